What follows belongs to an exercise in optimizing a design on an open flow for small area, a short achievable clock period and few clock cycles per item; a production flow would make more cautious choices. At most, simulation tests tie the RTL to the original design; equivalence was not proved. Order is by start time. A run may have started before the one above it ended, and the first run may already hold edits. Some runs may be left out. An edit can pass the tests and still lose a function that they never use. For runs 3, 4, 7, 8, 10, 11 and 15, only the layout was checked, not whether the RTL still works. Power and IR drop assume default switching activity.

### design.v
module flex_counter
#(
	parameter NUM_CNT_BITS = 4
)
(
	input wire clk,
	input wire n_rst,
	input wire clear,
	input wire count_enable,
	input wire [(NUM_CNT_BITS-1):0] rollover_val,
	output logic [(NUM_CNT_BITS-1):0] count_out,
	output logic rollover_flag
);
	logic [(NUM_CNT_BITS-1):0] next_count;  
	logic next_rollover_flag;
	always_ff @ (posedge clk, negedge n_rst) begin
	if (n_rst == 1'b0) begin  
		rollover_flag <= 0;
		count_out <= 0;
	end
	else begin
		count_out <= next_count;
		rollover_flag <= next_rollover_flag;
	end
	end
	always_comb begin
	  next_count = count_out;
	  next_rollover_flag = 0;
	  if (clear == 1'b1) begin 
		next_count = 0;
	  end
	  else if ((rollover_val == count_out) && (count_enable == 1)) begin
		next_count = 1;
	  end
	  else if (count_enable == 1) begin 
		next_count = count_out + 1; 
	  end
	  if (rollover_val == next_count) begin 
		next_rollover_flag = 1'b1; 
	  end
	end
endmodule
module counter(
    input clk,
          n_rst,
          cnt_up,
          clear,
    output one_k_samples
);
flex_counter 
					#(
                        .NUM_CNT_BITS(10)
					)
					A1 (
                    .clk(clk), 
					.n_rst(n_rst), 
					.clear(clear), 
					.count_enable(cnt_up), 	
					.rollover_val(10'd1000),
					.count_out(),
					.rollover_flag(one_k_samples)
                    );
endmodule
module magnitude(
    input logic  [16:0] in,
    output logic [15:0] out
);
always_comb begin
    if (in[16] == 1'b1) begin  
        out = ~(in[15:0]) + 1;
    end
    else begin
        out = in[15:0];
    end
end
endmodule
module datapath (
    input  logic        clk,
    input  logic        n_reset,
    input  logic [2:0]  op,
    input  logic [3:0]  src1,
    input  logic [3:0]  src2,
    input  logic [3:0]  dest,
    input  logic [15:0] ext_data1,
    input  logic [15:0] ext_data2,
    output logic [16:0] outreg_data,
    output logic        overflow
);
    logic        w_en;
    logic [1:0]  w_data_sel;
    logic [1:0]  alu_op;
    logic [16:0] src1_data, src2_data, alu_result, dest_data;
    always_comb begin
        w_en = 1'b0;
        w_data_sel = 2'b10;
        alu_op = 2'b00;
        case (op)
            3'b001: begin w_en = 1'b1; w_data_sel = 2'b10; alu_op = 2'b00; end
            3'b010: begin w_en = 1'b1; w_data_sel = 2'b00; end
            3'b011: begin w_en = 1'b1; w_data_sel = 2'b01; end
            3'b100: begin w_en = 1'b1; w_data_sel = 2'b10; alu_op = 2'b01; end
            3'b101: begin w_en = 1'b1; w_data_sel = 2'b10; alu_op = 2'b10; end
            3'b110: begin w_en = 1'b1; w_data_sel = 2'b10; alu_op = 2'b11; end
            default: ;
        endcase
    end
    alu CORE (.src1_data(src1_data), .src2_data(src2_data), .alu_op(alu_op),
              .result(alu_result), .overflow(overflow));
    always_comb begin
        case (w_data_sel)
            2'b00:   dest_data = {1'b0, ext_data1};
            2'b01:   dest_data = {1'b0, ext_data2};
            default: dest_data = alu_result;
        endcase
    end
    register_file RF (.clk(clk), .n_reset(n_reset), .w_en(w_en),
                      .r1_sel(src1), .r2_sel(src2), .w_sel(dest),
                      .w_data(dest_data), .r1_data(src1_data),
                      .r2_data(src2_data), .outreg_data(outreg_data));
endmodule
module alu (
    input  logic [16:0] src1_data,
    input  logic [16:0] src2_data,
    input  logic [1:0]  alu_op,
    output logic [16:0] result,
    output logic        overflow
);
    logic [17:0] large_sum, large_dif;
    logic [31:0] full_mult;
    assign large_sum = {src1_data[16], src1_data} + {src2_data[16], src2_data};
    assign large_dif = {src1_data[16], src1_data} - {src2_data[16], src2_data};
    assign full_mult = src1_data[15:0] * src2_data[15:0];
    always_comb begin
        case (alu_op)
            2'b00: begin result = src1_data; overflow = 1'b0; end
            2'b01: begin result = large_sum[16:0]; overflow = large_sum[17] ^ large_sum[16]; end
            2'b10: begin result = large_dif[16:0]; overflow = large_dif[17] ^ large_dif[16]; end
            default: begin result = {1'b0, full_mult[30:15]}; overflow = full_mult[31]; end
        endcase
    end
endmodule
module register_file (
    input  logic        clk,
    input  logic        n_reset,
    input  logic        w_en,
    input  logic [3:0]  r1_sel,
    input  logic [3:0]  r2_sel,
    input  logic [3:0]  w_sel,
    input  logic [16:0] w_data,
    output logic [16:0] r1_data,
    output logic [16:0] r2_data,
    output logic [16:0] outreg_data
);
    logic [16:0] regs_matrix [15:0];
    always_ff @ (posedge clk, negedge n_reset) begin
        if (!n_reset) begin
            for (int i = 0; i < 16; i++) regs_matrix[i] <= 17'd0;
        end
        else if (w_en) begin
            regs_matrix[w_sel] <= w_data;
        end
    end
    assign r1_data = regs_matrix[r1_sel];
    assign r2_data = regs_matrix[r2_sel];
    assign outreg_data = regs_matrix[0];
endmodule
module controller (
    input clk,
          n_rst,
    input logic dr,
                lc,
                overflow,
    output logic cnt_up,
                 clear,
                 modwait,
    output reg [2:0] op,
    output reg [3:0] src1,
                     src2,
                     dest,
    output logic err,
                 processed
);
typedef enum bit[4:0] {idle, 
                    eidle, 
                    eidle2,
                    load1, 
                    load2, 
                    load3, 
                    load4, 
                    coeff1, 
                    coeff2, 
                    coeff3, 
                    coeff4, 
                    store, 
                    check, 
                    zero, 
                    sort1, 
                    sort2, 
                    sort3, 
                    sort4, 
                    mul1, 
                    mul2, 
                    mul3, 
                    mul4, 
                    sub1, 
                    sub2, 
                    add1, 
                    add2, 
                    done
}firState;
firState curstate, nexstate;
logic next_modwait, next_processed;
always_ff @ (posedge clk, negedge n_rst) begin
    if (!n_rst)begin
    curstate <= idle;
    modwait <= 0;
    processed <= 0;
    end
    else begin
    curstate <= nexstate;
    modwait <= next_modwait;
    processed <= next_processed;
    end
end
always_comb begin
    nexstate = idle;
    err = 0;
    clear = 0;
    cnt_up = 0;
    next_modwait = 0;
    next_processed = 0;
    op = 3'b000;
    src1 = 4'd0;
    src2 = 4'd0;
    dest = 4'd0;
    case (curstate) 
        idle:
            begin
                next_modwait = 0; 
                clear = 0;
                cnt_up = 0;
                op = 3'b000;
                err = 0;
                if (lc) begin
                    nexstate = load1;
                end
                else if (dr) begin
                    nexstate = store;
                    next_modwait = 1;
                end
                else begin
                    nexstate = idle;
                end
            end
        eidle:
                begin
                    err = 1;
                    next_modwait = 0;
                    nexstate = eidle2;
                end
        eidle2:
                begin
                    err = 1;
                    if (lc) begin
                        nexstate = load1;
                    end
                    else if (dr) begin
                        nexstate = store;
                    end
                    else begin
                        nexstate = eidle2; 
                    end
                end
        load1:  
                begin
                    next_modwait = 1;
                    clear = 1;
                    err = 0;
                    op = 3'b011;
                    dest = 4'd5;  
                    nexstate = coeff1;
                end
        coeff1:  
                begin
                    next_modwait = 0;
                    clear = 0;
                    op = 3'b000;
                    if (lc) begin
                        nexstate = load2;
                    end
                    else begin
                        nexstate = coeff1;
                    end
                end
        load2:
                begin
                    next_modwait = 1;
                    op = 3'b011;
                    dest = 4'd6;  
                    nexstate = coeff2;
                end
        coeff2:  
                begin
                    next_modwait = 0;
                    op = 3'b000;
                    if (lc) begin
                        nexstate = load3;
                    end
                    else begin
                        nexstate = coeff2;
                    end
                end
        load3:
                begin
                    next_modwait = 1;
                    op = 3'b011;
                    dest = 4'd7;  
                    nexstate = coeff3;
                end
        coeff3:  
                begin
                    next_modwait = 0;
                    op = 3'b000;
                    if (lc) begin
                        nexstate = load4;
                    end
                    else begin
                    nexstate = coeff3;
                    end
                end
        load4:
                begin
                  next_modwait = 1;
                  op = 3'b011;
                  dest = 4'd8;  
                  nexstate = coeff4;
                end
        coeff4:  
                begin
                    next_modwait = 0;
                    op = 3'b000;
                    nexstate = idle;
                end
        store:  
                begin
                    if (dr) begin
                    cnt_up = 1;
                    next_modwait = 1;
                    op = 3'b010;
                    dest = 4'd9;  
                    nexstate = zero;
                    end
                    else begin
                        nexstate = eidle;
                    end
                end
        zero:
                begin
                    cnt_up = 0;
                    next_modwait = 1;
                    src1 = 4'd0;
                    src2 = 4'd0;
                    dest = 4'd0;  
                    op = 3'b101;  
                    nexstate = sort1;
                end
        sort1:
                begin
                    next_modwait = 1;
                    src1 = 4'd2;
                    dest = 4'd1;  
                    op = 3'b001;  
                    nexstate = sort2;
                end
        sort2:
                begin
                    next_modwait = 1;
                    src1 = 4'd3;
                    dest = 4'd2;  
                    op = 3'b001;  
                    nexstate = sort3;
                end
        sort3:
                begin
                    next_modwait = 1;
                    src1 = 4'd4;
                    dest = 4'd3;  
                    op = 3'b001;  
                    nexstate = sort4;
                end
        sort4:
                begin
                    next_modwait = 1;
                    src1 = 4'd9;
                    dest = 4'd4;  
                    op = 3'b001;  
                    nexstate = mul1;
                end
        mul1:
                begin
                    next_modwait = 1;
                    src1 = 4'd4; 
                    src2 = 4'd5; 
                    dest = 4'd9;  
                    op = 3'b110;  
                    nexstate = sub1;
                end
        sub1:
                begin
                    next_modwait = 1;
                    src1 = 4'd0;
                    src2 = 4'd9;
                    dest = 4'd0;  
                    op = 3'b101;  
                    if (overflow) begin
                        nexstate = eidle;
                        next_processed = 1;
                    end
                    else begin
                        nexstate = mul2;
                    end
                end
        mul2: 
                begin
                    next_modwait = 1;
                    src1 = 4'd3; 
                    src2 = 4'd6; 
                    dest = 4'd9;  
                    op = 3'b110;  
                    nexstate = add1;
                end
        add1:
                begin
                    next_modwait = 1;
                    src1 = 4'd0;
                    src2 = 4'd9;
                    dest = 4'd0;  
                    op = 3'b100;  
                    if (overflow) begin
                        nexstate = eidle;
                        next_processed = 1;
                    end
                    else begin
                        nexstate = mul3;
                    end
                end
        mul3:
                begin
                    next_modwait = 1;
                    src1 = 4'd2; 
                    src2 = 4'd7; 
                    dest = 4'd9;  
                    op = 3'b110;  
                    nexstate = sub2;
                end
        sub2:
                begin
                    next_modwait = 1;
                    src1 = 4'd0;
                    src2 = 4'd9;
                    dest = 4'd0;  
                    op = 3'b101;  
                    if (overflow) begin
                        nexstate = eidle;
                        next_processed = 1;
                    end
                    else begin
                        nexstate = mul4;
                    end
                end
        mul4:
                begin
                    next_modwait = 1;
                    src1 = 4'd1; 
                    src2 = 4'd8; 
                    dest = 4'd9;  
                    op = 3'b110;  
                    nexstate = add2;
                end
        add2:
                begin
                    next_modwait = 1;
                    src1 = 4'd0;
                    src2 = 4'd9;
                    dest = 4'd0;  
                    op = 3'b100;  
                    if (overflow) begin
                        nexstate = eidle;
                        next_processed = 1;
                    end
                    else begin
                        nexstate = done;
                        next_processed = 1;
                    end
                end
        done:
                begin
                    op = 3'b000;
                    next_modwait = 0;
                    nexstate = idle;
                end
    endcase
end
endmodule
module fir_filter(
    input clk,
          n_reset,
    input logic [15:0] sample_data,
                        fir_coefficient,
    input logic load_coeff,
                data_ready,
    output logic one_k_samples,
                 processed,
                 modwait,
    output logic [15:0] fir_out,
    output logic err
);
    logic  cnt_up,
          clear,
          overflow;
    logic [2:0] op;
    logic [3:0] src1, src2, dest;
    logic [16:0] outreg_data;  
    logic done;
    assign processed = done;
    controller    B1(
                    .clk(clk),
                    .n_rst(n_reset),
                    .dr(data_ready),
                    .lc(load_coeff),
                    .overflow(overflow),
                    .cnt_up(cnt_up),
                    .clear(clear),
                    .modwait(modwait),
                    .op(op),
                    .src1(src1),
                    .src2(src2),
                    .dest(dest),
                    .err(err),
                    .processed(done)
                    );
    counter   C1(
                    .clk(clk),
                    .n_rst(n_reset),
                    .cnt_up(cnt_up),
                    .clear(clear),
                    .one_k_samples(one_k_samples)
                    );
    datapath    D1(
                    .clk(clk),
                    .n_reset(n_reset),
                    .op(op),
                    .src1(src1),
                    .src2(src2),
                    .dest(dest),
                    .ext_data1(sample_data),
                    .ext_data2(fir_coefficient),
                    .outreg_data(outreg_data),
                    .overflow(overflow)
                    );
    magnitude   E1(
                    .in(outreg_data),
                    .out(fir_out)
                    );
endmodule
module coefficient_loader(
    input clk,
          n_reset,
    input logic new_coefficient_set,
    input logic modwait,
    output logic load_coeff,
    output logic [1:0] coefficient_num,
    output logic clear_new_coefficient
);
typedef enum bit [2:0] {IDLE, 
                        F0,
                        F1,
                        F2,
			            F3} loadState;	
loadState state, nexstate;
always_ff @ (posedge clk, negedge n_reset) begin
    if(!n_reset) begin
        state <= IDLE;
    end
    else begin
        state <= nexstate;
    end
end
always_comb begin
     nexstate = state;  
     coefficient_num = 2'b00;  
     load_coeff = 0;  
     clear_new_coefficient = 0;  
    case (state)
        IDLE:
            begin
                clear_new_coefficient = 0;
                if(new_coefficient_set && !modwait) begin
                    nexstate = F0;
                end
                else begin
                    nexstate = IDLE;
                end
            end
        F0:
            begin
                coefficient_num = 2'b00;  
                if(!modwait) begin
                    load_coeff = 1;  
                end
                else if (load_coeff && !modwait) begin
                    load_coeff = 0;  
                end
                else begin
                    nexstate = F1;  
                end
            end
        F1:
            begin
                coefficient_num = 2'b01;  
                if(!modwait) begin
                    load_coeff = 1;  
                end
                else if (load_coeff) begin
                    load_coeff = 0;  
                end
                else begin
                     nexstate = F2;  
                end
            end
        F2:
            begin
                 coefficient_num = 2'b10;  
                if(!modwait) begin
                    load_coeff = 1;  
                end
                else if (load_coeff) begin
                    load_coeff = 0;  
                end
                else begin
                    nexstate = F3;  
                end
            end
        F3:
            begin
                  coefficient_num = 2'b11;  
                if(!modwait) begin
                    load_coeff = 1;  
                end
                else if (load_coeff) begin
                    load_coeff = 0;  
                end
                else begin
                    nexstate = IDLE;  
                    clear_new_coefficient = 1;  
                end
            end
    endcase 
end
endmodule
module ahb_lite_slave(
    input   clk,
            n_rst,
    output logic [15:0] sample_data,
    output logic data_ready,
                new_coefficient_set,
    input logic clear_new_coefficient,
                processed,
    input logic [1:0] coefficient_num,
    output logic [15:0] fir_coefficient,
    input logic modwait,
    input logic [15:0] fir_out,
    input logic err,
                hsel,
    input logic [3:0] haddr,
    input logic hsize,
    input logic [1:0] htrans,
    input logic hwrite,
    input logic [15:0] hwdata,
    output logic [15:0] hrdata,
    output logic hresp
);
logic [15:0] [7:0] register, nexregister; 
logic [15:0] nexhrdata, nexfir_coefficient;
logic next_data_ready;
logic write1, nexwrite1;
logic [3:0]storeadd, nexstoreadd;
always_ff @ (posedge clk, negedge n_rst) begin
if(!n_rst) begin
    hrdata <= 0;
    data_ready <= 0;
    write1 <= 0;
    storeadd <= 0;
    register[0] <= 0;
    register[1] <= 0;
    register[2] <= 0;
    register[3] <= 0;
    register[4] <= 0;
    register[5] <= 0;
    register[6] <= 0;
    register[7] <= 0;
    register[8] <= 0;
    register[9] <= 0;
    register[10] <= 0;
    register[11] <= 0;
    register[12] <= 0;
    register[13] <= 0;
    register[14] <= 0;
    register[15] <= 0;
end
else begin
    hrdata <= nexhrdata;
    data_ready <= next_data_ready;
    write1 <= nexwrite1;
    storeadd <= nexstoreadd;
    register[0] <= nexregister[0];
    register[1] <= nexregister[1];
    register[2] <= nexregister[2];
    register[3] <= nexregister[3];
    register[4] <= nexregister[4];
    register[5] <= nexregister[5];
    register[6] <= nexregister[6];
    register[7] <= nexregister[7];
    register[8] <= nexregister[8];
    register[9] <= nexregister[9];
    register[10] <= nexregister[10];
    register[11] <= nexregister[11];
    register[12] <= nexregister[12];
    register[13] <= nexregister[13];
    register[14] <= nexregister[14];
    register[15] <= nexregister[15];
end
end
always_comb begin
    hresp = 0;  
    nexhrdata = 0;  
    if(processed) begin
        next_data_ready = 0;
    end
    else begin
        next_data_ready = data_ready;  
    end
    nexwrite1 = write1;  
    nexstoreadd = storeadd;  
    nexregister[0][0] = {modwait | new_coefficient_set | data_ready | write1 | (hsel & hwrite & (htrans == 2'd2))};  
    nexregister[0][7:1] = {7'd0};  
    nexregister[1][0] = {err};  
    nexregister[1][7:1] = {7'd0};  
    nexregister[2] = fir_out[7:0];
    nexregister[3] = fir_out[15:8];
    nexregister[4] = register[4];
    nexregister[5] = register[5];
    nexregister[6] = register[6];
    nexregister[7] = register[7];
    nexregister[8] = register[8];
    nexregister[9] = register[9];
    nexregister[10] = register[10];
    nexregister[11] = register[11];
    nexregister[12] = register[12];
    nexregister[13] = register[13];
    if (clear_new_coefficient) begin
        nexregister[14] = 8'h0000;
    end
    else begin
        nexregister[14] = register[14];
    end
    nexregister[15] = register[15];
            if (write1) begin
                nexwrite1 = 0;  
                if({storeadd[3:1], 1'b0} == 4'd4) 
                begin
                    next_data_ready = 1'b1;
                end
                nexregister[{storeadd[3:1], 1'b0}] = hwdata[7:0];  
                nexregister[{storeadd[3:1], 1'b1}] = hwdata[15:8];  
            end
    if (hsel)  
    begin
        if(haddr < 0  ||  14 < haddr)
        begin
            hresp = 1;
        end
        else
        begin
            if(hwrite && (htrans == 2'd2)) 
            begin
                if(!hsize)  
                begin
                    if(!((haddr == 0)
                    | (haddr == 1)
                    | (haddr == 2)
                    | (haddr == 3))) 
                    begin
                        if(haddr[3:1] == 4'd6) 
                        begin
                            next_data_ready = 1'b1;
                        end
                        nexregister[haddr] = hwdata;  
                    end
                    else  
                    begin
                            hresp = 1;  
                    end  
                end
                else  
                begin
                    if(!((haddr == 0)
                    | (haddr == 1)
                    | (haddr == 2)
                    | (haddr == 3))) 
                    begin
                        nexwrite1 = 1;  
                        nexstoreadd = haddr;  
                    end
                    else  
                    begin
                            hresp = 1;  
                    end  
                end
            end
            else 
            begin
                if(!hsize)  
                begin
                        nexhrdata = register[haddr];  
                end
                else  
                begin
                       nexhrdata[7:0] = nexregister[{haddr[3:1], 1'b0}];  
                       nexhrdata[15:8] = nexregister[{haddr[3:1], 1'b1}];  
                end
            end
        end
    end
end
assign fir_coefficient = {register[7 + (coefficient_num * 2)], register[6 + (coefficient_num * 2)]};
assign new_coefficient_set = {register[14][0]};
assign  sample_data = {register[5], register[4]};
endmodule
module ahb_lite_fir_filter(
    input clk,
          n_rst,
    input logic hsel,
    input logic [3:0] haddr,
    input logic hsize,
    input logic [1:0] htrans,
    input logic hwrite,
    input logic [15:0] hwdata,
    output logic [15:0] hrdata,
    output logic hresp
);
logic [15:0] fir_out, sample_data, fir_coefficient;
logic [1:0] coefficient_num;
logic processed, err, modwait, data_ready, new_coefficient_set, load_coeff, clear_new_coefficient;
ahb_lite_slave AHB (.clk(clk), 
                    .n_rst(n_rst),
                    .fir_out(fir_out),
                    .modwait(modwait),
                    .err(err),
                    .sample_data(sample_data),
                    .data_ready(data_ready),
                    .fir_coefficient(fir_coefficient),
                    .new_coefficient_set(new_coefficient_set),
                    .coefficient_num(coefficient_num),
                    .clear_new_coefficient(clear_new_coefficient),
                    .hsel(hsel),
                    .htrans(htrans),
                    .haddr(haddr),
                    .hsize(hsize),
                    .hwrite(hwrite),
                    .hwdata(hwdata),
                    .hrdata(hrdata),
                    .hresp(hresp),
                    .processed(processed));
coefficient_loader CFL  (.clk(clk),
                        .n_reset(n_rst),
                        .new_coefficient_set(new_coefficient_set),
                        .modwait(modwait),
                        .load_coeff(load_coeff),
                        .coefficient_num(coefficient_num),
                        .clear_new_coefficient(clear_new_coefficient));
fir_filter FF      (.clk(clk),
                  .n_reset(n_rst),
                  .sample_data(sample_data),
                  .fir_coefficient(fir_coefficient),
                  .load_coeff(load_coeff),
                  .data_ready(data_ready),
                  .one_k_samples(),
                  .modwait(modwait),
                  .fir_out(fir_out),
                  .err(err),
                  .processed(processed)
);
endmodule
### config.mk
export PLATFORM = sky130hd
export DESIGN_NAME = ahb_lite_fir_filter
export DESIGN_NICKNAME = ahb_lite_fir_filter
export VERILOG_FILES = /design/flow/design.v
export SDC_FILE = /design/flow/constraint.sdc
export NUM_CORES = 4
export LEC_CHECK = 0
export CAP_MARGIN = 20
export CORE_MARGIN = 2
export CORE_UTILIZATION = 40
export SLEW_MARGIN = 20
### constraint.sdc
create_clock -name core_clock -period 12.0 [get_ports {clk}]
set_input_delay 2.4000 -clock core_clock [delete_from_list [all_inputs] [get_ports {clk}]]
set_output_delay 2.4000 -clock core_clock [all_outputs]
set_load 0.01 [all_outputs]
### run.sh
#!/bin/bash
# synth_recipe.tcl (not shown) runs the flow's synth.tcl, then flattens the netlist and writes it again
# the make line also repeats each setting of config.mk as NAME=value (left out here)
make -C /OpenROAD-flow-scripts/flow DESIGN_CONFIG=/design/flow/config.mk WORK_HOME=/design/flow/orfs CLKGATE_MAP_FILE= SYNTH_SCRIPT=/design/flow/synth_recipe.tcl finish
==> results of run 1 <==
==> through the flow <==
stage	instances	setup slack, ns
2_1_floorplan	3178	3.99
4_1_cts	4093	2.20
5_1_grt	4093	1.58
3_5_place_dp	4025	2.29
6_report	4094	2.02
3_3_place_gp	4025	2.34
==> flip-flops by register name (all words and copies together), names as in the netlist, 3 cells and up <==
| register | count |
|---|---|
| FF.D1.RF.regs_matrix | 170 |
| AHB.register | 128 |
| AHB.hrdata | 16 |
| FF.B1.curstate | 5 |
| AHB.storeadd | 3 |
| CFL.state | 3 |
==> cells in the mapped netlist (14+ instances only) <==
cell	count	area, um2
nand2_1	470	1760
nor2_1	343	1290
dfrtp_1	329	8230
inv_1	277	1040
fa_1	195	3900
o21ai_0	158	791
clkbuf_1	157	589
a21oi_1	153	766
ha_1	136	1700
mux2_2	115	1290
mux2i_1	68	681
mux4_2	51	1150
nor2b_1	48	300
a21o_1	38	285
a31oi_1	36	225
a22oi_1	34	255
nand3_1	34	170
nor3_1	31	155
a211oi_1	30	225
a222oi_1	30	300
and2_1	29	181
o221ai_1	24	210
o22ai_1	23	144
nand2b_1	22	138
buf_2	21	105
buf_1	20	75.1
a211o_1	18	158
nand3b_1	16	120
o21a_1	16	120
xor2_1	15	131
o31ai_1	14	105
==> worst reg2reg max path: cells and delay by family (launching register included) <==
kind            cells  cell delay [ns]
buf+inv             6             1.48
fa+ha+maj           7             3.34
compound gates      5             1.59
xor+xnor            1             0.21
mux                 2             1.10
flops               1             0.72
simple gates        6             1.45
==> final cells by class <==
class	instances	area, um2	area share [%]
inverters	290	1090	3.51
clock inverters	14	114	0.367
repair buffers	110	937	3.02
flip-flops and latches	329	8230	26.5
well taps	940	1180	3.79
diodes	1	2.50	0.00806
multi-input cells	2356	18400	59.3
clock buffers	54	1070	3.46
==> per-layer routing <==
layer,routed length [um],GRT usage [%]
met5,0,0
met4,3000,8.52
met3,9550,4.94
met2,42500,40.1
met1,43900,40.1
==> cell families (layout without fill, tap and decap cells) <==
kind of cell / Yosys count / count (layout) / synth area share [%]
AOI/OAI and AO/OA: 682 / 682 / 16.1
xor gates and xnor gates: 27 / 27 / 0.831
adders and majority gates: 331 / 331 / 19.7
buffers and inverters: 493 / 468 / 6.65
DFF: 329 / 329 / 28.9
muxes: 236 / 236 / 11.1
other: 0 / 1 / 0
and+or+nand+nor: 1080 / 1080 / 16.8
==> worst paths after layout <==
check                                            start                           to  slack [ns]  depth (start not counted)
min in group asynchronous                        n_rst  FF.D1.RF.regs_matrix[6][14]        1.88                          1
max in group asynchronous                        n_rst            FF.B1.curstate[1]        8.62                          2
hold / removal             FF.D1.RF.regs_matrix[1][11]  FF.D1.RF.regs_matrix[1][11]        0.48                          2
hold reg to reg            FF.D1.RF.regs_matrix[1][11]  FF.D1.RF.regs_matrix[1][11]        0.48                          2
setup reg to reg                     FF.B1.curstate[1]   FF.D1.RF.regs_matrix[2][2]        2.02                         27
setup / recovery                     FF.B1.curstate[1]   FF.D1.RF.regs_matrix[2][2]        2.02                         27
==> metrics.cfg, run 1 <==
[status]
status=complete, no violations

[cts]
postCtsResizedCells=0
htreeDepth=2
clockBufferDepth=3
cts-buffers-inserted=38
cts_tree=yes
clock_latency_ns=0.57
hold_buffers=0
clk_pin_slew_ns=0.06
cts_setup_buffers=0
cts_root_buffer=clkbuf_16
clock_sink_count=329

[yosys]
synth_edf_count=0
synthesis.nets=3536
synth-seq-area-share_pct=28.9
ys.flop_type=dfrtp_1
ys_types=99
synth_warnings=9
yosys_register_bits=329
synth.avg_cell_area_um2=8.95
synthesis.area_um2=28500
syn-instance-count=3178
async_flop_share_pct=100

[placed_design]
io_buffers=43
post-dp-hpwl_mm=72.3
routabilityCongestion=0.973
placed_cell_area_um2=29800

[layout]
final_core_util_pct=44.2
n_fill_cell=6823
mostFrequentLayoutCells=470 x nand2_1, 340 x nor2_1, 329 x dfrtp_1
finalInstanceArea_um2=31000
layout_commonest_cell=nand2_1
syn_to_final_growth_pct=9.06
nNetsFinal=3483
drive_gt1_share_pct=11.1

[detailed_routing]
via_per_inst=5.99
wl_per_cell_um=24.2
wirelength_mm=99.0
vias=24500
drt_pass1_iterations=8
dr.first_iter.drc_count=3155
ant_nets=0
drc=0

[timing]
fmax_mhz=100
hold_viol=0
tightest_slew_ns=1.18
rsz0062_at_grt=no
period_needed_ns=9.98
fin_crit_sh_pct=83.2
maxSlewViolCount=0
clock_skew_ns=0.0234
setup_tns_ns=0
hold_ws_ns=0.478
maxSlewHeadroom_pct=19.4
setup_viol=0

[global_route]
antenna_found_initial=1
grt_max_degree=163
grtUsageTotal_pct=27.1
grt_overflow=0
grt_pass1_wl_mm=153
grt_pass1_vias=24000

[floorplan]
die_h_um=271
row_count=97
core_area_um2=70300
dieArea_um2=73300
dieWidth_um=271
start_util_pct=40.5
pin_count=44

[critical_path]
path_common_cell=fa_1
critPathSlowestCell=dfrtp_1
critPathMaxFanout=30
required_ns=12.45
critPathBufInv=6
critPathArrivalTime_ns=10.43
critical_path_class=reg -> reg
crit_family=adder cells
max_stage_delay_ns=0.72
cp-end-kind=flop
cp-start-kind=flop

[flow_run]
drv_cap=0

[hold_path]
min_path_type=reg -> reg

Testbench counts, summed over its fixed seeds: cycles 10,248, samples 512.
Power of run 1 is left out: the tool's default activity adds up to more than one toggle a clock period on the data nets, which glitch-free logic cannot reach.
==> run 2: changes to the inputs <==
==> design.v (replaced) <==
module ahb_lite_fir_filter(
    input clk,
          n_rst,
    input logic hsel,
    input logic [3:0] haddr,
    input logic hsize,
    input logic [1:0] htrans,
    input logic hwrite,
    input logic [15:0] hwdata,
    output logic [15:0] hrdata,
    output logic hresp
);
    logic nonseq_wr, a15, ro, wr_req, rd_req;
    assign nonseq_wr = hwrite & (htrans == 2'b10);
    assign a15       = (haddr == 4'd15);
    assign ro        = (haddr[3:2] == 2'b00);
    assign hresp     = hsel & (a15 | (nonseq_wr & ro));
    assign wr_req    = hsel & nonseq_wr & ~ro & ~a15;
    assign rd_req    = hsel & ~nonseq_wr & ~a15;
    logic        wr_pend;
    logic [2:0]  wr_pair;
    logic [15:0] smp, c0, c1, c2, c3;       
    logic [7:0]  r14, r15;                  
    logic [15:0] f0, f1, f2, f3;            
    logic [15:0] h1, h2;                    
    logic        samp_pend;                 
    logic [1:0]  pst;                       
    logic        shf;                       
    logic [16:0] acc_a;                     
    logic [17:0] acc_b;                     
    logic [16:0] res;                       
    logic        err;
    logic wr_smp, wr_c0, wr_c1, wr_c2, wr_c3, wr_r14;
    assign wr_smp = wr_pend & (wr_pair == 3'd2);
    assign wr_c0  = wr_pend & (wr_pair == 3'd3);
    assign wr_c1  = wr_pend & (wr_pair == 3'd4);
    assign wr_c2  = wr_pend & (wr_pair == 3'd5);
    assign wr_c3  = wr_pend & (wr_pair == 3'd6);
    assign wr_r14 = wr_pend & (wr_pair == 3'd7);
    logic ready, do_cmp, do_load;
    assign ready   = (pst == 2'd0);
    assign do_cmp  = samp_pend & ready;
    assign do_load = r14[0] & ready & ~samp_pend;
    logic [15:0] ma, mb;
    always_comb begin
        case (pst)
            2'd0:    begin ma = smp;               mb = f0; end
            2'd1:    begin ma = h2;                mb = f3; end
            2'd2:    begin ma = h1;                mb = f2; end
            default: begin ma = shf ? h1 : smp;    mb = f1; end
        endcase
    end
    logic [30:0] prod;
    logic [15:0] t;
    assign prod = ma * mb;
    assign t    = prod[30:15];
    logic [17:0] u1_b, u1, u2;
    logic        u1_sub;
    assign u1_b   = (pst == 2'd1) ? 18'd0 : acc_b;
    assign u1_sub = (pst == 2'd0) | (pst == 2'd2);
    assign u1     = u1_sub ? (u1_b - {2'b00, t}) : (u1_b + {2'b00, t});
    assign u2     = {2'b00, t} - ((pst == 2'd2) ? 18'd0 : {acc_a[16], acc_a});
    logic err_new;
    assign err_new = (~u2[17] & u2[16] & (|u2[15:0])) | (~u1[17] & u1[16]);
    logic busy, err_bit;
    assign busy    = wr_pend | ((samp_pend | r14[0]) & ~ready) | (samp_pend & r14[0]);
    assign err_bit = do_cmp ? err_new : (do_load ? 1'b0 : err);
    logic [15:0] mag, pdata, rdata;
    assign mag = res[16] ? (~res[15:0] + 16'd1) : res[15:0];
    always_comb begin
        case (haddr[3:1])
            3'd0:    pdata = {7'd0, err_bit, 7'd0, busy};
            3'd1:    pdata = mag;
            3'd2:    pdata = smp;
            3'd3:    pdata = c0;
            3'd4:    pdata = c1;
            3'd5:    pdata = c2;
            3'd6:    pdata = c3;
            default: pdata = {r15, r14};
        endcase
        if (hsize)
            rdata = pdata;
        else
            rdata = {8'd0, haddr[0] ? pdata[15:8] : pdata[7:0]};
    end
    always_ff @(posedge clk, negedge n_rst) begin
        if (!n_rst) begin
            hrdata    <= 16'd0;
            wr_pend   <= 1'b0;
            wr_pair   <= 3'd0;
            smp       <= 16'd0;
            c0        <= 16'd0;
            c1        <= 16'd0;
            c2        <= 16'd0;
            c3        <= 16'd0;
            r14       <= 8'd0;
            r15       <= 8'd0;
            f0        <= 16'd0;
            f1        <= 16'd0;
            f2        <= 16'd0;
            f3        <= 16'd0;
            h1        <= 16'd0;
            h2        <= 16'd0;
            samp_pend <= 1'b0;
            pst       <= 2'd0;
            shf       <= 1'b0;
            acc_a     <= 17'd0;
            acc_b     <= 18'd0;
            res       <= 17'd0;
            err       <= 1'b0;
        end else begin
            hrdata  <= rd_req ? rdata : 16'd0;
            wr_pend <= wr_req;
            wr_pair <= haddr[3:1];
            if (wr_smp) begin
                smp <= hwdata;
                h1  <= smp;
                h2  <= h1;
            end
            if (wr_c0) c0 <= hwdata;
            if (wr_c1) c1 <= hwdata;
            if (wr_c2) c2 <= hwdata;
            if (wr_c3) c3 <= hwdata;
            if (wr_r14) begin
                r14 <= hwdata[7:0];
                r15 <= hwdata[15:8];
            end else if (do_load) begin
                r14 <= 8'd0;
            end
            if (do_load) begin
                f0 <= c0;
                f1 <= c1;
                f2 <= c2;
                f3 <= c3;
            end
            if (wr_smp)
                samp_pend <= 1'b1;
            else if (do_cmp)
                samp_pend <= 1'b0;
            if (do_cmp) begin
                res <= u1[16:0];
                err <= err_new;
            end else if (do_load) begin
                err <= 1'b0;
            end
            case (pst)
                2'd0:    pst <= (do_cmp | do_load) ? 2'd1 : 2'd0;
                2'd1:    pst <= 2'd2;
                2'd2:    pst <= 2'd3;
                default: pst <= 2'd0;
            endcase
            shf <= (pst == 2'd2) & wr_smp;
            if (pst != 2'd0) acc_b <= u1;
            if (pst[1]) acc_a <= u2[16:0];
        end
    end
endmodule
==> run 2 against run 1 <==
Effect of this change:
- largest cell class unchanged
- critical path type unchanged
- critical path depth up 12
- design area down 20%
- global-route usage down 4.3 points
- clock skew up 0.0023 ns
- sequential share of layout area up 0.57 points
- hold slack worse by 0.0024 ns
==> metrics.cfg, run 2 <==
[yosys]
ys_types=81  ; -18%
synth.avg_cell_area_um2=9.72  ; +8.5%
synthAdderAreaFrac_pct=24.9  ; +5.2 points
yosys_register_bits=269  ; -18%
synth_top_area_share_pct=29.9  ; +0.98 points
synth_top_family_by_area=adder cells
syn-instance-count=2316  ; -27%
synthSimpleGateAreaFrac_pct=13.3  ; -3.5 points
synthesis.area_um2=22500  ; -21%
synthMuxAreaShare_pct=12.2  ; +1.1 points
yosysMostFrequentCell=nand2_1
synthesis.nets=2672  ; -24%
synth_compound_area_share_pct=10.7  ; -5.4 points
synth.area.top_cells=dfrtp_1 30%, fa_1 17%, mux2_2 10%
synth_warnings=1  ; -8
ys.flop_type=dfrtp_1
async_flop_share_pct=100  ; unchanged
synth-seq-area-share_pct=29.9  ; +0.98 points
synth_common_cells=322 x nand2_1, 269 x dfrtp_1, 253 x inv_1, 207 x mux2_2, 197 x nor2_1
synth_edf_count=0  ; unchanged
synth-xor-area-share_pct=3.07  ; +2.2 points
yosys.area.top_type=dfrtp_1

[critical_path]
reg2regPathDepth=39  ; +44%
critical_path_class=reg -> reg
rr_startpoint=pst[1]
cp-start-kind=flop
critPathArrivalTime_ns=11.71  ; +1.28 ns
required_ns=12.42  ; -0.03 ns
worstReg2RegEnd=acc_b[17]
critPathMaxFanout=30  ; unchanged
critPathBufInv=8  ; +2
crit_family=adder cells
cp-end-kind=flop
path_common_cell=fa_1
reg2reg_slack_ns=0.70  ; -1.32 ns
max_stage_delay_ns=0.78  ; +0.06 ns
critPathSlowestCell=ha_2

[floorplan]
row_count=86  ; -11%
pin_count=44  ; unchanged
start_util_pct=40.7  ; +0.19 points
dieWidth_um=241  ; -11%
dieArea_um2=58200  ; -21%
die_h_um=241  ; -11%
core_area_um2=55300  ; -21%

[timing]
rsz0062_at_grt=no
setup_tns_ns=0  ; unchanged
hold_ws_ns=0.476  ; -0.00235 ns
clock_skew_ns=0.0257  ; +0.00231 ns
tightest_slew_ns=1.12  ; -0.0545 ns
setup_viol=0  ; unchanged
fmax_mhz=88.5  ; -12%
maxSlewViolCount=0  ; unchanged
maxSlewHeadroom_pct=24.8  ; +5.5 points
fin_crit_sh_pct=94.2  ; +11 points
hold_viol=0  ; unchanged
period_needed_ns=11.30  ; +1.32 ns

[layout]
drive_gt1_share_pct=14.2  ; +3.1 points
finalInstanceArea_um2=24800  ; -20%
nNetsFinal=2698  ; -23%
mostFrequentLayoutCells=322 x nand2_1, 269 x dfrtp_1, 253 x inv_1
regMostFlops=acc_b
final_core_util_pct=44.9  ; +0.74 points
layout_commonest_cell=nand2_1
largest_reg_flops=18  ; -89%
largestRegisters=acc_b: 18 flops, acc_a: 17 flops, res: 17 flops
syn_to_final_growth_pct=10.4
diodes=0  ; -1

[global_route]
grt_pass1_vias=17600  ; -27%
antenna_found_initial=0  ; -1
grt_overflow=0  ; unchanged
grt_pass1_wl_mm=102  ; -33%
grtUsageTotal_pct=22.9  ; -4.3 points
grt_max_degree=181  ; +11%

[flow_run]
drv_cap=0  ; unchanged

[cts]
clock_sink_count=269  ; -18%
cts-buffers-inserted=28  ; -26%
cts_tree=yes
clockBufferDepth=3  ; unchanged
clk_pin_slew_ns=0.07  ; about the same
htreeDepth=1  ; -1
cts_root_buffer=clkbuf_16
clock_latency_ns=0.57  ; about the same

[hold_path]
holdPathEnd=r15[1]
hold_depth=2  ; unchanged
hold_start=r15[1]
min_path_type=reg -> reg

[detailed_routing]
vias=17200  ; -30%
via_per_inst=5.52  ; -7.7%
ant_nets=0  ; unchanged
drt_pass1_iterations=8  ; unchanged
wirelength_mm=65.1  ; -34%
drc=0  ; unchanged
wl_per_cell_um=20.9  ; -13%
dr.first_iter.drc_count=1221  ; -61%

[placed_design]
post-dp-hpwl_mm=48.4  ; -33%
placed_cell_area_um2=23900  ; -20%
routabilityCongestion=0.945  ; -2.8%
io_buffers=43  ; unchanged

[status]
status=complete, no violations

==> run 2: final cells by class <==
class / instances / area, um2
well taps: 748 / 936
inverters: 257 / 965
fillers: 5368 / 30500
repair buffers: 92 / 806
multi-input cells: 1694 / 14400
flip-flops and latches: 269 / 6730
clock inverters: 8 / 143
clock buffers: 43 / 807
==> run 2: tightest hold or removal path: cells and delay by family (launching register included) <==
family	cells	cell delay (ns)
and+or+nand+nor	2	0.11
DFF	1	0.34
==> run 2: metrics by stage <==
step                cells  setup slack (ns)
CTS                  3111             0.798
global placement     3060              1.02
detailed placement   3060             0.921
global route         3111             0.115
floorplan            2316              1.97
finish               3111             0.701
==> run 2: worst max-delay path by stage <==
stage               startpoint        end  slack, ns  cells past startpoint
finish                  pst[1]  acc_b[17]       0.70                     39
global route            pst[1]  acc_b[17]       0.11                     39
CTS                     pst[1]  acc_b[17]       0.80                     39
detailed placement      pst[1]  acc_b[17]       0.92                     39
global placement        pst[1]  acc_b[17]       1.02                     38
floorplan               pst[1]  hrdata[0]       1.97                     43
==> run 2: cell families (layout without fill, tap and decap cells) <==
kind of cell	count (synthesis)	in the layout
compound gates	357	357
xor+xnor	78	78
fa+ha+maj	331	331
buf+inv	353	400
flops	269	269
mux	244	244
simple gates	684	684
==> run 2: routing by layer <==
metal  wire length [um]  vias up  track usage [%]
li1                   -     7767                -
met1              29300     8782             32.0
met2              29800      526             36.7
met3               3760      113             2.91
met4               2190        0             7.91
met5                  0        -                0
==> run 2: repair_timing <==
item,CTS,global route
endpoints found under the setup margin,0,1
hold buffers,0,0
buffers inserted,0,0
gates resized for setup,0,1
endpoints found under the hold margin,0,0
Testbench counts for the RTL of run 2, summed over its fixed seeds: cycles 2,064, samples 512.
Power of run 2 is left out for the same reason.
==> run 3: changes to the inputs <==
--- a/design.v
+++ b/design.v
@@ -26,4 +26,7 @@
     logic        samp_pend;                 
-    logic [1:0]  pst;                       
+    logic [1:0]  seq;                       
+    logic        s2_v;                      
+    logic [1:0]  s2_k;                      
     logic        shf;                       
+    logic [15:0] pl;                        
     logic [16:0] acc_a;                     
@@ -39,30 +42,45 @@
     assign wr_r14 = wr_pend & (wr_pair == 3'd7);
-    logic ready, do_cmp, do_load;
-    assign ready   = (pst == 2'd0);
-    assign do_cmp  = samp_pend & ready;
-    assign do_load = r14[0] & ready & ~samp_pend;
-    logic [15:0] ma, mb;
+    logic s1_free, s1_hw, s1_sm, do_load;
+    assign s1_free = (seq == 2'd0);
+    assign s1_hw   = s1_free & wr_smp;                  
+    assign s1_sm   = s1_free & ~wr_smp & samp_pend;     
+    assign do_load = s1_free & ~wr_smp & ~samp_pend & r14[0];
+    logic [7:0]  a1;
+    logic [15:0] b1;
     always_comb begin
-        case (pst)
-            2'd0:    begin ma = smp;               mb = f0; end
-            2'd1:    begin ma = h2;                mb = f3; end
-            2'd2:    begin ma = h1;                mb = f2; end
-            default: begin ma = shf ? h1 : smp;    mb = f1; end
+        case (seq)
+            2'd0:    begin a1 = s1_hw ? hwdata[7:0] : smp[7:0]; b1 = f0; end
+            2'd1:    begin a1 = h2[7:0];                        b1 = f3; end
+            2'd2:    begin a1 = h1[7:0];                        b1 = f2; end
+            default: begin a1 = smp[7:0];                       b1 = f1; end
         endcase
     end
-    logic [30:0] prod;
+    logic [23:0] p1;
+    assign p1 = a1 * b1;
+    logic [7:0]  a2;
+    logic [15:0] b2;
+    always_comb begin
+        case (s2_k)
+            2'd0:    begin a2 = smp[15:8];                  b2 = f0; end
+            2'd1:    begin a2 = h2[15:8];                   b2 = f3; end
+            2'd2:    begin a2 = h1[15:8];                   b2 = f2; end
+            default: begin a2 = shf ? h1[15:8] : smp[15:8]; b2 = f1; end
+        endcase
+    end
+    logic [23:0] p2;
     logic [15:0] t;
-    assign prod = ma * mb;
-    assign t    = prod[30:15];
+    assign p2 = a2 * b2 + {8'd0, pl};     
+    assign t  = p2[22:7];                 
     logic [17:0] u1_b, u1, u2;
     logic        u1_sub;
-    assign u1_b   = (pst == 2'd1) ? 18'd0 : acc_b;
-    assign u1_sub = (pst == 2'd0) | (pst == 2'd2);
+    assign u1_b   = (s2_k == 2'd1) ? 18'd0 : acc_b;
+    assign u1_sub = ~s2_k[0];
     assign u1     = u1_sub ? (u1_b - {2'b00, t}) : (u1_b + {2'b00, t});
-    assign u2     = {2'b00, t} - ((pst == 2'd2) ? 18'd0 : {acc_a[16], acc_a});
-    logic err_new;
+    assign u2     = {2'b00, t} - ((s2_k == 2'd2) ? 18'd0 : {acc_a[16], acc_a});
+    logic err_new, s2_t0;
     assign err_new = (~u2[17] & u2[16] & (|u2[15:0])) | (~u1[17] & u1[16]);
+    assign s2_t0   = s2_v & (s2_k == 2'd0);
     logic busy, err_bit;
-    assign busy    = wr_pend | ((samp_pend | r14[0]) & ~ready) | (samp_pend & r14[0]);
-    assign err_bit = do_cmp ? err_new : (do_load ? 1'b0 : err);
+    assign busy    = wr_pend | samp_pend | r14[0];
+    assign err_bit = s2_t0 ? err_new : err;
     logic [15:0] mag, pdata, rdata;
@@ -104,4 +122,7 @@
             samp_pend <= 1'b0;
-            pst       <= 2'd0;
+            seq       <= 2'd0;
+            s2_v      <= 1'b0;
+            s2_k      <= 2'd0;
             shf       <= 1'b0;
+            pl        <= 16'd0;
             acc_a     <= 17'd0;
@@ -135,7 +156,12 @@
             end
-            if (wr_smp)
+            if (wr_smp & ~s1_hw)
                 samp_pend <= 1'b1;
-            else if (do_cmp)
+            else if (s1_sm)
                 samp_pend <= 1'b0;
-            if (do_cmp) begin
+            seq  <= (s1_hw | s1_sm | do_load) ? 2'd1 : (seq + {1'b0, ~s1_free});
+            s2_v <= s1_hw | s1_sm | ~s1_free;
+            s2_k <= seq;
+            shf  <= (seq == 2'd3) & wr_smp;
+            pl   <= p1[23:8];
+            if (s2_t0) begin
                 res <= u1[16:0];
@@ -145,11 +171,4 @@
             end
-            case (pst)
-                2'd0:    pst <= (do_cmp | do_load) ? 2'd1 : 2'd0;
-                2'd1:    pst <= 2'd2;
-                2'd2:    pst <= 2'd3;
-                default: pst <= 2'd0;
-            endcase
-            shf <= (pst == 2'd2) & wr_smp;
-            if (pst != 2'd0) acc_b <= u1;
-            if (pst[1]) acc_a <= u2[16:0];
+            if (s2_v & (s2_k != 2'd0)) acc_b <= u1;
+            if (s2_v & s2_k[1]) acc_a <= u2[16:0];
         end
==> run 3 against run 2 <==
Effect of this change:
- via count is 5.7% higher
- worst setup slack better by 0.54 ns
- synthesized area is 4.7% higher
- critical endpoint is now hrdata[0]
==> metrics.cfg, run 3 <==
[status]
status=complete, no violations

[detailed_routing]
wirelength_mm=65.6  ; +0.90%
ant_nets=0  ; unchanged
wl_per_cell_um=20.1  ; -4.0%
via_per_inst=5.55  ; +0.49%
dr.first_iter.drc_count=1394  ; +14%
drt_pass1_iterations=5  ; -3
vias=18200  ; +5.7%
drc=0  ; unchanged

[global_route]
grt_max_degree=189  ; +4.4%
grt_pass1_vias=18900  ; +7.3%
antenna_found_initial=0  ; unchanged
grt_pass1_wl_mm=106  ; +3.2%
grtUsageTotal_pct=22.1  ; -0.76 points
grt_overflow=0  ; unchanged

[cts]
cts_setup_buffers=0  ; unchanged
cts_root_buffer=clkbuf_16
cts_tree=yes
clockBufferDepth=3  ; unchanged
clk_pin_slew_ns=0.06  ; about the same
clock_sink_count=288  ; +7.1%
cts-buffers-inserted=34  ; +21%
clock_latency_ns=0.55  ; -0.02 ns
postCtsResizedCells=0  ; unchanged
hold_buffers=0  ; unchanged
htreeDepth=2  ; +1

[floorplan]
core_area_um2=58000  ; +4.9%
die_h_um=247  ; +2.3%
dieWidth_um=247  ; +2.3%
pin_count=44  ; unchanged
start_util_pct=40.6  ; -0.064 points
row_count=88  ; +2.3%
dieArea_um2=60900  ; +4.7%

[timing]
hold_viol=0  ; unchanged
setup_tns_ns=0  ; unchanged
hold_ws_ns=0.472  ; -0.00367 ns
period_needed_ns=10.76  ; -0.544 ns
maxSlewHeadroom_pct=27.5  ; +2.7 points
fin_crit_sh_pct=89.6  ; -4.5 points
rsz0062_at_grt=no
fmax_mhz=93.0  ; +5.1%
setup_viol=0  ; unchanged
clock_skew_ns=0.0187  ; -0.00702 ns
maxSlewViolCount=0  ; unchanged
tightest_slew_ns=1.08  ; -0.0401 ns

[critical_path]
critPathArrivalTime_ns=11.22  ; -0.49 ns
path_common_cell=fa_1
cp-end-kind=flop
max_stage_delay_ns=0.94  ; +0.16 ns
critPathMaxFanout=34  ; +13%
critPathBufInv=3  ; -5
critical_path_class=reg -> reg
required_ns=12.47  ; +0.05 ns
cp-start-kind=flop
critPathSlowestCell=dfrtp_2
crit_family=compound AO/OA/AOI/OAI gates

[yosys]
yosys_register_bits=288  ; +7.1%
synth_edf_count=0  ; unchanged
yosysMostFrequentCell=nand2_1
synth-seq-area-share_pct=30.6  ; +0.66 points
ys.flop_type=dfrtp_1
ys_types=85  ; +4.9%
synth.area.top_cells=dfrtp_1 31%, fa_1 16%, mux2_2 7.9%
synth.avg_cell_area_um2=9.49  ; -2.3%
synth-xor-area-share_pct=3.32  ; +0.25 points
synth_compound_area_share_pct=11.4  ; +0.76 points
synth_top_area_share_pct=30.6  ; +0.66 points
synthMuxAreaShare_pct=10.5  ; -1.6 points
yosys.area.top_type=dfrtp_1
synth_common_cells=430 x nand2_1, 288 x dfrtp_1, 248 x inv_1, 183 x fa_1, 166 x mux2_2
synthesis.nets=2812  ; +5.2%
synthSimpleGateAreaFrac_pct=16.5  ; +3.2 points
synth_warnings=1  ; unchanged
syn-instance-count=2484  ; +7.3%
synthesis.area_um2=23600  ; +4.7%
synth_top_family_by_area=adder cells
synthAdderAreaFrac_pct=21.9  ; -3.0 points
async_flop_share_pct=100  ; unchanged

[layout]
largest_reg_flops=18  ; unchanged
syn_to_final_growth_pct=10.3  ; about the same
mostFrequentLayoutCells=430 x nand2_1, 287 x dfrtp_1, 248 x inv_1
diodes=0  ; unchanged
nNetsFinal=2813  ; +4.3%
regMostFlops=acc_b
layout_commonest_cell=nand2_1
largestRegisters=acc_b: 18 flops, acc_a: 17 flops, res: 17 flops
drive_gt1_share_pct=11.8  ; -2.4 points

[flow_run]
drv_cap=0  ; unchanged

[hold_path]
min_path_type=reg -> reg

[placed_design]
post-dp-hpwl_mm=48.7  ; +0.49%
routabilityCongestion=0.881  ; -6.8%
io_buffers=43  ; unchanged

run 3: cell types whose count changed in the layout (fill, tap and decap cells not counted), moves of 14 or more:
cell / change
nor2_1: -74
nor2b_1: +30
mux2_2: -41
nand2_1: +108
ha_1: -14
dfrtp_1: +18
o21ai_0: +19
and2_1: +54
a211oi_1: +21
a21oi_1: -24
a31oi_1: +16
buf_4: -20
run 3: logic make-up (layout without fill, tap and decap cells):
group,after synthesis,in the layout
simple gates,843,843
mux,210,210
flops,288,288
buf+inv,359,381
fa+ha+maj,302,302
xor+xnor,86,86
compound gates,396,396
run 3: path summary, 6_finish.rpt:
kind                           start  depth (start not counted)        end  slack (ns)
setup / recovery             s2_k[0]                         31  hrdata[0]        1.24
hold / removal             acc_b[12]                          2  acc_b[12]        0.47
setup reg to reg             s2_k[0]                         31  hrdata[0]        1.24
hold reg to reg            acc_b[12]                          2  acc_b[12]        0.47
max in group asynchronous      n_rst                          3      pl[8]        8.69
min in group asynchronous      n_rst                          1     r15[3]        1.86
run 3: stage by stage:
step	area (um2)	util, %	worst slack, ns	instances
floorplan	23600	-	2.40	2484
global placement	24800	42.8	1.73	3212
detailed placement	24800	42.8	1.41	3212
CTS	25900	44.7	1.40	3269
global route	26000	44.8	0.519	3271
finish	26000	44.8	1.24	3271
run 3: per-layer routing:
| layer | wire, um | track usage, % | part of all wire (%) | vias to the layer above |
|---|---|---|---|---|
| li1 | - | - | - | 8397 |
| met1 | 29600 | 30.4 | 45 | 9181 |
| met5 | 0 | 0 | 0 | - |
| met4 | 1620 | 6.40 | 2.5 | 0 |
| met2 | 31200 | 36.6 | 48 | 497 |
| met3 | 3180 | 2.87 | 4.8 | 85 |
run 3: worst register-to-register path: cells and delay by family, from the launching register on:
| family | cells | cell delay, ns |
|---|---|---|
| buffers and inverters | 3 | 0.15 |
| xor gates and xnor gates | 1 | 0.19 |
| DFF | 1 | 0.94 |
| and+or+nand+nor | 7 | 1.99 |
| adders and majority gates | 6 | 2.72 |
| AOI/OAI and AO/OA | 14 | 4.65 |
run 3: final cells by class:
cell class / count / area [um2]
clock buffer: 43 / 925
clock inverter: 14 / 204
fill: 5573 / 32000
inverter: 250 / 938
multi-input combinational: 1837 / 15100
sequential: 288 / 7210
tap: 765 / 957
timing repair buffer: 74 / 711
Power of run 3 is left out for the same reason.
==> run 4: changes to the inputs <==
--- a/config.mk
+++ b/config.mk
@@ -7,2 +7,3 @@
 export LEC_CHECK = 0
+export ABC_CLOCK_PERIOD_IN_PS = 6000
 export CAP_MARGIN = 20
@@ -10,2 +11,3 @@
 export CORE_UTILIZATION = 40
+export SETUP_SLACK_MARGIN = 5
 export SLEW_MARGIN = 20
==> run 4 against run 3 <==
Effect of this change:
- flip-flop and latch count unchanged
- design area up 12%
- cell count up 4.9%
- routed wire length up 5.4%
- critical path type unchanged
- die area unchanged
- register-to-register slack better by 2.1 ns
- fmax up 24%
==> metrics.cfg, run 4 <==
[status]
status=complete, no violations

[timing]
fin_crit_sh_pct=72.3  ; -17 points
clock_skew_ns=0.0452  ; +0.0265 ns
setup_viol=0  ; unchanged
setup_tns_ns=0  ; unchanged
maxSlewViolCount=0  ; unchanged
rsz0062_at_grt=yes
hold_viol=0  ; unchanged
maxSlewHeadroom_pct=27.7  ; +0.15 points
period_needed_ns=8.68  ; -2.08 ns
tightest_slew_ns=1.08  ; -0.00223 ns
hold_ws_ns=0.470  ; -0.00212 ns
fmax_mhz=115  ; +24%

[layout]
largestRegisters=acc_b: 18 flops, acc_a: 17 flops, res: 17 flops
regMostFlops=acc_b
largest_reg_flops=18  ; unchanged
instances_no_fill=3432  ; +4.9%
final_core_util_pct=50.2  ; +5.4 points
mostFrequentLayoutCells=425 x nand2_1, 286 x dfrtp_1, 244 x inv_1
layout_commonest_cell=nand2_1
syn_to_final_growth_pct=23.5
drive_gt1_share_pct=25.2  ; +13 points
nNetsFinal=2970  ; +5.6%

[yosys]
yosys_register_bits=288  ; unchanged
synth-seq-area-share_pct=30.6  ; unchanged
synth_warnings=1  ; unchanged
synth_common_cells=430 x nand2_1, 288 x dfrtp_1, 248 x inv_1, 183 x fa_1, 166 x mux2_2
synth.avg_cell_area_um2=9.49  ; unchanged
synthesis.area_um2=23600  ; unchanged
synth_edf_count=0  ; unchanged
synthesis.nets=2812  ; unchanged
synth_top_area_share_pct=30.6  ; unchanged
synth.area.top_cells=dfrtp_1 31%, fa_1 16%, mux2_2 7.9%
yosys.area.top_type=dfrtp_1
syn-instance-count=2484  ; unchanged
ys_types=85  ; unchanged
ys.flop_type=dfrtp_1
async_flop_share_pct=100  ; unchanged
yosysMostFrequentCell=nand2_1

[critical_path]
crit_end=hrdata[0]
required_ns=12.51  ; +0.04 ns
max_stage_delay_ns=0.67  ; -0.27 ns
startpoint=s2_k[0]
reg2regPathDepth=33  ; +6.5%
cp-start-kind=flop
path_common_cell=fa_1
cp-end-kind=flop
rr_startpoint=s2_k[0]
critPathSlowestCell=mux4_2
critical_path_class=reg -> reg
critPathMaxFanout=7  ; -79%
critPathArrivalTime_ns=9.18  ; -2.04 ns
worstReg2RegEnd=hrdata[0]
reg2reg_slack_ns=3.32  ; +2.08 ns

[detailed_routing]
wl_per_cell_um=20.2  ; +0.46%
drc=0  ; unchanged
wirelength_mm=69.2  ; +5.4%
drt_pass1_iterations=6  ; +1
via_per_inst=5.52  ; -0.50%
vias=19000  ; +4.4%
ant_nets=0  ; unchanged
dr.first_iter.drc_count=1339  ; -3.9%

[global_route]
grt_pass1_wl_mm=108  ; +2.4%
grtUsageTotal_pct=22.6  ; +0.44 points
grt_pass1_vias=19400  ; +2.6%
antenna_found_initial=0  ; unchanged
grt_overflow=0  ; unchanged
grt_max_degree=123  ; -35%

[cts]
cts_tree=yes
clockBufferDepth=3  ; unchanged
clk_pin_slew_ns=0.07  ; about the same
cts_root_buffer=clkbuf_16
clock_sink_count=288  ; unchanged
clock_latency_ns=0.63  ; +0.08 ns
cts-buffers-inserted=30  ; -12%
htreeDepth=1  ; -1

[floorplan]
pin_count=44  ; unchanged
dieWidth_um=247  ; unchanged
dieArea_um2=60900  ; unchanged
start_util_pct=40.6  ; unchanged
die_h_um=247  ; unchanged
row_count=88  ; unchanged
core_area_um2=58000  ; unchanged

[hold_path]
min_path_type=reg -> reg

[placed_design]
post-dp-hpwl_mm=48.3  ; -0.77%
dp.cells=3209  ; -0.093%
routabilityCongestion=0.886  ; +0.57%
io_buffers=43  ; unchanged

[flow_run]
drv_cap=0  ; unchanged

run 4: metal layers:
metal / vias up / wire length [um] / share of wire (%) / global-route usage (%)
met1: 9627 / 30900 / 45 / 31.2
met4: 0 / 2780 / 4.0 / 8.24
met5: - / 0 / 0 / 0
met3: 128 / 3020 / 4.4 / 2.19
met2: 509 / 32500 / 47 / 36.8
li1: 8694 / - / - / -
run 4: logic make-up after synthesis:
group | after synthesis | synth area share, %
AND/OR/NAND/NOR | 843 | 16.5
AO/OA/AOI/OAI | 396 | 11.4
buffers and inverters | 359 | 5.78
adder cells (fa/ha/maj) | 302 | 21.9
flip-flops | 288 | 30.6
multiplexers | 210 | 10.5
XOR/XNOR | 86 | 3.32
run 4: worst min-delay path by stage:
stage               cells past startpoint      end  slack, ns    from
global placement                        0  s2_k[1]       0.44  seq[1]
CTS                                     2   r15[3]       0.47  r15[3]
detailed placement                      0  s2_k[1]       0.46  seq[1]
floorplan                               0  s2_k[1]       0.42  seq[1]
finish                                  2   r15[3]       0.47  r15[3]
global route                            0  s2_k[1]       0.50  seq[1]
run 4: area by class of cell:
cell class / count / area (um2)
fill: 5201 / 28900
multi-input combinational: 1837 / 16700
inverter: 250 / 947
tap: 765 / 957
clock inverter: 12 / 201
clock buffer: 44 / 883
sequential: 288 / 7210
antenna: 1 / 2.50
timing repair buffer: 235 / 2210
run 4: metrics by stage:
step / instance area (um2) / setup slack (ns)
2_1_floorplan: 24000 / 3.92
3_3_place_gp: 25100 / 2.12
3_5_place_dp: 25100 / 2.25
4_1_cts: 27600 / 3.48
5_1_grt: 29100 / 3.06
6_report: 29100 / 3.32
run 4: what timing repair did:
action                                  4_1_cts  5_1_grt
buffers inserted                             83       77
pin swaps                                    51       75
cloned                                        3        2
endpoints found under the setup margin       65       52
hold buffers                                  0        0
resized for setup                           137      195
run 4: critical path, delay by kind of cell (launching register included):
family	cells	cell delay (ns)
flip-flops	1	0.47
adder cells (fa/ha/maj)	6	2.64
buffers and inverters	7	0.92
AND/OR/NAND/NOR	8	1.69
multiplexers	1	0.67
XOR/XNOR	1	0.18
AO/OA/AOI/OAI	10	2.00
Power of run 4 is left out for the same reason.
==> run 5: changes to the inputs <==
--- a/design.v
+++ b/design.v
@@ -27,8 +27,8 @@
     logic [1:0]  seq;                       
-    logic        s2_v;                      
-    logic [1:0]  s2_k;                      
-    logic        shf;                       
+    logic        k_t0, k_t2, k_t1, k_t3;    
     logic [15:0] pl;                        
-    logic [16:0] acc_a;                     
-    logic [17:0] acc_b;                     
+    logic [7:0]  a2;                        
+    logic [15:0] b2;                        
+    logic [17:0] ap;                        
+    logic [17:0] nb;                        
     logic [16:0] res;                       
@@ -47,10 +47,9 @@
     assign do_load = s1_free & ~wr_smp & ~samp_pend & r14[0];
-    logic [7:0]  a1;
-    logic [15:0] b1;
+    logic [15:0] a1, b1;
     always_comb begin
         case (seq)
-            2'd0:    begin a1 = s1_hw ? hwdata[7:0] : smp[7:0]; b1 = f0; end
-            2'd1:    begin a1 = h2[7:0];                        b1 = f3; end
-            2'd2:    begin a1 = h1[7:0];                        b1 = f2; end
-            default: begin a1 = smp[7:0];                       b1 = f1; end
+            2'd0:    begin a1 = s1_hw ? hwdata : smp; b1 = f0; end
+            2'd1:    begin a1 = h1;                   b1 = f2; end
+            2'd2:    begin a1 = smp;                  b1 = f1; end
+            default: begin a1 = h2;                   b1 = f3; end
         endcase
@@ -58,29 +57,19 @@
     logic [23:0] p1;
-    assign p1 = a1 * b1;
-    logic [7:0]  a2;
-    logic [15:0] b2;
-    always_comb begin
-        case (s2_k)
-            2'd0:    begin a2 = smp[15:8];                  b2 = f0; end
-            2'd1:    begin a2 = h2[15:8];                   b2 = f3; end
-            2'd2:    begin a2 = h1[15:8];                   b2 = f2; end
-            default: begin a2 = shf ? h1[15:8] : smp[15:8]; b2 = f1; end
-        endcase
-    end
+    assign p1 = a1[7:0] * b1;
     logic [23:0] p2;
-    logic [15:0] t;
+    logic [17:0] t;
     assign p2 = a2 * b2 + {8'd0, pl};     
-    assign t  = p2[22:7];                 
-    logic [17:0] u1_b, u1, u2;
+    assign t  = {2'b00, p2[22:7]};        
+    logic [17:0] u1_x, u2_y, u1, u2;
     logic        u1_sub;
-    assign u1_b   = (s2_k == 2'd1) ? 18'd0 : acc_b;
-    assign u1_sub = ~s2_k[0];
-    assign u1     = u1_sub ? (u1_b - {2'b00, t}) : (u1_b + {2'b00, t});
-    assign u2     = {2'b00, t} - ((s2_k == 2'd2) ? 18'd0 : {acc_a[16], acc_a});
-    logic err_new, s2_t0;
-    assign err_new = (~u2[17] & u2[16] & (|u2[15:0])) | (~u1[17] & u1[16]);
-    assign s2_t0   = s2_v & (s2_k == 2'd0);
+    assign u1_x   = k_t2 ? 18'h3FFFF : nb;
+    assign u1_sub = k_t1 | k_t3;
+    assign u1     = u1_x + (t ^ {18{u1_sub}}) + {17'd0, u1_sub};
+    assign u2_y   = k_t2 ? 18'd1 : ap;
+    assign u2     = t - u2_y;
+    logic err_new;
+    assign err_new = (u2[17:16] == 2'b01) | (u1[17:16] == 2'b10);
     logic busy, err_bit;
     assign busy    = wr_pend | samp_pend | r14[0];
-    assign err_bit = s2_t0 ? err_new : err;
+    assign err_bit = k_t0 ? err_new : err;
     logic [15:0] mag, pdata, rdata;
@@ -102,2 +91,7 @@
             rdata = {8'd0, haddr[0] ? pdata[15:8] : pdata[7:0]};
+    end
+    always_ff @(posedge clk) begin
+        pl <= p1[23:8];
+        a2 <= a1[15:8];
+        b2 <= b1;
     end
@@ -123,8 +117,8 @@
             seq       <= 2'd0;
-            s2_v      <= 1'b0;
-            s2_k      <= 2'd0;
-            shf       <= 1'b0;
-            pl        <= 16'd0;
-            acc_a     <= 17'd0;
-            acc_b     <= 18'd0;
+            k_t0      <= 1'b0;
+            k_t2      <= 1'b0;
+            k_t1      <= 1'b0;
+            k_t3      <= 1'b0;
+            ap        <= 18'd1;
+            nb        <= 18'h3FFFF;
             res       <= 17'd0;
@@ -161,8 +155,8 @@
             seq  <= (s1_hw | s1_sm | do_load) ? 2'd1 : (seq + {1'b0, ~s1_free});
-            s2_v <= s1_hw | s1_sm | ~s1_free;
-            s2_k <= seq;
-            shf  <= (seq == 2'd3) & wr_smp;
-            pl   <= p1[23:8];
-            if (s2_t0) begin
-                res <= u1[16:0];
+            k_t0 <= s1_hw | s1_sm;
+            k_t2 <= (seq == 2'd1);
+            k_t1 <= (seq == 2'd2);
+            k_t3 <= (seq == 2'd3);
+            if (k_t0) begin
+                res <= ~u1[16:0];
                 err <= err_new;
@@ -171,4 +165,4 @@
             end
-            if (s2_v & (s2_k != 2'd0)) acc_b <= u1;
-            if (s2_v & s2_k[1]) acc_a <= u2[16:0];
+            if (k_t2 | k_t1 | k_t3) nb <= u1;
+            if (k_t2 | k_t1) ap <= u2;
         end
--- a/config.mk
+++ b/config.mk
@@ -7,3 +7,2 @@
 export LEC_CHECK = 0
-export ABC_CLOCK_PERIOD_IN_PS = 6000
 export CAP_MARGIN = 20
@@ -11,3 +10,2 @@
 export CORE_UTILIZATION = 40
-export SETUP_SLACK_MARGIN = 5
 export SLEW_MARGIN = 20
==> run 5 against run 4 <==
Effect of this change:
- cell count is 10% lower
- hold slack is essentially flat
- routed wire length down 15%
- die area down 3.3%
- count of clock-buffer cells in the layout rose by 10
- fmax up 5.8%
- global-route usage shrank 2.4 points
- via count decreased by 14%
- first-iteration DRC count shrank 24%
==> metrics.cfg, run 5 <==
[yosys]
synth_warnings=1  ; unchanged
syn-instance-count=2286  ; -8.0%
ys.flop_type=dfrtp_1
yosys.area.top_type=dfrtp_1
async_flop_share_pct=87.2  ; -13 points
synthesis.nets=2612  ; -7.1%
yosys_register_bits=313  ; +8.7%
synthesis.area_um2=22800  ; -3.3%
synth_edf_count=0  ; unchanged
synth.avg_cell_area_um2=9.97  ; +5.0%
synth.area.top_cells=dfrtp_1 28%, fa_1 16%, mux2_2 9.1%
yosysMostFrequentCell=inv_1
synth_top_area_share_pct=27.9  ; -2.7 points
synth_common_cells=262 x inv_1, 254 x dfrtp_1, 251 x nand2_1, 184 x mux2_2, 183 x fa_1
synth-seq-area-share_pct=33.6  ; +3.0 points
ys_types=72  ; -15%

[detailed_routing]
ant_nets=0  ; unchanged
via_per_inst=5.30  ; -4.0%
drt_pass1_iterations=5  ; -1
wl_per_cell_um=19.1  ; -5.5%
vias=16400  ; -14%
drc=0  ; unchanged
dr.first_iter.drc_count=1019  ; -24%
wirelength_mm=58.8  ; -15%

[layout]
nNetsFinal=2631  ; -11%
n_fill_cell=5403  ; +3.9%
largestRegisters=ap: 18 flops, nb: 18 flops, res: 17 flops
diodes=0  ; -1
multi_input_area_um2=13800  ; -17%
layout_commonest_cell=inv_1
syn_to_final_growth_pct=11.3
drive_gt1_share_pct=14.4  ; -11 points
mostFrequentLayoutCells=262 x inv_1, 254 x dfrtp_1, 251 x nand2_1
final_core_util_pct=45.0  ; -5.2 points
regArea_um2=7660  ; +6.1%

[cts]
cts_root_buffer=clkbuf_16
cts_setup_buffers=0  ; -100%
clockBufferDepth=3  ; unchanged
postCtsResizedCells=0  ; -100%
cts_tree=yes
htreeDepth=2  ; +1
clock_latency_ns=0.56  ; -0.07 ns
clk_pin_slew_ns=0.06  ; about the same
clock_sink_count=313  ; +8.7%
hold_buffers=0  ; unchanged
cts-buffers-inserted=38  ; +27%

[critical_path]
critPathArrivalTime_ns=8.67  ; -0.51 ns
required_ns=12.48  ; -0.03 ns
rr_startpoint=a2[0]
critPathSlowestCell=dfxtp_1
cp-end-kind=flop
critical_path_class=reg -> reg
max_stage_delay_ns=0.69  ; +0.02 ns
cp-start-kind=flop
critPathMaxFanout=16  ; +9
startpoint=a2[0]

[timing]
maxSlewViolCount=0  ; unchanged
rsz0062_at_grt=no
period_needed_ns=8.20  ; -0.478 ns
hold_viol=0  ; unchanged
tightest_slew_ns=1.12  ; +0.0419 ns
setup_slack_ns=3.80  ; +0.478 ns
maxSlewHeadroom_pct=25.0  ; -2.6 points
fin_crit_sh_pct=68.3  ; -4.0 points
setup_tns_ns=0  ; unchanged
setup_viol=0  ; unchanged
clock_skew_ns=0.0223  ; -0.0228 ns
fmax_mhz=122  ; +5.8%

[placed_design]
post-dp-hpwl_mm=43.4  ; -10%
place_ws_ns=3.51  ; +1.25 ns
routabilityCongestion=0.848  ; -4.4%
io_buffers=43  ; unchanged

[hold_path]
min_path_type=reg -> reg
hold_start=r15[4]

[global_route]
grt_pass1_vias=17000  ; -12%
grtUsageTotal_pct=20.1  ; -2.4 points
grt_overflow=0  ; unchanged
grt_max_degree=129  ; +4.9%
antenna_found_initial=1  ; +1
grt_pass1_wl_mm=94.7  ; -12%

[floorplan]
start_util_pct=40.4  ; -0.22 points
core_area_um2=56400  ; -2.8%
row_count=87  ; -1.1%
dieArea_um2=58900  ; -3.3%
dieWidth_um=243  ; -1.7%
die_h_um=243  ; -1.7%
pin_count=44  ; unchanged

[status]
status=complete, no violations

[flow_run]
drv_cap=0  ; unchanged

[run 5: changes by cell type after synthesis, sizes merged, moves of 20 or more]
cell / previous run / this run
mux2: 166 / 186
nand2: 430 / 251
xnor2: 41 / 64
dfrtp: 288 / 254
dfxtp: 0 / 40
a21oi: 62 / 95
nor2b: 57 / 28
[run 5: path summary, 6_finish.rpt]
check / cells after the start / end / slack [ns]
max: 30 / hrdata[8] / 3.80
max in group asynchronous: 3 / ap[14] / 7.82
min in group asynchronous: 1 / f2[5] / 1.93
min: 2 / r15[4] / 0.47
max reg2reg: 30 / hrdata[8] / 3.80
min reg2reg: 2 / r15[4] / 0.47
[run 5: worst max-delay path: cells and delay by family, from the launching register on]
family                   cells  cell delay (ns)
flip-flops                   1             0.69
XOR/XNOR                     2             0.36
AO/OA/AOI/OAI               12             3.17
buffers and inverters        4             0.19
adder cells (fa/ha/maj)      6             2.62
AND/OR/NAND/NOR              5             0.96
multiplexers                 1             0.11
[run 5: final cells by class]
cell class,count,share of cell area (%)
well taps,756,3.73
repair buffers,73,2.63
clock inverters,14,0.627
clock buffers,54,4.47
multi-input cells,1616,54.5
inverters,263,3.89
flip-flops and latches,313,30.2
[run 5: kinds of logic after synthesis]
logic type / Yosys count / share of synthesized area [%]
multiplexers: 214 / 10.5
AND/OR/NAND/NOR: 643 / 13.4
AO/OA/AOI/OAI: 372 / 10.8
adder cells (fa/ha/maj): 299 / 22.5
flip-flops: 313 / 33.6
buffers and inverters: 357 / 5.89
XOR/XNOR: 88 / 3.38
[run 5: metal layers]
metal | part of all wire [%] | vias to the layer above | wire (um) | GRT usage [%]
met1 | 45 | 8334 | 26500 | 26.9
met2 | 48 | 323 | 28500 | 34.2
met3 | 3.7 | 93 | 2150 | 2.42
li1 | - | 7633 | - | -
met4 | 2.8 | 0 | 1670 | 6.21
met5 | 0 | - | 0 | 0
[run 5: through the flow]
stage               std cells  hold WS, ns  area, um2
floorplan                2286        0.440      22800
detailed placement       3020        0.459      24000
global placement         3020        0.454      24000
CTS                      3088        0.473      25300
finish                   3089        0.470      25400
global route             3089        0.496      25400
Testbench counts for the RTL of run 5, summed over its fixed seeds: cycles 2,064, samples 512.
Power of run 5 is left out for the same reason.
==> run 6: changes to the inputs <==
--- a/config.mk
+++ b/config.mk
@@ -7,2 +7,3 @@
 export LEC_CHECK = 0
+export ABC_CLOCK_PERIOD_IN_PS = 6000
 export CAP_MARGIN = 20
@@ -10,2 +11,3 @@
 export CORE_UTILIZATION = 40
+export SETUP_SLACK_MARGIN = 5
 export SLEW_MARGIN = 20
==> run 6 against run 5 <==
Effect of this change:
- via count increased by 2.2%
- flip-flop and latch count unchanged
- design area increased by 3.8%
- non-clock buffer count increased by 39
- critical path depth increased by 2
- critical path type unchanged
- register-to-register slack improved by 1.2 ns
- largest cell class unchanged
- hold slack improved by 0.0070 ns
- global-route usage increased by 0.26 points
==> metrics.cfg, run 6 <==
[yosys]
synth_top_area_share_pct=27.9  ; unchanged
synth_warnings=1  ; unchanged
synthesis.nets=2612  ; unchanged
synth_edf_count=0  ; unchanged
async_flop_share_pct=87.2  ; unchanged
synth_top_family_by_area=adder cells
synthSimpleGateAreaFrac_pct=13.4  ; unchanged
yosysMostFrequentCell=inv_1
synth_compound_area_share_pct=10.8  ; unchanged
synth-xor-area-share_pct=3.38  ; unchanged
yosys_register_bits=313  ; unchanged
synth.area.top_cells=dfrtp_1 28%, fa_1 16%, mux2_2 9.1%
synth_common_cells=262 x inv_1, 254 x dfrtp_1, 251 x nand2_1, 184 x mux2_2, 183 x fa_1
ys_types=72  ; unchanged
yosys.area.top_type=dfrtp_1
synthMuxAreaShare_pct=10.5  ; unchanged
synth.avg_cell_area_um2=9.97  ; unchanged
ys.flop_type=dfrtp_1
synth-seq-area-share_pct=33.6  ; unchanged
synthesis.area_um2=22800  ; unchanged
syn-instance-count=2286  ; unchanged
synthAdderAreaFrac_pct=22.5  ; unchanged

[timing]
setup_tns_ns=0  ; unchanged
hold_viol=0  ; unchanged
period_needed_ns=6.99  ; -1.21 ns
clock_skew_ns=0.0295  ; +0.00716 ns
fin_crit_sh_pct=58.2  ; -10 points
setup_viol=0  ; unchanged
maxSlewHeadroom_pct=30.5  ; +5.5 points
tightest_slew_ns=1.04  ; -0.0831 ns
fmax_mhz=143  ; +17%
maxSlewViolCount=0  ; unchanged
rsz0062_at_grt=yes

[critical_path]
path_common_cell=inv_1
cp-end-kind=flop
worstReg2RegEnd=hrdata[0]
critPathArrivalTime_ns=7.47  ; -1.20 ns
rr_startpoint=a2[0]
crit_family=compound AO/OA/AOI/OAI gates
crit_cells=32  ; +6.7%
reg2reg_slack_ns=5.01  ; +1.21 ns
reg2regPathDepth=32  ; +6.7%
critPathBufInv=6  ; +2
max_stage_delay_ns=0.50  ; -0.19 ns
required_ns=12.48  ; about the same
cp-start-kind=flop
critPathMaxFanout=7  ; -9
critical_path_class=reg -> reg
critPathSlowestCell=fa_1

[global_route]
grt_overflow=0  ; unchanged
grt_pass1_vias=17200  ; +1.4%
grt_max_degree=172  ; +33%
grtUsageTotal_pct=20.4  ; +0.26 points
grt_pass1_wl_mm=95.4  ; +0.74%
antenna_found_initial=0  ; -1

[floorplan]
pin_count=44  ; unchanged
start_util_pct=40.4  ; unchanged
dieArea_um2=58900  ; unchanged
row_count=87  ; unchanged
core_area_um2=56400  ; unchanged
dieWidth_um=243  ; unchanged
die_h_um=243  ; unchanged

[placed_design]
io_buffers=43  ; unchanged
placed_cell_area_um2=24100  ; +0.13%
routabilityCongestion=0.855  ; +0.86%
post-dp-hpwl_mm=42.8  ; -1.3%

[hold_path]
holdPathEnd=nb[16]
hold_depth=2  ; unchanged
hold_start=nb[16]
min_path_type=reg -> reg

[cts]
cts_tree=yes
clock_sink_count=313  ; unchanged
htreeDepth=2  ; unchanged
cts-buffers-inserted=36  ; -5.3%
clock_latency_ns=0.57  ; about the same
clockBufferDepth=3  ; unchanged
clk_pin_slew_ns=0.06  ; about the same
hold_buffers=0  ; unchanged
cts_root_buffer=clkbuf_16

[detailed_routing]
ant_nets=0  ; unchanged
wl_per_cell_um=19.4  ; +1.6%
wirelength_mm=60.6  ; +2.9%
vias=16700  ; +2.2%
drt_pass1_iterations=5  ; unchanged
via_per_inst=5.35  ; +0.91%
dr.first_iter.drc_count=1246  ; +22%
drc=0  ; unchanged

[layout]
mostFrequentLayoutCells=257 x inv_1, 254 x dfrtp_1, 249 x nand2_1
final_core_util_pct=46.7  ; +1.7 points
largestRegisters=ap: 18 flops, nb: 18 flops, res: 17 flops
nNetsFinal=2671  ; +1.5%
diodes=0  ; unchanged
layout_commonest_cell=inv_1
finalInstanceArea_um2=26300  ; +3.8%
drive_gt1_share_pct=20.4  ; +5.9 points
syn_to_final_growth_pct=15.5

[flow_run]
drv_cap=0  ; unchanged

[status]
status=complete, no violations

==> run 6: timing repair <==
| action | CTS | global route |
|---|---|---|
| setup buffers | 29 | 14 |
| endpoints found under the setup margin | 35 | 20 |
| gates cloned | 1 | 2 |
| gates resized for setup | 89 | 70 |
| pin swaps | 13 | 12 |
==> run 6: final cells by class <==
class / count / area [um2]
clock buffers: 49 / 1050
clock inverters: 17 / 293
fillers: 5335 / 30100
inverters: 263 / 987
multi-input cells: 1619 / 14400
flip-flops and latches: 313 / 7690
well taps: 756 / 946
repair buffers: 112 / 948
==> run 6: how the worst max path moves through the flow <==
stage          startpoint   endpoint  slack [ns]
2_1_floorplan   hwdata[2]     pl[14]        4.96
3_3_place_gp    hwdata[5]     pl[14]        3.72
3_5_place_dp    hwdata[5]     pl[14]        3.64
4_1_cts             a2[0]  hrdata[8]        5.00
5_1_grt             b2[4]  hrdata[8]        4.69
6_report            a2[0]  hrdata[0]        5.01
==> run 6: cell families after synthesis <==
logic type,count (synthesis)
adder cells (fa/ha/maj),299
AND/OR/NAND/NOR,643
AO/OA/AOI/OAI,372
multiplexers,214
XOR/XNOR,88
flip-flops,313
buffers and inverters,357
==> run 6: worst register-to-register path, delay by kind of cell (launching register included) <==
kind                     cells  cell delay [ns]
adder cells (fa/ha/maj)      6             2.35
buffers and inverters        6             0.53
AND/OR/NAND/NOR              5             0.69
flip-flops                   1             0.41
multiplexers                 1             0.08
AO/OA/AOI/OAI               12             2.58
XOR/XNOR                     2             0.28
==> run 6: metrics by stage <==
stage	hold WS (ns)	setup WS, ns	cells
CTS	0.480	5.00	3112
floorplan	0.440	4.96	2286
global placement	0.460	3.72	3016
detailed placement	0.465	3.64	3016
global route	0.504	4.69	3129
finish	0.477	5.01	3129
==> run 6: routing by layer <==
metal	vias up	wire length, um	global-route usage, %	share of wire [%]
met5	-	0	0	0
met4	0	1720	6.28	2.8
met3	86	2740	2.62	4.5
met2	408	29600	34.5	49
met1	8518	26600	27.2	44
li1	7734	-	-	-
Power of run 6 is left out for the same reason.
==> run 7: changes to the inputs <==
--- a/design.v
+++ b/design.v
@@ -12,2 +12,3 @@
 );
+    localparam int K = 4;                   
     logic nonseq_wr, a15, ro, wr_req, rd_req;
@@ -19,18 +20,20 @@
     assign rd_req    = hsel & ~nonseq_wr & ~a15;
-    logic        wr_pend;
-    logic [2:0]  wr_pair;
-    logic [15:0] smp, c0, c1, c2, c3;       
-    logic [7:0]  r14, r15;                  
-    logic [15:0] f0, f1, f2, f3;            
-    logic [15:0] h1, h2;                    
-    logic        samp_pend;                 
-    logic [1:0]  seq;                       
-    logic        k_t0, k_t2, k_t1, k_t3;    
-    logic [15:0] pl;                        
-    logic [7:0]  a2;                        
-    logic [15:0] b2;                        
-    logic [17:0] ap;                        
-    logic [17:0] nb;                        
-    logic [16:0] res;                       
-    logic        err;
+    logic          wr_pend;
+    logic [2:0]    wr_pair;
+    logic [15:0]   smp, c0, c1, c2, c3;     
+    logic [7:0]    r14, r15;                
+    logic [15:0]   f0, f1, f2, f3;          
+    logic [15:0]   h1, h2;                  
+    logic          samp_pend;               
+    logic [1:0]    seq;                     
+    logic          k_t0, k_t2, k_t1, k_t3;  
+    logic          s3_t0, s3_t2, s3_t1, s3_t3;  
+    logic [15:0]   pl;                      
+    logic [15-K:0] a2;                      
+    logic [15:0]   b2;                      
+    logic [15:0]   tq;                      
+    logic [16:0]   acc_a;                   
+    logic [17:0]   acc_b;                   
+    logic [16:0]   res;                     
+    logic          err;
     logic wr_smp, wr_c0, wr_c1, wr_c2, wr_c3, wr_r14;
@@ -56,17 +59,19 @@
     end
-    logic [23:0] p1;
-    assign p1 = a1[7:0] * b1;
-    logic [23:0] p2;
-    logic [17:0] t;
-    assign p2 = a2 * b2 + {8'd0, pl};     
-    assign t  = {2'b00, p2[22:7]};        
-    logic [17:0] u1_x, u2_y, u1, u2;
-    logic        u1_sub;
-    assign u1_x   = k_t2 ? 18'h3FFFF : nb;
-    assign u1_sub = k_t1 | k_t3;
-    assign u1     = u1_x + (t ^ {18{u1_sub}}) + {17'd0, u1_sub};
-    assign u2_y   = k_t2 ? 18'd1 : ap;
-    assign u2     = t - u2_y;
-    logic err_new;
-    assign err_new = (u2[17:16] == 2'b01) | (u1[17:16] == 2'b10);
+    logic [15+K:0] p1;
+    assign p1 = a1[K-1:0] * b1;
+    logic [31-K:0] p2;
+    logic [15:0]   t;
+    assign p2 = a2 * b2 + {{(16-K){1'b0}}, pl};    
+    assign t  = p2[30-K:15-K];                      
+    logic [17:0] ad, rn, ad_x, ad_y;
+    assign ad_x = s3_t2 ? 18'd0 : {acc_a[16], acc_a};
+    assign ad_y = s3_t2 ? (18'd0 - {2'b00, tq}) : {2'b00, tq};
+    assign ad   = ad_x + ad_y;
+    assign rn   = acc_b - {2'b00, tq};
+    logic [17:0] b_cmp;
+    logic        err3, err4, err_new;
+    assign b_cmp   = s3_t3 ? ad : acc_b;
+    assign err3    = acc_a[16] & (acc_a[15:0] < t);
+    assign err4    = (b_cmp[17:16] == 2'b01) & (b_cmp[15:0] >= t);
+    assign err_new = err3 | err4;
     logic busy, err_bit;
@@ -74,4 +79,6 @@
     assign err_bit = k_t0 ? err_new : err;
+    logic [16:0] res_now;
     logic [15:0] mag, pdata, rdata;
-    assign mag = res[16] ? (~res[15:0] + 16'd1) : res[15:0];
+    assign res_now = s3_t0 ? rn[16:0] : res;
+    assign mag = res_now[16] ? (~res_now[15:0] + 16'd1) : res_now[15:0];
     always_comb begin
@@ -93,5 +100,6 @@
     always_ff @(posedge clk) begin
-        pl <= p1[23:8];
-        a2 <= a1[15:8];
+        pl <= p1[15+K:K];
+        a2 <= a1[15:K];
         b2 <= b1;
+        tq <= t;
     end
@@ -121,4 +129,8 @@
             k_t3      <= 1'b0;
-            ap        <= 18'd1;
-            nb        <= 18'h3FFFF;
+            s3_t0     <= 1'b0;
+            s3_t2     <= 1'b0;
+            s3_t1     <= 1'b0;
+            s3_t3     <= 1'b0;
+            acc_a     <= 17'd0;
+            acc_b     <= 18'd0;
             res       <= 17'd0;
@@ -154,15 +166,18 @@
                 samp_pend <= 1'b0;
-            seq  <= (s1_hw | s1_sm | do_load) ? 2'd1 : (seq + {1'b0, ~s1_free});
-            k_t0 <= s1_hw | s1_sm;
-            k_t2 <= (seq == 2'd1);
-            k_t1 <= (seq == 2'd2);
-            k_t3 <= (seq == 2'd3);
-            if (k_t0) begin
-                res <= ~u1[16:0];
+            seq   <= (s1_hw | s1_sm | do_load) ? 2'd1 : (seq + {1'b0, ~s1_free});
+            k_t0  <= s1_hw | s1_sm;
+            k_t2  <= (seq == 2'd1);
+            k_t1  <= (seq == 2'd2);
+            k_t3  <= (seq == 2'd3);
+            s3_t0 <= k_t0;
+            s3_t2 <= k_t2;
+            s3_t1 <= k_t1;
+            s3_t3 <= k_t3;
+            if (k_t0)
                 err <= err_new;
-            end else if (do_load) begin
+            else if (do_load)
                 err <= 1'b0;
-            end
-            if (k_t2 | k_t1 | k_t3) nb <= u1;
-            if (k_t2 | k_t1) ap <= u2;
+            if (s3_t0) res <= rn[16:0];
+            if (s3_t2 | s3_t1) acc_a <= ad[16:0];
+            if (s3_t3) acc_b <= ad;
         end
--- a/config.mk
+++ b/config.mk
@@ -7,3 +7,3 @@
 export LEC_CHECK = 0
-export ABC_CLOCK_PERIOD_IN_PS = 6000
+export ABC_CLOCK_PERIOD_IN_PS = 4000
 export CAP_MARGIN = 20
==> run 7 against run 6 <==
Effect of this change:
- critical path depth rose by 3
- flip-flop and latch count rose by 23
- core utilization down 0.16 points
- synthesized cell count rose by 5.1%
- hold slack got worse by 0.13 ns
- fmax shrank 7.7%
- via count increased by 4.8%
- die area increased by 5.5%
- still clean on timing, DRC and antenna
- clock skew fell by 0.011 ns
- first-iteration DRC count up 2.5%
==> metrics.cfg, run 7 <==
[yosys]
ys_types=85  ; +18%
synth-seq-area-share_pct=33.7  ; +0.11 points
synthesis.nets=2765  ; +5.9%
synth.area.top_cells=dfrtp_1 29%, fa_1 15%, mux2_2 9.2%
yosys_register_bits=336  ; +7.3%
async_flop_share_pct=82.1  ; -5.1 points
synth_warnings=1  ; unchanged
ys.flop_type=dfrtp_1
synth.avg_cell_area_um2=10.0  ; +0.45%
synth_common_cells=320 x inv_1, 276 x dfrtp_1, 263 x nand2_1, 197 x mux2_2, 182 x fa_1
yosysMostFrequentCell=inv_1
synth_edf_count=0  ; unchanged
syn-instance-count=2402  ; +5.1%
synth_top_area_share_pct=28.7  ; +0.82 points
yosys.area.top_type=dfrtp_1
synthesis.area_um2=24000  ; +5.5%

[detailed_routing]
drc=0  ; unchanged
wl_per_cell_um=19.7  ; +1.5%
dr.first_iter.drc_count=1277  ; +2.5%
wirelength_mm=64.2  ; +6.0%
drt_pass1_iterations=5  ; unchanged
ant_nets=0  ; unchanged
vias=17500  ; +4.8%
via_per_inst=5.37  ; +0.31%

[layout]
regArea_um2=8200  ; +6.7%
mostFrequentLayoutCells=312 x inv_1, 276 x dfrtp_1, 261 x nand2_1
multi_input_area_um2=14800  ; +3.0%
n_fill_cell=5537  ; +3.8%
layout_commonest_cell=inv_1
drive_gt1_share_pct=18.6  ; -1.8 points
regMostFlops=acc_b
diodes=0  ; unchanged
largestRegisters=acc_b: 18 flops, acc_a: 17 flops, res: 17 flops
syn_to_final_growth_pct=14.6
nNetsFinal=2829  ; +5.9%
largest_reg_flops=18

[critical_path]
critPathSlowestCell=or4_4
reg2regPathDepth=35  ; +9.4%
max_stage_delay_ns=0.57  ; +0.07 ns
critPathArrivalTime_ns=8.01  ; +0.54 ns
cp-start-kind=flop
cp-end-kind=flop
critPathMaxFanout=6  ; -1
required_ns=12.44  ; -0.04 ns
reg2reg_slack_ns=4.43  ; -0.58 ns
worstReg2RegEnd=hrdata[0]
rr_startpoint=a2[0]
critical_path_class=reg -> reg
path_common_cell=fa_1

[hold_path]
holdPathEnd=s3_t3
hold_start=k_t3
min_path_type=reg -> reg
hold_depth=0  ; -2

[floorplan]
die_h_um=249  ; +2.7%
dieWidth_um=249  ; +2.7%
start_util_pct=40.6  ; +0.19 points
pin_count=44  ; unchanged
core_area_um2=59200  ; +5.1%
row_count=89  ; +2.3%
dieArea_um2=62100  ; +5.5%

[timing]
period_needed_ns=7.57  ; +0.580 ns
fin_crit_sh_pct=63.1  ; +4.8 points
maxSlewHeadroom_pct=23.4  ; -7.2 points
setup_tns_ns=0  ; unchanged
rsz0062_at_grt=yes
setup_viol=0  ; unchanged
fmax_mhz=132  ; -7.7%
clock_skew_ns=0.0190  ; -0.0105 ns
tightest_slew_ns=1.15  ; +0.108 ns
maxSlewViolCount=0  ; unchanged
hold_viol=0  ; unchanged

[placed_design]
post-dp-hpwl_mm=46.5  ; +8.6%
io_buffers=43  ; unchanged
routabilityCongestion=0.869  ; +1.6%

[global_route]
grt_max_degree=81  ; -53%
antenna_found_initial=1  ; +1
grt_pass1_vias=18300  ; +6.1%
grtUsageTotal_pct=20.6  ; +0.20 points
grt_overflow=0  ; unchanged
grt_pass1_wl_mm=102  ; +6.6%

[cts]
cts_root_buffer=clkbuf_16
clockBufferDepth=3  ; unchanged
cts-buffers-inserted=40  ; +11%
cts_tree=yes
htreeDepth=2  ; unchanged
clock_sink_count=336  ; +7.3%
clock_latency_ns=0.58  ; about the same
clk_pin_slew_ns=0.06  ; about the same

[status]
status=complete, no violations

[flow_run]
drv_cap=0  ; unchanged

==> run 7: changes by cell type after synthesis, sizes merged, moves of 13 or more <==
cell	previous run	this run
inv	262	321
ha	116	154
nor2	133	103
nand2b	41	15
dfrtp	254	276
dfxtp	40	60
or2	24	4
dfstp	19	0
and2	90	107
o21ai	92	79
==> run 7: worst max-delay path: cells and delay by family, from the launching register on <==
| kind | cells | cell delay, ns |
|---|---|---|
| and+or+nand+nor | 8 | 1.49 |
| adders and majority gates | 7 | 3.03 |
| DFF | 1 | 0.36 |
| buffers and inverters | 7 | 0.62 |
| AOI/OAI and AO/OA | 12 | 1.62 |
| xor gates and xnor gates | 1 | 0.28 |
==> run 7: cell type report <==
cell class	count	share of cell area (%)
multi-input combinational	1646	53.8
tap	773	3.51
sequential	336	29.8
inverter	322	4.39
clock inverter	14	0.699
timing repair buffer	120	3.78
clock buffer	57	4.05
==> run 7: cell families (layout without fill, tap and decap cells) <==
group                      count (synthesis)  after routing  synth area share (%)
AOI/OAI and AO/OA                        393            393                  11.0
xor gates and xnor gates                  81             81                  2.98
adders and majority gates                336            336                  23.2
buffers and inverters                    420            513                  6.58
DFF                                      336            336                  33.7
muxes                                    216            216                  10.1
and+or+nand+nor                          620            620                  12.4
==> run 7: per-stage QoR <==
stage | utilization [%] | std cells | setup WS [ns] | area [um2] | hold WS [ns]
global placement | 42.7 | 3141 | 3.56 | 25300 | 0.336
floorplan | - | 2402 | 5.00 | 24100 | 0.331
global route | 46.5 | 3268 | 4.13 | 27600 | 0.350
finish | 46.5 | 3268 | 4.43 | 27600 | 0.345
CTS | 45.9 | 3242 | 4.31 | 27200 | 0.345
detailed placement | 42.7 | 3141 | 3.42 | 25300 | 0.335
==> run 7: timing repair <==
action | in CTS | in global routing
buffers inserted | 30 | 26
endpoints found under the setup margin | 3 | 3
gates cloned | 0 | 0
hold buffers | 0 | 0
pin swaps | 46 | 39
resized for setup | 109 | 36
==> run 7: worst max path at each step <==
stage | start | end | slack (ns)
after detailed placement | a2[5] | hrdata[0] | 3.42
final | a2[0] | hrdata[0] | 4.43
after global placement | a2[5] | hrdata[0] | 3.56
after floorplan | a2[10] | hrdata[0] | 5.00
after CTS | a2[2] | hrdata[0] | 4.31
after global routing | b2[6] | hrdata[0] | 4.13
==> run 7: per-layer routing <==
| metal | routed length, um | track usage, % |
|---|---|---|
| met2 | 30900 | 34.6 |
| met5 | 0 | 0 |
| met3 | 3320 | 3.27 |
| met1 | 28500 | 27.7 |
| met4 | 1530 | 5.20 |
Power of run 7 is not shown: the default activity estimate is doubtful for this run.
==> run 8: changes to the inputs <==
--- a/config.mk
+++ b/config.mk
@@ -7,3 +7,3 @@
 export LEC_CHECK = 0
-export ABC_CLOCK_PERIOD_IN_PS = 4000
+export ABC_CLOCK_PERIOD_IN_PS = 6000
 export CAP_MARGIN = 20
==> run 8 against run 7 <==
Effect of this change:
- first-iteration DRC count is the same
- synthesized cell count did not move
- worst setup slack unchanged
- still clean on timing, DRC and antenna
- count of clock-buffer cells in the layout is the same
- fmax stayed put
- cell count unchanged
- hold slack stayed put
- design area unchanged
- highest routed layer unchanged
==> metrics.cfg, run 8 <==
[status]
status=complete, no violations

[yosys]
yosys.area.top_type=dfrtp_1
yosys_register_bits=336  ; unchanged
synth_common_cells=320 x inv_1, 276 x dfrtp_1, 263 x nand2_1, 197 x mux2_2, 182 x fa_1
ys.flop_type=dfrtp_1
synth.avg_cell_area_um2=10.0  ; unchanged
synth_top_area_share_pct=28.7  ; unchanged
syn-instance-count=2402  ; unchanged
synth_warnings=1  ; unchanged
yosysMostFrequentCell=inv_1
synthesis.nets=2765  ; unchanged
synth.area.top_cells=dfrtp_1 29%, fa_1 15%, mux2_2 9.2%
ys_types=85  ; unchanged
synth_edf_count=0  ; unchanged
synthesis.area_um2=24000  ; unchanged
synth-seq-area-share_pct=33.7  ; unchanged
async_flop_share_pct=82.1  ; unchanged

[layout]
layout_commonest_cell=inv_1
largestRegisters=acc_b: 18 flops, acc_a: 17 flops, res: 17 flops
mostFrequentLayoutCells=312 x inv_1, 276 x dfrtp_1, 261 x nand2_1
final_core_util_pct=46.5  ; unchanged
finalInstanceArea_um2=27600  ; unchanged
multi_input_area_um2=14800  ; unchanged
regArea_um2=8200  ; unchanged
nNetsFinal=2829  ; unchanged
n_fill_cell=5537  ; unchanged
largest_reg_flops=18  ; unchanged
syn_to_final_growth_pct=14.6  ; unchanged
diodes=0  ; unchanged
regMostFlops=acc_b
drive_gt1_share_pct=18.6  ; unchanged

[placed_design]
routabilityCongestion=0.869  ; unchanged
post-dp-hpwl_mm=46.5  ; unchanged
io_buffers=43  ; unchanged
placed_cell_area_um2=25300  ; unchanged

[global_route]
grt_overflow=0  ; unchanged
grt_max_degree=81  ; unchanged
antenna_found_initial=1  ; unchanged
grt_pass1_vias=18300  ; unchanged
grt_pass1_wl_mm=102  ; unchanged
grtUsageTotal_pct=20.6  ; unchanged

[critical_path]
cp-end-kind=flop
reg2regPathDepth=35  ; unchanged
max_stage_delay_ns=0.57  ; about the same
rr_startpoint=a2[0]
cp-start-kind=flop
critPathArrivalTime_ns=8.01  ; about the same
critical_path_class=reg -> reg
path_common_cell=fa_1
critPathBufInv=7  ; unchanged
critPathSlowestCell=or4_4
crit_family=adder cells
reg2reg_slack_ns=4.43  ; about the same
required_ns=12.44  ; about the same
critPathMaxFanout=6  ; unchanged
worstReg2RegEnd=hrdata[0]

[detailed_routing]
via_per_inst=5.37  ; unchanged
wl_met3_mm=3.32  ; unchanged
wl_per_cell_um=19.7  ; unchanged
wl_met2_mm=30.9  ; unchanged
drt_pass1_iterations=5  ; unchanged
met1Wirelength_mm=28.5  ; unchanged
top_layer_used=met4
drc=0  ; unchanged
dr.first_iter.drc_count=1277  ; unchanged
wirelength_mm=64.2  ; unchanged
vias=17500  ; unchanged
ant_nets=0  ; unchanged

[floorplan]
row_count=89  ; unchanged
dieArea_um2=62100  ; unchanged
pin_count=44  ; unchanged
core_area_um2=59200  ; unchanged
dieWidth_um=249  ; unchanged
start_util_pct=40.6  ; unchanged
die_h_um=249  ; unchanged

[cts]
clock_latency_ns=0.58  ; about the same
clk_pin_slew_ns=0.06  ; about the same
cts_tree=yes
htreeDepth=2  ; unchanged
clock_sink_count=336  ; unchanged
cts_root_buffer=clkbuf_16
cts-buffers-inserted=40  ; unchanged
clockBufferDepth=3  ; unchanged

[hold_path]
min_path_type=reg -> reg
hold_start=k_t3
holdPathEnd=s3_t3
hold_depth=0  ; unchanged

[timing]
fin_crit_sh_pct=63.1  ; unchanged
tightest_slew_ns=1.15  ; unchanged
hold_viol=0  ; unchanged
maxSlewViolCount=0  ; unchanged
rsz0062_at_grt=yes
setup_viol=0  ; unchanged
clock_skew_ns=0.0190  ; unchanged
maxSlewHeadroom_pct=23.4  ; unchanged
setup_tns_ns=0  ; unchanged
fmax_mhz=132  ; unchanged
period_needed_ns=7.57  ; unchanged

[flow_run]
drv_cap=0  ; unchanged

==> run 8: repair_timing <==
item,CTS,global route
setup buffers,30,26
setup endpoints to repair,3,3
hold buffers,0,0
gates cloned,0,0
pin swaps,46,39
resized for setup,109,36
==> run 8: layer usage <==
layer | GRT usage, % | vias to the layer above
met4 | 5.20 | 0
met5 | 0 | -
li1 | - | 8157
met2 | 34.6 | 439
met1 | 27.7 | 8856
met3 | 3.27 | 93
==> run 8: worst max-delay path by stage <==
stage	endpoint	start	slack, ns	cells past startpoint
detailed placement	hrdata[0]	a2[5]	3.42	32
finish	hrdata[0]	a2[0]	4.43	35
global placement	hrdata[0]	a2[5]	3.56	32
floorplan	hrdata[0]	a2[10]	5.00	33
CTS	hrdata[0]	a2[2]	4.31	35
global route	hrdata[0]	b2[6]	4.13	34
==> run 8: stage by stage <==
stage	setup slack [ns]	std cells	hold slack [ns]
final	4.43	3268	0.345
after global routing	4.13	3268	0.350
after CTS	4.31	3242	0.345
after detailed placement	3.42	3141	0.335
after global placement	3.56	3141	0.336
after floorplan	5.00	2402	0.331
==> run 8: layout make-up <==
cell class                      instances  area share, %
Tap cell                              773           3.51
Clock buffer                           57           4.05
Inverter                              322           4.39
Sequential cell                       336           29.8
Multi-Input combinational cell       1646           53.8
Timing Repair Buffer                  120           3.78
Clock inverter                         14          0.699
==> run 8: cells by family after synthesis <==
group | synth area share (%)
adders and majority gates | 23.2
DFF | 33.7
AOI/OAI and AO/OA | 11.0
muxes | 10.1
buffers and inverters | 6.58
and+or+nand+nor | 12.4
xor gates and xnor gates | 2.98
Power of run 8 is not shown: the default activity estimate is doubtful for this run.
--- run 9: outline of the changes from run 8 ---
design.v: 185 -> 683 lines; modules unchanged: 0
  ahb_lite_fir_filter: edited, 185 -> 683 lines, shown in part
==> module ahb_lite_fir_filter, changes in run 9, first 44 of 641 lines <==
@@ -12,3 +12,2 @@
 );
-    localparam int K = 4;                   
     logic nonseq_wr, a15, ro, wr_req, rd_req;
@@ -20,2 +19,4 @@
     assign rd_req    = hsel & ~nonseq_wr & ~a15;
+    localparam int K = 9;                   
+    localparam int L = 15 - K;              
     logic          wr_pend;
@@ -29,9 +30,8 @@
     logic          k_t0, k_t2, k_t1, k_t3;  
-    logic          s3_t0, s3_t2, s3_t1, s3_t3;  
-    logic [15:0]   pl;                      
+    logic [15:0]   s1s, s1c;                
+    logic          s1k;                     
     logic [15-K:0] a2;                      
     logic [15:0]   b2;                      
-    logic [15:0]   tq;                      
-    logic [16:0]   acc_a;                   
-    logic [17:0]   acc_b;                   
+    logic [17:0]   ap;                      
+    logic [17:0]   nb;                      
     logic [16:0]   res;                     
@@ -50,28 +50,534 @@
     assign do_load = s1_free & ~wr_smp & ~samp_pend & r14[0];
-    logic [15:0] a1, b1;
+    logic [15:0] a1r, a1, b1;
     always_comb begin
         case (seq)
-            2'd0:    begin a1 = s1_hw ? hwdata : smp; b1 = f0; end
-            2'd1:    begin a1 = h1;                   b1 = f2; end
-            2'd2:    begin a1 = smp;                  b1 = f1; end
-            default: begin a1 = h2;                   b1 = f3; end
+            2'd0:    begin a1r = smp; b1 = f0; end
+            2'd1:    begin a1r = h1;  b1 = f2; end
+            2'd2:    begin a1r = smp; b1 = f1; end
+            default: begin a1r = h2;  b1 = f3; end
         endcase
     end
-    logic [15+K:0] p1;
-    assign p1 = a1[K-1:0] * b1;
-    logic [31-K:0] p2;
-    logic [15:0]   t;
-    assign p2 = a2 * b2 + {{(16-K){1'b0}}, pl};    
==> run 9 against run 8 <==
Effect of this change:
- die area down 3.3%
- core utilization decreased by 1.7 points
- clock skew rose by 0.013 ns
- hold slack improved by 0.11 ns
- sequential share of layout area grew 1.1 points
- synthesized cell count decreased by 4.4%
- largest cell class unchanged
==> metrics.cfg, run 9 <==
[status]
status=complete, no violations

[critical_path]
critPathSlowestCell=clkdlybuf4s50_1
path_common_cell=clkdlybuf4s50_1
critPathMaxFanout=37  ; +31
cp-start-kind=input pin
critPathBufInv=3  ; -4
crit_family=buffers and inverters
required_ns=9.60  ; -2.84 ns
max_stage_delay_ns=0.53  ; -0.04 ns
cp-end-kind=output port
critPathArrivalTime_ns=4.34  ; -3.67 ns
critical_path_class=in -> out
crit_chain=clkdlybuf4s50_1, buf_4, nand4_1, o31ai_1, and2_1, clkdlybuf4s50_1

[floorplan]
die_h_um=245  ; -1.7%
row_count=88  ; -1.1%
pin_count=44  ; unchanged
dieWidth_um=245  ; -1.7%
core_area_um2=57600  ; -2.8%
dieArea_um2=60000  ; -3.3%
start_util_pct=40.4  ; -0.23 points

[layout]
final_core_util_pct=44.8  ; -1.7 points
n_fill_cell=5447  ; -1.6%
largestRegisters=ap: 18 flops, nb: 18 flops, res: 17 flops
layout_commonest_cell=inv_1
drive_gt1_share_pct=14.7  ; -3.9 points
mostFrequentLayoutCells=311 x inv_1, 292 x nand2_1, 254 x dfrtp_1
syn_to_final_growth_pct=11.0
nNetsFinal=2668  ; -5.7%
diodes=0  ; unchanged

[yosys]
async_flop_share_pct=83.5  ; +1.3 points
synthesis.area_um2=23200  ; -3.3%
synth-seq-area-share_pct=34.1  ; +0.43 points
synthMuxAreaShare_pct=10.7  ; +0.64 points
synth_common_cells=311 x inv_1, 292 x nand2_1, 254 x dfrtp_1, 228 x fa_1, 186 x mux2_2
synth.area.top_cells=dfrtp_1 27%, fa_1 20%, mux2_2 9.0%
syn-instance-count=2296  ; -4.4%
synthSimpleGateAreaFrac_pct=12.6  ; +0.15 points
synth_top_family_by_area=adder cells
synth_warnings=1  ; unchanged
synth-xor-area-share_pct=2.86  ; -0.12 points
synthAdderAreaFrac_pct=24.4  ; +1.3 points
synth_top_area_share_pct=27.3  ; -1.4 points
ys_types=72  ; -15%
yosys_register_bits=327  ; -2.7%
ys.flop_type=dfrtp_1
yosysMostFrequentCell=inv_1
yosys.area.top_type=dfrtp_1
synthesis.nets=2640  ; -4.5%
synth_compound_area_share_pct=8.76  ; -2.3 points
synth_edf_count=0  ; unchanged
synth.avg_cell_area_um2=10.1  ; +1.1%

[timing]
hold_viol=0  ; unchanged
hold_ws_ns=0.452  ; +0.108 ns
setup_tns_ns=0  ; unchanged
setup_slack_ns=5.26  ; +0.830 ns
maxSlewHeadroom_pct=25.5  ; +2.1 points
fin_crit_sh_pct=56.2  ; -6.9 points
setup_viol=0  ; unchanged
tightest_slew_ns=1.09  ; -0.0629 ns
period_needed_ns=6.74  ; -0.830 ns
rsz0062_at_grt=no
maxSlewViolCount=0  ; unchanged
fmax_mhz=148  ; +12%
clock_skew_ns=0.0323  ; +0.0133 ns

[placed_design]
place_ws_ns=4.71  ; +1.29 ns
post-dp-hpwl_mm=46.3  ; -0.39%
routabilityCongestion=0.900  ; +3.6%
io_buffers=43  ; unchanged

[cts]
clk_pin_slew_ns=0.06  ; about the same
clock_sink_count=327  ; -2.7%
htreeDepth=2  ; unchanged
clock_latency_ns=0.58  ; about the same
cts_root_buffer=clkbuf_16
hold_buffers=0  ; unchanged
clockBufferDepth=3  ; unchanged
cts_tree=yes
cts-buffers-inserted=37  ; -7.5%

[global_route]
antenna_found_initial=0  ; -1
grtUsageTotal_pct=21.2  ; +0.58 points
grt_pass1_vias=17300  ; -5.1%
grt_max_degree=107  ; +32%
grt_pass1_wl_mm=98.8  ; -2.9%
grt_overflow=0  ; unchanged

[detailed_routing]
ant_nets=0  ; unchanged
vias=16500  ; -5.8%
drc=0  ; unchanged
drt_pass1_iterations=5  ; unchanged
wl_per_cell_um=20.1  ; +2.4%
via_per_inst=5.31  ; -1.1%
dr.first_iter.drc_count=1101  ; -14%
wirelength_mm=62.7  ; -2.4%

[flow_run]
drv_cap=0  ; unchanged

[hold_path]
min_path_type=reg -> reg

[run 9: cell types whose count changed after synthesis, moves of 15 or more]
cell     delta
nor2_1     +64
nand2_1    +29
dfstp_2    +19
or2_2      +16
a22oi_1    +15
fa_1       +46
ha_1       -65
a21oi_1    -52
dfrtp_1    -22
and2_1     -63
[run 9: tightest hold or removal path, cell delays in order, from the launching register on]
cell and delay, ns:
dfstp_2 0.37, nand2_1 0.04, nand2_1 0.04
[run 9: metrics by stage]
stage	instances	instance area (um2)
after floorplan	2296	23200
after global placement	3048	24600
after detailed placement	3048	24600
after CTS	3112	25800
after global routing	3114	25800
final	3114	25800
[run 9: routing by layer]
layer  vias up  global-route usage (%)  part of all wire [%]
met4         0                    6.33                   2.9
met2       455                    35.2                    48
met1      8408                    28.7                    44
met5         -                       0                     0
met3       107                    2.86                   5.0
li1       7565                       -                     -
[run 9: layout make-up]
type | instances | area, um2 | area share (%)
inverter | 312 | 1170 | 4.54
clock inverter | 12 | 154 | 0.596
tap | 765 | 957 | 3.71
timing repair buffer | 78 | 688 | 2.67
clock buffer | 52 | 1020 | 3.96
sequential | 327 | 7960 | 30.8
multi-input combinational | 1568 | 13900 | 53.7
[run 9: kinds of logic (layout without fill, tap and decap cells)]
| family | count (synthesis) | count (layout) |
|---|---|---|
| AO/OA/AOI/OAI | 303 | 303 |
| XOR/XNOR | 76 | 76 |
| multiplexers | 218 | 218 |
| buffers and inverters | 401 | 454 |
| AND/OR/NAND/NOR | 654 | 654 |
| adder cells (fa/ha/maj) | 317 | 317 |
| flip-flops | 327 | 327 |
[run 9: path summary, 6_finish.rpt]
kind	endpoint	slack (ns)	cells past startpoint	startpoint
hold reg to reg	nb[9]	0.45	2	nb[9]
max in group asynchronous	h2[4]	8.03	3	n_rst
setup / recovery	hresp	5.26	6	haddr[3]
hold / removal	nb[9]	0.45	2	nb[9]
min in group asynchronous	ap[9]	1.88	1	n_rst
setup reg to reg	hrdata[0]	5.42	27	a2[1]
[run 9: timing repair]
item,in CTS,in global routing
setup buffers,0,2
pin swaps,0,3
setup endpoints to repair,3,3
gates resized for setup,7,14
Testbench counts for the RTL of run 9, summed over its fixed seeds: cycles 2,064, samples 512.
Power of run 9 is not shown: default switching activity piles up to over one toggle a cycle in this logic, so the estimate is an artifact.
==> run 10: changes to the inputs <==
--- a/design.v
+++ b/design.v
@@ -557,15 +557,9 @@
     assign m2_r1 = {1'b0, m2_w222, m2_w220, m2_w218, m2_w217, m2_w215, m2_w213, m2_w211, m2_w209, m2_w207, m2_w205, m2_w203, m2_w201, m2_w199, m2_w197, m2_w195, m2_w193, m2_w191, m2_w189, m2_w187, m2_w185, m2_w183, m2_w181};
-    logic [L:0]  m2_lo;
-    logic [15:0] s16, c16;
-    logic        c_lo;
-    assign m2_lo = {1'b0, m2_r0[L-1:0]} + {1'b0, m2_r1[L-1:0]} + {{L{1'b0}}, s1k};
-    assign c_lo  = m2_lo[L];
-    assign s16   = m2_r0[L+15:L];
-    assign c16   = m2_r1[L+15:L];
-    logic [16:0] wsum;
-    logic        w;                         
-    assign wsum  = {1'b0, s16} + {1'b0, c16} + {16'd0, c_lo};
-    assign w     = wsum[16];
-    logic [17:0] nb_x, ap_y, s18, c18, v1, v2, u1, u2;
-    logic        sub;
+    logic [31-K:0] r;
+    logic          w;
+    assign r = m2_r0 + m2_r1 + {{(31-K){1'b0}}, s1k};
+    assign w = r[31-K];
+    logic [17:0]   nb_x, ap_y, v1, v2, u1, u2;
+    logic [17+L:0] z1, z2;
+    logic          sub;
     assign sub  = k_t1 | k_t3;
@@ -573,11 +567,10 @@
     assign ap_y = k_t2 ? 18'd1 : ap;
-    assign s18  = {2'b00, s16} ^ {18{sub}};
-    assign c18  = {2'b00, c16} ^ {18{sub}};
-    assign v1   = nb_x + s18 + c18 + {17'd0, sub} + {17'd0, c_lo ^ sub};    
-    assign v2   = {2'b00, s16} + {2'b00, c16} + {17'd0, c_lo} + ~ap_y + 18'd1;   
-    assign u1   = {v1[17:16] + (sub ? {1'b0, w} : -{1'b0, w}), v1[15:0]};
+    assign z1   = {nb_x ^ {18{sub}}, {L{1'b0}}} + m2_r0 + m2_r1 + {{(17+L){1'b0}}, s1k};
+    assign z2   = {~ap_y, {L{1'b1}}} + m2_r0 + m2_r1 + {{(17+L){1'b0}}, s1k} + {{(17+L){1'b0}}, 1'b1};
+    assign v1   = z1[17+L:L];
+    assign v2   = z2[17+L:L];
+    assign u1   = sub ? {~v1[17:16] + {1'b0, w}, ~v1[15:0]} : {v1[17:16] - {1'b0, w}, v1[15:0]};
     assign u2   = {v2[17:16] - {1'b0, w}, v2[15:0]};
     logic err_new;
-    assign err_new = (w ? (v2[17:16] == 2'b10) : (v2[17:16] == 2'b01)) |
-                     (w ? (v1[17:16] == 2'b11) : (v1[17:16] == 2'b10));
+    assign err_new = (v1[17] & ~(v1[16] ^ w)) | ((v2[17] ^ v2[16]) & ~(v2[17] ^ w));
     logic busy, err_bit;
@@ -586,6 +579,9 @@
     logic [15:0] mag, pdata, rdata;
+    logic        st_hw, st_b1;
     assign mag = res[16] ? (~res[15:0] + 16'd1) : res[15:0];
+    assign st_hw = rd_req & (haddr[3:1] == 3'd0) & hsize;
+    assign st_b1 = rd_req & (haddr == 4'd1) & ~hsize;
     always_comb begin
         case (haddr[3:1])
-            3'd0:    pdata = {7'd0, err_bit, 7'd0, busy};
+            3'd0:    pdata = {15'd0, busy};
             3'd1:    pdata = mag;
@@ -598,3 +594,5 @@
         endcase
-        if (hsize)
+        if (!rd_req)
+            rdata = 16'd0;
+        else if (hsize)
             rdata = pdata;
@@ -602,2 +600,4 @@
             rdata = {8'd0, haddr[0] ? pdata[15:8] : pdata[7:0]};
+        rdata[8] = rdata[8] | (st_hw & err_bit);
+        rdata[0] = rdata[0] | (st_b1 & err_bit);
     end
@@ -639,3 +639,3 @@
         end else begin
-            hrdata  <= rd_req ? rdata : 16'd0;
+            hrdata  <= rdata;
             wr_pend <= wr_req;
==> flow/run.sh (new file) <==
#!/bin/bash
# The standard layout, with timing repair aimed at a setup slack margin
# (a shorter achieved period than the 12 ns constraint) and port buffers of a
# regular buffer cell. The clock and constraints are the standard flow's own.
set -euo pipefail
MARGIN=${MARGIN:-7.0}
bash standard.sh "SETUP_SLACK_MARGIN=$MARGIN" \
    "BUFFER_PORTS_ARGS=-buffer_cell sky130_fd_sc_hd__buf_2" finish > standard_flow.log 2>&1
==> standard.sh (new file) <==
#!/bin/bash
# synth_recipe.tcl (not shown) runs the flow's synth.tcl, then flattens the netlist and writes it again
# the make line also repeats each setting of config.mk as NAME=value (left out here)
make -C /OpenROAD-flow-scripts/flow DESIGN_CONFIG=/design/flow/config.mk WORK_HOME=/design/flow/orfs CLKGATE_MAP_FILE= SYNTH_SCRIPT=/design/flow/synth_recipe.tcl "${@:-finish}"
--- a/config.mk
+++ b/config.mk
@@ -7,3 +7,3 @@
 export LEC_CHECK = 0
-export ABC_CLOCK_PERIOD_IN_PS = 6000
+export ABC_CLOCK_PERIOD_IN_PS = 5500
 export CAP_MARGIN = 20
@@ -11,3 +11,2 @@
 export CORE_UTILIZATION = 40
-export SETUP_SLACK_MARGIN = 5
 export SLEW_MARGIN = 20
removed: run.sh
==> run 10 against run 9 <==
Effect of this change:
- still clean
- synthesized cell count is 6.1% higher
- via count is 12% higher
- core utilization is 4.3 points higher
- critical endpoint is now hrdata[0]
==> metrics.cfg, run 10 <==
[yosys]
ys_types=80  ; +11%
ys.flop_type=dfrtp_1
synth_top_area_share_pct=26.2  ; -1.2 points
async_flop_share_pct=83.5  ; unchanged
syn-instance-count=2437  ; +6.1%
synth.area.top_cells=dfrtp_1 26%, fa_1 19%, mux2_2 9.0%
yosys.area.top_type=dfrtp_1
synthesis.area_um2=24300  ; +4.5%
synth_common_cells=350 x inv_1, 301 x nand2_1, 254 x dfrtp_1, 231 x fa_1, 194 x mux2_2
synthesis.nets=2815  ; +6.6%
synth_edf_count=0  ; unchanged
synth.avg_cell_area_um2=9.96  ; -1.6%
synth-seq-area-share_pct=32.7  ; -1.5 points
yosys_register_bits=327  ; unchanged
synth_warnings=1  ; unchanged
yosysMostFrequentCell=inv_1

[timing]
setup_slack_ns=5.84  ; +0.581 ns
period_needed_ns=6.16  ; -0.581 ns
hold_ws_ns=0.480  ; +0.0275 ns
setup_viol=0  ; unchanged
hold_viol=0  ; unchanged
fmax_mhz=162  ; +9.4%
setup_tns_ns=0  ; unchanged
rsz0062_at_grt=yes
clock_skew_ns=0.0241  ; -0.00821 ns
tightest_slew_ns=1.08  ; -0.00581 ns
fin_crit_sh_pct=51.3  ; -4.8 points
maxSlewViolCount=0  ; unchanged
maxSlewHeadroom_pct=25.9  ; +0.40 points

[global_route]
grtUsageTotal_pct=22.7  ; +1.5 points
grt_pass1_vias=19500  ; +12%
grt_overflow=0  ; unchanged
grt_pass1_wl_mm=111  ; +12%
antenna_found_initial=2  ; +2
grt_max_degree=84  ; -21%

[critical_path]
worstReg2RegEnd=hrdata[0]
reg2regPathDepth=23  ; -15%
max_stage_delay_ns=0.56  ; +0.03 ns
crit_chain=and2_4, fa_1, fa_2, fa_2, inv_2, fa_2, fa_1, inv_2, ha_4, o21ai_2, a32oi_2, a21oi_2, o31a_1, o211ai_1, a211oi_2, nor3_2, xnor2_1, ha_2, nand2b_1, or4_1, nand4_1, a211oi_2, o21ai_1
crit_family=adder cells
critPathArrivalTime_ns=6.65  ; +2.31 ns
rr_startpoint=b2[3]
critPathSlowestCell=fa_1
crit_end=hrdata[0]
reg2reg_slack_ns=5.84  ; +0.42 ns
startpoint=b2[3]
cp-end-kind=flop
critPathBufInv=2  ; -1
crit_cells=23  ; +17
cp-start-kind=flop
critPathMaxFanout=7  ; -81%
path_common_cell=fa_2
required_ns=12.49  ; +2.89 ns
critical_path_class=reg -> reg

[cts]
hold_buffers=0  ; unchanged
cts_root_buffer=clkbuf_16
clockBufferDepth=3  ; unchanged
clock_latency_ns=0.57  ; about the same
cts-buffers-inserted=39  ; +5.4%
cts_tree=yes
clk_pin_slew_ns=0.06  ; about the same
htreeDepth=2  ; unchanged
clock_sink_count=327  ; unchanged

[placed_design]
routabilityCongestion=0.882  ; -2.0%
placed_cell_area_um2=25700  ; +4.7%
place_ws_ns=5.38  ; +0.675 ns
io_buffers=43  ; unchanged
post-dp-hpwl_mm=49.0  ; +5.8%

[layout]
n_fill_cell=5506  ; +1.1%
finalInstanceArea_um2=29600  ; +15%
syn_to_final_growth_pct=21.7
multi_input_area_um2=16100  ; +16%
nNetsFinal=2973  ; +11%
diodes=0  ; unchanged
mostFrequentLayoutCells=332 x inv_1, 281 x nand2_1, 254 x dfrtp_1
largestRegisters=ap: 18 flops, nb: 18 flops, res: 17 flops
drive_gt1_share_pct=28.4  ; +14 points
regArea_um2=8000  ; +0.46%
layout_commonest_cell=inv_1

[floorplan]
row_count=90  ; +2.3%
dieArea_um2=62700  ; +4.4%
dieWidth_um=250  ; +2.2%
die_h_um=250  ; +2.2%
pin_count=44  ; unchanged
start_util_pct=40.4  ; about the same
core_area_um2=60100  ; +4.4%

[detailed_routing]
ant_nets=0  ; unchanged
drt_pass1_iterations=6  ; +1
dr.first_iter.drc_count=1545  ; +40%
drc=0  ; unchanged
wl_per_cell_um=21.0  ; +4.4%
wirelength_mm=71.6  ; +14%
vias=18600  ; +12%
via_per_inst=5.45  ; +2.6%

[flow_run]
drv_cap=0  ; unchanged

[hold_path]
min_path_type=reg -> reg

[status]
status=complete, no violations

==> run 10: area by class of cell <==
type / instances / area share [%]
Multi-Input combinational cell: 1667 / 54.5
Sequential cell: 327 / 27.1
Tap cell: 782 / 3.31
Inverter: 351 / 4.46
Timing Repair Buffer: 209 / 6.28
Clock inverter: 20 / 0.775
Clock buffer: 51 / 3.66
==> run 10: worst min-delay path by stage <==
stage / from / endpoint / cells after the start
after floorplan: r15[1] / r15[1] / 2
after global placement: r15[7] / r15[7] / 2
after detailed placement: r15[5] / r15[5] / 2
after CTS: r15[5] / r15[5] / 2
after global routing: r15[5] / r15[5] / 2
final: r15[5] / r15[5] / 2
==> run 10: tightest hold or removal path: stages, from the launching register on <==
cell     delay, ns
dfrtp_1       0.34
nand2_1       0.05
nand2_1       0.05
==> run 10: stage by stage <==
stage	utilization, %	std cells
after global routing	49.1	3407
after CTS	47.6	3368
final	49.1	3407
after floorplan	-	2437
after detailed placement	42.8	3200
after global placement	42.8	3200
==> run 10: metal layers <==
layer	vias to the layer above	GRT usage [%]	share of wire (%)
li1	8340	-	-
met1	9486	30.3	43
met2	602	38.2	49
met3	124	3.06	5.5
met4	4	7.36	3.0
met5	-	0	0.034
==> run 10: timing repair <==
| action | in CTS | in global routing |
|---|---|---|
| pin swaps | 94 | 104 |
| hold endpoints to repair | 0 | 0 |
| resized for setup | 203 | 150 |
| endpoints found under the setup margin | 56 | 66 |
| cloned | 2 | 1 |
| setup buffers | 95 | 38 |
==> run 10: logic make-up (layout without fill, tap and decap cells) <==
| kind of cell | count (synthesis) | in the layout | share of synthesized area, % |
|---|---|---|---|
| adder cells (fa/ha/maj) | 352 | 352 | 25.3 |
| XOR/XNOR | 79 | 79 | 2.91 |
| AND/OR/NAND/NOR | 655 | 656 | 12.1 |
| flip-flops | 327 | 327 | 32.7 |
| buffers and inverters | 444 | 631 | 6.88 |
| multiplexers | 229 | 229 | 10.5 |
| AO/OA/AOI/OAI | 351 | 351 | 9.65 |
Power of run 10 is left out for the same reason.
==> run 11: changes to the inputs <==
--- a/flow/run.sh
+++ b/flow/run.sh
@@ -5,3 +5,3 @@
 set -euo pipefail
-MARGIN=${MARGIN:-7.0}
+MARGIN=${MARGIN:-6.5}
 bash standard.sh "SETUP_SLACK_MARGIN=$MARGIN" \
==> run 11 against run 10 <==
Effect of this change:
- synthesized cell count stayed put
- largest cell class unchanged
- still clean on timing, DRC and antenna
- worst setup slack worse by 0.057 ns
- critical path type unchanged
- global-route usage is 0.14 points lower
==> metrics.cfg, run 11 <==
[timing]
fmax_mhz=161  ; -0.91%
clock_skew_ns=0.0154  ; -0.00869 ns
hold_viol=0  ; unchanged
setup_tns_ns=0  ; unchanged
period_needed_ns=6.22  ; +0.0567 ns
maxSlewHeadroom_pct=24.9  ; -1.0 points
tightest_slew_ns=1.10  ; +0.0149 ns
maxSlewViolCount=0  ; unchanged
setup_viol=0  ; unchanged
fin_crit_sh_pct=51.8  ; +0.47 points
rsz0062_at_grt=yes

[critical_path]
required_ns=12.48  ; about the same
startpoint=a2[3]
critPathMaxFanout=6  ; -1
reg2regPathDepth=28  ; +22%
rr_startpoint=a2[3]
critPathSlowestCell=fa_1
worstReg2RegEnd=hrdata[8]
cp-end-kind=flop
path_common_cell=inv_2
critPathArrivalTime_ns=6.70  ; +0.05 ns
reg2reg_slack_ns=5.78  ; -0.06 ns
cp-start-kind=flop
crit_end=hrdata[8]
max_stage_delay_ns=0.54  ; -0.02 ns
critical_path_class=reg -> reg

[hold_path]
min_path_type=reg -> reg

[yosys]
syn-instance-count=2437  ; unchanged
yosys.area.top_type=dfrtp_1
synth_top_family_by_area=adder cells
async_flop_share_pct=83.5  ; unchanged
synthMuxAreaShare_pct=10.5  ; unchanged
yosys_register_bits=327  ; unchanged
synthAdderAreaFrac_pct=25.3  ; unchanged
synth_common_cells=350 x inv_1, 301 x nand2_1, 254 x dfrtp_1, 231 x fa_1, 194 x mux2_2
synth_warnings=1  ; unchanged
synth_compound_area_share_pct=9.65  ; unchanged
ys_types=80  ; unchanged
ys.flop_type=dfrtp_1
synth.avg_cell_area_um2=9.96  ; unchanged
synthesis.area_um2=24300  ; unchanged
synth_edf_count=0  ; unchanged
synth-seq-area-share_pct=32.7  ; unchanged
synth.area.top_cells=dfrtp_1 26%, fa_1 19%, mux2_2 9.0%
synthSimpleGateAreaFrac_pct=12.1  ; unchanged
synth_top_area_share_pct=26.2  ; unchanged
synth-xor-area-share_pct=2.91  ; unchanged
yosysMostFrequentCell=inv_1
synthesis.nets=2815  ; unchanged

[detailed_routing]
drc=0  ; unchanged
ant_nets=0  ; unchanged
via_per_inst=5.46  ; +0.26%
dr.first_iter.drc_count=1371  ; -11%
drt_pass1_iterations=6  ; unchanged
wl_per_cell_um=21.0  ; -0.20%
wirelength_mm=70.4  ; -1.6%
vias=18300  ; -1.2%

[placed_design]
io_buffers=43  ; unchanged
routabilityCongestion=0.891  ; +1.0%
post-dp-hpwl_mm=49.1  ; +0.18%
placed_cell_area_um2=25500  ; -0.87%

[layout]
nNetsFinal=2928  ; -1.5%
largestRegisters=ap: 18 flops, nb: 18 flops, res: 17 flops
mostFrequentLayoutCells=332 x inv_1, 287 x nand2_1, 254 x dfrtp_1
layout_commonest_cell=inv_1
drive_gt1_share_pct=24.2  ; -4.2 points
syn_to_final_growth_pct=17.4
final_core_util_pct=47.4  ; -1.7 points
finalInstanceArea_um2=28500  ; -3.5%
n_fill_cell=5498  ; -0.15%

[cts]
cts-buffers-inserted=39  ; unchanged
clock_sink_count=327  ; unchanged
clock_latency_ns=0.57  ; about the same
cts_tree=yes
clockBufferDepth=3  ; unchanged
htreeDepth=2  ; unchanged
cts_root_buffer=clkbuf_16
hold_buffers=0  ; unchanged
clk_pin_slew_ns=0.06  ; about the same

[floorplan]
die_h_um=250  ; unchanged
start_util_pct=40.4  ; unchanged
dieArea_um2=62700  ; unchanged
pin_count=44  ; unchanged
row_count=90  ; unchanged
core_area_um2=60100  ; unchanged
dieWidth_um=250  ; unchanged

[global_route]
grtUsageTotal_pct=22.6  ; -0.14 points
grt_util_met1_pct=29.2  ; -1.1 points
met3_usage_pct=3.69  ; +0.63 points
grt_overflow=0  ; unchanged
busiest_layer=met2
antenna_found_initial=3  ; +1
grt_max_degree=78  ; -7.1%
use_met2_pct=37.9  ; -0.36 points
grt_pass1_wl_mm=110  ; -0.52%
grt_pass1_vias=19500  ; -0.056%

[status]
status=complete, no violations

[flow_run]
drv_cap=0  ; unchanged

## run 11: stage by stage
step                      cells  setup WS [ns]  hold slack [ns]
after floorplan            2437           6.12            0.440
after global placement     3201           5.38            0.453
after detailed placement   3201           5.20            0.457
after CTS                  3345           5.89            0.471
after global routing       3358           5.58            0.493
final                      3359           5.78            0.469
## run 11: worst min-delay path by stage
stage,cells after the start,start,slack (ns),to
floorplan,2,r15[1],0.44,r15[1]
global placement,2,r15[5],0.45,r15[5]
detailed placement,2,r15[5],0.46,r15[5]
CTS,2,r15[5],0.47,r15[5]
global route,2,r15[6],0.49,r15[6]
finish,2,r15[3],0.47,r15[3]
## run 11: area by class of cell
type	count	area (um2)	area share, %
Antenna cell	1	2.50	0.00878
Clock buffer	58	1160	4.06
Clock inverter	9	136	0.478
Inverter	351	1320	4.62
Multi-Input combinational cell	1666	15600	54.6
Sequential cell	327	7990	28.0
Tap cell	782	978	3.43
Timing Repair Buffer	165	1350	4.73
## run 11: routing by layer
metal | vias to the layer above | wire, um
li1 | 8242 | -
met1 | 9324 | 29700
met2 | 620 | 33700
met3 | 154 | 4310
met4 | 2 | 2720
met5 | - | 11
## run 11: cells by family after synthesis
group           after synthesis
simple gates                655
buf+inv                     444
fa+ha+maj                   352
compound gates              351
flops                       327
mux                         229
xor+xnor                     79
## run 11: what timing repair did
action,in CTS,in global routing
gates cloned,4,0
endpoints found under the setup margin,42,38
pin swaps,72,24
gates resized for setup,165,46
setup buffers,73,13
## run 11: critical path, delay by kind of cell, from the launching register on
| kind | cells | cell delay [ns] |
|---|---|---|
| simple gates | 6 | 0.95 |
| buf+inv | 7 | 0.50 |
| fa+ha+maj | 7 | 2.84 |
| xor+xnor | 1 | 0.13 |
| flops | 1 | 0.41 |
| compound gates | 7 | 1.30 |
Power of run 11 is left out for the same reason.
==> run 12: changes to the inputs <==
==> design.v: back to that of run 9 <==
==> run 12 against run 11 <==
Effect of this change:
- still clean
- synthesized cell count decreased by 5.8%
- cell count shrank 4.7%
- non-clock buffer count fell by 5
- worst setup slack improved by 0.14 ns
- sequential share of layout area grew 1.3 points
- synthesized area decreased by 4.3%
==> metrics.cfg, run 12 <==
[status]
status=complete, no violations

[timing]
tightest_slew_ns=1.17  ; +0.0713 ns
clock_skew_ns=0.0398  ; +0.0244 ns
setup_tns_ns=0  ; unchanged
period_needed_ns=6.07  ; -0.141 ns
maxSlewViolCount=0  ; unchanged
hold_viol=0  ; unchanged
fin_crit_sh_pct=50.6  ; -1.2 points
setup_viol=0  ; unchanged
maxSlewHeadroom_pct=21.7  ; -3.2 points
fmax_mhz=165  ; +2.3%
hold_ws_ns=0.452  ; -0.0165 ns
rsz0062_at_grt=yes

[cts]
clk_pin_slew_ns=0.06  ; about the same
cts_tree=yes
clock_latency_ns=0.59  ; +0.02 ns
cts-buffers-inserted=37  ; -5.1%
clockBufferDepth=3  ; unchanged
hold_buffers=0  ; unchanged
cts_root_buffer=clkbuf_16
clock_sink_count=327  ; unchanged
htreeDepth=2  ; unchanged

[critical_path]
critical_path_class=reg -> reg
cp-start-kind=flop
crit_end=hrdata[0]
rr_startpoint=a2[2]
critPathSlowestCell=fa_1
reg2regPathDepth=27  ; -3.6%
cp-end-kind=flop
critPathArrivalTime_ns=6.59  ; -0.11 ns
worstReg2RegEnd=hrdata[0]
reg2reg_slack_ns=5.93  ; +0.14 ns
critPathMaxFanout=6  ; unchanged
startpoint=a2[2]
required_ns=12.52  ; +0.04 ns
max_stage_delay_ns=0.52  ; -0.02 ns

[yosys]
ys_types=72  ; -10%
synth.area.top_cells=dfrtp_1 27%, fa_1 20%, mux2_2 9.0%
synth_warnings=1  ; unchanged
synthesis.nets=2640  ; -6.2%
synth.avg_cell_area_um2=10.1  ; +1.6%
synth_common_cells=311 x inv_1, 292 x nand2_1, 254 x dfrtp_1, 228 x fa_1, 186 x mux2_2
syn-instance-count=2296  ; -5.8%
yosys_register_bits=327  ; unchanged
async_flop_share_pct=83.5  ; unchanged
synthesis.area_um2=23200  ; -4.3%
synth_top_area_share_pct=27.3  ; +1.2 points
yosysMostFrequentCell=inv_1
yosys.area.top_type=dfrtp_1
synth-seq-area-share_pct=34.1  ; +1.5 points
ys.flop_type=dfrtp_1
synth_edf_count=0  ; unchanged

[global_route]
grt_max_degree=113  ; +45%
grt_pass1_vias=18200  ; -6.7%
grtUsageTotal_pct=22.5  ; -0.076 points
grt_pass1_wl_mm=104  ; -5.9%
grt_overflow=0  ; unchanged
antenna_found_initial=5  ; +2

[detailed_routing]
drc=0  ; unchanged
wirelength_mm=66.5  ; -5.6%
wl_per_cell_um=20.8  ; -0.89%
drt_pass1_iterations=6  ; unchanged
dr.first_iter.drc_count=1218  ; -11%
ant_nets=0  ; unchanged
vias=17200  ; -6.3%
via_per_inst=5.37  ; -1.6%

[floorplan]
dieWidth_um=245  ; -2.1%
pin_count=44  ; unchanged
start_util_pct=40.4  ; about the same
dieArea_um2=60000  ; -4.2%
core_area_um2=57600  ; -4.2%
row_count=88  ; -2.2%
die_h_um=245  ; -2.1%

[hold_path]
hold_depth=2  ; unchanged
min_path_type=reg -> reg
hold_start=nb[9]

[layout]
finalInstanceArea_um2=27200  ; -4.6%
drive_gt1_share_pct=23.7  ; -0.44 points
largestRegisters=ap: 18 flops, nb: 18 flops, res: 17 flops
syn_to_final_growth_pct=17.0
mostFrequentLayoutCells=304 x inv_1, 291 x nand2_1, 254 x dfrtp_1
nNetsFinal=2750  ; -6.1%
layout_commonest_cell=inv_1

[placed_design]
post-dp-hpwl_mm=46.0  ; -6.3%
routabilityCongestion=0.893  ; +0.31%
io_buffers=43  ; unchanged
placed_cell_area_um2=24500  ; -4.0%

[flow_run]
drv_cap=0  ; unchanged

run 12: cell type report:
cell class | instances | area [um2]
Clock buffer | 51 | 1060
Multi-Input combinational cell | 1568 | 14400
Sequential cell | 327 | 7990
Fill cell | 5297 | 30400
Tap cell | 765 | 957
Inverter | 312 | 1170
Antenna cell | 2 | 5.00
Timing Repair Buffer | 160 | 1350
Clock inverter | 16 | 259
run 12: metrics by stage:
step	utilization, %	setup slack (ns)	instances
6_report	47.2	5.93	3201
5_1_grt	47.2	5.58	3199
4_1_cts	46.5	5.87	3184
3_5_place_dp	42.5	5.23	3047
3_3_place_gp	42.5	5.39	3047
2_1_floorplan	-	6.25	2296
run 12: what timing repair did:
| action | CTS | global route |
|---|---|---|
| gates cloned | 5 | 0 |
| setup endpoints to repair | 24 | 35 |
| gates resized for setup | 76 | 67 |
| pin swaps | 22 | 32 |
| setup buffers | 65 | 15 |
run 12: routing by layer:
metal	wire, um	up-vias	track usage, %	part of all wire, %
li1	-	7738	-	-
met1	28100	8799	29.4	42
met2	31700	505	37.3	48
met3	3950	147	3.75	5.9
met4	2720	6	8.82	4.1
met5	43	-	0	0.065
run 12: worst min-delay path by stage:
stage / to / slack [ns]
2_1_floorplan: nb[3] / 0.43
6_report: nb[9] / 0.45
5_1_grt: nb[13] / 0.47
3_5_place_dp: nb[3] / 0.44
3_3_place_gp: nb[9] / 0.44
4_1_cts: nb[3] / 0.45
run 12: cells by family (layout without fill, tap and decap cells):
| kind of cell | count (synthesis) | after routing | synth area share (%) |
|---|---|---|---|
| AND/OR/NAND/NOR | 654 | 654 | 12.6 |
| flip-flops | 327 | 327 | 34.1 |
| other | 0 | 2 | 0 |
| XOR/XNOR | 76 | 76 | 2.86 |
| buffers and inverters | 401 | 539 | 6.50 |
| AO/OA/AOI/OAI | 303 | 303 | 8.76 |
| adder cells (fa/ha/maj) | 317 | 317 | 24.4 |
| multiplexers | 218 | 218 | 10.7 |
run 12: worst max-delay path: cells and delay by family, from the launching register on:
family / cells / cell delay [ns]
DFF: 1 / 0.37
muxes: 1 / 0.27
AOI/OAI and AO/OA: 10 / 1.60
and+or+nand+nor: 3 / 0.71
adders and majority gates: 7 / 2.54
xor gates and xnor gates: 2 / 0.33
buffers and inverters: 4 / 0.20
Testbench counts for the RTL of run 12, summed over its fixed seeds: cycles 2,064, samples 512.
Power of run 12 is left out for the same reason.
## Run 13: large edit since run 12, in outline
design.v: 683 -> 609 lines; modules unchanged: 0
  ahb_lite_fir_filter: edited, 683 -> 609 lines, shown in part
==> module ahb_lite_fir_filter, changes in run 13, first 33 of 414 lines <==
@@ -32,3 +32,4 @@
     logic          s1k;                     
-    logic [15-K:0] a2;                      
+    localparam int M = (18 - K) / 2;        
+    logic [M-1:0]  bo_neg, bo_one, bo_two;  
     logic [15:0]   b2;                      
@@ -60,2 +61,12 @@
     assign a1 = s1_hw ? hwdata : a1r;
+    logic [17-K:0] xb;
+    logic [M-1:0]  b1_neg, b1_one, b1_two;
+    assign xb = {1'b0, a1[15:K], 1'b0};
+    always_comb begin
+        for (int i = 0; i < M; i++) begin
+            b1_neg[i] = xb[2*i+2];
+            b1_one[i] = xb[2*i+1] ^ xb[2*i];
+            b1_two[i] = (xb[2*i+2] & ~xb[2*i+1] & ~xb[2*i]) | (~xb[2*i+2] & xb[2*i+1] & xb[2*i]);
+        end
+    end
     logic [15+K:0] m1_r0, m1_r1;
@@ -321,238 +332,151 @@
     logic m2_w137, m2_w138, m2_w139, m2_w140, m2_w141, m2_w142, m2_w143, m2_w144;
-    logic m2_w145, m2_w146, m2_w147, m2_w148, m2_w149, m2_w150, m2_w151, m2_w152;
-    logic m2_w153, m2_w154, m2_w155, m2_w156, m2_w157, m2_w158, m2_w159, m2_w160;
-    logic m2_w161, m2_w162, m2_w163, m2_w164, m2_w165, m2_w166, m2_w167, m2_w168;
-    logic m2_w169, m2_w170, m2_w171, m2_w172, m2_w173, m2_w174, m2_w175, m2_w176;
-    logic m2_w177, m2_w178, m2_w179, m2_w180, m2_w181, m2_w182, m2_w183, m2_w184;
-    logic m2_w185, m2_w186, m2_w187, m2_w188, m2_w189, m2_w190, m2_w191, m2_w192;
-    logic m2_w193, m2_w194, m2_w195, m2_w196, m2_w197, m2_w198, m2_w199, m2_w200;
-    logic m2_w201, m2_w202, m2_w203, m2_w204, m2_w205, m2_w206, m2_w207, m2_w208;
-    logic m2_w209, m2_w210, m2_w211, m2_w212, m2_w213, m2_w214, m2_w215, m2_w216;
-    logic m2_w217, m2_w218, m2_w219, m2_w220, m2_w221, m2_w222, m2_w223, m2_w224;
-    assign m2_w1 = (a2[0] & b2[4]) ^ (a2[1] & b2[3]);
-    assign m2_w2 = (a2[0] & b2[4]) & (a2[1] & b2[3]);
==> flow/run.sh (replaced) <==
#!/bin/bash
# The standard layout (its synthesis script, registers unchanged), with:
#  - adders mapped by ABC like the rest of the logic (no fixed full/half-adder cells),
#  - timing repair aimed at a setup slack margin (a shorter achieved period than
#    the 12 ns constraint), and
#  - port buffers of a regular buffer cell.
# The clock and constraints are the standard flow's own.
set -euo pipefail
MARGIN=${MARGIN:-6.5}
bash standard.sh "ADDER_MAP_FILE=" "SETUP_SLACK_MARGIN=$MARGIN" \
    "BUFFER_PORTS_ARGS=-buffer_cell sky130_fd_sc_hd__buf_2" finish > standard_flow.log 2>&1
==> run 13 against run 12 <==
Effect of this change:
- synthesized cell count grew 22%
- fmax grew 6.4%
- count of clock-buffer cells in the layout is the same
- design area grew 3.7%
- routed wire length grew 11%
- critical endpoint is now hresp
==> metrics.cfg, run 13 <==
[critical_path]
critPathMaxFanout=2  ; -4
max_stage_delay_ns=0.39  ; -0.13 ns
cp-start-kind=input pin
critical_path_class=in -> out
required_ns=9.60  ; -2.92 ns
crit_family=simple AND/OR/NAND/NOR gates
crit_chain=buf_6, nand3b_1, or3_4, a21boi_2, buf_2
critPathBufInv=2  ; -2
cp-end-kind=output port
critPathArrivalTime_ns=3.31  ; -3.28 ns
critPathSlowestCell=or3_4

[placed_design]
placed_cell_area_um2=26200  ; +6.9%
routabilityCongestion=0.943  ; +5.5%
post-dp-hpwl_mm=52.7  ; +15%
io_buffers=43  ; unchanged

[cts]
clk_pin_slew_ns=0.06  ; about the same
hold_buffers=0  ; unchanged
clock_sink_count=331  ; +1.2%
clockBufferDepth=3  ; unchanged
cts_tree=yes
cts-buffers-inserted=38  ; +2.7%
cts_root_buffer=clkbuf_16
clock_latency_ns=0.57  ; -0.02 ns
htreeDepth=2  ; unchanged

[layout]
nNetsFinal=2820  ; +2.5%
layout_commonest_cell=nand2_1
multi_input_area_um2=16900  ; +17%
finalInstanceArea_um2=28200  ; +3.7%
mostFrequentLayoutCells=519 x nand2_1, 289 x xnor2_1, 252 x dfrtp_1
largestRegisters=ap: 18 flops, nb: 18 flops, res: 17 flops
drive_gt1_share_pct=18.0  ; -5.8 points
regArea_um2=8060  ; +0.89%
syn_to_final_growth_pct=11.3
n_fill_cell=6102  ; +15%

[yosys]
async_flop_share_pct=82.5  ; -1.0 points
synthSimpleGateAreaFrac_pct=16.1  ; +3.5 points
ys_types=98  ; +36%
synth_common_cells=520 x nand2_1, 305 x xnor2_1, 254 x dfrtp_1, 173 x nor2_1, 145 x mux2_2
synthesis.area_um2=25300  ; +9.0%
synth_warnings=1  ; unchanged
synth-seq-area-share_pct=31.6  ; -2.5 points
yosys.area.top_type=dfrtp_1
synthAdderAreaFrac_pct=6.19  ; -18 points
synth_edf_count=0  ; unchanged
yosysMostFrequentCell=nand2_1
yosys_register_bits=331  ; +1.2%
synth_top_family_by_area=XOR/XNOR gates
synth-xor-area-share_pct=19.1  ; +16 points
ys.flop_type=dfrtp_1
synth_top_area_share_pct=25.1  ; -2.3 points
synthesis.nets=2835  ; +7.4%
synth.area.top_cells=dfrtp_1 25%, xnor2_1 11%, nand2_1 7.7%
synth.avg_cell_area_um2=9.02  ; -11%
synth_compound_area_share_pct=13.6  ; +4.8 points
synthMuxAreaShare_pct=9.96  ; -0.75 points
syn-instance-count=2808  ; +22%

[detailed_routing]
drc=0  ; unchanged
via_per_inst=5.63  ; +4.8%
ant_nets=0  ; unchanged
dr.first_iter.drc_count=1481  ; +22%
vias=20700  ; +20%
wl_per_cell_um=20.1  ; -3.2%
drt_pass1_iterations=6  ; unchanged
wirelength_mm=73.8  ; +11%

[timing]
rsz0062_at_grt=yes
hold_viol=0  ; unchanged
setup_tns_ns=0  ; unchanged
setup_viol=0  ; unchanged
maxSlewHeadroom_pct=32.9  ; +11 points
fin_crit_sh_pct=47.6  ; -3.0 points
tightest_slew_ns=1.00  ; -0.163 ns
period_needed_ns=5.71  ; -0.366 ns
maxSlewViolCount=0  ; unchanged
fmax_mhz=175  ; +6.4%
clock_skew_ns=0.0266  ; -0.0131 ns
hold_ws_ns=0.457  ; +0.00477 ns

[floorplan]
die_h_um=256  ; +4.4%
start_util_pct=40.3  ; about the same
row_count=92  ; +4.5%
dieArea_um2=65400  ; +8.9%
core_area_um2=62900  ; +9.1%
dieWidth_um=256  ; +4.4%
pin_count=44  ; unchanged

[global_route]
grt_overflow=0  ; unchanged
antenna_found_initial=4  ; -1
grtUsageTotal_pct=21.9  ; -0.63 points
grt_max_degree=81  ; -28%
grt_pass1_vias=20400  ; +12%
grt_pass1_wl_mm=115  ; +11%

[hold_path]
min_path_type=reg -> reg

[flow_run]
drv_cap=0  ; unchanged

[status]
status=complete, no violations

==> run 13: cells by family (layout without fill, tap and decap cells) <==
logic type,Yosys count,in the layout
AO/OA/AOI/OAI,499,499
XOR/XNOR,487,487
adder cells (fa/ha/maj),154,154
buffers and inverters,197,208
flip-flops,331,331
multiplexers,210,210
other,0,1
AND/OR/NAND/NOR,930,932
==> run 13: area by class of cell <==
type / count / area share (%)
diodes: 1 / 0.00887
clock buffers: 51 / 3.79
clock inverters: 17 / 0.595
inverters: 45 / 0.621
multi-input cells: 2282 / 59.9
flip-flops and latches: 331 / 28.6
well taps: 846 / 3.75
repair buffers: 95 / 2.70
==> run 13: timing repair <==
action                                  CTS  global route
endpoints found under the setup margin   27            17
cloned                                    3             2
gates resized for setup                  52            62
pin swaps                                 1            13
buffers inserted                          8            13
hold endpoints to repair                  0             0
==> run 13: layer usage <==
layer / part of all wire (%) / up-vias / track usage, %
met1: 45 / 10200 / 29.3
met2: 48 / 571 / 37.2
li1: - / 9743 / -
met3: 4.8 / 107 / 2.49
met4: 2.3 / 4 / 6.21
met5: 0.038 / - / 0
==> run 13: worst register-to-register path: cells and delay by family, from the launching register on <==
| kind | cells | cell delay, ns |
|---|---|---|
| adders and majority gates | 1 | 0.40 |
| AOI/OAI and AO/OA | 6 | 1.29 |
| xor gates and xnor gates | 5 | 1.70 |
| buffers and inverters | 2 | 0.27 |
| and+or+nand+nor | 4 | 1.18 |
| DFF | 1 | 0.43 |
==> run 13: path summary, 6_finish.rpt <==
path | start | to | slack [ns] | cells past startpoint
setup / recovery | htrans[0] | hresp | 6.29 | 5
setup reg to reg | bo_one[3] | hrdata[0] | 6.65 | 18
min in group asynchronous | n_rst | ap[1] | 1.75 | 1
hold reg to reg | ap[12] | ap[12] | 0.46 | 2
hold / removal | ap[12] | ap[12] | 0.46 | 2
max in group asynchronous | n_rst | f2[3] | 8.83 | 2
==> run 13: metrics by stage <==
stage | cells | util [%] | setup slack (ns)
6_report | 3668 | 44.9 | 6.29
5_1_grt | 3668 | 44.9 | 6.27
4_1_cts | 3652 | 44.2 | 6.29
3_5_place_dp | 3573 | 41.6 | 5.77
3_3_place_gp | 3573 | 41.6 | 5.78
2_1_floorplan | 2808 | - | 6.28
Testbench counts for the RTL of run 13, summed over its fixed seeds: cycles 2,064, samples 512.
Power of run 13 is left out for the same reason.
==> run 14: changes to the inputs <==
==> flow/run.sh (replaced) <==
#!/bin/bash
# The standard layout, with timing repair aimed at a setup slack margin
# (a shorter achieved period than the 12 ns constraint) and port buffers of a
# regular buffer cell. The clock and constraints are the standard flow's own.
set -euo pipefail
MARGIN=${MARGIN:-6.5}
bash standard.sh "SETUP_SLACK_MARGIN=$MARGIN" \
    "BUFFER_PORTS_ARGS=-buffer_cell sky130_fd_sc_hd__buf_2" finish > standard_flow.log 2>&1
==> run 14 against run 13 <==
Effect of this change:
- flip-flop and latch count stayed put
- synthesized cell count down 22%
- synthesized area down 9.9%
- fmax shrank 3.0%
- count of clock-buffer cells in the layout up 1
- hold slack got worse by 0.0032 ns
- critical path type is now reg -> reg
==> metrics.cfg, run 14 <==
[detailed_routing]
dr.first_iter.drc_count=1017  ; -31%
drc=0  ; unchanged
via_per_inst=5.44  ; -3.3%
wirelength_mm=62.2  ; -16%
wl_per_cell_um=20.6  ; +2.6%
vias=16400  ; -21%
drt_pass1_iterations=5  ; -1
ant_nets=0  ; unchanged

[critical_path]
required_ns=12.46  ; +2.86 ns
reg2regPathDepth=23  ; +5
cp-end-kind=flop
worstReg2RegEnd=nb[17]
critPathArrivalTime_ns=6.35  ; +3.04 ns
critical_path_class=reg -> reg
cp-start-kind=flop
startpoint=bo_two[0]
critPathMaxFanout=9  ; +7
rr_startpoint=bo_two[0]
reg2reg_slack_ns=6.11  ; -0.54 ns
crit_end=nb[17]

[yosys]
ys_types=87  ; -11%
synth_common_cells=254 x dfrtp_1, 242 x inv_1, 208 x nand2_1, 196 x mux2_2, 190 x fa_1
synth_edf_count=0  ; unchanged
yosysMostFrequentCell=dfrtp_1
synth.area.top_cells=dfrtp_1 28%, fa_1 17%, mux2_2 9.7%
synthesis.nets=2490  ; -12%
synth.avg_cell_area_um2=10.4  ; +16%
yosys.area.top_type=dfrtp_1
async_flop_share_pct=82.5  ; unchanged
synth_warnings=1  ; unchanged
syn-instance-count=2186  ; -22%
synth_top_area_share_pct=27.8  ; +2.8 points
synthesis.area_um2=22800  ; -9.9%
synth-seq-area-share_pct=35.1  ; +3.5 points
ys.flop_type=dfrtp_1
yosys_register_bits=331  ; unchanged

[timing]
clock_skew_ns=0.0288  ; +0.00219 ns
maxSlewHeadroom_pct=21.2  ; -12 points
period_needed_ns=5.89  ; +0.178 ns
rsz0062_at_grt=yes
setup_tns_ns=0  ; unchanged
tightest_slew_ns=1.15  ; +0.145 ns
setup_viol=0  ; unchanged
fin_crit_sh_pct=49.1  ; +1.5 points
maxSlewViolCount=0  ; unchanged
fmax_mhz=170  ; -3.0%
hold_viol=0  ; unchanged

[global_route]
grtUsageTotal_pct=21.2  ; -0.67 points
grt_max_degree=85  ; +4.9%
grt_pass1_wl_mm=97.8  ; -15%
grt_overflow=0  ; unchanged
grt_pass1_vias=16900  ; -17%
antenna_found_initial=1  ; -3

[layout]
largestRegisters=ap: 18 flops, nb: 18 flops, res: 17 flops
nNetsFinal=2530  ; -10%
mostFrequentLayoutCells=253 x dfrtp_1, 237 x inv_1, 207 x nand2_1
n_fill_cell=5242  ; -14%
multi_input_area_um2=13800  ; -18%
layout_commonest_cell=dfrtp_1
regArea_um2=8050  ; about the same
syn_to_final_growth_pct=14.2
drive_gt1_share_pct=23.3  ; +5.3 points

[hold_path]
holdPathEnd=nb[6]
hold_start=nb[6]
hold_depth=2  ; unchanged
min_path_type=reg -> reg

[cts]
hold_buffers=0  ; unchanged
clock_latency_ns=0.57  ; about the same
clock_sink_count=331  ; unchanged
cts-buffers-inserted=37  ; -2.6%
cts_root_buffer=clkbuf_16
cts_tree=yes
clk_pin_slew_ns=0.06  ; about the same
htreeDepth=2  ; unchanged
clockBufferDepth=3  ; unchanged

[floorplan]
row_count=87  ; -5.4%
pin_count=44  ; unchanged
dieArea_um2=59000  ; -9.8%
dieWidth_um=243  ; -5.0%
die_h_um=243  ; -5.0%
start_util_pct=40.5  ; +0.16 points
core_area_um2=56400  ; -10%

[placed_design]
post-dp-hpwl_mm=43.6  ; -17%
io_buffers=43  ; unchanged
routabilityCongestion=0.868  ; -8.0%

[flow_run]
drv_cap=0  ; unchanged

[status]
status=complete, no violations

## run 14: cell types whose count changed after synthesis, moves of 39 or more
cell / previous run / this run
xnor2_1: 305 / 76
xor2_1: 137 / 51
maj3_1: 135 / 1
a21oi_1: 101 / 55
fa_1: 0 / 190
o21ai_0: 119 / 74
ha_1: 0 / 87
nand2_1: 520 / 208
inv_1: 44 / 242
a22oi_1: 43 / 82
mux2_2: 145 / 196
## run 14: timing repair
action | in CTS | in global routing
pin swaps | 46 | 41
gates cloned | 4 | 0
buffers inserted | 25 | 14
setup endpoints to repair | 24 | 22
resized for setup | 72 | 48
## run 14: final cells by class
cell class / instances / share of cell area [%]
multi-input combinational: 1495 / 53.1
sequential: 331 / 30.9
clock buffer: 52 / 4.20
timing repair buffer: 119 / 3.96
tap: 756 / 3.63
inverter: 242 / 3.48
clock inverter: 15 / 0.749
antenna: 1 / 0.00960
## run 14: worst max-delay path, stage by stage, from the launching register on
cell and delay [ns]:
dfxtp_4 0.37, buf_8 0.14, buf_4 0.15, a22oi_1 0.22, xnor2_1 0.17, fa_1 0.47
fa_1 0.54, inv_1 0.05, fa_1 0.58, inv_1 0.14, xnor2_2 0.17, fa_1 0.56
ha_4 0.23, o21a_1 0.20, o21ai_1 0.18, a31oi_2 0.07, o31a_2 0.38, a21oi_4 0.17
or4_4 0.16, nand3_4 0.06, ha_4 0.16, xor2_2 0.18, o21a_1 0.20, a311oi_2 0.23
## run 14: stage by stage
| step | setup slack, ns | cells | util, % | cell area, um2 | hold WS, ns |
|---|---|---|---|---|---|
| detailed placement | 5.54 | 2900 | 42.3 | 23900 | 0.445 |
| global route | 5.89 | 3010 | 46.2 | 26100 | 0.469 |
| global placement | 5.67 | 2900 | 42.3 | 23900 | 0.439 |
| finish | 6.11 | 3011 | 46.2 | 26100 | 0.454 |
| floorplan | 6.28 | 2186 | - | 23000 | 0.431 |
| CTS | 6.07 | 2996 | 45.7 | 25800 | 0.453 |
## run 14: layer usage
metal	routed length (um)	global-route usage [%]	share of wire [%]
met3	3170	2.70	5.1
met2	30100	35.5	48
met5	11	0	0.018
met1	27500	29.0	44
met4	1420	5.68	2.3
## run 14: cells by family (layout without fill, tap and decap cells)
family                   count (synthesis)  in the layout  share of synthesized area (%)
flip-flops                             331            331                           35.1
AO/OA/AOI/OAI                          352            352                           10.8
other                                    0              1                              0
buffers and inverters                  360            428                           6.13
XOR/XNOR                               127            127                           4.87
AND/OR/NAND/NOR                        499            499                           9.92
multiplexers                           239            239                           11.7
adder cells (fa/ha/maj)                278            278                           21.5
Power of run 14 is left out for the same reason.
==> run 15: changes to the inputs <==
--- a/design.v
+++ b/design.v
@@ -481,14 +481,15 @@
     assign m2_r1 = {m2_w144, m2_w143, m2_w140, m2_w139, m2_w137, m2_w135, m2_w133, m2_w131, m2_w129, m2_w127, m2_w125, m2_w123, m2_w121, m2_w119, m2_w117, m2_w115, m2_w113, m2_w111, m2_w109, m2_w107, m2_w105, m2_w103, m2_w101};
-    logic [L:0]  m2_lo;
-    logic [15:0] s16, c16;
-    logic        c_lo;
-    assign m2_lo = {1'b0, m2_r0[L-1:0]} + {1'b0, m2_r1[L-1:0]} + {{L{1'b0}}, s1k};
-    assign c_lo  = m2_lo[L];
+    logic [L+1:0] m2_lo;
+    logic [15:0]  s16, c16;
+    logic         c_lo;
+    assign m2_lo = {1'b0, m2_r0[L-1:0], 1'b1} + {1'b0, m2_r1[L-1:0], s1k};
+    assign c_lo  = m2_lo[L+1];
     assign s16   = m2_r0[L+15:L];
     assign c16   = m2_r1[L+15:L];
-    logic [16:0] wsum;
+    logic [17:0] wsum;
     logic        w;                         
-    assign wsum  = {1'b0, s16} + {1'b0, c16} + {16'd0, c_lo};
-    assign w     = wsum[16];
-    logic [17:0] nb_x, ap_y, s18, c18, v1, v2, u1, u2;
+    assign wsum  = {1'b0, s16, 1'b1} + {1'b0, c16, c_lo};
+    assign w     = wsum[17];
+    logic [17:0] nb_x, ap_y, ra, rb, x1, y1, x2, y2, v1, v2, u1, u2;
+    logic [18:0] v2c;
     logic        sub;
@@ -497,11 +498,21 @@
     assign ap_y = k_t2 ? 18'd1 : ap;
-    assign s18  = {2'b00, s16} ^ {18{sub}};
-    assign c18  = {2'b00, c16} ^ {18{sub}};
-    assign v1   = nb_x + s18 + c18 + {17'd0, sub} + {17'd0, c_lo ^ sub};    
-    assign v2   = {2'b00, s16} + {2'b00, c16} + {17'd0, c_lo} + ~ap_y + 18'd1;   
-    assign u1   = {v1[17:16] + (sub ? {1'b0, w} : -{1'b0, w}), v1[15:0]};
+    assign ra   = {2'b00, s16};
+    assign rb   = {2'b00, c16};
+    logic [17:0] a1x, a2x;
+    assign a1x  = nb_x ^ {18{sub}};
+    assign a2x  = ~ap_y;
+    logic [17:0] q1, q2;
+    assign x1   = a1x ^ ra ^ rb;
+    assign q1   = (a1x & ra) | (rb & (a1x ^ ra));
+    assign y1   = {q1[16:0], c_lo};
+    assign x2   = a2x ^ ra ^ rb;
+    assign q2   = (a2x & ra) | (rb & (a2x ^ ra));
+    assign y2   = {q2[16:0], 1'b1};
+    assign v1   = x1 + y1;
+    assign v2c  = {x2, 1'b1} + {y2, c_lo};
+    assign v2   = v2c[18:1];
+    assign u1   = sub ? {~v1[17:16] + {1'b0, w}, ~v1[15:0]} : {v1[17:16] - {1'b0, w}, v1[15:0]};
     assign u2   = {v2[17:16] - {1'b0, w}, v2[15:0]};
     logic err_new;
-    assign err_new = (w ? (v2[17:16] == 2'b10) : (v2[17:16] == 2'b01)) |
-                     (w ? (v1[17:16] == 2'b11) : (v1[17:16] == 2'b10));
+    assign err_new = (v1[17] & ~(v1[16] ^ w)) | ((v2[17] ^ v2[16]) & ~(v2[17] ^ w));
     logic busy, err_bit;
==> run 15 against run 14 <==
Effect of this change:
- highest routed layer unchanged
- register-to-register slack better by 0.07 ns
- via count grew 4.0%
- cell count rose by 3.9%
- synthesized area increased by 0.92%
- flip-flop and latch count unchanged
- count of clock-buffer cells in the layout did not move
- still clean on timing, DRC and antenna
- global-route usage rose by 0.68 points
- hold slack improved by 0.021 ns
==> metrics.cfg, run 15 <==
[critical_path]
critPathArrivalTime_ns=6.30  ; -0.05 ns
required_ns=12.48  ; +0.02 ns
reg2reg_slack_ns=6.18  ; +0.07 ns
critical_path_class=reg -> reg
cp-start-kind=flop
startpoint=bo_two[0]
reg2regPathDepth=26  ; +13%
cp-end-kind=flop
rr_startpoint=bo_two[0]
worstReg2RegEnd=hrdata[0]
critPathMaxFanout=5  ; -4

[cts]
clock_latency_ns=0.57  ; about the same
cts_root_buffer=clkbuf_16
clock_sink_count=331  ; unchanged
clk_pin_slew_ns=0.06  ; about the same
htreeDepth=2  ; unchanged
cts-buffers-inserted=37  ; unchanged
cts_tree=yes
hold_buffers=0  ; unchanged
clockBufferDepth=3  ; unchanged

[global_route]
grt_pass1_wl_mm=102  ; +3.9%
grt_overflow=0  ; unchanged
grt_pass1_vias=17700  ; +4.6%
antenna_found_initial=3  ; +2
grt_max_degree=79  ; -7.1%
grtUsageTotal_pct=21.9  ; +0.68 points

[timing]
rsz0062_at_grt=yes
setup_tns_ns=0  ; unchanged
setup_viol=0  ; unchanged
fin_crit_sh_pct=48.5  ; -0.56 points
maxSlewViolCount=0  ; unchanged
tightest_slew_ns=1.13  ; -0.0193 ns
maxSlewHeadroom_pct=24.4  ; +3.2 points
clock_skew_ns=0.0322  ; +0.00336 ns
period_needed_ns=5.82  ; -0.0671 ns
hold_viol=0  ; unchanged
fmax_mhz=172  ; +1.2%

[yosys]
synth_common_cells=254 x dfrtp_1, 253 x inv_1, 196 x mux2_2, 190 x nand2_1, 187 x nor2_1
synth-seq-area-share_pct=34.8  ; -0.32 points
yosys_register_bits=331  ; unchanged
synth_top_area_share_pct=27.6  ; -0.25 points
synthesis.area_um2=23000  ; +0.92%
ys.flop_type=dfrtp_1
ys_types=72  ; -17%
synthesis.nets=2580  ; +3.6%
synth_edf_count=0  ; unchanged
async_flop_share_pct=82.5  ; unchanged
syn-instance-count=2275  ; +4.1%
synth.avg_cell_area_um2=10.1  ; -3.0%
yosys.area.top_type=dfrtp_1
synth.area.top_cells=dfrtp_1 28%, fa_1 15%, mux2_2 9.6%
yosysMostFrequentCell=dfrtp_1
synth_warnings=1  ; unchanged

[detailed_routing]
vias=17000  ; +4.0%
wl_per_cell_um=20.6  ; -0.11%
via_per_inst=5.45  ; about the same
dr.first_iter.drc_count=1276  ; +25%
drc=0  ; unchanged
ant_nets=0  ; unchanged
drt_pass1_iterations=6  ; +1
wirelength_mm=64.5  ; +3.8%

[layout]
final_core_util_pct=46.8  ; +0.59 points
drive_gt1_share_pct=22.8  ; -0.54 points
mostFrequentLayoutCells=254 x dfrtp_1, 243 x inv_1, 195 x mux2_2
largestRegisters=ap: 18 flops, nb: 18 flops, res: 17 flops
layout_commonest_cell=dfrtp_1
diodes=0  ; -1
syn_to_final_growth_pct=15.3
nNetsFinal=2652  ; +4.8%

[placed_design]
io_buffers=43  ; unchanged
routabilityCongestion=0.898  ; +3.5%
post-dp-hpwl_mm=45.3  ; +3.8%

[hold_path]
hold_depth=2  ; unchanged
min_path_type=reg -> reg
hold_start=r15[5]
holdPathEnd=r15[5]

[floorplan]
pin_count=44  ; unchanged
core_area_um2=56700  ; +0.58%
start_util_pct=40.6  ; +0.14 points
dieArea_um2=59500  ; +0.90%
row_count=87  ; unchanged
dieWidth_um=244  ; +0.45%
die_h_um=244  ; +0.45%

[status]
status=complete, no violations

[flow_run]
drv_cap=0  ; unchanged

-- run 15: cell types whose count changed in the layout (fill, tap and decap cells not counted), moves of 20 or more --
cell | before | now
buf_4 | 59 | 91
o21ai_0 | 69 | 93
a21oi_1 | 52 | 72
nor2_1 | 148 | 184
xnor2_1 | 70 | 100
nand2_1 | 207 | 187
-- run 15: how the worst max path moves through the flow --
stage,endpoint,slack (ns),depth (start not counted)
floorplan,hrdata[0],6.26,26
global placement,hrdata[0],5.20,28
detailed placement,hrdata[0],5.07,28
CTS,hrdata[0],6.26,24
global route,hrdata[0],5.94,24
finish,hrdata[0],6.18,26
-- run 15: through the flow --
step | area (um2) | hold slack, ns | cells | worst slack [ns]
2_1_floorplan | 23200 | 0.440 | 2275 | 6.26
3_3_place_gp | 24100 | 0.455 | 2993 | 5.20
3_5_place_dp | 24100 | 0.460 | 2993 | 5.07
4_1_cts | 26200 | 0.475 | 3108 | 6.26
5_1_grt | 26600 | 0.502 | 3129 | 5.94
6_report | 26600 | 0.475 | 3129 | 6.18
-- run 15: cell families after synthesis --
kind of cell / synth area share, %
mux: 11.0
xor+xnor: 5.21
compound gates: 12.1
simple gates: 9.84
buf+inv: 6.11
fa+ha+maj: 20.9
flops: 34.8
-- run 15: area by class of cell --
cell class | instances | area [um2]
timing repair buffer | 150 | 1220
clock buffer | 52 | 1070
fill | 5264 | 30200
sequential | 331 | 8080
inverter | 255 | 962
multi-input combinational | 1572 | 14100
tap | 756 | 946
clock inverter | 13 | 223
-- run 15: per-layer routing --
metal	wire (um)	share of wire, %	track usage, %	vias up
met5	34	0.053	0	-
met4	2100	3.3	7.84	6
met3	3740	5.8	3.33	154
met2	30500	47	35.7	498
met1	28200	44	29.6	8631
li1	-	-	-	7755
-- run 15: repair_timing --
action,4_1_cts,5_1_grt
buffers inserted,47,21
endpoints found under the setup margin,42,21
resized for setup,84,58
cloned,3,0
pin swaps,18,45
-- run 15: critical path, stage by stage, from the launching register on --
cell,delay (ns)
dfxtp_4,0.37
buf_6,0.13
a22oi_2,0.15
xor2_1,0.22
fa_2,0.25
inv_2,0.04
fa_1,0.51
inv_1,0.06
fa_2,0.54
inv_2,0.06
fa_1,0.53
ha_4,0.15
inv_2,0.04
fa_2,0.41
nor2b_4,0.13
o21ai_2,0.08
a21oi_2,0.18
o221ai_2,0.17
a211oi_2,0.30
nor3_2,0.08
o21bai_1,0.16
a21oi_2,0.10
xor2_2,0.20
ha_4,0.30
nand2_4,0.05
a311o_1,0.31
a211oi_2,0.20
Power of run 15 is left out for the same reason.
==> run 16: changes to the inputs <==
==> design.v: back to that of run 13 <==
--- a/flow/run.sh
+++ b/flow/run.sh
@@ -5,3 +5,3 @@
 set -euo pipefail
-MARGIN=${MARGIN:-6.5}
+MARGIN=${MARGIN:-6.0}
 bash standard.sh "SETUP_SLACK_MARGIN=$MARGIN" \
==> run 16 against run 15 <==
Effect of this change:
- worst setup slack got worse by 0.11 ns
- routed wire length down 4.2%
- critical path depth up 1
- design area down 2.5%
- hold slack worse by 0.025 ns
- die area decreased by 0.90%
- core utilization decreased by 0.91 points
- global-route usage shrank 0.77 points
- non-clock buffer count down 41
- highest routed layer unchanged
==> metrics.cfg, run 16 <==
[status]
status=complete, no violations

[yosys]
synthAdderAreaFrac_pct=21.5  ; +0.56 points
yosys_register_bits=331  ; unchanged
synth.area.top_cells=dfrtp_1 28%, fa_1 17%, mux2_2 9.7%
ys_types=87  ; +21%
synth_warnings=1  ; unchanged
synth_common_cells=254 x dfrtp_1, 242 x inv_1, 208 x nand2_1, 196 x mux2_2, 190 x fa_1
synthesis.nets=2490  ; -3.5%
yosysMostFrequentCell=dfrtp_1
synthesis.area_um2=22800  ; -0.91%
synth_compound_area_share_pct=10.8  ; -1.3 points
yosys.area.top_type=dfrtp_1
synth.avg_cell_area_um2=10.4  ; +3.1%
synth_top_area_share_pct=27.8  ; +0.25 points
async_flop_share_pct=82.5  ; unchanged
synth-xor-area-share_pct=4.87  ; -0.34 points
syn-instance-count=2186  ; -3.9%
synthMuxAreaShare_pct=11.7  ; +0.70 points
synth_edf_count=0  ; unchanged
synth-seq-area-share_pct=35.1  ; +0.32 points
synthSimpleGateAreaFrac_pct=9.92  ; +0.074 points
ys.flop_type=dfrtp_1
synth_top_family_by_area=adder cells

[layout]
syn_to_final_growth_pct=13.4
finalInstanceArea_um2=25900  ; -2.5%
diodes=0  ; unchanged
largestRegisters=ap: 18 flops, nb: 18 flops, res: 17 flops
nNetsFinal=2522  ; -4.9%
layout_commonest_cell=dfrtp_1
mostFrequentLayoutCells=253 x dfrtp_1, 236 x inv_1, 208 x nand2_1
drive_gt1_share_pct=22.5  ; -0.23 points

[floorplan]
pin_count=44  ; unchanged
core_area_um2=56400  ; -0.58%
row_count=87  ; unchanged
die_h_um=243  ; -0.45%
dieWidth_um=243  ; -0.45%
dieArea_um2=59000  ; -0.90%
start_util_pct=40.5  ; -0.14 points

[global_route]
grt_pass1_vias=17100  ; -2.9%
grtUsageTotal_pct=21.1  ; -0.77 points
antenna_found_initial=6  ; +3
grt_overflow=0  ; unchanged
grt_pass1_wl_mm=97.5  ; -4.1%
grt_max_degree=82  ; +3.8%

[cts]
clockBufferDepth=3  ; unchanged
hold_buffers=0  ; unchanged
clock_latency_ns=0.56  ; about the same
cts-buffers-inserted=39  ; +5.4%
clock_sink_count=331  ; unchanged
cts_root_buffer=clkbuf_16
htreeDepth=2  ; unchanged
cts_tree=yes
clk_pin_slew_ns=0.06  ; about the same

[detailed_routing]
top_layer_used=met5
drt_pass1_iterations=5  ; -1
wl_met2_mm=29.5  ; -3.3%
vias=16200  ; -5.1%
wl_met3_mm=3.59  ; -4.0%
wirelength_mm=61.8  ; -4.2%
met1Wirelength_mm=26.7  ; -5.3%
via_per_inst=5.39  ; -1.1%
ant_nets=0  ; unchanged
wl_per_cell_um=20.6  ; -0.14%
dr.first_iter.drc_count=1173  ; -8.1%
drc=0  ; unchanged

[critical_path]
startpoint=bo_one[0]
rr_startpoint=bo_one[0]
cp-end-kind=flop
required_ns=12.45  ; -0.03 ns
reg2reg_slack_ns=6.07  ; -0.11 ns
critical_path_class=reg -> reg
critPathMaxFanout=5  ; unchanged
reg2regPathDepth=27  ; +3.8%
cp-start-kind=flop
critPathArrivalTime_ns=6.38  ; +0.08 ns
worstReg2RegEnd=nb[17]
crit_end=nb[17]

[placed_design]
post-dp-hpwl_mm=43.9  ; -3.1%
io_buffers=43  ; unchanged
placed_cell_area_um2=23800  ; -1.5%
routabilityCongestion=0.872  ; -3.0%

[timing]
period_needed_ns=5.93  ; +0.111 ns
clock_skew_ns=0.0199  ; -0.0123 ns
hold_viol=0  ; unchanged
fmax_mhz=169  ; -1.9%
setup_viol=0  ; unchanged
fin_crit_sh_pct=49.4  ; +0.93 points
setup_tns_ns=0  ; unchanged
rsz0062_at_grt=yes
tightest_slew_ns=1.08  ; -0.0473 ns
maxSlewHeadroom_pct=25.7  ; +1.4 points
maxSlewViolCount=0  ; unchanged

[flow_run]
drv_cap=0  ; unchanged

[hold_path]
min_path_type=reg -> reg
hold_depth=2  ; unchanged

## run 16: cell types whose count changed after synthesis, moves of 17 or more
cell,previous run,this run
a21o_1,27,10
a21oi_1,79,55
buf_2,3,24
nand2_1,190,208
nor2_1,187,152
o21ai_0,101,74
xnor2_1,103,76
xor2_1,34,51
## run 16: how the worst min path moves through the flow
stage	slack, ns	start	end
2_1_floorplan	0.43	nb[9]	nb[9]
6_report	0.45	nb[9]	nb[9]
3_3_place_gp	0.44	nb[9]	nb[9]
4_1_cts	0.45	nb[9]	nb[9]
3_5_place_dp	0.44	nb[9]	nb[9]
5_1_grt	0.47	nb[13]	nb[13]
## run 16: cells by family after synthesis
group | count (synthesis)
AND/OR/NAND/NOR | 499
buffers and inverters | 360
AO/OA/AOI/OAI | 352
flip-flops | 331
adder cells (fa/ha/maj) | 278
multiplexers | 239
XOR/XNOR | 127
## run 16: metal layers
layer  vias up  GRT usage (%)
li1       7362              -
met1      8236           27.5
met2       428           34.7
met3       131           4.27
met4        14           7.74
met5         -          0.490
## run 16: area by class of cell
class / instances / area, um2
inverters: 242 / 908
flip-flops and latches: 331 / 8050
multi-input cells: 1495 / 13800
repair buffers: 109 / 835
fillers: 5257 / 30500
clock buffers: 54 / 1140
well taps: 756 / 946
clock inverters: 15 / 228
## run 16: metrics by stage
stage / hold WS (ns) / utilization [%] / instances / setup slack (ns)
3_5_place_dp: 0.444 / 42.1 / 2899 / 5.17
3_3_place_gp: 0.439 / 42.1 / 2899 / 5.38
5_1_grt: 0.473 / 45.9 / 3002 / 5.82
4_1_cts: 0.452 / 45.3 / 2993 / 5.92
2_1_floorplan: 0.431 / - / 2186 / 6.00
6_report: 0.450 / 45.9 / 3002 / 6.07
## run 16: timing repair
item,CTS,global route
buffers inserted,25,6
pin swaps,29,40
setup endpoints to repair,12,9
gates cloned,0,1
gates resized for setup,60,43
## run 16: worst max-delay path, stage by stage (launching register included)
cell      delay, ns
dfxtp_4        0.37
buf_6          0.13
buf_8          0.13
a22oi_2        0.14
xnor2_1        0.15
ha_2           0.20
inv_2          0.04
fa_1           0.54
inv_2          0.04
fa_1           0.55
ha_4           0.22
a31oi_4        0.27
buf_6          0.15
xnor2_2        0.07
fa_2           0.39
fa_2           0.35
nor2b_1        0.12
o21a_1         0.15
o21ai_2        0.08
a31oi_2        0.21
o31a_2         0.21
a21oi_4        0.07
or4_4          0.51
nand3_4        0.09
ha_4           0.16
xor2_4         0.17
a21oi_1        0.07
a311oi_2       0.26
Testbench counts for the RTL of run 16, summed over its fixed seeds: cycles 2,064, samples 512.
Power of run 16 is left out for the same reason.
==> run 17: changes to the inputs <==
--- a/flow/run.sh
+++ b/flow/run.sh
@@ -5,3 +5,3 @@
 set -euo pipefail
-MARGIN=${MARGIN:-6.0}
+MARGIN=${MARGIN:-7.0}
 bash standard.sh "SETUP_SLACK_MARGIN=$MARGIN" \
==> run 17 against run 16 <==
Effect of this change:
- core utilization is 1.6 points higher
- hold slack better by 0.0086 ns
- global-route usage increased by 0.72 points
- critical endpoint is now hrdata[8]
- die area is the same
- synthesized cell count is the same
- via count increased by 2.2%
- cell count is 1.6% higher
- count of clock-buffer cells in the layout up 3
- routed wire length grew 4.0%
==> metrics.cfg, run 17 <==
[detailed_routing]
via_per_inst=5.42  ; +0.56%
dr.first_iter.drc_count=1240  ; +5.7%
drt_pass1_iterations=6  ; +1
vias=16500  ; +2.2%
wl_per_cell_um=21.1  ; +2.3%
wirelength_mm=64.3  ; +4.0%
drc=0  ; unchanged
ant_nets=0  ; unchanged

[critical_path]
critical_path_class=reg -> reg
reg2reg_slack_ns=6.21  ; +0.14 ns
critPathMaxFanout=7  ; +2
rr_startpoint=b2[1]
required_ns=12.50  ; +0.05 ns
critPathArrivalTime_ns=6.29  ; -0.09 ns
reg2regPathDepth=26  ; -3.7%
cp-start-kind=flop
cp-end-kind=flop
worstReg2RegEnd=hrdata[8]

[yosys]
synth.avg_cell_area_um2=10.4  ; unchanged
yosys.area.top_type=dfrtp_1
synth_top_area_share_pct=27.8  ; unchanged
yosysMostFrequentCell=dfrtp_1
synth.area.top_cells=dfrtp_1 28%, fa_1 17%, mux2_2 9.7%
async_flop_share_pct=82.5  ; unchanged
yosys_register_bits=331  ; unchanged
synth_common_cells=254 x dfrtp_1, 242 x inv_1, 208 x nand2_1, 196 x mux2_2, 190 x fa_1
synth_warnings=1  ; unchanged
ys.flop_type=dfrtp_1
synthesis.nets=2490  ; unchanged
syn-instance-count=2186  ; unchanged
ys_types=87  ; unchanged
synthesis.area_um2=22800  ; unchanged
synth-seq-area-share_pct=35.1  ; unchanged
synth_edf_count=0  ; unchanged

[timing]
hold_viol=0  ; unchanged
maxSlewViolCount=0  ; unchanged
setup_viol=0  ; unchanged
clock_skew_ns=0.0309  ; +0.0110 ns
setup_tns_ns=0  ; unchanged
hold_ws_ns=0.459  ; +0.00857 ns
maxSlewHeadroom_pct=23.5  ; -2.2 points
tightest_slew_ns=1.14  ; +0.0618 ns
fin_crit_sh_pct=48.2  ; -1.2 points
rsz0062_at_grt=yes
period_needed_ns=5.79  ; -0.142 ns
fmax_mhz=173  ; +2.4%

[hold_path]
hold_depth=2  ; unchanged
min_path_type=reg -> reg
hold_start=nb[6]
holdPathEnd=nb[6]

[placed_design]
routabilityCongestion=0.883  ; +1.3%
post-dp-hpwl_mm=43.7  ; -0.34%
io_buffers=43  ; unchanged

[layout]
diodes=0  ; unchanged
final_core_util_pct=47.5  ; +1.6 points
mostFrequentLayoutCells=253 x dfrtp_1, 231 x inv_1, 206 x nand2_1
layout_commonest_cell=dfrtp_1
largestRegisters=ap: 18 flops, nb: 18 flops, res: 17 flops
nNetsFinal=2570  ; +1.9%
syn_to_final_growth_pct=17.3
n_fill_cell=5157  ; -1.9%
drive_gt1_share_pct=27.6  ; +5.1 points

[cts]
cts_root_buffer=clkbuf_16
clockBufferDepth=3  ; unchanged
htreeDepth=2  ; unchanged
clock_latency_ns=0.59  ; +0.03 ns
clock_sink_count=331  ; unchanged
cts-buffers-inserted=38  ; -2.6%
clk_pin_slew_ns=0.06  ; about the same
cts_tree=yes

[global_route]
grt_overflow=0  ; unchanged
grt_pass1_vias=17200  ; +0.55%
grt_pass1_wl_mm=99.7  ; +2.3%
grtUsageTotal_pct=21.8  ; +0.72 points
grt_max_degree=163  ; +99%
antenna_found_initial=3  ; -3

[floorplan]
core_area_um2=56400  ; unchanged
dieArea_um2=59000  ; unchanged
dieWidth_um=243  ; unchanged
row_count=87  ; unchanged
start_util_pct=40.5  ; unchanged
die_h_um=243  ; unchanged
pin_count=44  ; unchanged

[flow_run]
drv_cap=0  ; unchanged

[status]
status=complete, no violations

[run 17: changes by cell type in the layout (fill, tap and decap cells not counted), sizes merged]
cell    previous run  this run
buf              106       154
bufbuf             0         4
bufinv             4         0
clkinv             7         6
inv              245       246
[run 17: final cells by class]
cell class                      instances  area (um2)  share of cell area (%)
Multi-Input combinational cell       1495       14200                    53.0
Clock buffer                           57        1140                    4.27
Sequential cell                       331        8070                    30.1
Inverter                              242         908                    3.39
Timing Repair Buffer                  158        1410                    5.26
Clock inverter                         11         110                   0.411
Tap cell                              756         946                    3.53
[run 17: what timing repair did]
action	4_1_cts	5_1_grt
pin swaps	81	50
hold endpoints to repair	0	0
cloned	4	0
resized for setup	159	59
setup buffers	57	23
hold buffers	0	0
setup endpoints to repair	61	38
[run 17: worst max path at each step]
stage	endpoint	startpoint	depth (start not counted)	slack, ns
floorplan	nb[17]	bo_two[0]	26	6.28
global placement	nb[17]	bo_one[0]	24	5.67
detailed placement	nb[17]	bo_one[0]	24	5.55
CTS	nb[17]	bo_two[0]	24	6.11
global route	hrdata[8]	bo_neg[2]	26	5.95
finish	hrdata[8]	b2[1]	26	6.21
[run 17: cells by family (layout without fill, tap and decap cells)]
logic type	Yosys count	in the layout	share of synthesized area (%)
AOI/OAI and AO/OA	352	352	10.8
and+or+nand+nor	499	499	9.92
adders and majority gates	278	278	21.5
xor gates and xnor gates	127	127	4.87
muxes	239	239	11.7
buffers and inverters	360	468	6.13
DFF	331	331	35.1
[run 17: stage by stage]
| step | std cells | worst slack, ns | cell area, um2 |
|---|---|---|---|
| floorplan | 2186 | 6.28 | 23100 |
| global placement | 2898 | 5.67 | 23900 |
| detailed placement | 2898 | 5.55 | 23900 |
| CTS | 3027 | 6.11 | 26400 |
| global route | 3050 | 5.95 | 26800 |
| finish | 3050 | 6.21 | 26800 |
[run 17: per-layer routing]
layer	vias to the layer above	share of wire (%)	global-route usage, %
li1	7470	-	-
met1	8376	42	28.8
met2	534	48	35.8
met3	136	6.5	3.95
met4	6	3.5	8.25
met5	-	0.068	0
[run 17: worst max-delay path, stage by stage, from the launching register on]
cell,delay (ns)
dfxtp_4,0.34
buf_4,0.16
a22oi_2,0.16
xnor2_1,0.09
ha_1,0.28
inv_1,0.06
fa_1,0.51
inv_1,0.06
fa_1,0.51
ha_4,0.29
a31oi_4,0.12
buf_6,0.15
ha_4,0.26
fa_2,0.23
inv_2,0.05
fa_2,0.33
a21o_1,0.18
a21oi_2,0.16
o21ai_2,0.10
a311oi_2,0.28
o21ai_1,0.15
a41o_1,0.22
a21oi_2,0.14
xnor2_1,0.10
ha_1,0.35
o221a_4,0.31
a21oi_2,0.13
Power of run 17 is left out for the same reason.
==> run 18: changes to the inputs <==
--- a/design.v
+++ b/design.v
@@ -36,4 +36,7 @@
     logic [17:0]   ap;                      
+    logic          apw;
     logic [17:0]   nb;                      
+    logic [1:0]    nbc;
     logic [16:0]   res;                     
+    logic          resw;
     logic          err;
@@ -481,27 +484,38 @@
     assign m2_r1 = {m2_w144, m2_w143, m2_w140, m2_w139, m2_w137, m2_w135, m2_w133, m2_w131, m2_w129, m2_w127, m2_w125, m2_w123, m2_w121, m2_w119, m2_w117, m2_w115, m2_w113, m2_w111, m2_w109, m2_w107, m2_w105, m2_w103, m2_w101};
-    logic [L:0]  m2_lo;
-    logic [15:0] s16, c16;
-    logic        c_lo;
-    assign m2_lo = {1'b0, m2_r0[L-1:0]} + {1'b0, m2_r1[L-1:0]} + {{L{1'b0}}, s1k};
-    assign c_lo  = m2_lo[L];
+    logic [L+1:0] m2_lo;
+    logic [15:0]  s16, c16;
+    logic         c_lo;
+    assign m2_lo = {1'b0, m2_r0[L-1:0], 1'b1} + {1'b0, m2_r1[L-1:0], s1k};
+    assign c_lo  = m2_lo[L+1];
     assign s16   = m2_r0[L+15:L];
     assign c16   = m2_r1[L+15:L];
-    logic [16:0] wsum;
+    logic [17:0] wsum;
     logic        w;                         
-    assign wsum  = {1'b0, s16} + {1'b0, c16} + {16'd0, c_lo};
-    assign w     = wsum[16];
-    logic [17:0] nb_x, ap_y, s18, c18, v1, v2, u1, u2;
+    assign wsum  = {1'b0, s16, 1'b1} + {1'b0, c16, c_lo};
+    assign w     = wsum[17];
+    logic [17:0] nb_x, ap_y, ra, rb, x1, y1, x2, y2, v1, v2;
+    logic [18:0] v2c;
     logic        sub;
     assign sub  = k_t1 | k_t3;
-    assign nb_x = k_t2 ? 18'h3FFFF : nb;
-    assign ap_y = k_t2 ? 18'd1 : ap;
-    assign s18  = {2'b00, s16} ^ {18{sub}};
-    assign c18  = {2'b00, c16} ^ {18{sub}};
-    assign v1   = nb_x + s18 + c18 + {17'd0, sub} + {17'd0, c_lo ^ sub};    
-    assign v2   = {2'b00, s16} + {2'b00, c16} + {17'd0, c_lo} + ~ap_y + 18'd1;   
-    assign u1   = {v1[17:16] + (sub ? {1'b0, w} : -{1'b0, w}), v1[15:0]};
-    assign u2   = {v2[17:16] - {1'b0, w}, v2[15:0]};
-    logic err_new;
-    assign err_new = (w ? (v2[17:16] == 2'b10) : (v2[17:16] == 2'b01)) |
-                     (w ? (v1[17:16] == 2'b11) : (v1[17:16] == 2'b10));
+    assign nb_x = k_t2 ? 18'h3FFFF : {nb[17:16] + nbc, nb[15:0]};
+    assign ap_y = k_t2 ? 18'd1 : {ap[17:16] - {1'b0, apw}, ap[15:0]};
+    assign ra   = {2'b00, s16};
+    assign rb   = {2'b00, c16};
+    logic [17:0] a1x, a2x;
+    assign a1x  = nb_x ^ {18{sub}};
+    assign a2x  = ~ap_y;
+    logic [17:0] q1, q2;
+    assign x1   = a1x ^ ra ^ rb;
+    assign q1   = (a1x & ra) | (rb & (a1x ^ ra));
+    assign y1   = {q1[16:0], c_lo};
+    assign x2   = a2x ^ ra ^ rb;
+    assign q2   = (a2x & ra) | (rb & (a2x ^ ra));
+    assign y2   = {q2[16:0], 1'b1};
+    assign v1   = x1 + y1;
+    assign v2c  = {x2, 1'b1} + {y2, c_lo};
+    assign v2   = v2c[18:1];
+    logic err_new, err3, err4;
+    assign err4    = w ? (v1[17] & v1[16]) : (v1[17] & ~v1[16]);
+    assign err3    = w ? (v2[17] & ~v2[16]) : (~v2[17] & v2[16]);
+    assign err_new = err3 | err4;
     logic busy, err_bit;
@@ -509,7 +523,12 @@
     assign err_bit = k_t0 ? err_new : err;
+    logic [16:0] res_c;
     logic [15:0] mag, pdata, rdata;
-    assign mag = res[16] ? (~res[15:0] + 16'd1) : res[15:0];
+    logic        st_hw, st_b1;
+    assign res_c = {res[16] ^ resw, res[15:0]};
+    assign mag   = res_c[16] ? (~res_c[15:0] + 16'd1) : res_c[15:0];
+    assign st_hw = rd_req & (haddr[3:1] == 3'd0) & hsize;
+    assign st_b1 = rd_req & (haddr == 4'd1) & ~hsize;
     always_comb begin
         case (haddr[3:1])
-            3'd0:    pdata = {7'd0, err_bit, 7'd0, busy};
+            3'd0:    pdata = {15'd0, busy};
             3'd1:    pdata = mag;
@@ -522,3 +541,5 @@
         endcase
-        if (hsize)
+        if (!rd_req)
+            rdata = 16'd0;
+        else if (hsize)
             rdata = pdata;
@@ -526,2 +547,4 @@
             rdata = {8'd0, haddr[0] ? pdata[15:8] : pdata[7:0]};
+        rdata[8] = rdata[8] | (st_hw & err_bit);
+        rdata[0] = rdata[0] | (st_b1 & err_bit);
     end
@@ -561,7 +584,10 @@
             ap        <= 18'd1;
+            apw       <= 1'b0;
             nb        <= 18'h3FFFF;
+            nbc       <= 2'd0;
             res       <= 17'd0;
+            resw      <= 1'b0;
             err       <= 1'b0;
         end else begin
-            hrdata  <= rd_req ? rdata : 16'd0;
+            hrdata  <= rdata;
             wr_pend <= wr_req;
@@ -599,4 +625,5 @@
             if (k_t0) begin
-                res <= ~u1[16:0];
-                err <= err_new;
+                res  <= ~v1[16:0];
+                resw <= w;
+                err  <= err_new;
             end else if (do_load) begin
@@ -604,4 +631,10 @@
             end
-            if (k_t2 | k_t1 | k_t3) nb <= u1;
-            if (k_t2 | k_t1) ap <= u2;
+            if (k_t2 | k_t1 | k_t3) begin
+                nb  <= sub ? ~v1 : v1;
+                nbc <= sub ? {1'b0, w} : {w, w};
+            end
+            if (k_t2 | k_t1) begin
+                ap  <= v2;
+                apw <= w;
+            end
         end
--- a/flow/run.sh
+++ b/flow/run.sh
@@ -5,3 +5,3 @@
 set -euo pipefail
-MARGIN=${MARGIN:-7.0}
+MARGIN=${MARGIN:-6.5}
 bash standard.sh "SETUP_SLACK_MARGIN=$MARGIN" \
==> run 18 against run 17 <==
Effect of this change:
- largest cell class unchanged
- core utilization decreased by 0.93 points
- still clean on timing, DRC and antenna
- first-iteration DRC count shrank 11%
- non-clock buffer count fell by 29
- count of clock-buffer cells in the layout decreased by 1
- via count up 1.8%
==> metrics.cfg, run 18 <==
[floorplan]
core_area_um2=56700  ; +0.58%
dieArea_um2=59600  ; +0.97%
pin_count=44  ; unchanged
start_util_pct=40.6  ; +0.16 points
row_count=87  ; unchanged
die_h_um=244  ; +0.48%
dieWidth_um=244  ; +0.48%

[global_route]
grt_util_met1_pct=29.1  ; +0.27 points
grtUsageTotal_pct=21.5  ; -0.29 points
grt_pass1_wl_mm=100  ; +0.44%
met3_usage_pct=3.25  ; -0.70 points
busiest_layer=met2
antenna_found_initial=3  ; unchanged
grt_pass1_vias=17400  ; +1.1%
grt_overflow=0  ; unchanged
grt_max_degree=84  ; -48%
use_met2_pct=35.1  ; -0.68 points

[cts]
clock_sink_count=335  ; +1.2%
cts_tree=yes
hold_buffers=0  ; unchanged
cts-buffers-inserted=38  ; unchanged
cts_root_buffer=clkbuf_16
htreeDepth=2  ; unchanged
clock_latency_ns=0.58  ; about the same
clk_pin_slew_ns=0.06  ; about the same
clockBufferDepth=3  ; unchanged

[layout]
mostFrequentLayoutCells=258 x dfrtp_1, 242 x inv_1, 206 x nand2_1
largestRegisters=ap: 18 flops, nb: 18 flops, res: 17 flops
syn_to_final_growth_pct=14.6
layout_commonest_cell=dfrtp_1
nNetsFinal=2606  ; +1.4%
n_fill_cell=5179  ; +0.43%
drive_gt1_share_pct=23.2  ; -4.4 points
instances_no_fill=3087  ; +1.2%

[placed_design]
dp.cells=2962  ; +2.2%
io_buffers=43  ; unchanged
routabilityCongestion=0.898  ; +1.7%
post-dp-hpwl_mm=45.1  ; +3.0%

[yosys]
synth.area.top_cells=dfrtp_1 28%, fa_1 15%, mux2_2 9.7%
syn-instance-count=2246  ; +2.7%
yosys_register_bits=335  ; +1.2%
synth_common_cells=258 x dfrtp_1, 254 x inv_1, 207 x nand2_1, 199 x mux2_2, 177 x fa_1
synth.avg_cell_area_um2=10.3  ; -1.7%
yosys.area.top_type=dfrtp_1
ys.flop_type=dfrtp_1
async_flop_share_pct=82.7  ; +0.21 points
synth_edf_count=0  ; unchanged
synthesis.area_um2=23000  ; +0.98%
synthesis.nets=2550  ; +2.4%
synth_warnings=1  ; unchanged
synth-seq-area-share_pct=35.2  ; +0.093 points
synth_top_area_share_pct=28.0  ; +0.16 points
ys_types=81  ; -6.9%
yosysMostFrequentCell=dfrtp_1

[status]
status=complete, no violations

[critical_path]
max_stage_delay_ns=0.15  ; -0.36 ns
cp-end-kind=output port
reg2regPathDepth=18  ; -31%
startpoint=haddr[1]
critPathArrivalTime_ns=3.04  ; -3.25 ns
critical_path_class=in -> out
rr_startpoint=bo_two[1]
crit_family=buffers and inverters
crit_cells=5  ; -81%
critPathSlowestCell=buf_2
critPathBufInv=3  ; -2
required_ns=9.60  ; -2.90 ns
cp-start-kind=input pin
crit_chain=buf_6, buf_12, nand4_1, a21boi_1, buf_2
critPathMaxFanout=3  ; -4

[timing]
maxSlewHeadroom_pct=20.3  ; -3.2 points
hold_ws_ns=0.468  ; +0.00960 ns
setup_viol=0  ; unchanged
maxSlewViolCount=0  ; unchanged
tightest_slew_ns=1.16  ; +0.0176 ns
period_needed_ns=5.44  ; -0.347 ns
fin_crit_sh_pct=45.4  ; -2.9 points
hold_viol=0  ; unchanged
setup_tns_ns=0  ; unchanged
clock_skew_ns=0.0276  ; -0.00327 ns
fmax_mhz=184  ; +6.4%
rsz0062_at_grt=yes

[hold_path]
hold_start=r15[5]
min_path_type=reg -> reg
hold_depth=2  ; unchanged

[detailed_routing]
drc=0  ; unchanged
via_per_inst=5.45  ; +0.54%
ant_nets=0  ; unchanged
drt_pass1_iterations=5  ; -1
wl_per_cell_um=20.9  ; -0.91%
dr.first_iter.drc_count=1107  ; -11%
wirelength_mm=64.5  ; +0.29%
vias=16800  ; +1.8%

[flow_run]
drv_cap=0  ; unchanged

==> run 18: cell count changes after synthesis, sizes merged, moves of 13 or more <==
cell   before  now
xor2       51   31
a21oi      58   83
ha         87  100
nor2      152  171
xnor2      76   98
fa        190  177
==> run 18: routing by layer <==
metal	vias to the layer above	routed length, um
met4	2	2290
met2	539	30400
met5	-	14
met3	139	3710
met1	8478	28100
li1	7655	-
==> run 18: timing repair <==
action	in CTS	in global routing
resized for setup	64	86
setup buffers	14	38
setup endpoints to repair	42	13
cloned	3	1
pin swaps	14	35
==> run 18: layout make-up <==
| class | instances | area (um2) | area share [%] |
|---|---|---|---|
| Multi-Input combinational cell | 1543 | 14000 | 52.9 |
| Timing Repair Buffer | 129 | 1060 | 4.02 |
| Inverter | 255 | 962 | 3.64 |
| Clock buffer | 56 | 1120 | 4.24 |
| Antenna cell | 2 | 5.00 | 0.0190 |
| Sequential cell | 335 | 8180 | 31.0 |
| Tap cell | 756 | 946 | 3.58 |
| Clock inverter | 11 | 163 | 0.616 |
==> run 18: stage by stage <==
step,utilization [%],cell area (um2),setup WS (ns)
final,46.6,26400,6.56
after floorplan,-,23100,6.51
after global placement,42.4,24000,5.28
after detailed placement,42.4,24000,5.19
after global routing,46.5,26400,6.38
after CTS,45.4,25700,6.49
==> run 18: path summary, 6_finish.rpt <==
path,to,slack [ns]
setup / recovery,hresp,6.56
hold / removal,r15[5],0.47
setup reg to reg,hrdata[8],6.60
hold reg to reg,r15[5],0.47
max in group asynchronous,smp[1],8.17
min in group asynchronous,ap[7],1.74
==> run 18: cells by family (layout without fill, tap and decap cells) <==
family | Yosys count | in the layout | synth area share [%]
mux | 237 | 237 | 11.6
xor+xnor | 129 | 129 | 4.90
compound gates | 394 | 394 | 11.8
fa+ha+maj | 278 | 278 | 20.8
buf+inv | 368 | 451 | 6.16
simple gates | 505 | 505 | 9.53
other cells | 0 | 2 | 0
flops | 335 | 335 | 35.2
==> run 18: worst register-to-register path, cell delays in order (launching register included) <==
cell,delay [ns]
dfxtp_4,0.40
clkbuf_4,0.21
a22oi_1,0.25
xnor2_1,0.11
fa_1,0.40
fa_1,0.53
fa_1,0.53
inv_1,0.19
fa_1,0.43
inv_1,0.07
ha_1,0.30
a21oi_1,0.17
o21ai_0,0.16
a2111o_1,0.45
o221ai_2,0.22
xnor2_2,0.15
a221o_1,0.37
a31oi_4,0.25
o22ai_1,0.10
Testbench counts for the RTL of run 18, summed over its fixed seeds: cycles 2,064, samples 512.
Power of run 18 is left out for the same reason.
==> run 19: changes to the inputs <==
--- a/flow/run.sh
+++ b/flow/run.sh
@@ -5,3 +5,3 @@
 set -euo pipefail
-MARGIN=${MARGIN:-6.5}
+MARGIN=${MARGIN:-7.2}
 bash standard.sh "SETUP_SLACK_MARGIN=$MARGIN" \
==> run 19 against run 18 <==
Effect of this change:
- fmax rose by 0.34%
- clock skew rose by 0.0079 ns
- first-iteration DRC count rose by 2.3%
- still clean on timing, DRC and antenna
- critical path type unchanged
- synthesized area did not move
- cell count rose by 1.8%
- die area did not move
==> metrics.cfg, run 19 <==
[status]
status=complete, no violations

[timing]
maxSlewViolCount=0  ; unchanged
setup_tns_ns=0  ; unchanged
setup_slack_ns=6.58  ; +0.0183 ns
period_needed_ns=5.42  ; -0.0183 ns
tightest_slew_ns=1.12  ; -0.0443 ns
fmax_mhz=184  ; +0.34%
maxSlewHeadroom_pct=25.3  ; +5.0 points
hold_viol=0  ; unchanged
fin_crit_sh_pct=45.2  ; -0.15 points
clock_skew_ns=0.0355  ; +0.00793 ns
setup_viol=0  ; unchanged
rsz0062_at_grt=yes

[layout]
final_core_util_pct=48.8  ; +2.3 points
nNetsFinal=2662  ; +2.1%
layout_commonest_cell=dfrtp_1
largestRegisters=ap: 18 flops, nb: 18 flops, res: 17 flops
drive_gt1_share_pct=30.0  ; +6.8 points
finalInstanceArea_um2=27700  ; +4.9%
mostFrequentLayoutCells=258 x dfrtp_1, 232 x inv_1, 203 x nand2_1
syn_to_final_growth_pct=20.2
n_fill_cell=5093  ; -1.7%

[global_route]
grt_pass1_vias=18000  ; +3.3%
grt_pass1_wl_mm=105  ; +5.1%
grt_overflow=0  ; unchanged
grtUsageTotal_pct=22.8  ; +1.3 points
antenna_found_initial=4  ; +1
grt_max_degree=84  ; unchanged

[flow_run]
drv_cap=0  ; unchanged

[detailed_routing]
drt_pass1_iterations=8  ; +3
dr.first_iter.drc_count=1133  ; +2.3%
via_per_inst=5.49  ; +0.81%
top_layer_used=met5
wl_met2_mm=32.6  ; +7.5%
drc=0  ; unchanged
wl_met3_mm=4.04  ; +9.1%
wl_per_cell_um=21.6  ; +3.2%
ant_nets=0  ; unchanged
wirelength_mm=67.8  ; +5.1%
met1Wirelength_mm=28.4  ; +1.2%
vias=17300  ; +2.6%

[cts]
cts_tree=yes
clock_sink_count=335  ; unchanged
cts-buffers-inserted=38  ; unchanged
hold_buffers=0  ; unchanged
htreeDepth=2  ; unchanged
clock_latency_ns=0.59  ; about the same
cts_root_buffer=clkbuf_16
clk_pin_slew_ns=0.07  ; about the same
clockBufferDepth=3  ; unchanged

[yosys]
synth.avg_cell_area_um2=10.3  ; unchanged
async_flop_share_pct=82.7  ; unchanged
synthesis.nets=2550  ; unchanged
yosysMostFrequentCell=dfrtp_1
yosys.area.top_type=dfrtp_1
ys.flop_type=dfrtp_1
synth_common_cells=258 x dfrtp_1, 254 x inv_1, 207 x nand2_1, 199 x mux2_2, 177 x fa_1
syn-instance-count=2246  ; unchanged
synth-seq-area-share_pct=35.2  ; unchanged
synth_warnings=1  ; unchanged
synthesis.area_um2=23000  ; unchanged
synth_top_area_share_pct=28.0  ; unchanged
synth.area.top_cells=dfrtp_1 28%, fa_1 15%, mux2_2 9.7%
synth_edf_count=0  ; unchanged
yosys_register_bits=335  ; unchanged
ys_types=81  ; unchanged

[critical_path]
critical_path_class=in -> out
cp-end-kind=output port
critPathArrivalTime_ns=3.02  ; -0.02 ns
max_stage_delay_ns=0.16  ; about the same
critPathSlowestCell=a21boi_2
critPathMaxFanout=3  ; unchanged
crit_chain=buf_8, buf_12, nand4_1, a21boi_2, buf_2
required_ns=9.60  ; about the same
cp-start-kind=input pin

[placed_design]
post-dp-hpwl_mm=46.2  ; +2.5%
place_ws_ns=5.34  ; +0.156 ns
routabilityCongestion=0.873  ; -2.7%
io_buffers=43  ; unchanged
placed_cell_area_um2=24200  ; +0.67%

[floorplan]
core_area_um2=56700  ; unchanged
pin_count=44  ; unchanged
dieWidth_um=244  ; unchanged
row_count=87  ; unchanged
die_h_um=244  ; unchanged
start_util_pct=40.6  ; unchanged
dieArea_um2=59600  ; unchanged

[hold_path]
min_path_type=reg -> reg

[run 19: cell counts after synthesis]
Identical to the previous run, type by type.
[run 19: cell families (layout without fill, tap and decap cells)]
logic type,Yosys count,after routing,share of synthesized area (%)
and+or+nand+nor,505,505,9.53
adders and majority gates,278,278,20.8
buffers and inverters,368,508,6.16
muxes,237,237,11.6
other,0,1,0
AOI/OAI and AO/OA,394,394,11.8
xor gates and xnor gates,129,129,4.90
DFF,335,335,35.2
[run 19: final timing paths]
check | startpoint | end | slack [ns] | cells past startpoint
setup / recovery | haddr[1] | hresp | 6.58 | 5
hold / removal | ap[7] | ap[7] | 0.47 | 2
setup reg to reg | b2[6] | hrdata[0] | 6.69 | 20
hold reg to reg | ap[7] | ap[7] | 0.47 | 2
max in group asynchronous | n_rst | c3[6] | 8.27 | 3
min in group asynchronous | n_rst | ap[7] | 1.71 | 1
[run 19: layout make-up]
type,instances,area [um2],area share [%]
Antenna cell,1,2.50,0.00903
Clock buffer,57,1120,4.05
Clock inverter,11,165,0.596
Inverter,255,960,3.46
Multi-Input combinational cell,1543,14700,53.2
Sequential cell,335,8180,29.5
Tap cell,756,946,3.41
Timing Repair Buffer,185,1600,5.77
[run 19: metrics by stage]
stage	hold WS, ns	cells
3_5_place_dp	0.457	2959
5_1_grt	0.486	3142
4_1_cts	0.472	3107
3_3_place_gp	0.454	2959
6_report	0.470	3143
2_1_floorplan	0.440	2246
[run 19: worst max-delay path, delay by kind of cell]
family	cells	cell delay, ns
AO/OA/AOI/OAI	1	0.16
AND/OR/NAND/NOR	1	0.12
buffers and inverters	3	0.35
[run 19: timing repair]
item,in CTS,in global routing
gates resized for setup,186,114
setup endpoints to repair,79,53
pin swaps,57,105
endpoints found under the hold margin,0,0
setup buffers,75,35
gates cloned,5,0
[run 19: layer usage]
layer | up-vias | global-route usage [%]
met5 | - | 0
met4 | 6 | 8.68
met3 | 155 | 3.98
met2 | 541 | 38.1
met1 | 8804 | 29.7
li1 | 7750 | -
Power of run 19 is left out for the same reason.
==> run 20: changes to the inputs <==
--- a/flow/run.sh
+++ b/flow/run.sh
@@ -5,3 +5,3 @@
 set -euo pipefail
-MARGIN=${MARGIN:-7.2}
+MARGIN=${MARGIN:-6.8}
 bash standard.sh "SETUP_SLACK_MARGIN=$MARGIN" \
==> run 20 against run 19 <==
Effect of this change:
- still clean
- core utilization fell by 1.8 points
- cell count fell by 0.95%
- non-clock buffer count fell by 31
- global-route usage fell by 0.83 points
- critical path depth rose by 15
- hold slack improved by 0.0021 ns
- first-iteration DRC count fell by 4.6%
- count of clock-buffer cells in the layout fell by 6
- design area fell by 3.6%
- via count fell by 1.6%
- flip-flop and latch count did not move
- highest routed layer is now met4
==> metrics.cfg, run 20 <==
[status]
status=complete, no violations

[cts]
htreeDepth=2  ; unchanged
clk_pin_slew_ns=0.06  ; about the same
cts_root_buffer=clkbuf_16
clock_sink_count=335  ; unchanged
clock_latency_ns=0.57  ; -0.02 ns
clockBufferDepth=3  ; unchanged
hold_buffers=0  ; unchanged
cts-buffers-inserted=38  ; unchanged
cts_tree=yes

[detailed_routing]
drt_pass1_iterations=5  ; -3
ant_nets=0  ; unchanged
wl_per_cell_um=21.0  ; -2.8%
wirelength_mm=65.3  ; -3.7%
via_per_inst=5.45  ; -0.66%
drc=0  ; unchanged
dr.first_iter.drc_count=1081  ; -4.6%
vias=17000  ; -1.6%

[yosys]
synthesis.nets=2550  ; unchanged
syn-instance-count=2246  ; unchanged
synth.avg_cell_area_um2=10.3  ; unchanged
synth-seq-area-share_pct=35.2  ; unchanged
async_flop_share_pct=82.7  ; unchanged
synthesis.area_um2=23000  ; unchanged
synth_top_area_share_pct=28.0  ; unchanged
yosysMostFrequentCell=dfrtp_1
ys_types=81  ; unchanged
yosys_register_bits=335  ; unchanged
synth_warnings=1  ; unchanged
yosys.area.top_type=dfrtp_1
ys.flop_type=dfrtp_1
synth_common_cells=258 x dfrtp_1, 254 x inv_1, 207 x nand2_1, 199 x mux2_2, 177 x fa_1
synth.area.top_cells=dfrtp_1 28%, fa_1 15%, mux2_2 9.7%
synth_edf_count=0  ; unchanged

[flow_run]
drv_cap=0  ; unchanged

[critical_path]
crit_chain=a22oi_2, xnor2_2, fa_1, fa_1, inv_1, fa_1, inv_2, fa_1, ha_4, inv_2, fa_2, nor2b_4, o31ai_4, a221oi_4, buf_4, a211oi_4, a2111oi_4, o221ai_2, a31oi_4, o22ai_2
critPathMaxFanout=4  ; +1
startpoint=b2[6]
crit_end=hrdata[8]
worstReg2RegEnd=hrdata[8]
reg2reg_slack_ns=6.53  ; -0.16 ns
cp-start-kind=flop
max_stage_delay_ns=0.58  ; +0.42 ns
reg2regPathDepth=20  ; unchanged
rr_startpoint=b2[6]
required_ns=12.43  ; +2.83 ns
cp-end-kind=flop
path_common_cell=fa_1
critical_path_class=reg -> reg
critPathArrivalTime_ns=5.91  ; +2.89 ns
critPathSlowestCell=fa_1

[global_route]
grt_overflow=0  ; unchanged
grt_max_degree=86  ; +2.4%
grtUsageTotal_pct=22.0  ; -0.83 points
grt_pass1_vias=17500  ; -2.6%
grt_pass1_wl_mm=102  ; -2.7%
antenna_found_initial=0  ; -4

[timing]
period_needed_ns=5.47  ; +0.0498 ns
maxSlewHeadroom_pct=23.5  ; -1.8 points
maxSlewViolCount=0  ; unchanged
setup_tns_ns=0  ; unchanged
setup_slack_ns=6.53  ; -0.0498 ns
clock_skew_ns=0.0240  ; -0.0115 ns
fmax_mhz=183  ; -0.91%
rsz0062_at_grt=yes
setup_viol=0  ; unchanged
fin_crit_sh_pct=45.6  ; +0.41 points
tightest_slew_ns=1.12  ; -0.00256 ns
hold_viol=0  ; unchanged

[floorplan]
die_h_um=244  ; unchanged
pin_count=44  ; unchanged
start_util_pct=40.6  ; unchanged
row_count=87  ; unchanged
dieArea_um2=59600  ; unchanged
core_area_um2=56700  ; unchanged
dieWidth_um=244  ; unchanged

[layout]
largestRegisters=ap: 18 flops, nb: 18 flops, res: 17 flops
n_fill_cell=5163  ; +1.4%
nNetsFinal=2631  ; -1.2%
drive_gt1_share_pct=24.7  ; -5.3 points
syn_to_final_growth_pct=15.8
instances_no_fill=3113  ; -0.95%
multi_input_area_um2=14100  ; -4.4%
diodes=0  ; -1
mostFrequentLayoutCells=258 x dfrtp_1, 244 x inv_1, 206 x nand2_1
regArea_um2=8180  ; about the same
layout_commonest_cell=dfrtp_1

[hold_path]
min_path_type=reg -> reg
hold_start=ap[1]

[placed_design]
io_buffers=43  ; unchanged
post-dp-hpwl_mm=45.0  ; -2.5%
place_ws_ns=5.29  ; -0.0577 ns
routabilityCongestion=0.879  ; +0.61%
dp.cells=2960  ; +0.034%

==> run 20: cell count changes in the layout (fill, tap and decap cells not counted), sizes merged <==
cell      before  now
bufinv         2    3
clkinvlp       2    3
clkinv         6   11
inv          256  257
diode          1    0
buf          180  149
bufbuf         5    4
clkbuf        57   52
==> run 20: through the flow <==
stage	utilization [%]	instance area [um2]	hold WS, ns
floorplan	-	23200	0.440
global placement	42.5	24100	0.452
detailed placement	42.5	24100	0.457
CTS	46.2	26200	0.472
global route	47.1	26700	0.490
finish	47.1	26700	0.472
==> run 20: worst min path at each step <==
stage / cells past startpoint / slack (ns) / to
6_report: 2 / 0.47 / ap[1]
5_1_grt: 2 / 0.49 / r15[4]
4_1_cts: 2 / 0.47 / r15[0]
3_5_place_dp: 2 / 0.46 / r15[0]
3_3_place_gp: 2 / 0.45 / r15[0]
2_1_floorplan: 2 / 0.44 / r15[0]
==> run 20: repair_timing <==
action,CTS,global route
setup buffers,43,36
pin swaps,41,29
cloned,4,0
setup endpoints to repair,66,29
resized for setup,109,53
==> run 20: layout make-up <==
cell class              count  area share, %
multi-input cells        1543           52.7
flip-flops and latches    335           30.6
repair buffers            154           4.76
clock buffers              51           3.89
inverters                 255           3.60
well taps                 756           3.54
clock inverters            19          0.848
==> run 20: routing by layer <==
metal / global-route usage (%) / part of all wire, %
met3: 2.92 / 5.2
met5: 0 / 0
met4: 6.24 / 2.7
met1: 30.1 / 44
met2: 36.6 / 48
==> run 20: cell families after synthesis <==
| group | after synthesis | share of synthesized area (%) |
|---|---|---|
| AO/OA/AOI/OAI | 394 | 11.8 |
| XOR/XNOR | 129 | 4.90 |
| AND/OR/NAND/NOR | 505 | 9.53 |
| buffers and inverters | 368 | 6.16 |
| adder cells (fa/ha/maj) | 278 | 20.8 |
| flip-flops | 335 | 35.2 |
| multiplexers | 237 | 11.6 |
==> run 20: critical path: cells and delay by family (launching register included) <==
family	cells	cell delay, ns
AND/OR/NAND/NOR	1	0.15
AO/OA/AOI/OAI	8	1.72
adder cells (fa/ha/maj)	6	2.61
flip-flops	1	0.36
buffers and inverters	4	0.35
XOR/XNOR	1	0.16
Power of run 20 is left out for the same reason.
==> run 21: changes to the inputs <==
--- a/flow/run.sh
+++ b/flow/run.sh
@@ -5,3 +5,3 @@
 set -euo pipefail
-MARGIN=${MARGIN:-6.8}
+MARGIN=${MARGIN:-6.5}
 bash standard.sh "SETUP_SLACK_MARGIN=$MARGIN" \
--- a/config.mk
+++ b/config.mk
@@ -10,3 +10,3 @@
 export CORE_MARGIN = 2
-export CORE_UTILIZATION = 40
+export CORE_UTILIZATION = 55
 export SLEW_MARGIN = 20
==> run 21 against run 20 <==
Effect of this change:
- critical endpoint is now hresp
- global-route usage up 7.6 points
- still clean
- register-to-register slack improved by 0.07 ns
- critical path type is now in -> out
- hold slack lost 0.0030 ns
- sequential share of layout area is 0.83 points higher
- synthesized area did not move
- non-clock buffer count shrank 39
==> metrics.cfg, run 21 <==
[critical_path]
required_ns=9.60  ; -2.83 ns
critical_path_class=in -> out
startpoint=haddr[1]
rr_startpoint=bo_one[0]
reg2regPathDepth=25  ; +25%
critPathMaxFanout=3  ; -1
cp-end-kind=output port
crit_end=hresp
cp-start-kind=input pin
worstReg2RegEnd=hrdata[0]
reg2reg_slack_ns=6.60  ; +0.07 ns
critPathArrivalTime_ns=3.07  ; -2.84 ns

[timing]
maxSlewHeadroom_pct=23.4  ; -0.14 points
setup_tns_ns=0  ; unchanged
fmax_mhz=183  ; +0.15%
setup_viol=0  ; unchanged
clock_skew_ns=0.0188  ; -0.00527 ns
period_needed_ns=5.47  ; -0.00818 ns
rsz0062_at_grt=yes
fin_crit_sh_pct=45.5  ; -0.068 points
maxSlewViolCount=0  ; unchanged
hold_viol=0  ; unchanged
tightest_slew_ns=1.12  ; +0.00200 ns
hold_ws_ns=0.469  ; -0.00299 ns

[yosys]
synthesis.nets=2550  ; unchanged
synth_top_family_by_area=adder cells
synth.area.top_cells=dfrtp_1 28%, fa_1 15%, mux2_2 9.7%
synth.avg_cell_area_um2=10.3  ; unchanged
synth_compound_area_share_pct=11.8  ; unchanged
synthAdderAreaFrac_pct=20.8  ; unchanged
yosysMostFrequentCell=dfrtp_1
async_flop_share_pct=82.7  ; unchanged
synthesis.area_um2=23000  ; unchanged
synth-seq-area-share_pct=35.2  ; unchanged
synthMuxAreaShare_pct=11.6  ; unchanged
synthSimpleGateAreaFrac_pct=9.53  ; unchanged
synth_warnings=1  ; unchanged
syn-instance-count=2246  ; unchanged
yosys_register_bits=335  ; unchanged
synth_edf_count=0  ; unchanged
ys_types=81  ; unchanged
synth_common_cells=258 x dfrtp_1, 254 x inv_1, 207 x nand2_1, 199 x mux2_2, 177 x fa_1
ys.flop_type=dfrtp_1
synth_top_area_share_pct=28.0  ; unchanged
yosys.area.top_type=dfrtp_1
synth-xor-area-share_pct=4.90  ; unchanged

[cts]
cts-buffers-inserted=38  ; unchanged
htreeDepth=2  ; unchanged
clock_latency_ns=0.56  ; about the same
cts_root_buffer=clkbuf_16
hold_buffers=0  ; unchanged
clk_pin_slew_ns=0.05  ; about the same
clockBufferDepth=3  ; unchanged
cts_tree=yes
clock_sink_count=335  ; unchanged

[flow_run]
drv_cap=0  ; unchanged

[layout]
n_fill_cell=3400  ; -34%
largestRegisters=ap: 18 flops, nb: 18 flops, res: 17 flops
layout_commonest_cell=dfrtp_1
drive_gt1_share_pct=22.9  ; -1.8 points
syn_to_final_growth_pct=12.6
nNetsFinal=2592  ; -1.5%
mostFrequentLayoutCells=258 x dfrtp_1, 243 x inv_1, 204 x nand2_1

[detailed_routing]
vias=16700  ; -1.9%
wirelength_mm=62.7  ; -3.9%
dr.first_iter.drc_count=1354  ; +25%
drc=0  ; unchanged
wl_per_cell_um=22.0  ; +5.1%
ant_nets=0  ; unchanged
drt_pass1_iterations=6  ; +1
via_per_inst=5.85  ; +7.3%

[global_route]
antenna_found_initial=1  ; +1
grt_pass1_vias=17300  ; -1.1%
grtUsageTotal_pct=29.6  ; +7.6 points
grt_pass1_wl_mm=99.2  ; -3.1%
met3_usage_pct=4.55  ; +1.6 points
grt_max_degree=186  ; +120%
busiest_layer=met2
use_met2_pct=49.1  ; +12 points
grt_util_met1_pct=39.4  ; +9.3 points
grt_overflow=0  ; unchanged

[floorplan]
dieArea_um2=43600  ; -27%
die_h_um=209  ; -14%
row_count=74  ; -15%
core_area_um2=41100  ; -28%
dieWidth_um=209  ; -14%
pin_count=44  ; unchanged
start_util_pct=56.1  ; +15 points

[status]
status=complete, no violations

[placed_design]
post-dp-hpwl_mm=44.5  ; -1.2%
io_buffers=43  ; unchanged
routabilityCongestion=0.903  ; +2.7%

[hold_path]
min_path_type=reg -> reg

## run 21: repair_timing
item                                   CTS  global route
resized for setup                       73            79
setup endpoints to repair               50            15
pin swaps                               15            46
gates cloned                             3             0
setup buffers                           28            15
endpoints found under the hold margin    0             0
## run 21: layer usage
metal	up-vias	share of wire, %
met1	8361	43
li1	7623	-
met5	-	0
met2	526	47
met4	0	3.9
met3	150	6.0
## run 21: worst min path at each step
stage | startpoint | endpoint | slack, ns | cells past startpoint
floorplan | r15[0] | r15[0] | 0.44 | 2
global placement | r15[1] | r15[1] | 0.45 | 2
detailed placement | r15[4] | r15[4] | 0.46 | 2
CTS | r15[4] | r15[4] | 0.47 | 2
global route | r15[5] | r15[5] | 0.50 | 2
finish | ap[7] | ap[7] | 0.47 | 2
## run 21: metrics by stage
| stage | cells | setup WS, ns | instance area (um2) | util (%) |
|---|---|---|---|---|
| floorplan | 2246 | 6.51 | 23100 | - |
| global placement | 2734 | 5.36 | 23700 | 57.7 |
| finish | 2847 | 6.53 | 26000 | 63.1 |
| CTS | 2831 | 6.50 | 25600 | 62.2 |
| detailed placement | 2734 | 5.21 | 23700 | 57.7 |
| global route | 2846 | 6.46 | 26000 | 63.1 |
## run 21: cell type report
cell class	instances	area, um2	area share [%]
antenna	1	2.50	0.00964
clock buffer	53	1080	4.15
clock inverter	13	183	0.704
inverter	255	962	3.71
multi-input combinational	1543	14000	53.8
sequential	335	8170	31.5
tap	532	666	2.56
timing repair buffer	115	933	3.60
## run 21: critical path, cell delays in order
cell      delay (ns)
buf_4           0.14
buf_12          0.11
nand4_1         0.12
a21boi_1        0.15
buf_2           0.15
## run 21: logic make-up after synthesis
| family | count (synthesis) |
|---|---|
| XOR/XNOR | 129 |
| flip-flops | 335 |
| AO/OA/AOI/OAI | 394 |
| adder cells (fa/ha/maj) | 278 |
| buffers and inverters | 368 |
| AND/OR/NAND/NOR | 505 |
| multiplexers | 237 |
Power of run 21 is left out for the same reason.
==> run 22: changes to the inputs <==
--- a/config.mk
+++ b/config.mk
@@ -10,3 +10,3 @@
 export CORE_MARGIN = 2
-export CORE_UTILIZATION = 55
+export CORE_UTILIZATION = 70
 export SLEW_MARGIN = 20
==> run 22 against run 21 <==
Effect of this change:
- still clean
- hold slack gained 0.0096 ns
- synthesized cell count is the same
- cell count shrank 3.6%
- critical path depth grew 1
- sequential share of layout area grew 0.37 points
- design area shrank 1.1%
- non-clock buffer count shrank 13
- count of clock-buffer cells in the layout shrank 4
==> metrics.cfg, run 22 <==
[critical_path]
reg2reg_slack_ns=6.59  ; about the same
max_stage_delay_ns=0.14  ; about the same
critical_path_class=in -> out
critPathArrivalTime_ns=3.08  ; about the same
cp-end-kind=output port
critPathSlowestCell=buf_2
cp-start-kind=input pin
required_ns=9.60  ; about the same
critPathMaxFanout=4  ; +1
crit_chain=buf_6, buf_12, nor2_4, nand2_1, a21boi_1, buf_2

[timing]
hold_viol=0  ; unchanged
tightest_slew_ns=1.15  ; +0.0283 ns
setup_viol=0  ; unchanged
maxSlewViolCount=0  ; unchanged
setup_slack_ns=6.52  ; -0.0188 ns
rsz0062_at_grt=yes
maxSlewHeadroom_pct=23.1  ; -0.27 points
fin_crit_sh_pct=45.7  ; +0.16 points
clock_skew_ns=0.0239  ; +0.00515 ns
fmax_mhz=182  ; -0.34%
period_needed_ns=5.48  ; +0.0188 ns
setup_tns_ns=0  ; unchanged

[cts]
clock_sink_count=335  ; unchanged
cts-buffers-inserted=37  ; -2.6%
clock_latency_ns=0.55  ; about the same
cts_tree=yes
clockBufferDepth=3  ; unchanged
cts_root_buffer=clkbuf_16
clk_pin_slew_ns=0.06  ; about the same
htreeDepth=2  ; unchanged

[detailed_routing]
dr.first_iter.drc_count=1631  ; +20%
drt_pass1_iterations=5  ; -1
drc=0  ; unchanged
vias=17200  ; +3.0%
ant_nets=0  ; unchanged
wl_per_cell_um=22.6  ; +2.7%
via_per_inst=6.26  ; +6.9%
wirelength_mm=62.1  ; -1.0%

[hold_path]
min_path_type=reg -> reg

[yosys]
syn-instance-count=2246  ; unchanged
ys.flop_type=dfrtp_1
synth_edf_count=0  ; unchanged
synthesis.area_um2=23000  ; unchanged
synth_common_cells=258 x dfrtp_1, 254 x inv_1, 207 x nand2_1, 199 x mux2_2, 177 x fa_1
synth_top_area_share_pct=28.0  ; unchanged
synthesis.nets=2550  ; unchanged
yosys.area.top_type=dfrtp_1
yosys_register_bits=335  ; unchanged
synth-seq-area-share_pct=35.2  ; unchanged
synth.area.top_cells=dfrtp_1 28%, fa_1 15%, mux2_2 9.7%
synth.avg_cell_area_um2=10.3  ; unchanged
yosysMostFrequentCell=dfrtp_1
synth_warnings=1  ; unchanged
async_flop_share_pct=82.7  ; unchanged
ys_types=81  ; unchanged

[placed_design]
io_buffers=43  ; unchanged
post-dp-hpwl_mm=43.1  ; -3.1%
routabilityCongestion=0.966  ; +7.0%
place_ws_ns=5.39  ; +0.181 ns
placed_cell_area_um2=23600  ; -0.59%
dp.cells=2642  ; -3.4%

[floorplan]
core_area_um2=32500  ; -21%
die_h_um=185  ; -11%
pin_count=44  ; unchanged
dieArea_um2=34400  ; -21%
row_count=66  ; -11%
dieWidth_um=185  ; -11%
start_util_pct=71.0  ; +15 points

[global_route]
antenna_found_initial=3  ; +2
grt_pass1_wl_mm=95.9  ; -3.4%
grt_overflow=0  ; unchanged
grt_pass1_vias=17400  ; +0.31%
grtUsageTotal_pct=36.7  ; +7.1 points
grt_max_degree=140  ; -25%

[layout]
mostFrequentLayoutCells=258 x dfrtp_1, 252 x inv_1, 206 x nand2_1
nNetsFinal=2578  ; -0.54%
instances_no_fill=2744  ; -3.6%
largestRegisters=ap: 18 flops, nb: 18 flops, res: 17 flops
finalInstanceArea_um2=25700  ; -1.1%
syn_to_final_growth_pct=11.4
layout_commonest_cell=dfrtp_1
n_fill_cell=2098  ; -38%
drive_gt1_share_pct=21.1  ; -1.8 points

[status]
status=complete, no violations

[flow_run]
drv_cap=0  ; unchanged

[run 22: cell counts after synthesis]
No cell type changed its count.
[run 22: final timing paths]
kind                              to       from  depth (start not counted)
setup / recovery               hresp   haddr[2]                          6
hold / removal                ap[11]     ap[11]                          2
setup reg to reg           hrdata[8]  bo_one[0]                         21
hold reg to reg               ap[11]     ap[11]                          2
max in group asynchronous      ap[1]      n_rst                          3
min in group asynchronous     seq[1]      n_rst                          1
[run 22: metal layers]
layer / GRT usage, % / routed length, um / vias up
met5: 0 / 27 / -
met4: 16.2 / 2950 / 4
met3: 7.34 / 4940 / 181
met2: 60.0 / 29600 / 761
met1: 47.7 / 24600 / 8619
li1: - / - / 7599
[run 22: what timing repair did]
item | in CTS | in global routing
buffers inserted | 17 | 12
gates resized for setup | 57 | 47
hold endpoints to repair | 0 | 0
hold buffers | 0 | 0
cloned | 3 | 1
pin swaps | 10 | 18
setup endpoints to repair | 34 | 11
[run 22: worst max-delay path, delay by kind of cell]
kind            cells  cell delay (ns)
simple gates        2             0.18
buf+inv             3             0.38
compound gates      1             0.12
[run 22: logic make-up after synthesis]
kind of cell,share of synthesized area [%]
AND/OR/NAND/NOR,9.53
buffers and inverters,6.16
flip-flops,35.2
AO/OA/AOI/OAI,11.8
adder cells (fa/ha/maj),20.8
multiplexers,11.6
XOR/XNOR,4.90
[run 22: final cells by class]
type / instances / area, um2 / area share, %
clock buffer: 49 / 1040 / 4.06
tap: 442 / 553 / 2.15
inverter: 255 / 957 / 3.73
clock inverter: 17 / 269 / 1.05
sequential: 335 / 8170 / 31.8
antenna: 1 / 2.50 / 0.00975
timing repair buffer: 102 / 881 / 3.43
multi-input combinational: 1543 / 13800 / 53.7
[run 22: through the flow]
step,util (%),hold slack [ns]
after detailed placement,72.7,0.464
after CTS,77.9,0.479
after global placement,72.7,0.454
after global routing,79.1,0.498
after floorplan,-,0.440
final,79.1,0.479
Power of run 22 is left out for the same reason.
==> run 23: changes to the inputs <==
==> flow/run.sh (replaced) <==
#!/bin/bash
# The standard layout (its synthesis script, registers unchanged), with:
#  - no ABC pass inside yosys's generic synth before the adders are extracted
#    (SYNTH_ARGS=-noabc), so the hand-built adder trees reach extract_fa as
#    written, without inverters around every full adder; ABC still maps the
#    logic afterwards as usual,
#  - timing repair aimed at a setup slack margin (a shorter achieved period
#    than the 12 ns constraint), and
#  - port buffers of a regular buffer cell.
# The clock and constraints are the standard flow's own.
set -euo pipefail
MARGIN=${MARGIN:-6.8}
bash standard.sh "SYNTH_ARGS=-noabc" "SETUP_SLACK_MARGIN=$MARGIN" \
    "BUFFER_PORTS_ARGS=-buffer_cell sky130_fd_sc_hd__buf_2" finish > standard_flow.log 2>&1
==> run 23 against run 22 <==
Effect of this change:
- still clean
- synthesized cell count decreased by 9.2%
- fmax grew 0.91%
- sequential share of layout area is 0.26 points higher
- critical endpoint is now err
- non-clock buffer count up 50
==> metrics.cfg, run 23 <==
[status]
status=complete, no violations

[global_route]
grt_util_met1_pct=49.6  ; +1.8 points
grt_pass1_wl_mm=94.0  ; -2.0%
use_met2_pct=59.8  ; -0.21 points
grt_pass1_vias=17000  ; -2.1%
grt_overflow=0  ; unchanged
grt_max_degree=160  ; +14%
grtUsageTotal_pct=37.1  ; +0.41 points
met3_usage_pct=5.67  ; -1.7 points
antenna_found_initial=1  ; -2
busiest_layer=met2

[hold_path]
min_path_type=reg -> reg

[yosys]
synth.avg_cell_area_um2=10.9  ; +6.3%
yosys.area.top_type=dfrtp_1
synth-seq-area-share_pct=36.5  ; +1.3 points
syn-instance-count=2040  ; -9.2%
synth_common_cells=258 x dfrtp_1, 227 x nor2_1, 207 x mux2_2, 189 x fa_1, 125 x nand2_1
ys.flop_type=dfrtp_1
synth_top_area_share_pct=29.0  ; +1.0 points
synth.area.top_cells=dfrtp_1 29%, fa_1 17%, mux2_2 10%
yosysMostFrequentCell=dfrtp_1
synth_edf_count=0  ; unchanged
synthesis.area_um2=22200  ; -3.5%
ys_types=76  ; -6.2%
async_flop_share_pct=82.7  ; unchanged
synthesis.nets=2345  ; -8.0%
synth_warnings=1  ; unchanged
yosys_register_bits=335  ; unchanged

[timing]
tightest_slew_ns=1.18  ; +0.0321 ns
setup_tns_ns=0  ; unchanged
setup_viol=0  ; unchanged
maxSlewViolCount=0  ; unchanged
fmax_mhz=184  ; +0.91%
maxSlewHeadroom_pct=21.0  ; -2.2 points
clock_skew_ns=0.0326  ; +0.00870 ns
rsz0062_at_grt=yes
hold_viol=0  ; unchanged
period_needed_ns=5.44  ; -0.0492 ns
fin_crit_sh_pct=45.3  ; -0.41 points

[critical_path]
reg2reg_slack_ns=6.56  ; -0.03 ns
critical_path_class=reg -> reg
required_ns=12.45  ; +2.85 ns
critPathArrivalTime_ns=5.89  ; +2.81 ns
critPathSlowestCell=fa_2
crit_chain=buf_8, a22oi_2, xnor2_1, fa_1, fa_1, fa_2, buf_6, fa_2, fa_2, a211o_1, o211ai_1, a21oi_2, a221o_1, o22ai_2, xor2_2, xnor2_2, buf_4, o21ai_1, nand2_1, o21ai_1
cp-end-kind=flop
crit_family=adder cells
max_stage_delay_ns=0.57  ; +0.43 ns
critPathBufInv=3  ; unchanged
path_common_cell=fa_2
critPathMaxFanout=7  ; +3
cp-start-kind=flop

[floorplan]
start_util_pct=70.9  ; -0.14 points
core_area_um2=31400  ; -3.3%
die_h_um=182  ; -1.7%
dieArea_um2=33200  ; -3.4%
dieWidth_um=182  ; -1.7%
pin_count=44  ; unchanged
row_count=65  ; -1.5%

[cts]
clock_latency_ns=0.55  ; about the same
clock_sink_count=335  ; unchanged
cts_root_buffer=clkbuf_16
clk_pin_slew_ns=0.06  ; about the same
cts-buffers-inserted=36  ; -2.7%
hold_buffers=0  ; unchanged
cts_tree=yes
clockBufferDepth=3  ; unchanged
htreeDepth=2  ; unchanged

[detailed_routing]
vias=16600  ; -3.2%
via_per_inst=6.54  ; +4.6%
dr.first_iter.drc_count=1578  ; -3.2%
drc=0  ; unchanged
wl_per_cell_um=24.0  ; +5.9%
drt_pass1_iterations=8  ; +3
ant_nets=0  ; unchanged
wirelength_mm=60.9  ; -2.0%

[layout]
multi_input_area_um2=13900  ; +0.65%
mostFrequentLayoutCells=258 x dfrtp_1, 221 x nor2_1, 207 x mux2_2
drive_gt1_share_pct=27.9  ; +6.8 points
largestRegisters=ap: 18 flops, nb: 18 flops, res: 17 flops
diodes=0  ; -1
regArea_um2=8170  ; about the same
layout_commonest_cell=dfrtp_1
syn_to_final_growth_pct=14.4
n_fill_cell=1865  ; -11%
nNetsFinal=2417  ; -6.2%
finalInstanceArea_um2=25400  ; -0.86%

[placed_design]
post-dp-hpwl_mm=39.9  ; -7.3%
routabilityCongestion=0.951  ; -1.6%
placed_cell_area_um2=22800  ; -3.3%
io_buffers=43  ; unchanged

[flow_run]
drv_cap=0  ; unchanged

## run 23: cell count changes in the layout (fill, tap and decap cells not counted), moves of 20 or more
cell	before	now
inv_1	252	99
nand2_1	206	124
nor2_1	165	221
buf_4	48	86
a21oi_1	81	52
ha_1	98	74
a22oi_1	68	48
## run 23: tightest hold or removal path, cell delays in order (launching register included)
cell     delay [ns]
dfrtp_1        0.34
nand2_1        0.05
o31ai_1        0.05
## run 23: layout make-up
class,instances,share of cell area (%)
repair buffers,152,5.24
inverters,105,1.55
well taps,402,1.98
flip-flops and latches,335,32.1
clock inverters,10,0.462
clock buffers,54,4.12
multi-input cells,1482,54.5
## run 23: routing by layer
| layer | share of wire [%] | wire length (um) | vias to the layer above |
|---|---|---|---|
| li1 | - | - | 7189 |
| met1 | 39 | 23600 | 8357 |
| met2 | 48 | 29000 | 872 |
| met3 | 8.2 | 4970 | 200 |
| met4 | 5.3 | 3260 | 2 |
| met5 | 0.021 | 13 | - |
## run 23: stage by stage
step | util, % | setup slack [ns] | std cells | hold slack (ns)
after global routing | 81.1 | 6.39 | 2540 | 0.485
final | 81.1 | 6.56 | 2540 | 0.468
after floorplan | - | 6.58 | 2040 | 0.440
after detailed placement | 72.7 | 5.82 | 2398 | 0.457
after global placement | 72.7 | 5.93 | 2398 | 0.454
after CTS | 79.3 | 6.59 | 2504 | 0.472
## run 23: logic make-up after synthesis
family,share of synthesized area (%)
buffers and inverters,3.87
and+or+nand+nor,9.35
DFF,36.5
AOI/OAI and AO/OA,11.8
xor gates and xnor gates,4.82
muxes,11.7
adders and majority gates,22.0
## run 23: timing repair
action                     4_1_cts  5_1_grt
gates cloned                     3        0
setup buffers                   39       35
setup endpoints to repair       33       19
pin swaps                       29       41
hold endpoints to repair         0        0
resized for setup              124       55
## run 23: final timing paths
check                               start      to  cells after the start
worst max register to register  bo_one[0]     err                     20
worst min register to register     ap[10]  ap[10]                      2
max in group asynchronous           n_rst   h1[6]                      2
min in group asynchronous           n_rst   ap[3]                      1
worst max-delay path            bo_one[0]     err                     20
worst min-delay path               ap[10]  ap[10]                      2
Power of run 23 is left out for the same reason.
==> run 24: changes to the inputs <==
--- a/flow/run.sh
+++ b/flow/run.sh
@@ -11,3 +11,3 @@
 set -euo pipefail
-MARGIN=${MARGIN:-6.8}
+MARGIN=${MARGIN:-6.5}
 bash standard.sh "SYNTH_ARGS=-noabc" "SETUP_SLACK_MARGIN=$MARGIN" \
==> run 24 against run 23 <==
Effect of this change:
- still clean on timing, DRC and antenna
- design area is 2.1% lower
- cell count fell by 0.51%
- sequential share of layout area increased by 0.72 points
- critical path depth decreased by 2
- global-route usage shrank 0.98 points
- flip-flop and latch count unchanged
- clock skew shrank 0.015 ns
==> metrics.cfg, run 24 <==
[critical_path]
required_ns=12.42  ; -0.03 ns
cp-start-kind=flop
reg2regPathDepth=18  ; -10%
critPathArrivalTime_ns=5.96  ; +0.07 ns
critPathSlowestCell=fa_2
rr_startpoint=bo_two[0]
critPathMaxFanout=15  ; +8
worstReg2RegEnd=hrdata[8]
path_common_cell=fa_1
critical_path_class=reg -> reg
crit_chain=a22oi_1, xnor2_1, fa_1, fa_1, fa_2, fa_1, ha_1, fa_2, a211o_1, o211ai_1, a21oi_2, a221o_1, o22ai_2, xor2_2, xnor2_2, o211ai_2, a31oi_1, nor2_1
max_stage_delay_ns=0.62  ; +0.05 ns
reg2reg_slack_ns=6.46  ; -0.10 ns
cp-end-kind=flop

[cts]
clk_pin_slew_ns=0.06  ; about the same
cts_tree=yes
clock_latency_ns=0.55  ; about the same
cts_root_buffer=clkbuf_16
cts-buffers-inserted=37  ; +2.8%
clock_sink_count=335  ; unchanged
hold_buffers=0  ; unchanged
htreeDepth=2  ; unchanged
clockBufferDepth=3  ; unchanged

[status]
status=complete, no violations

[timing]
fmax_mhz=181  ; -1.8%
fin_crit_sh_pct=46.1  ; +0.83 points
tightest_slew_ns=1.10  ; -0.0754 ns
period_needed_ns=5.54  ; +0.100 ns
maxSlewHeadroom_pct=26.0  ; +5.1 points
hold_ws_ns=0.474  ; +0.00626 ns
setup_viol=0  ; unchanged
setup_tns_ns=0  ; unchanged
clock_skew_ns=0.0173  ; -0.0153 ns
hold_viol=0  ; unchanged
maxSlewViolCount=0  ; unchanged
rsz0062_at_grt=yes

[yosys]
synth-seq-area-share_pct=36.5  ; unchanged
synth.avg_cell_area_um2=10.9  ; unchanged
synth_common_cells=258 x dfrtp_1, 227 x nor2_1, 207 x mux2_2, 189 x fa_1, 125 x nand2_1
synth_compound_area_share_pct=11.8  ; unchanged
synthAdderAreaFrac_pct=22.0  ; unchanged
synth_warnings=1  ; unchanged
ys.flop_type=dfrtp_1
syn-instance-count=2040  ; unchanged
synth-xor-area-share_pct=4.82  ; unchanged
async_flop_share_pct=82.7  ; unchanged
yosysMostFrequentCell=dfrtp_1
ys_types=76  ; unchanged
synthesis.nets=2345  ; unchanged
yosys.area.top_type=dfrtp_1
synth_top_family_by_area=adder cells
yosys_register_bits=335  ; unchanged
synthSimpleGateAreaFrac_pct=9.35  ; unchanged
synth_top_area_share_pct=29.0  ; unchanged
synthMuxAreaShare_pct=11.7  ; unchanged
synth.area.top_cells=dfrtp_1 29%, fa_1 17%, mux2_2 10%
synth_edf_count=0  ; unchanged
synthesis.area_um2=22200  ; unchanged

[layout]
finalInstanceArea_um2=24900  ; -2.1%
mostFrequentLayoutCells=258 x dfrtp_1, 224 x nor2_1, 207 x mux2_2
regArea_um2=8180  ; +0.12%
instances_no_fill=2527  ; -0.51%
drive_gt1_share_pct=25.5  ; -2.5 points
diodes=0  ; unchanged
multi_input_area_um2=13600  ; -2.3%
n_fill_cell=1997  ; +7.1%
layout_commonest_cell=dfrtp_1
syn_to_final_growth_pct=12.0
nNetsFinal=2401  ; -0.66%
largestRegisters=ap: 18 flops, nb: 18 flops, res: 17 flops

[placed_design]
routabilityCongestion=0.929  ; -2.4%
post-dp-hpwl_mm=40.1  ; +0.30%
placed_cell_area_um2=22800  ; -0.26%
dp.cells=2398  ; unchanged
io_buffers=43  ; unchanged

[global_route]
grt_overflow=0  ; unchanged
antenna_found_initial=1  ; unchanged
grt_max_degree=175  ; +9.4%
grtUsageTotal_pct=36.1  ; -0.98 points
grt_pass1_wl_mm=91.9  ; -2.3%
grt_pass1_vias=16400  ; -3.9%

[floorplan]
dieArea_um2=33200  ; unchanged
start_util_pct=70.9  ; unchanged
row_count=65  ; unchanged
dieWidth_um=182  ; unchanged
pin_count=44  ; unchanged
core_area_um2=31400  ; unchanged
die_h_um=182  ; unchanged

[detailed_routing]
ant_nets=0  ; unchanged
drc=0  ; unchanged
dr.first_iter.drc_count=1674  ; +6.1%
vias=16400  ; -1.2%
wl_per_cell_um=23.5  ; -1.8%
via_per_inst=6.50  ; -0.68%
drt_pass1_iterations=6  ; -2
wirelength_mm=59.5  ; -2.3%

[hold_path]
hold_start=ap[13]
min_path_type=reg -> reg
holdPathEnd=ap[13]
hold_depth=2  ; unchanged

[flow_run]
drv_cap=0  ; unchanged

-- run 24: cell counts after synthesis --
No cell type changed its count.
-- run 24: cell type report --
class / instances / share of cell area, %
multi-input combinational: 1482 / 54.4
clock inverter: 16 / 0.643
tap: 402 / 2.02
sequential: 335 / 32.8
timing repair buffer: 135 / 4.19
clock buffer: 52 / 4.31
inverter: 105 / 1.58
-- run 24: critical path, delay by kind of cell (launching register included) --
family                   cells  cell delay, ns
AO/OA/AOI/OAI                8            1.72
adder cells (fa/ha/maj)      6            2.63
XOR/XNOR                     3            0.58
flip-flops                   1            0.41
AND/OR/NAND/NOR              1            0.06
-- run 24: worst max-delay path by stage --
stage          cells past startpoint  slack, ns  startpoint        end
3_5_place_dp                      20       5.66   bo_neg[2]  hrdata[8]
5_1_grt                           20       6.29   bo_two[0]     ap[14]
6_report                          18       6.46   bo_two[0]  hrdata[8]
3_3_place_gp                      18       5.85   bo_neg[1]  hrdata[8]
4_1_cts                           19       6.50   bo_one[1]  hrdata[8]
2_1_floorplan                      4       6.46    haddr[2]      hresp
-- run 24: cell families after synthesis --
group / count (synthesis)
and+or+nand+nor: 473
adders and majority gates: 278
DFF: 335
buffers and inverters: 223
xor gates and xnor gates: 120
AOI/OAI and AO/OA: 379
muxes: 232
-- run 24: repair_timing --
item / CTS / global route
pin swaps: 12 / 23
buffers inserted: 18 / 41
setup endpoints to repair: 22 / 14
hold endpoints to repair: 0 / 0
resized for setup: 68 / 49
gates cloned: 1 / 0
-- run 24: metrics by stage --
| step | util (%) | worst slack (ns) |
|---|---|---|
| after CTS | 77.7 | 6.50 |
| final | 79.4 | 6.46 |
| after detailed placement | 72.5 | 5.66 |
| after floorplan | - | 6.46 |
| after global routing | 79.4 | 6.29 |
| after global placement | 72.5 | 5.85 |
-- run 24: layer usage --
layer / up-vias / track usage, % / wire, um
li1: 7139 / - / -
met1: 8269 / 49.0 / 23200
met2: 828 / 59.2 / 28800
met3: 185 / 4.31 / 4400
met4: 2 / 16.3 / 3100
met5: - / 0 / 7
Power of run 24 is left out for the same reason.
==> run 25: changes to the inputs <==
--- a/config.mk
+++ b/config.mk
@@ -10,3 +10,3 @@
 export CORE_MARGIN = 2
-export CORE_UTILIZATION = 70
+export CORE_UTILIZATION = 40
 export SLEW_MARGIN = 20
==> run 25 against run 24 <==
Effect of this change:
- first-iteration DRC count down 33%
- count of clock-buffer cells in the layout grew 2
- cell count grew 13%
- synthesized area is the same
- sequential share of layout area decreased by 0.47 points
- synthesized cell count stayed put
- largest cell class unchanged
- highest routed layer unchanged
==> metrics.cfg, run 25 <==
[floorplan]
row_count=86  ; +32%
core_area_um2=55100  ; +75%
start_util_pct=40.4  ; -30 points
pin_count=44  ; unchanged
dieWidth_um=240  ; +32%
dieArea_um2=57500  ; +73%
die_h_um=240  ; +32%

[cts]
htreeDepth=2  ; unchanged
clock_latency_ns=0.58  ; +0.03 ns
cts_root_buffer=clkbuf_16
cts-buffers-inserted=38  ; +2.7%
clk_pin_slew_ns=0.06  ; about the same
hold_buffers=0  ; unchanged
cts_tree=yes
clockBufferDepth=3  ; unchanged
clock_sink_count=335  ; unchanged

[critical_path]
critPathMaxFanout=8  ; -7
required_ns=12.44  ; +0.02 ns
critical_path_class=reg -> reg
cp-end-kind=flop
critPathArrivalTime_ns=5.99  ; +0.03 ns
cp-start-kind=flop

[yosys]
synth-seq-area-share_pct=36.5  ; unchanged
synthesis.nets=2345  ; unchanged
synth.avg_cell_area_um2=10.9  ; unchanged
ys.flop_type=dfrtp_1
synth_edf_count=0  ; unchanged
async_flop_share_pct=82.7  ; unchanged
syn-instance-count=2040  ; unchanged
ys_types=76  ; unchanged
synth.area.top_cells=dfrtp_1 29%, fa_1 17%, mux2_2 10%
synth_top_area_share_pct=29.0  ; unchanged
yosysMostFrequentCell=dfrtp_1
synth_common_cells=258 x dfrtp_1, 227 x nor2_1, 207 x mux2_2, 189 x fa_1, 125 x nand2_1
yosys_register_bits=335  ; unchanged
synth_warnings=1  ; unchanged
yosys.area.top_type=dfrtp_1
synthesis.area_um2=22200  ; unchanged

[layout]
instances_no_fill=2850  ; +13%
mostFrequentLayoutCells=258 x dfrtp_1, 225 x nor2_1, 207 x mux2_2
syn_to_final_growth_pct=13.5
drive_gt1_share_pct=23.8  ; -1.7 points
nNetsFinal=2378  ; -0.96%
layout_commonest_cell=dfrtp_1
largestRegisters=ap: 18 flops, nb: 18 flops, res: 17 flops

[placed_design]
io_buffers=43  ; unchanged
place_ws_ns=5.61  ; -0.0428 ns
post-dp-hpwl_mm=41.9  ; +4.6%
dp.cells=2751  ; +15%
routabilityCongestion=0.866  ; -6.7%

[global_route]
grt_pass1_wl_mm=94.5  ; +2.8%
grt_overflow=0  ; unchanged
grt_pass1_vias=16200  ; -1.1%
grt_max_degree=154  ; -12%
antenna_found_initial=4  ; +3
grtUsageTotal_pct=21.5  ; -15 points

[timing]
fmax_mhz=180  ; -0.30%
maxSlewHeadroom_pct=21.7  ; -4.3 points
fin_crit_sh_pct=46.3  ; +0.14 points
setup_tns_ns=0  ; unchanged
rsz0062_at_grt=yes
hold_ws_ns=0.474  ; -0.000447 ns
period_needed_ns=5.55  ; +0.0167 ns
hold_viol=0  ; unchanged
clock_skew_ns=0.0311  ; +0.0138 ns
tightest_slew_ns=1.17  ; +0.0694 ns
setup_slack_ns=6.45  ; -0.0167 ns
maxSlewViolCount=0  ; unchanged
setup_viol=0  ; unchanged

[flow_run]
drv_cap=0  ; unchanged

[status]
status=complete, no violations

[detailed_routing]
ant_nets=0  ; unchanged
wl_per_cell_um=21.4  ; -9.3%
drc=0  ; unchanged
wirelength_mm=60.9  ; +2.3%
drt_pass1_iterations=6  ; unchanged
via_per_inst=5.52  ; -15%
vias=15700  ; -4.2%
dr.first_iter.drc_count=1125  ; -33%

[hold_path]
min_path_type=reg -> reg

[run 25: cell counts after synthesis]
Identical to the previous run, type by type.
[run 25: final cells by class]
cell class,count,area (um2)
fill,5159,29800
multi-input combinational,1482,13500
sequential,335,8170
clock buffer,54,1080
timing repair buffer,111,948
tap,748,936
inverter,105,394
clock inverter,14,178
antenna,1,2.50
[run 25: logic make-up after synthesis]
logic type	count (synthesis)	synth area share [%]
muxes	232	11.7
and+or+nand+nor	473	9.35
xor gates and xnor gates	120	4.82
adders and majority gates	278	22.0
buffers and inverters	223	3.87
DFF	335	36.5
AOI/OAI and AO/OA	379	11.8
[run 25: critical path: stages (launching register included)]
cell and delay, ns:
dfxtp_4 0.35, buf_6 0.14, a22oi_2 0.20, xnor2_2 0.11, fa_2 0.59, fa_1 0.45, fa_2 0.66, fa_1 0.44
ha_2 0.20, fa_2 0.37, a211o_1 0.30, o211ai_1 0.15, a21oi_2 0.11, a221o_1 0.36, o22ai_2 0.22, xor2_2 0.25
xnor2_2 0.16, o211ai_2 0.12, a31oi_1 0.20, nor2_1 0.06
[run 25: metrics by stage]
step / area [um2] / util, %
floorplan: 22300 / -
global placement: 23300 / 42.2
detailed placement: 23300 / 42.2
CTS: 24900 / 45.2
global route: 25200 / 45.8
finish: 25200 / 45.8
[run 25: worst paths after layout]
check / depth (start not counted) / slack [ns] / start / endpoint
max: 19 / 6.45 / bo_two[0] / hrdata[8]
min: 2 / 0.47 / ap[9] / ap[9]
min in group asynchronous: 1 / 1.69 / n_rst / ap[14]
min reg2reg: 2 / 0.47 / ap[9] / ap[9]
max reg2reg: 19 / 6.45 / bo_two[0] / hrdata[8]
max in group asynchronous: 2 / 9.13 / n_rst / h1[8]
[run 25: timing repair]
| item | in CTS | in global routing |
|---|---|---|
| pin swaps | 8 | 28 |
| gates cloned | 3 | 0 |
| setup endpoints to repair | 22 | 11 |
| buffers inserted | 16 | 10 |
| resized for setup | 52 | 53 |
[run 25: metal layers]
layer	GRT usage, %	up-vias	part of all wire [%]
met5	0	-	0.056
met4	8.47	6	3.8
met3	4.37	122	6.5
met2	33.5	492	46
met1	29.3	8019	44
li1	-	7093	-
Power of run 25 is not shown: the default activity estimate is doubtful for this run.
==> run 26: changes to the inputs <==
--- a/config.mk
+++ b/config.mk
@@ -7,3 +7,3 @@
 export LEC_CHECK = 0
-export ABC_CLOCK_PERIOD_IN_PS = 5500
+export ABC_CLOCK_PERIOD_IN_PS = 4500
 export CAP_MARGIN = 20
==> run 26 against run 25 <==
Effect of this change:
- fmax did not move
- sequential share of layout area did not move
- global-route usage did not move
- synthesized area did not move
- die area did not move
- flip-flop and latch count did not move
- worst setup slack did not move
- critical path depth did not move
- count of clock-buffer cells in the layout did not move
- core utilization did not move
- first-iteration DRC count did not move
==> metrics.cfg, run 26 <==
[global_route]
grt_max_degree=154  ; unchanged
grtUsageTotal_pct=21.5  ; unchanged
grt_pass1_vias=16200  ; unchanged
grt_overflow=0  ; unchanged
grt_pass1_wl_mm=94.5  ; unchanged
antenna_found_initial=4  ; unchanged

[detailed_routing]
dr.first_iter.drc_count=1125  ; unchanged
wl_per_cell_um=21.4  ; unchanged
via_per_inst=5.52  ; unchanged
ant_nets=0  ; unchanged
wirelength_mm=60.9  ; unchanged
drt_pass1_iterations=6  ; unchanged
vias=15700  ; unchanged
drc=0  ; unchanged

[yosys]
ys_types=76  ; unchanged
synth.avg_cell_area_um2=10.9  ; unchanged
synthesis.nets=2345  ; unchanged
yosysMostFrequentCell=dfrtp_1
synth_edf_count=0  ; unchanged
synth-seq-area-share_pct=36.5  ; unchanged
ys.flop_type=dfrtp_1
synthesis.area_um2=22200  ; unchanged
synth_top_area_share_pct=29.0  ; unchanged
async_flop_share_pct=82.7  ; unchanged
synth.area.top_cells=dfrtp_1 29%, fa_1 17%, mux2_2 10%
yosys.area.top_type=dfrtp_1
yosys_register_bits=335  ; unchanged
synth_common_cells=258 x dfrtp_1, 227 x nor2_1, 207 x mux2_2, 189 x fa_1, 125 x nand2_1
synth_warnings=1  ; unchanged
syn-instance-count=2040  ; unchanged

[floorplan]
row_count=86  ; unchanged
start_util_pct=40.4  ; unchanged
dieArea_um2=57500  ; unchanged
pin_count=44  ; unchanged
core_area_um2=55100  ; unchanged
dieWidth_um=240  ; unchanged
die_h_um=240  ; unchanged

[layout]
n_fill_cell=5159  ; unchanged
syn_to_final_growth_pct=13.5  ; unchanged
layout_commonest_cell=dfrtp_1
mostFrequentLayoutCells=258 x dfrtp_1, 225 x nor2_1, 207 x mux2_2
multi_input_area_um2=13500  ; unchanged
nNetsFinal=2378  ; unchanged
regArea_um2=8170  ; unchanged
drive_gt1_share_pct=23.8  ; unchanged
largestRegisters=ap: 18 flops, nb: 18 flops, res: 17 flops

[timing]
rsz0062_at_grt=yes
clock_skew_ns=0.0311  ; unchanged
hold_viol=0  ; unchanged
setup_tns_ns=0  ; unchanged
tightest_slew_ns=1.17  ; unchanged
maxSlewHeadroom_pct=21.7  ; unchanged
maxSlewViolCount=0  ; unchanged
fmax_mhz=180  ; unchanged
setup_viol=0  ; unchanged
fin_crit_sh_pct=46.3  ; unchanged
period_needed_ns=5.55  ; unchanged

[critical_path]
cp-start-kind=flop
reg2regPathDepth=19  ; unchanged
critical_path_class=reg -> reg
cp-end-kind=flop
required_ns=12.44  ; about the same
critPathArrivalTime_ns=5.99  ; about the same
rr_startpoint=bo_two[0]
critPathMaxFanout=8  ; unchanged
startpoint=bo_two[0]

[hold_path]
min_path_type=reg -> reg
hold_start=ap[9]
hold_depth=2  ; unchanged

[cts]
htreeDepth=2  ; unchanged
clock_sink_count=335  ; unchanged
hold_buffers=0  ; unchanged
clockBufferDepth=3  ; unchanged
cts_root_buffer=clkbuf_16
clock_latency_ns=0.58  ; about the same
cts_tree=yes
clk_pin_slew_ns=0.06  ; about the same
cts-buffers-inserted=38  ; unchanged

[placed_design]
io_buffers=43  ; unchanged
post-dp-hpwl_mm=41.9  ; unchanged
routabilityCongestion=0.866  ; unchanged

[flow_run]
drv_cap=0  ; unchanged

[status]
status=complete, no violations

[run 26: cell counts in the layout (fill, tap and decap cells not counted)]
Identical to the previous run, type by type.
[run 26: area by class of cell]
type / instances / share of cell area, %
Multi-Input combinational cell: 1482 / 53.6
Antenna cell: 1 / 0.00991
Sequential cell: 335 / 32.3
Inverter: 105 / 1.56
Tap cell: 748 / 3.71
Timing Repair Buffer: 111 / 3.76
Clock inverter: 14 / 0.704
Clock buffer: 54 / 4.28
[run 26: path summary, 6_finish.rpt]
path / end / slack, ns
worst min-delay path: ap[9] / 0.47
worst max register to register: hrdata[8] / 6.45
max in group asynchronous: h1[8] / 9.13
worst min register to register: ap[9] / 0.47
min in group asynchronous: ap[14] / 1.69
worst max-delay path: hrdata[8] / 6.45
[run 26: routing by layer]
| metal | vias up | routed length [um] | track usage [%] |
|---|---|---|---|
| met1 | 8019 | 26700 | 29.3 |
| met4 | 6 | 2340 | 8.47 |
| met5 | - | 34 | 0 |
| met3 | 122 | 3960 | 4.37 |
| met2 | 492 | 27900 | 33.5 |
| li1 | 7093 | - | - |
[run 26: critical path: stages, from the launching register on]
cell	delay [ns]
dfxtp_4	0.35
buf_6	0.14
a22oi_2	0.20
xnor2_2	0.11
fa_2	0.59
fa_1	0.45
fa_2	0.66
fa_1	0.44
ha_2	0.20
fa_2	0.37
a211o_1	0.30
o211ai_1	0.15
a21oi_2	0.11
a221o_1	0.36
o22ai_2	0.22
xor2_2	0.25
xnor2_2	0.16
o211ai_2	0.12
a31oi_1	0.20
nor2_1	0.06
[run 26: cells by family after synthesis]
family	count (synthesis)	share of synthesized area, %
simple gates	473	9.35
compound gates	379	11.8
flops	335	36.5
fa+ha+maj	278	22.0
mux	232	11.7
buf+inv	223	3.87
xor+xnor	120	4.82
[run 26: through the flow]
stage	hold WS [ns]	area, um2	util, %	worst slack (ns)	cells
final	0.474	25200	45.8	6.45	2850
after global routing	0.501	25200	45.8	6.22	2849
after CTS	0.481	24900	45.2	6.49	2838
after detailed placement	0.466	23300	42.2	5.61	2751
after global placement	0.457	23300	42.2	5.79	2751
after floorplan	0.440	22300	-	6.46	2040
[run 26: what timing repair did]
action,CTS,global route
gates cloned,3,0
endpoints found under the setup margin,22,11
gates resized for setup,52,53
setup buffers,16,10
pin swaps,8,28
Power of run 26 is not shown: the default activity estimate is doubtful for this run.
==> run 27: changes to the inputs <==
--- a/config.mk
+++ b/config.mk
@@ -7,6 +7,6 @@
 export LEC_CHECK = 0
-export ABC_CLOCK_PERIOD_IN_PS = 4500
-export CAP_MARGIN = 20
+export ABC_CLOCK_PERIOD_IN_PS = 5500
+export CAP_MARGIN = 0
 export CORE_MARGIN = 2
 export CORE_UTILIZATION = 40
-export SLEW_MARGIN = 20
+export SLEW_MARGIN = 0
==> run 27 against run 26 <==
Effect of this change:
- core utilization down 0.050 points
- synthesized area unchanged
- sequential share of layout area about the same
- clock skew up 0.0018 ns
==> metrics.cfg, run 27 <==
[status]
status=complete, no violations

[floorplan]
start_util_pct=40.4  ; unchanged
core_area_um2=55100  ; unchanged
dieWidth_um=240  ; unchanged
row_count=86  ; unchanged
die_h_um=240  ; unchanged
dieArea_um2=57500  ; unchanged
pin_count=44  ; unchanged

[yosys]
synthesis.area_um2=22200  ; unchanged
synth_common_cells=258 x dfrtp_1, 227 x nor2_1, 207 x mux2_2, 189 x fa_1, 125 x nand2_1
ys.flop_type=dfrtp_1
synthesis.nets=2345  ; unchanged
async_flop_share_pct=82.7  ; unchanged
yosysMostFrequentCell=dfrtp_1
synth_edf_count=0  ; unchanged
synth_warnings=1  ; unchanged
synth-seq-area-share_pct=36.5  ; unchanged
yosys.area.top_type=dfrtp_1
syn-instance-count=2040  ; unchanged
yosys_register_bits=335  ; unchanged
ys_types=76  ; unchanged
synth_top_area_share_pct=29.0  ; unchanged
synth.area.top_cells=dfrtp_1 29%, fa_1 17%, mux2_2 10%
synth.avg_cell_area_um2=10.9  ; unchanged

[detailed_routing]
drt_pass1_iterations=7  ; +1
ant_nets=0  ; unchanged
vias=15700  ; -0.50%
via_per_inst=5.49  ; -0.47%
drc=0  ; unchanged
wirelength_mm=61.0  ; +0.12%
dr.first_iter.drc_count=1129  ; +0.36%
wl_per_cell_um=21.4  ; +0.16%

[cts]
clockBufferDepth=3  ; unchanged
clock_sink_count=335  ; unchanged
htreeDepth=2  ; unchanged
clk_pin_slew_ns=0.06  ; about the same
cts-buffers-inserted=38  ; unchanged
clock_latency_ns=0.58  ; about the same
cts_root_buffer=clkbuf_16
cts_tree=yes

[flow_run]
drv_cap=0  ; unchanged

[timing]
rsz0062_at_grt=yes
fmax_mhz=180  ; -0.27%
setup_viol=0  ; unchanged
tightest_slew_ns=1.17  ; -0.00165 ns
fin_crit_sh_pct=46.4  ; +0.13 points
clock_skew_ns=0.0328  ; +0.00178 ns
hold_viol=0  ; unchanged
maxSlewViolCount=0  ; unchanged
maxSlewHeadroom_pct=21.8  ; +0.11 points
setup_tns_ns=0  ; unchanged
period_needed_ns=5.57  ; +0.0152 ns

[critical_path]
cp-end-kind=flop
worstReg2RegEnd=hrdata[8]
crit_chain=buf_6, a22oi_2, xnor2_2, fa_2, fa_1, fa_2, fa_1, ha_2, fa_2, a211o_1, o211ai_1, a21oi_2, a221o_1, o22ai_2, xor2_2, xnor2_2, o211ai_2, a31oi_1, nor2_1
critPathMaxFanout=8  ; unchanged
critPathArrivalTime_ns=6.00  ; about the same
critical_path_class=reg -> reg
reg2regPathDepth=19  ; unchanged
rr_startpoint=bo_two[0]
path_common_cell=fa_2
cp-start-kind=flop
critPathSlowestCell=fa_2
max_stage_delay_ns=0.66  ; about the same
reg2reg_slack_ns=6.43  ; -0.02 ns
required_ns=12.44  ; about the same

[global_route]
grtUsageTotal_pct=21.5  ; unchanged
grt_pass1_wl_mm=94.5  ; unchanged
grt_overflow=0  ; unchanged
grt_max_degree=154  ; unchanged
grt_pass1_vias=16200  ; unchanged
antenna_found_initial=4  ; unchanged

[hold_path]
hold_start=ap[9]
hold_depth=2  ; unchanged
holdPathEnd=ap[9]
min_path_type=reg -> reg

[layout]
drive_gt1_share_pct=23.8  ; -0.036 points
mostFrequentLayoutCells=258 x dfrtp_1, 225 x nor2_1, 207 x mux2_2
regArea_um2=8170  ; unchanged
instances_no_fill=2849  ; -0.035%
largestRegisters=ap: 18 flops, nb: 18 flops, res: 17 flops
syn_to_final_growth_pct=13.4
multi_input_area_um2=13500  ; unchanged
nNetsFinal=2377  ; -0.042%
layout_commonest_cell=dfrtp_1
n_fill_cell=5163  ; +0.078%

[placed_design]
routabilityCongestion=0.866  ; unchanged
post-dp-hpwl_mm=41.9  ; unchanged
io_buffers=43  ; unchanged
dp.cells=2751  ; unchanged

-- run 27: changes by cell type in the layout (fill, tap and decap cells not counted), sizes merged --
cell	previous run	this run
buf	108	107
-- run 27: area by class of cell --
class / count / area share [%]
repair buffers: 110 / 3.65
diodes: 1 / 0.00992
flip-flops and latches: 335 / 32.4
inverters: 105 / 1.56
well taps: 748 / 3.71
multi-input cells: 1482 / 53.7
clock inverters: 14 / 0.705
clock buffers: 54 / 4.29
-- run 27: timing repair --
item	in CTS	in global routing
resized for setup	52	53
endpoints found under the setup margin	22	11
hold buffers	0	0
setup buffers	16	10
cloned	3	0
pin swaps	8	28
-- run 27: cells by family (layout without fill, tap and decap cells) --
logic type	after synthesis	in the layout	synth area share [%]
and+or+nand+nor	473	473	9.35
AOI/OAI and AO/OA	379	379	11.8
DFF	335	335	36.5
adders and majority gates	278	278	22.0
muxes	232	232	11.7
buffers and inverters	223	283	3.87
xor gates and xnor gates	120	120	4.82
other	0	1	0
-- run 27: stage by stage --
step / worst slack [ns] / utilization, % / instance area, um2 / hold slack (ns)
finish: 6.43 / 45.8 / 25200 / 0.474
floorplan: 6.46 / - / 22300 / 0.440
detailed placement: 5.61 / 42.2 / 23300 / 0.466
CTS: 6.49 / 45.2 / 24900 / 0.481
global route: 6.22 / 45.8 / 25200 / 0.501
global placement: 5.79 / 42.2 / 23300 / 0.457
-- run 27: worst max-delay path by stage --
stage	startpoint	to	slack, ns	cells after the start
after global placement	bo_neg[2]	hrdata[8]	5.79	20
after global routing	bo_two[0]	hrdata[8]	6.22	20
after CTS	bo_two[0]	hrdata[8]	6.49	18
after floorplan	haddr[2]	hresp	6.46	4
final	bo_two[0]	hrdata[8]	6.43	19
after detailed placement	bo_neg[2]	hrdata[8]	5.61	20
-- run 27: routing by layer --
metal	global-route usage [%]	up-vias	wire, um
met5	0	-	34
met4	8.47	6	2300
met3	4.37	119	3740
met2	33.5	463	28000
met1	29.3	7983	26900
li1	-	7082	-
-- run 27: worst max-delay path, delay by kind of cell, from the launching register on --
kind,cells,cell delay (ns)
flip-flops,1,0.35
AO/OA/AOI/OAI,8,1.69
adder cells (fa/ha/maj),6,2.70
AND/OR/NAND/NOR,1,0.06
XOR/XNOR,3,0.52
buffers and inverters,1,0.14
Power of run 27 is not shown: the default activity estimate is doubtful for this run.
==> run 28: changes to the inputs <==
--- a/config.mk
+++ b/config.mk
@@ -8,5 +8,6 @@
 export ABC_CLOCK_PERIOD_IN_PS = 5500
-export CAP_MARGIN = 0
+export CAP_MARGIN = 20
 export CORE_MARGIN = 2
 export CORE_UTILIZATION = 40
-export SLEW_MARGIN = 0
+export CTS_BUF_LIST = sky130_fd_sc_hd__clkbuf_4 sky130_fd_sc_hd__clkbuf_8
+export SLEW_MARGIN = 20
==> run 28 against run 27 <==
Effect of this change:
- synthesized area is the same
- fmax up 1.9%
- via count grew 1.0%
- synthesized cell count unchanged
- register-to-register slack better by 0.15 ns
- non-clock buffer count is 6 higher
- design area rose by 1.0%
- global-route usage is essentially flat
- largest cell class unchanged
==> metrics.cfg, run 28 <==
[status]
status=complete, no violations

[placed_design]
io_buffers=43  ; unchanged
dp.cells=2751  ; unchanged
routabilityCongestion=0.866  ; unchanged
post-dp-hpwl_mm=41.9  ; unchanged

[global_route]
busiest_layer=met2
grt_pass1_vias=16300  ; +0.79%
grt_util_met1_pct=29.5  ; +0.18 points
grtUsageTotal_pct=21.5  ; +0.046 points
grt_max_degree=154  ; unchanged
grt_pass1_wl_mm=94.7  ; +0.22%
antenna_found_initial=4  ; unchanged
grt_overflow=0  ; unchanged
met3_usage_pct=4.29  ; -0.081 points
use_met2_pct=33.6  ; +0.079 points

[yosys]
synth_warnings=1  ; unchanged
synth-seq-area-share_pct=36.5  ; unchanged
synth_common_cells=258 x dfrtp_1, 227 x nor2_1, 207 x mux2_2, 189 x fa_1, 125 x nand2_1
synthesis.area_um2=22200  ; unchanged
ys_types=76  ; unchanged
synth_top_area_share_pct=29.0  ; unchanged
yosys_register_bits=335  ; unchanged
async_flop_share_pct=82.7  ; unchanged
synthesis.nets=2345  ; unchanged
yosys.area.top_type=dfrtp_1
syn-instance-count=2040  ; unchanged
synth.avg_cell_area_um2=10.9  ; unchanged
synth.area.top_cells=dfrtp_1 29%, fa_1 17%, mux2_2 10%
ys.flop_type=dfrtp_1
synth_edf_count=0  ; unchanged
yosysMostFrequentCell=dfrtp_1

[floorplan]
start_util_pct=40.4  ; unchanged
pin_count=44  ; unchanged
core_area_um2=55100  ; unchanged
row_count=86  ; unchanged
die_h_um=240  ; unchanged
dieArea_um2=57500  ; unchanged
dieWidth_um=240  ; unchanged

[timing]
tightest_slew_ns=1.16  ; -0.0138 ns
maxSlewViolCount=0  ; unchanged
fin_crit_sh_pct=45.5  ; -0.86 points
clock_skew_ns=0.0442  ; +0.0114 ns
fmax_mhz=183  ; +1.9%
setup_viol=0  ; unchanged
rsz0062_at_grt=yes
period_needed_ns=5.46  ; -0.103 ns
setup_tns_ns=0  ; unchanged
hold_viol=0  ; unchanged
maxSlewHeadroom_pct=22.8  ; +0.95 points

[critical_path]
critPathBufInv=3  ; +2
critPathSlowestCell=buf_12
max_stage_delay_ns=0.13  ; -0.53 ns
critPathArrivalTime_ns=3.06  ; -2.94 ns
critical_path_class=in -> out
critPathMaxFanout=3  ; -5
crit_chain=buf_8, buf_12, nor2_4, nand2_2, a21boi_2, buf_2
cp-start-kind=input pin
required_ns=9.60  ; -2.84 ns
crit_family=buffers and inverters
cp-end-kind=output port

[cts]
clock_sink_count=335  ; unchanged
cts-buffers-inserted=58  ; +53%
htreeDepth=2  ; unchanged
cts_tree=yes
hold_buffers=0  ; unchanged
cts_root_buffer=clkbuf_8
clockBufferDepth=3  ; unchanged
clock_latency_ns=0.67  ; +0.09 ns
clk_pin_slew_ns=0.06  ; about the same

[detailed_routing]
vias=15800  ; +1.0%
dr.first_iter.drc_count=1002  ; -11%
ant_nets=0  ; unchanged
wl_per_cell_um=21.2  ; -0.98%
drt_pass1_iterations=6  ; -1
drc=0  ; unchanged
via_per_inst=5.46  ; -0.58%
wirelength_mm=61.3  ; +0.62%

[layout]
syn_to_final_growth_pct=14.5
instances_no_fill=2895  ; +1.6%
drive_gt1_share_pct=26.3  ; +2.5 points
nNetsFinal=2403  ; +1.1%
n_fill_cell=5153  ; -0.19%
layout_commonest_cell=dfrtp_1
mostFrequentLayoutCells=258 x dfrtp_1, 225 x nor2_1, 207 x mux2_2
largestRegisters=ap: 18 flops, nb: 18 flops, res: 17 flops

[hold_path]
min_path_type=reg -> reg

[flow_run]
drv_cap=0  ; unchanged

run 28: cell families after synthesis:
family	synth area share, %
DFF	36.5
xor gates and xnor gates	4.82
AOI/OAI and AO/OA	11.8
muxes	11.7
adders and majority gates	22.0
buffers and inverters	3.87
and+or+nand+nor	9.35
run 28: metal layers:
metal	vias to the layer above	wire length [um]
met5	-	34
met4	6	2000
met3	113	3820
met2	482	28300
met1	8063	27100
li1	7149	-
run 28: layout make-up:
type | instances | area (um2) | area share [%]
clock buffer | 87 | 1100 | 4.31
timing repair buffer | 116 | 992 | 3.90
clock inverter | 20 | 263 | 1.03
antenna | 2 | 5.00 | 0.0196
tap | 748 | 936 | 3.67
inverter | 105 | 394 | 1.55
multi-input combinational | 1482 | 13600 | 53.4
sequential | 335 | 8180 | 32.1
run 28: stage by stage:
step                utilization [%]  setup slack, ns  hold slack (ns)  area (um2)
global placement               42.2             5.79            0.457       23300
floorplan                         -             6.46            0.440       22300
global route                   46.2             6.32            0.503       25500
finish                         46.2             6.54            0.474       25500
CTS                            45.3             6.49            0.481       25000
detailed placement             42.2             5.61            0.466       23300
run 28: worst paths after layout:
kind	startpoint	slack, ns	end	depth (start not counted)
worst max-delay path	haddr[2]	6.54	hresp	6
worst min-delay path	ap[9]	0.47	ap[9]	2
worst max register to register	bo_two[0]	6.58	hrdata[8]	20
worst min register to register	ap[9]	0.47	ap[9]	2
max in group asynchronous	n_rst	8.80	smp[11]	2
min in group asynchronous	n_rst	1.78	ap[14]	1
run 28: worst min-delay path, cell delays in order (launching register included):
cell     delay (ns)
dfrtp_1        0.34
nand2_1        0.05
o31ai_1        0.05
run 28: timing repair:
item,4_1_cts,5_1_grt
gates cloned,3,0
gates resized for setup,48,75
endpoints found under the setup margin,22,11
endpoints found under the hold margin,0,0
setup buffers,15,15
pin swaps,7,33
Power of run 28 is not shown: the default activity estimate is doubtful for this run.
==> run 29: changes to the inputs <==
--- a/config.mk
+++ b/config.mk
@@ -11,3 +11,4 @@
 export CORE_UTILIZATION = 40
-export CTS_BUF_LIST = sky130_fd_sc_hd__clkbuf_4 sky130_fd_sc_hd__clkbuf_8
+export CTS_BUF_LIST = sky130_fd_sc_hd__clkbuf_2 sky130_fd_sc_hd__clkbuf_4 sky130_fd_sc_hd__clkbuf_8
+export CTS_CLUSTER_SIZE = 30
 export SLEW_MARGIN = 20
==> run 29 against run 28 <==
Effect of this change:
- still clean on timing, DRC and antenna
- core utilization stayed put
- die area stayed put
- worst setup slack stayed put
- via count stayed put
- largest cell class unchanged
==> metrics.cfg, run 29 <==
[status]
status=complete, no violations

[placed_design]
post-dp-hpwl_mm=41.9  ; unchanged
dp.cells=2751  ; unchanged
io_buffers=43  ; unchanged
routabilityCongestion=0.866  ; unchanged

[critical_path]
critPathArrivalTime_ns=3.06  ; about the same
cp-end-kind=output port
required_ns=9.60  ; about the same
critical_path_class=in -> out
cp-start-kind=input pin
critPathMaxFanout=3  ; unchanged

[timing]
clock_skew_ns=0.0442  ; unchanged
rsz0062_at_grt=yes
fmax_mhz=183  ; unchanged
hold_viol=0  ; unchanged
maxSlewHeadroom_pct=22.8  ; unchanged
setup_tns_ns=0  ; unchanged
period_needed_ns=5.46  ; unchanged
tightest_slew_ns=1.16  ; unchanged
maxSlewViolCount=0  ; unchanged
fin_crit_sh_pct=45.5  ; unchanged
setup_viol=0  ; unchanged

[cts]
cts_root_buffer=clkbuf_8
htreeDepth=2  ; unchanged
cts-buffers-inserted=58  ; unchanged
cts_tree=yes
clk_pin_slew_ns=0.06  ; about the same
clock_latency_ns=0.67  ; about the same
clockBufferDepth=3  ; unchanged
clock_sink_count=335  ; unchanged

[yosys]
yosys_register_bits=335  ; unchanged
synth.area.top_cells=dfrtp_1 29%, fa_1 17%, mux2_2 10%
synth_common_cells=258 x dfrtp_1, 227 x nor2_1, 207 x mux2_2, 189 x fa_1, 125 x nand2_1
synth.avg_cell_area_um2=10.9  ; unchanged
synthesis.area_um2=22200  ; unchanged
syn-instance-count=2040  ; unchanged
synthesis.nets=2345  ; unchanged
async_flop_share_pct=82.7  ; unchanged
yosysMostFrequentCell=dfrtp_1
ys.flop_type=dfrtp_1
synth_top_area_share_pct=29.0  ; unchanged
ys_types=76  ; unchanged
synth_warnings=1  ; unchanged
synth-seq-area-share_pct=36.5  ; unchanged
synth_edf_count=0  ; unchanged
yosys.area.top_type=dfrtp_1

[floorplan]
row_count=86  ; unchanged
dieWidth_um=240  ; unchanged
core_area_um2=55100  ; unchanged
die_h_um=240  ; unchanged
start_util_pct=40.4  ; unchanged
pin_count=44  ; unchanged
dieArea_um2=57500  ; unchanged

[detailed_routing]
via_per_inst=5.46  ; unchanged
drc=0  ; unchanged
vias=15800  ; unchanged
dr.first_iter.drc_count=1002  ; unchanged
drt_pass1_iterations=6  ; unchanged
ant_nets=0  ; unchanged
wl_per_cell_um=21.2  ; unchanged
wirelength_mm=61.3  ; unchanged

[layout]
nNetsFinal=2403  ; unchanged
largestRegisters=ap: 18 flops, nb: 18 flops, res: 17 flops
mostFrequentLayoutCells=258 x dfrtp_1, 225 x nor2_1, 207 x mux2_2
instances_no_fill=2895  ; unchanged
layout_commonest_cell=dfrtp_1
syn_to_final_growth_pct=14.5  ; unchanged
drive_gt1_share_pct=26.3  ; unchanged

[global_route]
busiest_layer=met2
met3_usage_pct=4.29  ; unchanged
grt_util_met1_pct=29.5  ; unchanged
antenna_found_initial=4  ; unchanged
grt_pass1_wl_mm=94.7  ; unchanged
grt_pass1_vias=16300  ; unchanged
grt_overflow=0  ; unchanged
grt_max_degree=154  ; unchanged
grtUsageTotal_pct=21.5  ; unchanged
use_met2_pct=33.6  ; unchanged

[flow_run]
drv_cap=0  ; unchanged

[hold_path]
min_path_type=reg -> reg

[run 29: worst max-delay path, stage by stage]
cell      delay, ns
buf_8          0.10
buf_12         0.13
nor2_4         0.11
nand2_2        0.06
a21boi_2       0.13
buf_2          0.13
[run 29: per-stage QoR]
| stage | util (%) | instance area (um2) | hold WS, ns | setup WS [ns] |
|---|---|---|---|---|
| 2_1_floorplan | - | 22300 | 0.440 | 6.46 |
| 3_3_place_gp | 42.2 | 23300 | 0.457 | 5.79 |
| 3_5_place_dp | 42.2 | 23300 | 0.466 | 5.61 |
| 4_1_cts | 45.3 | 25000 | 0.481 | 6.49 |
| 5_1_grt | 46.2 | 25500 | 0.503 | 6.32 |
| 6_report | 46.2 | 25500 | 0.474 | 6.54 |
[run 29: cells by family (layout without fill, tap and decap cells)]
group                    count (synthesis)  count (layout)  share of synthesized area, %
buffers and inverters                  223             328                          3.87
other                                    0               2                             0
XOR/XNOR                               120             120                          4.82
adder cells (fa/ha/maj)                278             278                          22.0
flip-flops                             335             335                          36.5
AND/OR/NAND/NOR                        473             473                          9.35
AO/OA/AOI/OAI                          379             379                          11.8
multiplexers                           232             232                          11.7
[run 29: worst paths after layout]
kind,start,end,slack [ns],cells after the start
setup / recovery,haddr[2],hresp,6.54,6
hold / removal,ap[9],ap[9],0.47,2
setup reg to reg,bo_two[0],hrdata[8],6.58,20
hold reg to reg,ap[9],ap[9],0.47,2
max in group asynchronous,n_rst,smp[11],8.80,2
min in group asynchronous,n_rst,ap[14],1.78,1
[run 29: routing by layer]
metal / vias up / share of wire [%]
li1: 7149 / -
met1: 8063 / 44
met2: 482 / 46
met3: 113 / 6.2
met4: 6 / 3.3
met5: - / 0.055
[run 29: layout make-up]
type                    instances  area [um2]
inverters                     105         394
flip-flops and latches        335        8180
well taps                     748         936
fillers                      5153       29600
clock inverters                20         263
multi-input cells            1482       13600
diodes                          2        5.00
clock buffers                  87        1100
repair buffers                116         992
[run 29: repair_timing]
action                     CTS  global route
setup endpoints to repair   22            11
gates cloned                 3             0
pin swaps                    7            33
hold buffers                 0             0
setup buffers               15            15
resized for setup           48            75
Power of run 29 is not shown: the default activity estimate is doubtful for this run.
==> run 30: changes to the inputs <==
--- a/flow/run.sh
+++ b/flow/run.sh
@@ -8,3 +8,5 @@
 #    than the 12 ns constraint), and
-#  - port buffers of a regular buffer cell.
+#  - port buffers of a regular buffer cell, and
+#  - clock tree synthesis without dummy loads (capacitive cells that only balance
+#    the tree).
 # The clock and constraints are the standard flow's own.
@@ -13,2 +15,3 @@
 bash standard.sh "SYNTH_ARGS=-noabc" "SETUP_SLACK_MARGIN=$MARGIN" \
-    "BUFFER_PORTS_ARGS=-buffer_cell sky130_fd_sc_hd__buf_2" finish > standard_flow.log 2>&1
+    "BUFFER_PORTS_ARGS=-buffer_cell sky130_fd_sc_hd__buf_2" \
+    "CTS_ARGS=-sink_clustering_enable -repair_clock_nets -dont_use_dummy_load" finish > standard_flow.log 2>&1
--- a/config.mk
+++ b/config.mk
@@ -11,4 +11,2 @@
 export CORE_UTILIZATION = 40
-export CTS_BUF_LIST = sky130_fd_sc_hd__clkbuf_2 sky130_fd_sc_hd__clkbuf_4 sky130_fd_sc_hd__clkbuf_8
-export CTS_CLUSTER_SIZE = 30
 export SLEW_MARGIN = 20
==> run 30 against run 29 <==
Effect of this change:
- highest routed layer unchanged
- count of clock-buffer cells in the layout down 49
- synthesized area unchanged
- flip-flop and latch count unchanged
- global-route usage about the same
- synthesized cell count unchanged
- first-iteration DRC count up 8.3%
- design area down 1.4%
- die area unchanged
==> metrics.cfg, run 30 <==
[layout]
nNetsFinal=2388  ; -0.62%
instances_no_fill=2830  ; -2.2%
syn_to_final_growth_pct=12.9
drive_gt1_share_pct=24.3  ; -2.0 points
finalInstanceArea_um2=25100  ; -1.4%
layout_commonest_cell=dfrtp_1
n_fill_cell=5159  ; +0.12%
multi_input_area_um2=13600  ; +0.29%
regArea_um2=8170  ; about the same
mostFrequentLayoutCells=258 x dfrtp_1, 225 x nor2_1, 207 x mux2_2
largestRegisters=ap: 18 flops, nb: 18 flops, res: 17 flops

[critical_path]
crit_cells=6  ; unchanged
reg2reg_slack_ns=6.59  ; about the same
reg2regPathDepth=22  ; +10%
critPathMaxFanout=3  ; unchanged
critical_path_class=in -> out
max_stage_delay_ns=0.13  ; about the same
crit_chain=buf_8, buf_12, nor2_4, nand2_2, a21boi_2, buf_2
required_ns=9.60  ; about the same
critPathSlowestCell=buf_12
critPathBufInv=3  ; unchanged
critPathArrivalTime_ns=3.06  ; about the same
worstReg2RegEnd=hrdata[8]
cp-end-kind=output port
rr_startpoint=bo_one[0]
cp-start-kind=input pin
crit_family=buffers and inverters

[yosys]
yosys.area.top_type=dfrtp_1
synth.area.top_cells=dfrtp_1 29%, fa_1 17%, mux2_2 10%
synth.avg_cell_area_um2=10.9  ; unchanged
synth-seq-area-share_pct=36.5  ; unchanged
ys_types=76  ; unchanged
synth_warnings=1  ; unchanged
synth_common_cells=258 x dfrtp_1, 227 x nor2_1, 207 x mux2_2, 189 x fa_1, 125 x nand2_1
ys.flop_type=dfrtp_1
synthesis.nets=2345  ; unchanged
synth_top_area_share_pct=29.0  ; unchanged
synthesis.area_um2=22200  ; unchanged
syn-instance-count=2040  ; unchanged
async_flop_share_pct=82.7  ; unchanged
yosys_register_bits=335  ; unchanged
yosysMostFrequentCell=dfrtp_1
synth_edf_count=0  ; unchanged

[timing]
setup_tns_ns=0  ; unchanged
maxSlewViolCount=0  ; unchanged
setup_viol=0  ; unchanged
clock_skew_ns=0.0776  ; +0.0334 ns
fmax_mhz=183  ; about the same
tightest_slew_ns=1.15  ; -0.00941 ns
maxSlewHeadroom_pct=23.0  ; +0.27 points
rsz0062_at_grt=yes
period_needed_ns=5.46  ; -0.00174 ns
fin_crit_sh_pct=45.5  ; about the same
hold_viol=0  ; unchanged

[cts]
htreeDepth=2  ; unchanged
cts_root_buffer=clkbuf_16
clockBufferDepth=3  ; unchanged
cts_tree=yes
clk_pin_slew_ns=0.05  ; about the same
hold_buffers=0  ; unchanged
clock_sink_count=335  ; unchanged
clock_latency_ns=0.57  ; -0.10 ns
cts-buffers-inserted=38  ; -34%

[placed_design]
io_buffers=43  ; unchanged
dp.cells=2751  ; unchanged
post-dp-hpwl_mm=41.9  ; unchanged
routabilityCongestion=0.866  ; unchanged
placed_cell_area_um2=23300  ; unchanged

[flow_run]
drv_cap=0  ; unchanged

[floorplan]
start_util_pct=40.4  ; unchanged
die_h_um=240  ; unchanged
row_count=86  ; unchanged
core_area_um2=55100  ; unchanged
dieArea_um2=57500  ; unchanged
pin_count=44  ; unchanged
dieWidth_um=240  ; unchanged

[global_route]
grt_overflow=0  ; unchanged
antenna_found_initial=4  ; unchanged
grt_pass1_vias=16200  ; -0.94%
grt_max_degree=154  ; unchanged
grtUsageTotal_pct=21.5  ; about the same
grt_pass1_wl_mm=94.6  ; -0.10%

[hold_path]
hold_start=ap[9]
min_path_type=reg -> reg
holdPathEnd=ap[9]
hold_depth=2  ; unchanged

[detailed_routing]
wirelength_mm=61.3  ; about the same
drc=0  ; unchanged
dr.first_iter.drc_count=1085  ; +8.3%
via_per_inst=5.53  ; +1.2%
vias=15600  ; -1.1%
wl_per_cell_um=21.7  ; +2.3%
ant_nets=0  ; unchanged
drt_pass1_iterations=5  ; -1

[status]
status=complete, no violations

-- run 30: cells by family after synthesis --
group / synth area share, %
buffers and inverters: 3.87
DFF: 36.5
adders and majority gates: 22.0
and+or+nand+nor: 9.35
AOI/OAI and AO/OA: 11.8
xor gates and xnor gates: 4.82
muxes: 11.7
-- run 30: layout make-up --
type / instances / share of cell area [%]
multi-input cells: 1482 / 54.4
well taps: 748 / 3.73
clock buffers: 38 / 3.79
diodes: 1 / 0.00997
inverters: 105 / 1.57
repair buffers: 121 / 4.00
flip-flops and latches: 335 / 32.6
-- run 30: layer usage --
metal / part of all wire [%] / up-vias / track usage (%)
met5: 0.062 / - / 0
met4: 4.1 / 6 / 8.60
met3: 6.3 / 124 / 4.52
met2: 45 / 440 / 33.4
met1: 44 / 7990 / 29.4
li1: - / 7078 / -
-- run 30: tightest hold or removal path: stages, from the launching register on --
cell and delay [ns]:
dfrtp_1 0.33, nand2_1 0.05, o31ai_1 0.05
-- run 30: worst max-delay path by stage --
stage | start | to | slack, ns
floorplan | haddr[2] | hresp | 6.46
global placement | bo_neg[2] | hrdata[8] | 5.79
detailed placement | bo_neg[2] | hrdata[8] | 5.61
CTS | b2[12] | hrdata[8] | 6.50
global route | bo_one[0] | hrdata[8] | 6.40
finish | haddr[2] | hresp | 6.54
-- run 30: what timing repair did --
action | 4_1_cts | 5_1_grt
gates cloned | 3 | 0
setup buffers | 18 | 17
pin swaps | 7 | 46
resized for setup | 50 | 82
endpoints found under the setup margin | 22 | 11
-- run 30: stage by stage --
| step | setup WS [ns] | hold slack, ns | utilization, % |
|---|---|---|---|
| global placement | 5.79 | 0.457 | 42.2 |
| CTS | 6.50 | 0.479 | 44.6 |
| floorplan | 6.46 | 0.440 | - |
| finish | 6.54 | 0.474 | 45.6 |
| detailed placement | 5.61 | 0.466 | 42.2 |
| global route | 6.40 | 0.499 | 45.6 |
Power of run 30 is not shown: the default activity estimate is doubtful for this run.
==> run 31: changes to the inputs <==
--- a/flow/run.sh
+++ b/flow/run.sh
@@ -16,2 +16,2 @@
     "BUFFER_PORTS_ARGS=-buffer_cell sky130_fd_sc_hd__buf_2" \
-    "CTS_ARGS=-sink_clustering_enable -repair_clock_nets -dont_use_dummy_load" finish > standard_flow.log 2>&1
+    "CTS_ARGS=-sink_clustering_enable -repair_clock_nets -dont_use_dummy_load -buf_list {sky130_fd_sc_hd__clkbuf_4 sky130_fd_sc_hd__clkbuf_8}" finish > standard_flow.log 2>&1
==> run 31 against run 30 <==
Effect of this change:
- still clean
- core utilization fell by 0.25 points
- sequential share of layout area rose by 0.19 points
- synthesized area did not move
- hold slack got worse by 0.00059 ns
- worst setup slack got worse by 0.0038 ns
- die area did not move
- via count rose by 1.2%
- register-to-register slack barely moved
- critical path depth did not move
- first-iteration DRC count fell by 2.8%
- critical endpoint unchanged
- largest cell class unchanged
==> metrics.cfg, run 31 <==
[critical_path]
max_stage_delay_ns=0.13  ; about the same
critPathSlowestCell=buf_12
reg2regPathDepth=22  ; unchanged
crit_cells=6  ; unchanged
crit_family=buffers and inverters
critical_path_class=in -> out
cp-end-kind=output port
critPathArrivalTime_ns=3.07  ; about the same
worstReg2RegEnd=hrdata[8]
critPathMaxFanout=3  ; unchanged
startpoint=haddr[2]
critPathBufInv=3  ; unchanged
rr_startpoint=bo_one[0]
required_ns=9.60  ; about the same
crit_end=hresp
reg2reg_slack_ns=6.59  ; about the same
crit_chain=buf_8, buf_12, nor2_4, nand2_2, a21boi_2, buf_2
cp-start-kind=input pin

[detailed_routing]
via_per_inst=5.55  ; +0.46%
ant_nets=0  ; unchanged
vias=15800  ; +1.2%
drc=0  ; unchanged
dr.first_iter.drc_count=1055  ; -2.8%
wirelength_mm=61.0  ; -0.55%
wl_per_cell_um=21.4  ; -1.3%
drt_pass1_iterations=6  ; +1

[yosys]
yosys_register_bits=335  ; unchanged
async_flop_share_pct=82.7  ; unchanged
synth_common_cells=258 x dfrtp_1, 227 x nor2_1, 207 x mux2_2, 189 x fa_1, 125 x nand2_1
synth-seq-area-share_pct=36.5  ; unchanged
yosysMostFrequentCell=dfrtp_1
synth.area.top_cells=dfrtp_1 29%, fa_1 17%, mux2_2 10%
synth.avg_cell_area_um2=10.9  ; unchanged
synth_top_area_share_pct=29.0  ; unchanged
synthesis.area_um2=22200  ; unchanged
synthesis.nets=2345  ; unchanged
synth_warnings=1  ; unchanged
yosys.area.top_type=dfrtp_1
ys.flop_type=dfrtp_1
ys_types=76  ; unchanged
syn-instance-count=2040  ; unchanged
synth_edf_count=0  ; unchanged

[layout]
finalInstanceArea_um2=25000  ; -0.55%
syn_to_final_growth_pct=12.2
regArea_um2=8180  ; about the same
largestRegisters=ap: 18 flops, nb: 18 flops, res: 17 flops
n_fill_cell=5199  ; +0.78%
multi_input_area_um2=13600  ; about the same
layout_commonest_cell=dfrtp_1
nNetsFinal=2409  ; +0.88%
mostFrequentLayoutCells=258 x dfrtp_1, 225 x nor2_1, 207 x mux2_2
drive_gt1_share_pct=25.0  ; +0.71 points

[cts]
clockBufferDepth=3  ; unchanged
clock_latency_ns=0.67  ; +0.10 ns
htreeDepth=2  ; unchanged
cts-buffers-inserted=58  ; +53%
clk_pin_slew_ns=0.05  ; about the same
clock_sink_count=335  ; unchanged
cts_root_buffer=clkbuf_8
cts_tree=yes

[timing]
setup_tns_ns=0  ; unchanged
hold_ws_ns=0.473  ; -0.000589 ns
fin_crit_sh_pct=45.5  ; about the same
fmax_mhz=183  ; about the same
maxSlewHeadroom_pct=20.2  ; -2.8 points
maxSlewViolCount=0  ; unchanged
hold_viol=0  ; unchanged
tightest_slew_ns=1.19  ; +0.0424 ns
period_needed_ns=5.47  ; +0.00383 ns
rsz0062_at_grt=yes
setup_viol=0  ; unchanged
clock_skew_ns=0.109  ; +0.0313 ns

[placed_design]
placed_cell_area_um2=23300  ; unchanged
post-dp-hpwl_mm=41.9  ; unchanged
routabilityCongestion=0.866  ; unchanged
io_buffers=43  ; unchanged

[global_route]
grt_max_degree=154  ; unchanged
grt_pass1_vias=16300  ; +0.56%
grt_overflow=0  ; unchanged
grtUsageTotal_pct=21.4  ; -0.14 points
grt_pass1_wl_mm=94.1  ; -0.56%
antenna_found_initial=4  ; unchanged

[flow_run]
drv_cap=0  ; unchanged

[floorplan]
start_util_pct=40.4  ; unchanged
core_area_um2=55100  ; unchanged
row_count=86  ; unchanged
die_h_um=240  ; unchanged
dieWidth_um=240  ; unchanged
dieArea_um2=57500  ; unchanged
pin_count=44  ; unchanged

[status]
status=complete, no violations

[hold_path]
min_path_type=reg -> reg

-- run 31: cell counts after synthesis --
Identical to the previous run, type by type.
-- run 31: per-stage QoR --
stage,cells,util [%],setup slack [ns]
5_1_grt,2851,45.3,6.35
2_1_floorplan,2040,-,6.46
3_5_place_dp,2751,42.2,5.61
4_1_cts,2827,44.3,6.49
3_3_place_gp,2751,42.2,5.79
6_report,2851,45.3,6.53
-- run 31: timing repair --
item	4_1_cts	5_1_grt
cloned	3	0
pin swaps	7	46
gates resized for setup	49	82
buffers inserted	15	21
endpoints found under the setup margin	21	11
hold buffers	0	0
-- run 31: worst reg2reg max path: cells and delay by family, from the launching register on --
| kind | cells | cell delay (ns) |
|---|---|---|
| AO/OA/AOI/OAI | 9 | 1.95 |
| adder cells (fa/ha/maj) | 5 | 1.90 |
| XOR/XNOR | 3 | 0.52 |
| AND/OR/NAND/NOR | 3 | 0.39 |
| flip-flops | 1 | 0.38 |
| buffers and inverters | 2 | 0.22 |
-- run 31: cell families (layout without fill, tap and decap cells) --
group | Yosys count | count (layout) | share of synthesized area (%)
AND/OR/NAND/NOR | 473 | 473 | 9.35
AO/OA/AOI/OAI | 379 | 379 | 11.8
flip-flops | 335 | 335 | 36.5
adder cells (fa/ha/maj) | 278 | 278 | 22.0
multiplexers | 232 | 232 | 11.7
buffers and inverters | 223 | 285 | 3.87
XOR/XNOR | 120 | 120 | 4.82
other | 0 | 1 | 0
-- run 31: how the worst min path moves through the flow --
stage	start	end	slack [ns]	cells after the start
after floorplan	r15[1]	r15[1]	0.44	2
after global placement	ap[5]	ap[5]	0.46	2
after detailed placement	ap[8]	ap[8]	0.47	2
after CTS	h1[0]	h2[0]	0.47	1
after global routing	h1[0]	h2[0]	0.50	1
final	ap[9]	ap[9]	0.47	2
-- run 31: layer usage --
metal	track usage (%)	vias up	part of all wire (%)
met4	7.94	6	3.3
met3	4.11	106	6.4
met1	29.4	8061	44
met5	0	-	0.056
met2	33.6	534	46
li1	-	7120	-
-- run 31: area by class of cell --
cell class	instances	area share (%)
repair buffers	122	4.10
diodes	1	0.0100
well taps	748	3.75
clock buffers	58	3.20
inverters	105	1.58
multi-input cells	1482	54.6
flip-flops and latches	335	32.7
Power of run 31 is not shown: the default activity estimate is doubtful for this run.
==> run 32: changes to the inputs <==
--- a/config.mk
+++ b/config.mk
@@ -10,3 +10,4 @@
 export CORE_MARGIN = 2
-export CORE_UTILIZATION = 40
+export CORE_UTILIZATION = 60
+export PLACE_DENSITY = 0.75
 export SLEW_MARGIN = 20
==> run 32 against run 31 <==
Effect of this change:
- flip-flop and latch count stayed put
- cell count decreased by 10%
- routed wire length fell by 4.3%
- first-iteration DRC count rose by 35%
- synthesized area did not move
- count of clock-buffer cells in the layout is 3 lower
- hold slack lost 0.0042 ns
- still clean
- worst setup slack lost 0.0038 ns
- core utilization grew 22 points
- critical path depth fell by 1
- fmax hardly changed
- synthesized cell count is the same
==> metrics.cfg, run 32 <==
[timing]
setup_viol=0  ; unchanged
period_needed_ns=5.47  ; +0.00383 ns
hold_viol=0  ; unchanged
clock_skew_ns=0.0842  ; -0.0247 ns
fmax_mhz=183  ; about the same
maxSlewViolCount=0  ; unchanged
maxSlewHeadroom_pct=26.2  ; +6.0 points
tightest_slew_ns=1.10  ; -0.0850 ns
rsz0062_at_grt=yes
setup_tns_ns=0  ; unchanged
fin_crit_sh_pct=45.6  ; about the same

[yosys]
synth.area.top_cells=dfrtp_1 29%, fa_1 17%, mux2_2 10%
ys.flop_type=dfrtp_1
yosys_register_bits=335  ; unchanged
ys_types=76  ; unchanged
synth.avg_cell_area_um2=10.9  ; unchanged
async_flop_share_pct=82.7  ; unchanged
synthesis.area_um2=22200  ; unchanged
synthesis.nets=2345  ; unchanged
yosysMostFrequentCell=dfrtp_1
synth-seq-area-share_pct=36.5  ; unchanged
synth_edf_count=0  ; unchanged
yosys.area.top_type=dfrtp_1
synth_top_area_share_pct=29.0  ; unchanged
synth_common_cells=258 x dfrtp_1, 227 x nor2_1, 207 x mux2_2, 189 x fa_1, 125 x nand2_1
syn-instance-count=2040  ; unchanged
synth_warnings=1  ; unchanged

[hold_path]
holdPathEnd=ap[2]
hold_start=ap[2]
min_path_type=reg -> reg
hold_depth=2  ; unchanged

[global_route]
grt_max_degree=153  ; -0.65%
grtUsageTotal_pct=30.8  ; +9.5 points
grt_pass1_vias=16600  ; +2.4%
antenna_found_initial=4  ; unchanged
grt_pass1_wl_mm=92.0  ; -2.2%
grt_overflow=0  ; unchanged

[layout]
mostFrequentLayoutCells=258 x dfrtp_1, 223 x nor2_1, 207 x mux2_2
syn_to_final_growth_pct=9.73
nNetsFinal=2400  ; -0.37%
largestRegisters=ap: 18 flops, nb: 18 flops, res: 17 flops
diodes=0  ; -1
n_fill_cell=2722  ; -48%
finalInstanceArea_um2=24400  ; -2.2%
drive_gt1_share_pct=24.5  ; -0.51 points
layout_commonest_cell=dfrtp_1

[detailed_routing]
drt_pass1_iterations=6  ; unchanged
dr.first_iter.drc_count=1422  ; +35%
via_per_inst=6.27  ; +13%
wl_per_cell_um=22.8  ; +6.6%
ant_nets=0  ; unchanged
drc=0  ; unchanged
wirelength_mm=58.4  ; -4.3%
vias=16100  ; +1.5%

[critical_path]
critical_path_class=in -> out
required_ns=9.60  ; about the same
worstReg2RegEnd=hrdata[8]
critPathMaxFanout=3  ; unchanged
reg2reg_slack_ns=6.58  ; about the same
cp-end-kind=output port
reg2regPathDepth=20  ; -9.1%
critPathArrivalTime_ns=3.07  ; about the same
cp-start-kind=input pin
rr_startpoint=bo_one[0]
startpoint=haddr[3]

[cts]
clock_sink_count=335  ; unchanged
clockBufferDepth=3  ; unchanged
clk_pin_slew_ns=0.05  ; about the same
cts_tree=yes
clock_latency_ns=0.63  ; -0.04 ns
cts_root_buffer=clkbuf_8
htreeDepth=2  ; unchanged
hold_buffers=0  ; unchanged
cts-buffers-inserted=55  ; -5.2%

[placed_design]
placed_cell_area_um2=22900  ; -1.6%
post-dp-hpwl_mm=40.1  ; -4.2%
io_buffers=43  ; unchanged
routabilityCongestion=0.943  ; +8.8%

[floorplan]
start_util_pct=60.9  ; +21 points
dieArea_um2=38600  ; -33%
pin_count=44  ; unchanged
die_h_um=197  ; -18%
dieWidth_um=197  ; -18%
core_area_um2=36500  ; -34%
row_count=70  ; -19%

[flow_run]
drv_cap=0  ; unchanged

[status]
status=complete, no violations

[run 32: cell types whose count changed in the layout (fill, tap and decap cells not counted), moves of 3 or more]
cell	previous run	this run
clkbuf_8	58	55
buf_8	5	1
ha_4	7	2
ha_1	80	85
[run 32: worst max-delay path, stage by stage]
cell      delay [ns]
buf_6           0.10
buf_12          0.12
nand4_1         0.16
a21boi_2        0.16
buf_2           0.13
[run 32: stage by stage]
step / setup slack [ns] / utilization, % / hold WS, ns / std cells
after detailed placement: 5.74 / 62.7 / 0.463 / 2469
after CTS: 6.49 / 65.5 / 0.475 / 2535
after global routing: 6.30 / 66.8 / 0.499 / 2561
after floorplan: 6.46 / - / 0.440 / 2040
final: 6.53 / 66.8 / 0.469 / 2561
after global placement: 5.88 / 62.7 / 0.454 / 2469
[run 32: logic make-up after synthesis]
family / count (synthesis) / synth area share, %
xor gates and xnor gates: 120 / 4.82
DFF: 335 / 36.5
and+or+nand+nor: 473 / 9.35
muxes: 232 / 11.7
buffers and inverters: 223 / 3.87
AOI/OAI and AO/OA: 379 / 11.8
adders and majority gates: 278 / 22.0
[run 32: layout make-up]
| type | count | area (um2) | area share [%] |
|---|---|---|---|
| repair buffers | 116 | 928 | 3.80 |
| flip-flops and latches | 335 | 8180 | 33.5 |
| clock buffers | 55 | 757 | 3.10 |
| inverters | 105 | 394 | 1.61 |
| well taps | 468 | 586 | 2.40 |
| multi-input cells | 1482 | 13600 | 55.6 |
[run 32: how the worst max path moves through the flow]
| stage | endpoint | slack, ns |
|---|---|---|
| finish | hresp | 6.53 |
| global route | hrdata[8] | 6.30 |
| CTS | hrdata[8] | 6.49 |
| detailed placement | hrdata[8] | 5.74 |
| global placement | hrdata[8] | 5.88 |
| floorplan | hresp | 6.46 |
[run 32: layer usage]
metal  up-vias  routed length (um)  track usage [%]
li1       7105                   -                -
met1      8114               23500             40.6
met2       677               28200             51.4
met3       164                4080             4.84
met4         8                2570             12.8
met5         -                  47                0
[run 32: timing repair]
action	4_1_cts	5_1_grt
resized for setup	50	72
endpoints found under the hold margin	0	0
buffers inserted	9	26
endpoints found under the setup margin	20	12
cloned	2	0
pin swaps	5	26
Power of run 32 is not shown: the default activity estimate is doubtful for this run.
==> run 33: changes to the inputs <==
--- a/flow/run.sh
+++ b/flow/run.sh
@@ -16,2 +16,2 @@
     "BUFFER_PORTS_ARGS=-buffer_cell sky130_fd_sc_hd__buf_2" \
-    "CTS_ARGS=-sink_clustering_enable -repair_clock_nets -dont_use_dummy_load -buf_list {sky130_fd_sc_hd__clkbuf_4 sky130_fd_sc_hd__clkbuf_8}" finish > standard_flow.log 2>&1
+    "CTS_ARGS=-sink_clustering_enable -repair_clock_nets -dont_use_dummy_load -sink_clustering_size 30 -sink_clustering_max_diameter 100" finish > standard_flow.log 2>&1
--- a/config.mk
+++ b/config.mk
@@ -10,4 +10,3 @@
 export CORE_MARGIN = 2
-export CORE_UTILIZATION = 60
-export PLACE_DENSITY = 0.75
+export CORE_UTILIZATION = 40
 export SLEW_MARGIN = 20
==> run 33 against run 32 <==
Effect of this change:
- still clean on timing, DRC and antenna
- flip-flop and latch count unchanged
- first-iteration DRC count decreased by 25%
- design area increased by 1.4%
- core utilization decreased by 22 points
- sequential share of layout area decreased by 0.47 points
- critical path type unchanged
- largest cell class unchanged
==> metrics.cfg, run 33 <==
[yosys]
synthMuxAreaShare_pct=11.7  ; unchanged
synth_top_family_by_area=adder cells
async_flop_share_pct=82.7  ; unchanged
synth_top_area_share_pct=29.0  ; unchanged
synthSimpleGateAreaFrac_pct=9.35  ; unchanged
yosys.area.top_type=dfrtp_1
synth.area.top_cells=dfrtp_1 29%, fa_1 17%, mux2_2 10%
ys_types=76  ; unchanged
ys.flop_type=dfrtp_1
synth_warnings=1  ; unchanged
synthAdderAreaFrac_pct=22.0  ; unchanged
synth.avg_cell_area_um2=10.9  ; unchanged
syn-instance-count=2040  ; unchanged
synth-seq-area-share_pct=36.5  ; unchanged
synth_edf_count=0  ; unchanged
yosysMostFrequentCell=dfrtp_1
yosys_register_bits=335  ; unchanged
synthesis.area_um2=22200  ; unchanged
synthesis.nets=2345  ; unchanged
synth_common_cells=258 x dfrtp_1, 227 x nor2_1, 207 x mux2_2, 189 x fa_1, 125 x nand2_1
synth-xor-area-share_pct=4.82  ; unchanged
synth_compound_area_share_pct=11.8  ; unchanged

[layout]
nNetsFinal=2384  ; -0.67%
regArea_um2=8170  ; about the same
syn_to_final_growth_pct=11.2
multi_input_area_um2=13600  ; +0.56%
diodes=0  ; unchanged
instances_no_fill=2825  ; +10%
largestRegisters=ap: 18 flops, nb: 18 flops, res: 17 flops
layout_commonest_cell=dfrtp_1
n_fill_cell=5200  ; +91%
drive_gt1_share_pct=24.3  ; -0.20 points
mostFrequentLayoutCells=258 x dfrtp_1, 224 x nor2_1, 207 x mux2_2
finalInstanceArea_um2=24700  ; +1.4%

[placed_design]
post-dp-hpwl_mm=41.9  ; +4.4%
routabilityCongestion=0.866  ; -8.1%
dp.cells=2751  ; +11%
placed_cell_area_um2=23300  ; +1.6%
io_buffers=43  ; unchanged

[cts]
clock_sink_count=335  ; unchanged
clk_pin_slew_ns=0.06  ; about the same
cts-buffers-inserted=17  ; -69%
hold_buffers=0  ; unchanged
clock_latency_ns=0.55  ; -0.08 ns
cts_tree=yes
clockBufferDepth=3  ; unchanged
cts_root_buffer=clkbuf_16
htreeDepth=1  ; -1

[critical_path]
cp-start-kind=input pin
cp-end-kind=output port
critPathBufInv=3  ; unchanged
required_ns=9.60  ; about the same
crit_family=buffers and inverters
max_stage_delay_ns=0.13  ; -0.03 ns
critPathArrivalTime_ns=3.06  ; about the same
critPathMaxFanout=3  ; unchanged
critPathSlowestCell=buf_12
crit_chain=buf_8, buf_12, nor2_4, nand2_2, a21boi_2, buf_2
critical_path_class=in -> out

[floorplan]
die_h_um=240  ; +22%
core_area_um2=55100  ; +51%
pin_count=44  ; unchanged
dieWidth_um=240  ; +22%
dieArea_um2=57500  ; +49%
start_util_pct=40.4  ; -21 points
row_count=86  ; +23%

[global_route]
grt_overflow=0  ; unchanged
antenna_found_initial=3  ; -1
grt_max_degree=154  ; +0.65%
grt_pass1_vias=15900  ; -4.4%
grt_pass1_wl_mm=93.8  ; +1.9%
grtUsageTotal_pct=21.2  ; -9.6 points

[timing]
fmax_mhz=183  ; +0.25%
period_needed_ns=5.46  ; -0.0136 ns
hold_viol=0  ; unchanged
clock_skew_ns=0.0785  ; -0.00572 ns
maxSlewViolCount=0  ; unchanged
maxSlewHeadroom_pct=20.6  ; -5.6 points
hold_ws_ns=0.475  ; +0.00641 ns
rsz0062_at_grt=yes
setup_tns_ns=0  ; unchanged
setup_viol=0  ; unchanged
fin_crit_sh_pct=45.5  ; -0.11 points
tightest_slew_ns=1.19  ; +0.0837 ns

[flow_run]
drv_cap=0  ; unchanged

[detailed_routing]
drc=0  ; unchanged
vias=15600  ; -2.7%
ant_nets=0  ; unchanged
wl_per_cell_um=21.5  ; -5.8%
via_per_inst=5.54  ; -12%
dr.first_iter.drc_count=1069  ; -25%
drt_pass1_iterations=8  ; +2
wirelength_mm=60.7  ; +4.0%

[hold_path]
min_path_type=reg -> reg

[status]
status=complete, no violations

## run 33: cell counts after synthesis
Identical to the previous run, type by type.
## run 33: logic make-up after synthesis
logic type / after synthesis
AOI/OAI and AO/OA: 379
xor gates and xnor gates: 120
adders and majority gates: 278
buffers and inverters: 223
DFF: 335
muxes: 232
and+or+nand+nor: 473
## run 33: per-layer routing
layer | routed length (um) | global-route usage (%)
met4 | 1990 | 6.59
met3 | 3980 | 4.15
met5 | 34 | 0
met1 | 26600 | 29.3
met2 | 28100 | 33.6
## run 33: cell type report
| class | count | area share (%) |
|---|---|---|
| inverter | 105 | 1.59 |
| clock buffer | 17 | 1.72 |
| multi-input combinational | 1482 | 55.2 |
| sequential | 335 | 33.0 |
| timing repair buffer | 138 | 4.73 |
| tap | 748 | 3.78 |
## run 33: final timing paths
path                               start   endpoint  cells past startpoint  slack, ns
min in group asynchronous          n_rst     ap[14]                      1       1.93
worst max register to register     b2[0]  hrdata[8]                     22       6.60
max in group asynchronous          n_rst      h2[5]                      2       8.71
worst min-delay path               ap[9]      ap[9]                      2       0.48
worst min register to register     ap[9]      ap[9]                      2       0.48
worst max-delay path            haddr[2]      hresp                      6       6.54
## run 33: worst reg2reg max path: stages (launching register included)
cell	delay, ns
dfxtp_1	0.51
a22oi_2	0.10
xnor2_1	0.14
ha_1	0.30
fa_1	0.54
fa_1	0.44
ha_1	0.34
o21ai_2	0.07
nor2_2	0.06
nor3_2	0.22
inv_2	0.11
ha_4	0.17
fa_2	0.36
a211o_1	0.30
o211ai_1	0.14
a21oi_1	0.14
a221o_1	0.39
o22ai_2	0.20
xor2_2	0.25
xnor2_2	0.17
o211ai_4	0.11
a31oi_1	0.16
nor2_1	0.06
## run 33: through the flow
stage / util (%) / setup slack [ns]
CTS: 43.9 / 6.50
finish: 44.9 / 6.54
detailed placement: 42.2 / 5.61
floorplan: - / 6.46
global route: 44.9 / 6.36
global placement: 42.2 / 5.79
## run 33: timing repair
action                     4_1_cts  5_1_grt
cloned                           3        0
pin swaps                       14       40
resized for setup               63       72
setup buffers                   26       26
setup endpoints to repair       23       11
Power of run 33 is not shown: the default activity estimate is doubtful for this run.
==> run 34: changes to the inputs <==
--- a/flow/run.sh
+++ b/flow/run.sh
@@ -16,2 +16,2 @@
     "BUFFER_PORTS_ARGS=-buffer_cell sky130_fd_sc_hd__buf_2" \
-    "CTS_ARGS=-sink_clustering_enable -repair_clock_nets -dont_use_dummy_load -sink_clustering_size 30 -sink_clustering_max_diameter 100" finish > standard_flow.log 2>&1
+    "CTS_ARGS=-sink_clustering_enable -repair_clock_nets -dont_use_dummy_load -sink_clustering_size 18 -sink_clustering_max_diameter 100" finish > standard_flow.log 2>&1
--- a/config.mk
+++ b/config.mk
@@ -10,3 +10,4 @@
 export CORE_MARGIN = 2
-export CORE_UTILIZATION = 40
+export CORE_UTILIZATION = 60
+export PLACE_DENSITY = 0.75
 export SLEW_MARGIN = 20
==> run 34 against run 33 <==
Effect of this change:
- fmax decreased by 0.36%
- cell count decreased by 10%
- via count increased by 2.7%
- routed wire length decreased by 3.5%
- synthesized area unchanged
- first-iteration DRC count increased by 23%
- die area decreased by 33%
- core utilization increased by 22 points
- count of clock-buffer cells in the layout increased by 7
- sequential share of layout area increased by 0.52 points
==> metrics.cfg, run 34 <==
[status]
status=complete, no violations

[critical_path]
worstReg2RegEnd=err
critPathBufInv=3  ; unchanged
critPathArrivalTime_ns=3.08  ; +0.02 ns
cp-end-kind=output port
crit_cells=5  ; -1
crit_chain=buf_4, buf_12, nand4_1, a21boi_2, buf_2
crit_end=hresp
max_stage_delay_ns=0.16  ; +0.03 ns
rr_startpoint=bo_one[0]
critical_path_class=in -> out
crit_family=buffers and inverters
critPathSlowestCell=a21boi_2
reg2reg_slack_ns=6.55  ; -0.05 ns
required_ns=9.60  ; about the same
critPathMaxFanout=2  ; -1
startpoint=haddr[1]
reg2regPathDepth=22  ; unchanged
cp-start-kind=input pin

[cts]
cts_root_buffer=clkbuf_16
cts-buffers-inserted=24  ; +7
clock_sink_count=335  ; unchanged
hold_buffers=0  ; unchanged
clockBufferDepth=3  ; unchanged
htreeDepth=1  ; unchanged
clk_pin_slew_ns=0.06  ; about the same
cts_tree=yes
clock_latency_ns=0.58  ; +0.03 ns

[yosys]
synth-xor-area-share_pct=4.82  ; unchanged
yosys_register_bits=335  ; unchanged
synthesis.nets=2345  ; unchanged
synthesis.area_um2=22200  ; unchanged
synth.avg_cell_area_um2=10.9  ; unchanged
syn-instance-count=2040  ; unchanged
ys_types=76  ; unchanged
synth_warnings=1  ; unchanged
ys.flop_type=dfrtp_1
synthAdderAreaFrac_pct=22.0  ; unchanged
yosys.area.top_type=dfrtp_1
synth_common_cells=258 x dfrtp_1, 227 x nor2_1, 207 x mux2_2, 189 x fa_1, 125 x nand2_1
synth_edf_count=0  ; unchanged
synth_compound_area_share_pct=11.8  ; unchanged
synthMuxAreaShare_pct=11.7  ; unchanged
synth_top_family_by_area=adder cells
synthSimpleGateAreaFrac_pct=9.35  ; unchanged
synth-seq-area-share_pct=36.5  ; unchanged
synth.area.top_cells=dfrtp_1 29%, fa_1 17%, mux2_2 10%
synth_top_area_share_pct=29.0  ; unchanged
yosysMostFrequentCell=dfrtp_1
async_flop_share_pct=82.7  ; unchanged

[timing]
rsz0062_at_grt=yes
maxSlewViolCount=0  ; unchanged
fmax_mhz=183  ; -0.36%
setup_tns_ns=0  ; unchanged
hold_viol=0  ; unchanged
fin_crit_sh_pct=45.6  ; +0.16 points
tightest_slew_ns=1.11  ; -0.0769 ns
maxSlewHeadroom_pct=25.7  ; +5.1 points
clock_skew_ns=0.103  ; +0.0241 ns
setup_viol=0  ; unchanged
period_needed_ns=5.48  ; +0.0195 ns

[global_route]
grt_overflow=0  ; unchanged
antenna_found_initial=3  ; unchanged
grt_pass1_vias=16500  ; +3.5%
grt_pass1_wl_mm=91.7  ; -2.2%
grt_max_degree=153  ; -0.65%
grtUsageTotal_pct=30.6  ; +9.4 points

[detailed_routing]
via_per_inst=6.32  ; +14%
wl_per_cell_um=23.0  ; +7.3%
wirelength_mm=58.5  ; -3.5%
drc=0  ; unchanged
vias=16100  ; +2.7%
dr.first_iter.drc_count=1310  ; +23%
drt_pass1_iterations=8  ; unchanged
ant_nets=0  ; unchanged

[layout]
syn_to_final_growth_pct=9.49
drive_gt1_share_pct=24.0  ; -0.24 points
n_fill_cell=2715  ; -48%
largestRegisters=ap: 18 flops, nb: 18 flops, res: 17 flops
multi_input_area_um2=13600  ; -0.31%
diodes=0  ; unchanged
nNetsFinal=2380  ; -0.17%
layout_commonest_cell=dfrtp_1
regArea_um2=8170  ; unchanged
instances_no_fill=2541  ; -10%
mostFrequentLayoutCells=258 x dfrtp_1, 224 x nor2_1, 207 x mux2_2

[floorplan]
start_util_pct=60.9  ; +21 points
dieArea_um2=38600  ; -33%
row_count=70  ; -19%
dieWidth_um=197  ; -18%
pin_count=44  ; unchanged
die_h_um=197  ; -18%
core_area_um2=36500  ; -34%

[flow_run]
drv_cap=0  ; unchanged

[placed_design]
routabilityCongestion=0.943  ; +8.8%
dp.cells=2469  ; -10%
io_buffers=43  ; unchanged
post-dp-hpwl_mm=40.1  ; -4.2%

[hold_path]
min_path_type=reg -> reg

run 34: changes by cell type in the layout (fill, tap and decap cells not counted), sizes merged:
cell	delta
clkbuf	+7
bufbuf	-1
buf	-10
run 34: layout make-up:
cell class | count | area share (%)
clock buffer | 24 | 2.47
inverter | 105 | 1.62
multi-input combinational | 1482 | 55.9
sequential | 335 | 33.5
tap | 468 | 2.40
timing repair buffer | 127 | 4.12
run 34: worst min-delay path: stages, from the launching register on:
cell	delay [ns]
dfrtp_1	0.33
nand2_1	0.04
o21ai_0	0.06
run 34: cell families after synthesis:
group,after synthesis
flops,335
compound gates,379
simple gates,473
mux,232
fa+ha+maj,278
buf+inv,223
xor+xnor,120
run 34: worst min path at each step:
stage	slack [ns]	start	end	cells past startpoint
after floorplan	0.44	r15[1]	r15[1]	2
after global placement	0.45	ap[6]	ap[6]	2
after detailed placement	0.46	ap[8]	ap[8]	2
after CTS	0.48	ap[2]	ap[2]	2
after global routing	0.50	ap[9]	ap[9]	2
final	0.47	ap[2]	ap[2]	2
run 34: metrics by stage:
stage / hold WS (ns) / worst slack (ns) / util (%) / area [um2]
detailed placement: 0.463 / 5.74 / 62.7 / 22900
global placement: 0.454 / 5.88 / 62.7 / 22900
finish: 0.471 / 6.52 / 66.7 / 24400
floorplan: 0.440 / 6.46 / - / 22300
CTS: 0.476 / 6.50 / 65.0 / 23700
global route: 0.500 / 6.33 / 66.7 / 24400
run 34: what timing repair did:
item                       CTS  global route
gates cloned                 2             0
buffers inserted             9            37
setup endpoints to repair   20            12
pin swaps                    5            25
gates resized for setup     49            72
run 34: layer usage:
metal  vias to the layer above  GRT usage (%)  share of wire (%)
met5                         -              0              0.068
met4                         6           13.0                4.3
met3                       146           4.93                7.2
met2                       647           51.1                 49
met1                      8190           40.1                 40
li1                       7067              -                  -
Power of run 34 is not shown: the default activity estimate is doubtful for this run.
==> run 35: changes to the inputs <==
--- a/flow/run.sh
+++ b/flow/run.sh
@@ -16,2 +16,2 @@
     "BUFFER_PORTS_ARGS=-buffer_cell sky130_fd_sc_hd__buf_2" \
-    "CTS_ARGS=-sink_clustering_enable -repair_clock_nets -dont_use_dummy_load -sink_clustering_size 18 -sink_clustering_max_diameter 100" finish > standard_flow.log 2>&1
+    "CTS_ARGS=-sink_clustering_enable -repair_clock_nets -dont_use_dummy_load -sink_clustering_size 22 -sink_clustering_max_diameter 100" finish > standard_flow.log 2>&1
==> run 35 against run 34 <==
Effect of this change:
- sequential share of layout area up 0.052 points
- register-to-register slack is essentially flat
- count of clock-buffer cells in the layout decreased by 3
- via count down 0.45%
- routed wire length shrank 0.46%
- synthesized area unchanged
- largest cell class unchanged
- highest routed layer unchanged
==> metrics.cfg, run 35 <==
[status]
status=complete, no violations

[timing]
maxSlewViolCount=0  ; unchanged
fin_crit_sh_pct=45.5  ; -0.11 points
tightest_slew_ns=1.15  ; +0.0432 ns
hold_viol=0  ; unchanged
maxSlewHeadroom_pct=22.9  ; -2.9 points
setup_tns_ns=0  ; unchanged
clock_skew_ns=0.0684  ; -0.0342 ns
setup_slack_ns=6.54  ; +0.0131 ns
fmax_mhz=183  ; +0.24%
setup_viol=0  ; unchanged
rsz0062_at_grt=yes
period_needed_ns=5.46  ; -0.0131 ns

[detailed_routing]
wirelength_mm=58.3  ; -0.46%
via_per_inst=6.29  ; -0.49%
drc=0  ; unchanged
vias=16000  ; -0.45%
wl_per_cell_um=22.9  ; -0.50%
drt_pass1_iterations=6  ; -2
dr.first_iter.drc_count=1471  ; +12%
ant_nets=0  ; unchanged

[yosys]
yosys.area.top_type=dfrtp_1
yosysMostFrequentCell=dfrtp_1
synth-seq-area-share_pct=36.5  ; unchanged
synthesis.nets=2345  ; unchanged
async_flop_share_pct=82.7  ; unchanged
synth_warnings=1  ; unchanged
ys.flop_type=dfrtp_1
syn-instance-count=2040  ; unchanged
synth_top_area_share_pct=29.0  ; unchanged
synth_common_cells=258 x dfrtp_1, 227 x nor2_1, 207 x mux2_2, 189 x fa_1, 125 x nand2_1
yosys_register_bits=335  ; unchanged
synth.area.top_cells=dfrtp_1 29%, fa_1 17%, mux2_2 10%
synthesis.area_um2=22200  ; unchanged
synth.avg_cell_area_um2=10.9  ; unchanged
ys_types=76  ; unchanged
synth_edf_count=0  ; unchanged

[cts]
clockBufferDepth=3  ; unchanged
hold_buffers=0  ; unchanged
clk_pin_slew_ns=0.06  ; about the same
clock_sink_count=335  ; unchanged
htreeDepth=1  ; unchanged
cts-buffers-inserted=21  ; -13%
cts_root_buffer=clkbuf_16
clock_latency_ns=0.55  ; -0.03 ns
cts_tree=yes

[floorplan]
row_count=70  ; unchanged
dieArea_um2=38600  ; unchanged
dieWidth_um=197  ; unchanged
die_h_um=197  ; unchanged
pin_count=44  ; unchanged
core_area_um2=36500  ; unchanged
start_util_pct=60.9  ; unchanged

[layout]
nNetsFinal=2381  ; +0.042%
diodes=0  ; unchanged
drive_gt1_share_pct=23.7  ; -0.30 points
mostFrequentLayoutCells=258 x dfrtp_1, 223 x nor2_1, 207 x mux2_2
n_fill_cell=2681  ; -1.3%
largestRegisters=ap: 18 flops, nb: 18 flops, res: 17 flops
finalInstanceArea_um2=24300  ; -0.11%
syn_to_final_growth_pct=9.37
layout_commonest_cell=dfrtp_1

[placed_design]
routabilityCongestion=0.943  ; unchanged
place_ws_ns=5.74  ; unchanged
io_buffers=43  ; unchanged
placed_cell_area_um2=22900  ; unchanged
post-dp-hpwl_mm=40.1  ; unchanged

[hold_path]
min_path_type=reg -> reg

[global_route]
grt_overflow=0  ; unchanged
grt_pass1_vias=16400  ; -0.57%
grtUsageTotal_pct=30.4  ; -0.21 points
grt_pass1_wl_mm=91.0  ; -0.74%
antenna_found_initial=4  ; +1
grt_max_degree=153  ; unchanged

[critical_path]
max_stage_delay_ns=0.13  ; -0.03 ns
required_ns=9.60  ; about the same
critPathSlowestCell=buf_12
critical_path_class=in -> out
cp-end-kind=output port
crit_chain=buf_6, buf_12, nor2_4, nand2_2, a21boi_2, buf_2
critPathArrivalTime_ns=3.06  ; -0.02 ns
cp-start-kind=input pin
critPathMaxFanout=3  ; +1

[flow_run]
drv_cap=0  ; unchanged

-- run 35: metal layers --
layer / wire [um] / up-vias / GRT usage, %
li1: - / 7063 / -
met1: 23800 / 8169 / 40.3
met2: 28300 / 603 / 51.5
met5: 46 / - / 0
met4: 2470 / 8 / 11.3
met3: 3710 / 141 / 4.12
-- run 35: repair_timing --
action                                  4_1_cts  5_1_grt
cloned                                        2        0
gates resized for setup                      55       71
buffers inserted                             11       39
pin swaps                                     5       42
endpoints found under the setup margin       21       12
-- run 35: critical path: cells and delay by family --
kind | cells | cell delay [ns]
buffers and inverters | 3 | 0.37
AO/OA/AOI/OAI | 1 | 0.11
AND/OR/NAND/NOR | 2 | 0.17
-- run 35: area by class of cell --
type	count	area (um2)	share of cell area, %
Tap cell	468	586	2.41
Sequential cell	335	8170	33.6
Multi-Input combinational cell	1482	13600	56.1
Timing Repair Buffer	131	1020	4.18
Clock buffer	21	526	2.16
Inverter	105	394	1.62
-- run 35: per-stage QoR --
step / hold WS [ns] / util [%] / instances
after floorplan: 0.440 / - / 2040
after global placement: 0.454 / 62.7 / 2469
after detailed placement: 0.463 / 62.7 / 2469
after CTS: 0.476 / 64.9 / 2503
after global routing: 0.499 / 66.6 / 2542
final: 0.469 / 66.6 / 2542
-- run 35: cell families after synthesis --
family | count (synthesis) | share of synthesized area (%)
simple gates | 473 | 9.35
mux | 232 | 11.7
xor+xnor | 120 | 4.82
buf+inv | 223 | 3.87
fa+ha+maj | 278 | 22.0
flops | 335 | 36.5
compound gates | 379 | 11.8
-- run 35: final timing paths --
kind                                start     end  slack (ns)  cells after the start
max in group asynchronous           n_rst  smp[1]        8.63                      2
worst min-delay path                ap[2]   ap[2]        0.47                      2
worst min register to register      ap[2]   ap[2]        0.47                      2
worst max-delay path             haddr[3]   hresp        6.54                      6
worst max register to register  bo_one[2]  ap[15]        6.56                     19
min in group asynchronous           n_rst  ap[13]        1.96                      1
Power of run 35 is left out: the tool's default activity adds up to more than one toggle a clock period on the data nets, which glitch-free logic cannot reach.
==> run 36: changes to the inputs <==
--- a/config.mk
+++ b/config.mk
@@ -10,4 +10,3 @@
 export CORE_MARGIN = 2
-export CORE_UTILIZATION = 60
-export PLACE_DENSITY = 0.75
+export CORE_UTILIZATION = 40
 export SLEW_MARGIN = 20
==> run 36 against run 35 <==
Effect of this change:
- still clean
- core utilization shrank 22 points
- hold slack gained 0.0061 ns
- via count shrank 2.2%
- die area grew 49%
- clock skew shrank 0.014 ns
- non-clock buffer count shrank 18
- flip-flop and latch count is the same
- critical path depth is the same
- cell count grew 10%
- synthesized cell count is the same
- global-route usage shrank 9.2 points
- register-to-register slack gained 0.02 ns
==> metrics.cfg, run 36 <==
[layout]
layout_commonest_cell=dfrtp_1
final_core_util_pct=44.4  ; -22 points
diodes=0  ; unchanged
syn_to_final_growth_pct=9.97
drive_gt1_share_pct=22.0  ; -1.7 points
n_fill_cell=5227  ; +95%
largestRegisters=ap: 18 flops, nb: 18 flops, res: 17 flops
mostFrequentLayoutCells=258 x dfrtp_1, 226 x nor2_1, 207 x mux2_2
nNetsFinal=2363  ; -0.76%

[critical_path]
critPathBufInv=3  ; unchanged
crit_family=buffers and inverters
critPathArrivalTime_ns=3.06  ; about the same
cp-end-kind=output port
critical_path_class=in -> out
rr_startpoint=bo_two[0]
crit_chain=buf_8, buf_12, nor2_4, nand2_2, a21boi_2, buf_2
cp-start-kind=input pin
reg2reg_slack_ns=6.58  ; +0.02 ns
required_ns=9.60  ; about the same
critPathMaxFanout=3  ; unchanged
max_stage_delay_ns=0.13  ; about the same
startpoint=haddr[2]
critPathSlowestCell=buf_12

[cts]
cts_tree=yes
cts-buffers-inserted=21  ; unchanged
clockBufferDepth=3  ; unchanged
htreeDepth=1  ; unchanged
clock_sink_count=335  ; unchanged
clock_latency_ns=0.56  ; about the same
hold_buffers=0  ; unchanged
clk_pin_slew_ns=0.06  ; about the same
cts_root_buffer=clkbuf_16

[detailed_routing]
via_per_inst=5.57  ; -11%
drc=0  ; unchanged
ant_nets=0  ; unchanged
wirelength_mm=60.6  ; +3.9%
wl_per_cell_um=21.6  ; -5.8%
dr.first_iter.drc_count=1060  ; -28%
vias=15600  ; -2.2%
drt_pass1_iterations=5  ; -1

[global_route]
grtUsageTotal_pct=21.2  ; -9.2 points
grt_pass1_vias=16000  ; -2.4%
antenna_found_initial=3  ; -1
grt_max_degree=154  ; +0.65%
grt_pass1_wl_mm=93.8  ; +3.1%
grt_overflow=0  ; unchanged

[yosys]
ys.flop_type=dfrtp_1
synth.avg_cell_area_um2=10.9  ; unchanged
synthAdderAreaFrac_pct=22.0  ; unchanged
synth_compound_area_share_pct=11.8  ; unchanged
synth_top_family_by_area=adder cells
synth_top_area_share_pct=29.0  ; unchanged
synthSimpleGateAreaFrac_pct=9.35  ; unchanged
yosys_register_bits=335  ; unchanged
synth.area.top_cells=dfrtp_1 29%, fa_1 17%, mux2_2 10%
synthMuxAreaShare_pct=11.7  ; unchanged
synth-seq-area-share_pct=36.5  ; unchanged
synthesis.area_um2=22200  ; unchanged
synth_warnings=1  ; unchanged
yosys.area.top_type=dfrtp_1
synth_common_cells=258 x dfrtp_1, 227 x nor2_1, 207 x mux2_2, 189 x fa_1, 125 x nand2_1
synth_edf_count=0  ; unchanged
yosysMostFrequentCell=dfrtp_1
syn-instance-count=2040  ; unchanged
async_flop_share_pct=82.7  ; unchanged
synthesis.nets=2345  ; unchanged
synth-xor-area-share_pct=4.82  ; unchanged
ys_types=76  ; unchanged

[timing]
maxSlewViolCount=0  ; unchanged
hold_viol=0  ; unchanged
rsz0062_at_grt=yes
setup_tns_ns=0  ; unchanged
fmax_mhz=183  ; about the same
setup_slack_ns=6.54  ; +0.00159 ns
maxSlewHeadroom_pct=18.7  ; -4.2 points
tightest_slew_ns=1.21  ; +0.0570 ns
clock_skew_ns=0.0544  ; -0.0140 ns
setup_viol=0  ; unchanged
period_needed_ns=5.46  ; -0.00159 ns
hold_ws_ns=0.475  ; +0.00606 ns
fin_crit_sh_pct=45.5  ; about the same

[placed_design]
place_ws_ns=5.61  ; -0.121 ns
routabilityCongestion=0.866  ; -8.1%
io_buffers=43  ; unchanged
post-dp-hpwl_mm=41.9  ; +4.4%

[floorplan]
dieArea_um2=57500  ; +49%
row_count=86  ; +23%
pin_count=44  ; unchanged
start_util_pct=40.4  ; -21 points
core_area_um2=55100  ; +51%
die_h_um=240  ; +22%
dieWidth_um=240  ; +22%

[flow_run]
drv_cap=0  ; unchanged

[status]
status=complete, no violations

[hold_path]
hold_start=ap[9]
min_path_type=reg -> reg

==> run 36: repair_timing <==
item | in CTS | in global routing
hold endpoints to repair | 0 | 0
pin swaps | 7 | 15
resized for setup | 52 | 41
setup buffers | 17 | 11
setup endpoints to repair | 22 | 11
cloned | 3 | 0
==> run 36: metal layers <==
layer	GRT usage (%)	vias to the layer above	part of all wire [%]
met4	7.17	6	3.8
met5	0	-	0.056
li1	-	7025	-
met1	29.5	8054	45
met2	33.4	438	45
met3	4.03	104	6.0
==> run 36: path summary, 6_finish.rpt <==
path,endpoint,cells past startpoint
min,ap[9],2
max in group asynchronous,r15[4],2
min in group asynchronous,ap[14],1
max,hresp,6
min reg2reg,ap[9],2
max reg2reg,ap[14],20
==> run 36: area by class of cell <==
| type | instances | area, um2 | area share [%] |
|---|---|---|---|
| tap | 748 | 936 | 3.83 |
| multi-input combinational | 1482 | 13500 | 55.1 |
| timing repair buffer | 113 | 976 | 3.99 |
| sequential | 335 | 8170 | 33.4 |
| inverter | 105 | 394 | 1.61 |
| clock buffer | 21 | 526 | 2.15 |
==> run 36: stage by stage <==
stage | instances | area, um2
after global placement | 2751 | 23300
after floorplan | 2040 | 22300
after detailed placement | 2751 | 23300
after global routing | 2804 | 24500
after CTS | 2792 | 24200
final | 2804 | 24500
==> run 36: logic make-up after synthesis <==
group | count (synthesis)
buf+inv | 223
mux | 232
flops | 335
simple gates | 473
fa+ha+maj | 278
compound gates | 379
xor+xnor | 120
==> run 36: worst reg2reg max path: cells and delay by family, from the launching register on <==
kind | cells | cell delay, ns
AOI/OAI and AO/OA | 7 | 1.17
xor gates and xnor gates | 2 | 0.33
adders and majority gates | 5 | 2.29
buffers and inverters | 3 | 0.30
DFF | 1 | 0.40
and+or+nand+nor | 3 | 0.80
Power of run 36 is not shown: the default activity estimate is doubtful for this run.
==> run 37: changes to the inputs <==
--- a/design.v
+++ b/design.v
@@ -42,2 +42,4 @@
     logic          err;
+    logic          smp_v, h1_v, h2_v, r_v, acc_v, res_v;
+    logic [3:0]    c_v, f_v;
     logic wr_smp, wr_c0, wr_c1, wr_c2, wr_c3, wr_r14;
@@ -57,6 +59,6 @@
         case (seq)
-            2'd0:    begin a1r = smp; b1 = f0; end
-            2'd1:    begin a1r = h1;  b1 = f2; end
-            2'd2:    begin a1r = smp; b1 = f1; end
-            default: begin a1r = h2;  b1 = f3; end
+            2'd0:    begin a1r = smp_v ? smp : 16'd0; b1 = f_v[0] ? f0 : 16'd0; end
+            2'd1:    begin a1r = h1_v  ? h1  : 16'd0; b1 = f_v[2] ? f2 : 16'd0; end
+            2'd2:    begin a1r = smp_v ? smp : 16'd0; b1 = f_v[1] ? f1 : 16'd0; end
+            default: begin a1r = h2_v  ? h2  : 16'd0; b1 = f_v[3] ? f3 : 16'd0; end
         endcase
@@ -499,4 +501,4 @@
     assign sub  = k_t1 | k_t3;
-    assign nb_x = k_t2 ? 18'h3FFFF : {nb[17:16] + nbc, nb[15:0]};
-    assign ap_y = k_t2 ? 18'd1 : {ap[17:16] - {1'b0, apw}, ap[15:0]};
+    assign nb_x = (k_t2 | ~acc_v) ? 18'h3FFFF : {nb[17:16] + nbc, nb[15:0]};
+    assign ap_y = (k_t2 | ~acc_v) ? 18'd1 : {ap[17:16] - {1'b0, apw}, ap[15:0]};
     assign ra   = {2'b00, s16};
@@ -526,3 +528,3 @@
     logic        st_hw, st_b1;
-    assign res_c = {res[16] ^ resw, res[15:0]};
+    assign res_c = res_v ? {res[16] ^ resw, res[15:0]} : 17'd0;
     assign mag   = res_c[16] ? (~res_c[15:0] + 16'd1) : res_c[15:0];
@@ -534,8 +536,8 @@
             3'd1:    pdata = mag;
-            3'd2:    pdata = smp;
-            3'd3:    pdata = c0;
-            3'd4:    pdata = c1;
-            3'd5:    pdata = c2;
-            3'd6:    pdata = c3;
-            default: pdata = {r15, r14};
+            3'd2:    pdata = smp_v  ? smp : 16'd0;
+            3'd3:    pdata = c_v[0] ? c0  : 16'd0;
+            3'd4:    pdata = c_v[1] ? c1  : 16'd0;
+            3'd5:    pdata = c_v[2] ? c2  : 16'd0;
+            3'd6:    pdata = c_v[3] ? c3  : 16'd0;
+            default: pdata = r_v ? {r15, r14[7:1], r14[0]} : {15'd0, r14[0]};
         endcase
@@ -559,2 +561,37 @@
     end
+    always_ff @(posedge clk) begin
+        if (wr_smp) begin
+            smp <= hwdata;
+            h1  <= smp;
+            h2  <= h1;
+        end
+        if (wr_c0) c0 <= hwdata;
+        if (wr_c1) c1 <= hwdata;
+        if (wr_c2) c2 <= hwdata;
+        if (wr_c3) c3 <= hwdata;
+        if (wr_r14) begin
+            r14[7:1] <= hwdata[7:1];
+            r15      <= hwdata[15:8];
+        end else if (do_load) begin
+            r14[7:1] <= 7'd0;
+        end
+        if (do_load) begin
+            f0 <= c0;
+            f1 <= c1;
+            f2 <= c2;
+            f3 <= c3;
+        end
+        if (k_t0) begin
+            res  <= ~v1[16:0];
+            resw <= w;
+        end
+        if (k_t2 | k_t1 | k_t3) begin
+            nb  <= sub ? ~v1 : v1;
+            nbc <= sub ? {1'b0, w} : {w, w};
+        end
+        if (k_t2 | k_t1) begin
+            ap  <= v2;
+            apw <= w;
+        end
+    end
     always_ff @(posedge clk, negedge n_rst) begin
@@ -564,15 +601,11 @@
             wr_pair   <= 3'd0;
-            smp       <= 16'd0;
-            c0        <= 16'd0;
-            c1        <= 16'd0;
-            c2        <= 16'd0;
-            c3        <= 16'd0;
-            r14       <= 8'd0;
-            r15       <= 8'd0;
-            f0        <= 16'd0;
-            f1        <= 16'd0;
-            f2        <= 16'd0;
-            f3        <= 16'd0;
-            h1        <= 16'd0;
-            h2        <= 16'd0;
+            r14[0]    <= 1'b0;
+            smp_v     <= 1'b0;
+            h1_v      <= 1'b0;
+            h2_v      <= 1'b0;
+            c_v       <= 4'd0;
+            r_v       <= 1'b0;
+            f_v       <= 4'd0;
+            acc_v     <= 1'b0;
+            res_v     <= 1'b0;
             samp_pend <= 1'b0;
@@ -583,8 +616,2 @@
             k_t3      <= 1'b0;
-            ap        <= 18'd1;
-            apw       <= 1'b0;
-            nb        <= 18'h3FFFF;
-            nbc       <= 2'd0;
-            res       <= 17'd0;
-            resw      <= 1'b0;
             err       <= 1'b0;
@@ -595,22 +622,19 @@
             if (wr_smp) begin
-                smp <= hwdata;
-                h1  <= smp;
-                h2  <= h1;
+                smp_v <= 1'b1;
+                h1_v  <= smp_v;
+                h2_v  <= h1_v;
             end
-            if (wr_c0) c0 <= hwdata;
-            if (wr_c1) c1 <= hwdata;
-            if (wr_c2) c2 <= hwdata;
-            if (wr_c3) c3 <= hwdata;
+            if (wr_c0) c_v[0] <= 1'b1;
+            if (wr_c1) c_v[1] <= 1'b1;
+            if (wr_c2) c_v[2] <= 1'b1;
+            if (wr_c3) c_v[3] <= 1'b1;
             if (wr_r14) begin
-                r14 <= hwdata[7:0];
-                r15 <= hwdata[15:8];
+                r14[0] <= hwdata[0];
+                r_v    <= 1'b1;
             end else if (do_load) begin
-                r14 <= 8'd0;
-            end
-            if (do_load) begin
-                f0 <= c0;
-                f1 <= c1;
-                f2 <= c2;
-                f3 <= c3;
+                r14[0] <= 1'b0;
             end
+            if (do_load) f_v <= c_v;
+            if (k_t2) acc_v <= 1'b1;
+            if (k_t0) res_v <= 1'b1;
             if (wr_smp & ~s1_hw)
@@ -624,17 +648,6 @@
             k_t3 <= (seq == 2'd3);
-            if (k_t0) begin
-                res  <= ~v1[16:0];
-                resw <= w;
-                err  <= err_new;
-            end else if (do_load) begin
+            if (k_t0)
+                err <= err_new;
+            else if (do_load)
                 err <= 1'b0;
-            end
-            if (k_t2 | k_t1 | k_t3) begin
-                nb  <= sub ? ~v1 : v1;
-                nbc <= sub ? {1'b0, w} : {w, w};
-            end
-            if (k_t2 | k_t1) begin
-                ap  <= v2;
-                apw <= w;
-            end
         end
==> run 37 against run 36 <==
Effect of this change:
- design area fell by 4.3%
- highest routed layer unchanged
- hold slack got worse by 0.028 ns
- first-iteration DRC count stayed put
- global-route usage shrank 0.95 points
- register-to-register slack worse by 0.099 ns
- count of clock-buffer cells in the layout did not move
- clock skew increased by 0.020 ns
- sequential share of layout area rose by 8.2 points
- synthesized area down 5.0%
- synthesized cell count is 14% lower
- core utilization grew 0.23 points
==> metrics.cfg, run 37 <==
[cts]
clk_pin_slew_ns=0.10  ; +0.04 ns
htreeDepth=1  ; unchanged
cts-buffers-inserted=21  ; unchanged
clock_latency_ns=0.55  ; about the same
hold_buffers=0  ; unchanged
cts_tree=yes
cts_root_buffer=clkbuf_16
clockBufferDepth=3  ; unchanged
clock_sink_count=349  ; +4.2%

[placed_design]
routabilityCongestion=0.899  ; +3.7%
post-dp-hpwl_mm=38.7  ; -7.8%
io_buffers=43  ; unchanged
placed_cell_area_um2=22100  ; -4.9%

[detailed_routing]
via_per_inst=5.62  ; +0.80%
ant_nets=0  ; unchanged
dr.first_iter.drc_count=1060  ; unchanged
drt_pass1_iterations=5  ; unchanged
vias=13900  ; -11%
drc=0  ; unchanged
wirelength_mm=54.6  ; -9.8%
wl_per_cell_um=22.1  ; +2.1%

[timing]
period_needed_ns=5.52  ; +0.0584 ns
hold_viol=0  ; unchanged
setup_viol=0  ; unchanged
clock_skew_ns=0.0745  ; +0.0201 ns
setup_tns_ns=0  ; unchanged
maxSlewViolCount=0  ; unchanged
tightest_slew_ns=1.10  ; -0.116 ns
fmax_mhz=181  ; -1.1%
rsz0062_at_grt=yes
fin_crit_sh_pct=46.0  ; +0.49 points
maxSlewHeadroom_pct=27.0  ; +8.3 points

[yosys]
synth-seq-area-share_pct=45.8  ; +9.3 points
ys.flop_type=edfxtp_1
synth_warnings=1  ; unchanged
syn-instance-count=1754  ; -14%
yosys.area.top_type=edfxtp_1
ys_types=81  ; +6.6%
async_flop_share_pct=12.3  ; -70 points
synth.avg_cell_area_um2=12.1  ; +10%
synthesis.area_um2=21100  ; -5.0%
synth_common_cells=248 x edfxtp_1, 211 x nor2_1, 189 x fa_1, 101 x inv_1, 92 x a21oi_1
synth.area.top_cells=edfxtp_1 35%, fa_1 18%, dfxtp_1 5.5%
synth_edf_count=248  ; +248
synth_top_area_share_pct=35.2  ; +6.2 points
yosys_register_bits=349  ; +4.2%
synthesis.nets=2059  ; -12%
yosysMostFrequentCell=edfxtp_1

[floorplan]
dieArea_um2=54700  ; -4.9%
pin_count=44  ; unchanged
die_h_um=234  ; -2.5%
dieWidth_um=234  ; -2.5%
row_count=84  ; -2.3%
core_area_um2=52400  ; -4.8%
start_util_pct=40.3  ; -0.080 points

[global_route]
grt_overflow=0  ; unchanged
grtUsageTotal_pct=20.3  ; -0.95 points
grt_pass1_vias=14300  ; -10%
grt_pass1_wl_mm=84.2  ; -10%
antenna_found_initial=1  ; -2
grt_max_degree=71  ; -54%

[critical_path]
reg2reg_slack_ns=6.48  ; -0.10 ns
startpoint=b2[5]
critPathArrivalTime_ns=5.95  ; +2.89 ns
critPathMaxFanout=8  ; +5
required_ns=12.43  ; +2.83 ns
rr_startpoint=b2[5]
cp-start-kind=flop
cp-end-kind=flop
critical_path_class=reg -> reg

[layout]
finalInstanceArea_um2=23400  ; -4.3%
diodes=0  ; unchanged
largestRegisters=ap: 18 flops, nb: 18 flops, res: 17 flops
nNetsFinal=2095  ; -11%
drive_gt1_share_pct=15.3  ; -6.7 points
mostFrequentLayoutCells=248 x edfxtp_1, 208 x nor2_1, 171 x fa_1
layout_commonest_cell=edfxtp_1
syn_to_final_growth_pct=10.7

[hold_path]
min_path_type=reg -> reg
hold_start=c3[2]

[flow_run]
drv_cap=0  ; unchanged

[status]
status=complete, no violations

==> run 37: worst paths after layout <==
path                                   end  depth (start not counted)
max in group asynchronous             h2_v                          1
worst max register to register   hrdata[0]                         19
worst max-delay path             hrdata[0]                         19
min in group asynchronous       wr_pair[1]                          1
worst min register to register       f3[2]                          0
worst min-delay path                 f3[2]                          0
==> run 37: cell type report <==
type                    count  area [um2]
clock buffers              21         526
fillers                  4749       29000
inverters                 101         379
multi-input cells        1206       11100
flip-flops and latches    349        9740
well taps                 688         861
repair buffers            111         773
==> run 37: repair_timing <==
action,4_1_cts,5_1_grt
pin swaps,31,43
setup buffers,20,12
setup endpoints to repair,25,8
resized for setup,80,56
==> run 37: layer usage <==
layer / track usage, % / up-vias / share of wire (%)
met3: 2.37 / 97 / 5.7
met1: 27.2 / 7078 / 42
li1: - / 6239 / -
met2: 34.4 / 494 / 49
met4: 6.57 / 2 / 3.3
met5: 0 / - / 0.024
==> run 37: logic make-up after synthesis <==
| kind of cell | after synthesis | share of synthesized area [%] |
|---|---|---|
| and+or+nand+nor | 420 | 8.96 |
| AOI/OAI and AO/OA | 363 | 12.2 |
| DFF | 349 | 45.8 |
| adders and majority gates | 278 | 23.2 |
| buffers and inverters | 199 | 3.70 |
| xor gates and xnor gates | 132 | 5.54 |
| muxes | 13 | 0.651 |
==> run 37: metrics by stage <==
stage	setup WS (ns)	util, %	hold WS, ns	std cells
after CTS	6.46	44.0	0.446	2463
after global placement	5.48	42.1	0.429	2420
after global routing	6.29	44.6	0.449	2476
after detailed placement	5.41	42.2	0.433	2422
after floorplan	6.41	-	0.425	1754
final	6.48	44.6	0.447	2476
==> run 37: critical path: stages, from the launching register on <==
cell and delay [ns]:
dfxtp_4 0.39, a22oi_2 0.22, xnor2_2 0.14, fa_1 0.46
fa_1 0.53, fa_2 0.62, fa_1 0.45, ha_2 0.21
fa_2 0.36, a211oi_2 0.24, o211ai_2 0.16, nand2_2 0.13
o21ai_4 0.08, o22a_1 0.21, xor2_2 0.16, buf_4 0.15
a221o_2 0.36, o211ai_4 0.12, a2111oi_4 0.11, o311a_1 0.29
Testbench counts for the RTL of run 37, summed over its fixed seeds: cycles 2,064, samples 512.
Power of run 37 is not shown: the default activity estimate is doubtful for this run.
==> run 38: changes to the inputs <==
--- a/design.v
+++ b/design.v
@@ -522,5 +522,4 @@
     assign err_new = err3 | err4;
-    logic busy, err_bit;
+    logic busy;
     assign busy    = wr_pend | samp_pend | r14[0];
-    assign err_bit = k_t0 ? err_new : err;
     logic [16:0] res_c;
@@ -549,4 +548,4 @@
             rdata = {8'd0, haddr[0] ? pdata[15:8] : pdata[7:0]};
-        rdata[8] = rdata[8] | (st_hw & err_bit);
-        rdata[0] = rdata[0] | (st_b1 & err_bit);
+        rdata[8] = (st_hw & k_t0) ? err_new : (rdata[8] | (st_hw & err));
+        rdata[0] = (st_b1 & k_t0) ? err_new : (rdata[0] | (st_b1 & err));
     end
@@ -562,2 +561,3 @@
     always_ff @(posedge clk) begin
+        wr_pair <= haddr[3:1];              
         if (wr_smp) begin
@@ -600,3 +600,2 @@
             wr_pend   <= 1'b0;
-            wr_pair   <= 3'd0;
             r14[0]    <= 1'b0;
@@ -620,3 +619,2 @@
             wr_pend <= wr_req;
-            wr_pair <= haddr[3:1];
             if (wr_smp) begin
==> run 38 against run 37 <==
Effect of this change:
- synthesized cell count is 1.3% higher
- still clean
- cell count unchanged
- largest cell class unchanged
- critical endpoint is now hresp
- register-to-register slack improved by 0.20 ns
- sequential share of layout area rose by 0.63 points
==> metrics.cfg, run 38 <==
[status]
status=complete, no violations

[placed_design]
io_buffers=43  ; unchanged
dp.cells=2443  ; +0.87%
post-dp-hpwl_mm=39.3  ; +1.6%
placed_cell_area_um2=22200  ; +0.38%
routabilityCongestion=0.892  ; -0.71%

[layout]
final_core_util_pct=43.9  ; -0.77 points
nNetsFinal=2094  ; -0.048%
layout_commonest_cell=edfxtp_1
instances_no_fill=2476  ; unchanged
n_fill_cell=4797  ; +1.0%
mostFrequentLayoutCells=248 x edfxtp_1, 202 x nor2_1, 186 x fa_1
finalInstanceArea_um2=23000  ; -1.7%
largestRegisters=ap: 18 flops, nb: 18 flops, res: 17 flops
syn_to_final_growth_pct=8.66
drive_gt1_share_pct=11.1  ; -4.2 points

[detailed_routing]
wl_met2_mm=26.5  ; -0.92%
top_layer_used=met5
wl_per_cell_um=21.8  ; -0.98%
vias=13800  ; -1.0%
dr.first_iter.drc_count=951  ; -10%
wirelength_mm=54.1  ; -0.98%
ant_nets=0  ; unchanged
met1Wirelength_mm=22.7  ; -1.0%
via_per_inst=5.56  ; -1.0%
wl_met3_mm=2.75  ; -12%
drt_pass1_iterations=5  ; unchanged
drc=0  ; unchanged

[global_route]
grtUsageTotal_pct=20.1  ; -0.22 points
grt_pass1_wl_mm=83.5  ; -0.80%
grt_max_degree=65  ; -8.5%
antenna_found_initial=2  ; +1
grt_pass1_vias=14200  ; -0.81%
grt_overflow=0  ; unchanged

[yosys]
synth.area.top_cells=edfxtp_1 35%, fa_1 18%, dfxtp_1 5.8%
synth-seq-area-share_pct=45.7  ; -0.15 points
syn-instance-count=1776  ; +1.3%
yosys.area.top_type=edfxtp_1
synthesis.area_um2=21200  ; +0.17%
synthesis.nets=2081  ; +1.1%
yosys_register_bits=349  ; unchanged
synth_edf_count=248  ; unchanged
async_flop_share_pct=11.5  ; -0.86 points
synth_top_area_share_pct=35.2  ; -0.060 points
ys.flop_type=edfxtp_1
synth_warnings=1  ; unchanged
synthSimpleGateAreaFrac_pct=9.26  ; +0.30 points
yosysMostFrequentCell=edfxtp_1
ys_types=69  ; -15%
synth-xor-area-share_pct=5.63  ; +0.085 points
synth_compound_area_share_pct=12.3  ; +0.10 points
synth.avg_cell_area_um2=11.9  ; -1.1%
synthMuxAreaShare_pct=0.343  ; -0.31 points
synth_common_cells=248 x edfxtp_1, 205 x nor2_1, 189 x fa_1, 105 x inv_1, 102 x nand2_1
synthAdderAreaFrac_pct=23.1  ; -0.040 points
synth_top_family_by_area=adder cells

[timing]
tightest_slew_ns=1.03  ; -0.0618 ns
maxSlewViolCount=0  ; unchanged
fin_crit_sh_pct=45.4  ; -0.57 points
setup_viol=0  ; unchanged
period_needed_ns=5.45  ; -0.0678 ns
setup_tns_ns=0  ; unchanged
hold_ws_ns=0.427  ; -0.0200 ns
hold_viol=0  ; unchanged
fmax_mhz=183  ; +1.2%
clock_skew_ns=0.0773  ; +0.00282 ns
rsz0062_at_grt=yes
maxSlewHeadroom_pct=31.1  ; +4.1 points

[critical_path]
critPathSlowestCell=nor2_4
critical_path_class=in -> out
cp-end-kind=output port
rr_startpoint=bo_neg[2]
critPathMaxFanout=9  ; +1
reg2regPathDepth=19  ; unchanged
required_ns=9.60  ; -2.83 ns
startpoint=haddr[3]
critPathArrivalTime_ns=3.05  ; -2.90 ns
max_stage_delay_ns=0.19  ; -0.43 ns
crit_chain=buf_6, nor2_4, nand2_1, a21boi_2, buf_2
cp-start-kind=input pin
reg2reg_slack_ns=6.68  ; +0.20 ns
worstReg2RegEnd=hrdata[0]

[power_and_ir_drop]
peakVddDrop_uv=199
leakagePower_uw=0.00930
power_density_nw_per_um2=272

[cts]
clk_pin_slew_ns=0.09  ; about the same
clock_sink_count=349  ; unchanged
cts_root_buffer=clkbuf_16
htreeDepth=1  ; unchanged
cts-buffers-inserted=21  ; unchanged
clock_latency_ns=0.55  ; about the same
cts_tree=yes
clockBufferDepth=3  ; unchanged

[floorplan]
row_count=84  ; unchanged
die_h_um=234  ; about the same
pin_count=44  ; unchanged
start_util_pct=40.4  ; +0.069 points
dieArea_um2=54800  ; +0.17%
core_area_um2=52400  ; unchanged
dieWidth_um=234  ; about the same

[hold_path]
holdPathEnd=f2[11]
hold_start=c2[11]
hold_depth=0  ; unchanged
min_path_type=reg -> reg

[flow_run]
drv_cap=0  ; unchanged

[run 38: area by class of cell]
class / instances / area, um2 / share of cell area, %
antenna: 1 / 2.50 / 0.0109
clock buffer: 21 / 526 / 2.28
inverter: 105 / 394 / 1.71
multi-input combinational: 1224 / 10900 / 47.5
sequential: 349 / 9720 / 42.2
tap: 688 / 861 / 3.74
timing repair buffer: 88 / 588 / 2.56
[run 38: power by group]
group | switching, uW | internal, uW
logic | 2260 | 1450
registers | 140 | 1710
clock network | 374 | 311
total | 2780 | 3470
[run 38: cell families (layout without fill, tap and decap cells)]
family / count (synthesis) / count (layout)
AO/OA/AOI/OAI: 365 / 365
XOR/XNOR: 136 / 136
adder cells (fa/ha/maj): 278 / 278
buffers and inverters: 203 / 214
flip-flops: 349 / 349
multiplexers: 7 / 7
other: 0 / 1
AND/OR/NAND/NOR: 438 / 438
[run 38: what timing repair did]
action	in CTS	in global routing
pin swaps	1	2
endpoints found under the hold margin	0	0
hold buffers	0	0
setup buffers	1	10
gates resized for setup	32	34
setup endpoints to repair	23	9
[run 38: critical path, delay by kind of cell]
kind | cells | cell delay [ns]
and+or+nand+nor | 2 | 0.28
buffers and inverters | 2 | 0.26
AOI/OAI and AO/OA | 1 | 0.11
[run 38: metal layers]
layer / track usage [%] / vias to the layer above
met5: 0 / -
met4: 7.40 / 2
met3: 2.27 / 87
met2: 34.0 / 427
met1: 26.6 / 6986
li1: - / 6269
[run 38: worst max-delay path by stage]
stage                            to  cells past startpoint
after global routing      hrdata[0]                     19
after floorplan               hresp                      5
after CTS                     hresp                      5
final                         hresp                      5
after detailed placement  hrdata[0]                     18
after global placement    hrdata[0]                     18
[run 38: per-stage QoR]
stage	total power (uW)	setup slack [ns]
3_5_place_dp	5370	5.89
5_1_grt	6730	6.45
6_report	6250	6.55
2_1_floorplan	4410	6.48
4_1_cts	6130	6.50
3_3_place_gp	5310	5.92
Testbench counts for the RTL of run 38, summed over its fixed seeds: cycles 2,064, samples 512.
==> run 39: changes to the inputs <==
--- a/flow/run.sh
+++ b/flow/run.sh
@@ -13,3 +13,3 @@
 set -euo pipefail
-MARGIN=${MARGIN:-6.5}
+MARGIN=${MARGIN:-6.7}
 bash standard.sh "SYNTH_ARGS=-noabc" "SETUP_SLACK_MARGIN=$MARGIN" \
==> run 39 against run 38 <==
Effect of this change:
- via count up 2.5%
- core utilization up 0.99 points
- die area unchanged
- hold slack better by 0.015 ns
==> metrics.cfg, run 39 <==
[timing]
tightest_slew_ns=1.15  ; +0.116 ns
clock_skew_ns=0.0723  ; -0.00505 ns
hold_ws_ns=0.442  ; +0.0148 ns
setup_tns_ns=0  ; unchanged
fmax_mhz=185  ; +0.83%
period_needed_ns=5.41  ; -0.0450 ns
setup_viol=0  ; unchanged
hold_viol=0  ; unchanged
rsz0062_at_grt=yes
maxSlewHeadroom_pct=23.3  ; -7.8 points
maxSlewViolCount=0  ; unchanged
fin_crit_sh_pct=45.1  ; -0.37 points

[critical_path]
critPathBufInv=2  ; unchanged
path_common_cell=buf_2
reg2regPathDepth=17  ; -2
critPathArrivalTime_ns=3.01  ; -0.04 ns
required_ns=9.60  ; about the same
startpoint=hwrite
cp-start-kind=input pin
cp-end-kind=output port
crit_chain=buf_2, nand2_2, nor2_2, nand2_1, a21boi_2, buf_2
critical_path_class=in -> out
critPathSlowestCell=buf_2
rr_startpoint=bo_one[0]
critPathMaxFanout=2  ; -7
max_stage_delay_ns=0.14  ; -0.05 ns
worstReg2RegEnd=hrdata[0]
crit_cells=6  ; +1
crit_family=simple AND/OR/NAND/NOR gates
reg2reg_slack_ns=6.70  ; +0.02 ns

[yosys]
synth_edf_count=248  ; unchanged
synth.avg_cell_area_um2=11.9  ; unchanged
synthesis.nets=2081  ; unchanged
synthesis.area_um2=21200  ; unchanged
synth_warnings=1  ; unchanged
yosys_register_bits=349  ; unchanged
synth_top_area_share_pct=35.2  ; unchanged
async_flop_share_pct=11.5  ; unchanged
synth.area.top_cells=edfxtp_1 35%, fa_1 18%, dfxtp_1 5.8%
ys_types=69  ; unchanged
yosysMostFrequentCell=edfxtp_1
ys.flop_type=edfxtp_1
syn-instance-count=1776  ; unchanged
synth_common_cells=248 x edfxtp_1, 205 x nor2_1, 189 x fa_1, 105 x inv_1, 102 x nand2_1
yosys.area.top_type=edfxtp_1
synth-seq-area-share_pct=45.7  ; unchanged

[detailed_routing]
drt_pass1_iterations=6  ; +1
ant_nets=0  ; unchanged
drc=0  ; unchanged
vias=14100  ; +2.5%
dr.first_iter.drc_count=953  ; +0.21%
wl_per_cell_um=21.9  ; +0.13%
wirelength_mm=54.9  ; +1.5%
via_per_inst=5.62  ; +1.0%

[layout]
largestRegisters=ap: 18 flops, nb: 18 flops, res: 17 flops
mostFrequentLayoutCells=248 x edfxtp_1, 200 x nor2_1, 174 x fa_1
nNetsFinal=2129  ; +1.7%
layout_commonest_cell=edfxtp_1
syn_to_final_growth_pct=11.1
drive_gt1_share_pct=15.5  ; +4.4 points

[flow_run]
drv_cap=0  ; unchanged

[cts]
cts_root_buffer=clkbuf_16
clockBufferDepth=3  ; unchanged
htreeDepth=1  ; unchanged
clock_latency_ns=0.55  ; about the same
clk_pin_slew_ns=0.09  ; about the same
cts_tree=yes
cts-buffers-inserted=21  ; unchanged
clock_sink_count=349  ; unchanged

[placed_design]
io_buffers=43  ; unchanged
post-dp-hpwl_mm=39.1  ; -0.52%
routabilityCongestion=0.926  ; +3.8%

[floorplan]
dieWidth_um=234  ; unchanged
pin_count=44  ; unchanged
dieArea_um2=54800  ; unchanged
die_h_um=234  ; unchanged
core_area_um2=52400  ; unchanged
start_util_pct=40.4  ; unchanged
row_count=84  ; unchanged

[global_route]
grt_overflow=0  ; unchanged
grt_pass1_wl_mm=85.2  ; +2.0%
antenna_found_initial=1  ; -1
grt_pass1_vias=14600  ; +3.1%
grt_max_degree=61  ; -6.2%
grtUsageTotal_pct=20.3  ; +0.26 points

[hold_path]
min_path_type=reg -> reg
hold_start=h1[1]
holdPathEnd=h2[1]
hold_depth=0  ; unchanged

[status]
status=complete, no violations

run 39: cell counts after synthesis:
No cell type changed its count.
run 39: worst max path at each step:
stage	endpoint	slack, ns
5_1_grt	hrdata[0]	6.54
2_1_floorplan	hresp	6.56
3_3_place_gp	hrdata[0]	5.88
3_5_place_dp	hrdata[0]	5.74
6_report	hresp	6.59
4_1_cts	hresp	6.60
run 39: area by class of cell:
class                   instances  area (um2)
fillers                      4754       28900
multi-input cells            1224       11100
flip-flops and latches        349        9730
repair buffers                123         896
well taps                     688         861
clock buffers                  21         526
inverters                     105         394
diodes                          1        2.50
run 39: routing by layer:
metal	up-vias	wire length (um)	global-route usage, %
met5	-	0	0
met4	0	1660	6.53
met3	84	3170	2.37
met2	491	27400	35.2
met1	7193	22700	26.6
li1	6341	-	-
run 39: repair_timing:
item,in CTS,in global routing
endpoints found under the hold margin,0,0
hold buffers,0,0
pin swaps,11,14
setup endpoints to repair,31,17
buffers inserted,23,28
cloned,0,0
gates resized for setup,58,76
run 39: cell families (layout without fill, tap and decap cells):
| kind of cell | count (synthesis) | after routing | synth area share (%) |
|---|---|---|---|
| AOI/OAI and AO/OA | 365 | 365 | 12.3 |
| xor gates and xnor gates | 136 | 136 | 5.63 |
| adders and majority gates | 278 | 278 | 23.1 |
| buffers and inverters | 203 | 249 | 3.71 |
| DFF | 349 | 349 | 45.7 |
| muxes | 7 | 7 | 0.343 |
| other | 0 | 1 | 0 |
| and+or+nand+nor | 438 | 438 | 9.26 |
run 39: worst reg2reg max path, stage by stage (launching register included):
cell	delay [ns]
dfxtp_4	0.41
buf_6	0.16
a22oi_2	0.15
xnor2_1	0.16
fa_2	0.48
fa_1	0.47
fa_2	0.60
fa_1	0.44
ha_2	0.21
fa_2	0.38
a211oi_4	0.27
o21a_1	0.20
o211ai_1	0.15
a221o_1	0.42
xnor2_1	0.23
nor2_2	0.08
o31ai_2	0.27
a21oi_1	0.10
run 39: per-stage QoR:
step	utilization, %	instances	instance area (um2)	setup slack (ns)
floorplan	-	1776	21200	6.56
global placement	42.2	2438	22200	5.88
detailed placement	42.3	2438	22200	5.74
CTS	43.9	2482	23000	6.60
global route	44.9	2511	23500	6.54
finish	44.9	2511	23500	6.59
Power of run 39 is not shown: the default activity estimate is doubtful for this run.
==> run 40: changes to the inputs <==
--- a/flow/run.sh
+++ b/flow/run.sh
@@ -13,5 +13,5 @@
 set -euo pipefail
-MARGIN=${MARGIN:-6.7}
+MARGIN=${MARGIN:-6.5}
 bash standard.sh "SYNTH_ARGS=-noabc" "SETUP_SLACK_MARGIN=$MARGIN" \
-    "BUFFER_PORTS_ARGS=-buffer_cell sky130_fd_sc_hd__buf_2" \
+    "BUFFER_PORTS_ARGS=-buffer_cell sky130_fd_sc_hd__buf_4" \
     "CTS_ARGS=-sink_clustering_enable -repair_clock_nets -dont_use_dummy_load -sink_clustering_size 22 -sink_clustering_max_diameter 100" finish > standard_flow.log 2>&1
==> run 40 against run 39 <==
Effect of this change:
- flip-flop and latch count unchanged
- core utilization down 0.74 points
- via count down 2.2%
- non-clock buffer count down 33
- highest routed layer unchanged
==> metrics.cfg, run 40 <==
[status]
status=complete, no violations

[critical_path]
critPathBufInv=2  ; unchanged
cp-end-kind=output port
required_ns=9.60  ; about the same
critical_path_class=in -> out
critPathSlowestCell=and3_4
worstReg2RegEnd=hrdata[0]
reg2regPathDepth=18  ; +1
cp-start-kind=input pin
crit_family=simple AND/OR/NAND/NOR gates
rr_startpoint=bo_two[1]
max_stage_delay_ns=0.20  ; +0.06 ns
reg2reg_slack_ns=6.70  ; about the same
critPathArrivalTime_ns=3.05  ; +0.04 ns
critPathMaxFanout=9  ; +7
crit_chain=buf_8, and3_4, nand2_2, a21boi_2, buf_4

[detailed_routing]
ant_nets=0  ; unchanged
drt_pass1_iterations=7  ; +1
drc=0  ; unchanged
dr.first_iter.drc_count=887  ; -6.9%
via_per_inst=5.57  ; -0.85%
vias=13800  ; -2.2%
wl_per_cell_um=21.8  ; -0.20%
wirelength_mm=54.1  ; -1.5%

[timing]
period_needed_ns=5.45  ; +0.0442 ns
maxSlewViolCount=0  ; unchanged
hold_viol=0  ; unchanged
tightest_slew_ns=1.04  ; -0.109 ns
fin_crit_sh_pct=45.4  ; +0.37 points
rsz0062_at_grt=yes
setup_slack_ns=6.55  ; -0.0442 ns
maxSlewHeadroom_pct=30.5  ; +7.2 points
fmax_mhz=183  ; -0.81%
setup_viol=0  ; unchanged
setup_tns_ns=0  ; unchanged
clock_skew_ns=0.0635  ; -0.00873 ns

[floorplan]
start_util_pct=40.4  ; unchanged
row_count=84  ; unchanged
die_h_um=234  ; unchanged
core_area_um2=52400  ; unchanged
dieArea_um2=54800  ; unchanged
pin_count=44  ; unchanged
dieWidth_um=234  ; unchanged

[power_and_ir_drop]
leakagePower_uw=0.00934
switching_share_pct=44.5
power.internal_uw=3470
p_sw_uw=2780
p_total_uw=6240
peakVddDrop_uv=187
comb_power_share_pct=59.4
power_density_nw_per_um2=270
clock_power_share_pct=10.9
seqPwrFrac_pct=29.7

[hold_path]
hold_depth=0  ; unchanged
holdPathEnd=f3[2]
hold_start=c3[2]
min_path_type=reg -> reg

[yosys]
yosys.area.top_type=edfxtp_1
async_flop_share_pct=11.5  ; unchanged
yosysMostFrequentCell=edfxtp_1
synth_top_area_share_pct=35.2  ; unchanged
synth_edf_count=248  ; unchanged
syn-instance-count=1776  ; unchanged
synth.avg_cell_area_um2=11.9  ; unchanged
synth_warnings=1  ; unchanged
synthesis.nets=2081  ; unchanged
synth-seq-area-share_pct=45.7  ; unchanged
ys.flop_type=edfxtp_1
ys_types=69  ; unchanged
yosys_register_bits=349  ; unchanged
synth_common_cells=248 x edfxtp_1, 205 x nor2_1, 189 x fa_1, 105 x inv_1, 102 x nand2_1
synth.area.top_cells=edfxtp_1 35%, fa_1 18%, dfxtp_1 5.8%
synthesis.area_um2=21200  ; unchanged

[flow_run]
drv_cap=0  ; unchanged

[global_route]
antenna_found_initial=0  ; -1
grtUsageTotal_pct=20.2  ; -0.089 points
grt_overflow=0  ; unchanged
grt_pass1_wl_mm=84.3  ; -1.1%
grt_max_degree=55  ; -9.8%
grt_pass1_vias=14200  ; -3.3%

[layout]
layout_commonest_cell=edfxtp_1
mostFrequentLayoutCells=248 x edfxtp_1, 202 x nor2_1, 187 x fa_1
instances_no_fill=2477  ; -1.4%
largestRegisters=ap: 18 flops, nb: 18 flops, res: 17 flops
syn_to_final_growth_pct=9.27
finalInstanceArea_um2=23100  ; -1.7%
nNetsFinal=2096  ; -1.6%
drive_gt1_share_pct=11.1  ; -4.4 points
diodes=0  ; -1
n_fill_cell=4784  ; +0.63%

[cts]
clk_pin_slew_ns=0.08  ; about the same
clockBufferDepth=3  ; unchanged
htreeDepth=1  ; unchanged
clock_sink_count=349  ; unchanged
clock_latency_ns=0.55  ; about the same
cts_tree=yes
cts_root_buffer=clkbuf_16
cts-buffers-inserted=21  ; unchanged

[placed_design]
post-dp-hpwl_mm=39.2  ; +0.37%
routabilityCongestion=0.912  ; -1.5%
placed_cell_area_um2=22300  ; +0.56%
dp.cells=2441  ; +0.12%
place_ws_ns=5.87  ; +0.131 ns
io_buffers=43  ; unchanged

## run 40: what timing repair did
item	in CTS	in global routing
setup endpoints to repair	22	10
gates resized for setup	27	37
pin swaps	1	4
hold buffers	0	0
setup buffers	1	14
cloned	0	0
## run 40: power by group through the flow
stage / Combinational, uW / Sequential, uW / Clock, uW
after floorplan: 2640 / 1770 / 0
after detailed placement: 3500 / 1870 / 0
after global placement: 3460 / 1870 / 0
after global routing: 4100 / 1870 / 740
final: 3710 / 1850 / 683
after CTS: 3580 / 1840 / 706
## run 40: final cells by class
type	count	area [um2]	share of cell area [%]
tap	688	861	3.72
sequential	349	9720	42.0
clock buffer	21	526	2.27
multi-input combinational	1224	10900	47.2
timing repair buffer	90	728	3.15
inverter	105	394	1.70
## run 40: layer usage
| metal | up-vias | GRT usage (%) | part of all wire (%) |
|---|---|---|---|
| li1 | 6263 | - | - |
| met1 | 7031 | 26.9 | 42 |
| met2 | 427 | 35.0 | 50 |
| met3 | 78 | 2.18 | 4.8 |
| met4 | 0 | 5.89 | 2.8 |
| met5 | - | 0 | 0 |
## run 40: logic make-up (layout without fill, tap and decap cells)
family                   after synthesis  in the layout  share of synthesized area (%)
buffers and inverters                203            216                           3.71
multiplexers                           7              7                          0.343
flip-flops                           349            349                           45.7
AO/OA/AOI/OAI                        365            365                           12.3
XOR/XNOR                             136            136                           5.63
adder cells (fa/ha/maj)              278            278                           23.1
AND/OR/NAND/NOR                      438            438                           9.26
## run 40: worst register-to-register path: stages, from the launching register on
cell and delay [ns]:
dfxtp_4 0.42, a22oi_1 0.25, xnor2_1 0.13, fa_1 0.46, fa_1 0.50, fa_1 0.62, inv_1 0.09, fa_1 0.51
inv_1 0.05, ha_1 0.36, nand4_1 0.14, nor3_1 0.17, o21ai_0 0.15, a21oi_1 0.35, a21oi_2 0.12, xnor2_2 0.25
mux2i_4 0.39, o31ai_2 0.12, a21oi_1 0.14
## run 40: worst max-delay path by stage
stage / startpoint / to / slack (ns) / cells after the start
final: haddr[2] / hresp / 6.55 / 5
after global routing: bo_two[1] / hrdata[0] / 6.39 / 18
after CTS: bo_neg[2] / hrdata[0] / 6.50 / 19
after detailed placement: bo_neg[1] / hrdata[0] / 5.87 / 18
after global placement: bo_neg[1] / hrdata[0] / 5.93 / 18
after floorplan: haddr[1] / hresp / 6.48 / 5
## run 40: metrics by stage
| step | hold slack (ns) | util [%] |
|---|---|---|
| 6_report | 0.434 | 44.1 |
| 5_1_grt | 0.459 | 44.1 |
| 4_1_cts | 0.431 | 43.7 |
| 3_5_place_dp | 0.435 | 42.5 |
| 3_3_place_gp | 0.428 | 42.5 |
| 2_1_floorplan | 0.425 | - |
==> run 41: changes to the inputs <==
--- a/flow/run.sh
+++ b/flow/run.sh
@@ -15,3 +15,3 @@
 bash standard.sh "SYNTH_ARGS=-noabc" "SETUP_SLACK_MARGIN=$MARGIN" \
-    "BUFFER_PORTS_ARGS=-buffer_cell sky130_fd_sc_hd__buf_4" \
+    "BUFFER_PORTS_ARGS=-buffer_cell sky130_fd_sc_hd__buf_2" \
     "CTS_ARGS=-sink_clustering_enable -repair_clock_nets -dont_use_dummy_load -sink_clustering_size 22 -sink_clustering_max_diameter 100" finish > standard_flow.log 2>&1
--- a/config.mk
+++ b/config.mk
@@ -7,2 +7,3 @@
 export LEC_CHECK = 0
+export ABC_AREA = 1
 export ABC_CLOCK_PERIOD_IN_PS = 5500
==> run 41 against run 40 <==
Effect of this change:
- critical path type unchanged
- total power is 0.85% higher
- count of clock-buffer cells in the layout stayed put
- critical endpoint unchanged
- sequential share of layout area is 1.4 points lower
- still clean on timing, DRC and antenna
- clock power is 2% higher
==> metrics.cfg, run 41 <==
[timing]
clock_skew_ns=0.0570  ; -0.00655 ns
setup_slack_ns=6.49  ; -0.0577 ns
period_needed_ns=5.51  ; +0.0577 ns
rsz0062_at_grt=yes
maxSlewHeadroom_pct=29.7  ; -0.82 points
tightest_slew_ns=1.05  ; +0.00955 ns
fin_crit_sh_pct=45.9  ; +0.48 points
fmax_mhz=182  ; -1.0%
hold_viol=0  ; unchanged
maxSlewViolCount=0  ; unchanged
setup_viol=0  ; unchanged
setup_tns_ns=0  ; unchanged

[cts]
htreeDepth=1  ; unchanged
cts_tree=yes
clock_sink_count=349  ; unchanged
hold_buffers=0  ; unchanged
cts_root_buffer=clkbuf_16
clk_pin_slew_ns=0.08  ; about the same
cts-buffers-inserted=21  ; unchanged
clock_latency_ns=0.56  ; about the same
clockBufferDepth=3  ; unchanged

[yosys]
synth-seq-area-share_pct=44.1  ; -1.5 points
synth_edf_count=248  ; unchanged
synth_common_cells=413 x nand2_1, 259 x nor2_1, 252 x inv_1, 248 x edfxtp_1, 189 x fa_1
synthesis.nets=2444  ; +17%
synth_top_area_share_pct=34.0  ; -1.2 points
synth.avg_cell_area_um2=10.2  ; -14%
synth.area.top_cells=edfxtp_1 34%, fa_1 17%, nand2_1 7.1%
async_flop_share_pct=11.5  ; unchanged
ys.flop_type=edfxtp_1
ys_types=52  ; -25%
yosysMostFrequentCell=nand2_1
yosys_register_bits=349  ; unchanged
synthesis.area_um2=21900  ; +3.5%
syn-instance-count=2139  ; +20%
synth_warnings=1  ; unchanged
yosys.area.top_type=edfxtp_1

[critical_path]
required_ns=9.60  ; about the same
critPathArrivalTime_ns=3.11  ; +0.06 ns
cp-start-kind=input pin
critPathMaxFanout=3  ; -6
reg2reg_slack_ns=6.83  ; +0.13 ns
rr_startpoint=bo_one[0]
critical_path_class=in -> out
cp-end-kind=output port
reg2regPathDepth=22  ; +4
worstReg2RegEnd=err

[detailed_routing]
wl_per_cell_um=19.5  ; -11%
vias=15300  ; +11%
top_layer_used=met4
ant_nets=0  ; unchanged
wirelength_mm=56.5  ; +4.5%
drt_pass1_iterations=5  ; -2
dr.first_iter.drc_count=1262  ; +42%
met1Wirelength_mm=23.9  ; +4.7%
via_per_inst=5.26  ; -5.6%
wl_met2_mm=27.8  ; +2.4%
wl_met3_mm=3.24  ; +25%
drc=0  ; unchanged

[global_route]
grt_pass1_wl_mm=87.7  ; +4.1%
grt_overflow=0  ; unchanged
grtUsageTotal_pct=19.9  ; -0.30 points
antenna_found_initial=0  ; unchanged
grt_max_degree=67  ; +22%
grt_pass1_vias=15200  ; +7.4%

[floorplan]
row_count=85  ; +1.2%
dieArea_um2=56700  ; +3.4%
start_util_pct=40.6  ; +0.18 points
dieWidth_um=238  ; +1.7%
die_h_um=238  ; +1.7%
core_area_um2=54000  ; +3.0%
pin_count=44  ; unchanged

[layout]
nNetsFinal=2510  ; +20%
final_core_util_pct=44.1  ; about the same
diodes=0  ; unchanged
largestRegisters=ap: 18 flops, nb: 18 flops, res: 17 flops
layout_commonest_cell=nand2_1
drive_gt1_share_pct=9.26  ; -1.8 points
syn_to_final_growth_pct=8.81
mostFrequentLayoutCells=411 x nand2_1, 255 x nor2_1, 248 x edfxtp_1

[flow_run]
drv_cap=0  ; unchanged

[placed_design]
io_buffers=43  ; unchanged
routabilityCongestion=0.894  ; -1.9%
place_ws_ns=6.00  ; +0.123 ns
post-dp-hpwl_mm=41.7  ; +6.2%

[power_and_ir_drop]
power_density_nw_per_um2=264  ; -2.1%
leakagePower_uw=0.0108  ; +15%
p_total_uw=6300  ; +0.85%
peakVddDrop_uv=255  ; +36%

[hold_path]
hold_start=acc_v
holdPathEnd=acc_v
hold_depth=2  ; +2
min_path_type=reg -> reg

[status]
status=complete, no violations

run 41: changes by cell type after synthesis, sizes merged, moves of 61 or more:
cell | before | now
inv | 105 | 257
nor2 | 205 | 268
o22ai | 1 | 62
xnor2 | 77 | 15
nand3 | 34 | 99
clkbuf | 84 | 13
nand2 | 103 | 415
run 41: final cells by class:
class / count / area, um2
sequential: 349 / 9680
clock buffer: 21 / 526
fill: 5130 / 30200
timing repair buffer: 97 / 659
multi-input combinational: 1472 / 11100
timing repair inverter: 3 / 15.0
tap: 696 / 871
inverter: 261 / 1010
run 41: metrics by stage:
step                      cell area [um2]  hold WS, ns  instances
after floorplan                     21900        0.414       2139
after global placement              22900        0.427       2847
after detailed placement            22900        0.432       2847
after CTS                           23600        0.451       2874
after global routing                23800        0.459       2899
final                               23800        0.445       2899
run 41: worst max-delay path: stages:
cell     delay, ns
buf_8         0.08
nand2_4       0.05
nor2_4        0.12
inv_4         0.05
nor2_4        0.12
a21oi_2       0.04
nor2_1        0.10
buf_2         0.13
run 41: worst max-delay path by stage:
stage | from | endpoint | slack (ns) | cells past startpoint
2_1_floorplan | haddr[2] | hresp | 6.51 | 6
5_1_grt | haddr[3] | hresp | 6.45 | 8
3_5_place_dp | hwdata[1] | s1k | 6.00 | 12
3_3_place_gp | hwdata[1] | s1k | 6.04 | 12
6_report | haddr[2] | hresp | 6.49 | 8
4_1_cts | haddr[3] | hresp | 6.46 | 8
run 41: where the power goes:
group	switching (uW)	total, uW	internal [uW]	leakage [uW]
Combinational	2460	3810	1350	0.00723
Clock	386	697	312	0.000259
Sequential	80.3	1790	1700	0.00329
Total	2930	6300	3370	0.0108
run 41: what timing repair did:
action / CTS / global route
pin swaps: 4 / 5
buffers inserted: 6 / 22
endpoints found under the setup margin: 1 / 9
gates resized for setup: 15 / 29
cloned: 0 / 3
run 41: logic make-up (layout without fill, tap and decap cells):
| logic type | after synthesis | after routing | share of synthesized area, % |
|---|---|---|---|
| simple gates | 827 | 827 | 15.5 |
| flops | 349 | 349 | 44.1 |
| buf+inv | 318 | 382 | 5.80 |
| fa+ha+maj | 278 | 278 | 22.4 |
| compound gates | 246 | 246 | 7.33 |
| xor+xnor | 121 | 121 | 4.90 |
run 41: per-layer routing:
metal | GRT usage (%) | up-vias
li1 | - | 7124
met1 | 26.7 | 7520
met2 | 34.4 | 518
met3 | 2.08 | 88
met4 | 5.68 | 0
met5 | 0 | -
==> run 42: changes to the inputs <==
--- a/flow/run.sh
+++ b/flow/run.sh
@@ -16,2 +16,2 @@
     "BUFFER_PORTS_ARGS=-buffer_cell sky130_fd_sc_hd__buf_2" \
-    "CTS_ARGS=-sink_clustering_enable -repair_clock_nets -dont_use_dummy_load -sink_clustering_size 22 -sink_clustering_max_diameter 100" finish > standard_flow.log 2>&1
+    "CTS_ARGS=-sink_clustering_enable -repair_clock_nets -dont_use_dummy_load -sink_clustering_size 26 -sink_clustering_max_diameter 100" finish > standard_flow.log 2>&1
--- a/config.mk
+++ b/config.mk
@@ -7,3 +7,2 @@
 export LEC_CHECK = 0
-export ABC_AREA = 1
 export ABC_CLOCK_PERIOD_IN_PS = 5500
==> run 42 against run 41 <==
Effect of this change:
- critical endpoint unchanged
- flip-flop and latch count unchanged
- fmax increased by 0.81%
- critical path depth decreased by 3
- global-route usage increased by 0.15 points
- synthesized cell count decreased by 17%
- clock skew increased by 0.018 ns
- register-to-register slack got worse by 0.16 ns
- core utilization decreased by 0.32 points
- via count decreased by 9.7%
- sequential share of layout area increased by 1.7 points
- worst setup slack improved by 0.045 ns
- design area decreased by 3.6%
==> metrics.cfg, run 42 <==
[status]
status=complete, no violations

[yosys]
synth_top_area_share_pct=35.2  ; +1.2 points
yosysMostFrequentCell=edfxtp_1
ys.flop_type=edfxtp_1
yosys.area.top_type=edfxtp_1
synth_common_cells=248 x edfxtp_1, 205 x nor2_1, 189 x fa_1, 105 x inv_1, 102 x nand2_1
async_flop_share_pct=11.5  ; unchanged
synth_edf_count=248  ; unchanged
ys_types=69  ; +33%
synth.avg_cell_area_um2=11.9  ; +16%
syn-instance-count=1776  ; -17%
synth-seq-area-share_pct=45.7  ; +1.5 points
yosys_register_bits=349  ; unchanged
synthesis.area_um2=21200  ; -3.4%
synth.area.top_cells=edfxtp_1 35%, fa_1 18%, dfxtp_1 5.8%
synthesis.nets=2081  ; -15%
synth_warnings=1  ; unchanged

[layout]
syn_to_final_growth_pct=8.50
layout_commonest_cell=edfxtp_1
drive_gt1_share_pct=11.1  ; +1.9 points
mostFrequentLayoutCells=248 x edfxtp_1, 202 x nor2_1, 185 x fa_1
largestRegisters=ap: 18 flops, nb: 18 flops, res: 17 flops
nNetsFinal=2094  ; -17%

[timing]
maxSlewViolCount=0  ; unchanged
setup_slack_ns=6.54  ; +0.0445 ns
tightest_slew_ns=1.07  ; +0.0233 ns
clock_skew_ns=0.0750  ; +0.0181 ns
rsz0062_at_grt=yes
period_needed_ns=5.46  ; -0.0445 ns
setup_viol=0  ; unchanged
setup_tns_ns=0  ; unchanged
fmax_mhz=183  ; +0.81%
hold_viol=0  ; unchanged
maxSlewHeadroom_pct=28.4  ; -1.3 points
fin_crit_sh_pct=45.5  ; -0.37 points

[floorplan]
row_count=84  ; -1.2%
die_h_um=234  ; -1.7%
dieArea_um2=54800  ; -3.3%
core_area_um2=52400  ; -2.9%
dieWidth_um=234  ; -1.7%
start_util_pct=40.4  ; -0.18 points
pin_count=44  ; unchanged

[cts]
clockBufferDepth=3  ; unchanged
clock_sink_count=349  ; unchanged
clock_latency_ns=0.54  ; -0.02 ns
cts_tree=yes
clk_pin_slew_ns=0.10  ; +0.02 ns
cts_root_buffer=clkbuf_16
hold_buffers=0  ; unchanged
htreeDepth=1  ; unchanged
cts-buffers-inserted=19  ; -9.5%

[flow_run]
drv_cap=0  ; unchanged

[critical_path]
cp-end-kind=output port
required_ns=9.60  ; about the same
reg2regPathDepth=19  ; -14%
critPathMaxFanout=9  ; +6
critical_path_class=in -> out
worstReg2RegEnd=hrdata[0]
reg2reg_slack_ns=6.67  ; -0.16 ns
critPathArrivalTime_ns=3.06  ; -0.05 ns
rr_startpoint=bo_neg[2]
cp-start-kind=input pin

[detailed_routing]
ant_nets=0  ; unchanged
via_per_inst=5.56  ; +5.7%
drt_pass1_iterations=6  ; +1
dr.first_iter.drc_count=950  ; -25%
wirelength_mm=54.1  ; -4.3%
vias=13800  ; -9.7%
drc=0  ; unchanged
wl_per_cell_um=21.8  ; +12%

[global_route]
grt_overflow=0  ; unchanged
grt_pass1_vias=14200  ; -6.8%
antenna_found_initial=2  ; +2
grtUsageTotal_pct=20.1  ; +0.15 points
grt_max_degree=65  ; -3.0%
grt_pass1_wl_mm=83.5  ; -4.7%

[placed_design]
place_ws_ns=5.89  ; -0.106 ns
routabilityCongestion=0.892  ; -0.23%
io_buffers=43  ; unchanged
post-dp-hpwl_mm=39.3  ; -5.7%

[hold_path]
holdPathEnd=f2[11]
hold_depth=0  ; -2
hold_start=c2[11]
min_path_type=reg -> reg

-- run 42: cell count changes after synthesis, moves of 27 or more --
| cell | previous run | this run |
|---|---|---|
| nand2_1 | 413 | 102 |
| inv_1 | 252 | 105 |
| nand3_1 | 99 | 34 |
| clkbuf_1 | 13 | 75 |
| xnor2_1 | 15 | 77 |
| o22ai_1 | 62 | 1 |
| nor2_1 | 259 | 205 |
| xor2_1 | 105 | 59 |
| a32oi_1 | 0 | 43 |
| a22oi_1 | 18 | 56 |
| and2_1 | 0 | 31 |
| a21oi_1 | 65 | 92 |
-- run 42: final cells by class --
class | instances | area, um2
fillers | 4802 | 29500
multi-input cells | 1224 | 10900
flip-flops and latches | 349 | 9720
well taps | 688 | 861
repair buffers | 90 | 603
clock buffers | 19 | 475
inverters | 105 | 394
diodes | 1 | 2.50
-- run 42: metal layers --
metal,track usage (%),wire [um],vias up
met5,0,13,-
met4,8.15,2260,2
met3,2.21,2640,79
met2,33.8,26400,424
met1,26.5,22700,6995
li1,-,-,6267
-- run 42: through the flow --
stage          utilization, %  area (um2)  instances  hold WS, ns
2_1_floorplan               -       21200       1776        0.425
3_3_place_gp             42.3       22200       2442        0.429
6_report                 43.8       23000       2476        0.447
4_1_cts                  43.4       22800       2463        0.449
5_1_grt                  43.8       23000       2476        0.449
3_5_place_dp             42.3       22200       2443        0.433
-- run 42: worst max-delay path by stage --
| stage | from | end | slack (ns) |
|---|---|---|---|
| final | haddr[3] | hresp | 6.54 |
| after global routing | bo_neg[2] | hrdata[0] | 6.46 |
| after CTS | b2[11] | hrdata[0] | 6.49 |
| after detailed placement | bo_neg[1] | hrdata[0] | 5.89 |
| after global placement | bo_neg[1] | hrdata[0] | 5.92 |
| after floorplan | haddr[1] | hresp | 6.48 |
-- run 42: cell families (layout without fill, tap and decap cells) --
logic type | count (synthesis) | in the layout | synth area share (%)
AOI/OAI and AO/OA | 365 | 365 | 12.3
xor gates and xnor gates | 136 | 136 | 5.63
adders and majority gates | 278 | 278 | 23.1
buffers and inverters | 203 | 214 | 3.71
DFF | 349 | 349 | 45.7
muxes | 7 | 7 | 0.343
other | 0 | 1 | 0
and+or+nand+nor | 438 | 438 | 9.26
-- run 42: what timing repair did --
item,4_1_cts,5_1_grt
pin swaps,1,2
endpoints found under the hold margin,0,0
cloned,0,0
buffers inserted,1,12
endpoints found under the setup margin,23,9
gates resized for setup,32,35
-- run 42: worst max-delay path: stages --
cell	delay (ns)
buf_6	0.12
nor2_4	0.20
nand2_1	0.09
a21boi_2	0.11
buf_2	0.14
Power of run 42 is not shown: the default activity estimate is doubtful for this run.
==> run 43: changes to the inputs <==
--- a/flow/run.sh
+++ b/flow/run.sh
@@ -16,2 +16,2 @@
     "BUFFER_PORTS_ARGS=-buffer_cell sky130_fd_sc_hd__buf_2" \
-    "CTS_ARGS=-sink_clustering_enable -repair_clock_nets -dont_use_dummy_load -sink_clustering_size 26 -sink_clustering_max_diameter 100" finish > standard_flow.log 2>&1
+    "CTS_ARGS=-sink_clustering_enable -repair_clock_nets -dont_use_dummy_load -sink_clustering_size 22 -sink_clustering_max_diameter 100" finish > standard_flow.log 2>&1
--- a/config.mk
+++ b/config.mk
@@ -11,2 +11,3 @@
 export CORE_UTILIZATION = 40
+export GPL_ROUTABILITY_DRIVEN = 0
 export SLEW_MARGIN = 20
==> run 43 against run 42 <==
Effect of this change:
- still clean on timing, DRC and antenna
- critical path depth stayed put
- die area did not move
- fmax rose by 0.46%
- global-route usage is 0.077 points lower
- first-iteration DRC count decreased by 2.7%
- clock skew down 0.0044 ns
- via count up 0.78%
==> metrics.cfg, run 43 <==
[cts]
clock_sink_count=349  ; unchanged
cts_tree=yes
htreeDepth=1  ; unchanged
clk_pin_slew_ns=0.08  ; -0.02 ns
hold_buffers=0  ; unchanged
cts-buffers-inserted=21  ; +2
cts_root_buffer=clkbuf_16
clock_latency_ns=0.54  ; about the same
clockBufferDepth=3  ; unchanged

[timing]
period_needed_ns=5.44  ; -0.0253 ns
fin_crit_sh_pct=45.3  ; -0.21 points
maxSlewHeadroom_pct=27.5  ; -0.87 points
maxSlewViolCount=0  ; unchanged
setup_tns_ns=0  ; unchanged
tightest_slew_ns=1.09  ; +0.0131 ns
fmax_mhz=184  ; +0.46%
rsz0062_at_grt=yes
hold_viol=0  ; unchanged
hold_ws_ns=0.437  ; -0.00976 ns
setup_viol=0  ; unchanged
clock_skew_ns=0.0707  ; -0.00439 ns

[floorplan]
start_util_pct=40.4  ; unchanged
die_h_um=234  ; unchanged
row_count=84  ; unchanged
dieWidth_um=234  ; unchanged
core_area_um2=52400  ; unchanged
pin_count=44  ; unchanged
dieArea_um2=54800  ; unchanged

[layout]
drive_gt1_share_pct=11.9  ; +0.72 points
mostFrequentLayoutCells=248 x edfxtp_1, 202 x nor2_1, 181 x fa_1
regArea_um2=9720  ; about the same
layout_commonest_cell=edfxtp_1
n_fill_cell=4758  ; -0.92%
instances_no_fill=2477  ; +0.040%
final_core_util_pct=44.0  ; +0.24 points
multi_input_area_um2=11000  ; +0.63%
nNetsFinal=2095  ; +0.048%
largestRegisters=ap: 18 flops, nb: 18 flops, res: 17 flops
syn_to_final_growth_pct=9.10

[detailed_routing]
ant_nets=0  ; unchanged
drt_pass1_iterations=5  ; -1
vias=13900  ; +0.78%
drc=0  ; unchanged
dr.first_iter.drc_count=924  ; -2.7%
via_per_inst=5.60  ; +0.74%
wirelength_mm=53.6  ; -0.77%
wl_per_cell_um=21.7  ; -0.81%

[global_route]
antenna_found_initial=1  ; -1
grtUsageTotal_pct=20.0  ; -0.077 points
grt_pass1_vias=14400  ; +1.5%
grt_overflow=0  ; unchanged
grt_max_degree=65  ; unchanged
grt_pass1_wl_mm=83.9  ; +0.44%

[yosys]
yosys_register_bits=349  ; unchanged
yosys.area.top_type=edfxtp_1
synth_top_area_share_pct=35.2  ; unchanged
synthesis.nets=2081  ; unchanged
syn-instance-count=1776  ; unchanged
yosysMostFrequentCell=edfxtp_1
ys.flop_type=edfxtp_1
synth_edf_count=248  ; unchanged
synth.avg_cell_area_um2=11.9  ; unchanged
synth.area.top_cells=edfxtp_1 35%, fa_1 18%, dfxtp_1 5.8%
synth_common_cells=248 x edfxtp_1, 205 x nor2_1, 189 x fa_1, 105 x inv_1, 102 x nand2_1
synth_warnings=1  ; unchanged
synthesis.area_um2=21200  ; unchanged
ys_types=69  ; unchanged
async_flop_share_pct=11.5  ; unchanged
synth-seq-area-share_pct=45.7  ; unchanged

[status]
status=complete, no violations

[critical_path]
cp-start-kind=input pin
crit_chain=buf_8, and3_4, nand2_2, a21boi_2, buf_2
critPathMaxFanout=9  ; unchanged
critPathSlowestCell=and3_4
critPathBufInv=2  ; unchanged
required_ns=9.60  ; about the same
crit_family=simple AND/OR/NAND/NOR gates
max_stage_delay_ns=0.20  ; about the same
critical_path_class=in -> out
cp-end-kind=output port
critPathArrivalTime_ns=3.04  ; -0.02 ns

[hold_path]
min_path_type=reg -> reg

[flow_run]
drv_cap=0  ; unchanged

[placed_design]
dp.cells=2438  ; -0.20%
post-dp-hpwl_mm=38.7  ; -1.5%
io_buffers=43  ; unchanged

-- run 43: cell counts after synthesis --
No cell type changed its count.
-- run 43: worst paths after layout --
path                            from         to  slack, ns  cells after the start
max                         haddr[2]      hresp       6.56                      5
min                            c1[7]      f1[7]       0.44                      0
max reg2reg                bo_two[0]  hrdata[0]       6.68                     19
min reg2reg                    c1[7]      f1[7]       0.44                      0
max in group asynchronous      n_rst       h2_v       9.40                      1
min in group asynchronous      n_rst  hrdata[6]       2.02                      1
-- run 43: final cells by class --
type                            instances  share of cell area [%]
Multi-Input combinational cell       1224                    47.6
Sequential cell                       349                    42.1
Tap cell                              688                    3.73
Timing Repair Buffer                   89                    2.65
Clock buffer                           21                    2.27
Inverter                              105                    1.71
Antenna cell                            1                  0.0108
-- run 43: timing repair --
action	4_1_cts	5_1_grt
resized for setup	27	57
endpoints found under the setup margin	23	11
buffers inserted	2	15
pin swaps	1	9
-- run 43: per-stage QoR --
stage,area (um2),setup WS [ns]
6_report,23100,6.56
5_1_grt,23100,6.48
3_3_place_gp,22100,5.95
3_5_place_dp,22200,5.90
4_1_cts,22800,6.49
2_1_floorplan,21200,6.48
-- run 43: cell families after synthesis --
| kind of cell | Yosys count | synth area share, % |
|---|---|---|
| xor+xnor | 136 | 5.63 |
| fa+ha+maj | 278 | 23.1 |
| mux | 7 | 0.343 |
| buf+inv | 203 | 3.71 |
| flops | 349 | 45.7 |
| simple gates | 438 | 9.26 |
| compound gates | 365 | 12.3 |
-- run 43: routing by layer --
layer / wire length, um / up-vias / GRT usage, %
met3: 2680 / 95 / 2.42
li1: - / 6275 / -
met1: 22400 / 7057 / 26.6
met2: 26200 / 447 / 33.3
met5: 0 / - / 0
met4: 2350 / 0 / 8.09
Power of run 43 is not shown: the default activity estimate is doubtful for this run.
==> run 44: changes to the inputs <==
--- a/config.mk
+++ b/config.mk
@@ -11,3 +11,3 @@
 export CORE_UTILIZATION = 40
-export GPL_ROUTABILITY_DRIVEN = 0
+export GPL_TIMING_DRIVEN = 0
 export SLEW_MARGIN = 20
==> run 44 against run 43 <==
Effect of this change:
- highest routed layer unchanged
- clock skew is 0.022 ns lower
- still clean
- die area did not move
- routed wire length increased by 3.9%
- critical path depth rose by 2
==> metrics.cfg, run 44 <==
[status]
status=complete, no violations

[detailed_routing]
drt_pass1_iterations=5  ; unchanged
wl_met3_mm=3.13  ; +17%
top_layer_used=met4
ant_nets=0  ; unchanged
drc=0  ; unchanged
vias=14100  ; +1.4%
wl_per_cell_um=21.8  ; +0.51%
via_per_inst=5.49  ; -1.9%
wirelength_mm=55.7  ; +3.9%
met1Wirelength_mm=23.7  ; +5.7%
dr.first_iter.drc_count=1239  ; +34%
wl_met2_mm=26.5  ; +1.1%

[yosys]
synth-xor-area-share_pct=5.63  ; unchanged
yosys_register_bits=349  ; unchanged
async_flop_share_pct=11.5  ; unchanged
yosysMostFrequentCell=edfxtp_1
synth_compound_area_share_pct=12.3  ; unchanged
synth.avg_cell_area_um2=11.9  ; unchanged
synth_top_family_by_area=adder cells
synthesis.area_um2=21200  ; unchanged
synth.area.top_cells=edfxtp_1 35%, fa_1 18%, dfxtp_1 5.8%
synth_common_cells=248 x edfxtp_1, 205 x nor2_1, 189 x fa_1, 105 x inv_1, 102 x nand2_1
synth_warnings=1  ; unchanged
synthMuxAreaShare_pct=0.343  ; unchanged
synth-seq-area-share_pct=45.7  ; unchanged
ys_types=69  ; unchanged
synth_edf_count=248  ; unchanged
synth_top_area_share_pct=35.2  ; unchanged
synthAdderAreaFrac_pct=23.1  ; unchanged
yosys.area.top_type=edfxtp_1
synthesis.nets=2081  ; unchanged
synthSimpleGateAreaFrac_pct=9.26  ; unchanged
syn-instance-count=1776  ; unchanged
ys.flop_type=edfxtp_1

[timing]
fmax_mhz=181  ; -1.7%
setup_slack_ns=6.46  ; -0.0963 ns
setup_tns_ns=0  ; unchanged
maxSlewViolCount=0  ; unchanged
fin_crit_sh_pct=46.1  ; +0.80 points
maxSlewHeadroom_pct=33.8  ; +6.3 points
setup_viol=0  ; unchanged
clock_skew_ns=0.0486  ; -0.0221 ns
period_needed_ns=5.54  ; +0.0963 ns
hold_viol=0  ; unchanged
tightest_slew_ns=0.993  ; -0.0938 ns
rsz0062_at_grt=yes

[global_route]
grt_pass1_vias=14600  ; +1.5%
antenna_found_initial=0  ; -1
grtUsageTotal_pct=20.8  ; +0.77 points
grt_pass1_wl_mm=85.9  ; +2.4%
grt_overflow=0  ; unchanged
grt_max_degree=55  ; -15%

[critical_path]
critPathSlowestCell=and3_4
critPathArrivalTime_ns=3.14  ; +0.10 ns
critPathBufInv=4  ; +2
required_ns=9.60  ; about the same
rr_startpoint=bo_two[0]
critical_path_class=in -> out
cp-end-kind=output port
crit_family=buffers and inverters
startpoint=haddr[1]
path_common_cell=buf_8
cp-start-kind=input pin
critPathMaxFanout=3  ; -6
crit_chain=buf_8, buf_8, and3_4, buf_8, nand2_4, a21boi_2, buf_2
max_stage_delay_ns=0.18  ; -0.02 ns

[floorplan]
pin_count=44  ; unchanged
core_area_um2=52400  ; unchanged
die_h_um=234  ; unchanged
start_util_pct=40.4  ; unchanged
dieArea_um2=54800  ; unchanged
dieWidth_um=234  ; unchanged
row_count=84  ; unchanged

[cts]
cts_root_buffer=clkbuf_16
htreeDepth=1  ; unchanged
cts_tree=yes
clockBufferDepth=3  ; unchanged
clock_latency_ns=0.54  ; about the same
cts-buffers-inserted=21  ; unchanged
clk_pin_slew_ns=0.09  ; about the same
clock_sink_count=349  ; unchanged

[layout]
largestRegisters=ap: 18 flops, nb: 18 flops, res: 17 flops
mostFrequentLayoutCells=248 x edfxtp_1, 203 x nor2_1, 172 x fa_1
drive_gt1_share_pct=15.1  ; +3.2 points
nNetsFinal=2180  ; +4.1%
layout_commonest_cell=edfxtp_1
syn_to_final_growth_pct=12.6
n_fill_cell=4718  ; -0.84%
diodes=0  ; -1

[placed_design]
post-dp-hpwl_mm=42.8  ; +10%
routabilityCongestion=0.886
place_ws_ns=5.52  ; -0.381 ns
io_buffers=43  ; unchanged

[hold_path]
hold_start=c3[10]
min_path_type=reg -> reg

[power_and_ir_drop]
p_total_uw=6570
leakagePower_uw=0.00959
peakVddDrop_uv=211
power_density_nw_per_um2=276

[flow_run]
drv_cap=0  ; unchanged

==> run 44: cell counts after synthesis <==
Identical to the previous run, type by type.
==> run 44: repair_timing <==
item	4_1_cts	5_1_grt
hold buffers	0	0
buffers inserted	14	10
pin swaps	17	49
endpoints found under the setup margin	58	29
resized for setup	81	122
==> run 44: final cells by class <==
class	count	area (um2)	area share [%]
flip-flops and latches	349	9680	40.6
plain buffers	98	599	2.51
well taps	688	861	3.61
clock buffers	21	526	2.20
inverters	105	397	1.66
repair buffers	76	502	2.10
multi-input cells	1224	11300	47.3
==> run 44: kinds of logic (layout without fill, tap and decap cells) <==
kind of cell / after synthesis / count (layout)
AO/OA/AOI/OAI: 365 / 365
XOR/XNOR: 136 / 136
flip-flops: 349 / 349
multiplexers: 7 / 7
AND/OR/NAND/NOR: 438 / 438
adder cells (fa/ha/maj): 278 / 278
buffers and inverters: 203 / 300
==> run 44: path summary, 6_finish.rpt <==
path	end	slack, ns	depth (start not counted)
setup / recovery	hresp	6.46	7
hold reg to reg	f3[10]	0.40	0
hold / removal	f3[10]	0.40	0
min in group asynchronous	hrdata[7]	2.00	1
max in group asynchronous	seq[0]	9.40	1
setup reg to reg	nb[16]	6.62	17
==> run 44: worst reg2reg max path: cells and delay by family (launching register included) <==
family          cells  cell delay (ns)
fa+ha+maj           6             2.68
compound gates      5             1.23
flops               1             0.31
xor+xnor            2             0.29
buf+inv             4             0.62
==> run 44: routing by layer <==
metal  global-route usage, %  up-vias
met1                    27.9     7093
met4                    8.64        0
li1                        -     6438
met2                    33.9      446
met3                    2.99       93
met5                       0        -
==> run 44: per-stage QoR <==
step	std cells	instance area, um2	utilization (%)	hold slack (ns)
after floorplan	1776	21200	-	0.425
after global placement	2507	22300	42.5	0.430
after detailed placement	2516	22400	42.7	0.435
after CTS	2551	23300	44.5	0.401
after global routing	2561	23800	45.5	0.409
final	2561	23800	45.5	0.401
==> run 44: power breakdown <==
| group | internal, uW | switching, uW | leakage, uW | total (uW) |
|---|---|---|---|---|
| clock network | 312 | 377 | 0.000259 | 689 |
| registers | 1700 | 64.3 | 0.00330 | 1770 |
| logic | 1680 | 2430 | 0.00603 | 4120 |
==> run 45: changes to the inputs <==
--- a/flow/run.sh
+++ b/flow/run.sh
@@ -7,6 +7,8 @@
 #  - timing repair aimed at a setup slack margin (a shorter achieved period
-#    than the 12 ns constraint), and
-#  - port buffers of a regular buffer cell, and
+#    than the 12 ns constraint),
+#  - port buffers of a regular buffer cell (every port still gets one), and
 #  - clock tree synthesis without dummy loads (capacitive cells that only balance
-#    the tree).
+#    the tree) and with sink clusters of up to 22 flip-flops.
+# make's output goes to standard_flow.log; each ORFS step keeps its own log
+# under orfs/logs/.
 # The clock and constraints are the standard flow's own.
--- a/config.mk
+++ b/config.mk
@@ -11,3 +11,2 @@
 export CORE_UTILIZATION = 40
-export GPL_TIMING_DRIVEN = 0
 export SLEW_MARGIN = 20
==> run 45 against run 44 <==
Effect of this change:
- still clean on timing, DRC and antenna
- critical path depth shrank 2
- non-clock buffer count down 86
- routed wire length is 3.0% lower
- sequential power is 5% higher
- clock power fell by 0.6%
- combinational power fell by about 10%
- first-iteration DRC count decreased by 23%
- sequential share of layout area rose by 1.6 points
- global-route usage down 0.71 points
- flip-flop and latch count did not move
==> metrics.cfg, run 45 <==
[floorplan]
dieArea_um2=54800  ; unchanged
die_h_um=234  ; unchanged
dieWidth_um=234  ; unchanged
start_util_pct=40.4  ; unchanged
row_count=84  ; unchanged
core_area_um2=52400  ; unchanged
pin_count=44  ; unchanged

[timing]
fmax_mhz=183  ; +1.5%
setup_tns_ns=0  ; unchanged
maxSlewViolCount=0  ; unchanged
period_needed_ns=5.45  ; -0.0835 ns
rsz0062_at_grt=yes
maxSlewHeadroom_pct=31.1  ; -2.7 points
clock_skew_ns=0.0773  ; +0.0287 ns
hold_viol=0  ; unchanged
tightest_slew_ns=1.03  ; +0.0407 ns
fin_crit_sh_pct=45.4  ; -0.70 points
setup_viol=0  ; unchanged

[power_and_ir_drop]
power_density_nw_per_um2=272  ; -1.5%
leakagePower_uw=0.00930  ; -3.0%
peakVddDrop_uv=199  ; -5.6%

[layout]
nNetsFinal=2094  ; -3.9%
largestRegisters=ap: 18 flops, nb: 18 flops, res: 17 flops
drive_gt1_share_pct=11.1  ; -4.0 points
syn_to_final_growth_pct=8.66
n_fill_cell=4797  ; +1.7%
instances_no_fill=2476  ; -3.3%
layout_commonest_cell=edfxtp_1
mostFrequentLayoutCells=248 x edfxtp_1, 202 x nor2_1, 186 x fa_1

[critical_path]
critPathBufInv=2  ; -2
crit_family=simple AND/OR/NAND/NOR gates
cp-start-kind=input pin
critical_path_class=in -> out
critPathArrivalTime_ns=3.05  ; -0.09 ns
cp-end-kind=output port
crit_chain=buf_6, nor2_4, nand2_1, a21boi_2, buf_2
critPathMaxFanout=9  ; +6
required_ns=9.60  ; about the same
max_stage_delay_ns=0.19  ; about the same
critPathSlowestCell=nor2_4

[yosys]
synth_warnings=1  ; unchanged
synth-seq-area-share_pct=45.7  ; unchanged
synth_edf_count=248  ; unchanged
yosys.area.top_type=edfxtp_1
ys.flop_type=edfxtp_1
synthesis.nets=2081  ; unchanged
synth.avg_cell_area_um2=11.9  ; unchanged
synthesis.area_um2=21200  ; unchanged
syn-instance-count=1776  ; unchanged
synth.area.top_cells=edfxtp_1 35%, fa_1 18%, dfxtp_1 5.8%
yosysMostFrequentCell=edfxtp_1
async_flop_share_pct=11.5  ; unchanged
ys_types=69  ; unchanged
synth_common_cells=248 x edfxtp_1, 205 x nor2_1, 189 x fa_1, 105 x inv_1, 102 x nand2_1
synth_top_area_share_pct=35.2  ; unchanged
yosys_register_bits=349  ; unchanged

[cts]
htreeDepth=1  ; unchanged
cts_root_buffer=clkbuf_16
clock_latency_ns=0.55  ; about the same
hold_buffers=0  ; unchanged
clock_sink_count=349  ; unchanged
clockBufferDepth=3  ; unchanged
cts_tree=yes
cts-buffers-inserted=21  ; unchanged
clk_pin_slew_ns=0.09  ; about the same

[detailed_routing]
wirelength_mm=54.1  ; -3.0%
via_per_inst=5.56  ; +1.2%
vias=13800  ; -2.1%
ant_nets=0  ; unchanged
drc=0  ; unchanged
wl_per_cell_um=21.8  ; +0.33%
drt_pass1_iterations=5  ; unchanged
dr.first_iter.drc_count=951  ; -23%

[global_route]
grt_overflow=0  ; unchanged
grt_pass1_vias=14200  ; -2.7%
antenna_found_initial=2  ; +2
grt_max_degree=65  ; +18%
grt_pass1_wl_mm=83.5  ; -2.8%
grtUsageTotal_pct=20.1  ; -0.71 points

[placed_design]
routabilityCongestion=0.892  ; +0.71%
dp.cells=2443  ; -2.9%
io_buffers=43  ; unchanged
post-dp-hpwl_mm=39.3  ; -8.1%

[hold_path]
min_path_type=reg -> reg

[status]
status=complete, no violations

[flow_run]
drv_cap=0  ; unchanged

==> run 45: changes by cell type in the layout (fill, tap and decap cells not counted), moves of 9 or more <==
cell and change:
dfxtp_2 +13, xnor2_1 +9, a22oi_2 -16, buf_4 +11, buf_2 -12, dfxtp_1 -19, ha_1 +9, fa_1 +14
xnor2_2 -9, fa_2 -14, a22oi_1 +16, clkbuf_1 -46, clkbuf_2 -17
==> run 45: path summary, 6_finish.rpt <==
check / from / depth (start not counted) / slack (ns) / to
max in group asynchronous: n_rst / 1 / 9.36 / smp_v
worst min register to register: c2[11] / 0 / 0.43 / f2[11]
worst max-delay path: haddr[3] / 5 / 6.55 / hresp
worst min-delay path: c2[11] / 0 / 0.43 / f2[11]
worst max register to register: bo_neg[2] / 19 / 6.68 / hrdata[0]
min in group asynchronous: n_rst / 1 / 2.02 / hrdata[9]
==> run 45: cell type report <==
cell class / count / area (um2) / share of cell area, %
diodes: 1 / 2.50 / 0.0109
clock buffers: 21 / 526 / 2.28
repair buffers: 88 / 588 / 2.56
multi-input cells: 1224 / 10900 / 47.5
inverters: 105 / 394 / 1.71
flip-flops and latches: 349 / 9720 / 42.2
well taps: 688 / 861 / 3.74
==> run 45: per-stage QoR <==
stage	hold slack (ns)	power, uW	utilization [%]	area (um2)	setup WS [ns]
6_report	0.427	6250	43.9	23000	6.55
5_1_grt	0.436	6730	43.9	23000	6.45
4_1_cts	0.426	6130	43.5	22800	6.50
3_5_place_dp	0.433	5370	42.3	22200	5.89
3_3_place_gp	0.429	5310	42.3	22200	5.92
2_1_floorplan	0.425	4410	-	21200	6.48
==> run 45: timing repair <==
item | 4_1_cts | 5_1_grt
cloned | 0 | 0
pin swaps | 1 | 2
endpoints found under the setup margin | 23 | 9
gates resized for setup | 32 | 34
setup buffers | 1 | 10
==> run 45: logic make-up after synthesis <==
logic type      synth area share (%)
flops                           45.7
buf+inv                         3.71
simple gates                    9.26
fa+ha+maj                       23.1
mux                            0.343
xor+xnor                        5.63
compound gates                  12.3
==> run 45: power by group <==
part | internal [uW] | switching (uW) | leakage [uW] | total (uW)
Combinational | 1450 | 2260 | 0.00574 | 3710
Sequential | 1710 | 140 | 0.00331 | 1850
Clock | 311 | 374 | 0.000259 | 685
Total | 3470 | 2780 | 0.00930 | 6250
==> run 45: per-layer routing <==
| metal | part of all wire (%) | track usage, % |
|---|---|---|
| met1 | 42 | 26.6 |
| met2 | 49 | 34.0 |
| met3 | 5.1 | 2.27 |
| met4 | 3.9 | 7.40 |
| met5 | 0.024 | 0 |
==> run 46: changes to the inputs <==
--- a/flow/run.sh
+++ b/flow/run.sh
@@ -7,11 +7,9 @@
 #  - timing repair aimed at a setup slack margin (a shorter achieved period
-#    than the 12 ns constraint),
-#  - port buffers of a regular buffer cell (every port still gets one), and
+#    than the 12 ns constraint), and
+#  - port buffers of a regular buffer cell, and
 #  - clock tree synthesis without dummy loads (capacitive cells that only balance
-#    the tree) and with sink clusters of up to 22 flip-flops.
-# make's output goes to standard_flow.log; each ORFS step keeps its own log
-# under orfs/logs/.
+#    the tree).
 # The clock and constraints are the standard flow's own.
 set -euo pipefail
-MARGIN=${MARGIN:-6.5}
+MARGIN=${MARGIN:-6.2}
 bash standard.sh "SYNTH_ARGS=-noabc" "SETUP_SLACK_MARGIN=$MARGIN" \
==> run 46 against run 45 <==
Effect of this change:
- clock power hardly changed
- via count is 0.33% lower
- register-to-register slack worse by 0.31 ns
- cell count stayed put
- design area is 0.63% lower
- global-route usage is 0.11 points lower
- sequential power hardly changed
- flip-flop and latch count stayed put
- worst setup slack worse by 0.25 ns
- die area stayed put
- largest cell class unchanged
- largest power group unchanged
- highest routed layer is now met4
==> metrics.cfg, run 46 <==
[status]
status=complete, no violations

[yosys]
synthAdderAreaFrac_pct=23.1  ; unchanged
synth.avg_cell_area_um2=11.9  ; unchanged
ys_types=69  ; unchanged
synth_common_cells=248 x edfxtp_1, 205 x nor2_1, 189 x fa_1, 105 x inv_1, 102 x nand2_1
async_flop_share_pct=11.5  ; unchanged
ys.flop_type=edfxtp_1
synth_edf_count=248  ; unchanged
syn-instance-count=1776  ; unchanged
synthMuxAreaShare_pct=0.343  ; unchanged
synthesis.nets=2081  ; unchanged
synth_warnings=1  ; unchanged
synth.area.top_cells=edfxtp_1 35%, fa_1 18%, dfxtp_1 5.8%
synth_top_area_share_pct=35.2  ; unchanged
synthesis.area_um2=21200  ; unchanged
synth-xor-area-share_pct=5.63  ; unchanged
synth_compound_area_share_pct=12.3  ; unchanged
yosys_register_bits=349  ; unchanged
yosys.area.top_type=edfxtp_1
synth_top_family_by_area=adder cells
yosysMostFrequentCell=edfxtp_1
synthSimpleGateAreaFrac_pct=9.26  ; unchanged
synth-seq-area-share_pct=45.7  ; unchanged

[floorplan]
die_h_um=234  ; unchanged
core_area_um2=52400  ; unchanged
dieArea_um2=54800  ; unchanged
row_count=84  ; unchanged
dieWidth_um=234  ; unchanged
pin_count=44  ; unchanged
start_util_pct=40.4  ; unchanged

[cts]
clock_sink_count=349  ; unchanged
clockBufferDepth=3  ; unchanged
cts_tree=yes
cts_root_buffer=clkbuf_16
cts-buffers-inserted=21  ; unchanged
hold_buffers=0  ; unchanged
htreeDepth=1  ; unchanged
clock_latency_ns=0.55  ; about the same
clk_pin_slew_ns=0.09  ; about the same

[timing]
setup_viol=0  ; unchanged
rsz0062_at_grt=no
clock_skew_ns=0.0710  ; -0.00633 ns
maxSlewHeadroom_pct=21.6  ; -9.5 points
period_needed_ns=5.70  ; +0.251 ns
tightest_slew_ns=1.17  ; +0.141 ns
maxSlewViolCount=0  ; unchanged
hold_viol=0  ; unchanged
setup_tns_ns=0  ; unchanged
fmax_mhz=175  ; -4.4%
fin_crit_sh_pct=47.5  ; +2.1 points

[placed_design]
routabilityCongestion=0.875  ; -1.9%
io_buffers=43  ; unchanged
post-dp-hpwl_mm=38.8  ; -1.1%
dp.cells=2439  ; -0.16%

[power_and_ir_drop]
peakVddDrop_uv=165  ; -17%
p_sw_uw=2670  ; -3.7%
switching_share_pct=44.0  ; -0.37 points
comb_power_share_pct=58.4  ; -1.0 points
leakagePower_uw=0.00928  ; -0.24%
clock_power_share_pct=11.3  ; +0.3 points
power.internal_uw=3400  ; -2.2%
seqPwrFrac_pct=30.3  ; +0.7 points
power_density_nw_per_um2=266  ; -2.2%

[layout]
mostFrequentLayoutCells=248 x edfxtp_1, 202 x nor2_1, 189 x fa_1
drive_gt1_share_pct=9.46  ; -1.6 points
instances_no_fill=2476  ; unchanged
largestRegisters=ap: 18 flops, nb: 18 flops, res: 17 flops
nNetsFinal=2094  ; unchanged
syn_to_final_growth_pct=7.97
layout_commonest_cell=edfxtp_1

[critical_path]
max_stage_delay_ns=0.29  ; +0.10 ns
critical_path_class=in -> out
crit_chain=buf_2, and3_4, nand2_1, a21boi_1, buf_2
critPathSlowestCell=and3_4
required_ns=9.60  ; about the same
cp-start-kind=input pin
path_common_cell=buf_2
critPathArrivalTime_ns=3.30  ; +0.25 ns
cp-end-kind=output port
critPathMaxFanout=12  ; +3

[detailed_routing]
dr.first_iter.drc_count=1141  ; +20%
ant_nets=0  ; unchanged
via_per_inst=5.54  ; -0.33%
vias=13700  ; -0.33%
drc=0  ; unchanged
drt_pass1_iterations=5  ; unchanged
wirelength_mm=53.1  ; -1.8%
wl_per_cell_um=21.5  ; -1.8%

[flow_run]
drv_cap=0  ; unchanged

[global_route]
antenna_found_initial=1  ; -1
grtUsageTotal_pct=20.0  ; -0.11 points
grt_pass1_wl_mm=83.1  ; -0.53%
grt_overflow=0  ; unchanged
grt_max_degree=65  ; unchanged
grt_pass1_vias=14300  ; +0.46%

[hold_path]
min_path_type=reg -> reg

-- run 46: cell counts after synthesis --
No cell type changed its count.
-- run 46: area by class of cell --
type / count / area [um2]
multi-input combinational: 1224 / 10800
fill: 4753 / 29600
timing repair buffer: 88 / 553
sequential: 349 / 9710
clock buffer: 21 / 526
antenna: 1 / 2.50
tap: 688 / 861
inverter: 105 / 394
-- run 46: worst max-delay path, delay by kind of cell --
kind                   cells  cell delay (ns)
AO/OA/AOI/OAI              1             0.13
buffers and inverters      2             0.39
AND/OR/NAND/NOR            2             0.38
-- run 46: worst paths after layout --
kind / cells after the start / slack, ns / start / end
worst max-delay path: 5 / 6.30 / haddr[1] / hresp
worst min-delay path: 0 / 0.43 / c2[11] / f2[11]
worst max register to register: 19 / 6.37 / b2[6] / hrdata[0]
worst min register to register: 0 / 0.43 / c2[11] / f2[11]
max in group asynchronous: 1 / 9.42 / n_rst / hrdata[11]
min in group asynchronous: 1 / 1.99 / n_rst / hrdata[1]
-- run 46: per-layer routing --
layer  part of all wire (%)  vias up  wire length [um]  GRT usage [%]
met5                      0        -                 0              0
met4                    4.1        0              2200           7.97
met3                    5.2       79              2740           2.30
met2                     48      438             25700           33.2
met1                     42     6941             22500           26.7
li1                       -     6267                 -              -
-- run 46: power groups by stage --
stage               Combinational, uW  Clock [uW]  Sequential [uW]
finish                           3550         684             1840
global route                     3980         742             1860
CTS                              3490         702             1840
detailed placement               3450           0             1860
global placement                 3440           0             1860
floorplan                        2640           0             1770
-- run 46: logic make-up after synthesis --
logic type | count (synthesis)
and+or+nand+nor | 438
xor gates and xnor gates | 136
buffers and inverters | 203
DFF | 349
adders and majority gates | 278
muxes | 7
AOI/OAI and AO/OA | 365
-- run 46: repair_timing --
action | CTS | global route
buffers inserted | 0 | 15
gates resized for setup | 7 | 22
setup endpoints to repair | 14 | 14
-- run 46: stage by stage --
| step | hold slack (ns) | power, uW | util [%] | worst slack [ns] | cell area (um2) |
|---|---|---|---|---|---|
| 2_1_floorplan | 0.425 | 4410 | - | 6.27 | 21200 |
| 3_3_place_gp | 0.428 | 5300 | 42.2 | 5.91 | 22100 |
| 3_5_place_dp | 0.432 | 5320 | 42.2 | 5.76 | 22200 |
| 4_1_cts | 0.426 | 6030 | 43.3 | 6.16 | 22700 |
| 5_1_grt | 0.460 | 6580 | 43.6 | 6.13 | 22900 |
| 6_report | 0.433 | 6070 | 43.6 | 6.30 | 22900 |
==> run 47: changes to the inputs <==
--- a/design.v
+++ b/design.v
@@ -35,3 +35,3 @@
     logic [15:0]   b2;                      
-    logic [17:0]   ap;                      
+    logic [17:0]   nap;                     
     logic          apw;
@@ -497,3 +497,3 @@
     assign w     = wsum[17];
-    logic [17:0] nb_x, ap_y, ra, rb, x1, y1, x2, y2, v1, v2;
+    logic [17:0] nb_x, ra, rb, x1, y1, x2, y2, v1, v2;
     logic [18:0] v2c;
@@ -502,3 +502,2 @@
     assign nb_x = (k_t2 | ~acc_v) ? 18'h3FFFF : {nb[17:16] + nbc, nb[15:0]};
-    assign ap_y = (k_t2 | ~acc_v) ? 18'd1 : {ap[17:16] - {1'b0, apw}, ap[15:0]};
     assign ra   = {2'b00, s16};
@@ -507,3 +506,3 @@
     assign a1x  = nb_x ^ {18{sub}};
-    assign a2x  = ~ap_y;
+    assign a2x  = (k_t2 | ~acc_v) ? 18'h3FFFE : {nap[17:16] + {1'b0, apw}, nap[15:0]};
     logic [17:0] q1, q2;
@@ -527,3 +526,3 @@
     logic        st_hw, st_b1;
-    assign res_c = res_v ? {res[16] ^ resw, res[15:0]} : 17'd0;
+    assign res_c = res_v ? ~{res[16] ^ resw, res[15:0]} : 17'd0;
     assign mag   = res_c[16] ? (~res_c[15:0] + 16'd1) : res_c[15:0];
@@ -584,3 +583,3 @@
         if (k_t0) begin
-            res  <= ~v1[16:0];
+            res  <= v1[16:0];
             resw <= w;
@@ -592,3 +591,3 @@
         if (k_t2 | k_t1) begin
-            ap  <= v2;
+            nap <= ~v2;
             apw <= w;
--- a/flow/run.sh
+++ b/flow/run.sh
@@ -7,9 +7,11 @@
 #  - timing repair aimed at a setup slack margin (a shorter achieved period
-#    than the 12 ns constraint), and
-#  - port buffers of a regular buffer cell, and
+#    than the 12 ns constraint),
+#  - port buffers of a regular buffer cell (every port still gets one), and
 #  - clock tree synthesis without dummy loads (capacitive cells that only balance
-#    the tree).
+#    the tree) and with sink clusters of up to 22 flip-flops.
+# make's output goes to standard_flow.log; each ORFS step keeps its own log
+# under orfs/logs/.
 # The clock and constraints are the standard flow's own.
 set -euo pipefail
-MARGIN=${MARGIN:-6.2}
+MARGIN=${MARGIN:-6.5}
 bash standard.sh "SYNTH_ARGS=-noabc" "SETUP_SLACK_MARGIN=$MARGIN" \
==> run 47 against run 46 <==
Effect of this change:
- routed wire length up 3.0%
- hold slack improved by 0.0081 ns
- cell count decreased by 2.9%
- register-to-register slack gained 0.31 ns
- die area decreased by 0.85%
- worst setup slack gained 0.19 ns
==> metrics.cfg, run 47 <==
[layout]
nNetsFinal=2031  ; -3.0%
mostFrequentLayoutCells=248 x edfxtp_1, 199 x nor2_1, 180 x fa_1
drive_gt1_share_pct=11.1  ; +1.7 points
largestRegisters=nap: 18 flops, nb: 18 flops, res: 17 flops
layout_commonest_cell=edfxtp_1
syn_to_final_growth_pct=8.27

[yosys]
synth_edf_count=248  ; unchanged
yosys_register_bits=349  ; unchanged
synth.area.top_cells=edfxtp_1 35%, fa_1 18%, dfxtp_1 5.8%
ys_types=70  ; +1.4%
yosys.area.top_type=edfxtp_1
ys.flop_type=edfxtp_1
synthesis.nets=2026  ; -2.6%
synthesis.area_um2=21000  ; -0.87%
synth_top_area_share_pct=35.5  ; +0.31 points
synth_common_cells=248 x edfxtp_1, 202 x nor2_1, 189 x fa_1, 104 x xnor2_1
async_flop_share_pct=11.5  ; unchanged
synth-seq-area-share_pct=46.1  ; +0.40 points
yosysMostFrequentCell=edfxtp_1
synth.avg_cell_area_um2=12.2  ; +2.3%
synth_warnings=1  ; unchanged
syn-instance-count=1721  ; -3.1%

[cts]
clockBufferDepth=3  ; unchanged
cts-buffers-inserted=20  ; -4.8%
clock_latency_ns=0.53  ; -0.02 ns
htreeDepth=1  ; unchanged
clk_pin_slew_ns=0.09  ; about the same
cts_tree=yes
cts_root_buffer=clkbuf_16
clock_sink_count=349  ; unchanged
hold_buffers=0  ; unchanged

[critical_path]
path_common_cell=buf_2
max_stage_delay_ns=0.18  ; -0.11 ns
crit_family=simple AND/OR/NAND/NOR gates
critPathArrivalTime_ns=3.11  ; -0.19 ns
critPathSlowestCell=o31ai_1
required_ns=9.60  ; about the same
cp-start-kind=input pin
critPathBufInv=2  ; unchanged
cp-end-kind=output port
crit_chain=buf_2, nand3b_1, o31ai_1, and2_1, buf_2
critical_path_class=in -> out
crit_cells=5  ; unchanged
critPathMaxFanout=2  ; -10
reg2regPathDepth=17  ; -2

[timing]
period_needed_ns=5.51  ; -0.195 ns
setup_viol=0  ; unchanged
tightest_slew_ns=1.19  ; +0.0105 ns
maxSlewViolCount=0  ; unchanged
rsz0062_at_grt=yes
maxSlewHeadroom_pct=21.0  ; -0.61 points
hold_viol=0  ; unchanged
fin_crit_sh_pct=45.9  ; -1.6 points
clock_skew_ns=0.0472  ; -0.0238 ns
fmax_mhz=182  ; +3.5%
setup_tns_ns=0  ; unchanged

[detailed_routing]
drt_pass1_iterations=7  ; +2
wirelength_mm=54.7  ; +3.0%
wl_per_cell_um=22.8  ; +6.1%
drc=0  ; unchanged
vias=13800  ; +0.40%
via_per_inst=5.73  ; +3.4%
dr.first_iter.drc_count=1119  ; -1.9%
ant_nets=0  ; unchanged

[placed_design]
io_buffers=43  ; unchanged
routabilityCongestion=0.890  ; +1.7%
post-dp-hpwl_mm=38.7  ; -0.42%

[flow_run]
drv_cap=0  ; unchanged

[global_route]
grt_pass1_vias=14300  ; +0.17%
grt_pass1_wl_mm=84.1  ; +1.3%
grt_overflow=0  ; unchanged
antenna_found_initial=2  ; +1
grt_max_degree=66  ; +1.5%
grtUsageTotal_pct=20.4  ; +0.49 points

[status]
status=complete, no violations

[floorplan]
core_area_um2=51600  ; -1.6%
die_h_um=233  ; -0.43%
dieArea_um2=54300  ; -0.85%
start_util_pct=40.7  ; +0.29 points
row_count=83  ; -1.2%
dieWidth_um=233  ; -0.43%
pin_count=44  ; unchanged

[hold_path]
hold_depth=0  ; unchanged
min_path_type=reg -> reg

==> run 47: worst reg2reg max path, stage by stage (launching register included) <==
cell and delay, ns:
dfxtp_4 0.43, buf_4 0.20, nand2_1 0.08, xnor2_1 0.16
fa_1 0.48, fa_1 0.52, fa_2 0.62, fa_1 0.44
ha_1 0.42, nand2_1 0.14, nor2_1 0.25, a221oi_2 0.10
buf_4 0.15, and3_4 0.16, or4_1 0.48, mux2i_2 0.24
a21oi_2 0.11, a311oi_2 0.24
==> run 47: layout make-up <==
| type | count | area, um2 |
|---|---|---|
| clock buffer | 20 | 500 |
| multi-input combinational | 1226 | 10900 |
| fill | 4742 | 28900 |
| tap | 680 | 851 |
| antenna | 1 | 2.50 |
| timing repair buffer | 84 | 546 |
| sequential | 349 | 9720 |
| inverter | 45 | 169 |
==> run 47: through the flow <==
step	cells	instance area [um2]	setup slack [ns]	util, %	hold slack [ns]
after floorplan	1721	21000	6.49	-	0.425
after global placement	2377	21900	6.05	42.5	0.430
after detailed placement	2377	22000	5.90	42.5	0.432
after CTS	2399	22500	6.50	43.7	0.448
after global routing	2405	22700	6.43	44.0	0.465
final	2405	22700	6.49	44.0	0.441
==> run 47: what timing repair did <==
| item | in CTS | in global routing |
|---|---|---|
| gates resized for setup | 33 | 40 |
| setup buffers | 2 | 5 |
| pin swaps | 3 | 7 |
| endpoints found under the setup margin | 19 | 8 |
==> run 47: worst paths after layout <==
path | startpoint | to | slack (ns)
max in group asynchronous | n_rst | acc_v | 9.43
worst max register to register | bo_two[0] | hrdata[8] | 6.68
worst max-delay path | htrans[0] | hresp | 6.49
worst min register to register | h1[0] | h2[0] | 0.44
worst min-delay path | h1[0] | h2[0] | 0.44
min in group asynchronous | n_rst | hrdata[6] | 2.00
==> run 47: kinds of logic (layout without fill, tap and decap cells) <==
group                      count (synthesis)  after routing  synth area share (%)
buffers and inverters                    146            149                  2.80
muxes                                     14             14                 0.709
xor gates and xnor gates                 134            134                  5.59
AOI/OAI and AO/OA                        367            367                  12.1
DFF                                      349            349                  46.1
other                                      0              1                     0
adders and majority gates                278            278                  23.3
and+or+nand+nor                          433            433                  9.37
==> run 47: routing by layer <==
metal | track usage, % | up-vias | part of all wire, %
met3 | 2.66 | 105 | 6.2
met1 | 26.8 | 6982 | 41
met5 | 0 | - | 0
met2 | 34.7 | 537 | 49
li1 | - | 6156 | -
met4 | 7.52 | 0 | 3.6
Testbench counts for the RTL of run 47, summed over its fixed seeds: cycles 2,064, samples 512.
Power of run 47 is not shown: the default activity estimate is doubtful for this run.
==> run 48: changes to the inputs <==
--- a/flow/run.sh
+++ b/flow/run.sh
@@ -15,3 +15,3 @@
 set -euo pipefail
-MARGIN=${MARGIN:-6.5}
+MARGIN=${MARGIN:-6.6}
 bash standard.sh "SYNTH_ARGS=-noabc" "SETUP_SLACK_MARGIN=$MARGIN" \
==> run 48 against run 47 <==
Effect of this change:
- still clean
- die area is the same
- routed wire length rose by 1.3%
- flip-flop and latch count unchanged
- cell count rose by 2.2%
- count of clock-buffer cells in the layout unchanged
- core utilization is 1.3 points higher
- fmax fell by 0.13%
- clock skew increased by 0.0050 ns
- global-route usage barely moved
- non-clock buffer count grew 53
- synthesized area is the same
- critical path type unchanged
==> metrics.cfg, run 48 <==
[global_route]
grt_pass1_wl_mm=84.8  ; +0.74%
grtUsageTotal_pct=20.5  ; +0.024 points
grt_pass1_vias=14400  ; +0.82%
grt_overflow=0  ; unchanged
antenna_found_initial=0  ; -2
grt_max_degree=66  ; unchanged

[timing]
setup_slack_ns=6.49  ; -0.00692 ns
hold_viol=0  ; unchanged
tightest_slew_ns=1.12  ; -0.0607 ns
maxSlewHeadroom_pct=25.0  ; +4.0 points
hold_ws_ns=0.436  ; -0.00457 ns
fmax_mhz=181  ; -0.13%
clock_skew_ns=0.0521  ; +0.00496 ns
rsz0062_at_grt=yes
fin_crit_sh_pct=46.0  ; +0.058 points
setup_tns_ns=0  ; unchanged
period_needed_ns=5.51  ; +0.00692 ns
maxSlewViolCount=0  ; unchanged
setup_viol=0  ; unchanged

[critical_path]
reg2reg_slack_ns=6.70  ; +0.02 ns
worstReg2RegEnd=hrdata[8]
critPathSlowestCell=and3_4
critPathMaxFanout=10  ; +8
reg2regPathDepth=16  ; -1
crit_chain=buf_6, and3_4, nand2_4, o31ai_2, and2_1, buf_2
rr_startpoint=bo_one[0]
critical_path_class=in -> out
max_stage_delay_ns=0.22  ; +0.04 ns
cp-start-kind=input pin
critPathArrivalTime_ns=3.11  ; about the same
required_ns=9.60  ; about the same
cp-end-kind=output port

[placed_design]
place_ws_ns=5.84  ; -0.0696 ns
post-dp-hpwl_mm=38.8  ; +0.42%
io_buffers=43  ; unchanged
routabilityCongestion=0.863  ; -3.0%
dp.cells=2379  ; +0.084%

[detailed_routing]
ant_nets=0  ; unchanged
wirelength_mm=55.5  ; +1.3%
drt_pass1_iterations=5  ; -2
wl_per_cell_um=22.6  ; -0.81%
via_per_inst=5.67  ; -0.97%
drc=0  ; unchanged
dr.first_iter.drc_count=1126  ; +0.63%
vias=13900  ; +1.2%

[cts]
hold_buffers=0  ; unchanged
clockBufferDepth=3  ; unchanged
cts_tree=yes
cts-buffers-inserted=20  ; unchanged
clk_pin_slew_ns=0.08  ; about the same
htreeDepth=1  ; unchanged
cts_root_buffer=clkbuf_16
clock_latency_ns=0.54  ; about the same
clock_sink_count=349  ; unchanged

[status]
status=complete, no violations

[hold_path]
hold_start=c1[1]
hold_depth=0  ; unchanged
min_path_type=reg -> reg
holdPathEnd=f1[1]

[yosys]
synth.area.top_cells=edfxtp_1 35%, fa_1 18%, dfxtp_1 5.8%
yosys.area.top_type=edfxtp_1
synth-seq-area-share_pct=46.1  ; unchanged
synth_warnings=1  ; unchanged
syn-instance-count=1721  ; unchanged
synth_edf_count=248  ; unchanged
synthesis.nets=2026  ; unchanged
synthesis.area_um2=21000  ; unchanged
async_flop_share_pct=11.5  ; unchanged
synth_top_area_share_pct=35.5  ; unchanged
synth.avg_cell_area_um2=12.2  ; unchanged
ys.flop_type=edfxtp_1
yosys_register_bits=349  ; unchanged
ys_types=70  ; unchanged
synth_common_cells=248 x edfxtp_1, 202 x nor2_1, 189 x fa_1, 104 x xnor2_1
yosysMostFrequentCell=edfxtp_1

[layout]
nNetsFinal=2084  ; +2.6%
diodes=0  ; -1
drive_gt1_share_pct=16.1  ; +5.0 points
syn_to_final_growth_pct=11.6
instances_no_fill=2457  ; +2.2%
mostFrequentLayoutCells=248 x edfxtp_1, 198 x nor2_1, 173 x fa_1
largestRegisters=nap: 18 flops, nb: 18 flops, res: 17 flops
layout_commonest_cell=edfxtp_1

[floorplan]
dieWidth_um=233  ; unchanged
start_util_pct=40.7  ; unchanged
core_area_um2=51600  ; unchanged
die_h_um=233  ; unchanged
dieArea_um2=54300  ; unchanged
pin_count=44  ; unchanged
row_count=83  ; unchanged

[flow_run]
drv_cap=0  ; unchanged

-- run 48: layout make-up --
| class | count | area [um2] |
|---|---|---|
| Tap cell | 680 | 851 |
| Clock buffer | 20 | 500 |
| Sequential cell | 349 | 9730 |
| Timing Repair Buffer | 137 | 1020 |
| Fill cell | 4647 | 28200 |
| Inverter | 45 | 169 |
| Multi-Input combinational cell | 1226 | 11200 |
-- run 48: repair_timing --
item	4_1_cts	5_1_grt
pin swaps	4	37
gates resized for setup	41	86
setup buffers	30	27
endpoints found under the setup margin	28	24
-- run 48: per-stage QoR --
step | util [%] | area, um2
6_report | 45.4 | 23400
4_1_cts | 44.2 | 22800
3_5_place_dp | 42.6 | 22000
2_1_floorplan | - | 21000
3_3_place_gp | 42.6 | 22000
5_1_grt | 45.4 | 23400
-- run 48: kinds of logic (layout without fill, tap and decap cells) --
group	count (synthesis)	after routing	synth area share, %
mux	14	14	0.709
xor+xnor	134	134	5.59
compound gates	367	367	12.1
flops	349	349	46.1
fa+ha+maj	278	278	23.3
buf+inv	146	202	2.80
simple gates	433	433	9.37
-- run 48: worst max path at each step --
stage               startpoint  depth (start not counted)  slack, ns   endpoint
floorplan             haddr[3]                          6       6.53      hresp
global placement     hwdata[1]                         11       5.99        s1k
detailed placement   bo_neg[2]                         18       5.84  hrdata[0]
CTS                  htrans[0]                          5       6.51      hresp
global route         htrans[0]                          5       6.45      hresp
finish                haddr[3]                          6       6.49      hresp
-- run 48: metal layers --
metal / wire [um] / up-vias / share of wire, % / GRT usage, %
met5: 0 / - / 0 / 0
met4: 1800 / 0 / 3.2 / 6.93
met3: 3090 / 94 / 5.6 / 2.53
met2: 27800 / 482 / 50 / 35.8
met1: 22800 / 7096 / 41 / 26.3
li1: - / 6270 / - / -
-- run 48: critical path: cells and delay by family --
family          cells  cell delay, ns
buf+inv             2            0.24
compound gates      1            0.05
simple gates        3            0.43
Power of run 48 is not shown: the default activity estimate is doubtful for this run.

[what the ideal ports hide]
Ports are ideal in the flow. The routed layouts listed here were re-timed in OpenROAD.
Step 1 assumes that a clkbuf_16 drives the clock port and a buf_2 every other input.
Step 2, shift: input delay + t, output delay - t, t = (earliest + latest rising clock arrival at the registers) / 2. This alone moves slack from input paths to output paths.
a / b / c = ideal / step 1 / step 2; a / b = the first two.
run | shift t [ns] | slack for setup (ns) | worst hold slack (ns) | worst setup path after step 2
run 1 | 0.623 | 2.016 / 2.016 / 2.016 | 0.478 / 0.478 / 0.478 | register to register
run 2 | 0.619 | 0.701 / 0.701 / 0.701 | 0.476 / 0.476 / 0.476 | register to register
run 3 | 0.601 | 1.245 / 1.245 / 1.245 | 0.472 / 0.472 / 0.472 | register to register
run 4 | 0.666 | 3.324 / 3.324 / 3.324 | 0.470 / 0.470 / 0.470 | register to register
run 5 | 0.607 | 3.802 / 3.802 / 3.460 | 0.470 / 0.470 / 0.470 | input to register
run 6 | 0.613 | 5.011 / 5.011 / 4.588 | 0.477 / 0.477 / 0.477 | input to register
run 7 | 0.624 | 4.431 / 4.431 / 4.431 | 0.345 / 0.345 / 0.345 | register to register
run 8 | 0.624 | 4.431 / 4.431 / 4.431 | 0.345 / 0.345 / 0.345 | register to register
run 9 | 0.621 | 5.261 / 5.238 / 5.238 | 0.452 / 0.452 / 0.452 | input to output
run 10 | 0.616 | 5.841 / 5.841 / 5.841 | 0.480 / 0.480 / 0.480 | register to register
run 11 | 0.625 | 5.785 / 5.785 / 5.785 | 0.469 / 0.469 / 0.469 | register to register
run 12 | 0.628 | 5.925 / 5.925 / 5.925 | 0.452 / 0.452 / 0.452 | input to register
run 13 | 0.615 | 6.291 / 6.258 / 6.077 | 0.457 / 0.457 / 0.457 | input to register
run 14 | 0.612 | 6.113 / 6.113 / 6.091 | 0.454 / 0.454 / 0.454 | input to register
run 15 | 0.617 | 6.180 / 6.180 / 6.073 | 0.475 / 0.475 / 0.475 | input to register
run 16 | 0.616 | 6.069 / 6.069 / 5.895 | 0.450 / 0.450 / 0.450 | input to register
run 17 | 0.633 | 6.211 / 6.211 / 6.211 | 0.459 / 0.459 / 0.459 | register to register
run 18 | 0.623 | 6.558 / 6.442 / 6.019 | 0.468 / 0.468 / 0.468 | input to register
run 19 | 0.631 | 6.576 / 6.465 / 6.460 | 0.470 / 0.470 / 0.470 | input to register
run 20 | 0.617 | 6.526 / 6.442 / 6.273 | 0.472 / 0.472 / 0.472 | input to register
run 21 | 0.604 | 6.534 / 6.425 / 6.108 | 0.469 / 0.469 / 0.469 | input to register
run 22 | 0.590 | 6.515 / 6.463 / 6.207 | 0.479 / 0.479 / 0.479 | input to register
run 23 | 0.591 | 6.565 / 6.470 / 6.306 | 0.468 / 0.468 / 0.468 | input to register
run 24 | 0.591 | 6.465 / 6.465 / 6.167 | 0.474 / 0.474 / 0.474 | input to register
run 25 | 0.619 | 6.448 / 6.448 / 6.021 | 0.474 / 0.474 / 0.474 | input to register
run 26 | 0.619 | 6.448 / 6.448 / 6.021 | 0.474 / 0.474 / 0.474 | input to register
run 27 | 0.619 | 6.433 / 6.433 / 6.005 | 0.474 / 0.474 / 0.474 | input to register
run 28 | 0.707 | 6.536 / 6.498 / 5.913 | 0.474 / 0.474 / 0.474 | input to register
run 29 | 0.707 | 6.536 / 6.498 / 5.913 | 0.474 / 0.474 / 0.474 | input to register
run 30 | 0.595 | 6.538 / 6.500 / 6.017 | 0.474 / 0.474 / 0.474 | input to register
run 31 | 0.668 | 6.534 / 6.496 / 5.933 | 0.473 / 0.473 / 0.473 | input to register
run 32 | 0.641 | 6.530 / 6.470 / 6.078 | 0.469 / 0.469 / 0.469 | input to register
run 33 | 0.573 | 6.544 / 6.506 / 6.033 | 0.475 / 0.475 / 0.475 | input to register
run 34 | 0.585 | 6.524 / 6.470 / 6.187 | 0.471 / 0.471 / 0.471 | input to register
run 35 | 0.566 | 6.537 / 6.495 / 6.211 | 0.469 / 0.469 / 0.469 | input to register
run 36 | 0.597 | 6.539 / 6.501 / 6.013 | 0.475 / 0.475 / 0.475 | input to register
run 37 | 0.572 | 6.481 / 6.452 / 6.334 | 0.447 / 0.447 / 0.447 | input to register
run 38 | 0.571 | 6.548 / 6.500 / 6.262 | 0.427 / 0.427 / 0.427 | input to register
run 39 | 0.570 | 6.593 / 6.537 / 6.356 | 0.442 / 0.442 / 0.442 | input to register
run 40 | 0.577 | 6.549 / 6.500 / 6.284 | 0.434 / 0.434 / 0.434 | input to register
run 41 | 0.588 | 6.491 / 6.423 / 6.123 | 0.445 / 0.445 / 0.445 | input to register
run 42 | 0.560 | 6.536 / 6.495 / 6.234 | 0.447 / 0.447 / 0.447 | input to register
run 43 | 0.565 | 6.561 / 6.499 / 6.299 | 0.437 / 0.437 / 0.437 | input to register
run 44 | 0.577 | 6.465 / 6.412 / 6.166 | 0.401 / 0.401 / 0.401 | input to register
run 45 | 0.571 | 6.548 / 6.500 / 6.262 | 0.427 / 0.427 / 0.427 | input to register
run 46 | 0.575 | 6.298 / 6.277 / 6.107 | 0.433 / 0.433 / 0.433 | input to register
run 47 | 0.569 | 6.493 / 6.451 / 6.178 | 0.441 / 0.441 / 0.441 | input to register
run 48 | 0.576 | 6.486 / 6.446 / 6.027 | 0.436 / 0.436 / 0.436 | input to register
After both steps every run listed still meets setup and hold.
